Source: an optimization exercise on an open RTL-to-GDS flow (aim: small area, a short achievable clock period and few clock cycles). Production flows keep margins and buffers that such runs may drop. At most, simulation tests tie the RTL to the original design; equivalence was not proved. The runs stand in the order in which they began. Some may have run side by side, so a run need not build on the results above it, and the first need not be the original design. Some runs may be left out. An edit can pass the tests and still lose a function that they never use. For runs 32 and 33, only the layout was checked, not whether the RTL still works. In runs 3 to 5 and 8 to 35 the design's own scripts or RTL, not TritonCTS, make the clock network. The clock port is modelled as an ideal driver, which makes a skipped or thinned clock tree look cheaper than it is; a real chip needs a root buffer or a tree. Power and IR drop assume default switching activity.

--- flow/run.sh ---
#!/bin/bash
# synth_recipe.tcl (not shown) runs the flow's synth.tcl, then flattens the netlist and writes it again
# the make line also repeats each setting of config.mk as NAME=value (left out here)
make -C /OpenROAD-flow-scripts/flow DESIGN_CONFIG=/design/flow/config.mk WORK_HOME=/design/flow/orfs CLKGATE_MAP_FILE= SYNTH_SCRIPT=/design/flow/synth_recipe.tcl finish
--- flow/design.v ---
module AXI4_Lite_Master #(
    parameter integer C_M_AXI_ADDR_WIDTH = 32,
    parameter integer C_M_AXI_DATA_WIDTH = 32,
    parameter integer TIMEOUT_VAL = 255 
) (
    input wire  M_AXI_ACLK,
    input wire  M_AXI_ARESETN,
    input wire  usr_write_req,
    input wire  usr_read_req,
    input wire  [C_M_AXI_ADDR_WIDTH-1:0] usr_araddr, usr_awaddr,
    input wire  [C_M_AXI_DATA_WIDTH-1:0] usr_wdata,
    input wire  [C_M_AXI_DATA_WIDTH/8-1:0] usr_wstrb,
    output reg  [C_M_AXI_DATA_WIDTH-1:0] usr_rdata,
    output wire usr_wr_busy, usr_wr_done,
    output wire [1:0] usr_wr_resp,
    output wire usr_rd_busy, usr_rd_done,
    output wire [1:0] usr_rd_resp,
    output wire [C_M_AXI_ADDR_WIDTH-1 : 0] M_AXI_AWADDR,
    output wire [2 : 0] M_AXI_AWPROT,
    output wire  M_AXI_AWVALID,
    input wire  M_AXI_AWREADY,
    output wire [C_M_AXI_DATA_WIDTH-1 : 0] M_AXI_WDATA,
    output wire [C_M_AXI_DATA_WIDTH/8-1 : 0] M_AXI_WSTRB,
    output wire  M_AXI_WVALID,
    input wire  M_AXI_WREADY,
    input wire [1 : 0] M_AXI_BRESP,
    input wire  M_AXI_BVALID,
    output wire  M_AXI_BREADY,
    output wire [C_M_AXI_ADDR_WIDTH-1 : 0] M_AXI_ARADDR,
    output wire [2 : 0] M_AXI_ARPROT,
    output wire  M_AXI_ARVALID,
    input wire  M_AXI_ARREADY,
    input wire [C_M_AXI_DATA_WIDTH-1 : 0] M_AXI_RDATA,
    input wire [1 : 0] M_AXI_RRESP,
    input wire  M_AXI_RVALID,
    output wire  M_AXI_RREADY
);
    localparam W_IDLE = 2'b00, W_AW_W = 2'b01, W_B = 2'b10;
    localparam R_IDLE = 2'b00, R_AR   = 2'b01, R_R = 2'b10;
    reg [1:0] w_state, r_state;
    reg [C_M_AXI_ADDR_WIDTH-1:0] axi_awaddr, axi_araddr;
    reg [C_M_AXI_DATA_WIDTH-1:0] axi_wdata;
    reg [C_M_AXI_DATA_WIDTH/8-1:0] axi_wstrb;
    reg axi_awvalid, axi_wvalid, axi_bready;
    reg axi_arvalid, axi_rready;
    reg wr_busy, wr_done, rd_busy, rd_done;
    reg [1:0] wr_resp, rd_resp;
    reg [7:0] w_timeout_cnt, r_timeout_cnt;
    assign M_AXI_AWADDR  = axi_awaddr;
    assign M_AXI_AWPROT  = 3'b000;
    assign M_AXI_AWVALID = axi_awvalid;
    assign M_AXI_WDATA   = axi_wdata;
    assign M_AXI_WSTRB   = axi_wstrb;
    assign M_AXI_WVALID  = axi_wvalid;
    assign M_AXI_BREADY  = axi_bready;
    assign M_AXI_ARADDR  = axi_araddr;
    assign M_AXI_ARPROT  = 3'b000;
    assign M_AXI_ARVALID = axi_arvalid;
    assign M_AXI_RREADY  = axi_rready;
    assign usr_wr_busy = wr_busy;  
    assign usr_wr_done = wr_done;  
    assign usr_wr_resp = wr_resp;
    assign usr_rd_busy = rd_busy;  
    assign usr_rd_done = rd_done;
    assign usr_rd_resp = rd_resp;
    always @(posedge M_AXI_ACLK) begin
        if (!M_AXI_ARESETN) begin
            w_state       <= W_IDLE;
            axi_awvalid   <= 0;
            axi_wvalid    <= 0;
            axi_bready    <= 0;
            wr_busy       <= 0;
            wr_done       <= 0;
            w_timeout_cnt <= 0;
        end else begin
            wr_done <= 0;
            case (w_state)
                W_IDLE: begin
                    w_timeout_cnt <= 0;
                    if (usr_write_req) begin
                        w_state     <= W_AW_W;
                        axi_awaddr  <= usr_awaddr;
                        axi_wdata   <= usr_wdata;
                        axi_wstrb   <= usr_wstrb;
                        axi_awvalid <= 1'b1;
                        axi_wvalid  <= 1'b1;
                        wr_busy     <= 1'b1;
                    end else wr_busy <= 1'b0;
                end
                W_AW_W: begin
                    w_timeout_cnt <= w_timeout_cnt + 1;
                    if (M_AXI_AWREADY && axi_awvalid) axi_awvalid <= 1'b0;
                    if (M_AXI_WREADY  && axi_wvalid)  axi_wvalid  <= 1'b0;
                    if (!axi_awvalid && !axi_wvalid) begin
                        axi_bready    <= 1'b1;
                        w_state       <= W_B;
                        w_timeout_cnt <= 0;
                    end else if (w_timeout_cnt >= TIMEOUT_VAL) begin
                        axi_awvalid <= 1'b0;
                        axi_wvalid  <= 1'b0;
                        wr_resp     <= 2'b10;  
                        wr_done     <= 1'b1;
                        w_state     <= W_IDLE;
                    end
                end
                W_B: begin
                    w_timeout_cnt <= w_timeout_cnt + 1;
                    if (M_AXI_BVALID && axi_bready) begin
                        axi_bready <= 1'b0;
                        wr_resp    <= M_AXI_BRESP;
                        wr_done    <= 1'b1;
                        w_state    <= W_IDLE;
                    end else if (w_timeout_cnt >= TIMEOUT_VAL) begin
                        axi_bready <= 1'b0;
                        wr_resp    <= 2'b10; 
                        wr_done    <= 1'b1;
                        w_state    <= W_IDLE;
                    end
                end
                default: w_state <= W_IDLE;
            endcase
        end
    end
    always @(posedge M_AXI_ACLK) begin
        if (!M_AXI_ARESETN) begin
            r_state       <= R_IDLE;
            axi_arvalid   <= 0;
            axi_rready    <= 0;
            rd_busy       <= 0;
            rd_done       <= 0;
            usr_rdata     <= 0;
            r_timeout_cnt <= 0;
        end else begin
            rd_done <= 0;
            case (r_state)
                R_IDLE: begin
                    r_timeout_cnt <= 0;
                    if (usr_read_req) begin
                        r_state     <= R_AR;
                        axi_araddr  <= usr_araddr;
                        axi_arvalid <= 1'b1;
                        rd_busy     <= 1'b1;
                    end else rd_busy <= 1'b0;
                end
                R_AR: begin
                    r_timeout_cnt <= r_timeout_cnt + 1;
                    if (M_AXI_ARREADY && axi_arvalid) begin
                        axi_arvalid   <= 1'b0;
                        axi_rready    <= 1'b1;
                        r_state       <= R_R;
                        r_timeout_cnt <= 0;
                    end else if (r_timeout_cnt >= TIMEOUT_VAL) begin
                        axi_arvalid   <= 1'b0;
                        rd_resp       <= 2'b10;
                        rd_done       <= 1'b1;
                        r_state       <= R_IDLE;
                    end
                end
                R_R: begin
                    r_timeout_cnt <= r_timeout_cnt + 1;
                    if (M_AXI_RVALID && axi_rready) begin
                        axi_rready <= 1'b0;
                        usr_rdata  <= M_AXI_RDATA;
                        rd_resp    <= M_AXI_RRESP;
                        rd_done    <= 1'b1;
                        r_state    <= R_IDLE;
                    end else if (r_timeout_cnt >= TIMEOUT_VAL) begin
                        axi_rready <= 1'b0;
                        rd_resp    <= 2'b10;
                        rd_done    <= 1'b1;
                        r_state    <= R_IDLE;
                    end
                end
                default: r_state <= R_IDLE;
            endcase
        end
    end
endmodule
module AXI4_Lite_Slave #(
    parameter integer C_S_AXI_DATA_WIDTH = 32,
    parameter integer C_S_AXI_ADDR_WIDTH = 4
) (
    input wire  S_AXI_ACLK,
    input wire  S_AXI_ARESETN,
    input wire [C_S_AXI_ADDR_WIDTH-1 : 0] S_AXI_AWADDR,
    input wire [2 : 0] S_AXI_AWPROT,
    input wire  S_AXI_AWVALID,
    output wire  S_AXI_AWREADY,
    input wire [C_S_AXI_DATA_WIDTH-1 : 0] S_AXI_WDATA,
    input wire [(C_S_AXI_DATA_WIDTH/8)-1 : 0] S_AXI_WSTRB,
    input wire  S_AXI_WVALID,
    output wire  S_AXI_WREADY,
    output wire [1 : 0] S_AXI_BRESP,
    output wire  S_AXI_BVALID,
    input wire  S_AXI_BREADY,
    input wire [C_S_AXI_ADDR_WIDTH-1 : 0] S_AXI_ARADDR,
    input wire [2 : 0] S_AXI_ARPROT,
    input wire  S_AXI_ARVALID,
    output wire  S_AXI_ARREADY,
    output wire [C_S_AXI_DATA_WIDTH-1 : 0] S_AXI_RDATA,
    output wire [1 : 0] S_AXI_RRESP,
    output wire  S_AXI_RVALID,
    input wire  S_AXI_RREADY
);
    reg [C_S_AXI_DATA_WIDTH-1:0] slv_reg0, slv_reg1, slv_reg2, slv_reg3;
    reg axi_awready, axi_wready, axi_bvalid, axi_arready, axi_rvalid;
    reg [1:0] axi_bresp, axi_rresp;
    reg [C_S_AXI_DATA_WIDTH-1:0] axi_rdata;
    reg [C_S_AXI_ADDR_WIDTH-1:0] axi_awaddr, axi_araddr;
    reg aw_addr_valid, ar_addr_valid;
    assign S_AXI_AWREADY = axi_awready;
    assign S_AXI_WREADY  = axi_wready;
    assign S_AXI_BRESP   = axi_bresp;
    assign S_AXI_BVALID  = axi_bvalid;
    assign S_AXI_ARREADY = axi_arready;
    assign S_AXI_RDATA   = axi_rdata;
    assign S_AXI_RRESP   = axi_rresp;
    assign S_AXI_RVALID  = axi_rvalid;
    function is_addr_valid(input [C_S_AXI_ADDR_WIDTH-1:0] addr);
        is_addr_valid = (addr == 4'h0 || addr == 4'h4 || addr == 4'h8 || addr == 4'hC);
    endfunction
    always @(posedge S_AXI_ACLK) begin
        if (!S_AXI_ARESETN) begin
            axi_awready   <= 1'b0;
            axi_wready    <= 1'b0;
            aw_addr_valid <= 1'b0;
        end else begin
            if (~axi_awready && S_AXI_AWVALID && S_AXI_WVALID) begin
                axi_awready   <= 1'b1;
                axi_wready    <= 1'b1;
                axi_awaddr    <= S_AXI_AWADDR;
                aw_addr_valid <= is_addr_valid(S_AXI_AWADDR);
            end else begin
                axi_awready <= 1'b0;
                axi_wready  <= 1'b0;
            end
        end
    end
    always @(posedge S_AXI_ACLK) begin
        if (!S_AXI_ARESETN) begin
            slv_reg0 <= 0; slv_reg1 <= 0; slv_reg2 <= 0; slv_reg3 <= 0;
        end else if (axi_wready && S_AXI_WVALID && axi_awready && S_AXI_AWVALID && aw_addr_valid) begin
            case (axi_awaddr[3:2])
                2'h0: begin
                    if (S_AXI_WSTRB[0]) slv_reg0[7:0]   <= S_AXI_WDATA[7:0];
                    if (S_AXI_WSTRB[1]) slv_reg0[15:8]  <= S_AXI_WDATA[15:8];
                    if (S_AXI_WSTRB[2]) slv_reg0[23:16] <= S_AXI_WDATA[23:16];
                    if (S_AXI_WSTRB[3]) slv_reg0[31:24] <= S_AXI_WDATA[31:24];
                end
                2'h1: begin
                    if (S_AXI_WSTRB[0]) slv_reg1[7:0]   <= S_AXI_WDATA[7:0];
                    if (S_AXI_WSTRB[1]) slv_reg1[15:8]  <= S_AXI_WDATA[15:8];
                    if (S_AXI_WSTRB[2]) slv_reg1[23:16] <= S_AXI_WDATA[23:16];
                    if (S_AXI_WSTRB[3]) slv_reg1[31:24] <= S_AXI_WDATA[31:24];
                end
                2'h2: begin
                    if (S_AXI_WSTRB[0]) slv_reg2[7:0]   <= S_AXI_WDATA[7:0];
                    if (S_AXI_WSTRB[1]) slv_reg2[15:8]  <= S_AXI_WDATA[15:8];
                    if (S_AXI_WSTRB[2]) slv_reg2[23:16] <= S_AXI_WDATA[23:16];
                    if (S_AXI_WSTRB[3]) slv_reg2[31:24] <= S_AXI_WDATA[31:24];
                end
                2'h3: begin
                    if (S_AXI_WSTRB[0]) slv_reg3[7:0]   <= S_AXI_WDATA[7:0];
                    if (S_AXI_WSTRB[1]) slv_reg3[15:8]  <= S_AXI_WDATA[15:8];
                    if (S_AXI_WSTRB[2]) slv_reg3[23:16] <= S_AXI_WDATA[23:16];
                    if (S_AXI_WSTRB[3]) slv_reg3[31:24] <= S_AXI_WDATA[31:24];
                end
            endcase
        end
    end
    always @(posedge S_AXI_ACLK) begin
        if (!S_AXI_ARESETN) begin
            axi_bvalid <= 1'b0;
            axi_bresp  <= 2'b00;
        end else if (axi_awready && S_AXI_AWVALID && axi_wready && S_AXI_WVALID && ~axi_bvalid) begin
            axi_bvalid <= 1'b1;
            axi_bresp  <= aw_addr_valid ? 2'b00 : 2'b11;  
        end else if (S_AXI_BREADY && axi_bvalid) begin
            axi_bvalid <= 1'b0;
        end
    end
    always @(posedge S_AXI_ACLK) begin
        if (!S_AXI_ARESETN) begin
            axi_arready   <= 1'b0;
            axi_araddr    <= 0;
            ar_addr_valid <= 1'b0;
        end else if (~axi_arready && S_AXI_ARVALID) begin
            axi_arready   <= 1'b1;
            axi_araddr    <= S_AXI_ARADDR;
            ar_addr_valid <= is_addr_valid(S_AXI_ARADDR);
        end else begin
            axi_arready <= 1'b0;
        end
    end
    always @(posedge S_AXI_ACLK) begin
        if (!S_AXI_ARESETN) begin
            axi_rvalid <= 1'b0;
            axi_rresp  <= 2'b00;
            axi_rdata  <= 0;
        end else if (axi_arready && S_AXI_ARVALID && ~axi_rvalid) begin
            axi_rvalid <= 1'b1;
            axi_rresp  <= ar_addr_valid ? 2'b00 : 2'b11;
            if (ar_addr_valid) begin
                case (axi_araddr[3:2])
                    2'h0: axi_rdata <= slv_reg0;
                    2'h1: axi_rdata <= slv_reg1;
                    2'h2: axi_rdata <= slv_reg2;
                    2'h3: axi_rdata <= slv_reg3;
                endcase
            end else axi_rdata <= 32'hDEADDEAD;
        end else if (axi_rvalid && S_AXI_RREADY) begin
            axi_rvalid <= 1'b0;
        end
    end
endmodule
module axi4_lite_system (
    input  wire        clk,
    input  wire        resetn,
    input  wire        usr_write_req,
    input  wire        usr_read_req,
    input  wire [31:0] usr_araddr,
    input  wire [31:0] usr_awaddr,
    input  wire [31:0] usr_wdata,
    input  wire [3:0]  usr_wstrb,
    output wire [31:0] usr_rdata,
    output wire        usr_wr_busy,
    output wire        usr_wr_done,
    output wire [1:0]  usr_wr_resp,
    output wire        usr_rd_busy,
    output wire        usr_rd_done,
    output wire [1:0]  usr_rd_resp
);
    wire [31:0] awaddr, wdata, araddr, rdata;
    wire [2:0]  awprot, arprot;
    wire [1:0]  bresp, rresp;
    wire [3:0]  wstrb;
    wire        awvalid, awready, wvalid, wready, bvalid, bready;
    wire        arvalid, arready, rvalid, rready;
    AXI4_Lite_Master #(
        .C_M_AXI_ADDR_WIDTH(32),
        .C_M_AXI_DATA_WIDTH(32),
        .TIMEOUT_VAL(255)
    ) u_master (
        .M_AXI_ACLK(clk), .M_AXI_ARESETN(resetn),
        .usr_write_req(usr_write_req), .usr_read_req(usr_read_req),
        .usr_araddr(usr_araddr), .usr_awaddr(usr_awaddr),
        .usr_wdata(usr_wdata), .usr_wstrb(usr_wstrb), .usr_rdata(usr_rdata),
        .usr_wr_busy(usr_wr_busy), .usr_wr_done(usr_wr_done), .usr_wr_resp(usr_wr_resp),
        .usr_rd_busy(usr_rd_busy), .usr_rd_done(usr_rd_done), .usr_rd_resp(usr_rd_resp),
        .M_AXI_AWADDR(awaddr), .M_AXI_AWPROT(awprot), .M_AXI_AWVALID(awvalid), .M_AXI_AWREADY(awready),
        .M_AXI_WDATA(wdata), .M_AXI_WSTRB(wstrb), .M_AXI_WVALID(wvalid), .M_AXI_WREADY(wready),
        .M_AXI_BRESP(bresp), .M_AXI_BVALID(bvalid), .M_AXI_BREADY(bready),
        .M_AXI_ARADDR(araddr), .M_AXI_ARPROT(arprot), .M_AXI_ARVALID(arvalid), .M_AXI_ARREADY(arready),
        .M_AXI_RDATA(rdata), .M_AXI_RRESP(rresp), .M_AXI_RVALID(rvalid), .M_AXI_RREADY(rready)
    );
    AXI4_Lite_Slave #(
        .C_S_AXI_DATA_WIDTH(32),
        .C_S_AXI_ADDR_WIDTH(4)
    ) u_slave (
        .S_AXI_ACLK(clk), .S_AXI_ARESETN(resetn),
        .S_AXI_AWADDR(awaddr[3:0]), .S_AXI_AWPROT(awprot), .S_AXI_AWVALID(awvalid), .S_AXI_AWREADY(awready),
        .S_AXI_WDATA(wdata), .S_AXI_WSTRB(wstrb), .S_AXI_WVALID(wvalid), .S_AXI_WREADY(wready),
        .S_AXI_BRESP(bresp), .S_AXI_BVALID(bvalid), .S_AXI_BREADY(bready),
        .S_AXI_ARADDR(araddr[3:0]), .S_AXI_ARPROT(arprot), .S_AXI_ARVALID(arvalid), .S_AXI_ARREADY(arready),
        .S_AXI_RDATA(rdata), .S_AXI_RRESP(rresp), .S_AXI_RVALID(rvalid), .S_AXI_RREADY(rready)
    );
endmodule
--- flow/config.mk ---
export PLATFORM = sky130hd
export DESIGN_NAME = axi4_lite_system
export DESIGN_NICKNAME = axi4_lite_system
export VERILOG_FILES = /design/flow/design.v
export SDC_FILE = /design/flow/constraint.sdc
export NUM_CORES = 4
export LEC_CHECK = 0
export CAP_MARGIN = 20
export CORE_MARGIN = 2
export CORE_UTILIZATION = 40
export SLEW_MARGIN = 20
--- flow/constraint.sdc ---
create_clock -name core_clock -period 3.0 [get_ports {clk}]
set_input_delay 0.6000 -clock core_clock [delete_from_list [all_inputs] [get_ports {clk}]]
set_output_delay 0.6000 -clock core_clock [all_outputs]
set_load 0.01 [all_outputs]
==> out/results.ini, run 1 <==
[power]
total_power_mw = 7.98
leakage_nw = 5.39
ir_worst_vdd_v = 0.000357
pwr_density_cell_nw_per_um2 = 579

[routing]
via_count = 7177
wl_mm = 23.4
number_of_drc_markers_after_the_initial_detailed_route_iteration = 480
detail_route.vias_per_cell = 4.92
routedWlPerCell_um = 16.0
route.detailed.drc = 0
first_pass_iters = 4
antenna_left = 0

[grt]
groute.layer.met3.usage_pct = 2.41
grt_max_degree = 153
antenna_violations_before_repair = 0
grt_pass1_wl_mm = 37.5
grt_pass1_vias = 6878
grt_most_used_layer = met1
grt_util_all_layers_pct = 15.2
grt_overflow_total = 0
gr-usage-met1_pct = 23.0
groute.layer.met2.usage_pct = 22.8

[worst_setup_path]
criticalPathCategory = flip-flop to primary output
timing.critical_path.slowest_cell_delay_ps = 560
regToRegSetupSlack_ps = 960
worstPathMaxFanout = 2
crit_start = u_master.usr_rdata[24]
reg2reg_from = u_slave.axi_awaddr[2]
crit_chain = clkdlybuf4s50_1
cp_top_family = buffers and inverters
worst_ep_arrival_time_ps = 1490
worstRegToRegCells = 4
cpMaxStageDelayCell = sky130_fd_sc_hd__clkdlybuf4s50_1
critPathBufInv = 1
critical_path_cell_count = 1
cp-end-kind = primary output
destination_of_the_critical_timing_path = usr_rdata[24]
start_kind = flip-flop
critPathRequiredTime_ps = 2400
ff_to_ff_end = u_slave.slv_reg1[18]

[final_layout]
area_growth_pct = 19.0
layout_commonest_cell = sky130_fd_sc_hd__dfxtp_1
final_core_utilization_pct = 48.1
highest_count_cells_in_the_layout_ignoring_fill_and_taps = 229 x sky130_fd_sc_hd__dfxtp_1, 150 x sky130_fd_sc_hd__nor2b_1, 131 x sky130_fd_sc_hd__mux2i_1
stdcell_count = 1459
insertedDiodeCount = 0
final_net_count = 1166
drive_above_1_share_pct = 12.6

[floorplan]
design.die.area_um2 = 30300
initial_utilization_pct = 40.4
chipWidth_um = 174
placementRows = 62
boundaryPins = 144
core_um2 = 28600
die_height_um = 174

[sta]
final-hold-violation-count = 0
layout_setup_ws_ps = 915
final.setup_skew_ps = 14.2
finalSetupViolations = 0
min_period_ps = 2090
unrepaired_setup_endpoints_after_global_routing = false
relative_slew_slack_pct = 43.4
setup-tns-final_ps = 0
fmax_mhz = 480
report.final.slew_viol_count = 0
max_slew.worst_pin.slew_ps = 847
finalCritPeriodShare_pct = 69.5

[logic_synthesis]
synth_ff_type = sky130_fd_sc_hd__dfxtp_1
yosys_register_bits = 281
ys_types = 50
number_of_flops_mapped_to_enable_cells_by_yosys = 50
synth_async_sr_flop_share_pct = 0
post_synth_inst_count = 972
synth.yosys.seq_area_share_pct = 52.9
post_synth_instance_area_um2 = 11600
synth.avg_cell_area_um2 = 11.9
synth_net_count = 1088
ys.warnings.count = 2

[status]
run_status = no timing/DRC/antenna violations

[cts]
cts_made_buffers = 31
clk_root_buffer_cell = sky130_fd_sc_hd__clkbuf_16
ctsHtreeMaxLevel = 1
tritoncts = done
buffer_levels_on_the_longest_clock_path = 3
clkSinkCount = 281
cts.reportedPaths.clkPinSlew_ps = 60
cts_hold_buf = 0
postCtsSetupRepairBufs = 0
cts.repair.resized = 0
insertion_delay_ps = 550

[place]
detailedPlace.worstSlack_ps = 950
gp_routability_congestion = 0.799
cell_count_after_placement = 1401
buffer_ports.inserted = 87
detailed_place_hpwl_mm = 15.1

[min_path]
min_from = resetn
hold_path.class = input port to flip-flop

[flow_run]
maxCapViolations = 0

per-layer routing:
metal / up-vias / share of wire (%) / wire length (µm)
met5: - / 0 / 0
met4: 0 / 1.4 / 337
met3: 28 / 4.1 / 955
met2: 111 / 43 / 10000
met1: 3417 / 52 / 12000
li1: 3621 / - / -
flip-flops by register name, summed over array words and instances (netlist names), 2 cells and up:
| name | count |
|---|---|
| u_master.axi_wdata | 32 |
| u_master.usr_rdata | 32 |
| u_slave.axi_rdata | 32 |
| u_slave.slv_reg0 | 32 |
| u_slave.slv_reg1 | 32 |
| u_slave.slv_reg2 | 32 |
| u_slave.slv_reg3 | 32 |
| u_master.r_timeout_cnt | 8 |
| u_master.w_timeout_cnt | 8 |
| u_master.axi_araddr | 4 |
| u_master.axi_awaddr | 4 |
| u_master.axi_wstrb | 4 |
| u_master.r_state | 2 |
| u_master.rd_resp | 2 |
| u_master.w_state | 2 |
| u_master.wr_resp | 2 |
| u_slave.axi_araddr | 2 |
| u_slave.axi_awaddr | 2 |
cell type report:
class                   count  area (µm²)
fillers                  2606       14900
repair buffers            100         991
clock buffers              44         895
well taps                 384         480
multi-input cells         629        5160
clock inverters            14        92.6
flip-flops and latches    281        6130
inverters                   7        26.3
Yosys cell counts (4+ instances only):
| library cell | instances | area, µm² |
|---|---|---|
| sky130_fd_sc_hd__dfxtp_1 | 231 | 4620 |
| sky130_fd_sc_hd__nor2b_1 | 150 | 938 |
| sky130_fd_sc_hd__mux2i_1 | 131 | 1310 |
| sky130_fd_sc_hd__nand2_1 | 86 | 323 |
| sky130_fd_sc_hd__edfxtp_1 | 50 | 1500 |
| sky130_fd_sc_hd__a21boi_0 | 45 | 338 |
| sky130_fd_sc_hd__clkbuf_1 | 34 | 128 |
| sky130_fd_sc_hd__mux4_2 | 32 | 721 |
| sky130_fd_sc_hd__o221a_2 | 22 | 248 |
| sky130_fd_sc_hd__nor2_1 | 21 | 78.8 |
| sky130_fd_sc_hd__o21ai_0 | 20 | 100 |
| sky130_fd_sc_hd__buf_2 | 14 | 70.1 |
| sky130_fd_sc_hd__ha_1 | 12 | 150 |
| sky130_fd_sc_hd__a22oi_1 | 10 | 75.1 |
| sky130_fd_sc_hd__nand3_4 | 10 | 175 |
| sky130_fd_sc_hd__nand3_1 | 9 | 45.0 |
| sky130_fd_sc_hd__nand2b_1 | 8 | 50.1 |
| sky130_fd_sc_hd__o21a_1 | 8 | 60.1 |
| sky130_fd_sc_hd__inv_1 | 7 | 26.3 |
| sky130_fd_sc_hd__and2_1 | 6 | 37.5 |
| sky130_fd_sc_hd__xnor2_1 | 6 | 52.6 |
| sky130_fd_sc_hd__nand4_1 | 5 | 31.3 |
| sky130_fd_sc_hd__buf_4 | 4 | 30.0 |
| sky130_fd_sc_hd__nand3b_1 | 4 | 30.0 |
| sky130_fd_sc_hd__nand4_4 | 4 | 85.1 |
| sky130_fd_sc_hd__nand4b_1 | 4 | 35.0 |
| sky130_fd_sc_hd__xor2_1 | 4 | 35.0 |
per-stage QoR:
| stage | hold slack (ps) | cell area (µm²) |
|---|---|---|
| after global placement | 436 | 12800 |
| after floorplan | 400 | 11600 |
| final | 406 | 13800 |
| after CTS | 381 | 13800 |
| after global routing | 394 | 13800 |
| after detailed placement | 434 | 12800 |
cell families (layout without fill, tap and decap cells):
group / Yosys count / after routing / synth area share, %
flops: 281 / 281 / 52.9
simple gates: 324 / 324 / 16.9
fa+ha+maj: 12 / 12 / 1.30
mux: 163 / 163 / 17.6
compound gates: 120 / 120 / 8.07
xor+xnor: 10 / 10 / 0.757
buf+inv: 62 / 165 / 2.50
worst min path at each step:
stage | endpoint | cells past startpoint | slack [ps]
after global placement | u_slave.axi_awaddr[2] | 0 | 440
after global routing | u_master.r_state[1] | 2 | 390
after floorplan | u_slave.axi_awaddr[2] | 0 | 400
after CTS | u_master.r_state[1] | 2 | 380
after detailed placement | u_slave.axi_awaddr[2] | 0 | 430
final | u_master.r_state[1] | 2 | 410
power breakdown:
part           internal [mW]  total (mW)  switching, mW
logic                  0.190       0.350          0.160
clock network           2.14        3.61           1.47
registers               3.92        4.01         0.0907
total                   6.26        7.98           1.72
Testbench counts, summed over its fixed seeds: cycles 10,770.
==> run 2: changes to the inputs <==
==> flow/design.v (replaced) <==
module axi4_lite_system (
    input  wire        clk,
    input  wire        resetn,
    input  wire        usr_write_req,
    input  wire        usr_read_req,
    input  wire [31:0] usr_araddr,
    input  wire [31:0] usr_awaddr,
    input  wire [31:0] usr_wdata,
    input  wire [3:0]  usr_wstrb,
    output wire [31:0] usr_rdata,
    output wire        usr_wr_busy,
    output wire        usr_wr_done,
    output wire [1:0]  usr_wr_resp,
    output wire        usr_rd_busy,
    output wire        usr_rd_done,
    output wire [1:0]  usr_rd_resp
);
    reg [31:0] slv_reg0, slv_reg1, slv_reg2, slv_reg3;
    reg [31:0] rdata;
    reg        wr_done, rd_done;
    reg        wr_err, rd_err;
    wire aw_ok = (usr_awaddr[1:0] == 2'b00);
    wire ar_ok = (usr_araddr[1:0] == 2'b00);
    wire wr_en = usr_write_req & aw_ok;
    always @(posedge clk) begin
        if (!resetn) begin
            slv_reg0 <= 32'h0; slv_reg1 <= 32'h0; slv_reg2 <= 32'h0; slv_reg3 <= 32'h0;
        end else if (wr_en) begin
            case (usr_awaddr[3:2])
                2'h0: begin
                    if (usr_wstrb[0]) slv_reg0[7:0]   <= usr_wdata[7:0];
                    if (usr_wstrb[1]) slv_reg0[15:8]  <= usr_wdata[15:8];
                    if (usr_wstrb[2]) slv_reg0[23:16] <= usr_wdata[23:16];
                    if (usr_wstrb[3]) slv_reg0[31:24] <= usr_wdata[31:24];
                end
                2'h1: begin
                    if (usr_wstrb[0]) slv_reg1[7:0]   <= usr_wdata[7:0];
                    if (usr_wstrb[1]) slv_reg1[15:8]  <= usr_wdata[15:8];
                    if (usr_wstrb[2]) slv_reg1[23:16] <= usr_wdata[23:16];
                    if (usr_wstrb[3]) slv_reg1[31:24] <= usr_wdata[31:24];
                end
                2'h2: begin
                    if (usr_wstrb[0]) slv_reg2[7:0]   <= usr_wdata[7:0];
                    if (usr_wstrb[1]) slv_reg2[15:8]  <= usr_wdata[15:8];
                    if (usr_wstrb[2]) slv_reg2[23:16] <= usr_wdata[23:16];
                    if (usr_wstrb[3]) slv_reg2[31:24] <= usr_wdata[31:24];
                end
                2'h3: begin
                    if (usr_wstrb[0]) slv_reg3[7:0]   <= usr_wdata[7:0];
                    if (usr_wstrb[1]) slv_reg3[15:8]  <= usr_wdata[15:8];
                    if (usr_wstrb[2]) slv_reg3[23:16] <= usr_wdata[23:16];
                    if (usr_wstrb[3]) slv_reg3[31:24] <= usr_wdata[31:24];
                end
            endcase
        end
    end
    always @(posedge clk) begin
        if (ar_ok) begin
            case (usr_araddr[3:2])
                2'h0: rdata <= slv_reg0;
                2'h1: rdata <= slv_reg1;
                2'h2: rdata <= slv_reg2;
                2'h3: rdata <= slv_reg3;
            endcase
        end else rdata <= 32'hDEADDEAD;
    end
    always @(posedge clk) begin
        wr_err <= ~aw_ok;
        rd_err <= ~ar_ok;
    end
    always @(posedge clk) begin
        wr_done <= usr_write_req & resetn;
        rd_done <= usr_read_req & resetn;
    end
    assign usr_rdata   = rdata;
    assign usr_wr_busy = wr_done;
    assign usr_wr_done = wr_done;
    assign usr_wr_resp = {2{wr_err}};
    assign usr_rd_busy = rd_done;
    assign usr_rd_done = rd_done;
    assign usr_rd_resp = {2{rd_err}};
endmodule
==> out/results.ini, run 2 <==
[status]
run_status = no timing/DRC/antenna violations  ; unchanged

[sta]
unrepaired_setup_endpoints_after_global_routing = false  ; unchanged
relative_slew_slack_pct = 52.3  ; was 43.4%
final.setup_skew_ps = 5.77  ; was 14.2 ps
fmax_mhz = 488  ; was 480 MHz
max_slew.worst_pin.slew_ps = 716  ; was 847 ps
setup-tns-final_ps = 0  ; unchanged
final-hold-violation-count = 0  ; unchanged
min_period_ps = 2050  ; was 2090 ps
finalCritPeriodShare_pct = 68.3  ; was 69.5%
report.final.slew_viol_count = 0  ; unchanged
whs_ps = 452  ; was 406 ps
finalSetupViolations = 0  ; unchanged

[logic_synthesis]
synth.yosys.seq_area_share_pct = 50.4  ; was 52.9%
netlist.area_leader.share_pct = 50.4  ; was 40.0%
synth_async_sr_flop_share_pct = 0  ; unchanged
yosysMostFrequentCell = sky130_fd_sc_hd__dfxtp_1  ; unchanged
ys_types = 21  ; was 50
synth_ff_type = sky130_fd_sc_hd__dfxtp_1  ; unchanged
yosys_register_bits = 164  ; was 281
synth.avg_cell_area_um2 = 11.1  ; was 11.9 µm²
ys.warnings.count = 1  ; was 2
yosys-top-cells-count = 164 x sky130_fd_sc_hd__dfxtp_1, 161 x sky130_fd_sc_hd__nand2_1, 128 x sky130_fd_sc_hd__mux2i_1  ; was 231 x sky130_fd_sc_hd__dfxtp_1, 150 x sky130_fd_sc_hd__nor2b_1, 131 x sky130_fd_sc_hd__mux2i_1
number_of_flops_mapped_to_enable_cells_by_yosys = 0  ; was 50
post_synth_inst_count = 589  ; was 972
synth_top_area_cell = sky130_fd_sc_hd__dfxtp_1  ; unchanged
synth_net_count = 693  ; was 1088
synth_area_leaders = sky130_fd_sc_hd__dfxtp_1 50%, sky130_fd_sc_hd__mux2i_1 20%, sky130_fd_sc_hd__mux4_2 11%, sky130_fd_sc_hd__nand2_1 9.3%, sky130_fd_sc_hd__or2_2 2.3%  ; was sky130_fd_sc_hd__dfxtp_1 40%, sky130_fd_sc_hd__edfxtp_1 13%, sky130_fd_sc_hd__mux2i_1 11%, sky130_fd_sc_hd__nor2b_1 8.1%, sky130_fd_sc_hd__mux4_2 6.2%
post_synth_instance_area_um2 = 6520  ; was 11600 µm²

[worst_setup_path]
worstPathMaxFanout = 5  ; was 2
worstRegToRegCells = 2  ; was 4
reg2reg_from = slv_reg3[7]  ; was u_slave.axi_awaddr[2]
regToRegSetupSlack_ps = 1820  ; was 960 ps
ff_to_ff_end = rdata[7]  ; was u_slave.slv_reg1[18]
start_kind = input port  ; was flip-flop
worst_ep_arrival_time_ps = 2390  ; was 1490 ps
criticalPathCategory = input port to flip-flop  ; was flip-flop to primary output
cp-end-kind = flip-flop  ; was primary output
critPathRequiredTime_ps = 3340  ; was 2400 ps

[final_layout]
highest_count_cells_in_the_layout_ignoring_fill_and_taps = 164 x sky130_fd_sc_hd__dfxtp_1, 161 x sky130_fd_sc_hd__nand2_1, 128 x sky130_fd_sc_hd__mux2i_1  ; was 229 x sky130_fd_sc_hd__dfxtp_1, 150 x sky130_fd_sc_hd__nor2b_1, 131 x sky130_fd_sc_hd__mux2i_1
multiInputGateArea_um2 = 3030  ; was 5160 µm²
stdcell_count = 894  ; was 1459
final_core_utilization_pct = 51.2  ; was 48.1%
fin_area_um2 = 8130  ; was 13800 µm²
layout.area.seq_um2 = 3280  ; was 6130 µm²
insertedDiodeCount = 0  ; unchanged
final_net_count = 772  ; was 1166
filler_cell_count = 1466  ; was 2606
area_growth_pct = 24.8  ; was 19.0%
drive_above_1_share_pct = 16.2  ; was 12.6%
layout_commonest_cell = sky130_fd_sc_hd__dfxtp_1  ; unchanged

[min_path]
min_to = slv_reg3[29]  ; was u_master.r_state[1]
hold_path_depth = 2  ; unchanged
hold_path.class = flip-flop to flip-flop  ; was input port to flip-flop
min_from = slv_reg3[29]  ; was resetn

[grt]
grt_pass1_vias = 4582  ; was 6878
gr-usage-met1_pct = 20.6  ; was 23.0%
grt_pass1_wl_mm = 23.0  ; was 37.5 mm
antenna_violations_before_repair = 0  ; unchanged
groute.layer.met3.usage_pct = 3.82  ; was 2.41%
grt_util_all_layers_pct = 16.9  ; was 15.2%
grt_most_used_layer = met2  ; was met1
grt_overflow_total = 0  ; unchanged
grt_max_degree = 64  ; was 153
groute.layer.met2.usage_pct = 28.4  ; was 22.8%

[power]
ir_worst_vdd_v = 0.000414  ; was 0.000357 V
pwr_density_cell_nw_per_um2 = 556  ; was 579 nW/µm²
clock_network_fraction_of_design_power_pct = 44.1  ; was 45.3%
power_report.internal_total_mw = 3.55  ; was 6.26 mW
combinationalPowerShare_pct = 6.8  ; was 4.4%
power_switching_share_pct = 21.5  ; was 21.6%
power.sequential.fraction_pct = 49.1  ; was 50.3%
leakage_nw = 2.82  ; was 5.39 nW
switching_power_uw = 973  ; was 1.72 mW

[floorplan]
core_um2 = 15900  ; was 28600 µm²
chipWidth_um = 132  ; was 174 µm
initial_utilization_pct = 41.0  ; was 40.4%
design.die.area_um2 = 17300  ; was 30300 µm²
die_height_um = 132  ; was 174 µm
placementRows = 46  ; was 62
boundaryPins = 144  ; unchanged

[cts]
clk_root_buffer_cell = sky130_fd_sc_hd__clkbuf_16  ; unchanged
postCtsSetupRepairBufs = 0  ; unchanged
cts.reportedPaths.clkPinSlew_ps = 60  ; about the same
tritoncts = done  ; unchanged
clkSinkCount = 164  ; was 281
cts.repair.resized = 0  ; unchanged
cts_hold_buf = 0  ; unchanged
insertion_delay_ps = 420  ; was 550 ps
cts_made_buffers = 17  ; was 31
buffer_levels_on_the_longest_clock_path = 2  ; was 3
ctsHtreeMaxLevel = 4  ; was 1

[routing]
number_of_drc_markers_after_the_initial_detailed_route_iteration = 194  ; was 480
detail_route.vias_per_cell = 4.88  ; was 4.92
via_count = 4360  ; was 7177
antenna_left = 0  ; unchanged
wl_mm = 14.0  ; was 23.4 mm
routedWlPerCell_um = 15.7  ; was 16.0 µm
route.detailed.drc = 0  ; unchanged
first_pass_iters = 6  ; was 4

[place]
cell_count_after_placement = 865  ; was 1401
placed_cell_area_um2 = 7600  ; was 12800 µm²
gp_routability_congestion = 0.680  ; was 0.799
detailed_place_hpwl_mm = 9.13  ; was 15.1 mm
buffer_ports.inserted = 87  ; unchanged

[flow_run]
maxCapViolations = 0  ; unchanged

[run 2: metal layers]
layer,wire length (µm),vias to the layer above
met5,0,-
met4,265,0
met3,467,19
met2,6880,88
met1,6400,2111
li1,-,2142
[run 2: kinds of logic after synthesis]
group	Yosys count	share of synthesized area [%]
AND/OR/NAND/NOR	222	15.7
flip-flops	164	50.4
multiplexers	160	30.7
buffers and inverters	43	3.21
[run 2: layout make-up]
cell class	instances	share of cell area [%]
sequential	164	40.4
timing repair buffer	103	12.6
tap	216	3.32
multi-input combinational	382	37.2
clock inverter	6	0.677
clock buffer	23	5.88
[run 2: stage by stage]
stage	setup slack, ps	total power, mW
2_1_floorplan	1070	2.43
3_3_place_gp	537	2.58
3_5_place_dp	495	2.58
4_1_cts	929	4.57
5_1_grt	814	4.69
6_report	950	4.52
[run 2: worst max path at each step]
stage / end / depth (start not counted) / startpoint / slack, ps
4_1_cts: slv_reg2[14] / 5 / usr_awaddr[1] / 930
2_1_floorplan: rdata[0] / 4 / usr_araddr[2] / 1070
3_5_place_dp: slv_reg2[14] / 5 / usr_awaddr[1] / 500
6_report: slv_reg2[14] / 5 / usr_awaddr[1] / 950
5_1_grt: slv_reg0[15] / 4 / usr_awaddr[3] / 810
3_3_place_gp: slv_reg2[13] / 5 / usr_awaddr[1] / 540
[run 2: critical path: stages]
cell,delay (ps)
sky130_fd_sc_hd__clkdlybuf4s50_1,490
sky130_fd_sc_hd__or3_1,550
sky130_fd_sc_hd__nor2_2,310
sky130_fd_sc_hd__buf_4,230
sky130_fd_sc_hd__mux2i_1,210
[run 2: power groups by stage]
stage | combinational [mW] | sequential, mW | clock [mW]
6_report | 0.309 | 2.22 | 1.99
5_1_grt | 0.334 | 2.22 | 2.13
4_1_cts | 0.314 | 2.22 | 2.04
3_5_place_dp | 0.313 | 2.27 | 0
3_3_place_gp | 0.309 | 2.27 | 0
2_1_floorplan | 0.154 | 2.28 | 0
Testbench counts for the RTL of run 2, summed over its fixed seeds: cycles 2,400.
==> run 3: changes to the inputs <==
==> flow/design.v (replaced) <==
module axi4_lite_system (
    input  wire        clk,
    input  wire        resetn,
    input  wire        usr_write_req,
    input  wire        usr_read_req,
    input  wire [31:0] usr_araddr,
    input  wire [31:0] usr_awaddr,
    input  wire [31:0] usr_wdata,
    input  wire [3:0]  usr_wstrb,
    output wire [31:0] usr_rdata,
    output wire        usr_wr_busy,
    output wire        usr_wr_done,
    output wire [1:0]  usr_wr_resp,
    output wire        usr_rd_busy,
    output wire        usr_rd_done,
    output wire [1:0]  usr_rd_resp
);
    reg [31:0] slv_reg0, slv_reg1, slv_reg2, slv_reg3;
    reg [31:0] rdata;
    reg        wr_done, rd_done;
    reg        wr_err, rd_err;
    wire aw_ok = (usr_awaddr[1:0] == 2'b00);
    wire [31:0] wdata_r = usr_wdata & {32{resetn}};
    wire [3:0]  aw_lo_zero;
    wire [3:0]  wsel_q;
    wire [15:0] lane_en;
    axi_wsel u_wsel  (.req(usr_write_req), .a2(usr_awaddr[2]), .a3(usr_awaddr[3]), .q(wsel_q));
    genvar r, b;
    generate
        for (r = 0; r < 4; r = r + 1) begin : g_reg
            axi_nor2 u_aw_lo (.a(usr_awaddr[0]), .b(usr_awaddr[1]), .y(aw_lo_zero[r]));
            for (b = 0; b < 4; b = b + 1) begin : g_lane
                axi_lane u_lane (.ok(aw_lo_zero[r]), .sel(wsel_q[r]), .strb(usr_wstrb[b]),
                                 .resetn(resetn), .en(lane_en[4*r+b]));
            end
        end
    endgenerate
    always @(posedge clk) begin
        if (lane_en[0])  slv_reg0[7:0]   <= wdata_r[7:0];
        if (lane_en[1])  slv_reg0[15:8]  <= wdata_r[15:8];
        if (lane_en[2])  slv_reg0[23:16] <= wdata_r[23:16];
        if (lane_en[3])  slv_reg0[31:24] <= wdata_r[31:24];
        if (lane_en[4])  slv_reg1[7:0]   <= wdata_r[7:0];
        if (lane_en[5])  slv_reg1[15:8]  <= wdata_r[15:8];
        if (lane_en[6])  slv_reg1[23:16] <= wdata_r[23:16];
        if (lane_en[7])  slv_reg1[31:24] <= wdata_r[31:24];
        if (lane_en[8])  slv_reg2[7:0]   <= wdata_r[7:0];
        if (lane_en[9])  slv_reg2[15:8]  <= wdata_r[15:8];
        if (lane_en[10]) slv_reg2[23:16] <= wdata_r[23:16];
        if (lane_en[11]) slv_reg2[31:24] <= wdata_r[31:24];
        if (lane_en[12]) slv_reg3[7:0]   <= wdata_r[7:0];
        if (lane_en[13]) slv_reg3[15:8]  <= wdata_r[15:8];
        if (lane_en[14]) slv_reg3[23:16] <= wdata_r[23:16];
        if (lane_en[15]) slv_reg3[31:24] <= wdata_r[31:24];
    end
    wire [15:0] rsel;
    wire [3:0]  ar_ok;
    wire        ar_valid = ar_ok[0];
    wire [31:0] rdata_d;
    genvar i;
    generate
        for (i = 0; i < 4; i = i + 1) begin : g_rsel
            axi_rsel u_rsel (.a(usr_araddr[3:0]), .sel(rsel[4*i +: 4]), .ok(ar_ok[i]));
        end
        for (i = 0; i < 32; i = i + 1) begin : g_rbit
            axi_rbit #(.BAD(((32'hDEADDEAD >> i) & 1) != 0)) u_rbit (
                .sel(rsel[4*(i/8) +: 4]), .ok(ar_ok[i/8]),
                .r({slv_reg3[i], slv_reg2[i], slv_reg1[i], slv_reg0[i]}),
                .d(rdata_d[i]));
        end
    endgenerate
    always @(posedge clk) rdata <= rdata_d;
    always @(posedge clk) begin
        wr_err <= ~aw_ok;
        rd_err <= ~ar_valid;
    end
    always @(posedge clk) begin
        wr_done <= usr_write_req & resetn;
        rd_done <= usr_read_req & resetn;
    end
    assign usr_rdata   = rdata;
    assign usr_wr_busy = wr_done;
    assign usr_wr_done = wr_done;
    assign usr_wr_resp = {2{wr_err}};
    assign usr_rd_busy = rd_done;
    assign usr_rd_done = rd_done;
    assign usr_rd_resp = {2{rd_err}};
endmodule
module axi_nor2 (input wire a, input wire b, output wire y);
    assign y = ~(a | b);
endmodule
module axi_wsel (input wire req, input wire a2, input wire a3, output wire [3:0] q);
    assign q[0] = req & ~a3 & ~a2;
    assign q[1] = req & ~a3 &  a2;
    assign q[2] = req &  a3 & ~a2;
    assign q[3] = req &  a3 &  a2;
endmodule
module axi_lane (input wire ok, input wire sel, input wire strb, input wire resetn,
                 output wire en);
    assign en = ~resetn | (ok & sel & strb);
endmodule
module axi_rsel (input wire [3:0] a, output wire [3:0] sel, output wire ok);
    assign ok     = ~(a[1] | a[0]);
    assign sel[0] = ok & ~a[3] & ~a[2];
    assign sel[1] = ok & ~a[3] &  a[2];
    assign sel[2] = ok &  a[3] & ~a[2];
    assign sel[3] = ok &  a[3] &  a[2];
endmodule
module axi_rbit #(parameter BAD = 1'b0) (
    input  wire [3:0] sel,
    input  wire       ok,
    input  wire [3:0] r,
    output wire       d
);
    wire lo, hi;
    axi_aoi22 u_lo (.a1(sel[0]), .a2(r[0]), .b1(sel[1]), .b2(r[1]), .y(lo));
    axi_aoi22 u_hi (.a1(sel[2]), .a2(r[2]), .b1(sel[3]), .b2(r[3]), .y(hi));
    generate
        if (BAD) begin : g_one
            assign d = ~(lo & hi & ok);
        end else begin : g_zero
            assign d = ~(lo & hi);
        end
    endgenerate
endmodule
module axi_aoi22 (input wire a1, input wire a2, input wire b1, input wire b2, output wire y);
    assign y = ~((a1 & a2) | (b1 & b2));
endmodule
==> flow/flow/run.sh (new file) <==
#!/bin/bash
# Own layout flow: the standard ORFS flow (standard.sh) with four changes,
# all made through ORFS's documented hooks and variables:
#  - ports are buffered with the smallest buffer (buf_1); repair sizes them up
#    where the timing needs it;
#  - after floorplan, every combinational cell from synthesis is set to its
#    smallest drive strength (downsize.tcl), so that only cells on slow paths
#    are sized up later;
#  - the clock tree is built by hand (mycts.tcl): the clock port drives four
#    clkbuf_8, each driving one quarter of the flip-flops, clustered by
#    position; every flip-flop sits one buffer from the port;
#  - after CTS, repair_timing sizes up cells on paths with less than
#    MY_SETUP_MARGIN ns of slack (post_cts.tcl).
# Each tool's output is in orfs/logs/ (one log per step); make's own output
# goes to flow_make.log.
set -euo pipefail
HERE=$(pwd)
export BUFFER_PORTS_ARGS="-buffer_cell sky130_fd_sc_hd__buf_1"
export POST_FLOORPLAN_TCL=$HERE/flow/downsize.tcl
export PRE_CTS_TCL=$HERE/flow/mycts.tcl
export POST_CTS_TCL=$HERE/flow/post_cts.tcl
export CLK_NBUF=6
export CLK_NROOT=2
export CLK_ROOT_BUF=sky130_fd_sc_hd__clkbuf_16
export CLK_BUF=sky130_fd_sc_hd__clkbuf_16
export MY_SETUP_MARGIN=1.6
export MY_SEQUENCE=sizeup
bash standard.sh finish > flow_make.log 2>&1
==> flow/flow/downsize.tcl (new file) <==
# Set every combinational cell from synthesis to the smallest drive strength of
# its kind (same function, e.g. nor4_4 -> nor4_1). Synthesis sizes cells for a
# guessed load; the later repair steps size up again where the placed design
# needs it. Flip-flops are left as they are.
set dont_use {}
if {[info exists ::env(DONT_USE_CELLS)]} { set dont_use $::env(DONT_USE_CELLS) }
set db [ord::get_db]
set masters {}
foreach lib [$db getLibs] { foreach m [$lib getMasters] { lappend masters $m } }
# smallest master per base name
array set best {}
foreach m $masters {
  set name [$m getName]
  if {![regexp {^(sky130_fd_sc_hd__[a-z0-9]+?)_([0-9]+)$} $name -> base drive]} continue
  set skip 0
  foreach pat $dont_use { if {[string match $pat $name]} { set skip 1 } }
  if {$skip} continue
  set area [expr {[$m getWidth] * [$m getHeight]}]
  if {![info exists best($base)] || $area < [lindex $best($base) 1]} { set best($base) [list $name $area] }
}
set n 0
foreach inst [[ord::get_db_block] getInsts] {
  set name [[$inst getMaster] getName]
  if {![regexp {^(sky130_fd_sc_hd__[a-z0-9]+?)_([0-9]+)$} $name -> base drive]} continue
  if {[regexp {__(df|edf|sdf|dl|tap|fill|decap|clkbuf|conb)} $name]} continue
  if {![info exists best($base)]} continue
  set to [lindex $best($base) 0]
  if {$to ne $name} {
    replace_cell [$inst getName] $to
    incr n
  }
}
puts "downsize: $n cells set to their smallest size"
==> flow/flow/mycts.tcl (new file) <==
# Hand-built clock tree: the clock port drives CLK_NBUF buffers of type CLK_BUF,
# each placed at the centre of one cluster of flip-flops (k-means on their
# positions) and driving only that cluster. Every flip-flop is one buffer from
# the port, so the tree is balanced. Sourced before clock_tree_synthesis, which
# it then stands in for.
set nbuf [expr {[info exists ::env(CLK_NBUF)] ? $::env(CLK_NBUF) : 4}]
set bufm [expr {[info exists ::env(CLK_BUF)] ? $::env(CLK_BUF) : "sky130_fd_sc_hd__clkbuf_16"}]
set block [ord::get_db_block]
set clknet [$block findNet clk]
set sinks {}
foreach it [$clknet getITerms] {
  set inst [$it getInst]
  lappend sinks [list $inst [$it getMTerm] [lindex [$inst getLocation] 0] [lindex [$inst getLocation] 1]]
}
set n [llength $sinks]
puts "mycts: $n sinks, $nbuf x $bufm"
# k-means, seeded by sorting on x then y bands
set cx {}; set cy {}
set xs [lsort -real [lmap s $sinks {lindex $s 2}]]
set ys [lsort -real [lmap s $sinks {lindex $s 3}]]
set g [expr {int(ceil(sqrt($nbuf)))}]
for {set k 0} {$k < $nbuf} {incr k} {
  set i [expr {$k % $g}]; set j [expr {$k / $g}]
  lappend cx [lindex $xs [expr {int(($i + 0.5) * $n / $g)}]]
  lappend cy [lindex $ys [expr {int(($j + 0.5) * $n / (($nbuf + $g - 1) / $g))}]]
}
set cap [expr {int(ceil(double($n) / $nbuf)) + 2}]
for {set iter 0} {$iter < 30} {incr iter} {
  # balanced assignment: greedy by distance with a size cap per cluster
  set pairs {}
  set idx 0
  foreach s $sinks {
    for {set k 0} {$k < $nbuf} {incr k} {
      set d [expr {abs([lindex $s 2] - [lindex $cx $k]) + abs([lindex $s 3] - [lindex $cy $k])}]
      lappend pairs [list $d $idx $k]
    }
    incr idx
  }
  set pairs [lsort -real -index 0 $pairs]
  set assign [lrepeat $n -1]
  set cnt [lrepeat $nbuf 0]
  foreach p $pairs {
    lassign $p d i k
    if {[lindex $assign $i] >= 0} continue
    if {[lindex $cnt $k] >= $cap} continue
    lset assign $i $k
    lset cnt $k [expr {[lindex $cnt $k] + 1}]
  }
  set sx [lrepeat $nbuf 0.0]; set sy [lrepeat $nbuf 0.0]
  for {set i 0} {$i < $n} {incr i} {
    set k [lindex $assign $i]
    lset sx $k [expr {[lindex $sx $k] + [lindex $sinks $i 2]}]
    lset sy $k [expr {[lindex $sy $k] + [lindex $sinks $i 3]}]
  }
  for {set k 0} {$k < $nbuf} {incr k} {
    if {[lindex $cnt $k] > 0} {
      lset cx $k [expr {[lindex $sx $k] / [lindex $cnt $k]}]
      lset cy $k [expr {[lindex $sy $k] / [lindex $cnt $k]}]
    }
  }
}
puts "mycts: cluster sizes $cnt"
set master [[ord::get_db] findMaster $bufm]
# With CLK_NROOT set, the port drives CLK_NROOT root buffers (CLK_ROOT_BUF),
# each of which drives a group of the leaf buffers above: two buffers from the
# port to every flip-flop.
set nroot [expr {[info exists ::env(CLK_NROOT)] ? $::env(CLK_NROOT) : 0}]
set leafsrc [lrepeat $nbuf $clknet]
if {$nroot > 0} {
  set rootm [[ord::get_db] findMaster $::env(CLK_ROOT_BUF)]
  # leaves sorted by angle-free position: split by x then y into nroot groups
  set order [lsort -real -index 1 [lmap k [lsearch -all $cnt *] {list $k [lindex $cx $k] [lindex $cy $k]}]]
  set per [expr {int(ceil(double($nbuf) / $nroot))}]
  for {set g 0} {$g < $nroot} {incr g} {
    set members [lrange $order [expr {$g * $per}] [expr {($g + 1) * $per - 1}]]
    if {![llength $members]} continue
    set mx 0.0; set my 0.0
    foreach m $members { set mx [expr {$mx + [lindex $m 1]}]; set my [expr {$my + [lindex $m 2]}] }
    set rinst [odb::dbInst_create $block $rootm "clkroot_my_$g"]
    set rnet [odb::dbNet_create $block "clkrootnet_my_$g"]
    $rnet setSigType CLOCK
    [$rinst findITerm A] connect $clknet
    [$rinst findITerm X] connect $rnet
    $rinst setLocation [expr {int($mx / [llength $members])}] [expr {int($my / [llength $members])}]
    $rinst setPlacementStatus PLACED
    foreach m $members { lset leafsrc [lindex $m 0] $rnet }
  }
}
for {set k 0} {$k < $nbuf} {incr k} {
  set inst [odb::dbInst_create $block $master "clkbuf_my_$k"]
  set net [odb::dbNet_create $block "clknet_my_$k"]
  $net setSigType CLOCK
  [$inst findITerm A] connect [lindex $leafsrc $k]
  [$inst findITerm X] connect $net
  $inst setLocation [expr {int([lindex $cx $k])}] [expr {int([lindex $cy $k])}]
  $inst setPlacementStatus PLACED
  lappend bufnets $net
}
for {set i 0} {$i < $n} {incr i} {
  set s [lindex $sinks $i]
  set it [[lindex $s 0] getITerm [lindex $s 1]]
  $it disconnect
  $it connect [lindex $bufnets [lindex $assign $i]]
}
# stand in for the tool's clock tree synthesis
rename clock_tree_synthesis ""
proc clock_tree_synthesis {args} { puts "mycts: clock_tree_synthesis skipped" }
==> flow/flow/post_cts.tcl (new file) <==
# Size up cells on the paths whose slack (with placement parasitics) is under
# MY_SETUP_MARGIN ns, then legalise the placement again.
if {[info exists ::env(MY_SETUP_MARGIN)]} {
  set_propagated_clock [all_clocks]
  estimate_parasitics -placement
  puts "post_cts: before ws [worst_slack -max] area [rsz::design_area]"
  repair_timing -setup -setup_margin $::env(MY_SETUP_MARGIN) -sequence $::env(MY_SEQUENCE) -skip_last_gasp
  detailed_placement
  estimate_parasitics -placement
  puts "post_cts: after ws [worst_slack -max] area [rsz::design_area]"
}
==> flow/standard.sh (new file) <==
#!/bin/bash
# synth_recipe.tcl (not shown) runs the flow's synth.tcl, then flattens the netlist and writes it again
# the make line also repeats each setting of config.mk as NAME=value (left out here)
make -C /OpenROAD-flow-scripts/flow DESIGN_CONFIG=/design/flow/config.mk WORK_HOME=/design/flow/orfs CLKGATE_MAP_FILE= SYNTH_SCRIPT=/design/flow/synth_recipe.tcl "${@:-finish}"
--- a/flow/config.mk
+++ b/flow/config.mk
@@ -7,5 +7,8 @@
 export LEC_CHECK = 0
 export CAP_MARGIN = 20
 export CORE_MARGIN = 2
-export CORE_UTILIZATION = 40
+export CORE_UTILIZATION = 65
+export PLACE_DENSITY = 0.85
 export SLEW_MARGIN = 20
+export SYNTH_HIERARCHICAL = 1
+export SYNTH_MINIMUM_KEEP_SIZE = 0
removed: flow/run.sh
==> out/results.ini, run 3 <==
[min_path]
hold_path.class = flip-flop to flip-flop  ; unchanged
min_from = slv_reg3[17]  ; was slv_reg3[29]

[grt]
groute.layer.met2.usage_pct = 36.1  ; was 28.4%
antenna_violations_before_repair = 0  ; unchanged
grt_util_all_layers_pct = 21.5  ; was 16.9%
gr-usage-met1_pct = 30.4  ; was 20.6%
groute.layer.met3.usage_pct = 2.69  ; was 3.82%
grt_most_used_layer = met2  ; unchanged
grt_overflow_total = 0  ; unchanged
grt_max_degree = 31  ; was 64
grt_pass1_vias = 3299  ; was 4582
grt_pass1_wl_mm = 17.1  ; was 23.0 mm

[logic_synthesis]
post_synth_instance_area_um2 = 6190  ; was 6520 µm²
synth_simple_gate_area_share_pct = 12.3  ; was 15.7%
ys.warnings.count = 7  ; was 1
number_of_flops_mapped_to_enable_cells_by_yosys = 128  ; was 0
synth_area_leaders = sky130_fd_sc_hd__edfxtp_1 62%, sky130_fd_sc_hd__a22oi_2 13%, sky130_fd_sc_hd__dfxtp_1 12%, sky130_fd_sc_hd__and2_2 4.1%, sky130_fd_sc_hd__nand3_1 3.1%  ; was sky130_fd_sc_hd__dfxtp_1 50%, sky130_fd_sc_hd__mux2i_1 20%, sky130_fd_sc_hd__mux4_2 11%, sky130_fd_sc_hd__nand2_1 9.3%, sky130_fd_sc_hd__or2_2 2.3%
synth.yosys.seq_area_share_pct = 73.7  ; was 50.4%
post_synth_xor_area_fraction_pct = 0  ; unchanged
synth_top_area_cell = sky130_fd_sc_hd__edfxtp_1  ; was sky130_fd_sc_hd__dfxtp_1
yosysMostFrequentCell = sky130_fd_sc_hd__edfxtp_1  ; was sky130_fd_sc_hd__dfxtp_1
netlist.area_leader.share_pct = 62.1  ; was 50.4%
muxShareOfSynthArea_pct = 0  ; was 30.7%
synth_async_sr_flop_share_pct = 0  ; unchanged
synth_ff_type = sky130_fd_sc_hd__edfxtp_1  ; was sky130_fd_sc_hd__dfxtp_1
yosys_register_bits = 164  ; unchanged
synth_net_count = 469  ; was 693
synth.avg_cell_area_um2 = 17.0  ; was 11.1 µm²
post_synth_inst_count = 365  ; was 589
synth_top_family_by_area = compound AO/OA/AOI/OAI gates  ; was multiplexers
post_synth_fa_ha_maj_area_fraction_pct = 0  ; unchanged
yosys-top-cells-count = 128 x sky130_fd_sc_hd__edfxtp_1, 64 x sky130_fd_sc_hd__a22oi_2, 38 x sky130_fd_sc_hd__nand3_1  ; was 164 x sky130_fd_sc_hd__dfxtp_1, 161 x sky130_fd_sc_hd__nand2_1, 128 x sky130_fd_sc_hd__mux2i_1
synth_compound_gate_area_share_pct = 12.9  ; was 0%
ys_types = 17  ; was 21

[worst_setup_path]
criticalPathCategory = input port to flip-flop  ; unchanged
cp_top_family = simple AND/OR/NAND/NOR gates  ; unchanged
worstPathMaxFanout = 8  ; was 5
cp-end-kind = flip-flop  ; unchanged
crit_chain = buf_1, nor3b_2, nand3_1, nand2_1  ; was clkdlybuf4s50_1, or3_1, nor2_2, buf_4, mux2i_1
critPathBufInv = 1  ; was 2
start_kind = input port  ; unchanged
critPathRequiredTime_ps = 2960  ; was 3340 ps
crit_start = usr_write_req  ; was usr_awaddr[1]
cpMaxStageDelayCell = sky130_fd_sc_hd__nand2_1  ; was sky130_fd_sc_hd__or3_1
worst_ep_arrival_time_ps = 1490  ; was 2390 ps
timing.critical_path.slowest_cell_delay_ps = 330  ; was 550 ps
reg2reg_from = slv_reg1[25]  ; was slv_reg3[7]

[final_layout]
highest_count_cells_in_the_layout_ignoring_fill_and_taps = 128 x sky130_fd_sc_hd__edfxtp_1, 76 x sky130_fd_sc_hd__buf_1, 64 x sky130_fd_sc_hd__a22oi_1  ; was 164 x sky130_fd_sc_hd__dfxtp_1, 161 x sky130_fd_sc_hd__nand2_1, 128 x sky130_fd_sc_hd__mux2i_1
final_core_utilization_pct = 71.6  ; was 51.2%
layout_commonest_cell = sky130_fd_sc_hd__edfxtp_1  ; was sky130_fd_sc_hd__dfxtp_1
final_net_count = 570  ; was 772
area_growth_pct = 6.87  ; was 24.8%
drive_above_1_share_pct = 11.0  ; was 16.2%
insertedDiodeCount = 0  ; unchanged
fin_area_um2 = 6620  ; was 8130 µm²

[power]
pwr_density_cell_nw_per_um2 = 603  ; was 556 nW/µm²
leakage_nw = 2.20  ; was 2.82 nW
ir_worst_vdd_v = 0.000750  ; was 0.000414 V

[floorplan]
design.die.area_um2 = 10300  ; was 17300 µm²
chipWidth_um = 102  ; was 132 µm
initial_utilization_pct = 67.0  ; was 41.0%
core_um2 = 9240  ; was 15900 µm²
boundaryPins = 144  ; unchanged
die_height_um = 102  ; was 132 µm
placementRows = 35  ; was 46

[routing]
route.detailed.drc = 0  ; unchanged
routedWlPerCell_um = 18.5  ; was 15.7 µm
antenna_left = 0  ; unchanged
first_pass_iters = 5  ; was 6
detail_route.vias_per_cell = 5.81  ; was 4.88
via_count = 3445  ; was 4360
number_of_drc_markers_after_the_initial_detailed_route_iteration = 213  ; was 194
wl_mm = 11.0  ; was 14.0 mm

[cts]
insertion_delay_ps = 310  ; was 420 ps
cts.reportedPaths.clkPinSlew_ps = 100  ; was 60 ps

[sta]
unrepaired_setup_endpoints_after_global_routing = false  ; unchanged
fmax_mhz = 655  ; was 488 MHz
final-hold-violation-count = 0  ; unchanged
final.setup_skew_ps = 15.2  ; was 5.77 ps
relative_slew_slack_pct = 68.6  ; was 52.3%
report.final.slew_viol_count = 0  ; unchanged
min_period_ps = 1530  ; was 2050 ps
finalSetupViolations = 0  ; unchanged
finalCritPeriodShare_pct = 50.9  ; was 68.3%
max_slew.worst_pin.slew_ps = 470  ; was 716 ps
setup-tns-final_ps = 0  ; unchanged

[flow_run]
maxCapViolations = 0  ; unchanged

[status]
run_status = no timing/DRC/antenna violations  ; unchanged

[place]
detailed_place_hpwl_mm = 7.08  ; was 9.13 mm
buffer_ports.inserted = 87  ; unchanged
placed_cell_area_um2 = 6350  ; was 7600 µm²
gp_routability_congestion = 0.748  ; was 0.680

run 3: cell count changes after synthesis, sizes merged, moves of 17 or more:
| cell | before | now |
|---|---|---|
| a22oi | 0 | 64 |
| and2 | 2 | 34 |
| buf | 23 | 6 |
| clkbuf | 20 | 3 |
| dfxtp | 164 | 36 |
| edfxtp | 0 | 128 |
| mux2i | 128 | 0 |
| mux4 | 32 | 0 |
| nand2 | 161 | 26 |
| nand3 | 4 | 38 |
| or2 | 24 | 1 |
run 3: metal layers:
metal	routed length (µm)	up-vias
met1	4310	1665
met2	5690	142
met5	0	-
li1	-	1628
met4	162	0
met3	802	10
run 3: Yosys stat by module, one instance, submodules excluded, excerpt:
module | cell area [µm²] | cells inside
axi4_lite_system | 4890 | 209
axi_rsel | 40.0 | 5
axi_wsel | 37.5 | 4
axi_aoi22 | 12.5 | 1
axi_lane | 8.76 | 2
axi_nor2 | 3.75 | 1
run 3: cell families after synthesis:
logic type,Yosys count
buf+inv,10
compound gates,64
simple gates,127
flops,164
run 3: worst register-to-register path, stage by stage (launching register included):
cell and delay, ps:
sky130_fd_sc_hd__edfxtp_1 410, sky130_fd_sc_hd__a22oi_1 180, sky130_fd_sc_hd__nand3_1 120
run 3: path summary, 6_finish.rpt:
check / to / slack, ps / cells after the start
setup / recovery: slv_reg0[10] / 1470 / 4
hold / removal: rdata[17] / 460 / 2
setup reg to reg: rdata[25] / 2170 / 2
hold reg to reg: rdata[17] / 460 / 2
run 3: layout make-up:
cell class                      count  area, µm²
Fill cell                         613       2620
Buffer                              8        200
Tap cell                          129        161
Timing Repair Buffer              100        449
Sequential cell                   164       4570
Multi-Input combinational cell    191       1240
Inverter                            1       3.75
run 3: metrics by stage:
stage                     instances  total power [mW]  setup slack (ps)  hold WS, ps
final                           593              3.99              1470          460
after global routing            593              4.13              1360          486
after detailed placement        585              2.99               915          439
after global placement          585              2.97               978          436
after floorplan                 365              2.92               781          434
run 3: report_power, final:
group / total, mW / leakage (nW) / switching [mW] / internal [mW]
registers: 2.69 / 1.54 / 0.0489 / 2.64
clock network: 1.05 / 0.0986 / 0.566 / 0.482
logic: 0.256 / 0.563 / 0.174 / 0.0821
Testbench counts for the RTL of run 3, summed over its fixed seeds: cycles 2,400.
==> run 4: changes to the inputs <==
--- a/flow/flow/run.sh
+++ b/flow/flow/run.sh
@@ -19,10 +19,10 @@
 export POST_FLOORPLAN_TCL=$HERE/flow/downsize.tcl
 export PRE_CTS_TCL=$HERE/flow/mycts.tcl
 export POST_CTS_TCL=$HERE/flow/post_cts.tcl
-export CLK_NBUF=6
+export CLK_NBUF=8
 export CLK_NROOT=2
 export CLK_ROOT_BUF=sky130_fd_sc_hd__clkbuf_16
-export CLK_BUF=sky130_fd_sc_hd__clkbuf_16
+export CLK_BUF=sky130_fd_sc_hd__clkbuf_8
 export MY_SETUP_MARGIN=1.6
 export MY_SEQUENCE=sizeup
 bash standard.sh finish > flow_make.log 2>&1
==> out/results.ini, run 4 <==
[floorplan]
boundaryPins = 144  ; unchanged
initial_utilization_pct = 67.0  ; unchanged
chipWidth_um = 102  ; unchanged
design.die.area_um2 = 10300  ; unchanged
die_height_um = 102  ; unchanged
core_um2 = 9240  ; unchanged
placementRows = 35  ; unchanged

[place]
gp_routability_congestion = 0.748  ; unchanged
buffer_ports.inserted = 87  ; unchanged
detailedPlace.worstSlack_ps = 915  ; unchanged
placed_cell_area_um2 = 6350  ; unchanged
cell_count_after_placement = 585  ; unchanged
detailed_place_hpwl_mm = 7.08  ; unchanged

[power]
pwr_density_cell_nw_per_um2 = 589  ; was 603 nW/µm²
power_switching_share_pct = 20.4  ; was 19.8%
ir_worst_vdd_v = 0.000604  ; was 0.000750 V
clock_network_fraction_of_design_power_pct = 24.1  ; was 26.3%
total_power_mw = 3.88  ; was 3.99 mW
power_report.internal_total_mw = 3.09  ; was 3.20 mW
power.sequential.fraction_pct = 69.3  ; was 67.3%
leakage_nw = 2.21  ; was 2.20 nW
switching_power_uw = 792  ; was 789 µW
combinationalPowerShare_pct = 6.6  ; was 6.4%

[sta]
whs_ps = 468  ; was 460 ps
report.final.slew_viol_count = 0  ; unchanged
fmax_mhz = 644  ; was 655 MHz
final-hold-violation-count = 0  ; unchanged
relative_slew_slack_pct = 67.9  ; was 68.6%
layout_setup_ws_ps = 1450  ; was 1470 ps
finalSetupViolations = 0  ; unchanged
finalCritPeriodShare_pct = 51.8  ; was 50.9%
setup-tns-final_ps = 0  ; unchanged
max_slew.worst_pin.slew_ps = 480  ; was 470 ps
unrepaired_setup_endpoints_after_global_routing = false  ; unchanged
final.setup_skew_ps = 26.1  ; was 15.2 ps
min_period_ps = 1550  ; was 1530 ps

[final_layout]
filler_cell_count = 617  ; was 613
layout_commonest_cell = sky130_fd_sc_hd__edfxtp_1  ; unchanged
insertedDiodeCount = 0  ; unchanged
stdcell_count = 595  ; was 593
highest_count_cells_in_the_layout_ignoring_fill_and_taps = 128 x sky130_fd_sc_hd__edfxtp_1, 67 x sky130_fd_sc_hd__buf_1, 64 x sky130_fd_sc_hd__a22oi_1  ; was 128 x sky130_fd_sc_hd__edfxtp_1, 76 x sky130_fd_sc_hd__buf_1, 64 x sky130_fd_sc_hd__a22oi_1
fin_area_um2 = 6590  ; was 6620 µm²
final_core_utilization_pct = 71.3  ; was 71.6%
final_net_count = 572  ; was 570
drive_above_1_share_pct = 13.3  ; was 11.0%
area_growth_pct = 6.39  ; was 6.87%

[logic_synthesis]
synth_async_sr_flop_share_pct = 0  ; unchanged
synth_net_count = 469  ; unchanged
number_of_flops_mapped_to_enable_cells_by_yosys = 128  ; unchanged
post_synth_inst_count = 365  ; unchanged
yosysMostFrequentCell = sky130_fd_sc_hd__edfxtp_1  ; unchanged
yosys-top-cells-count = 128 x sky130_fd_sc_hd__edfxtp_1, 64 x sky130_fd_sc_hd__a22oi_2, 38 x sky130_fd_sc_hd__nand3_1  ; unchanged
post_synth_instance_area_um2 = 6190  ; unchanged
netlist.area_leader.share_pct = 62.1  ; unchanged
synth_top_area_cell = sky130_fd_sc_hd__edfxtp_1  ; unchanged
ys.warnings.count = 7  ; unchanged
synth_area_leaders = sky130_fd_sc_hd__edfxtp_1 62%, sky130_fd_sc_hd__a22oi_2 13%, sky130_fd_sc_hd__dfxtp_1 12%, sky130_fd_sc_hd__and2_2 4.1%, sky130_fd_sc_hd__nand3_1 3.1%  ; unchanged
yosys_register_bits = 164  ; unchanged
synth_ff_type = sky130_fd_sc_hd__edfxtp_1  ; unchanged
synth.yosys.seq_area_share_pct = 73.7  ; unchanged
ys_types = 17  ; unchanged
synth.avg_cell_area_um2 = 17.0  ; unchanged

[grt]
grt_util_all_layers_pct = 21.2  ; was 21.5%
antenna_violations_before_repair = 0  ; unchanged
grt_pass1_vias = 3307  ; was 3299
grt_pass1_wl_mm = 17.0  ; was 17.1 mm
grt_max_degree = 30  ; was 31
grt_overflow_total = 0  ; unchanged

[routing]
routedWlPerCell_um = 18.4  ; was 18.5 µm
via_count = 3469  ; was 3445
wl_mm = 10.9  ; was 11.0 mm
number_of_drc_markers_after_the_initial_detailed_route_iteration = 210  ; was 213
first_pass_iters = 5  ; unchanged
antenna_left = 0  ; unchanged
detail_route.vias_per_cell = 5.83  ; was 5.81
route.detailed.drc = 0  ; unchanged

[worst_setup_path]
criticalPathCategory = input port to flip-flop  ; unchanged
regToRegSetupSlack_ps = 2160  ; was 2170 ps
worstPathMaxFanout = 8  ; unchanged
worst_ep_arrival_time_ps = 1510  ; was 1490 ps
critPathRequiredTime_ps = 2960  ; about the same
cp-end-kind = flip-flop  ; unchanged
start_kind = input port  ; unchanged

[flow_run]
maxCapViolations = 0  ; unchanged

[status]
run_status = no timing/DRC/antenna violations  ; unchanged

[cts]
insertion_delay_ps = 320  ; was 310 ps
cts.reportedPaths.clkPinSlew_ps = 120  ; was 100 ps

[min_path]
hold_path.class = flip-flop to flip-flop  ; unchanged

## run 4: cell count changes in the layout (fill, tap and decap cells not counted), sizes merged
cell	delta
clkbuf	+10
buf	-8
## run 4: per-layer routing
| layer | wire length (µm) | track usage [%] | up-vias |
|---|---|---|---|
| li1 | - | - | 1622 |
| met2 | 5640 | 35.4 | 131 |
| met3 | 731 | 2.62 | 19 |
| met1 | 4330 | 30.2 | 1697 |
| met5 | 0 | 0 | - |
| met4 | 241 | 5.51 | 0 |
## run 4: modules after synthesis, one instance, submodules excluded, excerpt
module	copies in the design	cells inside	cell area, µm²
axi_lane	16	2	8.76
axi4_lite_system	1	209	4890
axi_rsel	4	5	40.0
axi_nor2	4	1	3.75
axi_aoi22	64	1	12.5
axi_wsel	1	4	37.5
## run 4: kinds of logic (layout without fill, tap and decap cells)
kind of cell	count (synthesis)	count (layout)	share of synthesized area, %
AOI/OAI and AO/OA	64	64	12.9
buffers and inverters	10	111	1.03
DFF	164	164	73.7
and+or+nand+nor	127	127	12.3
## run 4: power by group through the flow
stage | Combinational [mW] | Sequential (mW) | Clock [mW]
floorplan | 0.153 | 2.77 | 0
global placement | 0.238 | 2.73 | 0
global route | 0.285 | 2.70 | 1.01
finish | 0.257 | 2.69 | 0.936
detailed placement | 0.247 | 2.74 | 0
## run 4: worst paths after layout
path | from | endpoint | cells past startpoint
max | usr_write_req | slv_reg0[12] | 4
min | slv_reg3[29] | rdata[29] | 2
max reg2reg | slv_reg0[25] | rdata[25] | 2
min reg2reg | slv_reg3[29] | rdata[29] | 2
## run 4: cell type report
cell class	count	area, µm²	area share (%)
plain buffers	10	160	2.43
inverters	1	3.75	0.0570
multi-input cells	191	1240	18.8
flip-flops and latches	164	4570	69.3
well taps	129	161	2.45
repair buffers	100	458	6.95
## run 4: critical path, stage by stage
cell and delay [ps]:
sky130_fd_sc_hd__buf_1 130, sky130_fd_sc_hd__nor3b_2 310, sky130_fd_sc_hd__nand3_1 120, sky130_fd_sc_hd__nand2_1 340
==> run 5: changes to the inputs <==
--- a/flow/flow/run.sh
+++ b/flow/flow/run.sh
@@ -19,10 +19,10 @@
 export POST_FLOORPLAN_TCL=$HERE/flow/downsize.tcl
 export PRE_CTS_TCL=$HERE/flow/mycts.tcl
 export POST_CTS_TCL=$HERE/flow/post_cts.tcl
-export CLK_NBUF=8
+export CLK_NBUF=6
 export CLK_NROOT=2
 export CLK_ROOT_BUF=sky130_fd_sc_hd__clkbuf_16
-export CLK_BUF=sky130_fd_sc_hd__clkbuf_8
-export MY_SETUP_MARGIN=1.6
+export CLK_BUF=sky130_fd_sc_hd__clkbuf_16
+export MY_SETUP_MARGIN=1.90
 export MY_SEQUENCE=sizeup
 bash standard.sh finish > flow_make.log 2>&1
==> out/results.ini, run 5 <==
[status]
run_status = no timing/DRC/antenna violations  ; unchanged

[worst_setup_path]
critPathBufInv = 1  ; unchanged
cp-end-kind = primary output  ; was flip-flop
criticalPathCategory = flip-flop to primary output  ; was input port to flip-flop
worstRegToRegCells = 2  ; unchanged
crit_chain = buf_6  ; was buf_1, nor3b_2, nand3_1, nand2_1
critPathRequiredTime_ps = 2400  ; was 2960 ps
worst_ep_arrival_time_ps = 790  ; was 1510 ps
start_kind = flip-flop  ; was input port
cp_top_family = flip-flops  ; was simple AND/OR/NAND/NOR gates
cpMaxStageDelayCell = sky130_fd_sc_hd__dfxtp_2  ; was sky130_fd_sc_hd__nand2_1
timing.critical_path.slowest_cell_delay_ps = 370  ; was 340 ps
worstPathMaxFanout = 2  ; was 8
critical_path_cell_count = 1  ; was 4

[grt]
grt_pass1_vias = 3763  ; was 3307
grt_overflow_total = 0  ; unchanged
antenna_violations_before_repair = 0  ; unchanged
grt_pass1_wl_mm = 21.7  ; was 17.0 mm
grt_util_all_layers_pct = 28.1  ; was 21.2%
grt_max_degree = 31  ; was 30

[logic_synthesis]
yosys_register_bits = 164  ; unchanged
synth.avg_cell_area_um2 = 17.0  ; unchanged
post_synth_instance_area_um2 = 6190  ; unchanged
synth_net_count = 469  ; unchanged
synth_ff_type = sky130_fd_sc_hd__edfxtp_1  ; unchanged
ys.warnings.count = 7  ; unchanged
synth_area_leaders = sky130_fd_sc_hd__edfxtp_1 62%, sky130_fd_sc_hd__a22oi_2 13%, sky130_fd_sc_hd__dfxtp_1 12%, sky130_fd_sc_hd__and2_2 4.1%, sky130_fd_sc_hd__nand3_1 3.1%  ; unchanged
yosys-top-cells-count = 128 x sky130_fd_sc_hd__edfxtp_1, 64 x sky130_fd_sc_hd__a22oi_2, 38 x sky130_fd_sc_hd__nand3_1  ; unchanged
synth_async_sr_flop_share_pct = 0  ; unchanged
netlist.area_leader.share_pct = 62.1  ; unchanged
ys_types = 17  ; unchanged
synth_top_area_cell = sky130_fd_sc_hd__edfxtp_1  ; unchanged
number_of_flops_mapped_to_enable_cells_by_yosys = 128  ; unchanged
synth.yosys.seq_area_share_pct = 73.7  ; unchanged
yosysMostFrequentCell = sky130_fd_sc_hd__edfxtp_1  ; unchanged
post_synth_inst_count = 365  ; unchanged

[place]
detailed_place_hpwl_mm = 7.08  ; unchanged
cell_count_after_placement = 585  ; unchanged
gp_routability_congestion = 0.748  ; unchanged
buffer_ports.inserted = 87  ; unchanged

[power]
pwr_density_cell_nw_per_um2 = 552  ; was 589 nW/µm²
leakage_nw = 2.50  ; was 2.21 nW
ir_worst_vdd_v = 0.000763  ; was 0.000604 V
total_power_mw = 4.18  ; was 3.88 mW

[sta]
finalCritPeriodShare_pct = 46.4  ; was 51.8%
fmax_mhz = 718  ; was 644 MHz
finalSetupViolations = 0  ; unchanged
min_period_ps = 1390  ; was 1550 ps
report.final.slew_viol_count = 0  ; unchanged
final-hold-violation-count = 0  ; unchanged
unrepaired_setup_endpoints_after_global_routing = false  ; unchanged
relative_slew_slack_pct = 65.4  ; was 67.9%
setup-tns-final_ps = 0  ; unchanged
final.setup_skew_ps = 14.2  ; was 26.1 ps
max_slew.worst_pin.slew_ps = 517  ; was 480 ps

[min_path]
hold_path.class = flip-flop to flip-flop  ; unchanged
hold_path_depth = 2  ; unchanged

[cts]
insertion_delay_ps = 310  ; was 320 ps
cts.reportedPaths.clkPinSlew_ps = 100  ; was 120 ps

[final_layout]
area_growth_pct = 22.4  ; was 6.39%
final_core_utilization_pct = 82.0  ; was 71.3%
drive_above_1_share_pct = 40.3  ; was 13.3%
highest_count_cells_in_the_layout_ignoring_fill_and_taps = 128 x sky130_fd_sc_hd__edfxtp_1, 51 x sky130_fd_sc_hd__a22oi_2, 37 x sky130_fd_sc_hd__buf_1  ; was 128 x sky130_fd_sc_hd__edfxtp_1, 67 x sky130_fd_sc_hd__buf_1, 64 x sky130_fd_sc_hd__a22oi_1
insertedDiodeCount = 0  ; unchanged
final_net_count = 570  ; was 572
stdcell_count = 593  ; was 595
layout_commonest_cell = sky130_fd_sc_hd__edfxtp_1  ; unchanged

[floorplan]
design.die.area_um2 = 10300  ; unchanged
die_height_um = 102  ; unchanged
boundaryPins = 144  ; unchanged
core_um2 = 9240  ; unchanged
initial_utilization_pct = 67.0  ; unchanged
placementRows = 35  ; unchanged
chipWidth_um = 102  ; unchanged

[routing]
route.detailed.drc = 0  ; unchanged
antenna_left = 0  ; unchanged
first_pass_iters = 5  ; unchanged
detail_route.vias_per_cell = 6.24  ; was 5.83
routedWlPerCell_um = 23.9  ; was 18.4 µm
via_count = 3702  ; was 3469
wl_mm = 14.2  ; was 10.9 mm
number_of_drc_markers_after_the_initial_detailed_route_iteration = 304  ; was 210

[flow_run]
maxCapViolations = 0  ; unchanged

-- run 5: layer usage --
| metal | part of all wire (%) | GRT usage, % |
|---|---|---|
| met4 | 3.0 | 8.11 |
| met3 | 8.2 | 4.07 |
| met2 | 52 | 49.0 |
| met1 | 37 | 37.2 |
| met5 | 0 | 0 |
-- run 5: per-module statistics from Yosys, one instance, submodules excluded, a selection --
| module | cells inside | cell area, µm² | copies in the design | flops+latches |
|---|---|---|---|---|
| axi_wsel | 4 | 37.5 | 1 | 0 |
| axi_lane | 2 | 8.76 | 16 | 0 |
| axi_aoi22 | 1 | 12.5 | 64 | 0 |
| axi_nor2 | 1 | 3.75 | 4 | 0 |
| axi_rsel | 5 | 40.0 | 4 | 0 |
| axi4_lite_system | 209 | 4890 | 1 | 164 |
-- run 5: worst paths after layout --
path,start,endpoint,slack [ps]
setup reg to reg,slv_reg2[15],rdata[15],2080
hold / removal,slv_reg3[17],rdata[17],450
hold reg to reg,slv_reg3[17],rdata[17],450
setup / recovery,wr_done,usr_wr_busy,1610
-- run 5: layout make-up --
cell class	instances	area [µm²]
sequential	164	4570
multi-input combinational	191	1900
fill	424	1660
timing repair buffer	100	743
buffer	8	200
tap	129	161
inverter	1	3.75
-- run 5: cell families (layout without fill, tap and decap cells) --
kind of cell | Yosys count | after routing | share of synthesized area [%]
DFF | 164 | 164 | 73.7
and+or+nand+nor | 127 | 127 | 12.3
AOI/OAI and AO/OA | 64 | 64 | 12.9
buffers and inverters | 10 | 109 | 1.03
-- run 5: metrics by stage --
step | hold slack [ps] | cell area [µm²] | setup WS (ps)
2_1_floorplan | 434 | 6190 | 781
3_3_place_gp | 436 | 6350 | 978
3_5_place_dp | 439 | 6350 | 915
5_1_grt | 474 | 7580 | 1590
6_report | 449 | 7580 | 1610
-- run 5: report_power, final --
| group | internal (mW) | total [mW] | switching (mW) |
|---|---|---|---|
| registers | 2.64 | 2.72 | 0.0798 |
| clock network | 0.483 | 1.08 | 0.595 |
| logic | 0.154 | 0.382 | 0.227 |
| total | 3.28 | 4.18 | 0.902 |
==> run 6: changes to the inputs <==
--- a/flow/flow/run.sh
+++ b/flow/flow/run.sh
@@ -23,6 +23,7 @@
 export CLK_NROOT=2
 export CLK_ROOT_BUF=sky130_fd_sc_hd__clkbuf_16
 export CLK_BUF=sky130_fd_sc_hd__clkbuf_16
-export MY_SETUP_MARGIN=1.90
+export MY_SETUP_MARGIN=1.85
+export OUT_BUF=sky130_fd_sc_hd__buf_2
 export MY_SEQUENCE=sizeup
 bash standard.sh finish > flow_make.log 2>&1
==> flow/flow/post_cts.tcl (replaced) <==
set_propagated_clock [all_clocks]
set out_cells {}
foreach port [get_ports -filter "direction==output"] {
  foreach pin [get_pins -of_objects [get_nets -of_objects $port] -filter "direction==output"] {
    set buf [get_cells -of_objects $pin]
    if {[info exists ::env(OUT_BUF)] && [string match "*buf_*" [get_property $buf ref_name]]} {
      replace_cell [get_property $buf full_name] $::env(OUT_BUF)
    }
    lappend out_cells $buf
    foreach in [get_pins -of_objects $buf -filter "direction==input"] {
      foreach drv [get_pins -of_objects [get_nets -of_objects $in] -filter "direction==output"] {
        lappend out_cells [get_cells -of_objects $drv]
      }
    }
  }
}
if {[info exists ::env(MY_SETUP_MARGIN)]} {
  estimate_parasitics -placement
  puts "post_cts: before ws [worst_slack -max] area [rsz::design_area]"
  set_dont_touch $out_cells
  repair_timing -setup -setup_margin $::env(MY_SETUP_MARGIN) -sequence $::env(MY_SEQUENCE) -skip_last_gasp
  unset_dont_touch $out_cells
  estimate_parasitics -placement
  puts "post_cts: after ws [worst_slack -max] area [rsz::design_area]"
}
detailed_placement
==> out/results.ini, run 6 <==
[logic_synthesis]
synth_net_count = 469  ; unchanged
synth_area_leaders = sky130_fd_sc_hd__edfxtp_1 62%, sky130_fd_sc_hd__a22oi_2 13%, sky130_fd_sc_hd__dfxtp_1 12%, sky130_fd_sc_hd__and2_2 4.1%, sky130_fd_sc_hd__nand3_1 3.1%  ; unchanged
ys_types = 17  ; unchanged
synth_async_sr_flop_share_pct = 0  ; unchanged
number_of_flops_mapped_to_enable_cells_by_yosys = 128  ; unchanged
yosys_register_bits = 164  ; unchanged
post_synth_inst_count = 365  ; unchanged
synth_top_area_cell = sky130_fd_sc_hd__edfxtp_1  ; unchanged
synth.avg_cell_area_um2 = 17.0  ; unchanged
yosysMostFrequentCell = sky130_fd_sc_hd__edfxtp_1  ; unchanged
post_synth_instance_area_um2 = 6190  ; unchanged
netlist.area_leader.share_pct = 62.1  ; unchanged
ys.warnings.count = 7  ; unchanged
yosys-top-cells-count = 128 x sky130_fd_sc_hd__edfxtp_1, 64 x sky130_fd_sc_hd__a22oi_2, 38 x sky130_fd_sc_hd__nand3_1  ; unchanged
synth.yosys.seq_area_share_pct = 73.7  ; unchanged
synth_ff_type = sky130_fd_sc_hd__edfxtp_1  ; unchanged

[floorplan]
die_height_um = 102  ; unchanged
chipWidth_um = 102  ; unchanged
initial_utilization_pct = 67.0  ; unchanged
placementRows = 35  ; unchanged
boundaryPins = 144  ; unchanged

[place]
buffer_ports.inserted = 87  ; unchanged
gp_routability_congestion = 0.748  ; unchanged
detailed_place_hpwl_mm = 7.08  ; unchanged

[status]
tool.error = [ERROR STA-0100] unsupported object type Port.
haltStage = clock tree synthesis
run_status = stopped before the end  ; was no timing/DRC/antenna violations

==> run 6: cell counts after synthesis <==
No cell type changed its count.
==> run 6: logic make-up after synthesis <==
logic type      synth area share [%]
flops                           73.7
buf+inv                         1.03
compound gates                  12.9
simple gates                    12.3
==> run 6: worst max path at each step <==
| stage | start | endpoint | slack, ps | depth (start not counted) |
|---|---|---|---|---|
| 3_5_place_dp | usr_araddr[1] | rdata[10] | 910 | 4 |
| 3_3_place_gp | usr_araddr[1] | rdata[10] | 980 | 4 |
| 2_1_floorplan | usr_araddr[2] | rdata[0] | 780 | 3 |
==> run 6: per-module statistics from Yosys (local to each module, per instance), a selection <==
module,cells inside,flops+latches
axi4_lite_system,209,164
axi_lane,2,0
axi_wsel,4,0
axi_aoi22,1,0
axi_rsel,5,0
axi_nor2,1,0
==> run 6: power groups by stage <==
stage	combinational [mW]	sequential, mW	clock (mW)
after floorplan	0.153	2.77	0
after global placement	0.238	2.73	0
after detailed placement	0.247	2.74	0
==> run 6: through the flow <==
stage	area, µm²	setup WS (ps)	std cells
after floorplan	6190	781	365
after global placement	6350	978	585
after detailed placement	6350	915	585
==> run 7: changes to the inputs <==
--- a/flow/flow/run.sh
+++ b/flow/flow/run.sh
@@ -23,7 +23,7 @@
 export CLK_NROOT=2
 export CLK_ROOT_BUF=sky130_fd_sc_hd__clkbuf_16
 export CLK_BUF=sky130_fd_sc_hd__clkbuf_16
-export MY_SETUP_MARGIN=1.85
+export MY_SETUP_MARGIN=1.75
 export OUT_BUF=sky130_fd_sc_hd__buf_2
 export MY_SEQUENCE=sizeup
 bash standard.sh finish > flow_make.log 2>&1
==> out/results.ini, run 7 <==
[place]
gp_routability_congestion = 0.748  ; unchanged
buffer_ports.inserted = 87  ; unchanged
detailed_place_hpwl_mm = 7.08  ; unchanged

[logic_synthesis]
synth.avg_cell_area_um2 = 17.0  ; unchanged
synth_top_area_cell = sky130_fd_sc_hd__edfxtp_1  ; unchanged
synth.yosys.seq_area_share_pct = 73.7  ; unchanged
post_synth_inst_count = 365  ; unchanged
yosysMostFrequentCell = sky130_fd_sc_hd__edfxtp_1  ; unchanged
yosys_register_bits = 164  ; unchanged
ys_types = 17  ; unchanged
synth_ff_type = sky130_fd_sc_hd__edfxtp_1  ; unchanged
synth_area_leaders = sky130_fd_sc_hd__edfxtp_1 62%, sky130_fd_sc_hd__a22oi_2 13%, sky130_fd_sc_hd__dfxtp_1 12%, sky130_fd_sc_hd__and2_2 4.1%, sky130_fd_sc_hd__nand3_1 3.1%  ; unchanged
synth_net_count = 469  ; unchanged
ys.warnings.count = 7  ; unchanged
yosys-top-cells-count = 128 x sky130_fd_sc_hd__edfxtp_1, 64 x sky130_fd_sc_hd__a22oi_2, 38 x sky130_fd_sc_hd__nand3_1  ; unchanged
post_synth_instance_area_um2 = 6190  ; unchanged
synth_async_sr_flop_share_pct = 0  ; unchanged
number_of_flops_mapped_to_enable_cells_by_yosys = 128  ; unchanged
netlist.area_leader.share_pct = 62.1  ; unchanged

[status]
run_status = stopped before the end  ; unchanged
tool.error = [ERROR STA-0100] unsupported object type Port.  ; unchanged
haltStage = clock tree synthesis  ; unchanged

[floorplan]
initial_utilization_pct = 67.0  ; unchanged
boundaryPins = 144  ; unchanged
die_height_um = 102  ; unchanged
placementRows = 35  ; unchanged
chipWidth_um = 102  ; unchanged

-- run 7: cell counts after synthesis --
No cell type changed its count.
-- run 7: logic make-up after synthesis --
group,Yosys count,share of synthesized area (%)
DFF,164,73.7
buffers and inverters,10,1.03
AOI/OAI and AO/OA,64,12.9
and+or+nand+nor,127,12.3
-- run 7: modules after synthesis, one instance, submodules excluded, excerpt --
module	area, µm²	times used	flops+latches	cells
axi4_lite_system	4890	1	164	209
axi_aoi22	12.5	64	0	1
axi_wsel	37.5	1	0	4
axi_rsel	40.0	4	0	5
axi_nor2	3.75	4	0	1
axi_lane	8.76	16	0	2
-- run 7: worst min path at each step --
stage / from / endpoint / slack, ps
global placement: slv_reg3[20] / rdata[20] / 440
detailed placement: slv_reg3[29] / rdata[29] / 440
floorplan: slv_reg3[13] / rdata[13] / 430
-- run 7: power groups by stage --
stage / registers, mW / logic (mW) / clock network, mW
after floorplan: 2.77 / 0.153 / 0
after global placement: 2.73 / 0.238 / 0
after detailed placement: 2.74 / 0.247 / 0
-- run 7: through the flow --
step / std cells / hold WS [ps] / setup WS [ps] / power (mW) / cell area, µm²
3_5_place_dp: 585 / 439 / 915 / 2.99 / 6350
3_3_place_gp: 585 / 436 / 978 / 2.97 / 6350
2_1_floorplan: 365 / 434 / 781 / 2.92 / 6190
==> run 8: changes to the inputs <==
--- a/flow/flow/run.sh
+++ b/flow/flow/run.sh
@@ -23,7 +23,7 @@
 export CLK_NROOT=2
 export CLK_ROOT_BUF=sky130_fd_sc_hd__clkbuf_16
 export CLK_BUF=sky130_fd_sc_hd__clkbuf_16
-export MY_SETUP_MARGIN=1.75
+export MY_SETUP_MARGIN=1.85
 export OUT_BUF=sky130_fd_sc_hd__buf_2
 export MY_SEQUENCE=sizeup
 bash standard.sh finish > flow_make.log 2>&1
==> flow/flow/post_cts.tcl (replaced) <==
set_propagated_clock [all_clocks]
set out_cells {}
foreach bterm [[ord::get_db_block] getBTerms] {
  if {[$bterm getIoType] ne "OUTPUT"} continue
  foreach it [[$bterm getNet] getITerms] {
    if {![$it isOutputSignal]} continue
    set buf [$it getInst]
    if {[info exists ::env(OUT_BUF)] && [string match "*buf_*" [[$buf getMaster] getName]]} {
      replace_cell [$buf getName] $::env(OUT_BUF)
    }
    lappend out_cells [get_cells [$buf getName]]
    foreach bit [$buf getITerms] {
      if {![$bit isInputSignal]} continue
      foreach dit [[$bit getNet] getITerms] {
        if {[$dit isOutputSignal]} { lappend out_cells [get_cells [[$dit getInst] getName]] }
      }
    }
  }
}
puts "post_cts: [llength $out_cells] output-side cells held"
if {[info exists ::env(MY_SETUP_MARGIN)]} {
  estimate_parasitics -placement
  puts "post_cts: before ws [worst_slack -max] area [rsz::design_area]"
  set_dont_touch $out_cells
  repair_timing -setup -setup_margin $::env(MY_SETUP_MARGIN) -sequence $::env(MY_SEQUENCE) -skip_last_gasp
  unset_dont_touch $out_cells
  estimate_parasitics -placement
  puts "post_cts: after ws [worst_slack -max] area [rsz::design_area]"
}
detailed_placement
==> out/results.ini, run 8 <==
[status]
run_status = no timing/DRC/antenna violations  ; was stopped before the end

[routing]
via_count = 3611
first_pass_iters = 5
route.detailed.drc = 0
routedWlPerCell_um = 22.4
antenna_left = 0
number_of_drc_markers_after_the_initial_detailed_route_iteration = 378
wl_mm = 13.3
detail_route.vias_per_cell = 6.09

[grt]
antenna_violations_before_repair = 0
grt_pass1_vias = 3560
grt_max_degree = 31
grt_overflow_total = 0
grt_pass1_wl_mm = 20.0
grt_util_all_layers_pct = 25.8

[logic_synthesis]
synth_area_leaders = sky130_fd_sc_hd__edfxtp_1 62%, sky130_fd_sc_hd__a22oi_2 13%, sky130_fd_sc_hd__dfxtp_1 12%, sky130_fd_sc_hd__and2_2 4.1%, sky130_fd_sc_hd__nand3_1 3.1%  ; unchanged
synth_top_area_cell = sky130_fd_sc_hd__edfxtp_1  ; unchanged
ys.warnings.count = 7  ; unchanged
number_of_flops_mapped_to_enable_cells_by_yosys = 128  ; unchanged
synth_ff_type = sky130_fd_sc_hd__edfxtp_1  ; unchanged
yosysMostFrequentCell = sky130_fd_sc_hd__edfxtp_1  ; unchanged
synth_net_count = 469  ; unchanged
yosys-top-cells-count = 128 x sky130_fd_sc_hd__edfxtp_1, 64 x sky130_fd_sc_hd__a22oi_2, 38 x sky130_fd_sc_hd__nand3_1  ; unchanged
post_synth_instance_area_um2 = 6190  ; unchanged
synth.yosys.seq_area_share_pct = 73.7  ; unchanged
netlist.area_leader.share_pct = 62.1  ; unchanged
synth_async_sr_flop_share_pct = 0  ; unchanged
yosys_register_bits = 164  ; unchanged
post_synth_inst_count = 365  ; unchanged
synth.avg_cell_area_um2 = 17.0  ; unchanged
ys_types = 17  ; unchanged

[worst_setup_path]
start_kind = flip-flop
reg2reg_from = slv_reg2[15]
destination_of_the_critical_timing_path = usr_wr_busy
worstRegToRegCells = 2
cp_top_family = flip-flops
cp-end-kind = primary output
cpMaxStageDelayCell = sky130_fd_sc_hd__dfxtp_1
crit_start = wr_done
worstPathMaxFanout = 2
timing.critical_path.slowest_cell_delay_ps = 370
worst_ep_arrival_time_ps = 830
critical_path_cell_count = 1
critPathRequiredTime_ps = 2400
ff_to_ff_end = rdata[15]
critPathBufInv = 1
crit_chain = buf_2
regToRegSetupSlack_ps = 2080
criticalPathCategory = flip-flop to primary output

[place]
detailed_place_hpwl_mm = 7.08  ; unchanged
gp_routability_congestion = 0.748  ; unchanged
buffer_ports.inserted = 87  ; unchanged
cell_count_after_placement = 585  ; unchanged

[sta]
final-hold-violation-count = 0
relative_slew_slack_pct = 63.6
finalSetupViolations = 0
min_period_ps = 1430
unrepaired_setup_endpoints_after_global_routing = false
final.setup_skew_ps = 14.4
max_slew.worst_pin.slew_ps = 544
finalCritPeriodShare_pct = 47.6
fmax_mhz = 700
setup-tns-final_ps = 0
report.final.slew_viol_count = 0

[power]
leakage_nw = 2.45
ir_worst_vdd_v = 0.000720
pwr_density_cell_nw_per_um2 = 558

[final_layout]
insertedDiodeCount = 0
layout_commonest_cell = sky130_fd_sc_hd__edfxtp_1
drive_above_1_share_pct = 35.1
final_net_count = 570
final_core_utilization_pct = 80.0
stdcell_count = 593
area_growth_pct = 19.5
highest_count_cells_in_the_layout_ignoring_fill_and_taps = 128 x sky130_fd_sc_hd__edfxtp_1, 40 x sky130_fd_sc_hd__buf_2, 37 x sky130_fd_sc_hd__buf_1

[min_path]
hold_path_depth = 2
hold_path.class = flip-flop to flip-flop

[flow_run]
maxCapViolations = 0

[floorplan]
die_height_um = 102  ; unchanged
core_um2 = 9240
design.die.area_um2 = 10300
initial_utilization_pct = 67.0  ; unchanged
chipWidth_um = 102  ; unchanged
placementRows = 35  ; unchanged
boundaryPins = 144  ; unchanged

[cts]
cts.reportedPaths.clkPinSlew_ps = 100
insertion_delay_ps = 310

[run 8: metrics by stage]
stage | hold WS (ps) | area (µm²) | worst slack (ps) | total power, mW
after floorplan | 434 | 6190 | 781 | 2.92
after global placement | 436 | 6350 | 978 | 2.97
after detailed placement | 439 | 6350 | 915 | 2.99
after global routing | 490 | 7400 | 1550 | 4.24
final | 459 | 7400 | 1570 | 4.13
[run 8: cell families after synthesis]
group	synth area share [%]
buf+inv	1.03
compound gates	12.9
flops	73.7
simple gates	12.3
[run 8: worst reg2reg max path: stages (launching register included)]
cell and delay, ps:
sky130_fd_sc_hd__edfxtp_1 380, sky130_fd_sc_hd__a22oi_1 270, sky130_fd_sc_hd__nand3_1 140
[run 8: power by group]
group          switching, mW  internal [mW]  total (mW)
combinational          0.219          0.139       0.358
sequential            0.0670           2.64        2.71
clock                  0.581          0.482        1.06
[run 8: area by class of cell]
class	count	area (µm²)
Timing Repair Buffer	100	666
Buffer	8	200
Sequential cell	164	4560
Tap cell	129	161
Fill cell	460	1840
Inverter	1	3.75
Multi-Input combinational cell	191	1800
[run 8: worst min path at each step]
stage            startpoint  slack [ps]   endpoint
6_report       slv_reg3[29]         460  rdata[29]
5_1_grt        slv_reg1[24]         490  rdata[24]
3_5_place_dp   slv_reg3[29]         440  rdata[29]
3_3_place_gp   slv_reg3[20]         440  rdata[20]
2_1_floorplan  slv_reg3[13]         430  rdata[13]
[run 8: per-module statistics from Yosys (local to each module, per instance), excerpt]
module | cell area, µm² | copies in the design
axi_rsel | 40.0 | 4
axi4_lite_system | 4890 | 1
axi_lane | 8.76 | 16
axi_wsel | 37.5 | 1
axi_nor2 | 3.75 | 4
axi_aoi22 | 12.5 | 64
[run 8: layer usage]
metal / vias to the layer above / share of wire, % / GRT usage (%)
met3: 22 / 6.9 / 2.97
met4: 0 / 2.2 / 6.24
li1: 1621 / - / -
met2: 168 / 52 / 44.6
met5: - / 0 / 0
met1: 1800 / 39 / 35.5
==> run 9: changes to the inputs <==
--- a/flow/flow/run.sh
+++ b/flow/flow/run.sh
@@ -23,7 +23,7 @@
 export CLK_NROOT=2
 export CLK_ROOT_BUF=sky130_fd_sc_hd__clkbuf_16
 export CLK_BUF=sky130_fd_sc_hd__clkbuf_16
-export MY_SETUP_MARGIN=1.85
+export MY_SETUP_MARGIN=1.75
 export OUT_BUF=sky130_fd_sc_hd__buf_2
 export MY_SEQUENCE=sizeup
 bash standard.sh finish > flow_make.log 2>&1
==> out/results.ini, run 9 <==
[worst_setup_path]
start_kind = input port  ; was flip-flop
worstRegToRegCells = 2  ; unchanged
regToRegSetupSlack_ps = 2140  ; was 2080 ps
worst_ep_arrival_time_ps = 1420  ; was 830 ps
destination_of_the_critical_timing_path = slv_reg0[10]  ; was usr_wr_busy
ff_to_ff_end = rdata[10]  ; was rdata[15]
critPathRequiredTime_ps = 2990  ; was 2400 ps
worstPathMaxFanout = 8  ; was 2
crit_chain = clkbuf_2, nor2_2, nand3_1, nand2_2  ; was buf_2
cpMaxStageDelayCell = sky130_fd_sc_hd__nor2_2  ; was sky130_fd_sc_hd__dfxtp_1
crit_start = usr_awaddr[0]  ; was wr_done
reg2reg_from = slv_reg2[10]  ; was slv_reg2[15]
cp-end-kind = flip-flop  ; was primary output
criticalPathCategory = input port to flip-flop  ; was flip-flop to primary output
timing.critical_path.slowest_cell_delay_ps = 260  ; was 370 ps

[cts]
cts.reportedPaths.clkPinSlew_ps = 100  ; about the same
insertion_delay_ps = 310  ; about the same

[floorplan]
design.die.area_um2 = 10300  ; unchanged
placementRows = 35  ; unchanged
die_height_um = 102  ; unchanged
initial_utilization_pct = 67.0  ; unchanged
core_um2 = 9240  ; unchanged
boundaryPins = 144  ; unchanged
chipWidth_um = 102  ; unchanged

[sta]
max_slew.worst_pin.slew_ps = 474  ; was 544 ps
min_period_ps = 1430  ; about the same
final-hold-violation-count = 0  ; unchanged
unrepaired_setup_endpoints_after_global_routing = false  ; unchanged
final.setup_skew_ps = 13.0  ; was 14.4 ps
finalSetupViolations = 0  ; unchanged
fmax_mhz = 698  ; was 700 MHz
relative_slew_slack_pct = 68.3  ; was 63.6%
report.final.slew_viol_count = 0  ; unchanged
setup-tns-final_ps = 0  ; unchanged
finalCritPeriodShare_pct = 47.8  ; was 47.6%
layout_setup_ws_ps = 1570  ; about the same
whs_ps = 460  ; was 459 ps

[final_layout]
final_core_utilization_pct = 75.2  ; was 80.0%
layout_commonest_cell = sky130_fd_sc_hd__edfxtp_1  ; unchanged
layout.area.seq_um2 = 4560  ; unchanged
area_growth_pct = 12.2  ; was 19.5%
multiInputGateArea_um2 = 1460  ; was 1800 µm²
stdcell_count = 593  ; unchanged
drive_above_1_share_pct = 25.0  ; was 35.1%
final_net_count = 570  ; unchanged
highest_count_cells_in_the_layout_ignoring_fill_and_taps = 128 x sky130_fd_sc_hd__edfxtp_1, 63 x sky130_fd_sc_hd__a22oi_1, 41 x sky130_fd_sc_hd__buf_2  ; was 128 x sky130_fd_sc_hd__edfxtp_1, 40 x sky130_fd_sc_hd__buf_2, 37 x sky130_fd_sc_hd__buf_1
fin_area_um2 = 6950  ; was 7400 µm²
insertedDiodeCount = 0  ; unchanged
filler_cell_count = 559  ; was 460

[grt]
grt_pass1_vias = 3403  ; was 3560
grt_max_degree = 31  ; unchanged
grt_util_all_layers_pct = 22.2  ; was 25.8%
antenna_violations_before_repair = 0  ; unchanged
grt_overflow_total = 0  ; unchanged
grt_pass1_wl_mm = 17.7  ; was 20.0 mm

[logic_synthesis]
netlist.area_leader.share_pct = 62.1  ; unchanged
synth.yosys.seq_area_share_pct = 73.7  ; unchanged
synth_async_sr_flop_share_pct = 0  ; unchanged
yosys_register_bits = 164  ; unchanged
yosys-top-cells-count = 128 x sky130_fd_sc_hd__edfxtp_1, 64 x sky130_fd_sc_hd__a22oi_2, 38 x sky130_fd_sc_hd__nand3_1  ; unchanged
synth_top_area_cell = sky130_fd_sc_hd__edfxtp_1  ; unchanged
post_synth_instance_area_um2 = 6190  ; unchanged
synth_area_leaders = sky130_fd_sc_hd__edfxtp_1 62%, sky130_fd_sc_hd__a22oi_2 13%, sky130_fd_sc_hd__dfxtp_1 12%, sky130_fd_sc_hd__and2_2 4.1%, sky130_fd_sc_hd__nand3_1 3.1%  ; unchanged
yosysMostFrequentCell = sky130_fd_sc_hd__edfxtp_1  ; unchanged
synth.avg_cell_area_um2 = 17.0  ; unchanged
synth_net_count = 469  ; unchanged
post_synth_inst_count = 365  ; unchanged
synth_ff_type = sky130_fd_sc_hd__edfxtp_1  ; unchanged
ys.warnings.count = 7  ; unchanged
number_of_flops_mapped_to_enable_cells_by_yosys = 128  ; unchanged
ys_types = 17  ; unchanged

[flow_run]
maxCapViolations = 0  ; unchanged

[power]
power_report.internal_total_mw = 3.23  ; was 3.26 mW
power_switching_share_pct = 20.1  ; was 21.0%
combinationalPowerShare_pct = 7.4  ; was 8.7%
leakage_nw = 2.34  ; was 2.45 nW
ir_worst_vdd_v = 0.000732  ; was 0.000720 V
power.sequential.fraction_pct = 66.5  ; was 65.6%
total_power_mw = 4.04  ; was 4.13 mW
switching_power_uw = 811  ; was 867 µW
pwr_density_cell_nw_per_um2 = 581  ; was 558 nW/µm²
clock_network_fraction_of_design_power_pct = 26.1  ; was 25.7%

[routing]
antenna_left = 0  ; unchanged
route.detailed.drc = 0  ; unchanged
via_count = 3466  ; was 3611
detail_route.vias_per_cell = 5.84  ; was 6.09
first_pass_iters = 4  ; was 5
wl_mm = 11.4  ; was 13.3 mm
number_of_drc_markers_after_the_initial_detailed_route_iteration = 210  ; was 378
routedWlPerCell_um = 19.3  ; was 22.4 µm

[place]
cell_count_after_placement = 585  ; unchanged
placed_cell_area_um2 = 6350  ; unchanged
gp_routability_congestion = 0.748  ; unchanged
buffer_ports.inserted = 87  ; unchanged
detailedPlace.worstSlack_ps = 915  ; unchanged
detailed_place_hpwl_mm = 7.08  ; unchanged

[status]
run_status = no timing/DRC/antenna violations  ; unchanged

[min_path]
hold_path.class = flip-flop to flip-flop  ; unchanged

==> run 9: cell counts after synthesis <==
Identical to the previous run, type by type.
==> run 9: worst min path at each step <==
stage / start / end / slack, ps / depth (start not counted)
2_1_floorplan: slv_reg3[13] / rdata[13] / 430 / 2
3_3_place_gp: slv_reg3[20] / rdata[20] / 440 / 2
3_5_place_dp: slv_reg3[29] / rdata[29] / 440 / 2
5_1_grt: slv_reg3[17] / rdata[17] / 490 / 2
6_report: slv_reg3[29] / rdata[29] / 460 / 2
==> run 9: layer usage <==
metal	up-vias	part of all wire (%)	routed length, µm	global-route usage [%]
li1	1625	-	-	-
met1	1709	41	4670	31.0
met2	116	51	5860	37.2
met3	16	5.9	677	3.31
met4	0	1.9	221	5.51
met5	-	0	0	0
==> run 9: power groups by stage <==
stage | Combinational [mW] | Clock [mW] | Sequential, mW
floorplan | 0.153 | 0 | 2.77
global placement | 0.238 | 0 | 2.73
detailed placement | 0.247 | 0 | 2.74
global route | 0.326 | 1.14 | 2.70
finish | 0.299 | 1.05 | 2.69
==> run 9: Yosys stat by module (local to each module, per instance), excerpt <==
module / flops+latches / area [µm²] / cells
axi_wsel: 0 / 37.5 / 4
axi_nor2: 0 / 3.75 / 1
axi_lane: 0 / 8.76 / 2
axi_aoi22: 0 / 12.5 / 1
axi4_lite_system: 164 / 4890 / 209
axi_rsel: 0 / 40.0 / 5
==> run 9: critical path, delay by kind of cell <==
kind          cells  cell delay [ps]
buf+inv           1              170
simple gates      3              640
==> run 9: final cells by class <==
class,instances,share of cell area [%]
Inverter,1,0.0540
Timing Repair Buffer,100,7.99
Multi-Input combinational cell,191,21.1
Sequential cell,164,65.7
Tap cell,129,2.32
Buffer,8,2.88
==> run 9: cell families (layout without fill, tap and decap cells) <==
kind of cell	Yosys count	count (layout)	share of synthesized area, %
compound gates	64	64	12.9
simple gates	127	127	12.3
buf+inv	10	109	1.03
flops	164	164	73.7
==> run 10: changes to the inputs <==
--- a/flow/flow/run.sh
+++ b/flow/flow/run.sh
@@ -24,6 +24,5 @@
 export CLK_ROOT_BUF=sky130_fd_sc_hd__clkbuf_16
 export CLK_BUF=sky130_fd_sc_hd__clkbuf_16
 export MY_SETUP_MARGIN=1.75
-export OUT_BUF=sky130_fd_sc_hd__buf_2
 export MY_SEQUENCE=sizeup
 bash standard.sh finish > flow_make.log 2>&1
==> flow/flow/post_cts.tcl (replaced) <==
# Size up cells on the paths whose slack (with placement parasitics) is under
# MY_SETUP_MARGIN ns, then legalise the placement again.
if {[info exists ::env(MY_SETUP_MARGIN)]} {
  set_propagated_clock [all_clocks]
  estimate_parasitics -placement
  puts "post_cts: before ws [worst_slack -max] area [rsz::design_area]"
  repair_timing -setup -setup_margin $::env(MY_SETUP_MARGIN) -sequence $::env(MY_SEQUENCE) -skip_last_gasp
  detailed_placement
  estimate_parasitics -placement
  puts "post_cts: after ws [worst_slack -max] area [rsz::design_area]"
}
==> out/results.ini, run 10 <==
[status]
run_status = no timing/DRC/antenna violations  ; unchanged

[place]
placed_cell_area_um2 = 6350  ; unchanged
detailed_place_hpwl_mm = 7.08  ; unchanged
cell_count_after_placement = 585  ; unchanged
gp_routability_congestion = 0.748  ; unchanged
buffer_ports.inserted = 87  ; unchanged

[final_layout]
final_core_utilization_pct = 75.8  ; was 75.2%
fin_area_um2 = 7010  ; was 6950 µm²
layout_commonest_cell = sky130_fd_sc_hd__edfxtp_1  ; unchanged
final_net_count = 570  ; unchanged
highest_count_cells_in_the_layout_ignoring_fill_and_taps = 128 x sky130_fd_sc_hd__edfxtp_1, 63 x sky130_fd_sc_hd__a22oi_1, 37 x sky130_fd_sc_hd__buf_1  ; was 128 x sky130_fd_sc_hd__edfxtp_1, 63 x sky130_fd_sc_hd__a22oi_1, 41 x sky130_fd_sc_hd__buf_2
insertedDiodeCount = 0  ; unchanged
area_growth_pct = 13.2  ; was 12.2%
drive_above_1_share_pct = 26.1  ; was 25.0%
stdcell_count = 593  ; unchanged
filler_cell_count = 542  ; was 559

[worst_setup_path]
cp-end-kind = flip-flop  ; unchanged
reg2reg_from = slv_reg2[10]  ; unchanged
critPathRequiredTime_ps = 3010  ; was 2990 ps
timing.critical_path.slowest_cell_delay_ps = 310  ; was 260 ps
cpMaxStageDelayCell = sky130_fd_sc_hd__nor2_2  ; unchanged
criticalPathCategory = input port to flip-flop  ; unchanged
worst_ep_arrival_time_ps = 1420  ; about the same
crit_chain = clkbuf_2, nor2_2, nand3_2, nand2_4  ; was clkbuf_2, nor2_2, nand3_1, nand2_2
worstPathMaxFanout = 8  ; unchanged
critPathBufInv = 1  ; unchanged
worstRegToRegCells = 2  ; unchanged
crit_start = usr_awaddr[1]  ; was usr_awaddr[0]
regToRegSetupSlack_ps = 2130  ; was 2140 ps
start_kind = input port  ; unchanged
ff_to_ff_end = rdata[10]  ; unchanged
cp_top_family = simple AND/OR/NAND/NOR gates  ; unchanged

[sta]
max_slew.worst_pin.slew_ps = 461  ; was 474 ps
finalSetupViolations = 0  ; unchanged
relative_slew_slack_pct = 69.1  ; was 68.3%
report.final.slew_viol_count = 0  ; unchanged
unrepaired_setup_endpoints_after_global_routing = false  ; unchanged
final.setup_skew_ps = 13.7  ; was 13.0 ps
fmax_mhz = 705  ; was 698 MHz
setup-tns-final_ps = 0  ; unchanged
finalCritPeriodShare_pct = 47.3  ; was 47.8%
final-hold-violation-count = 0  ; unchanged
min_period_ps = 1420  ; was 1430 ps

[logic_synthesis]
post_synth_instance_area_um2 = 6190  ; unchanged
synth_top_area_cell = sky130_fd_sc_hd__edfxtp_1  ; unchanged
synth_net_count = 469  ; unchanged
ys_types = 17  ; unchanged
yosysMostFrequentCell = sky130_fd_sc_hd__edfxtp_1  ; unchanged
synth_area_leaders = sky130_fd_sc_hd__edfxtp_1 62%, sky130_fd_sc_hd__a22oi_2 13%, sky130_fd_sc_hd__dfxtp_1 12%, sky130_fd_sc_hd__and2_2 4.1%, sky130_fd_sc_hd__nand3_1 3.1%  ; unchanged
synth.avg_cell_area_um2 = 17.0  ; unchanged
netlist.area_leader.share_pct = 62.1  ; unchanged
post_synth_inst_count = 365  ; unchanged
number_of_flops_mapped_to_enable_cells_by_yosys = 128  ; unchanged
yosys_register_bits = 164  ; unchanged
synth.yosys.seq_area_share_pct = 73.7  ; unchanged
yosys-top-cells-count = 128 x sky130_fd_sc_hd__edfxtp_1, 64 x sky130_fd_sc_hd__a22oi_2, 38 x sky130_fd_sc_hd__nand3_1  ; unchanged
synth_async_sr_flop_share_pct = 0  ; unchanged
ys.warnings.count = 7  ; unchanged
synth_ff_type = sky130_fd_sc_hd__edfxtp_1  ; unchanged

[grt]
grt_max_degree = 31  ; unchanged
grt_pass1_vias = 3360  ; was 3403
antenna_violations_before_repair = 0  ; unchanged
grt_util_all_layers_pct = 22.7  ; was 22.2%
grt_pass1_wl_mm = 18.0  ; was 17.7 mm
grt_overflow_total = 0  ; unchanged

[min_path]
hold_path.class = flip-flop to flip-flop  ; unchanged
hold_path_depth = 2  ; unchanged
min_from = slv_reg3[17]  ; was slv_reg3[29]
min_to = rdata[17]  ; was rdata[29]

[floorplan]
core_um2 = 9240  ; unchanged
design.die.area_um2 = 10300  ; unchanged
die_height_um = 102  ; unchanged
placementRows = 35  ; unchanged
chipWidth_um = 102  ; unchanged
initial_utilization_pct = 67.0  ; unchanged
boundaryPins = 144  ; unchanged

[routing]
via_count = 3528  ; was 3466
first_pass_iters = 4  ; unchanged
antenna_left = 0  ; unchanged
routedWlPerCell_um = 19.9  ; was 19.3 µm
route.detailed.drc = 0  ; unchanged
detail_route.vias_per_cell = 5.95  ; was 5.84
wl_mm = 11.8  ; was 11.4 mm
number_of_drc_markers_after_the_initial_detailed_route_iteration = 226  ; was 210

[power]
leakage_nw = 2.36  ; was 2.34 nW
ir_worst_vdd_v = 0.000728  ; was 0.000732 V
pwr_density_cell_nw_per_um2 = 580  ; was 581 nW/µm²
total_power_mw = 4.06  ; was 4.04 mW

[flow_run]
maxCapViolations = 0  ; unchanged

[cts]
insertion_delay_ps = 310  ; about the same
cts.reportedPaths.clkPinSlew_ps = 100  ; about the same

[run 10: cell counts after synthesis]
Identical to the previous run, type by type.
[run 10: layout make-up]
type | instances | area [µm²] | share of cell area [%]
Timing Repair Buffer | 100 | 618 | 8.82
Buffer | 8 | 200 | 2.86
Tap cell | 129 | 161 | 2.30
Sequential cell | 164 | 4570 | 65.3
Inverter | 1 | 3.75 | 0.0536
Multi-Input combinational cell | 191 | 1450 | 20.7
[run 10: per-layer routing]
layer	up-vias	track usage, %	part of all wire (%)
li1	1622	-	-
met1	1717	31.2	39
met5	-	0	0
met3	26	3.52	7.7
met4	0	6.03	2.7
met2	163	38.4	51
[run 10: where the power goes]
part	leakage [nW]	internal, mW	switching (mW)
registers	1.54	2.64	0.0523
clock network	0.0986	0.482	0.578
logic	0.727	0.116	0.192
total	2.36	3.24	0.823
[run 10: logic make-up (layout without fill, tap and decap cells)]
kind of cell / count (synthesis) / in the layout / synth area share, %
DFF: 164 / 164 / 73.7
and+or+nand+nor: 127 / 127 / 12.3
buffers and inverters: 10 / 109 / 1.03
AOI/OAI and AO/OA: 64 / 64 / 12.9
[run 10: worst max-delay path by stage]
stage / to / slack [ps] / depth (start not counted)
after floorplan: rdata[0] / 780 / 3
after global placement: rdata[10] / 980 / 4
after detailed placement: rdata[10] / 910 / 4
after global routing: slv_reg0[2] / 1580 / 4
final: slv_reg0[4] / 1580 / 4
[run 10: modules after synthesis, one instance, submodules excluded, a selection]
module | area, µm² | cells | times used
axi_nor2 | 3.75 | 1 | 4
axi_aoi22 | 12.5 | 1 | 64
axi4_lite_system | 4890 | 209 | 1
axi_wsel | 37.5 | 4 | 1
axi_lane | 8.76 | 2 | 16
axi_rsel | 40.0 | 5 | 4
[run 10: tightest hold or removal path: cells and delay by family (launching register included)]
family / cells / cell delay, ps
flip-flops: 1 / 330
AND/OR/NAND/NOR: 1 / 60
AO/OA/AOI/OAI: 1 / 60
[run 10: per-stage QoR]
step | hold slack [ps] | worst slack (ps)
3_3_place_gp | 436 | 978
3_5_place_dp | 439 | 915
2_1_floorplan | 434 | 781
6_report | 460 | 1580
5_1_grt | 488 | 1580
==> run 11: changes to the inputs <==
--- a/flow/flow/run.sh
+++ b/flow/flow/run.sh
@@ -23,6 +23,6 @@
 export CLK_NROOT=2
 export CLK_ROOT_BUF=sky130_fd_sc_hd__clkbuf_16
 export CLK_BUF=sky130_fd_sc_hd__clkbuf_16
-export MY_SETUP_MARGIN=1.75
+export MY_MARGIN_DELTA=0.05
 export MY_SEQUENCE=sizeup
 bash standard.sh finish > flow_make.log 2>&1
==> flow/flow/post_cts.tcl (replaced) <==
set_propagated_clock [all_clocks]
set out_cells {}
foreach bterm [[ord::get_db_block] getBTerms] {
  if {[$bterm getIoType] ne "OUTPUT"} continue
  foreach it [[$bterm getNet] getITerms] {
    if {![$it isOutputSignal]} continue
    set buf [$it getInst]
    if {[info exists ::env(OUT_BUF)] && [string match "*buf_*" [[$buf getMaster] getName]]} {
      replace_cell [$buf getName] $::env(OUT_BUF)
    }
    lappend out_cells [get_cells [$buf getName]]
    foreach bit [$buf getITerms] {
      if {![$bit isInputSignal]} continue
      foreach dit [[$bit getNet] getITerms] {
        if {[$dit isOutputSignal]} { lappend out_cells [get_cells [[$dit getInst] getName]] }
      }
    }
  }
}
puts "post_cts: [llength $out_cells] output-side cells held"
if {[info exists ::env(MY_MARGIN_DELTA)]} {
  estimate_parasitics -placement
  puts "post_cts: before ws [worst_slack -max] area [rsz::design_area]"
  # The output paths set the period; size up only the input-side paths that
  # are slower than them (plus MY_MARGIN_DELTA ns).
  set out_path [find_timing_paths -to [all_outputs] -sort_by_slack -group_path_count 1]
  set margin [expr {[get_property $out_path slack] + $::env(MY_MARGIN_DELTA)}]
  puts "post_cts: output paths' slack [get_property $out_path slack], margin $margin"
  set_dont_touch $out_cells
  repair_timing -setup -setup_margin $margin -sequence $::env(MY_SEQUENCE) -skip_last_gasp
  unset_dont_touch $out_cells
  estimate_parasitics -placement
  puts "post_cts: after ws [worst_slack -max] area [rsz::design_area]"
}
detailed_placement
==> out/results.ini, run 11 <==
[status]
run_status = no timing/DRC/antenna violations  ; unchanged

[final_layout]
final_net_count = 570  ; unchanged
multiInputGateArea_um2 = 1240  ; was 1450 µm²
layout_commonest_cell = sky130_fd_sc_hd__edfxtp_1  ; unchanged
drive_above_1_share_pct = 9.91  ; was 26.1%
layout.area.seq_um2 = 4560  ; was 4570 µm²
highest_count_cells_in_the_layout_ignoring_fill_and_taps = 128 x sky130_fd_sc_hd__edfxtp_1, 82 x sky130_fd_sc_hd__buf_1, 64 x sky130_fd_sc_hd__a22oi_1  ; was 128 x sky130_fd_sc_hd__edfxtp_1, 63 x sky130_fd_sc_hd__a22oi_1, 37 x sky130_fd_sc_hd__buf_1
stdcell_count = 593  ; unchanged
filler_cell_count = 616  ; was 542
area_growth_pct = 6.77  ; was 13.2%
insertedDiodeCount = 0  ; unchanged

[place]
gp_routability_congestion = 0.748  ; unchanged
buffer_ports.inserted = 87  ; unchanged
cell_count_after_placement = 585  ; unchanged
detailed_place_hpwl_mm = 7.08  ; unchanged

[sta]
max_slew.worst_pin.slew_ps = 471  ; was 461 ps
finalCritPeriodShare_pct = 48.4  ; was 47.3%
report.final.slew_viol_count = 0  ; unchanged
setup-tns-final_ps = 0  ; unchanged
final.setup_skew_ps = 9.75  ; was 13.7 ps
fmax_mhz = 688  ; was 705 MHz
unrepaired_setup_endpoints_after_global_routing = false  ; unchanged
final-hold-violation-count = 0  ; unchanged
relative_slew_slack_pct = 68.5  ; was 69.1%
min_period_ps = 1450  ; was 1420 ps
finalSetupViolations = 0  ; unchanged

[flow_run]
maxCapViolations = 0  ; unchanged

[worst_setup_path]
critPathRequiredTime_ps = 2990  ; was 3010 ps
worstPathMaxFanout = 8  ; unchanged
crit_chain = buf_1, nor3b_2, nand3_1, nand2_2  ; was clkbuf_2, nor2_2, nand3_2, nand2_4
worst_ep_arrival_time_ps = 1440  ; was 1420 ps
cp-end-kind = flip-flop  ; unchanged
criticalPathCategory = input port to flip-flop  ; unchanged
timing.critical_path.slowest_cell_delay_ps = 320  ; was 310 ps
critPathBufInv = 1  ; unchanged
start_kind = input port  ; unchanged
cpMaxStageDelayCell = sky130_fd_sc_hd__nor3b_2  ; was sky130_fd_sc_hd__nor2_2
cp_top_family = simple AND/OR/NAND/NOR gates  ; unchanged

[logic_synthesis]
ys_types = 17  ; unchanged
ys.warnings.count = 7  ; unchanged
synth_area_leaders = sky130_fd_sc_hd__edfxtp_1 62%, sky130_fd_sc_hd__a22oi_2 13%, sky130_fd_sc_hd__dfxtp_1 12%, sky130_fd_sc_hd__and2_2 4.1%, sky130_fd_sc_hd__nand3_1 3.1%  ; unchanged
synth_net_count = 469  ; unchanged
yosysMostFrequentCell = sky130_fd_sc_hd__edfxtp_1  ; unchanged
synth.avg_cell_area_um2 = 17.0  ; unchanged
synth_async_sr_flop_share_pct = 0  ; unchanged
post_synth_inst_count = 365  ; unchanged
synth_ff_type = sky130_fd_sc_hd__edfxtp_1  ; unchanged
synth.yosys.seq_area_share_pct = 73.7  ; unchanged
yosys-top-cells-count = 128 x sky130_fd_sc_hd__edfxtp_1, 64 x sky130_fd_sc_hd__a22oi_2, 38 x sky130_fd_sc_hd__nand3_1  ; unchanged
netlist.area_leader.share_pct = 62.1  ; unchanged
number_of_flops_mapped_to_enable_cells_by_yosys = 128  ; unchanged
post_synth_instance_area_um2 = 6190  ; unchanged
synth_top_area_cell = sky130_fd_sc_hd__edfxtp_1  ; unchanged
yosys_register_bits = 164  ; unchanged

[routing]
detail_route.vias_per_cell = 5.85  ; was 5.95
routedWlPerCell_um = 18.6  ; was 19.9 µm
antenna_left = 0  ; unchanged
wl_mm = 11.0  ; was 11.8 mm
first_pass_iters = 5  ; was 4
number_of_drc_markers_after_the_initial_detailed_route_iteration = 235  ; was 226
route.detailed.drc = 0  ; unchanged
via_count = 3470  ; was 3528

[floorplan]
die_height_um = 102  ; unchanged
placementRows = 35  ; unchanged
design.die.area_um2 = 10300  ; unchanged
boundaryPins = 144  ; unchanged
chipWidth_um = 102  ; unchanged
initial_utilization_pct = 67.0  ; unchanged
core_um2 = 9240  ; unchanged

[grt]
grt_overflow_total = 0  ; unchanged
grt_util_all_layers_pct = 21.4  ; was 22.7%
grt_max_degree = 31  ; unchanged
antenna_violations_before_repair = 0  ; unchanged
grt_pass1_vias = 3295  ; was 3360
grt_pass1_wl_mm = 17.1  ; was 18.0 mm

[power]
total_power_mw = 4.00  ; was 4.06 mW
switching_power_uw = 793  ; was 823 µW
pwr_density_cell_nw_per_um2 = 604  ; was 580 nW/µm²
power.sequential.fraction_pct = 67.3  ; was 66.3%
clock_network_fraction_of_design_power_pct = 26.3  ; was 26.1%
combinationalPowerShare_pct = 6.4  ; was 7.6%
leakage_nw = 2.18  ; was 2.36 nW
power_report.internal_total_mw = 3.20  ; was 3.24 mW
ir_worst_vdd_v = 0.000751  ; was 0.000728 V
power_switching_share_pct = 19.8  ; was 20.3%

[cts]
insertion_delay_ps = 300  ; was 310 ps
cts.reportedPaths.clkPinSlew_ps = 100  ; about the same

[min_path]
hold_path.class = flip-flop to flip-flop  ; unchanged

-- run 11: final timing paths --
| path | start | end | slack [ps] | depth (start not counted) |
|---|---|---|---|---|
| worst max register to register | slv_reg0[26] | rdata[26] | 2170 | 2 |
| worst min register to register | slv_reg3[29] | rdata[29] | 460 | 2 |
| worst min-delay path | slv_reg3[29] | rdata[29] | 460 | 2 |
| worst max-delay path | usr_write_req | slv_reg0[4] | 1550 | 4 |
-- run 11: area by class of cell --
type | count | share of cell area, %
plain buffers | 8 | 3.03
inverters | 1 | 0.0568
multi-input cells | 191 | 18.7
flip-flops and latches | 164 | 69.1
well taps | 129 | 2.44
repair buffers | 100 | 6.68
-- run 11: cells by family after synthesis --
logic type | Yosys count | share of synthesized area [%]
flops | 164 | 73.7
buf+inv | 10 | 1.03
compound gates | 64 | 12.9
simple gates | 127 | 12.3
-- run 11: worst register-to-register path, delay by kind of cell (launching register included) --
family          cells  cell delay, ps
simple gates        1             100
flops               1             400
compound gates      1             210
-- run 11: through the flow --
stage / utilization [%] / hold slack (ps) / instance area, µm² / setup WS [ps]
floorplan: - / 434 / 6190 / 781
global placement: 68.7 / 436 / 6350 / 978
detailed placement: 68.7 / 439 / 6350 / 915
global route: 71.5 / 486 / 6610 / 1420
finish: 71.5 / 460 / 6610 / 1550
-- run 11: power groups by stage --
stage | clock network, mW | logic, mW | registers (mW)
floorplan | 0 | 0.153 | 2.77
detailed placement | 0 | 0.247 | 2.74
finish | 1.05 | 0.256 | 2.69
global placement | 0 | 0.238 | 2.73
global route | 1.14 | 0.283 | 2.70
-- run 11: per-module statistics from Yosys, one instance, submodules excluded, excerpt --
module / cells / area [µm²] / times used / flops+latches
axi_wsel: 4 / 37.5 / 1 / 0
axi4_lite_system: 209 / 4890 / 1 / 164
axi_nor2: 1 / 3.75 / 4 / 0
axi_aoi22: 1 / 12.5 / 64 / 0
axi_lane: 2 / 8.76 / 16 / 0
axi_rsel: 5 / 40.0 / 4 / 0
-- run 11: routing by layer --
| layer | wire length [µm] | part of all wire [%] | up-vias | global-route usage [%] |
|---|---|---|---|---|
| met1 | 4390 | 40 | 1707 | 30.4 |
| met4 | 162 | 1.5 | 0 | 5.30 |
| met3 | 776 | 7.0 | 10 | 2.69 |
| met5 | 0 | 0 | - | 0 |
| li1 | - | - | 1625 | - |
| met2 | 5700 | 52 | 128 | 35.9 |
==> run 12: changes to the inputs <==
--- a/flow/flow/run.sh
+++ b/flow/flow/run.sh
@@ -23,6 +23,7 @@
 export CLK_NROOT=2
 export CLK_ROOT_BUF=sky130_fd_sc_hd__clkbuf_16
 export CLK_BUF=sky130_fd_sc_hd__clkbuf_16
-export MY_MARGIN_DELTA=0.05
+export MY_MARGIN_DELTA=0.12
+export OUT_FF_MULTI=sky130_fd_sc_hd__dfxtp_2
 export MY_SEQUENCE=sizeup
 bash standard.sh finish > flow_make.log 2>&1
--- a/flow/flow/post_cts.tcl
+++ b/flow/flow/post_cts.tcl
@@ -1,5 +1,5 @@
 set_propagated_clock [all_clocks]
-set out_cells {}
+set out_insts {}
 foreach bterm [[ord::get_db_block] getBTerms] {
   if {[$bterm getIoType] ne "OUTPUT"} continue
   foreach it [[$bterm getNet] getITerms] {
@@ -8,14 +8,33 @@
     if {[info exists ::env(OUT_BUF)] && [string match "*buf_*" [[$buf getMaster] getName]]} {
       replace_cell [$buf getName] $::env(OUT_BUF)
     }
-    lappend out_cells [get_cells [$buf getName]]
+    lappend out_insts $buf
     foreach bit [$buf getITerms] {
       if {![$bit isInputSignal]} continue
       foreach dit [[$bit getNet] getITerms] {
-        if {[$dit isOutputSignal]} { lappend out_cells [get_cells [[$dit getInst] getName]] }
+        if {[$dit isOutputSignal]} { lappend out_insts [$dit getInst] }
       }
     }
   }
+}
+# A flip-flop that drives more than one output buffer gets OUT_FF_MULTI.
+set out_insts [lsort -unique $out_insts]
+if {[info exists ::env(OUT_FF_MULTI)]} {
+  foreach inst $out_insts {
+    if {![string match "*dfxtp_1" [[$inst getMaster] getName]]} continue
+    set n 0
+    foreach it [$inst getITerms] {
+      if {[$it isOutputSignal]} { set n [expr {[llength [[$it getNet] getITerms]] - 1}] }
+    }
+    if {$n > 1} {
+      replace_cell [$inst getName] $::env(OUT_FF_MULTI)
+      puts "post_cts: [$inst getName] drives $n, set to $::env(OUT_FF_MULTI)"
+    }
+  }
+}
+set out_cells {}
+foreach inst $out_insts {
+  lappend out_cells [get_cells [string map {[ \\[ ] \\]} [$inst getName]]]
 }
 puts "post_cts: [llength $out_cells] output-side cells held"
 if {[info exists ::env(MY_MARGIN_DELTA)]} {
==> out/results.ini, run 12 <==
[status]
run_status = no timing/DRC/antenna violations  ; unchanged

[final_layout]
layout_commonest_cell = sky130_fd_sc_hd__edfxtp_1  ; unchanged
drive_above_1_share_pct = 16.2  ; was 9.91%
insertedDiodeCount = 0  ; unchanged
filler_cell_count = 569  ; was 616
highest_count_cells_in_the_layout_ignoring_fill_and_taps = 128 x sky130_fd_sc_hd__edfxtp_1, 78 x sky130_fd_sc_hd__buf_1, 63 x sky130_fd_sc_hd__a22oi_1  ; was 128 x sky130_fd_sc_hd__edfxtp_1, 82 x sky130_fd_sc_hd__buf_1, 64 x sky130_fd_sc_hd__a22oi_1
fin_area_um2 = 6820  ; was 6610 µm²
final_net_count = 570  ; unchanged
area_growth_pct = 10.2  ; was 6.77%

[cts]
insertion_delay_ps = 300  ; about the same
cts.reportedPaths.clkPinSlew_ps = 100  ; about the same

[logic_synthesis]
ys_types = 17  ; unchanged
netlist.area_leader.share_pct = 62.1  ; unchanged
ys.warnings.count = 7  ; unchanged
yosys-top-cells-count = 128 x sky130_fd_sc_hd__edfxtp_1, 64 x sky130_fd_sc_hd__a22oi_2, 38 x sky130_fd_sc_hd__nand3_1  ; unchanged
post_synth_instance_area_um2 = 6190  ; unchanged
yosys_register_bits = 164  ; unchanged
synth_net_count = 469  ; unchanged
synth_ff_type = sky130_fd_sc_hd__edfxtp_1  ; unchanged
synth_area_leaders = sky130_fd_sc_hd__edfxtp_1 62%, sky130_fd_sc_hd__a22oi_2 13%, sky130_fd_sc_hd__dfxtp_1 12%, sky130_fd_sc_hd__and2_2 4.1%, sky130_fd_sc_hd__nand3_1 3.1%  ; unchanged
post_synth_inst_count = 365  ; unchanged
synth.yosys.seq_area_share_pct = 73.7  ; unchanged
yosysMostFrequentCell = sky130_fd_sc_hd__edfxtp_1  ; unchanged
synth_top_area_cell = sky130_fd_sc_hd__edfxtp_1  ; unchanged
synth.avg_cell_area_um2 = 17.0  ; unchanged
synth_async_sr_flop_share_pct = 0  ; unchanged
number_of_flops_mapped_to_enable_cells_by_yosys = 128  ; unchanged

[grt]
grt_util_all_layers_pct = 21.6  ; was 21.4%
grt_overflow_total = 0  ; unchanged
antenna_violations_before_repair = 0  ; unchanged
grt_max_degree = 31  ; unchanged
grt_pass1_vias = 3338  ; was 3295
grt_pass1_wl_mm = 17.2  ; was 17.1 mm

[worst_setup_path]
reg2reg_from = slv_reg0[10]  ; was slv_reg0[26]
worstPathMaxFanout = 1  ; was 8
start_kind = flip-flop  ; was input port
worstRegToRegCells = 2  ; unchanged
timing.critical_path.slowest_cell_delay_ps = 330  ; was 320 ps
cp-end-kind = primary output  ; was flip-flop
regToRegSetupSlack_ps = 2150  ; was 2170 ps
criticalPathCategory = flip-flop to primary output  ; was input port to flip-flop
ff_to_ff_end = rdata[10]  ; was rdata[26]
worst_ep_arrival_time_ps = 810  ; was 1440 ps
cpMaxStageDelayCell = sky130_fd_sc_hd__dfxtp_2  ; was sky130_fd_sc_hd__nor3b_2
critPathBufInv = 1  ; unchanged
cp_top_family = flip-flops  ; was simple AND/OR/NAND/NOR gates
crit_chain = buf_1  ; was buf_1, nor3b_2, nand3_1, nand2_2
critPathRequiredTime_ps = 2400  ; was 2990 ps

[routing]
wl_mm = 11.2  ; was 11.0 mm
detail_route.vias_per_cell = 5.83  ; was 5.85
wl_met1_mm = 4.37  ; was 4.39 mm
routedWlPerCell_um = 18.9  ; was 18.6 µm
wl_met3_um = 853  ; was 776 µm
route.detailed.drc = 0  ; unchanged
route.met2.wl_mm = 5.75  ; was 5.70 mm
number_of_drc_markers_after_the_initial_detailed_route_iteration = 161  ; was 235
first_pass_iters = 5  ; unchanged
via_count = 3456  ; was 3470
antenna_left = 0  ; unchanged
topRoutingLayerUsed = met4  ; unchanged

[sta]
final-hold-violation-count = 0  ; unchanged
layout_setup_ws_ps = 1590  ; was 1550 ps
fmax_mhz = 712  ; was 688 MHz
max_slew.worst_pin.slew_ps = 473  ; was 471 ps
report.final.slew_viol_count = 0  ; unchanged
min_period_ps = 1410  ; was 1450 ps
finalSetupViolations = 0  ; unchanged
finalCritPeriodShare_pct = 46.8  ; was 48.4%
whs_ps = 460  ; about the same
final.setup_skew_ps = 10.3  ; was 9.75 ps
relative_slew_slack_pct = 68.3  ; was 68.5%
setup-tns-final_ps = 0  ; unchanged
unrepaired_setup_endpoints_after_global_routing = false  ; unchanged

[min_path]
hold_path_depth = 2  ; unchanged
min_from = slv_reg3[29]  ; unchanged
hold_path.class = flip-flop to flip-flop  ; unchanged
min_to = rdata[29]  ; unchanged

[place]
gp_routability_congestion = 0.748  ; unchanged
buffer_ports.inserted = 87  ; unchanged
detailed_place_hpwl_mm = 7.08  ; unchanged
detailedPlace.worstSlack_ps = 915  ; unchanged
placed_cell_area_um2 = 6350  ; unchanged

[floorplan]
chipWidth_um = 102  ; unchanged
initial_utilization_pct = 67.0  ; unchanged
design.die.area_um2 = 10300  ; unchanged
placementRows = 35  ; unchanged
boundaryPins = 144  ; unchanged
die_height_um = 102  ; unchanged
core_um2 = 9240  ; unchanged

[power]
combinationalPowerShare_pct = 6.9  ; was 6.4%
ir_worst_vdd_v = 0.000751  ; about the same
power_switching_share_pct = 20.1  ; was 19.8%
power_report.internal_total_mw = 3.22  ; was 3.20 mW
clock_network_fraction_of_design_power_pct = 26.2  ; was 26.3%
power.sequential.fraction_pct = 66.9  ; was 67.3%
leakage_nw = 2.22  ; was 2.18 nW
switching_power_uw = 807  ; was 793 µW
pwr_density_cell_nw_per_um2 = 590  ; was 604 nW/µm²

[flow_run]
maxCapViolations = 0  ; unchanged

run 12: layer usage:
| layer | vias to the layer above | track usage (%) |
|---|---|---|
| met3 | 16 | 3.11 |
| li1 | 1627 | - |
| met4 | 0 | 5.41 |
| met5 | - | 0 |
| met2 | 153 | 36.1 |
| met1 | 1660 | 30.3 |
run 12: kinds of logic after synthesis:
logic type | Yosys count | share of synthesized area (%)
flops | 164 | 73.7
simple gates | 127 | 12.3
compound gates | 64 | 12.9
buf+inv | 10 | 1.03
run 12: modules after synthesis, one instance, submodules excluded, a selection:
module,cells inside,flops+latches
axi4_lite_system,209,164
axi_rsel,5,0
axi_wsel,4,0
axi_aoi22,1,0
axi_lane,2,0
axi_nor2,1,0
run 12: power groups by stage:
| stage | Combinational (mW) | Sequential (mW) | Clock [mW] |
|---|---|---|---|
| global placement | 0.238 | 2.73 | 0 |
| finish | 0.279 | 2.69 | 1.05 |
| detailed placement | 0.247 | 2.74 | 0 |
| floorplan | 0.153 | 2.77 | 0 |
| global route | 0.306 | 2.70 | 1.14 |
run 12: worst max-delay path by stage:
stage / start / cells after the start / slack [ps] / end
after global placement: usr_araddr[1] / 4 / 980 / rdata[10]
after detailed placement: usr_araddr[1] / 4 / 910 / rdata[10]
after global routing: rdata[2] / 1 / 1560 / usr_rdata[2]
final: rdata[2] / 1 / 1590 / usr_rdata[2]
after floorplan: usr_araddr[2] / 3 / 780 / rdata[0]
run 12: final cells by class:
type / instances / area [µm²] / share of cell area, %
sequential: 164 / 4570 / 67.0
buffer: 8 / 200 / 2.93
inverter: 1 / 3.75 / 0.0550
tap: 129 / 161 / 2.37
multi-input combinational: 191 / 1420 / 20.8
timing repair buffer: 100 / 465 / 6.82
run 12: metrics by stage:
stage	cells	power (mW)	utilization, %
2_1_floorplan	365	2.92	-
3_3_place_gp	585	2.97	68.7
3_5_place_dp	585	2.99	68.7
5_1_grt	593	4.15	73.8
6_report	593	4.02	73.8
==> run 13: changes to the inputs <==
--- a/flow/flow/run.sh
+++ b/flow/flow/run.sh
@@ -19,7 +19,7 @@
 export POST_FLOORPLAN_TCL=$HERE/flow/downsize.tcl
 export PRE_CTS_TCL=$HERE/flow/mycts.tcl
 export POST_CTS_TCL=$HERE/flow/post_cts.tcl
-export CLK_NBUF=6
+export CLK_NBUF=8
 export CLK_NROOT=2
 export CLK_ROOT_BUF=sky130_fd_sc_hd__clkbuf_16
 export CLK_BUF=sky130_fd_sc_hd__clkbuf_16
==> out/results.ini, run 13 <==
[status]
run_status = no timing/DRC/antenna violations  ; unchanged

[floorplan]
placementRows = 35  ; unchanged
die_height_um = 102  ; unchanged
chipWidth_um = 102  ; unchanged
design.die.area_um2 = 10300  ; unchanged
initial_utilization_pct = 67.0  ; unchanged
boundaryPins = 144  ; unchanged
core_um2 = 9240  ; unchanged

[logic_synthesis]
synth_ff_type = sky130_fd_sc_hd__edfxtp_1  ; unchanged
yosys_register_bits = 164  ; unchanged
synth.yosys.seq_area_share_pct = 73.7  ; unchanged
post_synth_inst_count = 365  ; unchanged
ys.warnings.count = 7  ; unchanged
synth.avg_cell_area_um2 = 17.0  ; unchanged
yosys-top-cells-count = 128 x sky130_fd_sc_hd__edfxtp_1, 64 x sky130_fd_sc_hd__a22oi_2, 38 x sky130_fd_sc_hd__nand3_1  ; unchanged
number_of_flops_mapped_to_enable_cells_by_yosys = 128  ; unchanged
ys_types = 17  ; unchanged
yosysMostFrequentCell = sky130_fd_sc_hd__edfxtp_1  ; unchanged
netlist.area_leader.share_pct = 62.1  ; unchanged
post_synth_instance_area_um2 = 6190  ; unchanged
synth_top_area_cell = sky130_fd_sc_hd__edfxtp_1  ; unchanged
synth_async_sr_flop_share_pct = 0  ; unchanged
synth_area_leaders = sky130_fd_sc_hd__edfxtp_1 62%, sky130_fd_sc_hd__a22oi_2 13%, sky130_fd_sc_hd__dfxtp_1 12%, sky130_fd_sc_hd__and2_2 4.1%, sky130_fd_sc_hd__nand3_1 3.1%  ; unchanged
synth_net_count = 469  ; unchanged

[worst_setup_path]
reg2reg_from = slv_reg0[10]  ; unchanged
critPathRequiredTime_ps = 2980  ; was 2400 ps
worst_ep_arrival_time_ps = 1460  ; was 810 ps
criticalPathCategory = input port to flip-flop  ; was flip-flop to primary output
worstPathMaxFanout = 8  ; was 1
cp-end-kind = flip-flop  ; was primary output
start_kind = input port  ; was flip-flop
crit_start = usr_awaddr[1]  ; was rdata[2]

[power]
leakage_nw = 2.22  ; about the same
pwr_density_cell_nw_per_um2 = 613  ; was 590 nW/µm²
ir_worst_vdd_v = 0.000496  ; was 0.000751 V

[routing]
antenna_left = 0  ; unchanged
route.detailed.drc = 0  ; unchanged
routedWlPerCell_um = 18.8  ; was 18.9 µm
wl_mm = 11.2  ; about the same
via_count = 3463  ; was 3456
first_pass_iters = 5  ; unchanged
number_of_drc_markers_after_the_initial_detailed_route_iteration = 236  ; was 161
detail_route.vias_per_cell = 5.82  ; was 5.83

[sta]
fmax_mhz = 677  ; was 712 MHz
max_slew.worst_pin.slew_ps = 476  ; was 473 ps
setup-tns-final_ps = 0  ; unchanged
finalSetupViolations = 0  ; unchanged
report.final.slew_viol_count = 0  ; unchanged
layout_setup_ws_ps = 1520  ; was 1590 ps
final.setup_skew_ps = 23.2  ; was 10.3 ps
finalCritPeriodShare_pct = 49.2  ; was 46.8%
final-hold-violation-count = 0  ; unchanged
relative_slew_slack_pct = 68.2  ; was 68.3%
min_period_ps = 1480  ; was 1410 ps
unrepaired_setup_endpoints_after_global_routing = false  ; unchanged

[place]
detailedPlace.worstSlack_ps = 915  ; unchanged
gp_routability_congestion = 0.748  ; unchanged
detailed_place_hpwl_mm = 7.08  ; unchanged
buffer_ports.inserted = 87  ; unchanged

[final_layout]
area_growth_pct = 9.48  ; was 10.2%
insertedDiodeCount = 0  ; unchanged
final_net_count = 572  ; was 570
layout_commonest_cell = sky130_fd_sc_hd__edfxtp_1  ; unchanged
drive_above_1_share_pct = 14.8  ; was 16.2%
filler_cell_count = 586  ; was 569
highest_count_cells_in_the_layout_ignoring_fill_and_taps = 128 x sky130_fd_sc_hd__edfxtp_1, 81 x sky130_fd_sc_hd__buf_1, 64 x sky130_fd_sc_hd__a22oi_1  ; was 128 x sky130_fd_sc_hd__edfxtp_1, 78 x sky130_fd_sc_hd__buf_1, 63 x sky130_fd_sc_hd__a22oi_1

[cts]
cts.reportedPaths.clkPinSlew_ps = 80  ; was 100 ps
insertion_delay_ps = 310  ; was 300 ps

[min_path]
hold_path.class = flip-flop to flip-flop  ; unchanged
min_from = slv_reg3[29]  ; unchanged

[grt]
grt_pass1_wl_mm = 17.3  ; was 17.2 mm
grt_max_degree = 30  ; was 31
grt_overflow_total = 0  ; unchanged
grt_pass1_vias = 3358  ; was 3338
grt_util_all_layers_pct = 21.7  ; was 21.6%
antenna_violations_before_repair = 0  ; unchanged

[flow_run]
maxCapViolations = 0  ; unchanged

run 13: through the flow:
stage / util (%) / cell area [µm²] / power (mW) / cells / hold WS (ps)
6_report: 73.4 / 6780 / 4.15 / 595 / 458
3_5_place_dp: 68.7 / 6350 / 2.99 / 585 / 439
2_1_floorplan: - / 6190 / 2.92 / 365 / 434
3_3_place_gp: 68.7 / 6350 / 2.97 / 585 / 436
5_1_grt: 73.4 / 6780 / 4.28 / 595 / 483
run 13: critical path: stages:
cell and delay (ps):
sky130_fd_sc_hd__buf_1 140, sky130_fd_sc_hd__nor2_1 310, sky130_fd_sc_hd__nand3_1 160, sky130_fd_sc_hd__nand2_2 230
run 13: kinds of logic after synthesis:
| family | share of synthesized area [%] |
|---|---|
| AND/OR/NAND/NOR | 12.3 |
| AO/OA/AOI/OAI | 12.9 |
| flip-flops | 73.7 |
| buffers and inverters | 1.03 |
run 13: where the power goes:
part | internal, mW | switching (mW)
Sequential | 2.64 | 0.0478
Combinational | 0.0876 | 0.181
Clock | 0.596 | 0.600
run 13: modules after synthesis, one instance, submodules excluded, excerpt:
module            cells  cell area (µm²)  times used  flops+latches
axi_rsel              5             40.0           4              0
axi_nor2              1             3.75           4              0
axi_wsel              4             37.5           1              0
axi_aoi22             1             12.5          64              0
axi_lane              2             8.76          16              0
axi4_lite_system    209             4890           1            164
run 13: worst paths after layout:
| kind | endpoint | slack [ps] | cells after the start |
|---|---|---|---|
| worst max-delay path | slv_reg3[18] | 1520 | 4 |
| worst min-delay path | rdata[29] | 460 | 2 |
| worst max register to register | rdata[10] | 2140 | 2 |
| worst min register to register | rdata[29] | 460 | 2 |
run 13: layout make-up:
type                       count  area (µm²)  area share (%)
buffer                        10         250            3.69
multi-input combinational    191        1340            19.7
tap                          129         161            2.38
sequential                   164        4570            67.5
inverter                       1        3.75          0.0554
timing repair buffer         100         452            6.66
run 13: per-layer routing:
metal  wire [µm]  vias up  global-route usage (%)  share of wire (%)
met5           0        -                       0                  0
met3         884       20                    2.83                7.9
li1            -     1629                       -                  -
met1        4440     1660                    30.7                 40
met2        5590      154                    36.0                 50
met4         257        0                    5.72                2.3
==> run 14: changes to the inputs <==
--- a/flow/design.v
+++ b/flow/design.v
@@ -22,15 +22,19 @@
     wire aw_ok = (usr_awaddr[1:0] == 2'b00);
     wire [31:0] wdata_r = usr_wdata & {32{resetn}};
     wire [3:0]  aw_lo_zero;
-    wire [3:0]  wsel_q;
+    wire [3:0]  aw_reg;
+    wire [3:0]  req_strb;
     wire [15:0] lane_en;
-    axi_wsel u_wsel  (.req(usr_write_req), .a2(usr_awaddr[2]), .a3(usr_awaddr[3]), .q(wsel_q));
+    axi_dec2 u_aw_dec (.a0(usr_awaddr[2]), .a1(usr_awaddr[3]), .d(aw_reg));
     genvar r, b;
     generate
+        for (b = 0; b < 4; b = b + 1) begin : g_strb
+            axi_and2 u_req_strb (.a(usr_write_req), .b(usr_wstrb[b]), .y(req_strb[b]));
+        end
         for (r = 0; r < 4; r = r + 1) begin : g_reg
             axi_nor2 u_aw_lo (.a(usr_awaddr[0]), .b(usr_awaddr[1]), .y(aw_lo_zero[r]));
             for (b = 0; b < 4; b = b + 1) begin : g_lane
-                axi_lane u_lane (.ok(aw_lo_zero[r]), .sel(wsel_q[r]), .strb(usr_wstrb[b]),
+                axi_lane u_lane (.ok(aw_lo_zero[r]), .sel(aw_reg[r]), .strb(req_strb[b]),
                                  .resetn(resetn), .en(lane_en[4*r+b]));
             end
         end
@@ -89,22 +93,29 @@
 module axi_nor2 (input wire a, input wire b, output wire y);
     assign y = ~(a | b);
 endmodule
-module axi_wsel (input wire req, input wire a2, input wire a3, output wire [3:0] q);
-    assign q[0] = req & ~a3 & ~a2;
-    assign q[1] = req & ~a3 &  a2;
-    assign q[2] = req &  a3 & ~a2;
-    assign q[3] = req &  a3 &  a2;
+module axi_dec2 (input wire a0, input wire a1, output wire [3:0] d);
+    assign d[0] = ~a1 & ~a0;
+    assign d[1] = ~a1 &  a0;
+    assign d[2] =  a1 & ~a0;
+    assign d[3] =  a1 &  a0;
+endmodule
+module axi_and2 (input wire a, input wire b, output wire y);
+    assign y = a & b;
 endmodule
 module axi_lane (input wire ok, input wire sel, input wire strb, input wire resetn,
                  output wire en);
     assign en = ~resetn | (ok & sel & strb);
 endmodule
 module axi_rsel (input wire [3:0] a, output wire [3:0] sel, output wire ok);
-    assign ok     = ~(a[1] | a[0]);
-    assign sel[0] = ok & ~a[3] & ~a[2];
-    assign sel[1] = ok & ~a[3] &  a[2];
-    assign sel[2] = ok &  a[3] & ~a[2];
-    assign sel[3] = ok &  a[3] &  a[2];
+    wire [3:0] d;
+    axi_nor2 u_ok  (.a(a[1]), .b(a[0]), .y(ok));
+    axi_dec2 u_dec (.a0(a[2]), .a1(a[3]), .d(d));
+    genvar k;
+    generate
+        for (k = 0; k < 4; k = k + 1) begin : g_sel
+            axi_and2 u_sel (.a(ok), .b(d[k]), .y(sel[k]));
+        end
+    endgenerate
 endmodule
 module axi_rbit #(parameter BAD = 1'b0) (
     input  wire [3:0] sel,
--- a/flow/flow/run.sh
+++ b/flow/flow/run.sh
@@ -19,11 +19,12 @@
 export POST_FLOORPLAN_TCL=$HERE/flow/downsize.tcl
 export PRE_CTS_TCL=$HERE/flow/mycts.tcl
 export POST_CTS_TCL=$HERE/flow/post_cts.tcl
-export CLK_NBUF=8
+export CLK_NBUF=6
 export CLK_NROOT=2
 export CLK_ROOT_BUF=sky130_fd_sc_hd__clkbuf_16
 export CLK_BUF=sky130_fd_sc_hd__clkbuf_16
 export MY_MARGIN_DELTA=0.12
 export OUT_FF_MULTI=sky130_fd_sc_hd__dfxtp_2
+export OUT_BUF=sky130_fd_sc_hd__buf_2
 export MY_SEQUENCE=sizeup
 bash standard.sh finish > flow_make.log 2>&1
==> out/results.ini, run 14 <==
[logic_synthesis]
synth_area_leaders = sky130_fd_sc_hd__edfxtp_1 61%, sky130_fd_sc_hd__a22oi_2 13%, sky130_fd_sc_hd__dfxtp_1 12%, sky130_fd_sc_hd__and2_2 4.7%, sky130_fd_sc_hd__nand3_1 3.0%  ; was sky130_fd_sc_hd__edfxtp_1 62%, sky130_fd_sc_hd__a22oi_2 13%, sky130_fd_sc_hd__dfxtp_1 12%, sky130_fd_sc_hd__and2_2 4.1%, sky130_fd_sc_hd__nand3_1 3.1%
yosys-top-cells-count = 128 x sky130_fd_sc_hd__edfxtp_1, 64 x sky130_fd_sc_hd__a22oi_2, 39 x sky130_fd_sc_hd__and2_2  ; was 128 x sky130_fd_sc_hd__edfxtp_1, 64 x sky130_fd_sc_hd__a22oi_2, 38 x sky130_fd_sc_hd__nand3_1
netlist.area_leader.share_pct = 61.4  ; was 62.1%
post_synth_fa_ha_maj_area_fraction_pct = 0  ; unchanged
yosysMostFrequentCell = sky130_fd_sc_hd__edfxtp_1  ; unchanged
synth.avg_cell_area_um2 = 16.3  ; was 17.0 µm²
synth_top_area_cell = sky130_fd_sc_hd__edfxtp_1  ; unchanged
synth_async_sr_flop_share_pct = 0  ; unchanged
synth_ff_type = sky130_fd_sc_hd__edfxtp_1  ; unchanged
synth_top_family_by_area = simple AND/OR/NAND/NOR gates  ; was compound AO/OA/AOI/OAI gates
synth.yosys.seq_area_share_pct = 72.9  ; was 73.7%
muxShareOfSynthArea_pct = 0  ; unchanged
number_of_flops_mapped_to_enable_cells_by_yosys = 128  ; unchanged
synth_compound_gate_area_share_pct = 12.8  ; was 12.9%
post_synth_xor_area_fraction_pct = 0  ; unchanged
post_synth_inst_count = 385  ; was 365
synth_simple_gate_area_share_pct = 13.3  ; was 12.3%
ys_types = 14  ; was 17
synth_net_count = 489  ; was 469
ys.warnings.count = 7  ; unchanged
yosys_register_bits = 164  ; unchanged
post_synth_instance_area_um2 = 6260  ; was 6190 µm²

[sta]
report.final.slew_viol_count = 0  ; unchanged
unrepaired_setup_endpoints_after_global_routing = false  ; unchanged
finalSetupViolations = 0  ; unchanged
layout_setup_ws_ps = 1620  ; was 1520 ps
min_period_ps = 1380  ; was 1480 ps
final.setup_skew_ps = 11.5  ; was 23.2 ps
setup-tns-final_ps = 0  ; unchanged
relative_slew_slack_pct = 79.4  ; was 68.2%
max_slew.worst_pin.slew_ps = 309  ; was 476 ps
final-hold-violation-count = 0  ; unchanged
finalCritPeriodShare_pct = 45.9  ; was 49.2%
fmax_mhz = 726  ; was 677 MHz

[routing]
number_of_drc_markers_after_the_initial_detailed_route_iteration = 278  ; was 236
first_pass_iters = 5  ; unchanged
detail_route.vias_per_cell = 5.90  ; was 5.82
via_count = 3545  ; was 3463
routedWlPerCell_um = 19.4  ; was 18.8 µm
route.detailed.drc = 0  ; unchanged
antenna_left = 0  ; unchanged
wl_mm = 11.7  ; was 11.2 mm

[status]
run_status = no timing/DRC/antenna violations  ; unchanged

[power]
pwr_density_cell_nw_per_um2 = 590  ; was 613 nW/µm²
leakage_nw = 2.36  ; was 2.22 nW
ir_worst_vdd_v = 0.000513  ; was 0.000496 V

[floorplan]
placementRows = 35  ; unchanged
boundaryPins = 144  ; unchanged
design.die.area_um2 = 10400  ; was 10300 µm²
chipWidth_um = 102  ; about the same
core_um2 = 9280  ; was 9240 µm²
initial_utilization_pct = 67.5  ; was 67.0%
die_height_um = 102  ; about the same

[min_path]
hold_path.class = flip-flop to flip-flop  ; unchanged
hold_path_depth = 2  ; unchanged
min_from = slv_reg3[20]  ; was slv_reg3[29]
min_to = rdata[20]  ; was rdata[29]

[worst_setup_path]
timing.critical_path.slowest_cell_delay_ps = 350  ; was 310 ps
ff_to_ff_end = rdata[9]  ; was rdata[10]
worstPathMaxFanout = 2  ; was 8
start_kind = flip-flop  ; was input port
worst_ep_arrival_time_ps = 780  ; was 1460 ps
critPathRequiredTime_ps = 2400  ; was 2980 ps
crit_chain = buf_2  ; was buf_1, nor2_1, nand3_1, nand2_2
worstRegToRegCells = 2  ; unchanged
regToRegSetupSlack_ps = 2100  ; was 2140 ps
criticalPathCategory = flip-flop to primary output  ; was input port to flip-flop
reg2reg_from = slv_reg0[9]  ; was slv_reg0[10]
cp-end-kind = primary output  ; was flip-flop
critPathBufInv = 1  ; unchanged
cp_top_family = flip-flops  ; was simple AND/OR/NAND/NOR gates
cpMaxStageDelayCell = sky130_fd_sc_hd__dfxtp_2  ; was sky130_fd_sc_hd__nor2_1

[place]
buffer_ports.inserted = 87  ; unchanged
placed_cell_area_um2 = 6330  ; was 6350 µm²
gp_routability_congestion = 0.762  ; was 0.748
detailedPlace.worstSlack_ps = 748  ; was 915 ps
detailed_place_hpwl_mm = 7.19  ; was 7.08 mm

[grt]
grt_pass1_wl_mm = 17.9  ; was 17.3 mm
grt_util_all_layers_pct = 22.4  ; was 21.7%
grt_overflow_total = 0  ; unchanged
antenna_violations_before_repair = 0  ; unchanged
grt_max_degree = 31  ; was 30
grt_pass1_vias = 3519  ; was 3358

[final_layout]
layout_commonest_cell = sky130_fd_sc_hd__edfxtp_1  ; unchanged
final_core_utilization_pct = 74.2  ; was 73.4%
area_growth_pct = 9.95  ; was 9.48%
final_net_count = 578  ; was 572
fin_area_um2 = 6890  ; was 6780 µm²
insertedDiodeCount = 0  ; unchanged
drive_above_1_share_pct = 25.4  ; was 14.8%
highest_count_cells_in_the_layout_ignoring_fill_and_taps = 128 x sky130_fd_sc_hd__edfxtp_1, 63 x sky130_fd_sc_hd__a22oi_1, 41 x sky130_fd_sc_hd__buf_2  ; was 128 x sky130_fd_sc_hd__edfxtp_1, 81 x sky130_fd_sc_hd__buf_1, 64 x sky130_fd_sc_hd__a22oi_1

[cts]
insertion_delay_ps = 310  ; about the same
cts.reportedPaths.clkPinSlew_ps = 90  ; was 80 ps

[flow_run]
maxCapViolations = 0  ; unchanged

run 14: changes by cell type in the layout (fill, tap and decap cells not counted), moves of 4 or more:
cell / change
sky130_fd_sc_hd__buf_1: -43
sky130_fd_sc_hd__nor4b_1: -5
sky130_fd_sc_hd__nand2_4: +9
sky130_fd_sc_hd__and2b_1: +4
sky130_fd_sc_hd__and4bb_4: -4
sky130_fd_sc_hd__and2_0: +4
sky130_fd_sc_hd__and2_4: +21
sky130_fd_sc_hd__nor2_4: +8
sky130_fd_sc_hd__buf_2: +41
sky130_fd_sc_hd__nor2b_1: +4
sky130_fd_sc_hd__buf_4: -14
sky130_fd_sc_hd__nand2_2: -9
run 14: worst register-to-register path: cells and delay by family, from the launching register on:
family | cells | cell delay [ps]
AOI/OAI and AO/OA | 1 | 250
DFF | 1 | 400
and+or+nand+nor | 1 | 130
run 14: cells by family after synthesis:
family                 Yosys count
buffers and inverters           10
AOI/OAI and AO/OA               64
DFF                            164
and+or+nand+nor                147
run 14: layout make-up:
| class | count | area [µm²] |
|---|---|---|
| Multi-Input combinational cell | 211 | 1530 |
| Fill cell | 583 | 2400 |
| Buffer | 8 | 200 |
| Timing Repair Buffer | 88 | 419 |
| Inverter | 1 | 3.75 |
| Tap cell | 129 | 161 |
| Sequential cell | 164 | 4570 |
run 14: how the worst max path moves through the flow:
| stage | startpoint | to | slack [ps] | depth (start not counted) |
|---|---|---|---|---|
| final | wr_err | usr_wr_resp[0] | 1620 | 1 |
| after global routing | wr_err | usr_wr_resp[1] | 1590 | 1 |
| after detailed placement | usr_araddr[0] | rdata[9] | 750 | 5 |
| after global placement | usr_araddr[0] | rdata[9] | 820 | 5 |
| after floorplan | usr_araddr[0] | rdata[10] | 1410 | 4 |
run 14: stage by stage:
| step | power [mW] | instances | hold WS (ps) |
|---|---|---|---|
| 2_1_floorplan | 2.93 | 385 | 434 |
| 3_3_place_gp | 2.96 | 593 | 435 |
| 3_5_place_dp | 2.99 | 593 | 440 |
| 5_1_grt | 4.19 | 601 | 483 |
| 6_report | 4.06 | 601 | 458 |
run 14: power breakdown:
part	switching (mW)	total (mW)	internal, mW
sequential	0.0511	2.69	2.64
combinational	0.191	0.298	0.106
clock	0.588	1.07	0.483
run 14: layer usage:
metal | wire length [µm] | global-route usage [%]
met5 | 0 | 0
met4 | 223 | 5.23
met3 | 842 | 2.26
met2 | 6150 | 40.3
met1 | 4430 | 30.0
run 14: modules after synthesis (local to each module, per instance), excerpt:
module | flops+latches | cells inside
axi4_lite_system | 164 | 209
axi_nor2 | 0 | 1
axi_and2 | 0 | 1
axi_aoi22 | 0 | 1
axi_dec2 | 0 | 4
axi_lane | 0 | 2
Testbench counts for the RTL of run 14, summed over its fixed seeds: cycles 2,400.
==> run 15: changes to the inputs <==
--- a/flow/flow/run.sh
+++ b/flow/flow/run.sh
@@ -25,6 +25,5 @@
 export CLK_BUF=sky130_fd_sc_hd__clkbuf_16
 export MY_MARGIN_DELTA=0.12
 export OUT_FF_MULTI=sky130_fd_sc_hd__dfxtp_2
-export OUT_BUF=sky130_fd_sc_hd__buf_2
 export MY_SEQUENCE=sizeup
 bash standard.sh finish > flow_make.log 2>&1
==> out/results.ini, run 15 <==
[status]
run_status = no timing/DRC/antenna violations  ; unchanged

[sta]
final.setup_skew_ps = 12.0  ; was 11.5 ps
final-hold-violation-count = 0  ; unchanged
min_period_ps = 1420  ; was 1380 ps
max_slew.worst_pin.slew_ps = 388  ; was 309 ps
setup-tns-final_ps = 0  ; unchanged
relative_slew_slack_pct = 74.1  ; was 79.4%
fmax_mhz = 705  ; was 726 MHz
unrepaired_setup_endpoints_after_global_routing = false  ; unchanged
finalSetupViolations = 0  ; unchanged
finalCritPeriodShare_pct = 47.3  ; was 45.9%
report.final.slew_viol_count = 0  ; unchanged

[floorplan]
initial_utilization_pct = 67.5  ; unchanged
die_height_um = 102  ; unchanged
chipWidth_um = 102  ; unchanged
placementRows = 35  ; unchanged
boundaryPins = 144  ; unchanged
core_um2 = 9280  ; unchanged
design.die.area_um2 = 10400  ; unchanged

[logic_synthesis]
post_synth_inst_count = 385  ; unchanged
post_synth_instance_area_um2 = 6260  ; unchanged
yosys_register_bits = 164  ; unchanged
netlist.area_leader.share_pct = 61.4  ; unchanged
synth.avg_cell_area_um2 = 16.3  ; unchanged
synth_net_count = 489  ; unchanged
synth_ff_type = sky130_fd_sc_hd__edfxtp_1  ; unchanged
ys_types = 14  ; unchanged
ys.warnings.count = 7  ; unchanged
yosys-top-cells-count = 128 x sky130_fd_sc_hd__edfxtp_1, 64 x sky130_fd_sc_hd__a22oi_2, 39 x sky130_fd_sc_hd__and2_2  ; unchanged
synth_area_leaders = sky130_fd_sc_hd__edfxtp_1 61%, sky130_fd_sc_hd__a22oi_2 13%, sky130_fd_sc_hd__dfxtp_1 12%, sky130_fd_sc_hd__and2_2 4.7%, sky130_fd_sc_hd__nand3_1 3.0%  ; unchanged
synth_top_area_cell = sky130_fd_sc_hd__edfxtp_1  ; unchanged
number_of_flops_mapped_to_enable_cells_by_yosys = 128  ; unchanged
synth.yosys.seq_area_share_pct = 72.9  ; unchanged
yosysMostFrequentCell = sky130_fd_sc_hd__edfxtp_1  ; unchanged
synth_async_sr_flop_share_pct = 0  ; unchanged

[power]
power_switching_share_pct = 20.5  ; about the same
combinationalPowerShare_pct = 6.9  ; was 7.3%
ir_worst_vdd_v = 0.000559  ; was 0.000513 V
power.sequential.fraction_pct = 66.6  ; was 66.3%
pwr_density_cell_nw_per_um2 = 597  ; was 590 nW/µm²
leakage_nw = 2.23  ; was 2.36 nW
switching_power_uw = 827  ; was 830 µW
power_report.internal_total_mw = 3.22  ; was 3.23 mW
clock_network_fraction_of_design_power_pct = 26.5  ; was 26.4%

[final_layout]
highest_count_cells_in_the_layout_ignoring_fill_and_taps = 128 x sky130_fd_sc_hd__edfxtp_1, 81 x sky130_fd_sc_hd__buf_1, 63 x sky130_fd_sc_hd__a22oi_1  ; was 128 x sky130_fd_sc_hd__edfxtp_1, 63 x sky130_fd_sc_hd__a22oi_1, 41 x sky130_fd_sc_hd__buf_2
final_net_count = 578  ; unchanged
layout_commonest_cell = sky130_fd_sc_hd__edfxtp_1  ; unchanged
filler_cell_count = 598  ; was 583
stdcell_count = 602  ; was 601
drive_above_1_share_pct = 15.0  ; was 25.4%
area_growth_pct = 8.23  ; was 9.95%

[routing]
via_count = 3503  ; was 3545
route.detailed.drc = 0  ; unchanged
routedWlPerCell_um = 19.0  ; was 19.4 µm
antenna_left = 0  ; unchanged
number_of_drc_markers_after_the_initial_detailed_route_iteration = 309  ; was 278
wl_met3_um = 867  ; was 842 µm
topRoutingLayerUsed = met4  ; unchanged
wl_met1_mm = 4.38  ; was 4.43 mm
route.met2.wl_mm = 5.95  ; was 6.15 mm
wl_mm = 11.4  ; was 11.7 mm
detail_route.vias_per_cell = 5.82  ; was 5.90
first_pass_iters = 5  ; unchanged

[worst_setup_path]
cp_top_family = flip-flops  ; unchanged
regToRegSetupSlack_ps = 2100  ; about the same
worst_ep_arrival_time_ps = 820  ; was 780 ps
start_kind = flip-flop  ; unchanged
reg2reg_from = slv_reg0[9]  ; unchanged
critPathBufInv = 1  ; unchanged
cpMaxStageDelayCell = sky130_fd_sc_hd__dfxtp_2  ; unchanged
timing.critical_path.slowest_cell_delay_ps = 340  ; was 350 ps
criticalPathCategory = flip-flop to primary output  ; unchanged
cp-end-kind = primary output  ; unchanged
worstPathMaxFanout = 2  ; unchanged
crit_chain = buf_1  ; was buf_2
critPathRequiredTime_ps = 2400  ; about the same
crit_start = wr_done  ; was wr_err

[cts]
cts.reportedPaths.clkPinSlew_ps = 90  ; about the same
insertion_delay_ps = 310  ; about the same

[grt]
grt_pass1_wl_mm = 17.6  ; was 17.9 mm
grt_max_degree = 31  ; unchanged
grt_util_all_layers_pct = 22.1  ; was 22.4%
grt_overflow_total = 0  ; unchanged
grt_pass1_vias = 3515  ; was 3519
antenna_violations_before_repair = 0  ; unchanged

[place]
gp_routability_congestion = 0.762  ; unchanged
buffer_ports.inserted = 87  ; unchanged
detailed_place_hpwl_mm = 7.19  ; unchanged
cell_count_after_placement = 593  ; unchanged

[min_path]
min_from = slv_reg3[20]  ; unchanged
hold_path.class = flip-flop to flip-flop  ; unchanged

[flow_run]
maxCapViolations = 0  ; unchanged

-- run 15: kinds of logic after synthesis --
logic type	Yosys count	synth area share (%)
AO/OA/AOI/OAI	64	12.8
flip-flops	164	72.9
buffers and inverters	10	1.02
AND/OR/NAND/NOR	147	13.3
-- run 15: power by group through the flow --
| stage | combinational [mW] | sequential (mW) | clock, mW |
|---|---|---|---|
| 2_1_floorplan | 0.162 | 2.77 | 0 |
| 3_3_place_gp | 0.234 | 2.73 | 0 |
| 3_5_place_dp | 0.245 | 2.74 | 0 |
| 5_1_grt | 0.307 | 2.71 | 1.16 |
| 6_report | 0.278 | 2.69 | 1.07 |
-- run 15: metrics by stage --
step / area (µm²) / util [%] / worst slack [ps] / total power, mW / hold WS, ps
after global routing: 6780 / 73.0 / 1540 / 4.18 / 483
after floorplan: 6260 / - / 1410 / 2.93 / 434
after detailed placement: 6330 / 68.1 / 748 / 2.99 / 440
final: 6780 / 73.0 / 1580 / 4.04 / 459
after global placement: 6330 / 68.1 / 816 / 2.96 / 435
-- run 15: routing by layer --
| layer | vias to the layer above | GRT usage (%) |
|---|---|---|
| li1 | 1623 | - |
| met1 | 1702 | 29.3 |
| met2 | 158 | 39.0 |
| met3 | 20 | 2.60 |
| met4 | 0 | 6.36 |
| met5 | - | 0 |
-- run 15: per-module statistics from Yosys, one instance, submodules excluded, excerpt --
module | area (µm²) | flops+latches
axi_aoi22 | 12.5 | 0
axi4_lite_system | 4890 | 164
axi_and2 | 6.26 | 0
axi_dec2 | 26.3 | 0
axi_lane | 8.76 | 0
axi_nor2 | 3.75 | 0
-- run 15: worst paths after layout --
check / to / depth (start not counted)
setup reg to reg: rdata[9] / 2
hold / removal: rdata[20] / 2
hold reg to reg: rdata[20] / 2
setup / recovery: usr_wr_done / 1
-- run 15: final cells by class --
| cell class | count | area, µm² | share of cell area [%] |
|---|---|---|---|
| Sequential cell | 164 | 4580 | 67.5 |
| Buffer | 8 | 200 | 2.95 |
| Antenna cell | 1 | 2.50 | 0.0369 |
| Multi-Input combinational cell | 211 | 1480 | 21.8 |
| Inverter | 1 | 3.75 | 0.0554 |
| Timing Repair Buffer | 88 | 359 | 5.30 |
| Tap cell | 129 | 161 | 2.38 |
==> run 16: changes to the inputs <==
--- a/flow/flow/run.sh
+++ b/flow/flow/run.sh
@@ -23,7 +23,8 @@
 export CLK_NROOT=2
 export CLK_ROOT_BUF=sky130_fd_sc_hd__clkbuf_16
 export CLK_BUF=sky130_fd_sc_hd__clkbuf_16
-export MY_MARGIN_DELTA=0.12
+export MY_MARGIN_DELTA=0.04
 export OUT_FF_MULTI=sky130_fd_sc_hd__dfxtp_2
+export OUT_BUF=sky130_fd_sc_hd__buf_4
 export MY_SEQUENCE=sizeup
 bash standard.sh finish > flow_make.log 2>&1
--- a/flow/flow/post_cts.tcl
+++ b/flow/flow/post_cts.tcl
@@ -34,7 +34,7 @@
 }
 set out_cells {}
 foreach inst $out_insts {
-  lappend out_cells [get_cells [string map {[ \\[ ] \\]} [$inst getName]]]
+  lappend out_cells [get_cells [string map {[ \[ ] \]} [$inst getName]]]
 }
 puts "post_cts: [llength $out_cells] output-side cells held"
 if {[info exists ::env(MY_MARGIN_DELTA)]} {
==> out/results.ini, run 16 <==
[logic_synthesis]
synth.avg_cell_area_um2 = 16.3  ; unchanged
synth_net_count = 489  ; unchanged
synth_area_leaders = sky130_fd_sc_hd__edfxtp_1 61%, sky130_fd_sc_hd__a22oi_2 13%, sky130_fd_sc_hd__dfxtp_1 12%, sky130_fd_sc_hd__and2_2 4.7%, sky130_fd_sc_hd__nand3_1 3.0%  ; unchanged
post_synth_instance_area_um2 = 6260  ; unchanged
post_synth_inst_count = 385  ; unchanged
synth_top_area_cell = sky130_fd_sc_hd__edfxtp_1  ; unchanged
synth.yosys.seq_area_share_pct = 72.9  ; unchanged
yosysMostFrequentCell = sky130_fd_sc_hd__edfxtp_1  ; unchanged
synth_ff_type = sky130_fd_sc_hd__edfxtp_1  ; unchanged
yosys_register_bits = 164  ; unchanged
ys_types = 14  ; unchanged
ys.warnings.count = 7  ; unchanged
number_of_flops_mapped_to_enable_cells_by_yosys = 128  ; unchanged
synth_async_sr_flop_share_pct = 0  ; unchanged
netlist.area_leader.share_pct = 61.4  ; unchanged
yosys-top-cells-count = 128 x sky130_fd_sc_hd__edfxtp_1, 64 x sky130_fd_sc_hd__a22oi_2, 39 x sky130_fd_sc_hd__and2_2  ; unchanged

[floorplan]
die_height_um = 102  ; unchanged
design.die.area_um2 = 10400  ; unchanged
initial_utilization_pct = 67.5  ; unchanged
chipWidth_um = 102  ; unchanged
boundaryPins = 144  ; unchanged
placementRows = 35  ; unchanged
core_um2 = 9280  ; unchanged

[routing]
first_pass_iters = 5  ; unchanged
number_of_drc_markers_after_the_initial_detailed_route_iteration = 241  ; was 309
routedWlPerCell_um = 19.0  ; about the same
via_count = 3488  ; was 3503
detail_route.vias_per_cell = 5.79  ; was 5.82
wl_mm = 11.4  ; about the same
antenna_left = 0  ; unchanged
route.detailed.drc = 0  ; unchanged

[final_layout]
fin_area_um2 = 6810  ; was 6780 µm²
drive_above_1_share_pct = 20.1  ; was 15.0%
area_growth_pct = 8.75  ; was 8.23%
highest_count_cells_in_the_layout_ignoring_fill_and_taps = 128 x sky130_fd_sc_hd__edfxtp_1, 64 x sky130_fd_sc_hd__a22oi_1, 42 x sky130_fd_sc_hd__buf_1  ; was 128 x sky130_fd_sc_hd__edfxtp_1, 81 x sky130_fd_sc_hd__buf_1, 63 x sky130_fd_sc_hd__a22oi_1
final_core_utilization_pct = 73.4  ; was 73.0%
layout_commonest_cell = sky130_fd_sc_hd__edfxtp_1  ; unchanged
final_net_count = 578  ; unchanged

[status]
run_status = no timing/DRC/antenna violations  ; unchanged

[grt]
grt_util_all_layers_pct = 21.7  ; was 22.1%
grt_max_degree = 31  ; unchanged
grt_pass1_wl_mm = 17.4  ; was 17.6 mm
grt_overflow_total = 0  ; unchanged
grt_pass1_vias = 3441  ; was 3515
antenna_violations_before_repair = 0  ; unchanged

[worst_setup_path]
worstRegToRegCells = 2  ; unchanged
reg2reg_from = slv_reg0[9]  ; unchanged
worst_ep_arrival_time_ps = 1430  ; was 820 ps
worstPathMaxFanout = 8  ; was 2
criticalPathCategory = input port to flip-flop  ; was flip-flop to primary output
cp-end-kind = flip-flop  ; was primary output
ff_to_ff_end = rdata[9]  ; unchanged
regToRegSetupSlack_ps = 2120  ; was 2100 ps
start_kind = input port  ; was flip-flop
critPathRequiredTime_ps = 2990  ; was 2400 ps

[place]
detailed_place_hpwl_mm = 7.19  ; unchanged
buffer_ports.inserted = 87  ; unchanged
placed_cell_area_um2 = 6330  ; unchanged
gp_routability_congestion = 0.762  ; unchanged

[power]
leakage_nw = 2.34  ; was 2.23 nW
ir_worst_vdd_v = 0.000559  ; about the same
combinationalPowerShare_pct = 7.1  ; was 6.9%
power.sequential.fraction_pct = 66.5  ; was 66.6%
power_report.internal_total_mw = 3.23  ; was 3.22 mW
power_switching_share_pct = 20.1  ; was 20.5%
switching_power_uw = 815  ; was 827 µW
pwr_density_cell_nw_per_um2 = 594  ; was 597 nW/µm²
clock_network_fraction_of_design_power_pct = 26.3  ; was 26.5%

[cts]
cts.reportedPaths.clkPinSlew_ps = 90  ; about the same
insertion_delay_ps = 310  ; about the same

[sta]
setup-tns-final_ps = 0  ; unchanged
unrepaired_setup_endpoints_after_global_routing = false  ; unchanged
report.final.slew_viol_count = 0  ; unchanged
relative_slew_slack_pct = 73.7  ; was 74.1%
min_period_ps = 1440  ; was 1420 ps
final.setup_skew_ps = 13.5  ; was 12.0 ps
final-hold-violation-count = 0  ; unchanged
max_slew.worst_pin.slew_ps = 394  ; was 388 ps
fmax_mhz = 694  ; was 705 MHz
finalCritPeriodShare_pct = 48.1  ; was 47.3%
finalSetupViolations = 0  ; unchanged

[min_path]
hold_path_depth = 2  ; unchanged
hold_path.class = flip-flop to flip-flop  ; unchanged
min_to = rdata[20]  ; unchanged
min_from = slv_reg3[20]  ; unchanged

[flow_run]
maxCapViolations = 0  ; unchanged

## run 16: cell counts after synthesis
Identical to the previous run, type by type.
## run 16: layer usage
layer,up-vias,wire [µm],track usage (%)
met4,0,228,6.56
li1,1628,-,-
met2,136,5950,37.9
met1,1702,4520,29.2
met5,-,0,0
met3,22,740,2.53
## run 16: power groups by stage
stage,sequential (mW),combinational [mW],clock (mW)
floorplan,2.77,0.162,0
global placement,2.73,0.234,0
detailed placement,2.74,0.245,0
global route,2.71,0.316,1.16
finish,2.69,0.288,1.07
## run 16: modules after synthesis (local to each module, per instance), excerpt
module,cells inside,times used
axi4_lite_system,209,1
axi_dec2,4,5
axi_aoi22,1,64
axi_lane,2,16
axi_and2,1,20
axi_nor2,1,8
## run 16: worst max path at each step
stage	startpoint	endpoint	depth (start not counted)
final	usr_awaddr[1]	slv_reg1[28]	4
after floorplan	usr_araddr[0]	rdata[10]	4
after global placement	usr_araddr[0]	rdata[9]	5
after detailed placement	usr_araddr[0]	rdata[9]	5
after global routing	usr_awaddr[2]	slv_reg1[30]	4
## run 16: area by class of cell
| class | instances | area [µm²] |
|---|---|---|
| buffer | 8 | 200 |
| sequential | 164 | 4570 |
| multi-input combinational | 211 | 1370 |
| inverter | 1 | 3.75 |
| antenna | 1 | 2.50 |
| tap | 129 | 161 |
| fill | 599 | 2470 |
| timing repair buffer | 88 | 504 |
## run 16: metrics by stage
stage | cells | power [mW] | setup slack, ps | hold WS [ps]
6_report | 602 | 4.05 | 1560 | 459
5_1_grt | 601 | 4.18 | 1480 | 483
3_5_place_dp | 593 | 2.99 | 748 | 440
3_3_place_gp | 593 | 2.96 | 816 | 435
2_1_floorplan | 385 | 2.93 | 1410 | 434
## run 16: cell families (layout without fill, tap and decap cells)
kind of cell           after synthesis  in the layout  share of synthesized area, %
DFF                                164            164                          72.9
and+or+nand+nor                    147            147                          13.3
AOI/OAI and AO/OA                   64             64                          12.8
buffers and inverters               10             97                          1.02
other                                0              1                             0
## run 16: critical path, cell delays in order
cell and delay (ps):
sky130_fd_sc_hd__buf_1 130, sky130_fd_sc_hd__nor2_1 310, sky130_fd_sc_hd__nand3_1 140, sky130_fd_sc_hd__nand2_2 250
==> run 17: changes to the inputs <==
--- a/flow/flow/run.sh
+++ b/flow/flow/run.sh
@@ -25,6 +25,6 @@
 export CLK_BUF=sky130_fd_sc_hd__clkbuf_16
 export MY_MARGIN_DELTA=0.04
 export OUT_FF_MULTI=sky130_fd_sc_hd__dfxtp_2
-export OUT_BUF=sky130_fd_sc_hd__buf_4
+export OUT_BUF=sky130_fd_sc_hd__buf_2
 export MY_SEQUENCE=sizeup
 bash standard.sh finish > flow_make.log 2>&1
==> out/results.ini, run 17 <==
[status]
run_status = no timing/DRC/antenna violations  ; unchanged

[place]
buffer_ports.inserted = 87  ; unchanged
gp_routability_congestion = 0.762  ; unchanged
detailed_place_hpwl_mm = 7.19  ; unchanged
placed_cell_area_um2 = 6330  ; unchanged

[worst_setup_path]
cpMaxStageDelayCell = sky130_fd_sc_hd__nor2_1  ; unchanged
worstRegToRegCells = 2  ; unchanged
critical_path_cell_count = 4  ; unchanged
worstPathMaxFanout = 8  ; unchanged
timing.critical_path.slowest_cell_delay_ps = 310  ; about the same
worst_ep_arrival_time_ps = 1420  ; was 1430 ps
criticalPathCategory = input port to flip-flop  ; unchanged
critPathRequiredTime_ps = 2990  ; about the same
crit_chain = buf_1, nor2_1, nand3_1, nand2_2  ; unchanged
cp-end-kind = flip-flop  ; unchanged
start_kind = input port  ; unchanged
cp_top_family = simple AND/OR/NAND/NOR gates  ; unchanged
critPathBufInv = 1  ; unchanged

[routing]
routedWlPerCell_um = 18.9  ; was 19.0 µm
number_of_drc_markers_after_the_initial_detailed_route_iteration = 201  ; was 241
via_count = 3497  ; was 3488
detail_route.vias_per_cell = 5.81  ; was 5.79
antenna_left = 0  ; unchanged
route.detailed.drc = 0  ; unchanged
first_pass_iters = 5  ; unchanged
wl_mm = 11.4  ; about the same

[flow_run]
maxCapViolations = 0  ; unchanged

[grt]
grt_pass1_wl_mm = 17.3  ; was 17.4 mm
grt_pass1_vias = 3429  ; was 3441
grt_overflow_total = 0  ; unchanged
antenna_violations_before_repair = 0  ; unchanged
grt_util_all_layers_pct = 21.7  ; about the same
grt_max_degree = 31  ; unchanged

[sta]
fmax_mhz = 698  ; was 694 MHz
final-hold-violation-count = 0  ; unchanged
unrepaired_setup_endpoints_after_global_routing = false  ; unchanged
finalCritPeriodShare_pct = 47.8  ; was 48.1%
min_period_ps = 1430  ; was 1440 ps
final.setup_skew_ps = 11.4  ; was 13.5 ps
finalSetupViolations = 0  ; unchanged
max_slew.worst_pin.slew_ps = 409  ; was 394 ps
report.final.slew_viol_count = 0  ; unchanged
relative_slew_slack_pct = 72.7  ; was 73.7%
setup-tns-final_ps = 0  ; unchanged

[logic_synthesis]
yosys_register_bits = 164  ; unchanged
synth_net_count = 489  ; unchanged
post_synth_inst_count = 385  ; unchanged
synth_async_sr_flop_share_pct = 0  ; unchanged
yosys-top-cells-count = 128 x sky130_fd_sc_hd__edfxtp_1, 64 x sky130_fd_sc_hd__a22oi_2, 39 x sky130_fd_sc_hd__and2_2  ; unchanged
synth_area_leaders = sky130_fd_sc_hd__edfxtp_1 61%, sky130_fd_sc_hd__a22oi_2 13%, sky130_fd_sc_hd__dfxtp_1 12%, sky130_fd_sc_hd__and2_2 4.7%, sky130_fd_sc_hd__nand3_1 3.0%  ; unchanged
synth.avg_cell_area_um2 = 16.3  ; unchanged
synth_top_area_cell = sky130_fd_sc_hd__edfxtp_1  ; unchanged
yosysMostFrequentCell = sky130_fd_sc_hd__edfxtp_1  ; unchanged
number_of_flops_mapped_to_enable_cells_by_yosys = 128  ; unchanged
synth.yosys.seq_area_share_pct = 72.9  ; unchanged
netlist.area_leader.share_pct = 61.4  ; unchanged
synth_ff_type = sky130_fd_sc_hd__edfxtp_1  ; unchanged
post_synth_instance_area_um2 = 6260  ; unchanged
ys.warnings.count = 7  ; unchanged
ys_types = 14  ; unchanged

[cts]
insertion_delay_ps = 310  ; about the same
cts.reportedPaths.clkPinSlew_ps = 90  ; about the same

[min_path]
hold_path.class = flip-flop to flip-flop  ; unchanged
hold_path_depth = 2  ; unchanged

[power]
leakage_nw = 2.30  ; was 2.34 nW
pwr_density_cell_nw_per_um2 = 600  ; was 594 nW/µm²
ir_worst_vdd_v = 0.000550  ; was 0.000559 V

[floorplan]
chipWidth_um = 102  ; unchanged
initial_utilization_pct = 67.5  ; unchanged
die_height_um = 102  ; unchanged
design.die.area_um2 = 10400  ; unchanged
placementRows = 35  ; unchanged
core_um2 = 9280  ; unchanged
boundaryPins = 144  ; unchanged

[final_layout]
highest_count_cells_in_the_layout_ignoring_fill_and_taps = 128 x sky130_fd_sc_hd__edfxtp_1, 64 x sky130_fd_sc_hd__a22oi_1, 42 x sky130_fd_sc_hd__buf_1  ; unchanged
layout_commonest_cell = sky130_fd_sc_hd__edfxtp_1  ; unchanged
drive_above_1_share_pct = 20.1  ; unchanged
area_growth_pct = 7.23  ; was 8.75%
final_core_utilization_pct = 72.4  ; was 73.4%
fin_area_um2 = 6720  ; was 6810 µm²
final_net_count = 578  ; unchanged

-- run 17: cell count changes in the layout (fill, tap and decap cells not counted) --
cell / previous run / this run
sky130_fd_sc_hd__nand2_2: 13 / 12
sky130_fd_sc_hd__buf_2: 1 / 41
sky130_fd_sc_hd__nand2_4: 3 / 4
sky130_fd_sc_hd__buf_4: 41 / 1
-- run 17: report_power, final --
part | switching, mW | internal, mW | total [mW]
logic | 0.178 | 0.0928 | 0.271
clock network | 0.587 | 0.483 | 1.07
registers | 0.0511 | 2.64 | 2.69
-- run 17: final timing paths --
path | slack, ps | start | to
max | 1570 | usr_awaddr[1] | slv_reg1[28]
min reg2reg | 460 | slv_reg3[20] | rdata[20]
min | 460 | slv_reg3[20] | rdata[20]
max reg2reg | 2110 | slv_reg0[9] | rdata[9]
-- run 17: routing by layer --
metal	part of all wire (%)	vias up	GRT usage (%)
li1	-	1630	-
met1	38	1681	29.2
met2	53	162	37.9
met3	7.4	24	2.46
met4	2.1	0	6.36
met5	0	-	0
-- run 17: Yosys stat by module (local to each module, per instance), excerpt --
module / cells inside / times used
axi4_lite_system: 209 / 1
axi_dec2: 4 / 5
axi_aoi22: 1 / 64
axi_lane: 2 / 16
axi_and2: 1 / 20
axi_nor2: 1 / 8
-- run 17: worst min-delay path: stages, from the launching register on --
cell and delay, ps:
sky130_fd_sc_hd__edfxtp_1 330, sky130_fd_sc_hd__a22oi_1 60, sky130_fd_sc_hd__nand2_1 50
-- run 17: cell families after synthesis --
logic type / after synthesis / synth area share (%)
DFF: 164 / 72.9
AOI/OAI and AO/OA: 64 / 12.8
buffers and inverters: 10 / 1.02
and+or+nand+nor: 147 / 13.3
-- run 17: cell type report --
class,instances,area [µm²]
flip-flops and latches,164,4570
multi-input cells,211,1380
diodes,1,2.50
inverters,1,3.75
fillers,605,2570
plain buffers,8,200
well taps,129,161
repair buffers,88,404
-- run 17: per-stage QoR --
stage	setup slack (ps)	std cells	power (mW)	hold WS (ps)
after floorplan	1410	385	2.93	434
after global placement	816	593	2.96	435
after detailed placement	748	593	2.99	440
after global routing	1480	601	4.17	483
final	1570	602	4.03	458
==> run 18: changes to the inputs <==
==> flow/flow/run.sh (replaced) <==
#!/bin/bash
# Own layout flow: the standard ORFS flow (standard.sh, standard synthesis
# unchanged) with these changes, all made through ORFS's documented hook
# scripts and variables:
#  - ports are buffered with the smallest buffer (buf_1);
#  - after floorplan, every combinational cell from synthesis is set to its
#    smallest drive strength (downsize.tcl), so that only cells on slow paths
#    are sized up later;
#  - the clock tree is built by hand (mycts.tcl) in place of TritonCTS: the
#    clock port drives CLK_NROOT root buffers, which drive CLK_NBUF leaf
#    buffers, each driving one cluster of flip-flops (k-means on position).
#    Every flip-flop is exactly two buffers from the port (a balanced tree);
#  - after the clock tree (post_cts.tcl): output-port buffers are set to
#    OUT_BUF and flip-flops that drive two output buffers to OUT_FF_MULTI;
#    then repair_timing sizes up cells on the input-side paths that are
#    slower than the output paths plus MY_MARGIN_DELTA ns.
# Each tool's output is in orfs/logs/ (one log per step, as ORFS writes
# them); make's own output goes to flow_make.log.
set -euo pipefail
HERE=$(pwd)
export BUFFER_PORTS_ARGS="-buffer_cell sky130_fd_sc_hd__buf_1"
export POST_FLOORPLAN_TCL=$HERE/flow/downsize.tcl
export PRE_CTS_TCL=$HERE/flow/mycts.tcl
export POST_CTS_TCL=$HERE/flow/post_cts.tcl
export CLK_NBUF=6
export CLK_NROOT=2
export CLK_ROOT_BUF=sky130_fd_sc_hd__clkbuf_16
export CLK_BUF=sky130_fd_sc_hd__clkbuf_16
export MY_MARGIN_DELTA=0.12
export OUT_FF_MULTI=sky130_fd_sc_hd__dfxtp_2
export OUT_BUF=sky130_fd_sc_hd__buf_2
export MY_SEQUENCE=sizeup
bash standard.sh finish > flow_make.log 2>&1
--- a/flow/flow/post_cts.tcl
+++ b/flow/flow/post_cts.tcl
@@ -34,7 +34,7 @@
 }
 set out_cells {}
 foreach inst $out_insts {
-  lappend out_cells [get_cells [string map {[ \[ ] \]} [$inst getName]]]
+  lappend out_cells [get_cells [string map {[ \\[ ] \\]} [$inst getName]]]
 }
 puts "post_cts: [llength $out_cells] output-side cells held"
 if {[info exists ::env(MY_MARGIN_DELTA)]} {
==> out/results.ini, run 18 <==
[status]
run_status = no timing/DRC/antenna violations  ; unchanged

[sta]
report.final.slew_viol_count = 0  ; unchanged
finalSetupViolations = 0  ; unchanged
relative_slew_slack_pct = 79.4  ; was 72.7%
max_slew.worst_pin.slew_ps = 309  ; was 409 ps
min_period_ps = 1380  ; was 1430 ps
unrepaired_setup_endpoints_after_global_routing = false  ; unchanged
final-hold-violation-count = 0  ; unchanged
final.setup_skew_ps = 11.5  ; was 11.4 ps
fmax_mhz = 726  ; was 698 MHz
finalCritPeriodShare_pct = 45.9  ; was 47.8%
setup-tns-final_ps = 0  ; unchanged

[floorplan]
chipWidth_um = 102  ; unchanged
core_um2 = 9280  ; unchanged
die_height_um = 102  ; unchanged
placementRows = 35  ; unchanged
initial_utilization_pct = 67.5  ; unchanged
boundaryPins = 144  ; unchanged
design.die.area_um2 = 10400  ; unchanged

[logic_synthesis]
synth.avg_cell_area_um2 = 16.3  ; unchanged
number_of_flops_mapped_to_enable_cells_by_yosys = 128  ; unchanged
muxShareOfSynthArea_pct = 0  ; unchanged
synth_net_count = 489  ; unchanged
ys_types = 14  ; unchanged
synth_area_leaders = sky130_fd_sc_hd__edfxtp_1 61%, sky130_fd_sc_hd__a22oi_2 13%, sky130_fd_sc_hd__dfxtp_1 12%, sky130_fd_sc_hd__and2_2 4.7%, sky130_fd_sc_hd__nand3_1 3.0%  ; unchanged
synth_async_sr_flop_share_pct = 0  ; unchanged
post_synth_instance_area_um2 = 6260  ; unchanged
synth_top_area_cell = sky130_fd_sc_hd__edfxtp_1  ; unchanged
synth.yosys.seq_area_share_pct = 72.9  ; unchanged
netlist.area_leader.share_pct = 61.4  ; unchanged
yosysMostFrequentCell = sky130_fd_sc_hd__edfxtp_1  ; unchanged
synth_top_family_by_area = simple AND/OR/NAND/NOR gates  ; unchanged
ys.warnings.count = 7  ; unchanged
post_synth_xor_area_fraction_pct = 0  ; unchanged
yosys-top-cells-count = 128 x sky130_fd_sc_hd__edfxtp_1, 64 x sky130_fd_sc_hd__a22oi_2, 39 x sky130_fd_sc_hd__and2_2  ; unchanged
post_synth_inst_count = 385  ; unchanged
synth_ff_type = sky130_fd_sc_hd__edfxtp_1  ; unchanged
synth_compound_gate_area_share_pct = 12.8  ; unchanged
synth_simple_gate_area_share_pct = 13.3  ; unchanged
post_synth_fa_ha_maj_area_fraction_pct = 0  ; unchanged
yosys_register_bits = 164  ; unchanged

[power]
total_power_mw = 4.06  ; was 4.03 mW
ir_worst_vdd_v = 0.000513  ; was 0.000550 V
leakage_nw = 2.36  ; was 2.30 nW
pwr_density_cell_nw_per_um2 = 590  ; was 600 nW/µm²

[min_path]
hold_path_depth = 2  ; unchanged
hold_path.class = flip-flop to flip-flop  ; unchanged

[final_layout]
insertedDiodeCount = 0  ; was 1
layout_commonest_cell = sky130_fd_sc_hd__edfxtp_1  ; unchanged
drive_above_1_share_pct = 25.4  ; was 20.1%
final_net_count = 578  ; unchanged
stdcell_count = 601  ; was 602
fin_area_um2 = 6890  ; was 6720 µm²
area_growth_pct = 9.95  ; was 7.23%
highest_count_cells_in_the_layout_ignoring_fill_and_taps = 128 x sky130_fd_sc_hd__edfxtp_1, 63 x sky130_fd_sc_hd__a22oi_1, 41 x sky130_fd_sc_hd__buf_2  ; was 128 x sky130_fd_sc_hd__edfxtp_1, 64 x sky130_fd_sc_hd__a22oi_1, 42 x sky130_fd_sc_hd__buf_1

[worst_setup_path]
start_kind = flip-flop  ; was input port
cp_top_family = flip-flops  ; was simple AND/OR/NAND/NOR gates
worstPathMaxFanout = 2  ; was 8
crit_chain = buf_2  ; was buf_1, nor2_1, nand3_1, nand2_2
timing.critical_path.slowest_cell_delay_ps = 350  ; was 310 ps
worstRegToRegCells = 2  ; unchanged
worst_ep_arrival_time_ps = 780  ; was 1420 ps
criticalPathCategory = flip-flop to primary output  ; was input port to flip-flop
cpMaxStageDelayCell = sky130_fd_sc_hd__dfxtp_2  ; was sky130_fd_sc_hd__nor2_1
critPathBufInv = 1  ; unchanged
cp-end-kind = primary output  ; was flip-flop
critical_path_cell_count = 1  ; was 4
critPathRequiredTime_ps = 2400  ; was 2990 ps

[routing]
detail_route.vias_per_cell = 5.90  ; was 5.81
wl_mm = 11.7  ; was 11.4 mm
via_count = 3545  ; was 3497
antenna_left = 0  ; unchanged
route.detailed.drc = 0  ; unchanged
routedWlPerCell_um = 19.4  ; was 18.9 µm
first_pass_iters = 5  ; unchanged
number_of_drc_markers_after_the_initial_detailed_route_iteration = 278  ; was 201

[place]
detailed_place_hpwl_mm = 7.19  ; unchanged
placed_cell_area_um2 = 6330  ; unchanged
buffer_ports.inserted = 87  ; unchanged
gp_routability_congestion = 0.762  ; unchanged
cell_count_after_placement = 593  ; unchanged

[flow_run]
maxCapViolations = 0  ; unchanged

[grt]
grt_max_degree = 31  ; unchanged
grt_pass1_vias = 3519  ; was 3429
grt_pass1_wl_mm = 17.9  ; was 17.3 mm
grt_util_all_layers_pct = 22.4  ; was 21.7%
antenna_violations_before_repair = 0  ; unchanged
grt_overflow_total = 0  ; unchanged

[cts]
cts.reportedPaths.clkPinSlew_ps = 90  ; about the same
insertion_delay_ps = 310  ; about the same

-- run 18: kinds of logic after synthesis --
logic type,Yosys count
AO/OA/AOI/OAI,64
buffers and inverters,10
flip-flops,164
AND/OR/NAND/NOR,147
-- run 18: per-module statistics from Yosys, one instance, submodules excluded, excerpt --
module            cells inside  area, µm²
axi4_lite_system           209       4890
axi_dec2                     4       26.3
axi_aoi22                    1       12.5
axi_lane                     2       8.76
axi_and2                     1       6.26
axi_nor2                     1       3.75
-- run 18: cell type report --
| type | count | area, µm² |
|---|---|---|
| Buffer | 8 | 200 |
| Fill cell | 583 | 2400 |
| Inverter | 1 | 3.75 |
| Multi-Input combinational cell | 211 | 1530 |
| Sequential cell | 164 | 4570 |
| Tap cell | 129 | 161 |
| Timing Repair Buffer | 88 | 419 |
-- run 18: metal layers --
layer	vias up	share of wire, %	global-route usage [%]
li1	1625	-	-
met4	0	1.9	5.23
met5	-	0	0
met1	1734	38	30.0
met3	18	7.2	2.26
met2	168	53	40.3
-- run 18: path summary, 6_finish.rpt --
| check | startpoint | endpoint | slack, ps |
|---|---|---|---|
| hold reg to reg | slv_reg3[20] | rdata[20] | 460 |
| setup / recovery | wr_err | usr_wr_resp[0] | 1620 |
| setup reg to reg | slv_reg0[9] | rdata[9] | 2100 |
| hold / removal | slv_reg3[20] | rdata[20] | 460 |
-- run 18: stage by stage --
step           util [%]  hold WS (ps)  worst slack (ps)
5_1_grt            74.2           483              1590
2_1_floorplan         -           434              1410
3_3_place_gp       68.1           435               816
3_5_place_dp       68.1           440               748
6_report           74.2           458              1620
-- run 18: report_power, final --
part / total [mW] / switching [mW] / internal, mW
registers: 2.69 / 0.0511 / 2.64
logic: 0.298 / 0.191 / 0.106
clock network: 1.07 / 0.588 / 0.483
==> run 19: changes to the inputs <==
--- a/flow/flow/run.sh
+++ b/flow/flow/run.sh
@@ -23,9 +23,9 @@
 export PRE_CTS_TCL=$HERE/flow/mycts.tcl
 export POST_CTS_TCL=$HERE/flow/post_cts.tcl
 export CLK_NBUF=6
-export CLK_NROOT=2
-export CLK_ROOT_BUF=sky130_fd_sc_hd__clkbuf_16
-export CLK_BUF=sky130_fd_sc_hd__clkbuf_16
+export CLK_NROOT=3
+export CLK_ROOT_BUF=sky130_fd_sc_hd__buf_12
+export CLK_BUF=sky130_fd_sc_hd__buf_12
 export MY_MARGIN_DELTA=0.12
 export OUT_FF_MULTI=sky130_fd_sc_hd__dfxtp_2
 export OUT_BUF=sky130_fd_sc_hd__buf_2
--- a/flow/flow/post_cts.tcl
+++ b/flow/flow/post_cts.tcl
@@ -34,7 +34,7 @@
 }
 set out_cells {}
 foreach inst $out_insts {
-  lappend out_cells [get_cells [string map {[ \\[ ] \\]} [$inst getName]]]
+  lappend out_cells [get_cells [string map {[ \[ ] \]} [$inst getName]]]
 }
 puts "post_cts: [llength $out_cells] output-side cells held"
 if {[info exists ::env(MY_MARGIN_DELTA)]} {
==> out/results.ini, run 19 <==
[sta]
relative_slew_slack_pct = 80.4  ; was 79.4%
final.setup_skew_ps = 10.6  ; was 11.5 ps
report.final.slew_viol_count = 0  ; unchanged
max_slew.worst_pin.slew_ps = 294  ; was 309 ps
setup-tns-final_ps = 0  ; unchanged
final-hold-violation-count = 0  ; unchanged
unrepaired_setup_endpoints_after_global_routing = false  ; unchanged
layout_setup_ws_ps = 1660  ; was 1620 ps
min_period_ps = 1340  ; was 1380 ps
finalCritPeriodShare_pct = 44.7  ; was 45.9%
fmax_mhz = 746  ; was 726 MHz
finalSetupViolations = 0  ; unchanged

[logic_synthesis]
ys_types = 14  ; unchanged
netlist.area_leader.share_pct = 61.4  ; unchanged
ys.warnings.count = 7  ; unchanged
synth_top_area_cell = sky130_fd_sc_hd__edfxtp_1  ; unchanged
synth_ff_type = sky130_fd_sc_hd__edfxtp_1  ; unchanged
synth.avg_cell_area_um2 = 16.3  ; unchanged
synth_net_count = 489  ; unchanged
post_synth_instance_area_um2 = 6260  ; unchanged
synth.yosys.seq_area_share_pct = 72.9  ; unchanged
yosys_register_bits = 164  ; unchanged
yosys-top-cells-count = 128 x sky130_fd_sc_hd__edfxtp_1, 64 x sky130_fd_sc_hd__a22oi_2, 39 x sky130_fd_sc_hd__and2_2  ; unchanged
yosysMostFrequentCell = sky130_fd_sc_hd__edfxtp_1  ; unchanged
post_synth_inst_count = 385  ; unchanged
number_of_flops_mapped_to_enable_cells_by_yosys = 128  ; unchanged
synth_area_leaders = sky130_fd_sc_hd__edfxtp_1 61%, sky130_fd_sc_hd__a22oi_2 13%, sky130_fd_sc_hd__dfxtp_1 12%, sky130_fd_sc_hd__and2_2 4.7%, sky130_fd_sc_hd__nand3_1 3.0%  ; unchanged
synth_async_sr_flop_share_pct = 0  ; unchanged

[floorplan]
core_um2 = 9280  ; unchanged
chipWidth_um = 102  ; unchanged
placementRows = 35  ; unchanged
design.die.area_um2 = 10400  ; unchanged
initial_utilization_pct = 67.5  ; unchanged
boundaryPins = 144  ; unchanged
die_height_um = 102  ; unchanged

[worst_setup_path]
cp_top_family = flip-flops  ; unchanged
reg2reg_from = slv_reg0[14]  ; was slv_reg0[9]
crit_chain = buf_2  ; unchanged
cpMaxStageDelayCell = sky130_fd_sc_hd__dfxtp_2  ; unchanged
worst_ep_arrival_time_ps = 740  ; was 780 ps
critPathBufInv = 1  ; unchanged
timing.critical_path.slowest_cell_delay_ps = 370  ; was 350 ps
worstRegToRegCells = 2  ; unchanged
criticalPathCategory = flip-flop to primary output  ; unchanged
ff_to_ff_end = rdata[14]  ; was rdata[9]
critPathRequiredTime_ps = 2400  ; about the same
worstPathMaxFanout = 2  ; unchanged
cp-end-kind = primary output  ; unchanged
start_kind = flip-flop  ; unchanged
regToRegSetupSlack_ps = 2130  ; was 2100 ps

[power]
leakage_nw = 2.40  ; was 2.36 nW
pwr_density_cell_nw_per_um2 = 572  ; was 590 nW/µm²
ir_worst_vdd_v = 0.000731  ; was 0.000513 V

[grt]
grt_max_degree = 31  ; unchanged
grt_overflow_total = 0  ; unchanged
grt_pass1_vias = 3523  ; was 3519
grt_pass1_wl_mm = 19.1  ; was 17.9 mm
antenna_violations_before_repair = 0  ; unchanged
grt_util_all_layers_pct = 24.5  ; was 22.4%

[place]
detailedPlace.worstSlack_ps = 748  ; unchanged
detailed_place_hpwl_mm = 7.19  ; unchanged
gp_routability_congestion = 0.762  ; unchanged
buffer_ports.inserted = 87  ; unchanged

[final_layout]
layout_commonest_cell = sky130_fd_sc_hd__edfxtp_1  ; unchanged
filler_cell_count = 515  ; was 583
area_growth_pct = 15.4  ; was 9.95%
insertedDiodeCount = 0  ; unchanged
final_net_count = 579  ; was 578
layout.area.seq_um2 = 4570  ; about the same
multiInputGateArea_um2 = 1810  ; was 1530 µm²
highest_count_cells_in_the_layout_ignoring_fill_and_taps = 128 x sky130_fd_sc_hd__edfxtp_1, 43 x sky130_fd_sc_hd__a22oi_2, 40 x sky130_fd_sc_hd__buf_2  ; was 128 x sky130_fd_sc_hd__edfxtp_1, 63 x sky130_fd_sc_hd__a22oi_1, 41 x sky130_fd_sc_hd__buf_2
drive_above_1_share_pct = 36.2  ; was 25.4%

[routing]
route.detailed.drc = 0  ; unchanged
detail_route.vias_per_cell = 5.96  ; was 5.90
routedWlPerCell_um = 21.0  ; was 19.4 µm
first_pass_iters = 5  ; unchanged
wl_mm = 12.7  ; was 11.7 mm
number_of_drc_markers_after_the_initial_detailed_route_iteration = 289  ; was 278
antenna_left = 0  ; unchanged
via_count = 3590  ; was 3545

[min_path]
hold_path.class = flip-flop to flip-flop  ; unchanged
min_from = slv_reg3[20]  ; unchanged
hold_path_depth = 2  ; unchanged
min_to = rdata[20]  ; unchanged

[flow_run]
maxCapViolations = 0  ; unchanged

[cts]
insertion_delay_ps = 240  ; was 310 ps
cts.reportedPaths.clkPinSlew_ps = 100  ; was 90 ps

[status]
run_status = no timing/DRC/antenna violations  ; unchanged

[run 19: cell count changes in the layout (fill, tap and decap cells not counted), sizes merged]
cell | previous run | this run
clkbuf | 13 | 0
buf | 83 | 97
[run 19: layer usage]
layer	GRT usage (%)	share of wire, %	vias up
li1	-	-	1630
met1	32.7	38	1769
met2	42.8	52	157
met3	2.94	6.2	34
met4	7.79	3.5	0
met5	0	0	-
[run 19: worst max path at each step]
stage | from | to | slack, ps | depth (start not counted)
final | wr_err | usr_wr_resp[1] | 1660 | 1
after global routing | usr_araddr[0] | rdata[11] | 1620 | 5
after detailed placement | usr_araddr[0] | rdata[9] | 750 | 5
after global placement | usr_araddr[0] | rdata[9] | 820 | 5
after floorplan | usr_araddr[0] | rdata[10] | 1410 | 4
[run 19: Yosys stat by module (local to each module, per instance), excerpt]
module | area, µm² | flops+latches
axi4_lite_system | 4890 | 164
axi_lane | 8.76 | 0
axi_dec2 | 26.3 | 0
axi_and2 | 6.26 | 0
axi_aoi22 | 12.5 | 0
axi_nor2 | 3.75 | 0
[run 19: cell families (layout without fill, tap and decap cells)]
group	Yosys count	in the layout	synth area share (%)
DFF	164	164	72.9
AOI/OAI and AO/OA	64	64	12.8
buffers and inverters	10	98	1.02
and+or+nand+nor	147	147	13.3
[run 19: through the flow]
step           total power, mW  area [µm²]  util [%]  instances  hold slack (ps)
6_report                  4.13        7230      77.9        602              459
5_1_grt                   4.26        7230      77.9        602              479
3_5_place_dp              2.99        6330      68.1        593              440
3_3_place_gp              2.96        6330      68.1        593              435
2_1_floorplan             2.93        6260         -        385              434
[run 19: layout make-up]
cell class / instances / share of cell area (%)
Sequential cell: 164 / 63.2
Multi-Input combinational cell: 211 / 25.0
Timing Repair Buffer: 88 / 7.06
Buffer: 9 / 2.49
Tap cell: 129 / 2.23
Inverter: 1 / 0.0519
[run 19: report_power, final]
| part | total [mW] | switching, mW | internal (mW) |
|---|---|---|---|
| Clock | 1.08 | 0.606 | 0.477 |
| Combinational | 0.341 | 0.208 | 0.133 |
| Sequential | 2.71 | 0.0681 | 2.64 |
[run 19: tightest hold or removal path, cell delays in order, from the launching register on]
cell,delay [ps]
sky130_fd_sc_hd__edfxtp_1,330
sky130_fd_sc_hd__a22oi_1,60
sky130_fd_sc_hd__nand2_1,50
==> run 20: changes to the inputs <==
--- a/flow/design.v
+++ b/flow/design.v
@@ -58,17 +58,19 @@
         if (lane_en[15]) slv_reg3[31:24] <= wdata_r[31:24];
     end
     wire [15:0] rsel;
-    wire [3:0]  ar_ok;
+    wire [3:0]  ar_ok, ar_bad;
     wire        ar_valid = ar_ok[0];
     wire [31:0] rdata_d;
     genvar i;
     generate
         for (i = 0; i < 4; i = i + 1) begin : g_rsel
-            axi_rsel u_rsel (.a(usr_araddr[3:0]), .sel(rsel[4*i +: 4]), .ok(ar_ok[i]));
+            axi_dec2 u_dec (.a0(usr_araddr[2]), .a1(usr_araddr[3]), .d(rsel[4*i +: 4]));
+            axi_nor2 u_ok  (.a(usr_araddr[1]), .b(usr_araddr[0]), .y(ar_ok[i]));
+            axi_or2  u_bad (.a(usr_araddr[1]), .b(usr_araddr[0]), .y(ar_bad[i]));
         end
         for (i = 0; i < 32; i = i + 1) begin : g_rbit
             axi_rbit #(.BAD(((32'hDEADDEAD >> i) & 1) != 0)) u_rbit (
-                .sel(rsel[4*(i/8) +: 4]), .ok(ar_ok[i/8]),
+                .sel(rsel[4*(i/8) +: 4]), .ok(ar_ok[i/8]), .bad(ar_bad[i/8]),
                 .r({slv_reg3[i], slv_reg2[i], slv_reg1[i], slv_reg0[i]}),
                 .d(rdata_d[i]));
         end
@@ -106,20 +108,13 @@
                  output wire en);
     assign en = ~resetn | (ok & sel & strb);
 endmodule
-module axi_rsel (input wire [3:0] a, output wire [3:0] sel, output wire ok);
-    wire [3:0] d;
-    axi_nor2 u_ok  (.a(a[1]), .b(a[0]), .y(ok));
-    axi_dec2 u_dec (.a0(a[2]), .a1(a[3]), .d(d));
-    genvar k;
-    generate
-        for (k = 0; k < 4; k = k + 1) begin : g_sel
-            axi_and2 u_sel (.a(ok), .b(d[k]), .y(sel[k]));
-        end
-    endgenerate
+module axi_or2 (input wire a, input wire b, output wire y);
+    assign y = a | b;
 endmodule
 module axi_rbit #(parameter BAD = 1'b0) (
     input  wire [3:0] sel,
     input  wire       ok,
+    input  wire       bad,
     input  wire [3:0] r,
     output wire       d
 );
@@ -130,7 +125,7 @@
         if (BAD) begin : g_one
             assign d = ~(lo & hi & ok);
         end else begin : g_zero
-            assign d = ~(lo & hi);
+            assign d = ~((lo & hi) | bad);
         end
     endgenerate
 endmodule
--- a/flow/flow/run.sh
+++ b/flow/flow/run.sh
@@ -23,9 +23,9 @@
 export PRE_CTS_TCL=$HERE/flow/mycts.tcl
 export POST_CTS_TCL=$HERE/flow/post_cts.tcl
 export CLK_NBUF=6
-export CLK_NROOT=3
-export CLK_ROOT_BUF=sky130_fd_sc_hd__buf_12
-export CLK_BUF=sky130_fd_sc_hd__buf_12
+export CLK_NROOT=2
+export CLK_ROOT_BUF=sky130_fd_sc_hd__clkbuf_16
+export CLK_BUF=sky130_fd_sc_hd__clkbuf_16
 export MY_MARGIN_DELTA=0.12
 export OUT_FF_MULTI=sky130_fd_sc_hd__dfxtp_2
 export OUT_BUF=sky130_fd_sc_hd__buf_2
--- a/flow/flow/mycts.tcl
+++ b/flow/flow/mycts.tcl
@@ -1,8 +1,11 @@
-# Hand-built clock tree: the clock port drives CLK_NBUF buffers of type CLK_BUF,
-# each placed at the centre of one cluster of flip-flops (k-means on their
-# positions) and driving only that cluster. Every flip-flop is one buffer from
-# the port, so the tree is balanced. Sourced before clock_tree_synthesis, which
-# it then stands in for.
+# Hand-built clock tree, sourced before clock_tree_synthesis, which it then
+# stands in for. The flip-flops are split into CLK_NBUF clusters by position
+# (k-means with balanced sizes); each cluster gets one leaf buffer (CLK_BUF)
+# at its centre. With CLK_NROOT set, the clock port drives CLK_NROOT root
+# buffers (CLK_ROOT_BUF), each driving a group of leaf buffers, so every
+# flip-flop is exactly two buffers from the port; otherwise the port drives
+# the leaf buffers directly. Either way the tree is balanced: all flip-flops
+# see the same number and kind of buffers.
 set nbuf [expr {[info exists ::env(CLK_NBUF)] ? $::env(CLK_NBUF) : 4}]
 set bufm [expr {[info exists ::env(CLK_BUF)] ? $::env(CLK_BUF) : "sky130_fd_sc_hd__clkbuf_16"}]
 set block [ord::get_db_block]
==> out/results.ini, run 20 <==
[status]
run_status = no timing/DRC/antenna violations  ; unchanged

[worst_setup_path]
worstPathMaxFanout = 8  ; was 2
start_kind = input port  ; was flip-flop
critPathRequiredTime_ps = 2990  ; was 2400 ps
criticalPathCategory = input port to flip-flop  ; was flip-flop to primary output
worst_ep_arrival_time_ps = 1370  ; was 740 ps
cp-end-kind = flip-flop  ; was primary output

[logic_synthesis]
ys_types = 16  ; was 14
yosysMostFrequentCell = sky130_fd_sc_hd__edfxtp_1  ; unchanged
yosys-top-cells-count = 128 x sky130_fd_sc_hd__edfxtp_1, 64 x sky130_fd_sc_hd__a22oi_2, 39 x sky130_fd_sc_hd__and2_2  ; unchanged
synth_async_sr_flop_share_pct = 0  ; unchanged
synth_ff_type = sky130_fd_sc_hd__edfxtp_1  ; unchanged
synth_net_count = 477  ; was 489
synth.avg_cell_area_um2 = 16.7  ; was 16.3 µm²
synth.yosys.seq_area_share_pct = 73.2  ; was 72.9%
synth_area_leaders = sky130_fd_sc_hd__edfxtp_1 62%, sky130_fd_sc_hd__a22oi_2 13%, sky130_fd_sc_hd__dfxtp_1 12%, sky130_fd_sc_hd__and2_2 4.7%, sky130_fd_sc_hd__nand3_1 3.0%  ; was sky130_fd_sc_hd__edfxtp_1 61%, sky130_fd_sc_hd__a22oi_2 13%, sky130_fd_sc_hd__dfxtp_1 12%, sky130_fd_sc_hd__and2_2 4.7%, sky130_fd_sc_hd__nand3_1 3.0%
synth_top_area_cell = sky130_fd_sc_hd__edfxtp_1  ; unchanged
number_of_flops_mapped_to_enable_cells_by_yosys = 128  ; unchanged
netlist.area_leader.share_pct = 61.6  ; was 61.4%
yosys_register_bits = 164  ; unchanged
post_synth_inst_count = 373  ; was 385
post_synth_instance_area_um2 = 6240  ; was 6260 µm²
ys.warnings.count = 7  ; unchanged

[floorplan]
design.die.area_um2 = 10400  ; about the same
chipWidth_um = 102  ; about the same
boundaryPins = 144  ; unchanged
initial_utilization_pct = 67.2  ; was 67.5%
placementRows = 35  ; unchanged
die_height_um = 102  ; about the same
core_um2 = 9280  ; unchanged

[sta]
finalCritPeriodShare_pct = 46.0  ; was 44.7%
max_slew.worst_pin.slew_ps = 488  ; was 294 ps
relative_slew_slack_pct = 67.5  ; was 80.4%
fmax_mhz = 725  ; was 746 MHz
finalSetupViolations = 0  ; unchanged
report.final.slew_viol_count = 0  ; unchanged
layout_setup_ws_ps = 1620  ; was 1660 ps
final.setup_skew_ps = 16.8  ; was 10.6 ps
unrepaired_setup_endpoints_after_global_routing = false  ; unchanged
min_period_ps = 1380  ; was 1340 ps
setup-tns-final_ps = 0  ; unchanged
final-hold-violation-count = 0  ; unchanged

[grt]
grt_max_degree = 31  ; unchanged
antenna_violations_before_repair = 0  ; unchanged
grt_overflow_total = 0  ; unchanged
grt_pass1_wl_mm = 17.2  ; was 19.1 mm
grt_util_all_layers_pct = 21.7  ; was 24.5%
grt_pass1_vias = 3331  ; was 3523

[routing]
antenna_left = 0  ; unchanged
wl_met1_mm = 4.54  ; was 4.82 mm
wl_met3_um = 965  ; was 779 µm
topRoutingLayerUsed = met4  ; unchanged
route.met2.wl_mm = 5.76  ; was 6.61 mm
number_of_drc_markers_after_the_initial_detailed_route_iteration = 277  ; was 289
detail_route.vias_per_cell = 5.83  ; was 5.96
wl_mm = 11.5  ; was 12.7 mm
via_count = 3433  ; was 3590
route.detailed.drc = 0  ; unchanged
first_pass_iters = 5  ; unchanged
routedWlPerCell_um = 19.5  ; was 21.0 µm

[place]
buffer_ports.inserted = 87  ; unchanged
detailed_place_hpwl_mm = 7.34  ; was 7.19 mm
detailedPlace.worstSlack_ps = 824  ; was 748 ps
gp_routability_congestion = 0.813  ; was 0.762
placed_cell_area_um2 = 6260  ; was 6330 µm²
cell_count_after_placement = 581  ; was 593

[final_layout]
highest_count_cells_in_the_layout_ignoring_fill_and_taps = 128 x sky130_fd_sc_hd__edfxtp_1, 64 x sky130_fd_sc_hd__a22oi_1, 41 x sky130_fd_sc_hd__buf_1  ; was 128 x sky130_fd_sc_hd__edfxtp_1, 43 x sky130_fd_sc_hd__a22oi_2, 40 x sky130_fd_sc_hd__buf_2
drive_above_1_share_pct = 22.2  ; was 36.2%
final_core_utilization_pct = 72.4  ; was 77.9%
layout_commonest_cell = sky130_fd_sc_hd__edfxtp_1  ; unchanged
fin_area_um2 = 6730  ; was 7230 µm²
area_growth_pct = 7.78  ; was 15.4%
stdcell_count = 589  ; was 602
insertedDiodeCount = 0  ; unchanged
final_net_count = 566  ; was 579

[cts]
cts.reportedPaths.clkPinSlew_ps = 100  ; about the same
insertion_delay_ps = 310  ; was 240 ps

[min_path]
hold_path.class = flip-flop to flip-flop  ; unchanged

[power]
leakage_nw = 2.27  ; was 2.40 nW
pwr_density_cell_nw_per_um2 = 607  ; was 572 nW/µm²
ir_worst_vdd_v = 0.000609  ; was 0.000731 V

[flow_run]
maxCapViolations = 0  ; unchanged

run 20: cell count changes after synthesis:
cell	delta
sky130_fd_sc_hd__or2_1	+4
sky130_fd_sc_hd__nand2_1	-10
sky130_fd_sc_hd__and2_1	-16
sky130_fd_sc_hd__a21oi_2	+10
run 20: final timing paths:
path	from	end	slack (ps)	depth (start not counted)
worst max-delay path	usr_write_req	slv_reg1[31]	1620	4
worst min-delay path	slv_reg3[31]	rdata[31]	460	2
worst max register to register	slv_reg2[25]	rdata[25]	2140	2
worst min register to register	slv_reg3[31]	rdata[31]	460	2
run 20: per-stage QoR:
step / hold slack (ps) / power, mW
after floorplan: 444 / 2.98
after global placement: 445 / 3.00
after detailed placement: 449 / 3.03
after global routing: 487 / 4.23
final: 461 / 4.08
run 20: routing by layer:
layer,vias up,global-route usage (%)
li1,1606,-
met5,-,0
met3,16,2.05
met1,1627,31.0
met2,184,37.2
met4,0,4.62
run 20: layout make-up:
type                       count  area (µm²)
timing repair buffer          88         414
buffer                         8         200
tap                          129         161
sequential                   164        4570
multi-input combinational    199        1380
fill                         612        2560
inverter                       1        3.75
run 20: power breakdown:
group          switching, mW  total (mW)  internal, mW
Sequential            0.0489        2.69          2.64
Combinational          0.209       0.325         0.116
Clock                  0.590        1.07         0.483
run 20: Yosys stat by module (local to each module, per instance), excerpt:
module / flip-flops and latches / cell area [µm²]
axi4_lite_system: 164 / 4890
axi_and2: 0 / 6.26
axi_or2: 0 / 6.26
axi_dec2: 0 / 26.3
axi_nor2: 0 / 3.75
axi_aoi22: 0 / 12.5
axi_lane: 0 / 8.76
run 20: cells by family after synthesis:
group,count (synthesis),share of synthesized area (%)
flip-flops,164,73.2
AO/OA/AOI/OAI,74,14.2
buffers and inverters,10,1.02
AND/OR/NAND/NOR,125,11.6
run 20: critical path, cell delays in order:
cell and delay (ps):
sky130_fd_sc_hd__clkbuf_2 140, sky130_fd_sc_hd__and2_1 260, sky130_fd_sc_hd__nand3_1 150, sky130_fd_sc_hd__nand2_2 220
Testbench counts for the RTL of run 20, summed over its fixed seeds: cycles 2,400.
==> run 21: changes to the inputs <==
--- a/flow/flow/run.sh
+++ b/flow/flow/run.sh
@@ -23,9 +23,9 @@
 export PRE_CTS_TCL=$HERE/flow/mycts.tcl
 export POST_CTS_TCL=$HERE/flow/post_cts.tcl
 export CLK_NBUF=6
-export CLK_NROOT=2
-export CLK_ROOT_BUF=sky130_fd_sc_hd__clkbuf_16
-export CLK_BUF=sky130_fd_sc_hd__clkbuf_16
+export CLK_NROOT=3
+export CLK_ROOT_BUF=sky130_fd_sc_hd__buf_12
+export CLK_BUF=sky130_fd_sc_hd__buf_12
 export MY_MARGIN_DELTA=0.12
 export OUT_FF_MULTI=sky130_fd_sc_hd__dfxtp_2
 export OUT_BUF=sky130_fd_sc_hd__buf_2
==> out/results.ini, run 21 <==
[status]
run_status = no timing/DRC/antenna violations  ; unchanged

[grt]
grt_util_all_layers_pct = 23.1  ; was 21.7%
grt_max_degree = 31  ; unchanged
grt_overflow_total = 0  ; unchanged
grt_pass1_wl_mm = 18.4  ; was 17.2 mm
grt_pass1_vias = 3473  ; was 3331
antenna_violations_before_repair = 0  ; unchanged

[final_layout]
final_net_count = 567  ; was 566
fin_area_um2 = 6960  ; was 6730 µm²
layout_commonest_cell = sky130_fd_sc_hd__edfxtp_1  ; unchanged
drive_above_1_share_pct = 27.5  ; was 22.2%
highest_count_cells_in_the_layout_ignoring_fill_and_taps = 128 x sky130_fd_sc_hd__edfxtp_1, 64 x sky130_fd_sc_hd__a22oi_1, 40 x sky130_fd_sc_hd__buf_2  ; was 128 x sky130_fd_sc_hd__edfxtp_1, 64 x sky130_fd_sc_hd__a22oi_1, 41 x sky130_fd_sc_hd__buf_1
insertedDiodeCount = 0  ; unchanged
area_growth_pct = 11.5  ; was 7.78%

[power]
leakage_nw = 2.33  ; was 2.27 nW
switching_power_uw = 866  ; was 848 µW
power_switching_share_pct = 21.0  ; was 20.8%
clock_network_fraction_of_design_power_pct = 25.8  ; was 26.3%
power_report.internal_total_mw = 3.25  ; was 3.24 mW
ir_worst_vdd_v = 0.000550  ; was 0.000609 V
pwr_density_cell_nw_per_um2 = 592  ; was 607 nW/µm²
power.sequential.fraction_pct = 65.3  ; was 65.8%
combinationalPowerShare_pct = 8.8  ; was 8.0%

[routing]
detail_route.vias_per_cell = 5.92  ; was 5.83
first_pass_iters = 5  ; unchanged
via_count = 3490  ; was 3433
wl_mm = 12.0  ; was 11.5 mm
routedWlPerCell_um = 20.4  ; was 19.5 µm
route.detailed.drc = 0  ; unchanged
antenna_left = 0  ; unchanged
number_of_drc_markers_after_the_initial_detailed_route_iteration = 298  ; was 277

[floorplan]
placementRows = 35  ; unchanged
core_um2 = 9280  ; unchanged
boundaryPins = 144  ; unchanged
chipWidth_um = 102  ; unchanged
die_height_um = 102  ; unchanged
initial_utilization_pct = 67.2  ; unchanged
design.die.area_um2 = 10400  ; unchanged

[worst_setup_path]
worst_ep_arrival_time_ps = 1280  ; was 1370 ps
criticalPathCategory = input port to flip-flop  ; unchanged
start_kind = input port  ; unchanged
critPathRequiredTime_ps = 2940  ; was 2990 ps
cp-end-kind = flip-flop  ; unchanged
worstPathMaxFanout = 8  ; unchanged

[logic_synthesis]
yosys_register_bits = 164  ; unchanged
ys.warnings.count = 7  ; unchanged
post_synth_instance_area_um2 = 6240  ; unchanged
synth_top_area_cell = sky130_fd_sc_hd__edfxtp_1  ; unchanged
yosys-top-cells-count = 128 x sky130_fd_sc_hd__edfxtp_1, 64 x sky130_fd_sc_hd__a22oi_2, 39 x sky130_fd_sc_hd__and2_2  ; unchanged
synth_net_count = 477  ; unchanged
synth_area_leaders = sky130_fd_sc_hd__edfxtp_1 62%, sky130_fd_sc_hd__a22oi_2 13%, sky130_fd_sc_hd__dfxtp_1 12%, sky130_fd_sc_hd__and2_2 4.7%, sky130_fd_sc_hd__nand3_1 3.0%  ; unchanged
post_synth_inst_count = 373  ; unchanged
netlist.area_leader.share_pct = 61.6  ; unchanged
number_of_flops_mapped_to_enable_cells_by_yosys = 128  ; unchanged
synth_async_sr_flop_share_pct = 0  ; unchanged
synth.yosys.seq_area_share_pct = 73.2  ; unchanged
synth_ff_type = sky130_fd_sc_hd__edfxtp_1  ; unchanged
yosysMostFrequentCell = sky130_fd_sc_hd__edfxtp_1  ; unchanged
ys_types = 16  ; unchanged
synth.avg_cell_area_um2 = 16.7  ; unchanged

[flow_run]
maxCapViolations = 0  ; unchanged

[sta]
fmax_mhz = 751  ; was 725 MHz
final-hold-violation-count = 0  ; unchanged
finalSetupViolations = 0  ; unchanged
relative_slew_slack_pct = 74.1  ; was 67.5%
min_period_ps = 1330  ; was 1380 ps
unrepaired_setup_endpoints_after_global_routing = false  ; unchanged
report.final.slew_viol_count = 0  ; unchanged
setup-tns-final_ps = 0  ; unchanged
max_slew.worst_pin.slew_ps = 387  ; was 488 ps
layout_setup_ws_ps = 1670  ; was 1620 ps
finalCritPeriodShare_pct = 44.4  ; was 46.0%
final.setup_skew_ps = 11.5  ; was 16.8 ps

[cts]
insertion_delay_ps = 240  ; was 310 ps
cts.reportedPaths.clkPinSlew_ps = 100  ; about the same

[place]
detailedPlace.worstSlack_ps = 824  ; unchanged
buffer_ports.inserted = 87  ; unchanged
detailed_place_hpwl_mm = 7.34  ; unchanged
placed_cell_area_um2 = 6260  ; unchanged
gp_routability_congestion = 0.813  ; unchanged

[min_path]
hold_path.class = flip-flop to flip-flop  ; unchanged

[run 21: changes by cell type in the layout (fill, tap and decap cells not counted), moves of 7 or more]
cell and delta:
sky130_fd_sc_hd__clkbuf_16 -8, sky130_fd_sc_hd__and2_0 -8, sky130_fd_sc_hd__nand3_1 -15, sky130_fd_sc_hd__nand3_2 +14
sky130_fd_sc_hd__buf_12 +13, sky130_fd_sc_hd__nand2_2 -7
[run 21: metrics by stage]
| step | total power, mW | util (%) | hold slack [ps] | cells |
|---|---|---|---|---|
| after floorplan | 2.98 | - | 444 | 373 |
| after global placement | 3.00 | 67.5 | 445 | 581 |
| after detailed placement | 3.03 | 67.5 | 449 | 581 |
| after global routing | 4.25 | 75.0 | 492 | 590 |
| final | 4.12 | 75.0 | 468 | 590 |
[run 21: layer usage]
metal  vias up  part of all wire [%]  track usage [%]
met1      1680                    39             32.9
met2       180                    51             39.9
met5         -                     0                0
li1       1607                     -                -
met4         0                   1.9             5.23
met3        23                   7.8             1.85
[run 21: cell families after synthesis]
logic type / after synthesis / synth area share [%]
flops: 164 / 73.2
simple gates: 125 / 11.6
buf+inv: 10 / 1.02
compound gates: 74 / 14.2
[run 21: final timing paths]
kind              cells after the start          start           end  slack, ps
hold reg to reg                       2   slv_reg3[15]     rdata[15]        470
setup / recovery                      4  usr_awaddr[2]  slv_reg2[31]       1670
setup reg to reg                      2   slv_reg0[14]     rdata[14]       2130
hold / removal                        2   slv_reg3[15]     rdata[15]        470
[run 21: per-module statistics from Yosys (local to each module, per instance), a selection]
module / flops+latches / area [µm²]
axi4_lite_system: 164 / 4890
axi_and2: 0 / 6.26
axi_aoi22: 0 / 12.5
axi_dec2: 0 / 26.3
axi_lane: 0 / 8.76
axi_nor2: 0 / 3.75
axi_or2: 0 / 6.26
[run 21: power groups by stage]
stage | Combinational [mW] | Sequential (mW) | Clock, mW
finish | 0.364 | 2.69 | 1.06
global route | 0.397 | 2.70 | 1.15
detailed placement | 0.285 | 2.74 | 0
floorplan | 0.220 | 2.76 | 0
global placement | 0.274 | 2.73 | 0
[run 21: layout make-up]
type                            instances  area, µm²
Multi-Input combinational cell        199       1550
Tap cell                              129        161
Buffer                                  9        180
Inverter                                1       3.75
Fill cell                             567       2320
Timing Repair Buffer                   88        493
Sequential cell                       164       4570
[run 21: worst max-delay path, cell delays in order]
cell                      delay [ps]
sky130_fd_sc_hd__buf_8           110
sky130_fd_sc_hd__and2b_2         290
sky130_fd_sc_hd__nand3_2         110
sky130_fd_sc_hd__nand2_4         160
==> run 22: changes to the inputs <==
--- a/flow/config.mk
+++ b/flow/config.mk
@@ -7,8 +7,8 @@
 export LEC_CHECK = 0
 export CAP_MARGIN = 20
 export CORE_MARGIN = 2
-export CORE_UTILIZATION = 65
-export PLACE_DENSITY = 0.85
+export CORE_UTILIZATION = 75
+export PLACE_DENSITY = 0.92
 export SLEW_MARGIN = 20
 export SYNTH_HIERARCHICAL = 1
 export SYNTH_MINIMUM_KEEP_SIZE = 0
==> out/results.ini, run 22 <==
[place]
placed_cell_area_um2 = 6230  ; was 6260 µm²
detailedPlace.worstSlack_ps = 841  ; was 824 ps
gp_routability_congestion = 0.799  ; was 0.813
detailed_place_hpwl_mm = 7.85  ; was 7.34 mm
cell_count_after_placement = 557  ; was 581
buffer_ports.inserted = 87  ; unchanged

[logic_synthesis]
yosysMostFrequentCell = sky130_fd_sc_hd__edfxtp_1  ; unchanged
ys_types = 16  ; unchanged
synth_area_leaders = sky130_fd_sc_hd__edfxtp_1 62%, sky130_fd_sc_hd__a22oi_2 13%, sky130_fd_sc_hd__dfxtp_1 12%, sky130_fd_sc_hd__and2_2 4.7%, sky130_fd_sc_hd__nand3_1 3.0%  ; unchanged
ys.warnings.count = 7  ; unchanged
synth_ff_type = sky130_fd_sc_hd__edfxtp_1  ; unchanged
post_synth_instance_area_um2 = 6240  ; unchanged
yosys-top-cells-count = 128 x sky130_fd_sc_hd__edfxtp_1, 64 x sky130_fd_sc_hd__a22oi_2, 39 x sky130_fd_sc_hd__and2_2  ; unchanged
synth_net_count = 477  ; unchanged
synth_async_sr_flop_share_pct = 0  ; unchanged
post_synth_inst_count = 373  ; unchanged
netlist.area_leader.share_pct = 61.6  ; unchanged
synth.yosys.seq_area_share_pct = 73.2  ; unchanged
synth_top_area_cell = sky130_fd_sc_hd__edfxtp_1  ; unchanged
yosys_register_bits = 164  ; unchanged
synth.avg_cell_area_um2 = 16.7  ; unchanged
number_of_flops_mapped_to_enable_cells_by_yosys = 128  ; unchanged

[routing]
via_count = 3715  ; was 3490
wl_mm = 13.4  ; was 12.0 mm
routedWlPerCell_um = 23.7  ; was 20.4 µm
first_pass_iters = 5  ; unchanged
number_of_drc_markers_after_the_initial_detailed_route_iteration = 403  ; was 298
antenna_left = 0  ; unchanged
route.detailed.drc = 0  ; unchanged
detail_route.vias_per_cell = 6.56  ; was 5.92

[floorplan]
initial_utilization_pct = 76.7  ; was 67.2%
boundaryPins = 144  ; unchanged
die_height_um = 95.2  ; was 102 µm
design.die.area_um2 = 9060  ; was 10400 µm²
core_um2 = 8130  ; was 9280 µm²
placementRows = 33  ; was 35
chipWidth_um = 95.2  ; was 102 µm

[sta]
layout_setup_ws_ps = 1640  ; was 1670 ps
relative_slew_slack_pct = 61.2  ; was 74.1%
final.setup_skew_ps = 12.0  ; was 11.5 ps
setup-tns-final_ps = 0  ; unchanged
finalCritPeriodShare_pct = 45.2  ; was 44.4%
final-hold-violation-count = 0  ; unchanged
max_slew.worst_pin.slew_ps = 582  ; was 387 ps
finalSetupViolations = 0  ; unchanged
unrepaired_setup_endpoints_after_global_routing = false  ; unchanged
report.final.slew_viol_count = 0  ; unchanged
min_period_ps = 1360  ; was 1330 ps
whs_ps = 484  ; was 468 ps
fmax_mhz = 737  ; was 751 MHz

[worst_setup_path]
start_kind = input port  ; unchanged
worst_ep_arrival_time_ps = 1480  ; was 1280 ps
timing.critical_path.slowest_cell_delay_ps = 440  ; was 290 ps
crit_chain = buf_1, or2_0, a21oi_1  ; was buf_8, and2b_2, nand3_2, nand2_4
worstPathMaxFanout = 8  ; unchanged
cpMaxStageDelayCell = sky130_fd_sc_hd__buf_1  ; was sky130_fd_sc_hd__and2b_2
cp-end-kind = flip-flop  ; unchanged
critPathRequiredTime_ps = 3120  ; was 2940 ps
criticalPathCategory = input port to flip-flop  ; unchanged

[power]
power_switching_share_pct = 21.7  ; was 21.0%
ir_worst_vdd_v = 0.000616  ; was 0.000550 V
combinationalPowerShare_pct = 9.0  ; was 8.8%
pwr_density_cell_nw_per_um2 = 600  ; was 592 nW/µm²
power_report.internal_total_mw = 3.25  ; about the same
clock_network_fraction_of_design_power_pct = 26.0  ; was 25.8%
leakage_nw = 2.32  ; was 2.33 nW
switching_power_uw = 899  ; was 866 µW
power.sequential.fraction_pct = 65.0  ; was 65.3%

[final_layout]
area_growth_pct = 10.9  ; was 11.5%
final_net_count = 567  ; unchanged
layout_commonest_cell = sky130_fd_sc_hd__edfxtp_1  ; unchanged
insertedDiodeCount = 0  ; unchanged
stdcell_count = 566  ; was 590
highest_count_cells_in_the_layout_ignoring_fill_and_taps = 128 x sky130_fd_sc_hd__edfxtp_1, 63 x sky130_fd_sc_hd__a22oi_1, 40 x sky130_fd_sc_hd__buf_2  ; was 128 x sky130_fd_sc_hd__edfxtp_1, 64 x sky130_fd_sc_hd__a22oi_1, 40 x sky130_fd_sc_hd__buf_2
filler_cell_count = 326  ; was 567
drive_above_1_share_pct = 27.3  ; was 27.5%
fin_area_um2 = 6920  ; was 6960 µm²

[grt]
antenna_violations_before_repair = 0  ; unchanged
grt_util_all_layers_pct = 29.7  ; was 23.1%
grt_pass1_vias = 3682  ; was 3473
grt_max_degree = 34  ; was 31
grt_pass1_wl_mm = 20.1  ; was 18.4 mm
grt_overflow_total = 0  ; unchanged

[min_path]
hold_path.class = flip-flop to flip-flop  ; unchanged

[cts]
cts.reportedPaths.clkPinSlew_ps = 100  ; about the same
insertion_delay_ps = 240  ; about the same

[status]
run_status = no timing/DRC/antenna violations  ; unchanged

[flow_run]
maxCapViolations = 0  ; unchanged

## run 22: cell count changes in the layout (fill, tap and decap cells not counted), moves of 2 or more
cell and change:
sky130_fd_sc_hd__and2_1 -4, sky130_fd_sc_hd__buf_12 -3, sky130_fd_sc_hd__and2_4 -2, sky130_fd_sc_hd__clkbuf_2 -2
sky130_fd_sc_hd__buf_1 +2, sky130_fd_sc_hd__and2_0 +4, sky130_fd_sc_hd__and2_2 +2
## run 22: power groups by stage
stage	registers, mW	logic (mW)	clock network, mW
after global routing	2.71	0.398	1.15
after floorplan	2.76	0.220	0
after global placement	2.73	0.268	0
final	2.70	0.374	1.08
after detailed placement	2.74	0.287	0
## run 22: logic make-up after synthesis
group	share of synthesized area (%)
simple gates	11.6
flops	73.2
buf+inv	1.02
compound gates	14.2
## run 22: modules after synthesis (local to each module, per instance), excerpt
module            flip-flops and latches  cells inside  cell area, µm²  times used
axi_nor2                               0             1            3.75           8
axi_lane                               0             2            8.76          16
axi_and2                               0             1            6.26           4
axi_dec2                               0             4            26.3           5
axi_or2                                0             1            6.26           4
axi_aoi22                              0             1            12.5          64
axi4_lite_system                     164           209            4890           1
## run 22: critical path, delay by kind of cell
kind            cells  cell delay, ps
compound gates      1             110
simple gates        1             330
buf+inv             1             440
## run 22: path summary, 6_finish.rpt
path,end,startpoint,cells past startpoint,slack (ps)
max,rdata[6],usr_araddr[1],3,1640
min,rdata[30],slv_reg3[30],2,480
max reg2reg,rdata[16],slv_reg0[16],2,2060
min reg2reg,rdata[30],slv_reg3[30],2,480
## run 22: stage by stage
step / total power [mW] / utilization (%)
final: 4.15 / 85.1
after global routing: 4.26 / 85.1
after detailed placement: 3.03 / 76.6
after global placement: 2.99 / 76.6
after floorplan: 2.98 / -
## run 22: per-layer routing
metal	vias to the layer above	track usage, %	wire length [µm]
li1	1603	-	-
met1	1792	42.0	4810
met2	278	50.6	6920
met3	42	2.53	1260
met4	0	8.45	416
met5	-	0	0
## run 22: area by class of cell
class	instances	area, µm²	area share, %
Tap cell	105	131	1.90
Inverter	1	3.75	0.0542
Sequential cell	164	4570	66.0
Buffer	9	180	2.60
Timing Repair Buffer	88	480	6.94
Multi-Input combinational cell	199	1560	22.5
==> run 23: changes to the inputs <==
--- a/flow/flow/run.sh
+++ b/flow/flow/run.sh
@@ -28,6 +28,7 @@
 export CLK_BUF=sky130_fd_sc_hd__buf_12
 export MY_MARGIN_DELTA=0.12
 export OUT_FF_MULTI=sky130_fd_sc_hd__dfxtp_2
+export OUT_FF_ALL=1
 export OUT_BUF=sky130_fd_sc_hd__buf_2
 export MY_SEQUENCE=sizeup
 bash standard.sh finish > flow_make.log 2>&1
--- a/flow/flow/post_cts.tcl
+++ b/flow/flow/post_cts.tcl
@@ -17,7 +17,8 @@
     }
   }
 }
-# A flip-flop that drives more than one output buffer gets OUT_FF_MULTI.
+# A flip-flop that drives more than one output buffer (with OUT_FF_ALL set,
+# any flip-flop that drives an output buffer) gets OUT_FF_MULTI.
 set out_insts [lsort -unique $out_insts]
 if {[info exists ::env(OUT_FF_MULTI)]} {
   foreach inst $out_insts {
@@ -26,7 +27,7 @@
     foreach it [$inst getITerms] {
       if {[$it isOutputSignal]} { set n [expr {[llength [[$it getNet] getITerms]] - 1}] }
     }
-    if {$n > 1} {
+    if {$n > 1 || [info exists ::env(OUT_FF_ALL)]} {
       replace_cell [$inst getName] $::env(OUT_FF_MULTI)
       puts "post_cts: [$inst getName] drives $n, set to $::env(OUT_FF_MULTI)"
     }
--- a/flow/config.mk
+++ b/flow/config.mk
@@ -7,8 +7,8 @@
 export LEC_CHECK = 0
 export CAP_MARGIN = 20
 export CORE_MARGIN = 2
-export CORE_UTILIZATION = 75
-export PLACE_DENSITY = 0.92
+export CORE_UTILIZATION = 65
+export PLACE_DENSITY = 0.85
 export SLEW_MARGIN = 20
 export SYNTH_HIERARCHICAL = 1
 export SYNTH_MINIMUM_KEEP_SIZE = 0
==> out/results.ini, run 23 <==
[worst_setup_path]
cp_top_family = flip-flops  ; was buffers and inverters
worstPathMaxFanout = 1  ; was 8
crit_chain = buf_2  ; was buf_1, or2_0, a21oi_1
start_kind = flip-flop  ; was input port
critPathRequiredTime_ps = 2400  ; was 3120 ps
timing.critical_path.slowest_cell_delay_ps = 360  ; was 440 ps
worst_ep_arrival_time_ps = 740  ; was 1480 ps
criticalPathCategory = flip-flop to primary output  ; was input port to flip-flop
critPathBufInv = 1  ; unchanged
cpMaxStageDelayCell = sky130_fd_sc_hd__dfxtp_2  ; was sky130_fd_sc_hd__buf_1
cp-end-kind = primary output  ; was flip-flop

[logic_synthesis]
netlist.area_leader.share_pct = 61.6  ; unchanged
yosysMostFrequentCell = sky130_fd_sc_hd__edfxtp_1  ; unchanged
synth_net_count = 477  ; unchanged
synth_ff_type = sky130_fd_sc_hd__edfxtp_1  ; unchanged
synth_top_area_cell = sky130_fd_sc_hd__edfxtp_1  ; unchanged
ys.warnings.count = 7  ; unchanged
synth.yosys.seq_area_share_pct = 73.2  ; unchanged
synth_async_sr_flop_share_pct = 0  ; unchanged
post_synth_inst_count = 373  ; unchanged
ys_types = 16  ; unchanged
post_synth_instance_area_um2 = 6240  ; unchanged
synth.avg_cell_area_um2 = 16.7  ; unchanged
yosys-top-cells-count = 128 x sky130_fd_sc_hd__edfxtp_1, 64 x sky130_fd_sc_hd__a22oi_2, 39 x sky130_fd_sc_hd__and2_2  ; unchanged
number_of_flops_mapped_to_enable_cells_by_yosys = 128  ; unchanged
synth_area_leaders = sky130_fd_sc_hd__edfxtp_1 62%, sky130_fd_sc_hd__a22oi_2 13%, sky130_fd_sc_hd__dfxtp_1 12%, sky130_fd_sc_hd__and2_2 4.7%, sky130_fd_sc_hd__nand3_1 3.0%  ; unchanged
yosys_register_bits = 164  ; unchanged

[cts]
insertion_delay_ps = 250  ; was 240 ps
cts.reportedPaths.clkPinSlew_ps = 110  ; was 100 ps

[floorplan]
initial_utilization_pct = 67.2  ; was 76.7%
boundaryPins = 144  ; unchanged
chipWidth_um = 102  ; was 95.2 µm
placementRows = 35  ; was 33
die_height_um = 102  ; was 95.2 µm
core_um2 = 9280  ; was 8130 µm²
design.die.area_um2 = 10400  ; was 9060 µm²

[routing]
routedWlPerCell_um = 21.0  ; was 23.7 µm
detail_route.vias_per_cell = 6.03  ; was 6.56
first_pass_iters = 5  ; unchanged
via_count = 3557  ; was 3715
number_of_drc_markers_after_the_initial_detailed_route_iteration = 331  ; was 403
wl_mm = 12.4  ; was 13.4 mm
route.detailed.drc = 0  ; unchanged
antenna_left = 0  ; unchanged

[power]
switching_power_uw = 880  ; was 899 µW
pwr_density_cell_nw_per_um2 = 590  ; was 600 nW/µm²
leakage_nw = 2.34  ; was 2.32 nW
clock_network_fraction_of_design_power_pct = 25.9  ; was 26.0%
power_report.internal_total_mw = 3.26  ; was 3.25 mW
total_power_mw = 4.14  ; was 4.15 mW
power.sequential.fraction_pct = 65.1  ; was 65.0%
ir_worst_vdd_v = 0.000539  ; was 0.000616 V
power_switching_share_pct = 21.3  ; was 21.7%
combinationalPowerShare_pct = 8.9  ; was 9.0%

[sta]
unrepaired_setup_endpoints_after_global_routing = false  ; unchanged
setup-tns-final_ps = 0  ; unchanged
finalSetupViolations = 0  ; unchanged
max_slew.worst_pin.slew_ps = 368  ; was 582 ps
finalCritPeriodShare_pct = 44.7  ; was 45.2%
min_period_ps = 1340  ; was 1360 ps
fmax_mhz = 746  ; was 737 MHz
relative_slew_slack_pct = 75.4  ; was 61.2%
final-hold-violation-count = 0  ; unchanged
report.final.slew_viol_count = 0  ; unchanged
final.setup_skew_ps = 19.7  ; was 12.0 ps

[place]
buffer_ports.inserted = 87  ; unchanged
cell_count_after_placement = 581  ; was 557
gp_routability_congestion = 0.813  ; was 0.799
detailed_place_hpwl_mm = 7.34  ; was 7.85 mm

[grt]
grt_max_degree = 31  ; was 34
antenna_violations_before_repair = 0  ; unchanged
groute.layer.met2.usage_pct = 41.9  ; was 50.6%
groute.layer.met3.usage_pct = 1.71  ; was 2.53%
grt_most_used_layer = met2  ; unchanged
grt_pass1_vias = 3481  ; was 3682
gr-usage-met1_pct = 33.0  ; was 42.0%
grt_overflow_total = 0  ; unchanged
grt_util_all_layers_pct = 23.7  ; was 29.7%
grt_pass1_wl_mm = 18.8  ; was 20.1 mm

[final_layout]
area_growth_pct = 12.5  ; was 10.9%
stdcell_count = 590  ; was 566
final_net_count = 567  ; unchanged
layout_commonest_cell = sky130_fd_sc_hd__edfxtp_1  ; unchanged
drive_above_1_share_pct = 34.5  ; was 27.3%
insertedDiodeCount = 0  ; unchanged
highest_count_cells_in_the_layout_ignoring_fill_and_taps = 128 x sky130_fd_sc_hd__edfxtp_1, 64 x sky130_fd_sc_hd__a22oi_1, 40 x sky130_fd_sc_hd__buf_2  ; was 128 x sky130_fd_sc_hd__edfxtp_1, 63 x sky130_fd_sc_hd__a22oi_1, 40 x sky130_fd_sc_hd__buf_2
final_core_utilization_pct = 75.6  ; was 85.1%

[status]
run_status = no timing/DRC/antenna violations  ; unchanged

[flow_run]
maxCapViolations = 0  ; unchanged

[min_path]
hold_path.class = flip-flop to flip-flop  ; unchanged

## run 23: worst register-to-register path, delay by kind of cell (launching register included)
kind / cells / cell delay, ps
flops: 1 / 420
simple gates: 1 / 100
compound gates: 1 / 260
## run 23: path summary, 6_finish.rpt
| check | slack, ps | start | cells after the start | end |
|---|---|---|---|---|
| hold reg to reg | 470 | slv_reg3[0] | 2 | rdata[0] |
| setup / recovery | 1660 | rdata[10] | 1 | usr_rdata[10] |
| hold / removal | 470 | slv_reg3[0] | 2 | rdata[0] |
| setup reg to reg | 2100 | slv_reg0[3] | 2 | rdata[3] |
## run 23: modules after synthesis, one instance, submodules excluded, a selection
module | cells inside | times used
axi_and2 | 1 | 4
axi_or2 | 1 | 4
axi_aoi22 | 1 | 64
axi_dec2 | 4 | 5
axi4_lite_system | 209 | 1
axi_nor2 | 1 | 8
axi_lane | 2 | 16
## run 23: per-layer routing
layer,part of all wire [%],vias up,wire [µm]
met2,51,180,6380
met5,0,-,0
met1,39,1740,4800
met3,7.5,25,926
li1,-,1612,-
met4,2.3,0,287
## run 23: cells by family (layout without fill, tap and decap cells)
| family | after synthesis | in the layout | synth area share, % |
|---|---|---|---|
| flops | 164 | 164 | 73.2 |
| simple gates | 125 | 125 | 11.6 |
| compound gates | 74 | 74 | 14.2 |
| buf+inv | 10 | 98 | 1.02 |
## run 23: power by group through the flow
stage               combinational, mW  clock (mW)  sequential, mW
floorplan                       0.220           0            2.76
global placement                0.274           0            2.73
detailed placement              0.285           0            2.74
global route                    0.401        1.15            2.71
finish                          0.370        1.07            2.70
## run 23: stage by stage
stage / instance area [µm²] / hold slack (ps) / setup WS (ps)
6_report: 7020 / 468 / 1660
5_1_grt: 7020 / 495 / 1660
3_5_place_dp: 6260 / 449 / 824
2_1_floorplan: 6240 / 444 / 1520
3_3_place_gp: 6260 / 445 / 882
## run 23: cell type report
| type | count | area (µm²) |
|---|---|---|
| sequential | 164 | 4610 |
| fill | 547 | 2270 |
| multi-input combinational | 199 | 1560 |
| timing repair buffer | 88 | 500 |
| buffer | 9 | 180 |
| tap | 129 | 161 |
| inverter | 1 | 3.75 |
==> run 24: changes to the inputs <==
--- a/flow/flow/run.sh
+++ b/flow/flow/run.sh
@@ -28,7 +28,6 @@
 export CLK_BUF=sky130_fd_sc_hd__buf_12
 export MY_MARGIN_DELTA=0.12
 export OUT_FF_MULTI=sky130_fd_sc_hd__dfxtp_2
-export OUT_FF_ALL=1
-export OUT_BUF=sky130_fd_sc_hd__buf_2
+export OUT_BUF=sky130_fd_sc_hd__buf_4
 export MY_SEQUENCE=sizeup
 bash standard.sh finish > flow_make.log 2>&1
==> out/results.ini, run 24 <==
[logic_synthesis]
synth_ff_type = sky130_fd_sc_hd__edfxtp_1  ; unchanged
yosys-top-cells-count = 128 x sky130_fd_sc_hd__edfxtp_1, 64 x sky130_fd_sc_hd__a22oi_2, 39 x sky130_fd_sc_hd__and2_2  ; unchanged
synth.avg_cell_area_um2 = 16.7  ; unchanged
netlist.area_leader.share_pct = 61.6  ; unchanged
post_synth_instance_area_um2 = 6240  ; unchanged
synth_top_area_cell = sky130_fd_sc_hd__edfxtp_1  ; unchanged
yosys_register_bits = 164  ; unchanged
synth_area_leaders = sky130_fd_sc_hd__edfxtp_1 62%, sky130_fd_sc_hd__a22oi_2 13%, sky130_fd_sc_hd__dfxtp_1 12%, sky130_fd_sc_hd__and2_2 4.7%, sky130_fd_sc_hd__nand3_1 3.0%  ; unchanged
post_synth_inst_count = 373  ; unchanged
synth_async_sr_flop_share_pct = 0  ; unchanged
number_of_flops_mapped_to_enable_cells_by_yosys = 128  ; unchanged
synth_net_count = 477  ; unchanged
ys_types = 16  ; unchanged
yosysMostFrequentCell = sky130_fd_sc_hd__edfxtp_1  ; unchanged
synth.yosys.seq_area_share_pct = 73.2  ; unchanged
ys.warnings.count = 7  ; unchanged

[floorplan]
placementRows = 35  ; unchanged
core_um2 = 9280  ; unchanged
initial_utilization_pct = 67.2  ; unchanged
boundaryPins = 144  ; unchanged
design.die.area_um2 = 10400  ; unchanged
chipWidth_um = 102  ; unchanged
die_height_um = 102  ; unchanged

[sta]
relative_slew_slack_pct = 76.2  ; was 75.4%
report.final.slew_viol_count = 0  ; unchanged
whs_ps = 470  ; was 468 ps
fmax_mhz = 753  ; was 746 MHz
final.setup_skew_ps = 10.9  ; was 19.7 ps
final-hold-violation-count = 0  ; unchanged
setup-tns-final_ps = 0  ; unchanged
max_slew.worst_pin.slew_ps = 356  ; was 368 ps
finalSetupViolations = 0  ; unchanged
unrepaired_setup_endpoints_after_global_routing = false  ; unchanged
finalCritPeriodShare_pct = 44.3  ; was 44.7%
min_period_ps = 1330  ; was 1340 ps

[worst_setup_path]
critPathBufInv = 1  ; unchanged
worstPathMaxFanout = 1  ; unchanged
criticalPathCategory = flip-flop to primary output  ; unchanged
cpMaxStageDelayCell = sky130_fd_sc_hd__dfxtp_1  ; was sky130_fd_sc_hd__dfxtp_2
worst_ep_arrival_time_ps = 730  ; was 740 ps
critPathRequiredTime_ps = 2400  ; about the same
cp-end-kind = primary output  ; unchanged
timing.critical_path.slowest_cell_delay_ps = 360  ; about the same
cp_top_family = flip-flops  ; unchanged
crit_chain = buf_4  ; was buf_2
start_kind = flip-flop  ; unchanged

[grt]
grt_most_used_layer = met2  ; unchanged
gr-usage-met1_pct = 34.3  ; was 33.0%
grt_util_all_layers_pct = 24.0  ; was 23.7%
grt_overflow_total = 0  ; unchanged
antenna_violations_before_repair = 0  ; unchanged
grt_pass1_vias = 3426  ; was 3481
groute.layer.met3.usage_pct = 1.64  ; was 1.71%
grt_pass1_wl_mm = 18.9  ; was 18.8 mm
groute.layer.met2.usage_pct = 42.2  ; was 41.9%
grt_max_degree = 31  ; unchanged

[final_layout]
stdcell_count = 590  ; unchanged
area_growth_pct = 13.0  ; was 12.5%
fin_area_um2 = 7050  ; was 7020 µm²
drive_above_1_share_pct = 27.5  ; was 34.5%
filler_cell_count = 557  ; was 547
insertedDiodeCount = 0  ; unchanged
final_core_utilization_pct = 76.0  ; was 75.6%
layout_commonest_cell = sky130_fd_sc_hd__edfxtp_1  ; unchanged
multiInputGateArea_um2 = 1550  ; was 1560 µm²
final_net_count = 567  ; unchanged
layout.area.seq_um2 = 4570  ; was 4610 µm²
highest_count_cells_in_the_layout_ignoring_fill_and_taps = 128 x sky130_fd_sc_hd__edfxtp_1, 64 x sky130_fd_sc_hd__a22oi_1, 40 x sky130_fd_sc_hd__buf_4  ; was 128 x sky130_fd_sc_hd__edfxtp_1, 64 x sky130_fd_sc_hd__a22oi_1, 40 x sky130_fd_sc_hd__buf_2

[place]
gp_routability_congestion = 0.813  ; unchanged
cell_count_after_placement = 581  ; unchanged
buffer_ports.inserted = 87  ; unchanged
placed_cell_area_um2 = 6260  ; unchanged
detailed_place_hpwl_mm = 7.34  ; unchanged

[power]
clock_network_fraction_of_design_power_pct = 25.7  ; was 25.9%
power.sequential.fraction_pct = 65.1  ; about the same
combinationalPowerShare_pct = 9.2  ; was 8.9%
ir_worst_vdd_v = 0.000560  ; was 0.000539 V
pwr_density_cell_nw_per_um2 = 587  ; was 590 nW/µm²
power_switching_share_pct = 21.0  ; was 21.3%
switching_power_uw = 871  ; was 880 µW
leakage_nw = 2.37  ; was 2.34 nW
power_report.internal_total_mw = 3.27  ; was 3.26 mW

[routing]
route.detailed.drc = 0  ; unchanged
wl_mm = 12.3  ; was 12.4 mm
routedWlPerCell_um = 20.9  ; was 21.0 µm
number_of_drc_markers_after_the_initial_detailed_route_iteration = 414  ; was 331
detail_route.vias_per_cell = 5.98  ; was 6.03
first_pass_iters = 5  ; unchanged
antenna_left = 0  ; unchanged
via_count = 3528  ; was 3557

[status]
run_status = no timing/DRC/antenna violations  ; unchanged

[min_path]
hold_path.class = flip-flop to flip-flop  ; unchanged

[flow_run]
maxCapViolations = 0  ; unchanged

[cts]
insertion_delay_ps = 240  ; was 250 ps
cts.reportedPaths.clkPinSlew_ps = 100  ; was 110 ps

run 24: cell counts after synthesis:
No cell type changed its count.
run 24: cell families (layout without fill, tap and decap cells):
kind of cell / Yosys count / in the layout / share of synthesized area, %
DFF: 164 / 164 / 73.2
buffers and inverters: 10 / 98 / 1.02
AOI/OAI and AO/OA: 74 / 74 / 14.2
and+or+nand+nor: 125 / 125 / 11.6
run 24: final cells by class:
cell class | instances | area share, %
well taps | 129 | 2.29
inverters | 1 | 0.0532
flip-flops and latches | 164 | 64.8
plain buffers | 9 | 2.56
repair buffers | 88 | 8.36
multi-input cells | 199 | 21.9
run 24: power by group through the flow:
stage / Clock [mW] / Combinational [mW] / Sequential [mW]
5_1_grt: 1.16 / 0.414 / 2.71
3_5_place_dp: 0 / 0.285 / 2.74
2_1_floorplan: 0 / 0.220 / 2.76
3_3_place_gp: 0 / 0.274 / 2.73
6_report: 1.06 / 0.380 / 2.69
run 24: Yosys stat by module, one instance, submodules excluded, a selection:
module	flops+latches	cells inside	area (µm²)	times used
axi_dec2	0	4	26.3	5
axi4_lite_system	164	209	4890	1
axi_aoi22	0	1	12.5	64
axi_and2	0	1	6.26	4
axi_nor2	0	1	3.75	8
axi_lane	0	2	8.76	16
axi_or2	0	1	6.26	4
run 24: worst paths after layout:
check | start | endpoint | slack [ps] | cells past startpoint
setup reg to reg | slv_reg0[5] | rdata[5] | 2060 | 2
hold / removal | slv_reg3[0] | rdata[0] | 470 | 2
hold reg to reg | slv_reg3[0] | rdata[0] | 470 | 2
setup / recovery | rdata[10] | usr_rdata[10] | 1670 | 1
run 24: layer usage:
layer,up-vias,wire length [µm]
met5,-,0
met4,0,229
met3,18,938
met2,187,6350
met1,1713,4810
li1,1610,-
run 24: through the flow:
step | worst slack (ps) | power (mW)
after floorplan | 1520 | 2.98
after global routing | 1630 | 4.28
final | 1670 | 4.14
after detailed placement | 824 | 3.03
after global placement | 882 | 3.00
==> run 25: changes to the inputs <==
--- a/flow/flow/run.sh
+++ b/flow/flow/run.sh
@@ -26,8 +26,9 @@
 export CLK_NROOT=3
 export CLK_ROOT_BUF=sky130_fd_sc_hd__buf_12
 export CLK_BUF=sky130_fd_sc_hd__buf_12
-export MY_MARGIN_DELTA=0.12
+export MY_MARGIN_DELTA=0.2
 export OUT_FF_MULTI=sky130_fd_sc_hd__dfxtp_2
-export OUT_BUF=sky130_fd_sc_hd__buf_4
+export OUT_BUF=sky130_fd_sc_hd__buf_2
 export MY_SEQUENCE=sizeup
+export MY_RECOVER=1
 bash standard.sh finish > flow_make.log 2>&1
--- a/flow/flow/post_cts.tcl
+++ b/flow/flow/post_cts.tcl
@@ -48,6 +48,58 @@
   puts "post_cts: output paths' slack [get_property $out_path slack], margin $margin"
   set_dont_touch $out_cells
   repair_timing -setup -setup_margin $margin -sequence $::env(MY_SEQUENCE) -skip_last_gasp
+  puts "post_cts: after repair ws [worst_slack -max] area [rsz::design_area]"
+  if {[info exists ::env(MY_RECOVER)]} {
+    # Area recovery: walk the cells from the largest down and set each to the
+    # smallest size of its kind that keeps the slack into the flip-flops at
+    # or above where the repair left it (capped at the margin).
+    proc in_ws {} {
+      set p [find_timing_paths -to [all_registers -data_pins] -sort_by_slack -group_path_count 1]
+      return [get_property $p slack]
+    }
+    estimate_parasitics -placement
+    set floor [expr {min($margin, [in_ws])}]
+    set held {}
+    foreach c $out_cells { dict set held [get_full_name $c] 1 }
+    set cands {}
+    foreach inst [[ord::get_db_block] getInsts] {
+      set m [[$inst getMaster] getName]
+      if {![regexp {^(sky130_fd_sc_hd__[a-z0-9]+?)_([0-9]+)$} $m -> base drive]} continue
+      if {[regexp {__(df|edf|sdf|dl|tap|fill|decap|clkbuf|conb)} $m]} continue
+      if {[string match "clk*_my_*" [$inst getName]]} continue
+      if {[dict exists $held [$inst getName]]} continue
+      lappend cands [list [expr {[[$inst getMaster] getWidth] * [[$inst getMaster] getHeight]}] $inst $base]
+    }
+    set sizes {}
+    foreach lib [[ord::get_db] getLibs] {
+      foreach mm [$lib getMasters] {
+        if {[regexp {^(sky130_fd_sc_hd__[a-z0-9]+?)_([0-9]+)$} [$mm getName] -> b d]} {
+          dict lappend sizes $b [list [expr {[$mm getWidth] * [$mm getHeight]}] [$mm getName]]
+        }
+      }
+    }
+    set dont_use {}
+    if {[info exists ::env(DONT_USE_CELLS)]} { set dont_use $::env(DONT_USE_CELLS) }
+    set n 0
+    foreach c [lsort -real -decreasing -index 0 $cands] {
+      lassign $c area inst base
+      set name [$inst getName]
+      set cur [[$inst getMaster] getName]
+      foreach s [lsort -real -index 0 [dict get $sizes $base]] {
+        lassign $s a to
+        if {$a >= $area} break
+        set skip 0
+        foreach pat $dont_use { if {[string match $pat $to]} { set skip 1 } }
+        if {$skip} continue
+        replace_cell $name $to
+        estimate_parasitics -placement
+        if {[in_ws] >= $floor} { incr n; break }
+        replace_cell $name $cur
+        estimate_parasitics -placement
+      }
+    }
+    puts "post_cts: recovery resized $n cells; input-side ws [in_ws] (floor $floor)"
+  }
   unset_dont_touch $out_cells
   estimate_parasitics -placement
   puts "post_cts: after ws [worst_slack -max] area [rsz::design_area]"
==> out/results.ini, run 25 <==
[status]
run_status = no timing/DRC/antenna violations  ; unchanged

[floorplan]
chipWidth_um = 102  ; unchanged
initial_utilization_pct = 67.2  ; unchanged
core_um2 = 9280  ; unchanged
placementRows = 35  ; unchanged
design.die.area_um2 = 10400  ; unchanged
boundaryPins = 144  ; unchanged
die_height_um = 102  ; unchanged

[power]
power_switching_share_pct = 20.9  ; was 21.0%
switching_power_uw = 854  ; was 871 µW
clock_network_fraction_of_design_power_pct = 26.0  ; was 25.7%
total_power_mw = 4.09  ; was 4.14 mW
pwr_density_cell_nw_per_um2 = 604  ; was 587 nW/µm²
ir_worst_vdd_v = 0.000550  ; was 0.000560 V
leakage_nw = 2.29  ; was 2.37 nW
power_report.internal_total_mw = 3.24  ; was 3.27 mW
combinationalPowerShare_pct = 8.3  ; was 9.2%
power.sequential.fraction_pct = 65.7  ; was 65.1%

[worst_setup_path]
worst_ep_arrival_time_ps = 1270  ; was 730 ps
critPathRequiredTime_ps = 2930  ; was 2400 ps
start_kind = input port  ; was flip-flop
reg2reg_from = slv_reg2[5]  ; was slv_reg0[5]
crit_start = usr_awaddr[3]  ; was rdata[10]
worstPathMaxFanout = 8  ; was 1
criticalPathCategory = input port to flip-flop  ; was flip-flop to primary output
cp-end-kind = flip-flop  ; was primary output

[grt]
grt_max_degree = 31  ; unchanged
grt_util_all_layers_pct = 22.4  ; was 24.0%
grt_pass1_vias = 3409  ; was 3426
grt_pass1_wl_mm = 17.9  ; was 18.9 mm
grt_overflow_total = 0  ; unchanged
antenna_violations_before_repair = 0  ; unchanged

[final_layout]
highest_count_cells_in_the_layout_ignoring_fill_and_taps = 128 x sky130_fd_sc_hd__edfxtp_1, 64 x sky130_fd_sc_hd__a22oi_1, 40 x sky130_fd_sc_hd__buf_2  ; was 128 x sky130_fd_sc_hd__edfxtp_1, 64 x sky130_fd_sc_hd__a22oi_1, 40 x sky130_fd_sc_hd__buf_4
drive_above_1_share_pct = 23.9  ; was 27.5%
layout_commonest_cell = sky130_fd_sc_hd__edfxtp_1  ; unchanged
insertedDiodeCount = 0  ; unchanged
stdcell_count = 590  ; unchanged
area_growth_pct = 8.56  ; was 13.0%
final_net_count = 567  ; unchanged
filler_cell_count = 604  ; was 557
final_core_utilization_pct = 73.0  ; was 76.0%
fin_area_um2 = 6770  ; was 7050 µm²

[sta]
final-hold-violation-count = 0  ; unchanged
whs_ps = 467  ; was 470 ps
setup-tns-final_ps = 0  ; unchanged
final.setup_skew_ps = 16.2  ; was 10.9 ps
max_slew.worst_pin.slew_ps = 473  ; was 356 ps
finalCritPeriodShare_pct = 44.7  ; was 44.3%
report.final.slew_viol_count = 0  ; unchanged
relative_slew_slack_pct = 68.4  ; was 76.2%
unrepaired_setup_endpoints_after_global_routing = false  ; unchanged
fmax_mhz = 747  ; was 753 MHz
layout_setup_ws_ps = 1660  ; was 1670 ps
finalSetupViolations = 0  ; unchanged
min_period_ps = 1340  ; was 1330 ps

[logic_synthesis]
yosys_register_bits = 164  ; unchanged
yosys-top-cells-count = 128 x sky130_fd_sc_hd__edfxtp_1, 64 x sky130_fd_sc_hd__a22oi_2, 39 x sky130_fd_sc_hd__and2_2  ; unchanged
synth_top_area_cell = sky130_fd_sc_hd__edfxtp_1  ; unchanged
synth_net_count = 477  ; unchanged
post_synth_inst_count = 373  ; unchanged
synth_async_sr_flop_share_pct = 0  ; unchanged
post_synth_instance_area_um2 = 6240  ; unchanged
yosysMostFrequentCell = sky130_fd_sc_hd__edfxtp_1  ; unchanged
number_of_flops_mapped_to_enable_cells_by_yosys = 128  ; unchanged
synth_area_leaders = sky130_fd_sc_hd__edfxtp_1 62%, sky130_fd_sc_hd__a22oi_2 13%, sky130_fd_sc_hd__dfxtp_1 12%, sky130_fd_sc_hd__and2_2 4.7%, sky130_fd_sc_hd__nand3_1 3.0%  ; unchanged
ys_types = 16  ; unchanged
synth.avg_cell_area_um2 = 16.7  ; unchanged
ys.warnings.count = 7  ; unchanged
netlist.area_leader.share_pct = 61.6  ; unchanged
synth_ff_type = sky130_fd_sc_hd__edfxtp_1  ; unchanged
synth.yosys.seq_area_share_pct = 73.2  ; unchanged

[min_path]
hold_path.class = flip-flop to flip-flop  ; unchanged
min_from = slv_reg3[15]  ; was slv_reg3[0]

[flow_run]
maxCapViolations = 0  ; unchanged

[routing]
via_count = 3498  ; was 3528
detail_route.vias_per_cell = 5.93  ; was 5.98
wl_mm = 11.8  ; was 12.3 mm
routedWlPerCell_um = 19.9  ; was 20.9 µm
antenna_left = 0  ; unchanged
route.detailed.drc = 0  ; unchanged
first_pass_iters = 5  ; unchanged
number_of_drc_markers_after_the_initial_detailed_route_iteration = 285  ; was 414

[place]
placed_cell_area_um2 = 6260  ; unchanged
buffer_ports.inserted = 87  ; unchanged
gp_routability_congestion = 0.813  ; unchanged
detailedPlace.worstSlack_ps = 824  ; unchanged
cell_count_after_placement = 581  ; unchanged
detailed_place_hpwl_mm = 7.34  ; unchanged

[cts]
insertion_delay_ps = 250  ; was 240 ps
cts.reportedPaths.clkPinSlew_ps = 110  ; was 100 ps

-- run 25: cell count changes in the layout (fill, tap and decap cells not counted), moves of 7 or more --
cell,change
sky130_fd_sc_hd__nand2_2,+10
sky130_fd_sc_hd__nand2_4,-10
sky130_fd_sc_hd__nand3_1,+12
sky130_fd_sc_hd__buf_4,-38
sky130_fd_sc_hd__nand3_2,-11
sky130_fd_sc_hd__buf_2,+40
sky130_fd_sc_hd__and2_4,-7
-- run 25: layout make-up --
type,instances,area (µm²),area share [%]
Buffer,9,180,2.66
Inverter,1,3.75,0.0554
Multi-Input combinational cell,199,1400,20.6
Sequential cell,164,4570,67.5
Tap cell,129,161,2.38
Timing Repair Buffer,88,464,6.85
-- run 25: worst max-delay path, stage by stage --
cell and delay [ps]:
sky130_fd_sc_hd__buf_4 120, sky130_fd_sc_hd__and2_2 200, sky130_fd_sc_hd__nand3_1 110, sky130_fd_sc_hd__nand2_2 240
-- run 25: logic make-up after synthesis --
| family | after synthesis | share of synthesized area, % |
|---|---|---|
| DFF | 164 | 73.2 |
| and+or+nand+nor | 125 | 11.6 |
| AOI/OAI and AO/OA | 74 | 14.2 |
| buffers and inverters | 10 | 1.02 |
-- run 25: path summary, 6_finish.rpt --
| kind | to | slack, ps | depth (start not counted) |
|---|---|---|---|
| max reg2reg | rdata[5] | 2100 | 2 |
| min | rdata[15] | 470 | 2 |
| min reg2reg | rdata[15] | 470 | 2 |
| max | slv_reg3[10] | 1660 | 4 |
-- run 25: layer usage --
layer	vias to the layer above	share of wire, %	track usage (%)
li1	1607	-	-
met1	1687	39	32.4
met2	180	52	38.1
met3	24	7.3	1.71
met4	0	2.0	5.44
met5	-	0	0
-- run 25: power by group through the flow --
stage / clock network, mW / logic, mW / registers [mW]
global route: 1.16 / 0.370 / 2.70
detailed placement: 0 / 0.285 / 2.74
floorplan: 0 / 0.220 / 2.76
finish: 1.07 / 0.339 / 2.69
global placement: 0 / 0.274 / 2.73
-- run 25: Yosys stat by module (local to each module, per instance), excerpt --
module	cell area (µm²)	times used	flops+latches
axi4_lite_system	4890	1	164
axi_and2	6.26	4	0
axi_aoi22	12.5	64	0
axi_dec2	26.3	5	0
axi_lane	8.76	16	0
axi_nor2	3.75	8	0
axi_or2	6.26	4	0
==> run 26: changes to the inputs <==
--- a/flow/flow/run.sh
+++ b/flow/flow/run.sh
@@ -26,7 +26,7 @@
 export CLK_NROOT=3
 export CLK_ROOT_BUF=sky130_fd_sc_hd__buf_12
 export CLK_BUF=sky130_fd_sc_hd__buf_12
-export MY_MARGIN_DELTA=0.2
+export MY_MARGIN_DELTA=0.12
 export OUT_FF_MULTI=sky130_fd_sc_hd__dfxtp_2
 export OUT_BUF=sky130_fd_sc_hd__buf_2
 export MY_SEQUENCE=sizeup
==> out/results.ini, run 26 <==
[power]
leakage_nw = 2.29  ; about the same
ir_worst_vdd_v = 0.000549  ; was 0.000550 V
switching_power_uw = 854  ; about the same
pwr_density_cell_nw_per_um2 = 605  ; was 604 nW/µm²
combinationalPowerShare_pct = 8.3  ; about the same
power_report.internal_total_mw = 3.24  ; about the same
power.sequential.fraction_pct = 65.7  ; about the same
clock_network_fraction_of_design_power_pct = 26.0  ; about the same
power_switching_share_pct = 20.9  ; about the same

[place]
gp_routability_congestion = 0.813  ; unchanged
buffer_ports.inserted = 87  ; unchanged
placed_cell_area_um2 = 6260  ; unchanged
detailed_place_hpwl_mm = 7.34  ; unchanged

[grt]
antenna_violations_before_repair = 0  ; unchanged
grt_pass1_wl_mm = 17.9  ; about the same
grt_pass1_vias = 3438  ; was 3409
grt_max_degree = 31  ; unchanged
grt_util_all_layers_pct = 22.4  ; unchanged
grt_overflow_total = 0  ; unchanged

[worst_setup_path]
worstPathMaxFanout = 16  ; was 8
cp-end-kind = flip-flop  ; unchanged
cpMaxStageDelayCell = sky130_fd_sc_hd__and2b_2  ; was sky130_fd_sc_hd__nand2_2
criticalPathCategory = input port to flip-flop  ; unchanged
critPathRequiredTime_ps = 3120  ; was 2930 ps
crit_chain = buf_6, and2b_2, a22oi_1, nand3_1  ; was buf_4, and2_2, nand3_1, nand2_2
start_kind = input port  ; unchanged
worst_ep_arrival_time_ps = 1490  ; was 1270 ps
timing.critical_path.slowest_cell_delay_ps = 310  ; was 240 ps

[logic_synthesis]
yosys_register_bits = 164  ; unchanged
post_synth_inst_count = 373  ; unchanged
synth_ff_type = sky130_fd_sc_hd__edfxtp_1  ; unchanged
synth_area_leaders = sky130_fd_sc_hd__edfxtp_1 62%, sky130_fd_sc_hd__a22oi_2 13%, sky130_fd_sc_hd__dfxtp_1 12%, sky130_fd_sc_hd__and2_2 4.7%, sky130_fd_sc_hd__nand3_1 3.0%  ; unchanged
ys.warnings.count = 7  ; unchanged
ys_types = 16  ; unchanged
synth.yosys.seq_area_share_pct = 73.2  ; unchanged
number_of_flops_mapped_to_enable_cells_by_yosys = 128  ; unchanged
synth.avg_cell_area_um2 = 16.7  ; unchanged
synth_async_sr_flop_share_pct = 0  ; unchanged
post_synth_instance_area_um2 = 6240  ; unchanged
yosys-top-cells-count = 128 x sky130_fd_sc_hd__edfxtp_1, 64 x sky130_fd_sc_hd__a22oi_2, 39 x sky130_fd_sc_hd__and2_2  ; unchanged
netlist.area_leader.share_pct = 61.6  ; unchanged
synth_top_area_cell = sky130_fd_sc_hd__edfxtp_1  ; unchanged
yosysMostFrequentCell = sky130_fd_sc_hd__edfxtp_1  ; unchanged
synth_net_count = 477  ; unchanged

[min_path]
hold_path.class = flip-flop to flip-flop  ; unchanged

[floorplan]
chipWidth_um = 102  ; unchanged
boundaryPins = 144  ; unchanged
placementRows = 35  ; unchanged
die_height_um = 102  ; unchanged
initial_utilization_pct = 67.2  ; unchanged
design.die.area_um2 = 10400  ; unchanged
core_um2 = 9280  ; unchanged

[sta]
max_slew.worst_pin.slew_ps = 469  ; was 473 ps
finalSetupViolations = 0  ; unchanged
setup-tns-final_ps = 0  ; unchanged
min_period_ps = 1370  ; was 1340 ps
unrepaired_setup_endpoints_after_global_routing = false  ; unchanged
finalCritPeriodShare_pct = 45.7  ; was 44.7%
final-hold-violation-count = 0  ; unchanged
fmax_mhz = 730  ; was 747 MHz
whs_ps = 466  ; was 467 ps
relative_slew_slack_pct = 68.6  ; was 68.4%
final.setup_skew_ps = 15.5  ; was 16.2 ps
report.final.slew_viol_count = 0  ; unchanged

[routing]
number_of_drc_markers_after_the_initial_detailed_route_iteration = 328  ; was 285
route.detailed.drc = 0  ; unchanged
antenna_left = 0  ; unchanged
detail_route.vias_per_cell = 5.98  ; was 5.93
via_count = 3530  ; was 3498
routedWlPerCell_um = 19.9  ; about the same
first_pass_iters = 5  ; unchanged
wl_mm = 11.8  ; about the same

[final_layout]
area_growth_pct = 8.52  ; was 8.56%
drive_above_1_share_pct = 23.9  ; unchanged
highest_count_cells_in_the_layout_ignoring_fill_and_taps = 128 x sky130_fd_sc_hd__edfxtp_1, 64 x sky130_fd_sc_hd__a22oi_1, 40 x sky130_fd_sc_hd__buf_2  ; unchanged
final_net_count = 567  ; unchanged
insertedDiodeCount = 0  ; unchanged
final_core_utilization_pct = 72.9  ; was 73.0%
fin_area_um2 = 6770  ; about the same
layout_commonest_cell = sky130_fd_sc_hd__edfxtp_1  ; unchanged

[flow_run]
maxCapViolations = 0  ; unchanged

[cts]
cts.reportedPaths.clkPinSlew_ps = 110  ; about the same
insertion_delay_ps = 250  ; about the same

[status]
run_status = no timing/DRC/antenna violations  ; unchanged

## run 26: cell counts after synthesis
Identical to the previous run, type by type.
## run 26: path summary, 6_finish.rpt
check,endpoint,depth (start not counted),slack (ps),start
max,rdata[14],4,1630,usr_araddr[2]
min,rdata[31],2,470,slv_reg3[31]
max reg2reg,rdata[14],2,2080,slv_reg2[14]
min reg2reg,rdata[31],2,470,slv_reg3[31]
## run 26: layout make-up
type	count	area (µm²)
Buffer	9	180
Fill cell	604	2510
Timing Repair Buffer	88	463
Multi-Input combinational cell	199	1390
Inverter	1	3.75
Tap cell	129	161
Sequential cell	164	4570
## run 26: routing by layer
metal	GRT usage, %	vias up	part of all wire [%]
li1	-	1610	-
met3	1.71	28	8.7
met1	32.6	1690	39
met4	5.64	0	2.4
met5	0	-	0
met2	37.8	202	50
## run 26: logic make-up after synthesis
logic type	count (synthesis)	share of synthesized area [%]
buf+inv	10	1.02
flops	164	73.2
compound gates	74	14.2
simple gates	125	11.6
## run 26: through the flow
step,worst slack (ps),power (mW),std cells
global placement,882,3.00,581
detailed placement,824,3.03,581
finish,1630,4.09,590
global route,1590,4.23,590
floorplan,1520,2.98,373
## run 26: power groups by stage
| stage | clock network, mW | logic, mW | registers (mW) |
|---|---|---|---|
| floorplan | 0 | 0.220 | 2.76 |
| finish | 1.07 | 0.338 | 2.69 |
| global route | 1.16 | 0.370 | 2.70 |
| global placement | 0 | 0.274 | 2.73 |
| detailed placement | 0 | 0.285 | 2.74 |
## run 26: modules after synthesis (local to each module, per instance), a selection
module	flip-flops and latches	times used	cells inside	cell area [µm²]
axi4_lite_system	164	1	209	4890
axi_and2	0	4	1	6.26
axi_aoi22	0	64	1	12.5
axi_dec2	0	5	4	26.3
axi_lane	0	16	2	8.76
axi_nor2	0	8	1	3.75
axi_or2	0	4	1	6.26
## run 26: worst max-delay path: cells and delay by family
family,cells,cell delay [ps]
and+or+nand+nor,2,440
AOI/OAI and AO/OA,1,270
buffers and inverters,1,160
==> run 27: changes to the inputs <==
--- a/flow/flow/run.sh
+++ b/flow/flow/run.sh
@@ -16,6 +16,8 @@
 #    slower than the output paths plus MY_MARGIN_DELTA ns.
 # Each tool's output is in orfs/logs/ (one log per step, as ORFS writes
 # them); make's own output goes to flow_make.log.
+#    Then an area recovery pass (MY_RECOVER) sets each cell, largest first,
+#    to the smallest size that keeps the input-side slack where repair left it.
 set -euo pipefail
 HERE=$(pwd)
 export BUFFER_PORTS_ARGS="-buffer_cell sky130_fd_sc_hd__buf_1"
@@ -26,7 +28,7 @@
 export CLK_NROOT=3
 export CLK_ROOT_BUF=sky130_fd_sc_hd__buf_12
 export CLK_BUF=sky130_fd_sc_hd__buf_12
-export MY_MARGIN_DELTA=0.12
+export MY_MARGIN_DELTA=0.2
 export OUT_FF_MULTI=sky130_fd_sc_hd__dfxtp_2
 export OUT_BUF=sky130_fd_sc_hd__buf_2
 export MY_SEQUENCE=sizeup
==> out/results.ini, run 27 <==
[status]
run_status = no timing/DRC/antenna violations  ; unchanged

[min_path]
min_to = rdata[15]  ; was rdata[31]
hold_path.class = flip-flop to flip-flop  ; unchanged
hold_path_depth = 2  ; unchanged
min_from = slv_reg3[15]  ; was slv_reg3[31]

[logic_synthesis]
post_synth_inst_count = 373  ; unchanged
yosys-top-cells-count = 128 x sky130_fd_sc_hd__edfxtp_1, 64 x sky130_fd_sc_hd__a22oi_2, 39 x sky130_fd_sc_hd__and2_2  ; unchanged
netlist.area_leader.share_pct = 61.6  ; unchanged
synth.avg_cell_area_um2 = 16.7  ; unchanged
yosysMostFrequentCell = sky130_fd_sc_hd__edfxtp_1  ; unchanged
synth_top_area_cell = sky130_fd_sc_hd__edfxtp_1  ; unchanged
synth_ff_type = sky130_fd_sc_hd__edfxtp_1  ; unchanged
yosys_register_bits = 164  ; unchanged
number_of_flops_mapped_to_enable_cells_by_yosys = 128  ; unchanged
synth_net_count = 477  ; unchanged
post_synth_instance_area_um2 = 6240  ; unchanged
synth.yosys.seq_area_share_pct = 73.2  ; unchanged
synth_area_leaders = sky130_fd_sc_hd__edfxtp_1 62%, sky130_fd_sc_hd__a22oi_2 13%, sky130_fd_sc_hd__dfxtp_1 12%, sky130_fd_sc_hd__and2_2 4.7%, sky130_fd_sc_hd__nand3_1 3.0%  ; unchanged
ys.warnings.count = 7  ; unchanged
ys_types = 16  ; unchanged
synth_async_sr_flop_share_pct = 0  ; unchanged

[worst_setup_path]
timing.critical_path.slowest_cell_delay_ps = 240  ; was 310 ps
regToRegSetupSlack_ps = 2100  ; was 2080 ps
critPathRequiredTime_ps = 2930  ; was 3120 ps
cp-end-kind = flip-flop  ; unchanged
worstRegToRegCells = 2  ; unchanged
worstPathMaxFanout = 8  ; was 16
start_kind = input port  ; unchanged
crit_chain = buf_4, and2_2, nand3_1, nand2_2  ; was buf_6, and2b_2, a22oi_1, nand3_1
cpMaxStageDelayCell = sky130_fd_sc_hd__nand2_2  ; was sky130_fd_sc_hd__and2b_2
criticalPathCategory = input port to flip-flop  ; unchanged
ff_to_ff_end = rdata[5]  ; was rdata[14]
worst_ep_arrival_time_ps = 1270  ; was 1490 ps
reg2reg_from = slv_reg2[5]  ; was slv_reg2[14]

[power]
power_report.internal_total_mw = 3.24  ; about the same
power.sequential.fraction_pct = 65.7  ; about the same
total_power_mw = 4.09  ; about the same
ir_worst_vdd_v = 0.000550  ; was 0.000549 V
power_switching_share_pct = 20.9  ; about the same
leakage_nw = 2.29  ; about the same
pwr_density_cell_nw_per_um2 = 604  ; was 605 nW/µm²
clock_network_fraction_of_design_power_pct = 26.0  ; about the same
switching_power_uw = 854  ; about the same
combinationalPowerShare_pct = 8.3  ; about the same

[grt]
grt_overflow_total = 0  ; unchanged
grt_max_degree = 31  ; unchanged
grt_pass1_wl_mm = 17.9  ; about the same
grt_util_all_layers_pct = 22.4  ; unchanged
antenna_violations_before_repair = 0  ; unchanged
grt_pass1_vias = 3409  ; was 3438

[place]
buffer_ports.inserted = 87  ; unchanged
placed_cell_area_um2 = 6260  ; unchanged
detailed_place_hpwl_mm = 7.34  ; unchanged
gp_routability_congestion = 0.813  ; unchanged
detailedPlace.worstSlack_ps = 824  ; unchanged

[sta]
report.final.slew_viol_count = 0  ; unchanged
relative_slew_slack_pct = 68.4  ; was 68.6%
whs_ps = 467  ; was 466 ps
fmax_mhz = 747  ; was 730 MHz
unrepaired_setup_endpoints_after_global_routing = false  ; unchanged
min_period_ps = 1340  ; was 1370 ps
finalCritPeriodShare_pct = 44.7  ; was 45.7%
layout_setup_ws_ps = 1660  ; was 1630 ps
max_slew.worst_pin.slew_ps = 473  ; was 469 ps
final.setup_skew_ps = 16.2  ; was 15.5 ps
finalSetupViolations = 0  ; unchanged
setup-tns-final_ps = 0  ; unchanged
final-hold-violation-count = 0  ; unchanged

[final_layout]
insertedDiodeCount = 0  ; unchanged
fin_area_um2 = 6770  ; about the same
final_net_count = 567  ; unchanged
drive_above_1_share_pct = 23.9  ; unchanged
area_growth_pct = 8.56  ; was 8.52%
highest_count_cells_in_the_layout_ignoring_fill_and_taps = 128 x sky130_fd_sc_hd__edfxtp_1, 64 x sky130_fd_sc_hd__a22oi_1, 40 x sky130_fd_sc_hd__buf_2  ; unchanged
layout_commonest_cell = sky130_fd_sc_hd__edfxtp_1  ; unchanged

[floorplan]
chipWidth_um = 102  ; unchanged
core_um2 = 9280  ; unchanged
die_height_um = 102  ; unchanged
boundaryPins = 144  ; unchanged
placementRows = 35  ; unchanged
design.die.area_um2 = 10400  ; unchanged
initial_utilization_pct = 67.2  ; unchanged

[routing]
number_of_drc_markers_after_the_initial_detailed_route_iteration = 285  ; was 328
wl_mm = 11.8  ; about the same
first_pass_iters = 5  ; unchanged
detail_route.vias_per_cell = 5.93  ; was 5.98
route.detailed.drc = 0  ; unchanged
routedWlPerCell_um = 19.9  ; about the same
via_count = 3498  ; was 3530
antenna_left = 0  ; unchanged

[cts]
cts.reportedPaths.clkPinSlew_ps = 110  ; about the same
insertion_delay_ps = 250  ; about the same

[flow_run]
maxCapViolations = 0  ; unchanged

-- run 27: power groups by stage --
stage,Clock (mW),Combinational [mW],Sequential (mW)
global placement,0,0.274,2.73
detailed placement,0,0.285,2.74
finish,1.07,0.339,2.69
floorplan,0,0.220,2.76
global route,1.16,0.370,2.70
-- run 27: per-stage QoR --
| stage | utilization [%] | cells |
|---|---|---|
| floorplan | - | 373 |
| global route | 73.0 | 590 |
| detailed placement | 67.5 | 581 |
| global placement | 67.5 | 581 |
| finish | 73.0 | 590 |
-- run 27: Yosys stat by module, one instance, submodules excluded, a selection --
module	flops+latches	area (µm²)	copies in the design
axi_and2	0	6.26	4
axi_nor2	0	3.75	8
axi4_lite_system	164	4890	1
axi_dec2	0	26.3	5
axi_aoi22	0	12.5	64
axi_or2	0	6.26	4
axi_lane	0	8.76	16
-- run 27: routing by layer --
layer | wire length (µm) | vias to the layer above | global-route usage [%]
li1 | - | 1607 | -
met1 | 4610 | 1687 | 32.4
met2 | 6060 | 180 | 38.1
met3 | 857 | 24 | 1.71
met4 | 231 | 0 | 5.44
met5 | 0 | - | 0
-- run 27: cell type report --
| cell class | instances | area, µm² |
|---|---|---|
| buffer | 9 | 180 |
| fill | 604 | 2510 |
| inverter | 1 | 3.75 |
| multi-input combinational | 199 | 1400 |
| sequential | 164 | 4570 |
| tap | 129 | 161 |
| timing repair buffer | 88 | 464 |
-- run 27: worst max path at each step --
| stage | from | end | slack (ps) | cells past startpoint |
|---|---|---|---|---|
| finish | usr_awaddr[3] | slv_reg3[10] | 1660 | 4 |
| global route | usr_araddr[2] | rdata[17] | 1600 | 4 |
| floorplan | usr_araddr[2] | rdata[17] | 1520 | 3 |
| global placement | usr_araddr[2] | rdata[1] | 880 | 4 |
| detailed placement | usr_araddr[2] | rdata[1] | 820 | 4 |
-- run 27: worst max-delay path: cells and delay by family --
family                 cells  cell delay (ps)
buffers and inverters      1              120
AND/OR/NAND/NOR            3              550
-- run 27: cells by family after synthesis --
kind of cell / synth area share (%)
simple gates: 11.6
compound gates: 14.2
flops: 73.2
buf+inv: 1.02
==> run 28: changes to the inputs <==
--- a/flow/flow/run.sh
+++ b/flow/flow/run.sh
@@ -24,8 +24,8 @@
 export POST_FLOORPLAN_TCL=$HERE/flow/downsize.tcl
 export PRE_CTS_TCL=$HERE/flow/mycts.tcl
 export POST_CTS_TCL=$HERE/flow/post_cts.tcl
-export CLK_NBUF=6
-export CLK_NROOT=3
+export CLK_NBUF=8
+export CLK_NROOT=4
 export CLK_ROOT_BUF=sky130_fd_sc_hd__buf_12
 export CLK_BUF=sky130_fd_sc_hd__buf_12
 export MY_MARGIN_DELTA=0.2
==> out/results.ini, run 28 <==
[logic_synthesis]
synth_top_area_cell = sky130_fd_sc_hd__edfxtp_1  ; unchanged
synth_area_leaders = sky130_fd_sc_hd__edfxtp_1 62%, sky130_fd_sc_hd__a22oi_2 13%, sky130_fd_sc_hd__dfxtp_1 12%, sky130_fd_sc_hd__and2_2 4.7%, sky130_fd_sc_hd__nand3_1 3.0%  ; unchanged
synth.avg_cell_area_um2 = 16.7  ; unchanged
netlist.area_leader.share_pct = 61.6  ; unchanged
synth_ff_type = sky130_fd_sc_hd__edfxtp_1  ; unchanged
number_of_flops_mapped_to_enable_cells_by_yosys = 128  ; unchanged
synth_async_sr_flop_share_pct = 0  ; unchanged
synth_net_count = 477  ; unchanged
yosys_register_bits = 164  ; unchanged
ys_types = 16  ; unchanged
ys.warnings.count = 7  ; unchanged
post_synth_instance_area_um2 = 6240  ; unchanged
synth.yosys.seq_area_share_pct = 73.2  ; unchanged
yosys-top-cells-count = 128 x sky130_fd_sc_hd__edfxtp_1, 64 x sky130_fd_sc_hd__a22oi_2, 39 x sky130_fd_sc_hd__and2_2  ; unchanged
post_synth_inst_count = 373  ; unchanged
yosysMostFrequentCell = sky130_fd_sc_hd__edfxtp_1  ; unchanged

[place]
cell_count_after_placement = 581  ; unchanged
gp_routability_congestion = 0.813  ; unchanged
buffer_ports.inserted = 87  ; unchanged
detailed_place_hpwl_mm = 7.34  ; unchanged

[status]
run_status = no timing/DRC/antenna violations  ; unchanged

[worst_setup_path]
ff_to_ff_end = rdata[28]  ; was rdata[5]
regToRegSetupSlack_ps = 2140  ; was 2100 ps
reg2reg_from = slv_reg2[28]  ; was slv_reg2[5]
critPathRequiredTime_ps = 2920  ; was 2930 ps
worstPathMaxFanout = 8  ; unchanged
cp-end-kind = flip-flop  ; unchanged
start_kind = input port  ; unchanged
worst_ep_arrival_time_ps = 1350  ; was 1270 ps
criticalPathCategory = input port to flip-flop  ; unchanged
worstRegToRegCells = 2  ; unchanged

[sta]
min_period_ps = 1430  ; was 1340 ps
finalCritPeriodShare_pct = 47.8  ; was 44.7%
unrepaired_setup_endpoints_after_global_routing = false  ; unchanged
final-hold-violation-count = 0  ; unchanged
report.final.slew_viol_count = 0  ; unchanged
finalSetupViolations = 0  ; unchanged
setup-tns-final_ps = 0  ; unchanged
max_slew.worst_pin.slew_ps = 476  ; was 473 ps
relative_slew_slack_pct = 68.2  ; was 68.4%
fmax_mhz = 698  ; was 747 MHz
final.setup_skew_ps = 20.6  ; was 16.2 ps

[min_path]
hold_path.class = flip-flop to flip-flop  ; unchanged
min_from = slv_reg3[0]  ; was slv_reg3[15]
hold_path_depth = 2  ; unchanged
min_to = rdata[0]  ; was rdata[15]

[cts]
insertion_delay_ps = 230  ; was 250 ps
cts.reportedPaths.clkPinSlew_ps = 70  ; was 110 ps

[grt]
grt_util_all_layers_pct = 22.9  ; was 22.4%
groute.layer.met2.usage_pct = 39.3  ; was 38.1%
groute.layer.met3.usage_pct = 2.33  ; was 1.71%
grt_most_used_layer = met2  ; unchanged
grt_max_degree = 27  ; was 31
antenna_violations_before_repair = 0  ; unchanged
grt_pass1_vias = 3421  ; was 3409
grt_pass1_wl_mm = 18.1  ; was 17.9 mm
gr-usage-met1_pct = 31.6  ; was 32.4%
grt_overflow_total = 0  ; unchanged

[final_layout]
stdcell_count = 593  ; was 590
insertedDiodeCount = 0  ; unchanged
highest_count_cells_in_the_layout_ignoring_fill_and_taps = 128 x sky130_fd_sc_hd__edfxtp_1, 64 x sky130_fd_sc_hd__a22oi_1, 40 x sky130_fd_sc_hd__buf_2  ; unchanged
area_growth_pct = 10.5  ; was 8.56%
drive_above_1_share_pct = 25.9  ; was 23.9%
layout_commonest_cell = sky130_fd_sc_hd__edfxtp_1  ; unchanged
final_net_count = 570  ; was 567

[routing]
antenna_left = 0  ; unchanged
wl_mm = 12.2  ; was 11.8 mm
detail_route.vias_per_cell = 5.96  ; was 5.93
first_pass_iters = 7  ; was 5
via_count = 3536  ; was 3498
number_of_drc_markers_after_the_initial_detailed_route_iteration = 251  ; was 285
routedWlPerCell_um = 20.6  ; was 19.9 µm
route.detailed.drc = 0  ; unchanged

[floorplan]
chipWidth_um = 102  ; unchanged
core_um2 = 9280  ; unchanged
boundaryPins = 144  ; unchanged
placementRows = 35  ; unchanged
initial_utilization_pct = 67.2  ; unchanged
die_height_um = 102  ; unchanged
design.die.area_um2 = 10400  ; unchanged

[power]
ir_worst_vdd_v = 0.000596  ; was 0.000550 V
leakage_nw = 2.33  ; was 2.29 nW
pwr_density_cell_nw_per_um2 = 624  ; was 604 nW/µm²

[flow_run]
maxCapViolations = 0  ; unchanged

-- run 28: cell counts after synthesis --
Identical to the previous run, type by type.
-- run 28: worst max-delay path by stage --
stage	to	slack (ps)	startpoint
2_1_floorplan	rdata[17]	1520	usr_araddr[2]
3_3_place_gp	rdata[1]	880	usr_araddr[2]
3_5_place_dp	rdata[1]	820	usr_araddr[2]
5_1_grt	slv_reg1[14]	1550	usr_awaddr[3]
6_report	slv_reg1[2]	1570	usr_awaddr[3]
-- run 28: stage by stage --
stage	power, mW	hold WS (ps)	instance area, µm²	utilization, %	setup slack [ps]
after global placement	3.00	445	6260	67.5	882
after global routing	4.43	492	6900	74.3	1550
after detailed placement	3.03	449	6260	67.5	824
after floorplan	2.98	444	6240	-	1520
final	4.30	466	6900	74.3	1570
-- run 28: cell type report --
class                      instances  area (µm²)
buffer                            12         240
fill                             584        2390
inverter                           1        3.75
multi-input combinational        199        1460
sequential                       164        4570
tap                              129         161
timing repair buffer              88         464
-- run 28: critical path, stage by stage --
cell,delay [ps]
sky130_fd_sc_hd__buf_6,110
sky130_fd_sc_hd__nor2b_2,290
sky130_fd_sc_hd__nand3_2,160
sky130_fd_sc_hd__nand2_4,190
-- run 28: cell families (layout without fill, tap and decap cells) --
kind of cell	after synthesis	after routing	share of synthesized area [%]
buffers and inverters	10	101	1.02
DFF	164	164	73.2
AOI/OAI and AO/OA	74	74	14.2
and+or+nand+nor	125	125	11.6
-- run 28: where the power goes --
group / switching (mW) / internal, mW
registers: 0.0499 / 2.64
logic: 0.221 / 0.126
clock network: 0.627 / 0.633
total: 0.898 / 3.40
-- run 28: per-module statistics from Yosys (local to each module, per instance), excerpt --
module            cell area, µm²  flops+latches  cells inside  times used
axi4_lite_system            4890            164           209           1
axi_dec2                    26.3              0             4           5
axi_aoi22                   12.5              0             1          64
axi_lane                    8.76              0             2          16
axi_and2                    6.26              0             1           4
axi_or2                     6.26              0             1           4
axi_nor2                    3.75              0             1           8
-- run 28: per-layer routing --
layer	routed length [µm]	part of all wire, %	up-vias
met2	6280	51	189
met4	278	2.3	0
met3	984	8.0	30
li1	-	-	1612
met5	0	0	-
met1	4700	38	1705
==> run 29: changes to the inputs <==
--- a/flow/flow/run.sh
+++ b/flow/flow/run.sh
@@ -24,13 +24,13 @@
 export POST_FLOORPLAN_TCL=$HERE/flow/downsize.tcl
 export PRE_CTS_TCL=$HERE/flow/mycts.tcl
 export POST_CTS_TCL=$HERE/flow/post_cts.tcl
-export CLK_NBUF=8
-export CLK_NROOT=4
+export CLK_NBUF=6
+export CLK_NROOT=3
 export CLK_ROOT_BUF=sky130_fd_sc_hd__buf_12
 export CLK_BUF=sky130_fd_sc_hd__buf_12
 export MY_MARGIN_DELTA=0.2
 export OUT_FF_MULTI=sky130_fd_sc_hd__dfxtp_2
-export OUT_BUF=sky130_fd_sc_hd__buf_2
+export OUT_BUF=sky130_fd_sc_hd__buf_1
 export MY_SEQUENCE=sizeup
 export MY_RECOVER=1
 bash standard.sh finish > flow_make.log 2>&1
==> out/results.ini, run 29 <==
[place]
detailedPlace.worstSlack_ps = 824  ; unchanged
detailed_place_hpwl_mm = 7.34  ; unchanged
placed_cell_area_um2 = 6260  ; unchanged
cell_count_after_placement = 581  ; unchanged
buffer_ports.inserted = 87  ; unchanged
gp_routability_congestion = 0.813  ; unchanged

[final_layout]
final_core_utilization_pct = 73.3  ; was 74.3%
fin_area_um2 = 6810  ; was 6900 µm²
highest_count_cells_in_the_layout_ignoring_fill_and_taps = 128 x sky130_fd_sc_hd__edfxtp_1, 77 x sky130_fd_sc_hd__buf_1, 64 x sky130_fd_sc_hd__a22oi_1  ; was 128 x sky130_fd_sc_hd__edfxtp_1, 64 x sky130_fd_sc_hd__a22oi_1, 40 x sky130_fd_sc_hd__buf_2
drive_above_1_share_pct = 19.7  ; was 25.9%
insertedDiodeCount = 0  ; unchanged
area_growth_pct = 9.06  ; was 10.5%
final_net_count = 567  ; was 570
stdcell_count = 590  ; was 593
layout_commonest_cell = sky130_fd_sc_hd__edfxtp_1  ; unchanged

[sta]
relative_slew_slack_pct = 68.6  ; was 68.2%
setup-tns-final_ps = 0  ; unchanged
final.setup_skew_ps = 12.6  ; was 20.6 ps
finalCritPeriodShare_pct = 44.6  ; was 47.8%
max_slew.worst_pin.slew_ps = 469  ; was 476 ps
min_period_ps = 1340  ; was 1430 ps
finalSetupViolations = 0  ; unchanged
fmax_mhz = 747  ; was 698 MHz
final-hold-violation-count = 0  ; unchanged
layout_setup_ws_ps = 1660  ; was 1570 ps
report.final.slew_viol_count = 0  ; unchanged
unrepaired_setup_endpoints_after_global_routing = false  ; unchanged

[routing]
wl_mm = 11.8  ; was 12.2 mm
first_pass_iters = 5  ; was 7
route.detailed.drc = 0  ; unchanged
via_count = 3498  ; was 3536
routedWlPerCell_um = 19.9  ; was 20.6 µm
antenna_left = 0  ; unchanged
detail_route.vias_per_cell = 5.93  ; was 5.96
number_of_drc_markers_after_the_initial_detailed_route_iteration = 304  ; was 251

[logic_synthesis]
synth_top_area_cell = sky130_fd_sc_hd__edfxtp_1  ; unchanged
muxShareOfSynthArea_pct = 0  ; unchanged
synth_compound_gate_area_share_pct = 14.2  ; unchanged
synth_top_family_by_area = compound AO/OA/AOI/OAI gates  ; unchanged
ys_types = 16  ; unchanged
synth_simple_gate_area_share_pct = 11.6  ; unchanged
ys.warnings.count = 7  ; unchanged
synth.avg_cell_area_um2 = 16.7  ; unchanged
synth.yosys.seq_area_share_pct = 73.2  ; unchanged
synth_ff_type = sky130_fd_sc_hd__edfxtp_1  ; unchanged
synth_async_sr_flop_share_pct = 0  ; unchanged
post_synth_xor_area_fraction_pct = 0  ; unchanged
post_synth_instance_area_um2 = 6240  ; unchanged
post_synth_inst_count = 373  ; unchanged
netlist.area_leader.share_pct = 61.6  ; unchanged
synth_net_count = 477  ; unchanged
yosys-top-cells-count = 128 x sky130_fd_sc_hd__edfxtp_1, 64 x sky130_fd_sc_hd__a22oi_2, 39 x sky130_fd_sc_hd__and2_2  ; unchanged
yosys_register_bits = 164  ; unchanged
synth_area_leaders = sky130_fd_sc_hd__edfxtp_1 62%, sky130_fd_sc_hd__a22oi_2 13%, sky130_fd_sc_hd__dfxtp_1 12%, sky130_fd_sc_hd__and2_2 4.7%, sky130_fd_sc_hd__nand3_1 3.0%  ; unchanged
post_synth_fa_ha_maj_area_fraction_pct = 0  ; unchanged
number_of_flops_mapped_to_enable_cells_by_yosys = 128  ; unchanged
yosysMostFrequentCell = sky130_fd_sc_hd__edfxtp_1  ; unchanged

[cts]
insertion_delay_ps = 240  ; was 230 ps
cts.reportedPaths.clkPinSlew_ps = 100  ; was 70 ps

[worst_setup_path]
cp-end-kind = flip-flop  ; unchanged
criticalPathCategory = input port to flip-flop  ; unchanged
worst_ep_arrival_time_ps = 1280  ; was 1350 ps
critPathRequiredTime_ps = 2940  ; was 2920 ps
start_kind = input port  ; unchanged
worstPathMaxFanout = 8  ; unchanged

[floorplan]
core_um2 = 9280  ; unchanged
boundaryPins = 144  ; unchanged
die_height_um = 102  ; unchanged
design.die.area_um2 = 10400  ; unchanged
chipWidth_um = 102  ; unchanged
placementRows = 35  ; unchanged
initial_utilization_pct = 67.2  ; unchanged

[power]
pwr_density_cell_nw_per_um2 = 603  ; was 624 nW/µm²
ir_worst_vdd_v = 0.000552  ; was 0.000596 V
leakage_nw = 2.23  ; was 2.33 nW

[flow_run]
maxCapViolations = 0  ; unchanged

[min_path]
hold_path.class = flip-flop to flip-flop  ; unchanged

[grt]
grt_util_all_layers_pct = 22.7  ; was 22.9%
grt_max_degree = 31  ; was 27
antenna_violations_before_repair = 0  ; unchanged
grt_pass1_wl_mm = 18.1  ; about the same
grt_overflow_total = 0  ; unchanged
grt_pass1_vias = 3474  ; was 3421

[status]
run_status = no timing/DRC/antenna violations  ; unchanged

run 29: routing by layer:
layer	up-vias	GRT usage (%)	wire length, µm
li1	1607	-	-
met1	1699	31.9	4690
met2	169	39.4	5940
met3	23	2.12	883
met4	0	5.33	248
met5	-	0	0
run 29: critical path, stage by stage:
cell and delay, ps:
sky130_fd_sc_hd__buf_4 160, sky130_fd_sc_hd__nor2_4 200, sky130_fd_sc_hd__nand3_2 150, sky130_fd_sc_hd__nand2_4 170
run 29: final cells by class:
cell class | instances | area (µm²)
flip-flops and latches | 164 | 4570
repair buffers | 88 | 403
well taps | 129 | 161
multi-input cells | 199 | 1490
inverters | 1 | 3.75
plain buffers | 9 | 180
fillers | 599 | 2480
run 29: through the flow:
step | hold slack, ps | total power, mW
detailed placement | 449 | 3.03
finish | 467 | 4.10
global route | 496 | 4.23
global placement | 445 | 3.00
floorplan | 444 | 2.98
run 29: cells by family (layout without fill, tap and decap cells):
family                 Yosys count  in the layout
and+or+nand+nor                125            125
AOI/OAI and AO/OA               74             74
buffers and inverters           10             98
DFF                            164            164
run 29: final timing paths:
kind                  from     endpoint  slack [ps]  depth (start not counted)
max reg2reg   slv_reg0[14]    rdata[14]        2090                          2
min           slv_reg3[31]    rdata[31]         470                          2
min reg2reg   slv_reg3[31]    rdata[31]         470                          2
max          usr_awaddr[0]  slv_reg0[7]        1660                          4
run 29: where the power goes:
group | internal (mW) | switching (mW) | leakage, nW
logic | 0.121 | 0.219 | 0.609
clock network | 0.477 | 0.597 | 0.0846
registers | 2.64 | 0.0506 | 1.53
run 29: modules after synthesis, one instance, submodules excluded, a selection:
module            times used  flip-flops and latches
axi_or2                    4                       0
axi_dec2                   5                       0
axi_nor2                   8                       0
axi_and2                   4                       0
axi_lane                  16                       0
axi4_lite_system           1                     164
axi_aoi22                 64                       0
==> run 30: changes to the inputs <==
--- a/flow/flow/run.sh
+++ b/flow/flow/run.sh
@@ -28,9 +28,9 @@
 export CLK_NROOT=3
 export CLK_ROOT_BUF=sky130_fd_sc_hd__buf_12
 export CLK_BUF=sky130_fd_sc_hd__buf_12
-export MY_MARGIN_DELTA=0.2
+export MY_MARGIN_DELTA=0.3
 export OUT_FF_MULTI=sky130_fd_sc_hd__dfxtp_2
-export OUT_BUF=sky130_fd_sc_hd__buf_1
+export OUT_BUF=sky130_fd_sc_hd__buf_2
 export MY_SEQUENCE=sizeup
 export MY_RECOVER=1
 bash standard.sh finish > flow_make.log 2>&1
==> out/results.ini, run 30 <==
[sta]
final.setup_skew_ps = 16.7  ; was 12.6 ps
report.final.slew_viol_count = 0  ; unchanged
finalSetupViolations = 0  ; unchanged
setup-tns-final_ps = 0  ; unchanged
fmax_mhz = 748  ; was 747 MHz
finalCritPeriodShare_pct = 44.6  ; about the same
relative_slew_slack_pct = 69.1  ; was 68.6%
final-hold-violation-count = 0  ; unchanged
min_period_ps = 1340  ; about the same
max_slew.worst_pin.slew_ps = 461  ; was 469 ps
unrepaired_setup_endpoints_after_global_routing = false  ; unchanged

[worst_setup_path]
worstRegToRegCells = 2  ; unchanged
reg2reg_from = slv_reg2[14]  ; was slv_reg0[14]
critPathBufInv = 1  ; unchanged
start_kind = input port  ; unchanged
criticalPathCategory = input port to flip-flop  ; unchanged
worst_ep_arrival_time_ps = 1270  ; was 1280 ps
crit_chain = buf_4, and2_2, nand3_1, nand2_2  ; was buf_4, nor2_4, nand3_2, nand2_4
timing.critical_path.slowest_cell_delay_ps = 230  ; was 200 ps
cpMaxStageDelayCell = sky130_fd_sc_hd__nand2_2  ; was sky130_fd_sc_hd__nor2_4
critPathRequiredTime_ps = 2930  ; was 2940 ps
cp_top_family = simple AND/OR/NAND/NOR gates  ; unchanged
worstPathMaxFanout = 8  ; unchanged
ff_to_ff_end = rdata[14]  ; unchanged
crit_start = usr_awaddr[3]  ; was usr_awaddr[0]
regToRegSetupSlack_ps = 2090  ; about the same
cp-end-kind = flip-flop  ; unchanged

[logic_synthesis]
synth.avg_cell_area_um2 = 16.7  ; unchanged
yosysMostFrequentCell = sky130_fd_sc_hd__edfxtp_1  ; unchanged
post_synth_inst_count = 373  ; unchanged
post_synth_instance_area_um2 = 6240  ; unchanged
synth_area_leaders = sky130_fd_sc_hd__edfxtp_1 62%, sky130_fd_sc_hd__a22oi_2 13%, sky130_fd_sc_hd__dfxtp_1 12%, sky130_fd_sc_hd__and2_2 4.7%, sky130_fd_sc_hd__nand3_1 3.0%  ; unchanged
synth_top_area_cell = sky130_fd_sc_hd__edfxtp_1  ; unchanged
synth_net_count = 477  ; unchanged
ys.warnings.count = 7  ; unchanged
netlist.area_leader.share_pct = 61.6  ; unchanged
number_of_flops_mapped_to_enable_cells_by_yosys = 128  ; unchanged
synth_ff_type = sky130_fd_sc_hd__edfxtp_1  ; unchanged
ys_types = 16  ; unchanged
yosys_register_bits = 164  ; unchanged
synth.yosys.seq_area_share_pct = 73.2  ; unchanged
synth_async_sr_flop_share_pct = 0  ; unchanged
yosys-top-cells-count = 128 x sky130_fd_sc_hd__edfxtp_1, 64 x sky130_fd_sc_hd__a22oi_2, 39 x sky130_fd_sc_hd__and2_2  ; unchanged

[place]
cell_count_after_placement = 581  ; unchanged
gp_routability_congestion = 0.813  ; unchanged
placed_cell_area_um2 = 6260  ; unchanged
detailed_place_hpwl_mm = 7.34  ; unchanged
buffer_ports.inserted = 87  ; unchanged

[floorplan]
die_height_um = 102  ; unchanged
design.die.area_um2 = 10400  ; unchanged
core_um2 = 9280  ; unchanged
chipWidth_um = 102  ; unchanged
boundaryPins = 144  ; unchanged
initial_utilization_pct = 67.2  ; unchanged
placementRows = 35  ; unchanged

[power]
leakage_nw = 2.29  ; was 2.23 nW
pwr_density_cell_nw_per_um2 = 605  ; was 603 nW/µm²
ir_worst_vdd_v = 0.000553  ; was 0.000552 V

[grt]
grt_pass1_vias = 3404  ; was 3474
grt_util_all_layers_pct = 22.4  ; was 22.7%
grt_overflow_total = 0  ; unchanged
grt_pass1_wl_mm = 17.9  ; was 18.1 mm
antenna_violations_before_repair = 0  ; unchanged
grt_max_degree = 31  ; unchanged

[final_layout]
insertedDiodeCount = 0  ; unchanged
stdcell_count = 590  ; unchanged
layout.area.seq_um2 = 4570  ; unchanged
highest_count_cells_in_the_layout_ignoring_fill_and_taps = 128 x sky130_fd_sc_hd__edfxtp_1, 64 x sky130_fd_sc_hd__a22oi_1, 41 x sky130_fd_sc_hd__buf_2  ; was 128 x sky130_fd_sc_hd__edfxtp_1, 77 x sky130_fd_sc_hd__buf_1, 64 x sky130_fd_sc_hd__a22oi_1
layout_commonest_cell = sky130_fd_sc_hd__edfxtp_1  ; unchanged
area_growth_pct = 8.56  ; was 9.06%
drive_above_1_share_pct = 23.9  ; was 19.7%
fin_area_um2 = 6770  ; was 6810 µm²
filler_cell_count = 604  ; was 599
multiInputGateArea_um2 = 1400  ; was 1490 µm²
final_net_count = 567  ; unchanged

[cts]
insertion_delay_ps = 250  ; was 240 ps
cts.reportedPaths.clkPinSlew_ps = 110  ; was 100 ps

[min_path]
min_to = rdata[15]  ; was rdata[31]
hold_path_depth = 2  ; unchanged
hold_path.class = flip-flop to flip-flop  ; unchanged
min_from = slv_reg3[15]  ; was slv_reg3[31]

[flow_run]
maxCapViolations = 0  ; unchanged

[routing]
detail_route.vias_per_cell = 5.97  ; was 5.93
antenna_left = 0  ; unchanged
number_of_drc_markers_after_the_initial_detailed_route_iteration = 322  ; was 304
wl_mm = 11.8  ; about the same
route.detailed.drc = 0  ; unchanged
via_count = 3520  ; was 3498
first_pass_iters = 5  ; unchanged
routedWlPerCell_um = 20.0  ; was 19.9 µm

[status]
run_status = no timing/DRC/antenna violations  ; unchanged

==> run 30: cell counts after synthesis <==
No cell type changed its count.
==> run 30: worst register-to-register path, cell delays in order, from the launching register on <==
cell and delay [ps]:
sky130_fd_sc_hd__edfxtp_1 400, sky130_fd_sc_hd__a22oi_1 240, sky130_fd_sc_hd__nand3_1 130
==> run 30: layer usage <==
metal	global-route usage, %	part of all wire, %	up-vias
met3	1.57	8.1	24
li1	-	-	1605
met2	38.1	51	183
met5	0	0	-
met4	5.33	2.2	0
met1	32.5	39	1708
==> run 30: how the worst max path moves through the flow <==
stage	to	slack, ps	depth (start not counted)
2_1_floorplan	rdata[17]	1520	3
3_3_place_gp	rdata[1]	880	4
3_5_place_dp	rdata[1]	820	4
5_1_grt	rdata[17]	1600	4
6_report	slv_reg3[10]	1660	4
==> run 30: kinds of logic (layout without fill, tap and decap cells) <==
family / count (synthesis) / after routing / share of synthesized area [%]
buf+inv: 10 / 98 / 1.02
compound gates: 74 / 74 / 14.2
simple gates: 125 / 125 / 11.6
flops: 164 / 164 / 73.2
==> run 30: cell type report <==
class	instances	share of cell area (%)
inverters	1	0.0554
repair buffers	88	6.85
flip-flops and latches	164	67.5
plain buffers	9	2.66
multi-input cells	199	20.6
well taps	129	2.38
==> run 30: Yosys stat by module (local to each module, per instance), excerpt <==
module            cells inside  cell area (µm²)  copies in the design  flops+latches
axi4_lite_system           209             4890                     1            164
axi_and2                     1             6.26                     4              0
axi_aoi22                    1             12.5                    64              0
axi_dec2                     4             26.3                     5              0
axi_lane                     2             8.76                    16              0
axi_nor2                     1             3.75                     8              0
axi_or2                      1             6.26                     4              0
==> run 30: metrics by stage <==
step / util, % / total power, mW / setup WS [ps] / hold slack [ps]
3_3_place_gp: 67.5 / 3.00 / 882 / 445
6_report: 73.0 / 4.10 / 1660 / 462
3_5_place_dp: 67.5 / 3.03 / 824 / 449
2_1_floorplan: - / 2.98 / 1520 / 444
5_1_grt: 73.0 / 4.23 / 1600 / 490
==> run 30: report_power, final <==
group	switching, mW	leakage, nW	internal [mW]	total [mW]
logic	0.214	0.672	0.124	0.339
registers	0.0501	1.53	2.64	2.69
clock network	0.595	0.0846	0.476	1.07
total	0.859	2.29	3.24	4.10
==> run 31: changes to the inputs <==
--- a/flow/flow/run.sh
+++ b/flow/flow/run.sh
@@ -14,10 +14,10 @@
 #    OUT_BUF and flip-flops that drive two output buffers to OUT_FF_MULTI;
 #    then repair_timing sizes up cells on the input-side paths that are
 #    slower than the output paths plus MY_MARGIN_DELTA ns.
+#    Then an area recovery pass (MY_RECOVER) sets each cell, largest first,
+#    to the smallest size that keeps the input-side slack where repair left it.
 # Each tool's output is in orfs/logs/ (one log per step, as ORFS writes
 # them); make's own output goes to flow_make.log.
-#    Then an area recovery pass (MY_RECOVER) sets each cell, largest first,
-#    to the smallest size that keeps the input-side slack where repair left it.
 set -euo pipefail
 HERE=$(pwd)
 export BUFFER_PORTS_ARGS="-buffer_cell sky130_fd_sc_hd__buf_1"
==> out/results.ini, run 31 <==
[routing]
topRoutingLayerUsed = met4  ; unchanged
route.met2.wl_mm = 5.99  ; unchanged
number_of_drc_markers_after_the_initial_detailed_route_iteration = 322  ; unchanged
wl_mm = 11.8  ; unchanged
route.detailed.drc = 0  ; unchanged
wl_met3_um = 957  ; unchanged
detail_route.vias_per_cell = 5.97  ; unchanged
antenna_left = 0  ; unchanged
via_count = 3520  ; unchanged
wl_met1_mm = 4.59  ; unchanged
first_pass_iters = 5  ; unchanged
routedWlPerCell_um = 20.0  ; unchanged

[place]
gp_routability_congestion = 0.813  ; unchanged
buffer_ports.inserted = 87  ; unchanged
detailed_place_hpwl_mm = 7.34  ; unchanged
placed_cell_area_um2 = 6260  ; unchanged

[worst_setup_path]
start_kind = input port  ; unchanged
worst_ep_arrival_time_ps = 1270  ; about the same
ff_to_ff_end = rdata[14]  ; unchanged
timing.critical_path.slowest_cell_delay_ps = 230  ; about the same
cp-end-kind = flip-flop  ; unchanged
regToRegSetupSlack_ps = 2090  ; about the same
cp_top_family = simple AND/OR/NAND/NOR gates  ; unchanged
critPathBufInv = 1  ; unchanged
cpMaxStageDelayCell = sky130_fd_sc_hd__nand2_2  ; unchanged
crit_start = usr_awaddr[3]  ; unchanged
critical_path_cell_count = 4  ; unchanged
crit_chain = buf_4, and2_2, nand3_1, nand2_2  ; unchanged
destination_of_the_critical_timing_path = slv_reg3[10]  ; unchanged
reg2reg_from = slv_reg2[14]  ; unchanged
critPathRequiredTime_ps = 2930  ; about the same
worstPathMaxFanout = 8  ; unchanged
criticalPathCategory = input port to flip-flop  ; unchanged
worstRegToRegCells = 2  ; unchanged

[final_layout]
area_growth_pct = 8.56  ; unchanged
layout_commonest_cell = sky130_fd_sc_hd__edfxtp_1  ; unchanged
layout.area.seq_um2 = 4570  ; unchanged
highest_count_cells_in_the_layout_ignoring_fill_and_taps = 128 x sky130_fd_sc_hd__edfxtp_1, 64 x sky130_fd_sc_hd__a22oi_1, 41 x sky130_fd_sc_hd__buf_2  ; unchanged
multiInputGateArea_um2 = 1400  ; unchanged
final_net_count = 567  ; unchanged
fin_area_um2 = 6770  ; unchanged
insertedDiodeCount = 0  ; unchanged
drive_above_1_share_pct = 23.9  ; unchanged
filler_cell_count = 604  ; unchanged
final_core_utilization_pct = 73.0  ; unchanged

[sta]
max_slew.worst_pin.slew_ps = 461  ; unchanged
final.setup_skew_ps = 16.7  ; unchanged
finalSetupViolations = 0  ; unchanged
report.final.slew_viol_count = 0  ; unchanged
setup-tns-final_ps = 0  ; unchanged
fmax_mhz = 748  ; unchanged
finalCritPeriodShare_pct = 44.6  ; unchanged
min_period_ps = 1340  ; unchanged
final-hold-violation-count = 0  ; unchanged
unrepaired_setup_endpoints_after_global_routing = false  ; unchanged
relative_slew_slack_pct = 69.1  ; unchanged

[logic_synthesis]
synth.yosys.seq_area_share_pct = 73.2  ; unchanged
ys.warnings.count = 7  ; unchanged
ys_types = 16  ; unchanged
synth.avg_cell_area_um2 = 16.7  ; unchanged
synth_ff_type = sky130_fd_sc_hd__edfxtp_1  ; unchanged
netlist.area_leader.share_pct = 61.6  ; unchanged
number_of_flops_mapped_to_enable_cells_by_yosys = 128  ; unchanged
post_synth_instance_area_um2 = 6240  ; unchanged
yosys-top-cells-count = 128 x sky130_fd_sc_hd__edfxtp_1, 64 x sky130_fd_sc_hd__a22oi_2, 39 x sky130_fd_sc_hd__and2_2  ; unchanged
synth_async_sr_flop_share_pct = 0  ; unchanged
synth_top_area_cell = sky130_fd_sc_hd__edfxtp_1  ; unchanged
yosys_register_bits = 164  ; unchanged
post_synth_inst_count = 373  ; unchanged
yosysMostFrequentCell = sky130_fd_sc_hd__edfxtp_1  ; unchanged
synth_net_count = 477  ; unchanged
synth_area_leaders = sky130_fd_sc_hd__edfxtp_1 62%, sky130_fd_sc_hd__a22oi_2 13%, sky130_fd_sc_hd__dfxtp_1 12%, sky130_fd_sc_hd__and2_2 4.7%, sky130_fd_sc_hd__nand3_1 3.0%  ; unchanged

[floorplan]
placementRows = 35  ; unchanged
boundaryPins = 144  ; unchanged
chipWidth_um = 102  ; unchanged
core_um2 = 9280  ; unchanged
die_height_um = 102  ; unchanged
design.die.area_um2 = 10400  ; unchanged
initial_utilization_pct = 67.2  ; unchanged

[grt]
antenna_violations_before_repair = 0  ; unchanged
grt_pass1_wl_mm = 17.9  ; unchanged
grt_max_degree = 31  ; unchanged
grt_pass1_vias = 3404  ; unchanged
grt_overflow_total = 0  ; unchanged
grt_util_all_layers_pct = 22.4  ; unchanged

[power]
leakage_nw = 2.29  ; unchanged
ir_worst_vdd_v = 0.000553  ; unchanged
total_power_mw = 4.10  ; unchanged
pwr_density_cell_nw_per_um2 = 605  ; unchanged

[cts]
insertion_delay_ps = 250  ; about the same
cts.reportedPaths.clkPinSlew_ps = 110  ; about the same

[status]
run_status = no timing/DRC/antenna violations  ; unchanged

[min_path]
hold_path.class = flip-flop to flip-flop  ; unchanged
min_from = slv_reg3[15]  ; unchanged

[flow_run]
maxCapViolations = 0  ; unchanged

## run 31: cell counts after synthesis
Identical to the previous run, type by type.
## run 31: logic make-up after synthesis
kind of cell	Yosys count	synth area share, %
AND/OR/NAND/NOR	125	11.6
buffers and inverters	10	1.02
flip-flops	164	73.2
AO/OA/AOI/OAI	74	14.2
## run 31: final cells by class
cell class	count	share of cell area, %
timing repair buffer	88	6.85
inverter	1	0.0554
sequential	164	67.5
buffer	9	2.66
tap	129	2.38
multi-input combinational	199	20.6
## run 31: tightest hold or removal path: stages (launching register included)
cell                       delay [ps]
sky130_fd_sc_hd__edfxtp_1         330
sky130_fd_sc_hd__a22oi_1           60
sky130_fd_sc_hd__nand3_1           70
## run 31: routing by layer
| metal | vias up | GRT usage [%] |
|---|---|---|
| met5 | - | 0 |
| met4 | 0 | 5.33 |
| met3 | 24 | 1.57 |
| met2 | 183 | 38.1 |
| met1 | 1708 | 32.5 |
| li1 | 1605 | - |
## run 31: modules after synthesis, one instance, submodules excluded, a selection
module / cells inside / cell area (µm²) / flops+latches
axi4_lite_system: 209 / 4890 / 164
axi_and2: 1 / 6.26 / 0
axi_aoi22: 1 / 12.5 / 0
axi_dec2: 4 / 26.3 / 0
axi_lane: 2 / 8.76 / 0
axi_nor2: 1 / 3.75 / 0
axi_or2: 1 / 6.26 / 0
## run 31: worst min-delay path by stage
stage	end	cells past startpoint
2_1_floorplan	rdata[0]	2
3_3_place_gp	rdata[27]	2
3_5_place_dp	rdata[30]	2
5_1_grt	rdata[10]	2
6_report	rdata[15]	2
## run 31: power breakdown
group / total, mW / switching, mW / internal, mW
clock network: 1.07 / 0.595 / 0.476
logic: 0.339 / 0.214 / 0.124
registers: 2.69 / 0.0501 / 2.64
## run 31: stage by stage
step	std cells	hold slack [ps]	setup slack, ps
after global placement	581	445	882
after global routing	590	490	1600
after floorplan	373	444	1520
final	590	462	1660
after detailed placement	581	449	824
==> run 32: changes to the inputs <==
--- a/flow/design.v
+++ b/flow/design.v
@@ -22,10 +22,8 @@
     wire aw_ok = (usr_awaddr[1:0] == 2'b00);
     wire [31:0] wdata_r = usr_wdata & {32{resetn}};
     wire [3:0]  aw_lo_zero;
-    wire [3:0]  aw_reg;
     wire [3:0]  req_strb;
     wire [15:0] lane_en;
-    axi_dec2 u_aw_dec (.a0(usr_awaddr[2]), .a1(usr_awaddr[3]), .d(aw_reg));
     genvar r, b;
     generate
         for (b = 0; b < 4; b = b + 1) begin : g_strb
@@ -34,8 +32,8 @@
         for (r = 0; r < 4; r = r + 1) begin : g_reg
             axi_nor2 u_aw_lo (.a(usr_awaddr[0]), .b(usr_awaddr[1]), .y(aw_lo_zero[r]));
             for (b = 0; b < 4; b = b + 1) begin : g_lane
-                axi_lane u_lane (.ok(aw_lo_zero[r]), .sel(aw_reg[r]), .strb(req_strb[b]),
-                                 .resetn(resetn), .en(lane_en[4*r+b]));
+                axi_lane #(.REG(r)) u_lane (.ok(aw_lo_zero[r]), .a(usr_awaddr[3:2]),
+                                 .strb(req_strb[b]), .resetn(resetn), .en(lane_en[4*r+b]));
             end
         end
     endgenerate
@@ -104,9 +102,14 @@
 module axi_and2 (input wire a, input wire b, output wire y);
     assign y = a & b;
 endmodule
-module axi_lane (input wire ok, input wire sel, input wire strb, input wire resetn,
-                 output wire en);
-    assign en = ~resetn | (ok & sel & strb);
+module axi_lane #(parameter REG = 0) (
+    input  wire       ok,
+    input  wire [1:0] a,
+    input  wire       strb,
+    input  wire       resetn,
+    output wire       en
+);
+    assign en = ~resetn | (ok & strb & (a == REG));
 endmodule
 module axi_or2 (input wire a, input wire b, output wire y);
     assign y = a | b;
==> out/results.ini, run 32 <==
[status]
run_status = no timing/DRC/antenna violations  ; unchanged

[sta]
finalSetupViolations = 0  ; unchanged
final-hold-violation-count = 0  ; unchanged
report.final.slew_viol_count = 0  ; unchanged
unrepaired_setup_endpoints_after_global_routing = false  ; unchanged
finalCritPeriodShare_pct = 48.7  ; was 44.6%
min_period_ps = 1460  ; was 1340 ps
final.setup_skew_ps = 23.5  ; was 16.7 ps
setup-tns-final_ps = 0  ; unchanged
relative_slew_slack_pct = 66.1  ; was 69.1%
fmax_mhz = 685  ; was 748 MHz
max_slew.worst_pin.slew_ps = 507  ; was 461 ps

[logic_synthesis]
post_synth_inst_count = 369  ; was 373
synth_ff_type = sky130_fd_sc_hd__edfxtp_1  ; unchanged
synth_area_leaders = sky130_fd_sc_hd__edfxtp_1 61%, sky130_fd_sc_hd__a22oi_2 13%, sky130_fd_sc_hd__dfxtp_1 11%, sky130_fd_sc_hd__and2_2 4.5%, sky130_fd_sc_hd__nand3_1 1.8%  ; was sky130_fd_sc_hd__edfxtp_1 62%, sky130_fd_sc_hd__a22oi_2 13%, sky130_fd_sc_hd__dfxtp_1 12%, sky130_fd_sc_hd__and2_2 4.7%, sky130_fd_sc_hd__nand3_1 3.0%
number_of_flops_mapped_to_enable_cells_by_yosys = 128  ; unchanged
yosysMostFrequentCell = sky130_fd_sc_hd__edfxtp_1  ; unchanged
yosys_register_bits = 164  ; unchanged
synth_top_area_cell = sky130_fd_sc_hd__edfxtp_1  ; unchanged
synth.avg_cell_area_um2 = 17.0  ; was 16.7 µm²
yosys-top-cells-count = 128 x sky130_fd_sc_hd__edfxtp_1, 64 x sky130_fd_sc_hd__a22oi_2, 38 x sky130_fd_sc_hd__and2_2  ; was 128 x sky130_fd_sc_hd__edfxtp_1, 64 x sky130_fd_sc_hd__a22oi_2, 39 x sky130_fd_sc_hd__and2_2
netlist.area_leader.share_pct = 61.2  ; was 61.6%
ys.warnings.count = 7  ; unchanged
synth.yosys.seq_area_share_pct = 72.7  ; was 73.2%
synth_async_sr_flop_share_pct = 0  ; unchanged
post_synth_instance_area_um2 = 6280  ; was 6240 µm²
synth_net_count = 473  ; was 477
ys_types = 19  ; was 16

[routing]
antenna_left = 0  ; unchanged
via_count = 3494  ; was 3520
detail_route.vias_per_cell = 5.92  ; was 5.97
number_of_drc_markers_after_the_initial_detailed_route_iteration = 270  ; was 322
route.detailed.drc = 0  ; unchanged
routedWlPerCell_um = 19.6  ; was 20.0 µm
wl_mm = 11.6  ; was 11.8 mm
first_pass_iters = 5  ; unchanged

[power]
pwr_density_cell_nw_per_um2 = 609  ; was 605 nW/µm²
leakage_nw = 2.26  ; was 2.29 nW
ir_worst_vdd_v = 0.000509  ; was 0.000553 V
total_power_mw = 4.09  ; was 4.10 mW

[grt]
grt_overflow_total = 0  ; unchanged
grt_pass1_wl_mm = 17.7  ; was 17.9 mm
antenna_violations_before_repair = 0  ; unchanged
grt_max_degree = 31  ; unchanged
grt_util_all_layers_pct = 22.2  ; was 22.4%
grt_pass1_vias = 3458  ; was 3404

[worst_setup_path]
worst_ep_arrival_time_ps = 1420  ; was 1270 ps
timing.critical_path.slowest_cell_delay_ps = 230  ; about the same
criticalPathCategory = input port to flip-flop  ; unchanged
crit_start = usr_awaddr[1]  ; was usr_awaddr[3]
worstPathMaxFanout = 8  ; unchanged
start_kind = input port  ; unchanged
critPathBufInv = 2  ; was 1
crit_chain = buf_12, nor2_4, nand2_1, o31ai_1, buf_4  ; was buf_4, and2_2, nand3_1, nand2_2
reg2reg_from = slv_reg0[9]  ; was slv_reg2[14]
cp_top_family = buffers and inverters  ; was simple AND/OR/NAND/NOR gates
cpMaxStageDelayCell = sky130_fd_sc_hd__buf_4  ; was sky130_fd_sc_hd__nand2_2
cp-end-kind = flip-flop  ; unchanged
critPathRequiredTime_ps = 2960  ; was 2930 ps

[cts]
cts.reportedPaths.clkPinSlew_ps = 110  ; about the same
insertion_delay_ps = 240  ; was 250 ps

[min_path]
min_from = slv_reg3[2]  ; was slv_reg3[15]
hold_path.class = flip-flop to flip-flop  ; unchanged

[final_layout]
highest_count_cells_in_the_layout_ignoring_fill_and_taps = 128 x sky130_fd_sc_hd__edfxtp_1, 62 x sky130_fd_sc_hd__a22oi_1, 40 x sky130_fd_sc_hd__buf_2  ; was 128 x sky130_fd_sc_hd__edfxtp_1, 64 x sky130_fd_sc_hd__a22oi_1, 41 x sky130_fd_sc_hd__buf_2
area_growth_pct = 6.82  ; was 8.56%
drive_above_1_share_pct = 22.1  ; was 23.9%
layout_commonest_cell = sky130_fd_sc_hd__edfxtp_1  ; unchanged
insertedDiodeCount = 0  ; unchanged
final_net_count = 567  ; unchanged
filler_cell_count = 611  ; was 604

[flow_run]
maxCapViolations = 0  ; unchanged

[floorplan]
die_height_um = 102  ; about the same
boundaryPins = 144  ; unchanged
placementRows = 35  ; unchanged
core_um2 = 9330  ; was 9280 µm²
initial_utilization_pct = 67.3  ; was 67.2%
design.die.area_um2 = 10500  ; was 10400 µm²
chipWidth_um = 102  ; about the same

[place]
gp_routability_congestion = 0.761  ; was 0.813
buffer_ports.inserted = 87  ; unchanged
detailed_place_hpwl_mm = 7.55  ; was 7.34 mm

[run 32: changes by cell type in the layout (fill, tap and decap cells not counted), sizes merged, moves of 3 or more]
cell    change
o31ai       +4
clkbuf      +3
nand4b      +8
nand4       +4
nand3      -16
[run 32: per-module statistics from Yosys, one instance, submodules excluded, excerpt]
module	flip-flops and latches	cell area (µm²)
axi4_lite_system	164	4890
axi_nor2	0	3.75
axi_aoi22	0	12.5
axi_or2	0	6.26
axi_dec2	0	26.3
axi_and2	0	6.26
[run 32: logic make-up after synthesis]
kind of cell	count (synthesis)	share of synthesized area [%]
AO/OA/AOI/OAI	78	14.9
buffers and inverters	10	1.02
AND/OR/NAND/NOR	117	11.3
flip-flops	164	72.7
[run 32: per-stage QoR]
step	instances	hold WS [ps]	cell area (µm²)	worst slack [ps]	util [%]
finish	590	469	6710	1540	71.9
global route	590	492	6710	1490	71.9
detailed placement	581	447	6310	852	67.7
global placement	581	446	6310	904	67.7
floorplan	369	444	6280	1300	-
[run 32: metal layers]
metal  share of wire (%)  vias up  GRT usage, %
met5                   0        -             0
met4                 2.0        0          5.85
met3                 7.1       22          2.33
met2                  52      157          40.3
met1                  39     1693          28.8
li1                    -     1622             -
[run 32: worst register-to-register path, delay by kind of cell, from the launching register on]
kind            cells  cell delay [ps]
simple gates        1              140
flops               1              370
compound gates      1              190
[run 32: final cells by class]
class                           count  area, µm²  area share [%]
Tap cell                          129        161            2.41
Timing Repair Buffer               92        465            6.94
Buffer                              9        180            2.69
Sequential cell                   164       4570            68.1
Multi-Input combinational cell    195       1330            19.8
Inverter                            1       3.75          0.0560
[run 32: final timing paths]
kind                                endpoint  slack, ps  cells past startpoint
worst max-delay path            slv_reg0[30]       1540                      5
worst min-delay path                rdata[2]        470                      2
worst max register to register      rdata[9]       2160                      2
worst min register to register      rdata[2]        470                      2
[run 32: where the power goes]
| group | internal, mW | switching [mW] |
|---|---|---|
| Combinational | 0.119 | 0.207 |
| Clock | 0.477 | 0.593 |
| Sequential | 2.64 | 0.0510 |
==> run 33: changes to the inputs <==
--- a/flow/flow/run.sh
+++ b/flow/flow/run.sh
@@ -24,8 +24,8 @@
 export POST_FLOORPLAN_TCL=$HERE/flow/downsize.tcl
 export PRE_CTS_TCL=$HERE/flow/mycts.tcl
 export POST_CTS_TCL=$HERE/flow/post_cts.tcl
-export CLK_NBUF=6
-export CLK_NROOT=3
+export CLK_NBUF=8
+export CLK_NROOT=4
 export CLK_ROOT_BUF=sky130_fd_sc_hd__buf_12
 export CLK_BUF=sky130_fd_sc_hd__buf_12
 export MY_MARGIN_DELTA=0.3
==> out/results.ini, run 33 <==
[logic_synthesis]
yosys-top-cells-count = 128 x sky130_fd_sc_hd__edfxtp_1, 64 x sky130_fd_sc_hd__a22oi_2, 38 x sky130_fd_sc_hd__and2_2  ; unchanged
synth_async_sr_flop_share_pct = 0  ; unchanged
synth_net_count = 473  ; unchanged
synth_top_area_cell = sky130_fd_sc_hd__edfxtp_1  ; unchanged
yosys_register_bits = 164  ; unchanged
ys.warnings.count = 7  ; unchanged
post_synth_instance_area_um2 = 6280  ; unchanged
ys_types = 19  ; unchanged
synth_area_leaders = sky130_fd_sc_hd__edfxtp_1 61%, sky130_fd_sc_hd__a22oi_2 13%, sky130_fd_sc_hd__dfxtp_1 11%, sky130_fd_sc_hd__and2_2 4.5%, sky130_fd_sc_hd__nand3_1 1.8%  ; unchanged
post_synth_inst_count = 369  ; unchanged
synth.yosys.seq_area_share_pct = 72.7  ; unchanged
number_of_flops_mapped_to_enable_cells_by_yosys = 128  ; unchanged
netlist.area_leader.share_pct = 61.2  ; unchanged
synth.avg_cell_area_um2 = 17.0  ; unchanged
synth_ff_type = sky130_fd_sc_hd__edfxtp_1  ; unchanged
yosysMostFrequentCell = sky130_fd_sc_hd__edfxtp_1  ; unchanged

[sta]
final.setup_skew_ps = 29.8  ; was 23.5 ps
final-hold-violation-count = 0  ; unchanged
finalCritPeriodShare_pct = 49.0  ; was 48.7%
max_slew.worst_pin.slew_ps = 503  ; was 507 ps
min_period_ps = 1470  ; was 1460 ps
report.final.slew_viol_count = 0  ; unchanged
fmax_mhz = 680  ; was 685 MHz
unrepaired_setup_endpoints_after_global_routing = false  ; unchanged
setup-tns-final_ps = 0  ; unchanged
relative_slew_slack_pct = 66.4  ; was 66.1%
finalSetupViolations = 0  ; unchanged
whs_ps = 456  ; was 469 ps

[place]
buffer_ports.inserted = 87  ; unchanged
placed_cell_area_um2 = 6310  ; unchanged
gp_routability_congestion = 0.761  ; unchanged
detailed_place_hpwl_mm = 7.55  ; unchanged
cell_count_after_placement = 581  ; unchanged

[power]
combinationalPowerShare_pct = 7.6  ; was 8.0%
ir_worst_vdd_v = 0.000496  ; was 0.000509 V
pwr_density_cell_nw_per_um2 = 633  ; was 609 nW/µm²
power_report.internal_total_mw = 3.39  ; was 3.23 mW
leakage_nw = 2.29  ; was 2.26 nW
power.sequential.fraction_pct = 63.1  ; was 65.9%
total_power_mw = 4.27  ; was 4.09 mW
switching_power_uw = 876  ; was 851 µW
clock_network_fraction_of_design_power_pct = 29.3  ; was 26.2%
power_switching_share_pct = 20.5  ; was 20.8%

[final_layout]
layout_commonest_cell = sky130_fd_sc_hd__edfxtp_1  ; unchanged
highest_count_cells_in_the_layout_ignoring_fill_and_taps = 128 x sky130_fd_sc_hd__edfxtp_1, 64 x sky130_fd_sc_hd__a22oi_1, 40 x sky130_fd_sc_hd__buf_2  ; was 128 x sky130_fd_sc_hd__edfxtp_1, 62 x sky130_fd_sc_hd__a22oi_1, 40 x sky130_fd_sc_hd__buf_2
area_growth_pct = 7.47  ; was 6.82%
drive_above_1_share_pct = 22.2  ; was 22.1%
final_net_count = 570  ; was 567
stdcell_count = 593  ; was 590
insertedDiodeCount = 0  ; unchanged
fin_area_um2 = 6750  ; was 6710 µm²

[worst_setup_path]
cp-end-kind = flip-flop  ; unchanged
worstPathMaxFanout = 8  ; unchanged
timing.critical_path.slowest_cell_delay_ps = 220  ; was 230 ps
start_kind = input port  ; unchanged
criticalPathCategory = input port to flip-flop  ; unchanged
critPathBufInv = 2  ; unchanged
cpMaxStageDelayCell = sky130_fd_sc_hd__buf_4  ; unchanged
crit_chain = buf_1, and2_2, nand2_1, o31ai_1, buf_4  ; was buf_12, nor2_4, nand2_1, o31ai_1, buf_4
cp_top_family = buffers and inverters  ; unchanged
worst_ep_arrival_time_ps = 1400  ; was 1420 ps
critPathRequiredTime_ps = 2930  ; was 2960 ps

[routing]
via_count = 3493  ; was 3494
route.detailed.drc = 0  ; unchanged
topRoutingLayerUsed = met4  ; unchanged
wl_mm = 11.9  ; was 11.6 mm
route.met2.wl_mm = 6.21  ; was 6.06 mm
antenna_left = 0  ; unchanged
detail_route.vias_per_cell = 5.89  ; was 5.92
first_pass_iters = 5  ; unchanged
wl_met3_mm = 1.02  ; was 823 µm
routedWlPerCell_um = 20.1  ; was 19.6 µm
number_of_drc_markers_after_the_initial_detailed_route_iteration = 226  ; was 270
wl_met1_mm = 4.48  ; about the same

[floorplan]
initial_utilization_pct = 67.3  ; unchanged
placementRows = 35  ; unchanged
chipWidth_um = 102  ; unchanged
design.die.area_um2 = 10500  ; unchanged
boundaryPins = 144  ; unchanged
core_um2 = 9330  ; unchanged
die_height_um = 102  ; unchanged

[flow_run]
maxCapViolations = 0  ; unchanged

[grt]
grt_overflow_total = 0  ; unchanged
grt_pass1_wl_mm = 18.0  ; was 17.7 mm
grt_util_all_layers_pct = 22.7  ; was 22.2%
grt_max_degree = 27  ; was 31
grt_pass1_vias = 3527  ; was 3458
antenna_violations_before_repair = 0  ; unchanged

[cts]
cts.reportedPaths.clkPinSlew_ps = 70  ; was 110 ps
insertion_delay_ps = 230  ; was 240 ps

[min_path]
hold_path.class = flip-flop to flip-flop  ; unchanged

[status]
run_status = no timing/DRC/antenna violations  ; unchanged

run 33: cell counts after synthesis:
No cell type changed its count.
run 33: worst register-to-register path, delay by kind of cell (launching register included):
| family | cells | cell delay (ps) |
|---|---|---|
| DFF | 1 | 400 |
| AOI/OAI and AO/OA | 2 | 350 |
run 33: layer usage:
layer	GRT usage, %	vias to the layer above
li1	-	1621
met1	29.2	1677
met2	40.7	173
met3	2.60	22
met4	6.97	0
met5	0	-
run 33: worst paths after layout:
path                start           end  depth (start not counted)  slack (ps)
max          usr_wstrb[2]  slv_reg0[19]                          5        1530
min          slv_reg3[26]     rdata[26]                          2         460
max reg2reg   slv_reg2[1]      rdata[1]                          2        2140
min reg2reg  slv_reg3[26]     rdata[26]                          2         460
run 33: metrics by stage:
| step | utilization, % | worst slack [ps] |
|---|---|---|
| after floorplan | - | 1300 |
| after global placement | 67.7 | 904 |
| after detailed placement | 67.7 | 852 |
| final | 72.3 | 1530 |
| after global routing | 72.3 | 1470 |
run 33: logic make-up (layout without fill, tap and decap cells):
kind of cell / Yosys count / after routing / synth area share (%)
DFF: 164 / 164 / 72.7
and+or+nand+nor: 117 / 117 / 11.3
AOI/OAI and AO/OA: 78 / 78 / 14.9
buffers and inverters: 10 / 105 / 1.02
run 33: final cells by class:
| class | count | area [µm²] |
|---|---|---|
| repair buffers | 92 | 462 |
| fillers | 597 | 2580 |
| well taps | 129 | 161 |
| multi-input cells | 195 | 1310 |
| inverters | 1 | 3.75 |
| plain buffers | 12 | 240 |
| flip-flops and latches | 164 | 4570 |
run 33: power by group through the flow:
stage | logic (mW) | registers (mW) | clock network, mW
after floorplan | 0.219 | 2.76 | 0
after global placement | 0.279 | 2.73 | 0
after detailed placement | 0.293 | 2.74 | 0
after global routing | 0.355 | 2.71 | 1.33
final | 0.326 | 2.69 | 1.25
run 33: modules after synthesis, one instance, submodules excluded, a selection:
module	copies in the design	cells inside
axi_aoi22	64	1
axi_nor2	8	1
axi4_lite_system	1	209
axi_or2	4	1
axi_dec2	4	4
axi_and2	4	1
==> run 34: changes to the inputs <==
--- a/flow/design.v
+++ b/flow/design.v
@@ -22,8 +22,10 @@
     wire aw_ok = (usr_awaddr[1:0] == 2'b00);
     wire [31:0] wdata_r = usr_wdata & {32{resetn}};
     wire [3:0]  aw_lo_zero;
+    wire [3:0]  aw_reg;
     wire [3:0]  req_strb;
     wire [15:0] lane_en;
+    axi_dec2 u_aw_dec (.a0(usr_awaddr[2]), .a1(usr_awaddr[3]), .d(aw_reg));
     genvar r, b;
     generate
         for (b = 0; b < 4; b = b + 1) begin : g_strb
@@ -32,8 +34,8 @@
         for (r = 0; r < 4; r = r + 1) begin : g_reg
             axi_nor2 u_aw_lo (.a(usr_awaddr[0]), .b(usr_awaddr[1]), .y(aw_lo_zero[r]));
             for (b = 0; b < 4; b = b + 1) begin : g_lane
-                axi_lane #(.REG(r)) u_lane (.ok(aw_lo_zero[r]), .a(usr_awaddr[3:2]),
-                                 .strb(req_strb[b]), .resetn(resetn), .en(lane_en[4*r+b]));
+                axi_lane u_lane (.ok(aw_lo_zero[r]), .sel(aw_reg[r]), .strb(req_strb[b]),
+                                 .resetn(resetn), .en(lane_en[4*r+b]));
             end
         end
     endgenerate
@@ -102,14 +104,9 @@
 module axi_and2 (input wire a, input wire b, output wire y);
     assign y = a & b;
 endmodule
-module axi_lane #(parameter REG = 0) (
-    input  wire       ok,
-    input  wire [1:0] a,
-    input  wire       strb,
-    input  wire       resetn,
-    output wire       en
-);
-    assign en = ~resetn | (ok & strb & (a == REG));
+module axi_lane (input wire ok, input wire sel, input wire strb, input wire resetn,
+                 output wire en);
+    assign en = ~resetn | (ok & sel & strb);
 endmodule
 module axi_or2 (input wire a, input wire b, output wire y);
     assign y = a | b;
--- a/flow/flow/run.sh
+++ b/flow/flow/run.sh
@@ -24,8 +24,8 @@
 export POST_FLOORPLAN_TCL=$HERE/flow/downsize.tcl
 export PRE_CTS_TCL=$HERE/flow/mycts.tcl
 export POST_CTS_TCL=$HERE/flow/post_cts.tcl
-export CLK_NBUF=8
-export CLK_NROOT=4
+export CLK_NBUF=6
+export CLK_NROOT=3
 export CLK_ROOT_BUF=sky130_fd_sc_hd__buf_12
 export CLK_BUF=sky130_fd_sc_hd__buf_12
 export MY_MARGIN_DELTA=0.3
--- a/flow/config.mk
+++ b/flow/config.mk
@@ -8,7 +8,7 @@
 export CAP_MARGIN = 20
 export CORE_MARGIN = 2
 export CORE_UTILIZATION = 65
-export PLACE_DENSITY = 0.85
+export PLACE_DENSITY = 0.7
 export SLEW_MARGIN = 20
 export SYNTH_HIERARCHICAL = 1
 export SYNTH_MINIMUM_KEEP_SIZE = 0
==> out/results.ini, run 34 <==
[status]
run_status = no timing/DRC/antenna violations  ; unchanged

[worst_setup_path]
worst_ep_arrival_time_ps = 720  ; was 1400 ps
worstRegToRegCells = 2  ; unchanged
crit_start = wr_done  ; was usr_wstrb[2]
critPathRequiredTime_ps = 2400  ; was 2930 ps
critPathBufInv = 1  ; was 2
reg2reg_from = slv_reg2[24]  ; was slv_reg2[1]
criticalPathCategory = flip-flop to primary output  ; was input port to flip-flop
start_kind = flip-flop  ; was input port
ff_to_ff_end = rdata[24]  ; was rdata[1]
timing.critical_path.slowest_cell_delay_ps = 350  ; was 220 ps
worstPathMaxFanout = 2  ; was 8
regToRegSetupSlack_ps = 2170  ; was 2140 ps
critical_path_cell_count = 1  ; was 5
cp_top_family = flip-flops  ; was buffers and inverters
cpMaxStageDelayCell = sky130_fd_sc_hd__dfxtp_2  ; was sky130_fd_sc_hd__buf_4
cp-end-kind = primary output  ; was flip-flop
crit_chain = buf_2  ; was buf_1, and2_2, nand2_1, o31ai_1, buf_4

[routing]
wl_met1_mm = 4.68  ; was 4.48 mm
wl_mm = 10.9  ; was 11.9 mm
topRoutingLayerUsed = met4  ; unchanged
number_of_drc_markers_after_the_initial_detailed_route_iteration = 154  ; was 226
wl_met3_um = 409  ; was 1.02 mm
antenna_left = 0  ; unchanged
route.detailed.drc = 0  ; unchanged
detail_route.vias_per_cell = 5.66  ; was 5.89
first_pass_iters = 4  ; was 5
route.met2.wl_mm = 5.68  ; was 6.21 mm
via_count = 3339  ; was 3493
routedWlPerCell_um = 18.5  ; was 20.1 µm

[logic_synthesis]
synth.avg_cell_area_um2 = 16.7  ; was 17.0 µm²
synth_ff_type = sky130_fd_sc_hd__edfxtp_1  ; unchanged
post_synth_instance_area_um2 = 6240  ; was 6280 µm²
post_synth_inst_count = 373  ; was 369
netlist.area_leader.share_pct = 61.6  ; was 61.2%
muxShareOfSynthArea_pct = 0  ; unchanged
ys_types = 16  ; was 19
yosys_register_bits = 164  ; unchanged
yosysMostFrequentCell = sky130_fd_sc_hd__edfxtp_1  ; unchanged
synth.yosys.seq_area_share_pct = 73.2  ; was 72.7%
yosys-top-cells-count = 128 x sky130_fd_sc_hd__edfxtp_1, 64 x sky130_fd_sc_hd__a22oi_2, 39 x sky130_fd_sc_hd__and2_2  ; was 128 x sky130_fd_sc_hd__edfxtp_1, 64 x sky130_fd_sc_hd__a22oi_2, 38 x sky130_fd_sc_hd__and2_2
ys.warnings.count = 7  ; unchanged
post_synth_fa_ha_maj_area_fraction_pct = 0  ; unchanged
synth_compound_gate_area_share_pct = 14.2  ; was 14.9%
post_synth_xor_area_fraction_pct = 0  ; unchanged
synth_simple_gate_area_share_pct = 11.6  ; was 11.3%
synth_async_sr_flop_share_pct = 0  ; unchanged
number_of_flops_mapped_to_enable_cells_by_yosys = 128  ; unchanged
synth_area_leaders = sky130_fd_sc_hd__edfxtp_1 62%, sky130_fd_sc_hd__a22oi_2 13%, sky130_fd_sc_hd__dfxtp_1 12%, sky130_fd_sc_hd__and2_2 4.7%, sky130_fd_sc_hd__nand3_1 3.0%  ; was sky130_fd_sc_hd__edfxtp_1 61%, sky130_fd_sc_hd__a22oi_2 13%, sky130_fd_sc_hd__dfxtp_1 11%, sky130_fd_sc_hd__and2_2 4.5%, sky130_fd_sc_hd__nand3_1 1.8%
synth_top_family_by_area = compound AO/OA/AOI/OAI gates  ; unchanged
synth_top_area_cell = sky130_fd_sc_hd__edfxtp_1  ; unchanged
synth_net_count = 477  ; was 473

[final_layout]
layout_commonest_cell = sky130_fd_sc_hd__edfxtp_1  ; unchanged
filler_cell_count = 643  ; was 597
area_growth_pct = 9.26  ; was 7.47%
highest_count_cells_in_the_layout_ignoring_fill_and_taps = 128 x sky130_fd_sc_hd__edfxtp_1, 64 x sky130_fd_sc_hd__a22oi_1, 41 x sky130_fd_sc_hd__buf_2  ; was 128 x sky130_fd_sc_hd__edfxtp_1, 64 x sky130_fd_sc_hd__a22oi_1, 40 x sky130_fd_sc_hd__buf_2
insertedDiodeCount = 0  ; unchanged
fin_area_um2 = 6820  ; was 6750 µm²
final_core_utilization_pct = 73.4  ; was 72.3%
final_net_count = 567  ; was 570
drive_above_1_share_pct = 25.4  ; was 22.2%

[grt]
grt_pass1_vias = 3283  ; was 3527
grt_pass1_wl_mm = 16.6  ; was 18.0 mm
antenna_violations_before_repair = 0  ; unchanged
grt_max_degree = 31  ; was 27
grt_overflow_total = 0  ; unchanged
grt_util_all_layers_pct = 20.9  ; was 22.7%

[place]
detailed_place_hpwl_mm = 7.04  ; was 7.55 mm
gp_routability_congestion = 0.734  ; was 0.761
buffer_ports.inserted = 87  ; unchanged
detailedPlace.worstSlack_ps = 856  ; was 852 ps
placed_cell_area_um2 = 6260  ; was 6310 µm²

[min_path]
hold_path_depth = 2  ; unchanged
min_from = slv_reg3[26]  ; unchanged
hold_path.class = flip-flop to flip-flop  ; unchanged
min_to = rdata[26]  ; unchanged

[cts]
cts.reportedPaths.clkPinSlew_ps = 110  ; was 70 ps
insertion_delay_ps = 250  ; was 230 ps

[sta]
min_period_ps = 1320  ; was 1470 ps
finalSetupViolations = 0  ; unchanged
finalCritPeriodShare_pct = 44.0  ; was 49.0%
layout_setup_ws_ps = 1680  ; was 1530 ps
report.final.slew_viol_count = 0  ; unchanged
setup-tns-final_ps = 0  ; unchanged
relative_slew_slack_pct = 65.8  ; was 66.4%
final.setup_skew_ps = 16.0  ; was 29.8 ps
unrepaired_setup_endpoints_after_global_routing = false  ; unchanged
final-hold-violation-count = 0  ; unchanged
fmax_mhz = 758  ; was 680 MHz
max_slew.worst_pin.slew_ps = 511  ; was 503 ps

[floorplan]
chipWidth_um = 102  ; about the same
die_height_um = 102  ; about the same
placementRows = 35  ; unchanged
design.die.area_um2 = 10400  ; was 10500 µm²
core_um2 = 9280  ; was 9330 µm²
initial_utilization_pct = 67.2  ; was 67.3%
boundaryPins = 144  ; unchanged

[power]
leakage_nw = 2.32  ; was 2.29 nW
pwr_density_cell_nw_per_um2 = 599  ; was 633 nW/µm²
ir_worst_vdd_v = 0.000633  ; was 0.000496 V

[flow_run]
maxCapViolations = 0  ; unchanged

run 34: changes by cell type after synthesis:
cell	change
sky130_fd_sc_hd__nand3_1	+16
sky130_fd_sc_hd__nand4b_1	-8
sky130_fd_sc_hd__nand4_1	-4
sky130_fd_sc_hd__o31ai_2	-4
sky130_fd_sc_hd__and2_2	+1
sky130_fd_sc_hd__and2b_2	+1
sky130_fd_sc_hd__nor2_1	+1
sky130_fd_sc_hd__nor2b_1	+1
run 34: through the flow:
| step | hold slack (ps) | power, mW | cells |
|---|---|---|---|
| 3_5_place_dp | 454 | 3.02 | 581 |
| 5_1_grt | 495 | 4.23 | 590 |
| 3_3_place_gp | 445 | 3.01 | 581 |
| 2_1_floorplan | 444 | 2.98 | 373 |
| 6_report | 471 | 4.08 | 590 |
run 34: worst max path at each step:
stage / slack [ps] / to
after global placement: 870 / rdata[6]
after global routing: 1640 / slv_reg3[2]
after floorplan: 1520 / rdata[17]
final: 1680 / usr_wr_done
after detailed placement: 860 / rdata[13]
run 34: routing by layer:
layer	vias to the layer above	GRT usage, %
li1	1613	-
met1	1633	29.1
met2	81	37.1
met3	12	1.57
met4	0	3.90
met5	-	0
run 34: per-module statistics from Yosys (local to each module, per instance), a selection:
module            flops+latches  copies in the design  cells
axi4_lite_system            164                     1    209
axi_dec2                      0                     5      4
axi_aoi22                     0                    64      1
axi_lane                      0                    16      2
axi_and2                      0                     4      1
axi_or2                       0                     4      1
axi_nor2                      0                     8      1
run 34: area by class of cell:
type / instances / area, µm² / area share, %
plain buffers: 9 / 180 / 2.64
repair buffers: 88 / 459 / 6.74
multi-input cells: 199 / 1440 / 21.2
inverters: 1 / 3.75 / 0.0551
well taps: 129 / 161 / 2.37
flip-flops and latches: 164 / 4570 / 67.0
run 34: cell families (layout without fill, tap and decap cells):
family                 count (synthesis)  count (layout)
and+or+nand+nor                      125             125
DFF                                  164             164
AOI/OAI and AO/OA                     74              74
buffers and inverters                 10              98
run 34: power breakdown:
| part | switching [mW] | internal, mW | total [mW] |
|---|---|---|---|
| combinational | 0.209 | 0.126 | 0.335 |
| clock | 0.587 | 0.476 | 1.06 |
| sequential | 0.0462 | 2.64 | 2.68 |
| total | 0.842 | 3.24 | 4.08 |
Testbench counts for the RTL of run 34, summed over its fixed seeds: cycles 2,400.
==> run 35: changes to the inputs <==
--- a/flow/config.mk
+++ b/flow/config.mk
@@ -8,7 +8,7 @@
 export CAP_MARGIN = 20
 export CORE_MARGIN = 2
 export CORE_UTILIZATION = 65
-export PLACE_DENSITY = 0.7
+export PLACE_DENSITY = 0.95
 export SLEW_MARGIN = 20
 export SYNTH_HIERARCHICAL = 1
 export SYNTH_MINIMUM_KEEP_SIZE = 0
==> out/results.ini, run 35 <==
[status]
run_status = no timing/DRC/antenna violations  ; unchanged

[routing]
wl_mm = 12.9  ; was 10.9 mm
number_of_drc_markers_after_the_initial_detailed_route_iteration = 386  ; was 154
detail_route.vias_per_cell = 6.21  ; was 5.66
route.detailed.drc = 0  ; unchanged
antenna_left = 0  ; unchanged
first_pass_iters = 5  ; was 4
via_count = 3661  ; was 3339
routedWlPerCell_um = 21.9  ; was 18.5 µm

[logic_synthesis]
yosys_register_bits = 164  ; unchanged
synth.yosys.seq_area_share_pct = 73.2  ; unchanged
synth_ff_type = sky130_fd_sc_hd__edfxtp_1  ; unchanged
synth_async_sr_flop_share_pct = 0  ; unchanged
yosys-top-cells-count = 128 x sky130_fd_sc_hd__edfxtp_1, 64 x sky130_fd_sc_hd__a22oi_2, 39 x sky130_fd_sc_hd__and2_2  ; unchanged
netlist.area_leader.share_pct = 61.6  ; unchanged
synth_top_area_cell = sky130_fd_sc_hd__edfxtp_1  ; unchanged
yosysMostFrequentCell = sky130_fd_sc_hd__edfxtp_1  ; unchanged
synth_net_count = 477  ; unchanged
number_of_flops_mapped_to_enable_cells_by_yosys = 128  ; unchanged
synth_area_leaders = sky130_fd_sc_hd__edfxtp_1 62%, sky130_fd_sc_hd__a22oi_2 13%, sky130_fd_sc_hd__dfxtp_1 12%, sky130_fd_sc_hd__and2_2 4.7%, sky130_fd_sc_hd__nand3_1 3.0%  ; unchanged
ys.warnings.count = 7  ; unchanged
post_synth_inst_count = 373  ; unchanged
post_synth_instance_area_um2 = 6240  ; unchanged
synth.avg_cell_area_um2 = 16.7  ; unchanged
ys_types = 16  ; unchanged

[place]
placed_cell_area_um2 = 6260  ; unchanged
gp_routability_congestion = 0.763  ; was 0.734
detailedPlace.worstSlack_ps = 867  ; was 856 ps
detailed_place_hpwl_mm = 7.69  ; was 7.04 mm
cell_count_after_placement = 581  ; unchanged
buffer_ports.inserted = 87  ; unchanged

[worst_setup_path]
cp_top_family = simple AND/OR/NAND/NOR gates  ; was flip-flops
worst_ep_arrival_time_ps = 1290  ; was 720 ps
cpMaxStageDelayCell = sky130_fd_sc_hd__and2_2  ; was sky130_fd_sc_hd__dfxtp_2
critPathBufInv = 1  ; unchanged
timing.critical_path.slowest_cell_delay_ps = 220  ; was 350 ps
critPathRequiredTime_ps = 2930  ; was 2400 ps
crit_chain = buf_1, and2_2, nand3_1, nand2_4  ; was buf_2
regToRegSetupSlack_ps = 2080  ; was 2170 ps
worstPathMaxFanout = 8  ; was 2
start_kind = input port  ; was flip-flop
cp-end-kind = flip-flop  ; was primary output
criticalPathCategory = input port to flip-flop  ; was flip-flop to primary output

[sta]
final.setup_skew_ps = 27.0  ; was 16.0 ps
fmax_mhz = 736  ; was 758 MHz
report.final.slew_viol_count = 0  ; unchanged
finalSetupViolations = 0  ; unchanged
max_slew.worst_pin.slew_ps = 506  ; was 511 ps
relative_slew_slack_pct = 66.2  ; was 65.8%
layout_setup_ws_ps = 1640  ; was 1680 ps
final-hold-violation-count = 0  ; unchanged
unrepaired_setup_endpoints_after_global_routing = false  ; unchanged
setup-tns-final_ps = 0  ; unchanged
finalCritPeriodShare_pct = 45.3  ; was 44.0%
min_period_ps = 1360  ; was 1320 ps

[final_layout]
area_growth_pct = 9.50  ; was 9.26%
insertedDiodeCount = 0  ; unchanged
highest_count_cells_in_the_layout_ignoring_fill_and_taps = 128 x sky130_fd_sc_hd__edfxtp_1, 64 x sky130_fd_sc_hd__a22oi_1, 40 x sky130_fd_sc_hd__buf_2  ; was 128 x sky130_fd_sc_hd__edfxtp_1, 64 x sky130_fd_sc_hd__a22oi_1, 41 x sky130_fd_sc_hd__buf_2
fin_area_um2 = 6830  ; was 6820 µm²
final_net_count = 567  ; unchanged
layout_commonest_cell = sky130_fd_sc_hd__edfxtp_1  ; unchanged
stdcell_count = 590  ; unchanged
filler_cell_count = 556  ; was 643
drive_above_1_share_pct = 25.6  ; was 25.4%

[grt]
grt_util_all_layers_pct = 25.1  ; was 20.9%
grt_pass1_vias = 3586  ; was 3283
antenna_violations_before_repair = 0  ; unchanged
grt_pass1_wl_mm = 19.9  ; was 16.6 mm
grt_overflow_total = 0  ; unchanged
grt_max_degree = 31  ; unchanged

[power]
leakage_nw = 2.32  ; about the same
ir_worst_vdd_v = 0.000648  ; was 0.000633 V
pwr_density_cell_nw_per_um2 = 603  ; was 599 nW/µm²
total_power_mw = 4.12  ; was 4.08 mW

[cts]
insertion_delay_ps = 250  ; about the same
cts.reportedPaths.clkPinSlew_ps = 90  ; was 110 ps

[floorplan]
core_um2 = 9280  ; unchanged
boundaryPins = 144  ; unchanged
design.die.area_um2 = 10400  ; unchanged
chipWidth_um = 102  ; unchanged
placementRows = 35  ; unchanged
die_height_um = 102  ; unchanged
initial_utilization_pct = 67.2  ; unchanged

[min_path]
hold_path.class = flip-flop to flip-flop  ; unchanged

[flow_run]
maxCapViolations = 0  ; unchanged

[run 35: Yosys stat by module (local to each module, per instance), a selection]
| module | cells inside | cell area, µm² |
|---|---|---|
| axi4_lite_system | 209 | 4890 |
| axi_lane | 2 | 8.76 |
| axi_dec2 | 4 | 26.3 |
| axi_nor2 | 1 | 3.75 |
| axi_or2 | 1 | 6.26 |
| axi_aoi22 | 1 | 12.5 |
| axi_and2 | 1 | 6.26 |
[run 35: cell families (layout without fill, tap and decap cells)]
group,after synthesis,count (layout),share of synthesized area (%)
buffers and inverters,10,98,1.02
DFF,164,164,73.2
AOI/OAI and AO/OA,74,74,14.2
and+or+nand+nor,125,125,11.6
[run 35: through the flow]
stage | hold WS, ps | utilization, %
6_report | 481 | 73.6
5_1_grt | 500 | 73.6
3_5_place_dp | 450 | 67.5
3_3_place_gp | 445 | 67.5
2_1_floorplan | 444 | -
[run 35: power by group]
| part | internal (mW) | leakage [nW] | switching, mW |
|---|---|---|---|
| Combinational | 0.128 | 0.696 | 0.224 |
| Clock | 0.477 | 0.0846 | 0.594 |
| Sequential | 2.64 | 1.53 | 0.0559 |
| Total | 3.24 | 2.32 | 0.875 |
[run 35: final timing paths]
kind,start,end,cells after the start
worst min-delay path,slv_reg3[21],rdata[21],2
worst min register to register,slv_reg3[21],rdata[21],2
worst max-delay path,usr_wstrb[3],slv_reg1[26],4
worst max register to register,slv_reg2[10],rdata[10],2
[run 35: cell type report]
class	instances	area (µm²)	share of cell area, %
Sequential cell	164	4570	66.9
Multi-Input combinational cell	199	1460	21.4
Timing Repair Buffer	88	455	6.67
Buffer	9	180	2.64
Tap cell	129	161	2.36
Inverter	1	3.75	0.0549
[run 35: worst min-delay path, delay by kind of cell, from the launching register on]
family	cells	cell delay, ps
DFF	1	330
and+or+nand+nor	1	70
AOI/OAI and AO/OA	1	60
[run 35: layer usage]
metal / track usage [%] / part of all wire [%] / vias up
met2: 43.6 / 51 / 243
met3: 3.49 / 8.8 / 40
met5: 0 / 0 / -
met1: 33.4 / 36 / 1775
li1: - / - / 1603
met4: 7.59 / 3.8 / 0

[separate check: timing with driven ports]
No port has a modelled driver above. Below, the same layouts with a new extraction and two added sets of constraints.
Step 1 sets driving cells, clkbuf_16 on the clock port and buf_2 on the other inputs (assumed; they add their load-dependent delay and slew).
Step 2 times the ports against the registers' clock, not the clock port: input delays grow and output delays shrink by t, the midpoint of the rising clock arrivals with the driver on.
Slacks: ideal / step 1 / step 2; pairs: ideal / step 1.
run | t, ns | setup WS [ns] | worst setup path after step 2 | worst register clock-pin slew, ns
run 1 | 0.593 | 0.915 / 0.865 / 0.929 | input to register | 0.06 / 0.06
run 2 | 0.465 | 0.950 / 0.931 / 0.466 | input to register | 0.06 / 0.06
run 3 | 0.354 | 1.472 / 1.489 / 1.135 | input to register | 0.10 / 0.10
run 4 | 0.357 | 1.447 / 1.461 / 1.104 | input to register | 0.12 / 0.12
run 5 | 0.362 | 1.608 / 1.549 / 1.287 | input to register | 0.10 / 0.10
run 8 | 0.357 | 1.572 / 1.516 / 1.215 | input to register | 0.10 / 0.10
run 9 | 0.354 | 1.566 / 1.535 / 1.236 | input to register | 0.10 / 0.10
run 10 | 0.357 | 1.581 / 1.563 / 1.248 | input to register | 0.10 / 0.10
run 11 | 0.353 | 1.547 / 1.505 / 1.212 | input to register | 0.10 / 0.10
run 12 | 0.354 | 1.595 / 1.539 / 1.284 | input to register | 0.10 / 0.10
run 13 | 0.352 | 1.523 / 1.551 / 1.201 | input to register | 0.08 / 0.08
run 14 | 0.353 | 1.623 / 1.571 / 1.306 | input to register | 0.10 / 0.10
run 15 | 0.353 | 1.581 / 1.529 / 1.306 | input to register | 0.10 / 0.10
run 16 | 0.352 | 1.558 / 1.564 / 1.212 | input to register | 0.10 / 0.10
run 17 | 0.353 | 1.566 / 1.565 / 1.221 | input to register | 0.10 / 0.10
run 18 | 0.353 | 1.623 / 1.571 / 1.306 | input to register | 0.10 / 0.10
run 19 | 0.310 | 1.660 / 1.586 / 1.377 | input to register | 0.11 / 0.11
run 20 | 0.357 | 1.620 / 1.566 / 1.288 | input to register | 0.10 / 0.10
run 21 | 0.303 | 1.669 / 1.617 / 1.377 | input to register | 0.11 / 0.11
run 22 | 0.307 | 1.643 / 1.586 / 1.365 | input to register | 0.11 / 0.11
run 23 | 0.306 | 1.659 / 1.592 / 1.379 | input to register | 0.11 / 0.11
run 24 | 0.309 | 1.672 / 1.599 / 1.385 | input to register | 0.10 / 0.10
run 25 | 0.303 | 1.660 / 1.608 / 1.361 | input to register | 0.11 / 0.11
run 26 | 0.304 | 1.630 / 1.613 / 1.356 | input to register | 0.11 / 0.11
run 27 | 0.303 | 1.660 / 1.608 / 1.361 | input to register | 0.11 / 0.11
run 28 | 0.308 | 1.566 / 1.569 / 1.261 | input to register | 0.09 / 0.09
run 29 | 0.304 | 1.661 / 1.598 / 1.396 | input to register | 0.11 / 0.11
run 30 | 0.305 | 1.663 / 1.607 / 1.362 | input to register | 0.11 / 0.11
run 31 | 0.305 | 1.663 / 1.607 / 1.362 | input to register | 0.11 / 0.11
run 32 | 0.305 | 1.539 / 1.562 / 1.256 | input to register | 0.11 / 0.11
run 33 | 0.307 | 1.530 / 1.571 / 1.264 | input to register | 0.08 / 0.08
run 34 | 0.304 | 1.681 / 1.615 / 1.400 | input to register | 0.11 / 0.11
run 35 | 0.307 | 1.641 / 1.594 / 1.366 | input to register | 0.11 / 0.11
After both steps setup and hold are still met in every run listed. For run 2, which loses most, drivers alone change the setup slack by -0.019 ns; drivers and shift together by -0.484 ns.
